What follows belongs to an exercise in optimizing a design on an open flow for small area and a short achievable clock period; a production flow would make more cautious choices. At most, simulation tests tie the RTL to the original design; equivalence was not proved. Runs are listed by start time; runs that overlapped did not see each other's results, and the first one shown may already differ from the original design. Not every run is shown, and edits may drop behaviour that the tests do not exercise. No functional check of the RTL was part of runs 2 to 4, 6, 7 and 19 to 23. No activity file was given, so power comes from the tool's default toggle rates.

File: flow/config.mk
export PLATFORM = sky130hd
export DESIGN_NAME = Microprocessor
export DESIGN_NICKNAME = Microprocessor
export VERILOG_FILES = /design/flow/design.v
export SDC_FILE = /design/flow/constraint.sdc
export NUM_CORES = 4
export LEC_CHECK = 0
export CAP_MARGIN = 20
export CORE_MARGIN = 2
export CORE_UTILIZATION = 40
export SLEW_MARGIN = 20
File: flow/constraint.sdc
create_clock -name core_clock -period 11.0 [get_ports {clk}]
set_input_delay 2.2000 -clock core_clock [delete_from_list [all_inputs] [get_ports {clk}]]
set_output_delay 2.2000 -clock core_clock [all_outputs]
set_load 0.01 [all_outputs]
File: flow/design.v
`timescale 1ns / 1ps
module Microprocessor(ins, A, B, current_address, ans_ex, mux_ans_dm, ans_wb, data_out, data_in, interrupt, clk, reset,
                      pm_data, dm_en, dm_we, dm_wdata, dm_rdata);
input [7:0] data_in;
input clk;
input interrupt;
input reset;
input [19:0] pm_data;
input [7:0] dm_rdata;
output [7:0] data_out;
output [19:0] ins;
output [7:0] A;
output [7:0] B;
output [7:0] current_address;
output [7:0] ans_ex;
output [7:0] mux_ans_dm;
output [7:0] ans_wb;
output dm_en;
output dm_we;
output [7:0] dm_wdata;
wire[19:0] ins_pm;
wire[4:0] RW_dec, RW_dm, RW_ex, op_dec;
wire[7:0] jmp_loc, B_Bypass, Imm;
wire pc_mux_sel, stall, stall_pm, mem_en_ex, mem_rw_ex, mem_mux_sel_ex, imm_sel, mem_en_dec, mem_rw_dec, mem_mux_sel_dec;
wire[1:0] mux_sel_A, mux_sel_B;
wire[3:0] flag_ex;
assign dm_en = mem_en_ex;
assign dm_we = mem_rw_ex;
assign dm_wdata = B_Bypass;
DM inst0(mux_ans_dm, RW_dm, ans_ex, B_Bypass, RW_ex, mem_en_ex, mem_rw_ex, mem_mux_sel_ex, clk, reset, dm_rdata);
DependencyCheckBlock inst1(mux_sel_A, mux_sel_B, imm_sel, Imm, mem_en_dec, mem_rw_dec, mem_mux_sel_dec, RW_dec, op_dec, ins, clk, reset);
ExecutionBlock inst2(flag_ex, ans_ex, data_out, B_Bypass, mem_en_ex, mem_rw_ex, mem_mux_sel_ex, RW_ex, A, B, data_in, op_dec, clk, mem_en_dec, mem_rw_dec, mem_mux_sel_dec, RW_dec, reset);
JumpControlBlock inst3(pc_mux_sel, jmp_loc, ins, clk, interrupt, current_address, flag_ex, reset);
PCandIM inst4(ins, ins_pm, current_address, jmp_loc, pc_mux_sel, stall, stall_pm, reset, clk, pm_data);
RB inst5(A, B, ins, RW_dm, ans_ex, mux_ans_dm, ans_wb, Imm, mux_sel_A, mux_sel_B, imm_sel, clk, reset);
StallControlBlock inst6(stall, stall_pm, ins_pm, clk, reset);
WriteBackBlock inst7(ans_wb, mux_ans_dm, clk, reset);
endmodule
`timescale 1ns / 1ps
module PCandIM(ins, ins_pm, current_address, jmp_loc, pc_mux_sel, stall, stall_pm, reset, clk, pm_data);
input[7:0] jmp_loc;
input pc_mux_sel, stall, stall_pm, reset, clk;
input[19:0] pm_data;				 
output[19:0] ins, ins_pm;
output[7:0] current_address;
wire[7:0] current_address_temp, new_current_address, increment_address, address_hold_reg, next_address_reg;
reg[7:0] next_address, address_hold;
wire[19:0] ins_reg, ins_pm_temp;
reg[19:0] ins_temp;
reg reset_FF;
assign current_address_temp = stall ? address_hold : next_address;							 
assign new_current_address = (pc_mux_sel==1'b1) ? jmp_loc : current_address_temp;		 
assign current_address = reset_FF ? new_current_address : 8'b0;									 
assign increment_address = current_address + 8'b00000001;
assign ins_reg = reset ? ins : 20'b0;
assign address_hold_reg = reset ? current_address : 8'b0;
assign next_address_reg = reset ? increment_address : 8'b0;
always@(posedge clk)
begin
		address_hold <= address_hold_reg;
		next_address <= next_address_reg;
		ins_temp <= ins_reg;
		reset_FF <= reset;
end
assign ins_pm_temp = pm_data;
assign ins = stall_pm ? ins_temp : ins_pm_temp;
assign ins_pm = reset_FF ? ins : 20'b0;
endmodule
`timescale 1ns / 1ps
module DependencyCheckBlock(mux_sel_A, mux_sel_B, imm_sel, Imm, mem_en_dec, mem_rw_dec, mem_mux_sel_dec, RW_dec, op_dec, ins, clk, reset);
input[19:0] ins;
input clk, reset;
output[1:0] mux_sel_A, mux_sel_B;
output reg imm_sel, mem_en_dec, mem_rw_dec;
output mem_mux_sel_dec;
output reg[7:0] Imm;
output reg[4:0] op_dec;
output[4:0] RW_dec;
wire Jump, Con_Jump, Load, Clear_adr, inter_imm, Ld_St, Ld_reg_input, mem_rw_dec_reg_input;
wire[14:0] register_adr;
wire sel_a_input1, sel_a_input2, sel_a_input3, sel_b_input1, sel_b_input2, sel_b_input3;
wire aEqualw2, aEqualw3, aEqualw4, bEqualw2, bEqualw3, bEqualw4;
wire[4:0] reset5bit;
reg[4:0] Ra, Rb, Rw1, Rw2, Rw3, Rw4;
reg [0:0] Load_reg;
assign reset5bit = {reset, reset, reset, reset, reset};
assign Jump = ins[19:15] == 5'b11000 ? 1'b1 : 1'b0;                           
assign Con_Jump = ins[19:17] == 3'b111 ? 1'b1 : 1'b0;                         
assign Load = (ins[19:15] == 5'b10100)&&(~Load_reg) ? 1'b1 : 1'b0;            
assign Clear_adr = ~(Jump | Con_Jump | Load_reg);                             
assign register_adr = Clear_adr ? ins[14:0] : 15'b0;                          
assign inter_imm = (~ins[19]) & ins[18];                                      
assign Ld_St = ins[19:16] == 4'b1010 ? 1'b1 : 1'b0;                           
assign Ld_reg_input = Ld_St & (~mem_en_dec);                                  
assign mem_rw_dec_reg_input = ins[0] & (~mem_rw_dec);                         
assign mem_mux_sel_dec = (~mem_rw_dec) & mem_en_dec;                          
always@(posedge clk)
begin
		Load_reg <= Load & reset;          						 
		imm_sel <= inter_imm & reset;            				 
		Imm[4:0] <= ins[4:0] & reset5bit;						 
		Imm[7:5] <= 3'b000;
		mem_en_dec <= Ld_reg_input & reset;						 
		mem_rw_dec <= mem_rw_dec_reg_input & reset;			 
		op_dec <= ins[19:15] & reset5bit;                   
		Rw1 <= register_adr[14:10] & reset5bit;             
		Rw2 <= Rw1 & reset5bit;                             
		Rw3 <= Rw2 & reset5bit;                             
		Rw4 <= Rw3 & reset5bit;                             
		Rb <= register_adr[4:0] & reset5bit;                
		Ra <= register_adr[9:5] & reset5bit;                
end
assign RW_dec = Rw1;                          
assign aEqualw2 = Ra == Rw2 ? 1'b1 : 1'b0;
assign aEqualw3 = Ra == Rw3 ? 1'b1 : 1'b0;
assign aEqualw4 = Ra == Rw4 ? 1'b1 : 1'b0;
assign bEqualw2 = Rb == Rw2 ? 1'b1 : 1'b0;
assign bEqualw3 = Rb == Rw3 ? 1'b1 : 1'b0;
assign bEqualw4 = Rb == Rw4 ? 1'b1 : 1'b0;
assign sel_a_input1 = aEqualw2;
assign sel_a_input2 = (~aEqualw2) & (aEqualw3); 
assign sel_a_input3 = (~aEqualw2) & (~aEqualw3) & (aEqualw4);
assign sel_b_input1 = bEqualw2;
assign sel_b_input2 = (~bEqualw2) & (bEqualw3); 
assign sel_b_input3 = (~bEqualw2) & (~bEqualw3) & (bEqualw4);
assign mux_sel_A[0] = sel_a_input3 | ((~sel_a_input2) & sel_a_input1);
assign mux_sel_A[1] = sel_a_input3 | sel_a_input2;
assign mux_sel_B[0] = sel_b_input3 | ((~sel_b_input2) & sel_b_input1);
assign mux_sel_B[1] = sel_b_input3 | sel_b_input2;
endmodule
`timescale 1ns / 1ps
module ExecutionBlock(flag_ex, ans_ex, data_out, B_Bypass, mem_en_ex, mem_rw_ex, mem_mux_sel_ex, RW_ex, A, B, data_in, op_dec, clk, mem_en_dec, mem_rw_dec, mem_mux_sel_dec, RW_dec, reset);
input[7:0] A, B, data_in;
input[4:0] op_dec, RW_dec;
input clk, mem_en_dec, mem_rw_dec, mem_mux_sel_dec, reset;
output reg[7:0] ans_ex, data_out, B_Bypass;
output reg[4:0] RW_ex;
output [3:0] flag_ex;
output reg mem_en_ex, mem_rw_ex, mem_mux_sel_ex;
wire[7:0] ans_ex_reg, B_Bypass_reg, data_out_reg; 
wire[4:0] RW_ex_reg;
wire mem_en_ex_reg, mem_rw_ex_reg, mem_mux_sel_ex_reg;
wire[7:0] ans_temp;
wire[7:0] data_out_buff;
reg[3:0] flag_ex_clk;
wire[7:0] temp1, temp2, temp3, temp4, temp5, temp6, temp7, temp8, temp9, temp10, temp11, temp12, temp13, temp14, temp15, temp16, temp17, temp18, temp19, temp20, temp21, temp22, temp23, temp24, temp25, temp26, temp27, temp28;
wire[3:0] f_temp1, f_temp2, f_temp3, f_temp4;
wire P, Z, C, V;
wire[7:0] A_temp;
wire[2:0] shiftAmt;
assign A_temp = A;
assign shiftAmt = B[2:0];
wire[7:0] retain1, retain2, retain3, retain4, retain5, retain6, retain7, retain8;
assign retain1 = {A[7], 7'b0000000};
assign retain2 = {A[7], A[7], 6'b000000};
assign retain3 = {A[7], A[7], A[7], 5'b00000};
assign retain4 = {A[7], A[7], A[7], A[7], 4'b0000};
assign retain5 = {A[7], A[7], A[7], A[7], A[7], 3'b000};
assign retain6 = {A[7], A[7], A[7], A[7], A[7], A[7], 2'b00};
assign retain7 = {A[7], A[7], A[7], A[7], A[7], A[7], A[7], 1'b0};
assign retain8 = {A[7], A[7], A[7], A[7], A[7], A[7], A[7], A[7]};
wire[7:0] Sum_temp1, Sum_temp2, B_SUB;
wire temp_carry, temp_carry1, C_temp1, C_temp2, V_temp1, V_temp2;
assign B_SUB = ~B + 8'b00000001;
assign {temp_carry , Sum_temp1[6:0] } = A[6:0] + B[6:0];
assign { C_temp1 ,Sum_temp1[7] } = A[7] + B[7] + temp_carry;
assign V_temp1 = temp_carry ^ C_temp1;
assign {temp_carry1 , Sum_temp2[6:0] } = A[6:0] + B_SUB[6:0];
assign { C_temp2 ,Sum_temp2[7] } = A[7] + B_SUB[7] + temp_carry1;
assign V_temp2 = temp_carry1 ^ C_temp2;
assign temp1 = (op_dec == 5'b00000) ? Sum_temp1 : 8'b00000000;
assign temp2 = (op_dec == 5'b00001) ? Sum_temp2 : 8'b00000000;
assign temp3 = (op_dec == 5'b00010) ? B : 8'b00000000;
assign temp4 = (op_dec == 5'b00100) ? (A & B) : 8'b00000000;
assign temp5 = (op_dec == 5'b00101) ? (A | B) : 8'b00000000;
assign temp6 = (op_dec == 5'b00110) ? (A ^ B) : 8'b00000000;
assign temp7 = (op_dec == 5'b00111) ? (~B) : 8'b00000000;
assign temp8 = (op_dec == 5'b01000) ? Sum_temp1 : 8'b00000000;
assign temp9 = (op_dec == 5'b01001) ? Sum_temp2 : 8'b00000000;
assign temp10 = (op_dec == 5'b01010) ? B : 8'b00000000;
assign temp11 = (op_dec == 5'b01100) ? (A & B) : 8'b00000000;
assign temp12 = (op_dec == 5'b01101) ? (A | B) : 8'b00000000;
assign temp13 = (op_dec == 5'b01110) ? (A ^ B) : 8'b00000000;
assign temp14 = (op_dec == 5'b01111) ? (~B) : 8'b00000000;
assign temp15 = (op_dec == 5'b10000) ? (ans_ex) : 8'b00000000;
assign temp16 = (op_dec == 5'b10001) ? (ans_ex) : 8'b00000000;
assign temp17 = (op_dec == 5'b10100) ? A : 8'b00000000;
assign temp18 = (op_dec == 5'b10101) ? A : 8'b00000000;
assign temp19 = (op_dec == 5'b10110) ? data_in : 8'b00000000;
assign temp20 = (op_dec == 5'b10111) ? (ans_ex) : 8'b00000000;
assign temp21 = (op_dec == 5'b11000) ? (ans_ex) : 8'b00000000;
assign temp22 = (op_dec == 5'b11001) ? (A_temp << shiftAmt) : 8'b00000000;
assign temp23 = (op_dec == 5'b11010) ? (A_temp >> shiftAmt) : 8'b00000000;
assign temp24 = (op_dec == 5'b11011) ? (shiftAmt == 3'b000 ? A_temp : (shiftAmt == 3'b001 ? ((A_temp >> 3'b001) | retain1) : (shiftAmt == 3'b010 ? ((A_temp >> 3'b010) | retain2) : (shiftAmt == 3'b011 ? ((A_temp >> 3'b011) | retain3) : (shiftAmt == 3'b100 ? ((A_temp >> 3'b100) | retain4) : (shiftAmt == 3'b101 ? ((A_temp >> 3'b101) | retain5) : (shiftAmt == 3'b110 ? ((A_temp >> 3'b110) | retain6) : (shiftAmt == 3'b111 ? ((A_temp >> 3'b111) | retain7) : retain8)))))))) : 8'b00000000;
assign temp25 = (op_dec == 5'b11100) ? (ans_ex) : 8'b00000000;
assign temp26 = (op_dec == 5'b11101) ? (ans_ex) : 8'b00000000;
assign temp27 = (op_dec == 5'b11110) ? (ans_ex) : 8'b00000000;
assign temp28 = (op_dec == 5'b11111) ? (ans_ex) : 8'b00000000;
assign ans_temp = (temp1 | temp2 | temp3 | temp4 | temp5 | temp6 | temp7 | temp8 | temp9 | temp10 | temp11 | temp12 | temp13 | temp14 | temp15 | temp16 | temp17 | temp18 | temp19 | temp20 | temp21 | temp22 | temp23 | temp24 | temp25 | temp26 | temp27 | temp28);
assign P = (ans_temp[7] ^ ans_temp[6] ^ ans_temp[5] ^ ans_temp[4] ^ ans_temp[3] ^ ans_temp[2] ^ ans_temp[1] ^ ans_temp[0]); 
assign Z = ~(ans_temp[7] | ans_temp[6] | ans_temp[5] | ans_temp[4] | ans_temp[3] | ans_temp[2] | ans_temp[1] | ans_temp[0]);
assign C = (op_dec == 5'b00000 || op_dec == 5'b01000) ? C_temp1 : ((op_dec == 5'b01001 || op_dec == 5'b00001) ? C_temp2 : 1'b0);
assign V = (op_dec == 5'b00000 || op_dec == 5'b01000) ? V_temp1 : ((op_dec == 5'b01001 || op_dec == 5'b00001) ? V_temp2 : 1'b0);
assign f_temp1 = (op_dec == 5'b00000 || op_dec == 5'b00001 || op_dec == 5'b01000 || op_dec == 5'b01001) ? ({P, V, Z, C}) : 4'b0000;
assign f_temp2 = (op_dec == 5'b00010 || op_dec == 5'b00100 || op_dec == 5'b00101 || op_dec == 5'b00110 || op_dec == 5'b00111 || op_dec == 5'b01010 || op_dec == 5'b01100 || op_dec == 5'b01101 || op_dec == 5'b01110 || op_dec == 5'b01111 || op_dec == 5'b10110 || op_dec == 5'b11001 || op_dec == 5'b11010 || op_dec == 5'b11011) ? ({P, 1'b0, Z, 1'b0}) : 4'b0000;
assign f_temp3 = 4'b0000;
assign f_temp4 = (op_dec == 5'b10100 || op_dec == 5'b10101 || op_dec == 5'b10111 || op_dec == 5'b11000 || op_dec == 5'b11100 || op_dec == 5'b11101 || op_dec == 5'b11110 || op_dec == 5'b11111) ? flag_ex_clk : 4'b0000;
assign flag_ex = f_temp1 | f_temp2 | f_temp3 | f_temp4;
assign ans_ex_reg = reset ? ans_temp : 8'b0;
assign data_out_reg = reset ? data_out_buff : 8'b0;
assign B_Bypass_reg = reset ? B : 8'b0;
assign mem_en_ex_reg = reset ? mem_en_dec : 1'b0;
assign mem_rw_ex_reg = reset ? mem_rw_dec : 1'b0;
assign RW_ex_reg = reset ? RW_dec : 5'b0;
assign mem_mux_sel_ex_reg = reset ? mem_mux_sel_dec : 1'b0;
assign data_out_buff = (op_dec==5'b10111) ? A : data_out;
always@(posedge clk)
begin 
	ans_ex <= ans_ex_reg;
	data_out <= data_out_reg;
	B_Bypass <= B_Bypass_reg;
	mem_en_ex <= mem_en_ex_reg;
	mem_rw_ex <= mem_rw_ex_reg;
	RW_ex <= RW_ex_reg;
	mem_mux_sel_ex <= mem_mux_sel_ex_reg;
	flag_ex_clk <= flag_ex;
end
endmodule
`timescale 1ns / 1ps
module JumpControlBlock(pc_mux_sel, jmp_loc, ins, clk, interrupt, current_address, flag_ex, reset);
input[19:0] ins;
input clk, interrupt, reset;
input[7:0] current_address;
input[3:0] flag_ex;
output pc_mux_sel;
output[7:0] jmp_loc;
wire JC, JNC, JZ, JNZ, JMP, RET, interrupt_reg_temp;
wire[7:0] jump_adr, jump_adr_mux, current_adr_mux, current_adr_reg_temp;
wire[1:0] final_flag, flag_in_reg, flag_reg_temp;
reg interrupt_reg;
reg[1:0] flag_reg;
reg[7:0] current_adr_reg;
assign JC = ins[19:15] == 5'b11100 ? 1'b1 : 1'b0;          
assign JNC = ins[19:15] == 5'b11101 ? 1'b1 : 1'b0;         
assign JZ = ins[19:15] == 5'b11110 ? 1'b1 : 1'b0;          
assign JNZ = ins[19:15] == 5'b11111 ? 1'b1 : 1'b0;         
assign JMP = ins[19:15] == 5'b11000 ? 1'b1 : 1'b0;         
assign RET = ins[19:15] == 5'b10000 ? 1'b1 : 1'b0;         
assign jump_adr = ins[7:0];                         		  
assign jump_adr_mux = interrupt_reg ? 8'hf0 : jump_adr;                		 
assign current_adr_mux = interrupt ? current_address : current_adr_reg;     
assign flag_in_reg = interrupt ? flag_ex[1:0] : flag_reg;                   
assign final_flag = RET ? flag_reg : flag_ex[1:0];                          
assign jmp_loc = RET ? current_adr_reg : jump_adr_mux;
assign pc_mux_sel = (JC & final_flag[0]) | (JNC & (~final_flag[0])) | (JZ & final_flag[1]) | (JNZ & (~final_flag[1])) | JMP | interrupt_reg | RET;
assign interrupt_reg_temp = reset ? interrupt : 1'b0;
assign current_adr_reg_temp = reset ? current_adr_mux : 8'b0;
assign flag_reg_temp = reset ? flag_in_reg : 4'b0;
always@(posedge clk)
begin
		interrupt_reg <= interrupt_reg_temp;
		current_adr_reg <= current_adr_reg_temp;
		flag_reg <= flag_reg_temp;
end
endmodule
`timescale 1ns / 1ps
module RB(A, B, ins, RW_dm, ans_ex, mux_ans_dm, ans_wb, imm, mux_sel_A, mux_sel_B, imm_sel, clk, reset);
input imm_sel, clk, reset;
input[19:0] ins;
input[4:0] RW_dm;
input[7:0] ans_ex, mux_ans_dm, ans_wb, imm;
input[1:0] mux_sel_A, mux_sel_B;
output[7:0] A, B;
wire[7:0] temp_B;
reg[7:0] Register_Bank[0:31];
reg[7:0] reg_A, reg_B;
wire[7:0] regA_temp, regB_temp;
assign regA_temp = reset ? Register_Bank[ins[9:5]] : 8'b0;
assign regB_temp = reset ? Register_Bank[ins[4:0]] : 8'b0;
integer k;
always@(posedge clk)
begin
	if (!reset)
	begin
		for (k = 0; k < 32; k = k + 1)
			Register_Bank[k] <= ((k / 10) << 4) | (k % 10);
	end
	else
		Register_Bank[RW_dm] <= mux_ans_dm;
	reg_A <= regA_temp;
	reg_B <= regB_temp;
end
assign A = mux_sel_A == 2'b00 ? reg_A : (mux_sel_A == 2'b01 ? ans_ex : (mux_sel_A == 2'b10 ? mux_ans_dm : (mux_sel_A == 2'b11 ? ans_wb : 8'b0)));
assign temp_B = mux_sel_B == 2'b00 ? reg_B : (mux_sel_B == 2'b01 ? ans_ex : (mux_sel_B == 2'b10 ? mux_ans_dm : (mux_sel_B == 2'b11 ? ans_wb : 8'b0)));
assign B = imm_sel ? imm : temp_B;
endmodule
`timescale 1ns / 1ps
module DM(mux_ans_dm, RW_dm, ans_ex, B_Bypass, RW_ex, mem_en_ex, mem_rw_ex, mem_mux_sel_ex, clk, reset, dm_rdata);
input[7:0] ans_ex, B_Bypass;
input[4:0] RW_ex;
input mem_en_ex, mem_rw_ex, mem_mux_sel_ex, clk, reset;
input[7:0] dm_rdata;				 
output [7:0] mux_ans_dm;
output reg[4:0] RW_dm;
wire[7:0] ans_dm;
reg[7:0] ans_reg;
reg mem_mux_sel_dm;
wire[7:0] ans_ex_temp;
wire[4:0] RW_ex_temp;
wire mem_mux_sel_ex_temp;
assign ans_ex_temp = reset ? ans_ex : 8'b0;
assign mem_mux_sel_ex_temp = reset ? mem_mux_sel_ex : 1'b0;
assign RW_ex_temp = reset ? RW_ex : 5'b0;
always@(posedge clk)
begin
	ans_reg <= ans_ex_temp;
	mem_mux_sel_dm <= mem_mux_sel_ex_temp;
	RW_dm <= RW_ex_temp;
end
assign ans_dm = dm_rdata;
assign mux_ans_dm = mem_mux_sel_dm ? ans_dm : ans_reg;
endmodule
`timescale 1ns / 1ps
module StallControlBlock(stall, stall_pm, ins_pm, clk, reset);
input[19:0] ins_pm;
input clk, reset;
output stall;
output reg stall_pm;
wire Jump, Load, HLT;
wire Q_LD_temp, Q_JMP1_temp, Q_JMP2_temp, stall_pm_temp;
reg Q_LD, Q_JMP1, Q_JMP2;
assign Load = (ins_pm[19: 15] == 5'b10100) & (~Q_LD) ? 1 : 0;		 
assign HLT = (ins_pm[19: 15] == 5'b10001) ? 1'b1 : 1'b0;				 
assign Jump = (ins_pm[19:17] == 3'b111) & (~Q_JMP2) ? 1 : 0;		 
assign Q_LD_temp = reset ? Load : 1'b0;
assign Q_JMP1_temp = reset ? Jump : 1'b0;
assign Q_JMP2_temp = reset ? Q_JMP1 : 1'b0;
assign stall_pm_temp = reset ? stall : 1'b0;
always@(posedge clk)
begin
	stall_pm <= stall_pm_temp;
	Q_LD <= Q_LD_temp;
	Q_JMP1 <= Q_JMP1_temp;
	Q_JMP2 <= Q_JMP2_temp;
end
assign stall = Load | HLT | Jump;
endmodule
`timescale 1ns / 1ps
module WriteBackBlock(ans_wb, mux_ans_dm, clk, reset);
input[7:0] mux_ans_dm;
input clk, reset;
output reg[7:0] ans_wb;
wire[7:0] ans_wb_reg;
assign ans_wb_reg = reset ? mux_ans_dm : 8'b0;
always@(posedge clk)
begin
	ans_wb <= ans_wb_reg;
end
endmodule
File: flow/run.sh
#!/bin/bash
# synth_recipe.tcl (not shown) runs the flow's synth.tcl, then flattens the netlist and writes it again
# the make line also repeats each setting of config.mk as NAME=value (left out here)
make -C /OpenROAD-flow-scripts/flow DESIGN_CONFIG=/design/flow/config.mk WORK_HOME=/design/flow/orfs CLKGATE_MAP_FILE= SYNTH_SCRIPT=/design/flow/synth_recipe.tcl finish
==> results of run 1 <==
==> repair_timing <==
action                     in CTS  in global routing
hold endpoints to repair        0                  0
hold buffers                    0                  0
resized for setup              16                 19
pin swaps                       4                  9
setup endpoints to repair       8                  8
buffers inserted                0                  2
==> cell type report <==
cell class	count	area (um^2)	share of cell area, %
timing repair buffer	253	2190	7.96
tap	765	957	3.48
clock buffer	67	1350	4.92
multi-input combinational	2082	11500	41.7
clock inverter	19	188	0.683
sequential	424	11100	40.2
inverter	78	300	1.09
==> cell families (layout without fill, tap and decap cells) <==
family | after synthesis | after routing | share of synthesized area, %
adders and majority gates | 34 | 34 | 1.95
AOI/OAI and AO/OA | 421 | 421 | 13.3
xor gates and xnor gates | 50 | 50 | 1.88
muxes | 68 | 68 | 3.09
buffers and inverters | 266 | 417 | 4.35
DFF | 424 | 424 | 47.3
and+or+nand+nor | 1509 | 1509 | 28.1
==> cells in the mapped netlist, types with 14 or more instances <==
master | count | area share (%)
nand2_1 | 749 | 12
nor2_1 | 348 | 5.6
edfxtp_1 | 256 | 33
dfxtp_1 | 168 | 14
clkbuf_1 | 153 | 2.5
nand3_1 | 139 | 3.0
a311oi_1 | 99 | 3.7
and3_1 | 90 | 2.4
inv_1 | 73 | 1.2
and2_1 | 62 | 1.7
a21oi_1 | 61 | 1.3
o21ai_0 | 54 | 1.2
a31oi_1 | 50 | 1.3
mux2i_1 | 50 | 2.1
xnor2_1 | 33 | 1.2
buf_1 | 31 | 0.50
nor3_1 | 31 | 0.66
ha_1 | 30 | 1.6
o311ai_0 | 21 | 0.79
xor2_1 | 17 | 0.64
nand4_1 | 16 | 0.43
a211oi_1 | 15 | 0.48
mux2_2 | 14 | 0.68
==> layer usage <==
metal	share of wire (%)	GRT usage, %	vias up	wire (um)
li1	-	-	9976	-
met1	40	39.4	10700	36800
met2	45	48.2	1368	42000
met3	9.9	4.98	268	9150
met4	4.7	13.5	4	4370
met5	0.028	0	-	26
==> stage by stage <==
stage	cell area [um^2]	hold WS [ns]	util [%]	total power [uW]
finish	27500	0.408	47.7	4930
global route	27500	0.440	47.7	5100
CTS	27500	0.406	47.6	4900
detailed placement	25900	0.398	44.9	3310
global placement	25900	0.398	44.9	3300
floorplan	23300	0.385	-	2630
==> where the power goes <==
part	total [uW]	switching, uW	internal, uW
logic	1490	929	563
clock network	1590	685	908
registers	1840	79.1	1760
total	4930	1690	3230
==> final timing paths <==
path | from | end | slack (ns)
max reg2reg | inst1.Rb[4]$_DFF_P_ | inst4.next_address[4]$_SDFF_PN0_ | 3.17
max | dm_rdata[0] | current_address[0] | 0.24
min | inst1.mem_en_dec$_DFF_P_ | inst1.mem_en_dec$_DFF_P_ | 0.41
min reg2reg | inst1.mem_en_dec$_DFF_P_ | inst1.mem_en_dec$_DFF_P_ | 0.41
==> flow_summary.json, run 1 <==
{
  "status": "complete, no violations",
  "coreArea_um2": 57700,
  "num_antenna_cells": 0,
  "async_reset_ff_share_pct": 0,
  "vdd_drop_max_mv": 0.124,
  "worst-path-stages": 30,
  "pre_cts_ws_ns": -0.422,
  "path_common_cell": "nor2_1",
  "start_kind": "input port",
  "yosysWarnings": 8,
  "clk_pin_slew_worst_paths_ns": 0.06,
  "drtIter0Drc": 2432,
  "maxSlewViolCount": 0,
  "largest_register_ffs": 256,
  "synthCells": 2772,
  "port_buffers": 124,
  "slew_headroom_pct": 26.5,
  "clockRootBuffer": "clkbuf_16",
  "largest-register": "inst5.Register_Bank",
  "synthesis.nets": 2845,
  "synth_edf_count": 256,
  "clock-sinks": 424,
  "layout_commonest_cell": "nand2_1",
  "p_leak_uw": 0.0104,
  "power_density_nw_per_um2": 179,
  "synth-main-ff-cell": "edfxtp_1",
  "worstRegToRegCells": 34,
  "grt_max_degree": 76,
  "grt.total_usage_pct": 29.9,
  "fin_worst_skew_ns": 0.0237,
  "antenna_found_initial": 2,
  "rsz0062_at_grt": "true",
  "period_share_pct": 97.8,
  "synthesis.area_per_instance_um2": 8.42,
  "cts-htree-levels": 2,
  "grt_pass1_vias": 21400,
  "final.setup.worst_slack_ns": 0.237,
  "viasPerCell": 6.04,
  "worstSetupPathType": "in2out",
  "die_h_um": 246,
  "grt_pass1_wl_um": 136000,
  "arrival_ns": 8.56,
  "cp-end-kind": "output port",
  "vias": 22300,
  "setup_viol": 0,
  "critPathBufInv": 5,
  "wl_um": 92400,
  "pin_count": 125,
  "drc": 0,
  "min_period_ns": 10.76,
  "crit_family": "simple AND/OR/NAND/NOR gates",
  "slowest_stage": "or4_4",
  "fin_cells": 3688,
  "hp-class": "reg2reg",
  "area_delta_synth_final_pct": 17.8,
  "nFillCells": 5599,
  "ys_ff_latch": 424,
  "drv_cap": 0,
  "avgRoutedWirePerCell_um": 25.0,
  "cp_max_fo": 5,
  "drt_pass1_iterations": 6,
  "syn_area_um2": 23300,
  "hold_viol": 0,
  "layout-drive-gt1-share_pct": 9.51,
  "netlist-cell-type-count": 88,
  "nets": 2960,
  "gp_congestion": 0.956,
  "fmax_mhz": 92.9,
  "yosysSeqAreaShare_pct": 47.3,
  "clock_path_buffers": 3,
  "tritoncts": "built",
  "required_ns": 8.80,
  "worst_pin_slew_ns": 1.09,
  "grt-ovfl-total": 0,
  "hold_path_depth": 1,
  "die_area_um2": 60300,
  "numCtsBuffers": 48,
  "fin_tns_setup_ns": 0,
  "row_count": 88,
  "dpl.hpwl_um": 62800,
  "cp_slowest_stage_delay_ns": 0.57,
  "clock_latency_ns": 0.60,
  "final_cell_mix": "nand2_1 (747), nor2_1 (347), edfxtp_1 (256)",
  "reg_top3": "inst5.Register_Bank x256, inst4.ins_temp x20",
  "dp.cells": 3600,
  "initial_core_util_pct": 40.5,
  "fp.dieW_um": 246,
  "drtAntennaViolNets": 0
}
==> run 2, diff against run 1 <==
==> flow/design.v (replaced) <==
`timescale 1ns / 1ps
module Microprocessor(ins, A, B, current_address, ans_ex, mux_ans_dm, ans_wb, data_out, data_in, interrupt, clk, reset,
                      pm_data, dm_en, dm_we, dm_wdata, dm_rdata);
input [7:0] data_in;
input clk;
input interrupt;
input reset;
input [19:0] pm_data;
input [7:0] dm_rdata;
output [7:0] data_out;
output [19:0] ins;
output [7:0] A;
output [7:0] B;
output [7:0] current_address;
output [7:0] ans_ex;
output [7:0] mux_ans_dm;
output [7:0] ans_wb;
output dm_en;
output dm_we;
output [7:0] dm_wdata;
reg        rst_d;                     
reg [19:0] ins_temp;                  
reg        stall_pm, Q_LD, Q_JMP1, Q_JMP2;
reg [7:0]  address_hold;              
reg        interrupt_reg;
reg [7:0]  current_adr_reg;
reg [1:0]  flag_reg;
reg        Load_reg, imm_sel, mem_en_dec, mem_rw_dec;
reg [4:0]  Imm;
reg [4:0]  op_dec;
reg [4:0]  Rw1, Rw2, Rw3, Rw4;
reg [4:0]  ra_raw, rb_raw;            
reg [1:0]  selA, selB;                
reg [7:0]  ans_ex_r, data_out_r, B_Bypass;
reg        mem_en_ex, mem_rw_ex;
reg [1:0]  flag_ex_clk;               
reg [7:0]  ans_reg;
reg        mem_mux_sel_dm;
reg [7:0]  ans_wb_r;
reg [7:0]  rf [0:31];
assign ins = stall_pm ? ins_temp : pm_data;
wire [4:0] op_i = ins[19:15];
wire st_load = (op_i == 5'b10100) & ~Q_LD;
wire st_hlt  = (op_i == 5'b10001);
wire st_jump = (ins[19:17] == 3'b111) & ~Q_JMP2;
wire stall   = rst_d & (st_load | st_hlt | st_jump);
wire d_jump    = (op_i == 5'b11000);
wire d_conj    = (ins[19:17] == 3'b111);
wire d_load    = (op_i == 5'b10100) & ~Load_reg;
wire clear_adr = ~(d_jump | d_conj | Load_reg);
wire ld_st     = (ins[19:16] == 4'b1010);
wire [4:0] ra_n  = (reset & clear_adr) ? ins[9:5]   : 5'b0;
wire [4:0] rb_n  = (reset & clear_adr) ? ins[4:0]   : 5'b0;
wire [4:0] rw1_n = (reset & clear_adr) ? ins[14:10] : 5'b0;
wire [4:0] rw2_n = reset ? Rw1 : 5'b0;
wire [4:0] rw3_n = reset ? Rw2 : 5'b0;
wire [4:0] rw4_n = reset ? Rw3 : 5'b0;
function [1:0] fsel;
	input [4:0] r, w2, w3, w4;
	fsel = (r == w2) ? 2'b01 : (r == w3) ? 2'b10 : (r == w4) ? 2'b11 : 2'b00;
endfunction
wire j_jmp = d_jump;
wire j_ret = (op_i == 5'b10000);
wire [7:0] jmp_loc = j_ret ? current_adr_reg : (interrupt_reg ? 8'hf0 : ins[7:0]);
wire taken_static = j_jmp | j_ret | interrupt_reg;
wire [7:0] A_bank = rf[ra_raw];
wire [7:0] B_bank = rf[rb_raw];
assign mux_ans_dm = mem_mux_sel_dm ? dm_rdata : ans_reg;
assign A = (selA == 2'b00) ? A_bank : (selA == 2'b01) ? ans_ex_r : (selA == 2'b10) ? mux_ans_dm : ans_wb_r;
wire [7:0] tB = (selB == 2'b00) ? B_bank : (selB == 2'b01) ? ans_ex_r : (selB == 2'b10) ? mux_ans_dm : ans_wb_r;
assign B = imm_sel ? {3'b000, Imm} : tB;
wire       op4 = op_dec[4];
wire [2:0] s   = B[2:0];
wire [8:0] sum = {1'b0, A} + {1'b0, B};
wire [7:0] dif = A - B;
wire [7:0] shl = A << s;
wire [7:0] shr = A >> s;
wire [7:0] sar = $signed(A) >>> s;
reg [7:0] ans_temp;
always @(*) begin
	case (op_dec)
		5'b00000, 5'b01000: ans_temp = sum[7:0];
		5'b00001, 5'b01001: ans_temp = dif;
		5'b00010, 5'b01010: ans_temp = B;
		5'b00100, 5'b01100: ans_temp = A & B;
		5'b00101, 5'b01101: ans_temp = A | B;
		5'b00110, 5'b01110: ans_temp = A ^ B;
		5'b00111, 5'b01111: ans_temp = ~B;
		5'b10100, 5'b10101: ans_temp = A;
		5'b10110:           ans_temp = data_in;
		5'b11001:           ans_temp = shl;
		5'b11010:           ans_temp = shr;
		5'b11011:           ans_temp = sar;
		5'b10000, 5'b10001, 5'b10111, 5'b11000,
		5'b11100, 5'b11101, 5'b11110, 5'b11111: ans_temp = ans_ex_r;
		default:            ans_temp = 8'b0;
	endcase
end
wire [7:0] axb = A ^ B;
wire [7:0] aob = A | B;
wire z_add = ~axb[0] & (axb[7:1] == aob[6:0]);
wire z_eq  = (axb == 8'b0);
reg z_f, c_f;
always @(*) begin
	case (op_dec)
		5'b00000, 5'b01000: begin z_f = z_add;             c_f = sum[8]; end
		5'b00001, 5'b01001: begin z_f = z_eq;              c_f = (A >= B) & (B != 8'b0); end
		5'b00010, 5'b01010: begin z_f = (B == 8'b0);       c_f = 1'b0; end
		5'b00100, 5'b01100: begin z_f = ((A & B) == 8'b0); c_f = 1'b0; end
		5'b00101, 5'b01101: begin z_f = (aob == 8'b0);     c_f = 1'b0; end
		5'b00110, 5'b01110: begin z_f = z_eq;              c_f = 1'b0; end
		5'b00111, 5'b01111: begin z_f = (B == 8'hff);      c_f = 1'b0; end
		5'b10110:           begin z_f = (data_in == 8'b0); c_f = 1'b0; end
		5'b11001:           begin z_f = (shl == 8'b0);     c_f = 1'b0; end
		5'b11010, 5'b11011: begin z_f = (shr == 8'b0);     c_f = 1'b0; end
		5'b10100, 5'b10101, 5'b10111, 5'b11000,
		5'b11100, 5'b11101, 5'b11110, 5'b11111: begin z_f = flag_ex_clk[1]; c_f = flag_ex_clk[0]; end
		default:            begin z_f = 1'b0;              c_f = 1'b0; end
	endcase
end
wire [1:0] flag_ex = {z_f, c_f};
wire cond_taken = (ins[19:17] == 3'b111) & ((ins[16] ? z_f : c_f) ^ ins[15]);
wire [7:0] seq_adr = stall ? address_hold : address_hold + 8'd1;
wire [7:0] ca_nt = rst_d ? (taken_static ? jmp_loc : seq_adr) : 8'b0;
wire [7:0] ca_t  = rst_d ? jmp_loc : 8'b0;
assign current_address = cond_taken ? ca_t : ca_nt;
assign ans_ex   = ans_ex_r;
assign data_out = data_out_r;
assign ans_wb   = ans_wb_r;
assign dm_en    = mem_en_ex;
assign dm_we    = mem_rw_ex;
assign dm_wdata = B_Bypass;
always @(posedge clk) begin
	rst_d        <= reset;
	ins_temp     <= ins;
	address_hold <= current_address;
	stall_pm     <= reset & stall;
	Q_LD         <= reset & st_load & rst_d;
	Q_JMP1       <= reset & st_jump & rst_d;
	Q_JMP2       <= reset & Q_JMP1;
	interrupt_reg   <= reset & interrupt;
	current_adr_reg <= reset ? (interrupt ? current_address : current_adr_reg) : 8'b0;
	flag_reg        <= reset ? (interrupt ? flag_ex : flag_reg) : 2'b0;
	Load_reg   <= reset & d_load;
	imm_sel    <= reset & ~ins[19] & ins[18];
	Imm        <= ins[4:0];
	mem_en_dec <= reset & ld_st & ~mem_en_dec;
	mem_rw_dec <= reset & ins[0] & ~mem_rw_dec;
	op_dec     <= reset ? op_i : 5'b0;
	Rw1 <= rw1_n;
	Rw2 <= rw2_n;
	Rw3 <= rw3_n;
	Rw4 <= rw4_n;
	ra_raw <= ins[9:5];
	rb_raw <= ins[4:0];
	selA <= fsel(ra_n, rw2_n, rw3_n, rw4_n);
	selB <= fsel(rb_n, rw2_n, rw3_n, rw4_n);
	ans_ex_r    <= reset ? ans_temp : 8'b0;
	data_out_r  <= reset ? ((op_dec == 5'b10111) ? A : data_out_r) : 8'b0;
	B_Bypass    <= B;
	mem_en_ex   <= reset & mem_en_dec;
	mem_rw_ex   <= reset & mem_rw_dec;
	flag_ex_clk <= flag_ex;
	ans_reg        <= reset ? ans_ex_r : 8'b0;
	mem_mux_sel_dm <= reset & mem_en_ex & ~mem_rw_ex;
	ans_wb_r       <= reset ? mux_ans_dm : 8'b0;
end
wire [7:0] wd0 = ans_wb_r & {8{rst_d}};
wire [7:0] wd1 = ans_wb_r | {8{~rst_d}};
genvar g;
generate
	for (g = 0; g < 32; g = g + 1) begin : bank
		localparam [7:0] RV = ((g / 10) << 4) | (g % 10);
		wire we = ~rst_d | (Rw4 == g);
		wire [7:0] wd = (wd1 & RV) | (wd0 & ~RV);
		always @(posedge clk)
			if (we) rf[g] <= wd;
	end
endgenerate
endmodule
--- a/flow/config.mk
+++ b/flow/config.mk
@@ -10,2 +10,3 @@
 export CORE_UTILIZATION = 40
+export SETUP_SLACK_MARGIN = 4.0
 export SLEW_MARGIN = 20
==> run 2 against run 1 <==
Net effect:
- hold slack better by 0.011 ns
- clock power is 7% lower
- register-to-register slack better by 1.2 ns
- area after synthesis is 9.9% lower
- largest power group unchanged
==> flow_summary.json, run 2 <==
{
  "cp_max_fo": 27,
  "synth_area_leaders": "edfxtp_1 (37%), dfxtp_1 (11%), mux2i_1 (3.6%)",
  "slew_headroom_pct": 17.6,
  "fmax_mhz": 110,
  "vdd_drop_max_mv": 0.103,
  "synthCells": 2047,
  "whs_endpoint": "mem_en_dec$_DFF_P_",
  "tritoncts": "built",
  "slowest_stage": "dfxtp_2",
  "fin_util_pct": 49.2,
  "drv_cap": 0,
  "dpl.hpwl_um": 68600,
  "worstRegToRegCells": 24,
  "nets": 2287,
  "yosysMostFrequentCell": "edfxtp_1",
  "worstSetupPathType": "reg2out",
  "grt.total_usage_pct": 35.6,
  "yosysSeqAreaShare_pct": 48.0,
  "clock-sinks": 376,
  "drt_pass1_iterations": 6,
  "regToRegSetupSlack_ns": 4.32,
  "yosysWarnings": 2,
  "wl_um": 99400,
  "synth-main-ff-cell": "edfxtp_1",
  "antenna_found_initial": 2,
  "avgRoutedWirePerCell_um": 33.8,
  "yosys.area.top_type": "edfxtp_1",
  "fin_worst_skew_ns": 0.0286,
  "hold_viol": 0,
  "async_reset_ff_share_pct": 0,
  "cts_hold_buf": 0,
  "clockRootBuffer": "clkbuf_16",
  "pin_count": 125,
  "status": "complete, no violations",
  "hold_slack_ns": 0.419,
  "drtIter0Drc": 3106,
  "grt.busiest_layer": "met2",
  "viasPerCell": 6.83,
  "hold_start": "mem_en_dec$_DFF_P_",
  "row_count": 84,
  "gp_congestion": 1.06,
  "layout-drive-gt1-share_pct": 19.4,
  "period_share_pct": 82.5,
  "critical_path.cell_chain": "buf_4 > nor2_2 > buf_4 > and3_1 > a311oi_1 > nand4_1 > a211oi_1 > a21oi_2 > inv_1 > ha_4 > or4_1 > or4_4 > o311ai_4 > a211oi_2 > o41ai_2 > a21o_1 > a21o_1 > o22ai_4 > and3_4 > o311a_4 > mux2i_4 > and2_4 > buf_6",
  "final_cell_mix": "edfxtp_1 (256), nand2_1 (144), buf_4 (137)",
  "numCtsBuffers": 45,
  "min_period_ns": 9.08,
  "synthesis.nets": 2115,
  "arrival_ns": 6.88,
  "syn_area_um2": 21000,
  "largest-register": "rf",
  "clock_latency_ns": 0.60,
  "synth_common_cells": "edfxtp_1 (256), nand2_1 (145), o21ai_0 (124)",
  "required_ns": 8.80,
  "design_area_um2": 25700,
  "total_power_uw": 4640,
  "die_h_um": 233,
  "clk_pin_slew_worst_paths_ns": 0.06,
  "cp-end-kind": "output port",
  "maxSlewViolCount": 0,
  "die_area_um2": 54400,
  "cts-htree-levels": 2,
  "reg_top3": "rf x256, ins_temp x12",
  "use_met1_pct": 46.3,
  "layout_commonest_cell": "edfxtp_1",
  "rsz0062_at_grt": "true",
  "largest_register_ffs": 256,
  "ys_ff_latch": 376,
  "netlist-cell-type-count": 100,
  "clock_path_buffers": 3,
  "synth_edf_count": 256,
  "fin_tns_setup_ns": 0,
  "hp-class": "reg2reg",
  "coreArea_um2": 52200,
  "grt_max_degree": 62,
  "yosysTopAreaCellShare_pct": 36.6,
  "power_density_nw_per_um2": 181,
  "r2r-start": "ra_raw[2]$_DFF_P_",
  "r2r_end": "current_adr_reg[7]$_SDFFE_PN0P_",
  "hold_path_depth": 1,
  "grtUsageMet2_pct": 50.9,
  "port_buffers": 124,
  "setup_viol": 0,
  "grt_pass1_vias": 18900,
  "start_kind": "flip-flop",
  "nFillCells": 4755,
  "area_delta_synth_final_pct": 22.1,
  "drc": 0,
  "drtAntennaViolNets": 0,
  "grt-ovfl-total": 0,
  "initial_core_util_pct": 40.2,
  "placed_area_um2": 23300,
  "fp.dieW_um": 233,
  "worst_pin_slew_ns": 1.24,
  "grt_use_met3_pct": 10.9,
  "p_leak_uw": 0.00956,
  "cp_slowest_stage_delay_ns": 0.64,
  "vias": 20100,
  "grt_pass1_wl_um": 138000,
  "synthesis.area_per_instance_um2": 10.3
}
## run 2: cell types whose count changed in the layout (fill, tap and decap cells not counted), sizes merged, moves of 30 or more
cell    before  now
dfxtp      168  120
nand2      749  147
mux2        17   59
nand3      140   95
o21ai       59  129
a22oi        8   40
o22ai        4   36
a311oi      99    3
and3        91   54
nor2       349  114
a31oi       50   20
## run 2: kinds of logic after synthesis
group                      count (synthesis)  synth area share [%]
and+or+nand+nor                          707                  18.1
AOI/OAI and AO/OA                        547                  18.8
DFF                                      376                  48.0
buffers and inverters                    212                  4.58
muxes                                    138                  7.20
xor gates and xnor gates                  38                  1.58
adders and majority gates                 29                  1.80
## run 2: area by class of cell
| type | instances | area (um^2) | area share, % |
|---|---|---|---|
| antenna | 2 | 5.00 | 0.0195 |
| clock buffer | 61 | 1270 | 4.96 |
| clock inverter | 16 | 146 | 0.570 |
| inverter | 64 | 263 | 1.02 |
| multi-input combinational | 1460 | 10600 | 41.3 |
| sequential | 376 | 10100 | 39.4 |
| tap | 688 | 861 | 3.35 |
| timing repair buffer | 272 | 2410 | 9.40 |
## run 2: timing repair
| item | 4_1_cts | 5_1_grt |
|---|---|---|
| gates resized for setup | 89 | 75 |
| pin swaps | 26 | 44 |
| buffers inserted | 29 | 26 |
| endpoints found under the setup margin | 23 | 12 |
| gates cloned | 0 | 1 |
## run 2: per-layer routing
metal,part of all wire [%],vias up
met3,13,431
li1,-,8200
met1,37,9704
met2,41,1720
met4,7.9,4
met5,0.065,-
## run 2: critical path: cells and delay by family (launching register included)
family	cells	cell delay [ns]
AO/OA/AOI/OAI	10	2.23
AND/OR/NAND/NOR	7	1.83
buffers and inverters	4	1.09
flip-flops	1	0.64
adder cells (fa/ha/maj)	1	0.25
multiplexers	1	0.21
## run 2: how the worst max path moves through the flow
stage                 startpoint                 end  slack, ns
2_1_floorplan        dm_rdata[4]  current_address[1]       2.25
3_3_place_gp         dm_rdata[0]  current_address[1]       0.72
3_5_place_dp         dm_rdata[5]  current_address[1]       0.65
4_1_cts              dm_rdata[4]  current_address[6]       1.78
5_1_grt              dm_rdata[0]  current_address[1]       1.81
6_report       ra_raw[2]$_DFF_P_  current_address[6]       1.92
## run 2: per-stage QoR
step                instances  setup slack [ns]
global placement         2804             0.722
detailed placement       2804             0.645
finish                   2939              1.92
global route             2938              1.81
CTS                      2910              1.78
floorplan                2047              2.25
## run 2: power by group
part	internal (uW)	switching [uW]	leakage (uW)	total, uW
registers	1620	116	0.00360	1740
clock network	855	621	0.000701	1480
logic	565	860	0.00525	1430
total	3040	1600	0.00956	4640
==> run 3, diff against run 2 <==
--- a/flow/design.v
+++ b/flow/design.v
@@ -71,29 +71,39 @@
 assign B = imm_sel ? {3'b000, Imm} : tB;
-wire       op4 = op_dec[4];
-wire [2:0] s   = B[2:0];
-wire [8:0] sum = {1'b0, A} + {1'b0, B};
-wire [7:0] dif = A - B;
-wire [7:0] shl = A << s;
-wire [7:0] shr = A >> s;
-wire [7:0] sar = $signed(A) >>> s;
-reg [7:0] ans_temp;
-always @(*) begin
-	case (op_dec)
-		5'b00000, 5'b01000: ans_temp = sum[7:0];
-		5'b00001, 5'b01001: ans_temp = dif;
-		5'b00010, 5'b01010: ans_temp = B;
-		5'b00100, 5'b01100: ans_temp = A & B;
-		5'b00101, 5'b01101: ans_temp = A | B;
-		5'b00110, 5'b01110: ans_temp = A ^ B;
-		5'b00111, 5'b01111: ans_temp = ~B;
-		5'b10100, 5'b10101: ans_temp = A;
-		5'b10110:           ans_temp = data_in;
-		5'b11001:           ans_temp = shl;
-		5'b11010:           ans_temp = shr;
-		5'b11011:           ans_temp = sar;
-		5'b10000, 5'b10001, 5'b10111, 5'b11000,
-		5'b11100, 5'b11101, 5'b11110, 5'b11111: ans_temp = ans_ex_r;
-		default:            ans_temp = 8'b0;
-	endcase
-end
+wire       lo     = ~op_dec[4];
+wire [2:0] f      = op_dec[2:0];
+wire       e_add  = lo & (f == 3'b000);
+wire       e_sub  = lo & (f == 3'b001);
+wire       e_mov  = lo & (f == 3'b010);
+wire       e_and  = lo & (f == 3'b100);
+wire       e_or   = lo & (f == 3'b101);
+wire       e_xor  = lo & (f == 3'b110);
+wire       e_not  = lo & (f == 3'b111);
+wire       e_pasa = (op_dec[4:1] == 4'b1010);             
+wire       e_in   = (op_dec == 5'b10110);
+wire       e_shl  = (op_dec == 5'b11001);
+wire       e_shr  = (op_dec == 5'b11010);
+wire       e_sar  = (op_dec == 5'b11011);
+wire       e_sh   = e_shl | e_shr | e_sar;
+wire       e_keep = (op_dec == 5'b10000) | (op_dec == 5'b10001) | (op_dec == 5'b10111) |
+                    (op_dec == 5'b11000) | (op_dec[4:2] == 3'b111);    
+wire       e_fkeep = e_pasa | (op_dec == 5'b10111) | (op_dec == 5'b11000) | (op_dec[4:2] == 3'b111);   
+wire [3:0] lut = ({4{e_mov}}  & 4'b1010) | ({4{e_and}} & 4'b1000) | ({4{e_or}} & 4'b1110) |
+                 ({4{e_xor}}  & 4'b0110) | ({4{e_not}} & 4'b0101) | ({4{e_pasa}} & 4'b1100);
+wire [7:0] lres;
+genvar gi;
+generate
+	for (gi = 0; gi < 8; gi = gi + 1) begin : lu
+		assign lres[gi] = lut[{A[gi], B[gi]}];
+	end
+endgenerate
+wire [8:0] sum    = {1'b0, A} + {1'b0, B ^ {8{f[0]}}} + {8'b0, f[0]};
+wire [2:0] s = B[2:0];
+wire [7:0] Ar = {A[0], A[1], A[2], A[3], A[4], A[5], A[6], A[7]};
+wire [7:0] shin = e_shl ? Ar : A;
+wire       fill = e_sar & A[7];
+wire [15:0] shw = {{8{fill}}, shin} >> s;
+wire [7:0] sho = shw[7:0];
+wire [7:0] shres = e_shl ? {sho[0], sho[1], sho[2], sho[3], sho[4], sho[5], sho[6], sho[7]} : sho;
+wire [7:0] ans_temp = lres | ({8{e_add | e_sub}} & sum[7:0]) | ({8{e_in}} & data_in) |
+                      ({8{e_sh}} & shres) | ({8{e_keep}} & ans_ex_r);
 wire [7:0] axb = A ^ B;
@@ -102,20 +112,12 @@
 wire z_eq  = (axb == 8'b0);
-reg z_f, c_f;
-always @(*) begin
-	case (op_dec)
-		5'b00000, 5'b01000: begin z_f = z_add;             c_f = sum[8]; end
-		5'b00001, 5'b01001: begin z_f = z_eq;              c_f = (A >= B) & (B != 8'b0); end
-		5'b00010, 5'b01010: begin z_f = (B == 8'b0);       c_f = 1'b0; end
-		5'b00100, 5'b01100: begin z_f = ((A & B) == 8'b0); c_f = 1'b0; end
-		5'b00101, 5'b01101: begin z_f = (aob == 8'b0);     c_f = 1'b0; end
-		5'b00110, 5'b01110: begin z_f = z_eq;              c_f = 1'b0; end
-		5'b00111, 5'b01111: begin z_f = (B == 8'hff);      c_f = 1'b0; end
-		5'b10110:           begin z_f = (data_in == 8'b0); c_f = 1'b0; end
-		5'b11001:           begin z_f = (shl == 8'b0);     c_f = 1'b0; end
-		5'b11010, 5'b11011: begin z_f = (shr == 8'b0);     c_f = 1'b0; end
-		5'b10100, 5'b10101, 5'b10111, 5'b11000,
-		5'b11100, 5'b11101, 5'b11110, 5'b11111: begin z_f = flag_ex_clk[1]; c_f = flag_ex_clk[0]; end
-		default:            begin z_f = 1'b0;              c_f = 1'b0; end
-	endcase
-end
+wire [7:0] mlo = 8'hff >> s;
+wire [7:0] mhi = 8'hff << s;
+wire z_shl = ((A & mlo) == 8'b0);
+wire z_shr = ((A & mhi) == 8'b0);
+wire c_sub = (A >= B) & (B != 8'b0);
+wire z_f = (e_add & z_add) | ((e_sub | e_xor) & z_eq) | (e_mov & (B == 8'b0)) |
+           (e_and & ((A & B) == 8'b0)) | (e_or & (aob == 8'b0)) | (e_not & (B == 8'hff)) |
+           (e_in & (data_in == 8'b0)) | (e_shl & z_shl) | ((e_shr | e_sar) & z_shr) |
+           (e_fkeep & flag_ex_clk[1]);
+wire c_f = (e_add & sum[8]) | (e_sub & c_sub) | (e_fkeep & flag_ex_clk[0]);
 wire [1:0] flag_ex = {z_f, c_f};
==> flow/flow/run.sh (new file) <==
#!/bin/bash
# Own layout flow: the standard layout (standard.sh), with one change to
# synthesis: Yosys's full/half-adder extraction (extract_fa + ADDER_MAP_FILE)
# is skipped, so ABC maps the adders and comparators as plain logic and can
# build fast carry paths instead of ripple chains of fa/ha cells. Everything
# else (registers, flattening, renaming, floorplan to finish) is unchanged.
set -euo pipefail
W=$PWD
# synthesis script = synth_recipe.tcl with ADDER_MAP_FILE cleared before ORFS's synth.tcl runs
awk 'NR==1 {print; print "set ::env(ADDER_MAP_FILE) \"\""; next} {print}' synth_recipe.tcl > own_synth.tcl
sed "s#SYNTH_SCRIPT=[^ ]*#SYNTH_SCRIPT=$W/own_synth.tcl#" standard.sh > own_standard.sh
bash own_standard.sh finish > flow_make.log 2>&1
==> flow/standard.sh (new file) <==
#!/bin/bash
# synth_recipe.tcl (not shown) runs the flow's synth.tcl, then flattens the netlist and writes it again
# the make line also repeats each setting of config.mk as NAME=value (left out here)
make -C /OpenROAD-flow-scripts/flow DESIGN_CONFIG=/design/flow/config.mk WORK_HOME=/design/flow/orfs CLKGATE_MAP_FILE= SYNTH_SCRIPT=/design/flow/synth_recipe.tcl "${@:-finish}"
removed: flow/run.sh
==> run 3 against run 2 <==
Net effect:
- critical endpoint unchanged
- sequential power is 3% higher
- area after synthesis is 0.52% lower
- critical path type is now in2out
- via count is 0.62% higher
- count of clock-buffer cells in the layout is 9 lower
==> flow_summary.json, run 3 <==
{
  "status": "complete, no violations",
  "synth_area_leaders": "edfxtp_1 (37%), dfxtp_1 (11%), nand3_1 (3.6%)",
  "numCtsBuffers": 43,
  "largest-register": "rf",
  "hp-class": "reg2reg",
  "fmax_mhz": 118,
  "clock_path_buffers": 3,
  "nFillCells": 4745,
  "pin_count": 125,
  "p_leak_uw": 0.00940,
  "worst_pin_slew_ns": 1.31,
  "grt.busiest_layer": "met2",
  "die_h_um": 233,
  "clockRootBuffer": "clkbuf_16",
  "die_area_um2": 54100,
  "viasPerCell": 6.85,
  "r2r-start": "Imm[3]$_DFF_P_",
  "drc": 0,
  "cp_slowest_stage_delay_ns": 0.34,
  "crit_end": "current_address[6]",
  "grt_max_degree": 53,
  "drv_cap": 0,
  "yosysWarnings": 2,
  "synthesis.area_per_instance_um2": 10.1,
  "required_ns": 8.80,
  "synth_edf_count": 256,
  "netlist-cell-type-count": 102,
  "setup_viol": 0,
  "grt_pass1_wl_um": 137000,
  "row_count": 83,
  "critical_path.cell_chain": "buf_6 > mux2_4 > mux2_4 > a221o_1 > a21oi_2 > a31o_4 > inv_6 > a31o_4 > a21oi_4 > buf_4 > nor4_4 > a221oi_4 > o21ai_2 > a221oi_4 > a211oi_2 > buf_4 > mux2i_1 > buf_4 > buf_6 > and3_4 > a211oi_2 > buf_2",
  "port_buffers": 124,
  "rsz0062_at_grt": "true",
  "final_cell_mix": "edfxtp_1 (256), nand2_1 (154), nand3_1 (149)",
  "wl_um": 98000,
  "synthesis.nets": 2105,
  "cp_max_fo": 5,
  "clk_pin_slew_worst_paths_ns": 0.06,
  "avgRoutedWirePerCell_um": 33.2,
  "yosysTopAreaCellShare_pct": 36.8,
  "drtIter0Drc": 2987,
  "reg_top3": "rf x256, ins_temp x12",
  "area_delta_synth_final_pct": 22.7,
  "pwr-share-clk_pct": 28.8,
  "period_share_pct": 76.7,
  "slew_headroom_pct": 12.5,
  "worstSetupPathType": "in2out",
  "hold_viol": 0,
  "seqPwrFrac_pct": 37.0,
  "drtAntennaViolNets": 0,
  "power_density_nw_per_um2": 189,
  "seqCellArea_um2": 10100,
  "nets": 2274,
  "grt.total_usage_pct": 35.2,
  "fp.dieW_um": 233,
  "dp.cells": 2788,
  "yosysSeqAreaShare_pct": 48.3,
  "antenna_found_initial": 1,
  "dpl.hpwl_um": 65300,
  "switching_share_pct": 35.9,
  "fin_worst_skew_ns": 0.0227,
  "cp-end-kind": "output port",
  "coreArea_um2": 51500,
  "async_reset_ff_share_pct": 0,
  "path_common_cell": "buf_4",
  "regToRegSetupSlack_ns": 5.35,
  "largest_register_ffs": 256,
  "synth-main-ff-cell": "edfxtp_1",
  "vias": 20200,
  "ys_ff_latch": 376,
  "cp-startpoint": "dm_rdata[1]",
  "grt-ovfl-total": 0,
  "slowest_stage": "a221oi_4",
  "arrival_ns": 6.24,
  "synthCells": 2066,
  "grtUsageMet2_pct": 51.1,
  "initial_core_util_pct": 40.6,
  "worstRegToRegCells": 22,
  "yosys.area.top_type": "edfxtp_1",
  "pwr-share-comb_pct": 34.3,
  "min_period_ns": 8.44,
  "drt_pass1_iterations": 7,
  "syn_area_um2": 20900,
  "gp_congestion": 1.02,
  "r2r_end": "current_adr_reg[7]$_SDFFE_PN0P_",
  "clock_latency_ns": 0.60,
  "use_met1_pct": 46.5,
  "p_int_uw": 3110,
  "fin_tns_setup_ns": 0,
  "layout-drive-gt1-share_pct": 20.7,
  "p_sw_uw": 1750,
  "layout_commonest_cell": "edfxtp_1",
  "clock-sinks": 376,
  "tritoncts": "built",
  "vdd_drop_max_mv": 0.106,
  "maxSlewViolCount": 0,
  "fin_cells": 2948,
  "grt_pass1_vias": 19000,
  "multi_input_area_um2": 10500,
  "synth_common_cells": "edfxtp_1 (256), nand2_1 (157), nand3_1 (150)",
  "cts-htree-levels": 2,
  "yosysMostFrequentCell": "edfxtp_1",
  "grt_use_met3_pct": 10.3,
  "start_kind": "input port"
}
## run 3: cell types whose count changed in the layout (fill, tap and decap cells not counted), sizes merged, moves of 16 or more
cell / delta
nand3: +56
ha: -27
a21oi: +17
o22ai: -17
and3: -16
## run 3: critical path, delay by kind of cell
| kind | cells | cell delay, ns |
|---|---|---|
| buffers and inverters | 7 | 0.96 |
| muxes | 3 | 0.66 |
| AOI/OAI and AO/OA | 10 | 2.21 |
| and+or+nand+nor | 2 | 0.20 |
## run 3: metal layers
layer,wire (um),vias to the layer above
met5,8,-
met4,6260,2
met3,12600,364
met2,41800,1588
met1,37300,9960
li1,-,8270
## run 3: worst min-delay path by stage
stage | start | endpoint | cells after the start
6_report | mem_en_dec$_DFF_P_ | mem_en_dec$_DFF_P_ | 1
5_1_grt | Q_JMP1$_DFF_P_ | Q_JMP2$_DFF_P_ | 1
4_1_cts | mem_en_dec$_DFF_P_ | mem_en_dec$_DFF_P_ | 1
3_5_place_dp | mem_en_dec$_DFF_P_ | mem_en_dec$_DFF_P_ | 1
3_3_place_gp | mem_en_dec$_DFF_P_ | mem_en_dec$_DFF_P_ | 1
2_1_floorplan | mem_rw_dec$_DFF_P_ | mem_rw_dec$_DFF_P_ | 1
## run 3: timing repair
action / 4_1_cts / 5_1_grt
buffers inserted: 47 / 34
pin swaps: 37 / 43
endpoints found under the setup margin: 16 / 9
cloned: 0 / 0
hold endpoints to repair: 0 / 0
resized for setup: 135 / 56
hold buffers: 0 / 0
## run 3: metrics by stage
step | power [uW] | cell area, um^2 | hold slack (ns) | setup slack (ns) | util, %
floorplan | 2590 | 21000 | 0.390 | 3.12 | -
global placement | 3160 | 23000 | 0.403 | 1.54 | 44.6
detailed placement | 3160 | 23000 | 0.406 | 1.42 | 44.6
CTS | 4700 | 25100 | 0.414 | 2.57 | 48.7
global route | 5000 | 25600 | 0.441 | 2.41 | 49.8
finish | 4860 | 25700 | 0.412 | 2.56 | 49.8
## run 3: cell families after synthesis
family	synth area share, %
fa+ha+maj	0.197
buf+inv	5.13
simple gates	19.3
compound gates	18.2
flops	48.3
mux	7.12
xor+xnor	1.84
## run 3: cell type report
| class | count | share of cell area (%) |
|---|---|---|
| multi-input cells | 1472 | 41.1 |
| repair buffers | 282 | 9.94 |
| flip-flops and latches | 376 | 39.5 |
| clock inverters | 24 | 0.629 |
| inverters | 60 | 0.966 |
| diodes | 2 | 0.0195 |
| clock buffers | 52 | 4.54 |
| well taps | 680 | 3.32 |
## run 3: power groups by stage
stage | Clock, uW | Combinational (uW) | Sequential (uW)
after floorplan | 0 | 849 | 1740
after global placement | 0 | 1340 | 1820
after detailed placement | 0 | 1340 | 1820
after CTS | 1400 | 1510 | 1790
after global routing | 1460 | 1740 | 1800
final | 1400 | 1660 | 1800
==> run 4: too many edits to list; what changed since run 3 <==
new, not shown: flow/flow/gl.v
--- a/flow/design.v
+++ b/flow/design.v
@@ -28,7 +28,6 @@
 reg        Load_reg, imm_sel, mem_en_dec, mem_rw_dec;
-reg [4:0]  Imm;
 reg [4:0]  op_dec;
 reg [4:0]  Rw1, Rw2, Rw3, Rw4;
-reg [4:0]  ra_raw, rb_raw;            
 reg [1:0]  selA, selB;                
+reg        dmA, dmB;                  
 reg [7:0]  ans_ex_r, data_out_r, B_Bypass;
@@ -40,8 +39,7 @@
 reg [7:0]  rf [0:31];
+wire [4:0] ra_raw = ins_temp[9:5];
+wire [4:0] rb_raw = ins_temp[4:0];
+wire [4:0] Imm    = ins_temp[4:0];
 assign ins = stall_pm ? ins_temp : pm_data;
 wire [4:0] op_i = ins[19:15];
-wire st_load = (op_i == 5'b10100) & ~Q_LD;
-wire st_hlt  = (op_i == 5'b10001);
-wire st_jump = (ins[19:17] == 3'b111) & ~Q_JMP2;
-wire stall   = rst_d & (st_load | st_hlt | st_jump);
 wire d_jump    = (op_i == 5'b11000);
@@ -61,12 +59,19 @@
 endfunction
-wire j_jmp = d_jump;
-wire j_ret = (op_i == 5'b10000);
-wire [7:0] jmp_loc = j_ret ? current_adr_reg : (interrupt_reg ? 8'hf0 : ins[7:0]);
-wire taken_static = j_jmp | j_ret | interrupt_reg;
-wire [7:0] A_bank = rf[ra_raw];
-wire [7:0] B_bank = rf[rb_raw];
+wire [1:0] selA_n = fsel(ra_n, rw2_n, rw3_n, rw4_n);
+wire [1:0] selB_n = fsel(rb_n, rw2_n, rw3_n, rw4_n);
+wire       msel_n = reset & mem_en_ex & ~mem_rw_ex;
+wire [255:0] rfv;
+genvar g;
+generate
+	for (g = 0; g < 32; g = g + 1) begin : rfw
+		assign rfv[g*8 +: 8] = rf[g];
+	end
+endgenerate
 assign mux_ans_dm = mem_mux_sel_dm ? dm_rdata : ans_reg;
-assign A = (selA == 2'b00) ? A_bank : (selA == 2'b01) ? ans_ex_r : (selA == 2'b10) ? mux_ans_dm : ans_wb_r;
-wire [7:0] tB = (selB == 2'b00) ? B_bank : (selB == 2'b01) ? ans_ex_r : (selB == 2'b10) ? mux_ans_dm : ans_wb_r;
-assign B = imm_sel ? {3'b000, Imm} : tB;
+opsel_a opA(.y(A), .m(rfv), .a(ra_raw), .ub(selA == 2'b00), .tex(selA == 2'b01),
+            .treg((selA == 2'b10) & ~dmA), .twb(selA == 2'b11), .tdm(dmA),
+            .ex(ans_ex_r), .rg(ans_reg), .wb(ans_wb_r), .dm(dm_rdata));
+opsel_b opB(.y(B), .m(rfv), .a(rb_raw), .ub((selB == 2'b00) & ~imm_sel), .tex((selB == 2'b01) & ~imm_sel),
+            .treg((selB == 2'b10) & ~dmB & ~imm_sel), .twb((selB == 2'b11) & ~imm_sel), .tdm(dmB),
+            .ex(ans_ex_r), .rg(ans_reg), .wb(ans_wb_r), .dm(dm_rdata), .timm(imm_sel), .imm(Imm));
 wire       lo     = ~op_dec[4];
@@ -83,8 +88,6 @@
 wire       e_shl  = (op_dec == 5'b11001);
-wire       e_shr  = (op_dec == 5'b11010);
 wire       e_sar  = (op_dec == 5'b11011);
-wire       e_sh   = e_shl | e_shr | e_sar;
+wire       e_sh   = e_shl | (op_dec == 5'b11010) | e_sar;
 wire       e_keep = (op_dec == 5'b10000) | (op_dec == 5'b10001) | (op_dec == 5'b10111) |
                     (op_dec == 5'b11000) | (op_dec[4:2] == 3'b111);    
-wire       e_fkeep = e_pasa | (op_dec == 5'b10111) | (op_dec == 5'b11000) | (op_dec[4:2] == 3'b111);   
 wire [3:0] lut = ({4{e_mov}}  & 4'b1010) | ({4{e_and}} & 4'b1000) | ({4{e_or}} & 4'b1110) |
@@ -98,3 +101,3 @@
 endgenerate
-wire [8:0] sum    = {1'b0, A} + {1'b0, B ^ {8{f[0]}}} + {8'b0, f[0]};
+wire [7:0] sum = A + (B ^ {8{f[0]}}) + {7'b0, f[0]};
 wire [2:0] s = B[2:0];
@@ -106,24 +109,23 @@
 wire [7:0] shres = e_shl ? {sho[0], sho[1], sho[2], sho[3], sho[4], sho[5], sho[6], sho[7]} : sho;
-wire [7:0] ans_temp = lres | ({8{e_add | e_sub}} & sum[7:0]) | ({8{e_in}} & data_in) |
+wire [7:0] ans_temp = lres | ({8{e_add | e_sub}} & sum) | ({8{e_in}} & data_in) |
                       ({8{e_sh}} & shres) | ({8{e_keep}} & ans_ex_r);
-wire [7:0] axb = A ^ B;
-wire [7:0] aob = A | B;
-wire z_add = ~axb[0] & (axb[7:1] == aob[6:0]);
-wire z_eq  = (axb == 8'b0);
-wire [7:0] mlo = 8'hff >> s;
-wire [7:0] mhi = 8'hff << s;
-wire z_shl = ((A & mlo) == 8'b0);
-wire z_shr = ((A & mhi) == 8'b0);
-wire c_sub = (A >= B) & (B != 8'b0);
-wire z_f = (e_add & z_add) | ((e_sub | e_xor) & z_eq) | (e_mov & (B == 8'b0)) |
-           (e_and & ((A & B) == 8'b0)) | (e_or & (aob == 8'b0)) | (e_not & (B == 8'hff)) |
-           (e_in & (data_in == 8'b0)) | (e_shl & z_shl) | ((e_shr | e_sar) & z_shr) |
-           (e_fkeep & flag_ex_clk[1]);
-wire c_f = (e_add & sum[8]) | (e_sub & c_sub) | (e_fkeep & flag_ex_clk[0]);
+wire st_load = (op_i == 5'b10100) & ~Q_LD;
+wire st_hlt  = (op_i == 5'b10001);
+wire st_jump = (ins[19:17] == 3'b111) & ~Q_JMP2;
+wire stall   = rst_d & (st_load | st_hlt | st_jump);
+wire j_ret = (op_i == 5'b10000);
+wire [7:0] jmp_loc = j_ret ? current_adr_reg : (interrupt_reg ? 8'hf0 : ins[7:0]);
+wire taken_static = d_jump | j_ret | interrupt_reg;
+wire [7:0] seq_adr = stall ? address_hold : address_hold + 8'd1;
+wire [7:0] P1 = ~rst_d ? 8'b0 : (taken_static | (d_conj & ~ins[15])) ? jmp_loc : seq_adr;
+wire [7:0] P0 = ~rst_d ? 8'b0 : (taken_static | (d_conj &  ins[15])) ? jmp_loc : seq_adr;
+wire e_fkeep = e_pasa | (op_dec == 5'b10111) | (op_dec == 5'b11000) | (op_dec[4:2] == 3'b111);   
+wire zk = (e_in & (data_in == 8'b0)) | (e_fkeep & flag_ex_clk[1]);
+wire ck = e_fkeep & flag_ex_clk[0];
+wire z_f, c_f;
+flagpc fpc(.ca(current_address), .Z(z_f), .C(c_f), .A(A), .B(B), .e_add(e_add), .e_sub(e_sub),
+           .e_eq(e_sub | e_xor), .e_mov(e_mov), .e_and(e_and), .e_or(e_or), .e_not(e_not),
+           .e_shl(e_shl), .e_shr((op_dec == 5'b11010) | e_sar), .zk(zk), .ck(ck), .fsel(ins[16]),
+           .P0(P0), .P1(P1));
 wire [1:0] flag_ex = {z_f, c_f};
-wire cond_taken = (ins[19:17] == 3'b111) & ((ins[16] ? z_f : c_f) ^ ins[15]);
-wire [7:0] seq_adr = stall ? address_hold : address_hold + 8'd1;
-wire [7:0] ca_nt = rst_d ? (taken_static ? jmp_loc : seq_adr) : 8'b0;
-wire [7:0] ca_t  = rst_d ? jmp_loc : 8'b0;
-assign current_address = cond_taken ? ca_t : ca_nt;
 assign ans_ex   = ans_ex_r;
@@ -139,4 +141,4 @@
 	stall_pm     <= reset & stall;
-	Q_LD         <= reset & st_load & rst_d;
-	Q_JMP1       <= reset & st_jump & rst_d;
+	Q_LD         <= reset & rst_d & st_load;
+	Q_JMP1       <= reset & rst_d & st_jump;
 	Q_JMP2       <= reset & Q_JMP1;
@@ -147,3 +149,2 @@
 	imm_sel    <= reset & ~ins[19] & ins[18];
-	Imm        <= ins[4:0];
 	mem_en_dec <= reset & ld_st & ~mem_en_dec;
@@ -155,6 +156,6 @@
 	Rw4 <= rw4_n;
-	ra_raw <= ins[9:5];
-	rb_raw <= ins[4:0];
-	selA <= fsel(ra_n, rw2_n, rw3_n, rw4_n);
-	selB <= fsel(rb_n, rw2_n, rw3_n, rw4_n);
+	selA <= selA_n;
+	selB <= selB_n;
+	dmA  <= (selA_n == 2'b10) & msel_n;
+	dmB  <= (selB_n == 2'b10) & msel_n & ~(reset & ~ins[19] & ins[18]);
 	ans_ex_r    <= reset ? ans_temp : 8'b0;
@@ -166,3 +167,3 @@
 	ans_reg        <= reset ? ans_ex_r : 8'b0;
-	mem_mux_sel_dm <= reset & mem_en_ex & ~mem_rw_ex;
+	mem_mux_sel_dm <= msel_n;
 	ans_wb_r       <= reset ? mux_ans_dm : 8'b0;
@@ -171,3 +172,2 @@
 wire [7:0] wd1 = ans_wb_r | {8{~rst_d}};
-genvar g;
 generate
@@ -182 +182,39 @@
 endmodule
+`timescale 1ns / 1ps
+module flagpc(ca, Z, C, A, B, e_add, e_sub, e_eq, e_mov, e_and, e_or, e_not, e_shl, e_shr, zk, ck, fsel, P0, P1);
+output [7:0] ca;
+output Z, C;
+input [7:0] A, B;
+input e_add, e_sub, e_eq, e_mov, e_and, e_or, e_not, e_shl, e_shr, zk, ck, fsel;
+input [7:0] P0, P1;
+wire [8:0] sum = {1'b0, A} + {1'b0, B};
+wire [2:0] s = B[2:0];
+wire [7:0] mlo = 8'hff >> s;
+wire [7:0] mhi = 8'hff << s;
+assign Z = zk | (e_add & (sum[7:0] == 8'b0)) | (e_eq & (A == B)) | (e_mov & (B == 8'b0)) |
+           (e_and & ((A & B) == 8'b0)) | (e_or & ((A | B) == 8'b0)) | (e_not & (B == 8'hff)) |
+           ((e_shl | e_shr) & ((A & (({8{e_shl}} & mlo) | ({8{e_shr}} & mhi))) == 8'b0));
+assign C = ck | (e_add & sum[8]) | (e_sub & (A >= B) & (B != 8'b0));
+wire F = fsel ? Z : C;
+assign ca = F ? P1 : P0;
+endmodule
+`timescale 1ns / 1ps
+module opsel_a(y, m, a, ub, tex, treg, twb, tdm, ex, rg, wb, dm);
+output [7:0] y;
+input [255:0] m;
+input [4:0] a;
+input ub, tex, treg, twb, tdm;
+input [7:0] ex, rg, wb, dm;
+assign y = ({8{ub}} & m[a*8 +: 8]) | ({8{tex}} & ex) | ({8{treg}} & rg) | ({8{twb}} & wb) | ({8{tdm}} & dm);
+endmodule
+module opsel_b(y, m, a, ub, tex, treg, twb, tdm, ex, rg, wb, dm, timm, imm);
+output [7:0] y;
+input [255:0] m;
+input [4:0] a;
+input ub, tex, treg, twb, tdm;
+input [7:0] ex, rg, wb, dm;
+input timm;
+input [4:0] imm;
+assign y = ({8{ub}} & m[a*8 +: 8]) | ({8{tex}} & ex) | ({8{treg}} & rg) | ({8{twb}} & wb) | ({8{tdm}} & dm) |
+           {3'b000, {5{timm}} & imm};
+endmodule
==> flow/flow/run.sh (replaced) <==
#!/bin/bash
# Own layout flow: the standard layout (standard.sh) with three changes to
# synthesis only. Registers, flattening, renaming, and floorplan to finish are
# as in the standard flow.
#  1. Yosys's full/half-adder extraction (ADDER_MAP_FILE) is skipped, so ABC
#     maps adders and comparators as plain logic with fast carry paths.
#  2. The combinational modules opsel_a, opsel_b (register-bank read port
#     merged with operand forwarding) and flagpc (flags and next address) are
#     replaced by flow/gl.v, hand-mapped sky130hd netlists of the same
#     functions (generated by gen/gen_gl.py). Synthesis treats them as black
#     boxes (SYNTH_BLACKBOXES), and they are read in before the final flatten.
set -euo pipefail
W=$PWD
{
  head -n 1 synth_recipe.tcl
  echo 'set ::env(ADDER_MAP_FILE) ""'
  sed -n '2p' synth_recipe.tcl
  echo "read_verilog -overwrite $W/flow/gl.v"
  echo 'hierarchy -check -top $::env(DESIGN_NAME)'
  tail -n +3 synth_recipe.tcl
} > own_synth.tcl
sed "s#SYNTH_SCRIPT=[^ ]*#SYNTH_SCRIPT=$W/own_synth.tcl#" standard.sh > own_standard.sh
export SYNTH_BLACKBOXES='opsel_a opsel_b flagpc'
bash own_standard.sh finish > flow_make.log 2>&1
--- a/flow/config.mk
+++ b/flow/config.mk
@@ -10,3 +10,3 @@
 export CORE_UTILIZATION = 40
-export SETUP_SLACK_MARGIN = 4.0
+export SETUP_SLACK_MARGIN = 3.5
 export SLEW_MARGIN = 20
==> run 4 against run 3 <==
Net effect:
- hold slack better by 0.0030 ns
- sequential share of layout area up 4.5 points
- final area down 10%
- global-route usage down 8.4 points
- total power down 9.6%
- sequential power down 3%
- clock skew up 0.0084 ns
- area after synthesis down 11%
- synthesized cell count down 17%
- worst setup slack better by 1.0 ns
- largest power group unchanged
==> flow_summary.json, run 4 <==
{
  "status": "complete, no violations",
  "final_cell_mix": "a22oi_1 (281), edfxtp_1 (256), nand2_1 (117)",
  "largest_register_ffs": 256,
  "clock_latency_ns": 0.59,
  "avgRoutedWirePerCell_um": 25.8,
  "drv_cap": 0,
  "drtAntennaViolNets": 0,
  "fin_tns_setup_ns": 0,
  "cts-htree-levels": 2,
  "grt_max_degree": 65,
  "required_ns": 8.80,
  "grt-ovfl-total": 0,
  "initial_core_util_pct": 40.7,
  "drtIter0Drc": 2296,
  "arrival_ns": 5.20,
  "regToRegSetupSlack_ns": 6.18,
  "dpl.hpwl_um": 45200,
  "p_leak_uw": 0.00831,
  "fin_worst_skew_ns": 0.0311,
  "clk_pin_slew_worst_paths_ns": 0.06,
  "die_h_um": 220,
  "vdd_drop_max_mv": 0.182,
  "slew_headroom_pct": 28.7,
  "synthesis.nets": 1748,
  "drt_pass1_iterations": 6,
  "design_area_um2": 23100,
  "crit_family": "simple AND/OR/NAND/NOR gates",
  "pin_count": 125,
  "vias": 16200,
  "total_power_uw": 4390,
  "layout-drive-gt1-share_pct": 16.3,
  "synthCells": 1709,
  "row_count": 78,
  "nets": 1938,
  "syn_area_um2": 18600,
  "r2r_end": "ans_ex_r[7]$_SDFF_PN0_",
  "cp_slowest_stage_delay_ns": 0.49,
  "numCtsBuffers": 44,
  "fp.dieW_um": 220,
  "power_density_nw_per_um2": 190,
  "port_buffers": 124,
  "worstSetupPathType": "in2out",
  "cp_max_fo": 9,
  "die_area_um2": 48200,
  "crit_end": "current_address[6]",
  "viasPerCell": 6.38,
  "synthesis.area_per_instance_um2": 10.9,
  "slowest_stage": "clkdlybuf4s50_1",
  "cts_hold_buf": 0,
  "clock-sinks": 378,
  "cp-startpoint": "dm_rdata[4]",
  "path_common_cell": "nor3_1",
  "layout_commonest_cell": "a22oi_1",
  "cp-end-kind": "output port",
  "largest-register": "rf",
  "coreArea_um2": 45700,
  "num_antenna_cells": 0,
  "yosysWarnings": 2,
  "gp_congestion": 0.934,
  "drc": 0,
  "worst_pin_slew_ns": 1.06,
  "r2r-start": "ins_temp[3]$_DFF_P_",
  "reg_top3": "rf x256, ins_temp x20",
  "grt_pass1_vias": 15400,
  "hold_viol": 0,
  "nFillCells": 4071,
  "grt_pass1_wl_um": 96800,
  "min_period_ns": 7.40,
  "fmax_mhz": 135,
  "hp-class": "reg2reg",
  "worstRegToRegCells": 16,
  "critical_path.cell_chain": "clkdlybuf4s50_1 > nand2_1 > nand3_4 > or2_1 > xor2_1 > nand4_1 > nor3_1 > nor3_1 > nand3_1 > mux2_4 > buf_4 > mux2_1 > dlygate4sd2_1",
  "tritoncts": "built",
  "grt.total_usage_pct": 26.8,
  "placed_area_um2": 20500,
  "hold_slack_ns": 0.415,
  "setup_viol": 0,
  "wl_um": 65500,
  "area_delta_synth_final_pct": 24.1,
  "worst-path-stages": 13,
  "clockRootBuffer": "clkbuf_16",
  "maxSlewViolCount": 0,
  "rsz0062_at_grt": "false",
  "start_kind": "input port",
  "clock_path_buffers": 3,
  "critPathBufInv": 3,
  "period_share_pct": 67.2,
  "antenna_found_initial": 0
}
## run 4: cell count changes in the layout (fill, tap and decap cells not counted), moves of 37 or more
cell,previous run,this run
a21oi_1,74,32
a22oi_1,46,281
buf_4,134,67
nand2_1,154,117
nand3_1,149,27
nand4_1,35,83
nor2_2,7,63
o21ai_0,88,47
## run 4: where the power goes
group / total [uW] / internal [uW] / switching, uW
Sequential: 1750 / 1650 / 103
Clock: 1510 / 916 / 597
Combinational: 1130 / 475 / 650
## run 4: cell type report
cell class	instances	area [um^2]	area share, %
sequential	378	10100	44.0
clock inverter	24	297	1.29
clock buffer	58	1170	5.09
timing repair buffer	199	1880	8.14
multi-input combinational	1223	8630	37.4
inverter	53	199	0.862
tap	600	751	3.25
## run 4: how the worst min path moves through the flow
| stage | startpoint | to | slack (ns) | cells after the start |
|---|---|---|---|---|
| detailed placement | mem_en_dec$_DFF_P_ | mem_en_dec$_DFF_P_ | 0.40 | 1 |
| global placement | mem_rw_dec$_DFF_P_ | mem_rw_dec$_DFF_P_ | 0.40 | 1 |
| floorplan | mem_en_dec$_DFF_P_ | mem_en_dec$_DFF_P_ | 0.39 | 1 |
| CTS | mem_en_dec$_DFF_P_ | mem_en_dec$_DFF_P_ | 0.41 | 1 |
| finish | mem_en_dec$_DFF_P_ | mem_en_dec$_DFF_P_ | 0.41 | 1 |
| global route | mem_rw_dec$_DFF_P_ | mem_rw_dec$_DFF_P_ | 0.43 | 1 |
## run 4: metal layers
metal,up-vias,part of all wire [%],global-route usage (%)
met4,0,3.5,8.72
li1,7053,-,-
met1,7910,41,37.1
met2,1037,45,41.3
met5,-,0,0
met3,185,11,6.49
## run 4: metrics by stage
| stage | util, % | worst slack [ns] | std cells |
|---|---|---|---|
| 6_report | 50.5 | 3.60 | 2535 |
| 5_1_grt | 50.5 | 3.51 | 2535 |
| 2_1_floorplan | - | 4.46 | 1709 |
| 3_5_place_dp | 45.0 | 2.46 | 2404 |
| 4_1_cts | 49.9 | 3.50 | 2524 |
| 3_3_place_gp | 44.9 | 2.52 | 2402 |
## run 4: timing repair
action,CTS,global route
setup endpoints to repair,8,8
pin swaps,6,9
gates cloned,3,0
resized for setup,110,63
buffers inserted,35,9
==> run 5, diff against run 4 <==
--- a/flow/design.v
+++ b/flow/design.v
@@ -119,4 +119,4 @@
 wire [7:0] seq_adr = stall ? address_hold : address_hold + 8'd1;
-wire [7:0] P1 = ~rst_d ? 8'b0 : (taken_static | (d_conj & ~ins[15])) ? jmp_loc : seq_adr;
-wire [7:0] P0 = ~rst_d ? 8'b0 : (taken_static | (d_conj &  ins[15])) ? jmp_loc : seq_adr;
+wire [7:0] P1n = ~rst_d ? 8'hff : ~( (taken_static | (d_conj & ~ins[15])) ? jmp_loc : seq_adr);
+wire [7:0] P0n = ~rst_d ? 8'hff : ~( (taken_static | (d_conj &  ins[15])) ? jmp_loc : seq_adr);
 wire e_fkeep = e_pasa | (op_dec == 5'b10111) | (op_dec == 5'b11000) | (op_dec[4:2] == 3'b111);   
@@ -128,3 +128,3 @@
            .e_shl(e_shl), .e_shr((op_dec == 5'b11010) | e_sar), .zk(zk), .ck(ck), .fsel(ins[16]),
-           .P0(P0), .P1(P1));
+           .P0n(P0n), .P1n(P1n));
 wire [1:0] flag_ex = {z_f, c_f};
@@ -183,3 +183,3 @@
 `timescale 1ns / 1ps
-module flagpc(ca, Z, C, A, B, e_add, e_sub, e_eq, e_mov, e_and, e_or, e_not, e_shl, e_shr, zk, ck, fsel, P0, P1);
+module flagpc(ca, Z, C, A, B, e_add, e_sub, e_eq, e_mov, e_and, e_or, e_not, e_shl, e_shr, zk, ck, fsel, P0n, P1n);
 output [7:0] ca;
@@ -188,3 +188,3 @@
 input e_add, e_sub, e_eq, e_mov, e_and, e_or, e_not, e_shl, e_shr, zk, ck, fsel;
-input [7:0] P0, P1;
+input [7:0] P0n, P1n;
 wire [8:0] sum = {1'b0, A} + {1'b0, B};
@@ -198,3 +198,3 @@
 wire F = fsel ? Z : C;
-assign ca = F ? P1 : P0;
+assign ca = F ? ~P1n : ~P0n;
 endmodule
--- a/flow/flow/run.sh
+++ b/flow/flow/run.sh
@@ -11,2 +11,5 @@
 #     boxes (SYNTH_BLACKBOXES), and they are read in before the final flatten.
+# One change to placement: the buffers that the standard flow puts on every
+# input and output port are sky130_fd_sc_hd__buf_2 (BUFFER_PORTS_ARGS) rather
+# than the delay cell buffer_ports picks by default; the resizer may size them.
 set -euo pipefail
@@ -23,2 +26,3 @@
 export SYNTH_BLACKBOXES='opsel_a opsel_b flagpc'
+export BUFFER_PORTS_ARGS='-buffer_cell sky130_fd_sc_hd__buf_2'
 bash own_standard.sh finish > flow_make.log 2>&1
--- a/flow/flow/gl.v
+++ b/flow/flow/gl.v
@@ -1061,3 +1061,3 @@
 endmodule
-module flagpc(ca, Z, C, A, B, e_add, e_sub, e_eq, e_mov, e_and, e_or, e_not, e_shl, e_shr, zk, ck, fsel, P0, P1);
+module flagpc(ca, Z, C, A, B, e_add, e_sub, e_eq, e_mov, e_and, e_or, e_not, e_shl, e_shr, zk, ck, fsel, P0n, P1n);
   output [7:0] ca;
@@ -1066,3 +1066,3 @@
   input e_add, e_sub, e_eq, e_mov, e_and, e_or, e_not, e_shl, e_shr, zk, ck, fsel;
-  input [7:0] P0, P1;
+  input [7:0] P0n, P1n;
   wire n1;
@@ -1167,4 +1167,4 @@
   wire n100;
+  wire n101;
   wire n102;
-  wire n103;
   wire n104;
@@ -1209,3 +1209,13 @@
   wire n143;
+  wire n144;
   wire n145;
+  wire n146;
+  wire n147;
+  wire n148;
+  wire n149;
+  wire n150;
+  wire n151;
+  wire n152;
+  wire n153;
+  wire n155;
   sky130_fd_sc_hd__xnor2_1 g1 (.A(A[0]), .B(B[0]), .Y(n1));
@@ -1256,109 +1266,119 @@
   sky130_fd_sc_hd__inv_1 g46 (.A(e_not), .Y(n46));
-  sky130_fd_sc_hd__nor2_1 g47 (.A(e_shl), .B(e_shr), .Y(n47));
-  sky130_fd_sc_hd__xor2_1 g48 (.A(n2), .B(n9), .X(n48));
-  sky130_fd_sc_hd__xor2_1 g49 (.A(n3), .B(n10), .X(n49));
-  sky130_fd_sc_hd__xor2_1 g50 (.A(n4), .B(n11), .X(n50));
-  sky130_fd_sc_hd__xor2_1 g51 (.A(n5), .B(n12), .X(n51));
-  sky130_fd_sc_hd__xor2_1 g52 (.A(n6), .B(n13), .X(n52));
-  sky130_fd_sc_hd__xor2_1 g53 (.A(n7), .B(n14), .X(n53));
-  sky130_fd_sc_hd__xor2_1 g54 (.A(n8), .B(n15), .X(n54));
-  sky130_fd_sc_hd__nand4_1 g55 (.A(n1), .B(n48), .C(n49), .D(n50), .Y(n55));
-  sky130_fd_sc_hd__nand4_1 g56 (.A(n51), .B(n52), .C(n53), .D(n54), .Y(n56));
-  sky130_fd_sc_hd__nor3_1 g57 (.A(n55), .B(n56), .C(n41), .Y(n57));
-  sky130_fd_sc_hd__nand4_1 g58 (.A(n1), .B(n2), .C(n3), .D(n4), .Y(n58));
-  sky130_fd_sc_hd__nand4_1 g59 (.A(n5), .B(n6), .C(n7), .D(n8), .Y(n59));
-  sky130_fd_sc_hd__nor3_1 g60 (.A(n58), .B(n59), .C(n42), .Y(n60));
-  sky130_fd_sc_hd__nand4_1 g61 (.A(n33), .B(n34), .C(n35), .D(n36), .Y(n61));
-  sky130_fd_sc_hd__nand4_1 g62 (.A(n37), .B(n38), .C(n39), .D(n40), .Y(n62));
-  sky130_fd_sc_hd__nor3_1 g63 (.A(n61), .B(n62), .C(n43), .Y(n63));
-  sky130_fd_sc_hd__nand4_1 g64 (.A(B[0]), .B(B[1]), .C(B[2]), .D(B[3]), .Y(n64));
-  sky130_fd_sc_hd__nand4_1 g65 (.A(B[4]), .B(B[5]), .C(B[6]), .D(B[7]), .Y(n65));
-  sky130_fd_sc_hd__nor3_1 g66 (.A(n64), .B(n65), .C(n46), .Y(n66));
-  sky130_fd_sc_hd__nand4_1 g67 (.A(n17), .B(n18), .C(n19), .D(n20), .Y(n67));
-  sky130_fd_sc_hd__nand4_1 g68 (.A(n21), .B(n22), .C(n23), .D(n24), .Y(n68));
-  sky130_fd_sc_hd__nor3_1 g69 (.A(n67), .B(n68), .C(n44), .Y(n69));
-  sky130_fd_sc_hd__nand4_1 g70 (.A(n25), .B(n26), .C(n27), .D(n28), .Y(n70));
-  sky130_fd_sc_hd__nand4_1 g71 (.A(n29), .B(n30), .C(n31), .D(n32), .Y(n71));
-  sky130_fd_sc_hd__nor3_1 g72 (.A(n70), .B(n71), .C(n45), .Y(n72));
-  sky130_fd_sc_hd__nor3_1 g73 (.A(B[0]), .B(B[1]), .C(B[2]), .Y(n73));
-  sky130_fd_sc_hd__nor2_1 g74 (.A(B[1]), .B(B[2]), .Y(n74));
-  sky130_fd_sc_hd__a21oi_1 g75 (.A1(B[1]), .A2(B[0]), .B1(B[2]), .Y(n75));
-  sky130_fd_sc_hd__o21ai_0 g76 (.A1(B[1]), .A2(B[0]), .B1(B[2]), .Y(n76));
-  sky130_fd_sc_hd__nand2_1 g77 (.A(B[2]), .B(B[1]), .Y(n77));
-  sky130_fd_sc_hd__nand3_1 g78 (.A(B[2]), .B(B[1]), .C(B[0]), .Y(n78));
-  sky130_fd_sc_hd__a21o_1 g79 (.A1(e_shr), .A2(n73), .B1(e_shl), .X(n79));
-  sky130_fd_sc_hd__a21o_1 g80 (.A1(e_shl), .A2(n73), .B1(e_shr), .X(n80));
-  sky130_fd_sc_hd__a22o_1 g81 (.A1(e_shl), .A2(n78), .B1(e_shr), .B2(n74), .X(n81));
-  sky130_fd_sc_hd__a22o_1 g82 (.A1(e_shl), .A2(n77), .B1(e_shr), .B2(n75), .X(n82));
-  sky130_fd_sc_hd__a22o_1 g83 (.A1(e_shl), .A2(n76), .B1(e_shr), .B2(n35), .X(n83));
-  sky130_fd_sc_hd__a22o_1 g84 (.A1(e_shl), .A2(n35), .B1(e_shr), .B2(n76), .X(n84));
-  sky130_fd_sc_hd__a22o_1 g85 (.A1(e_shl), .A2(n75), .B1(e_shr), .B2(n77), .X(n85));
-  sky130_fd_sc_hd__a22o_1 g86 (.A1(e_shl), .A2(n74), .B1(e_shr), .B2(n78), .X(n86));
-  sky130_fd_sc_hd__nand2_1 g87 (.A(A[0]), .B(n79), .Y(n87));
-  sky130_fd_sc_hd__nand2_1 g88 (.A(A[1]), .B(n81), .Y(n88));
-  sky130_fd_sc_hd__nand2_1 g89 (.A(A[2]), .B(n82), .Y(n89));
-  sky130_fd_sc_hd__nand2_1 g90 (.A(A[3]), .B(n83), .Y(n90));
-  sky130_fd_sc_hd__nand2_1 g91 (.A(A[4]), .B(n84), .Y(n91));
-  sky130_fd_sc_hd__nand2_1 g92 (.A(A[5]), .B(n85), .Y(n92));
-  sky130_fd_sc_hd__nand2_1 g93 (.A(A[6]), .B(n86), .Y(n93));
-  sky130_fd_sc_hd__nand2_1 g94 (.A(A[7]), .B(n80), .Y(n94));
-  sky130_fd_sc_hd__nand4_1 g95 (.A(n87), .B(n88), .C(n89), .D(n90), .Y(n95));
-  sky130_fd_sc_hd__nand4_1 g96 (.A(n91), .B(n92), .C(n93), .D(n94), .Y(n96));
-  sky130_fd_sc_hd__nor3_1 g97 (.A(n95), .B(n96), .C(n47), .Y(n97));
-  sky130_fd_sc_hd__nor3_1 g98 (.A(n57), .B(n60), .C(n63), .Y(n98));
-  sky130_fd_sc_hd__nor3_1 g99 (.A(n66), .B(n69), .C(n72), .Y(n99));
-  sky130_fd_sc_hd__nor2_1 g100 (.A(n97), .B(zk), .Y(n100));
-  sky130_fd_sc_hd__nand3_1 g101 (.A(n98), .B(n99), .C(n100), .Y(Z));
-  sky130_fd_sc_hd__o21ai_0 g102 (.A1(n26), .A2(n17), .B1(n18), .Y(n102));
-  sky130_fd_sc_hd__o21ai_0 g103 (.A1(n28), .A2(n19), .B1(n20), .Y(n103));
-  sky130_fd_sc_hd__nor2_1 g104 (.A(n28), .B(n27), .Y(n104));
-  sky130_fd_sc_hd__o21ai_0 g105 (.A1(n30), .A2(n21), .B1(n22), .Y(n105));
-  sky130_fd_sc_hd__nor2_1 g106 (.A(n30), .B(n29), .Y(n106));
-  sky130_fd_sc_hd__o21ai_0 g107 (.A1(n32), .A2(n23), .B1(n24), .Y(n107));
-  sky130_fd_sc_hd__nor2_1 g108 (.A(n32), .B(n31), .Y(n108));
-  sky130_fd_sc_hd__a21oi_1 g109 (.A1(n104), .A2(n102), .B1(n103), .Y(n109));
-  sky130_fd_sc_hd__a21oi_1 g110 (.A1(n108), .A2(n105), .B1(n107), .Y(n110));
-  sky130_fd_sc_hd__nand2_1 g111 (.A(n108), .B(n106), .Y(n111));
-  sky130_fd_sc_hd__o21ai_0 g112 (.A1(n111), .A2(n109), .B1(n110), .Y(n112));
-  sky130_fd_sc_hd__nand2_1 g113 (.A(A[0]), .B(n33), .Y(n113));
-  sky130_fd_sc_hd__nand2_1 g114 (.A(A[1]), .B(n34), .Y(n114));
-  sky130_fd_sc_hd__nand2_1 g115 (.A(A[2]), .B(n35), .Y(n115));
-  sky130_fd_sc_hd__nand2_1 g116 (.A(A[3]), .B(n36), .Y(n116));
-  sky130_fd_sc_hd__nand2_1 g117 (.A(A[4]), .B(n37), .Y(n117));
-  sky130_fd_sc_hd__nand2_1 g118 (.A(A[5]), .B(n38), .Y(n118));
-  sky130_fd_sc_hd__nand2_1 g119 (.A(A[6]), .B(n39), .Y(n119));
-  sky130_fd_sc_hd__nand2_1 g120 (.A(A[7]), .B(n40), .Y(n120));
-  sky130_fd_sc_hd__nor2_1 g121 (.A(A[0]), .B(n33), .Y(n121));
-  sky130_fd_sc_hd__nor2_1 g122 (.A(A[1]), .B(n34), .Y(n122));
-  sky130_fd_sc_hd__nor2_1 g123 (.A(A[2]), .B(n35), .Y(n123));
-  sky130_fd_sc_hd__nor2_1 g124 (.A(A[3]), .B(n36), .Y(n124));
-  sky130_fd_sc_hd__nor2_1 g125 (.A(A[4]), .B(n37), .Y(n125));
-  sky130_fd_sc_hd__nor2_1 g126 (.A(A[5]), .B(n38), .Y(n126));
-  sky130_fd_sc_hd__nor2_1 g127 (.A(A[6]), .B(n39), .Y(n127));
-  sky130_fd_sc_hd__nor2_1 g128 (.A(A[7]), .B(n40), .Y(n128));
-  sky130_fd_sc_hd__o21ai_0 g129 (.A1(n122), .A2(n121), .B1(n114), .Y(n129));
-  sky130_fd_sc_hd__o21ai_0 g130 (.A1(n124), .A2(n115), .B1(n116), .Y(n130));
-  sky130_fd_sc_hd__nor2_1 g131 (.A(n124), .B(n123), .Y(n131));
-  sky130_fd_sc_hd__o21ai_0 g132 (.A1(n126), .A2(n117), .B1(n118), .Y(n132));
-  sky130_fd_sc_hd__nor2_1 g133 (.A(n126), .B(n125), .Y(n133));
-  sky130_fd_sc_hd__o21ai_0 g134 (.A1(n128), .A2(n119), .B1(n120), .Y(n134));
-  sky130_fd_sc_hd__nor2_1 g135 (.A(n128), .B(n127), .Y(n135));
-  sky130_fd_sc_hd__a21oi_1 g136 (.A1(n131), .A2(n129), .B1(n130), .Y(n136));
-  sky130_fd_sc_hd__a21oi_1 g137 (.A1(n135), .A2(n132), .B1(n134), .Y(n137));
-  sky130_fd_sc_hd__nand2_1 g138 (.A(n135), .B(n133), .Y(n138));
-  sky130_fd_sc_hd__o21ai_0 g139 (.A1(n138), .A2(n136), .B1(n137), .Y(n139));
-  sky130_fd_sc_hd__or2_1 g140 (.A(n61), .B(n62), .X(n140));
-  sky130_fd_sc_hd__and2_1 g141 (.A(e_add), .B(n112), .X(n141));
-  sky130_fd_sc_hd__and3_1 g142 (.A(e_sub), .B(n139), .C(n140), .X(n142));
-  sky130_fd_sc_hd__nor3_1 g143 (.A(n141), .B(n142), .C(ck), .Y(n143));
-  sky130_fd_sc_hd__inv_1 g144 (.A(n143), .Y(C));
-  sky130_fd_sc_hd__mux2_1 g145 (.A0(C), .A1(Z), .S(fsel), .X(n145));
-  sky130_fd_sc_hd__mux2_1 g146 (.A0(P0[0]), .A1(P1[0]), .S(n145), .X(ca[0]));
-  sky130_fd_sc_hd__mux2_1 g147 (.A0(P0[1]), .A1(P1[1]), .S(n145), .X(ca[1]));
-  sky130_fd_sc_hd__mux2_1 g148 (.A0(P0[2]), .A1(P1[2]), .S(n145), .X(ca[2]));
-  sky130_fd_sc_hd__mux2_1 g149 (.A0(P0[3]), .A1(P1[3]), .S(n145), .X(ca[3]));
-  sky130_fd_sc_hd__mux2_1 g150 (.A0(P0[4]), .A1(P1[4]), .S(n145), .X(ca[4]));
-  sky130_fd_sc_hd__mux2_1 g151 (.A0(P0[5]), .A1(P1[5]), .S(n145), .X(ca[5]));
-  sky130_fd_sc_hd__mux2_1 g152 (.A0(P0[6]), .A1(P1[6]), .S(n145), .X(ca[6]));
-  sky130_fd_sc_hd__mux2_1 g153 (.A0(P0[7]), .A1(P1[7]), .S(n145), .X(ca[7]));
+  sky130_fd_sc_hd__inv_1 g47 (.A(zk), .Y(n47));
+  sky130_fd_sc_hd__inv_1 g48 (.A(fsel), .Y(n48));
+  sky130_fd_sc_hd__nor2_1 g49 (.A(e_shl), .B(e_shr), .Y(n49));
+  sky130_fd_sc_hd__xor2_1 g50 (.A(n2), .B(n9), .X(n50));
+  sky130_fd_sc_hd__xor2_1 g51 (.A(n3), .B(n10), .X(n51));
+  sky130_fd_sc_hd__xor2_1 g52 (.A(n4), .B(n11), .X(n52));
+  sky130_fd_sc_hd__xor2_1 g53 (.A(n5), .B(n12), .X(n53));
+  sky130_fd_sc_hd__xor2_1 g54 (.A(n6), .B(n13), .X(n54));
+  sky130_fd_sc_hd__xor2_1 g55 (.A(n7), .B(n14), .X(n55));
+  sky130_fd_sc_hd__xor2_1 g56 (.A(n8), .B(n15), .X(n56));
+  sky130_fd_sc_hd__nand4_1 g57 (.A(n1), .B(n50), .C(n51), .D(n52), .Y(n57));
+  sky130_fd_sc_hd__nand4_1 g58 (.A(n53), .B(n54), .C(n55), .D(n56), .Y(n58));
+  sky130_fd_sc_hd__nor3_1 g59 (.A(n57), .B(n58), .C(n41), .Y(n59));
+  sky130_fd_sc_hd__nand4_1 g60 (.A(n1), .B(n2), .C(n3), .D(n4), .Y(n60));
+  sky130_fd_sc_hd__nand4_1 g61 (.A(n5), .B(n6), .C(n7), .D(n8), .Y(n61));
+  sky130_fd_sc_hd__nor3_1 g62 (.A(n60), .B(n61), .C(n42), .Y(n62));
+  sky130_fd_sc_hd__nand4_1 g63 (.A(n33), .B(n34), .C(n35), .D(n36), .Y(n63));
+  sky130_fd_sc_hd__nand4_1 g64 (.A(n37), .B(n38), .C(n39), .D(n40), .Y(n64));
+  sky130_fd_sc_hd__nor3_1 g65 (.A(n63), .B(n64), .C(n43), .Y(n65));
+  sky130_fd_sc_hd__nand4_1 g66 (.A(B[0]), .B(B[1]), .C(B[2]), .D(B[3]), .Y(n66));
+  sky130_fd_sc_hd__nand4_1 g67 (.A(B[4]), .B(B[5]), .C(B[6]), .D(B[7]), .Y(n67));
+  sky130_fd_sc_hd__nor3_1 g68 (.A(n66), .B(n67), .C(n46), .Y(n68));
+  sky130_fd_sc_hd__nand4_1 g69 (.A(n17), .B(n18), .C(n19), .D(n20), .Y(n69));
+  sky130_fd_sc_hd__nand4_1 g70 (.A(n21), .B(n22), .C(n23), .D(n24), .Y(n70));
+  sky130_fd_sc_hd__nor3_1 g71 (.A(n69), .B(n70), .C(n44), .Y(n71));
+  sky130_fd_sc_hd__nand4_1 g72 (.A(n25), .B(n26), .C(n27), .D(n28), .Y(n72));
+  sky130_fd_sc_hd__nand4_1 g73 (.A(n29), .B(n30), .C(n31), .D(n32), .Y(n73));
+  sky130_fd_sc_hd__nor3_1 g74 (.A(n72), .B(n73), .C(n45), .Y(n74));
+  sky130_fd_sc_hd__nor3_1 g75 (.A(B[0]), .B(B[1]), .C(B[2]), .Y(n75));
+  sky130_fd_sc_hd__nor2_1 g76 (.A(B[1]), .B(B[2]), .Y(n76));
+  sky130_fd_sc_hd__a21oi_1 g77 (.A1(B[1]), .A2(B[0]), .B1(B[2]), .Y(n77));
+  sky130_fd_sc_hd__o21ai_0 g78 (.A1(B[1]), .A2(B[0]), .B1(B[2]), .Y(n78));
+  sky130_fd_sc_hd__nand2_1 g79 (.A(B[2]), .B(B[1]), .Y(n79));
+  sky130_fd_sc_hd__nand3_1 g80 (.A(B[2]), .B(B[1]), .C(B[0]), .Y(n80));
+  sky130_fd_sc_hd__a21o_1 g81 (.A1(e_shr), .A2(n75), .B1(e_shl), .X(n81));
+  sky130_fd_sc_hd__a21o_1 g82 (.A1(e_shl), .A2(n75), .B1(e_shr), .X(n82));
+  sky130_fd_sc_hd__a22o_1 g83 (.A1(e_shl), .A2(n80), .B1(e_shr), .B2(n76), .X(n83));
+  sky130_fd_sc_hd__a22o_1 g84 (.A1(e_shl), .A2(n79), .B1(e_shr), .B2(n77), .X(n84));
+  sky130_fd_sc_hd__a22o_1 g85 (.A1(e_shl), .A2(n78), .B1(e_shr), .B2(n35), .X(n85));
+  sky130_fd_sc_hd__a22o_1 g86 (.A1(e_shl), .A2(n35), .B1(e_shr), .B2(n78), .X(n86));
+  sky130_fd_sc_hd__a22o_1 g87 (.A1(e_shl), .A2(n77), .B1(e_shr), .B2(n79), .X(n87));
+  sky130_fd_sc_hd__a22o_1 g88 (.A1(e_shl), .A2(n76), .B1(e_shr), .B2(n80), .X(n88));
+  sky130_fd_sc_hd__nand2_1 g89 (.A(A[0]), .B(n81), .Y(n89));
+  sky130_fd_sc_hd__nand2_1 g90 (.A(A[1]), .B(n83), .Y(n90));
+  sky130_fd_sc_hd__nand2_1 g91 (.A(A[2]), .B(n84), .Y(n91));
+  sky130_fd_sc_hd__nand2_1 g92 (.A(A[3]), .B(n85), .Y(n92));
+  sky130_fd_sc_hd__nand2_1 g93 (.A(A[4]), .B(n86), .Y(n93));
+  sky130_fd_sc_hd__nand2_1 g94 (.A(A[5]), .B(n87), .Y(n94));
+  sky130_fd_sc_hd__nand2_1 g95 (.A(A[6]), .B(n88), .Y(n95));
+  sky130_fd_sc_hd__nand2_1 g96 (.A(A[7]), .B(n82), .Y(n96));
+  sky130_fd_sc_hd__nand4_1 g97 (.A(n89), .B(n90), .C(n91), .D(n92), .Y(n97));
+  sky130_fd_sc_hd__nand4_1 g98 (.A(n93), .B(n94), .C(n95), .D(n96), .Y(n98));
+  sky130_fd_sc_hd__nor3_1 g99 (.A(n97), .B(n98), .C(n49), .Y(n99));
+  sky130_fd_sc_hd__nor3_1 g100 (.A(n59), .B(n62), .C(n65), .Y(n100));
+  sky130_fd_sc_hd__nor3_1 g101 (.A(n68), .B(n71), .C(n74), .Y(n101));
+  sky130_fd_sc_hd__nor2_1 g102 (.A(n99), .B(zk), .Y(n102));
+  sky130_fd_sc_hd__nand3_1 g103 (.A(n100), .B(n101), .C(n102), .Y(Z));
+  sky130_fd_sc_hd__o311a_1 g104 (.A1(n49), .A2(n97), .A3(n98), .B1(fsel), .C1(n47), .X(n104));
+  sky130_fd_sc_hd__nand3_1 g105 (.A(A[0]), .B(B[0]), .C(e_add), .Y(n105));
+  sky130_fd_sc_hd__nand3_1 g106 (.A(A[1]), .B(B[1]), .C(e_add), .Y(n106));
+  sky130_fd_sc_hd__nand3_1 g107 (.A(A[2]), .B(B[2]), .C(e_add), .Y(n107));
+  sky130_fd_sc_hd__nand3_1 g108 (.A(A[3]), .B(B[3]), .C(e_add), .Y(n108));
+  sky130_fd_sc_hd__nand3_1 g109 (.A(A[4]), .B(B[4]), .C(e_add), .Y(n109));
+  sky130_fd_sc_hd__nand3_1 g110 (.A(A[5]), .B(B[5]), .C(e_add), .Y(n110));
+  sky130_fd_sc_hd__nand3_1 g111 (.A(A[6]), .B(B[6]), .C(e_add), .Y(n111));
+  sky130_fd_sc_hd__nand3_1 g112 (.A(A[7]), .B(B[7]), .C(e_add), .Y(n112));
+  sky130_fd_sc_hd__o21ai_0 g113 (.A1(n26), .A2(n105), .B1(n106), .Y(n113));
+  sky130_fd_sc_hd__o21ai_0 g114 (.A1(n28), .A2(n107), .B1(n108), .Y(n114));
+  sky130_fd_sc_hd__nor2_1 g115 (.A(n28), .B(n27), .Y(n115));
+  sky130_fd_sc_hd__o21ai_0 g116 (.A1(n30), .A2(n109), .B1(n110), .Y(n116));
+  sky130_fd_sc_hd__nor2_1 g117 (.A(n30), .B(n29), .Y(n117));
+  sky130_fd_sc_hd__o21ai_0 g118 (.A1(n32), .A2(n111), .B1(n112), .Y(n118));
+  sky130_fd_sc_hd__nor2_1 g119 (.A(n32), .B(n31), .Y(n119));
+  sky130_fd_sc_hd__a21oi_1 g120 (.A1(n115), .A2(n113), .B1(n114), .Y(n120));
+  sky130_fd_sc_hd__a21oi_1 g121 (.A1(n119), .A2(n116), .B1(n118), .Y(n121));
+  sky130_fd_sc_hd__nand2_1 g122 (.A(n119), .B(n117), .Y(n122));
+  sky130_fd_sc_hd__o21ai_0 g123 (.A1(n122), .A2(n120), .B1(n121), .Y(n123));
+  sky130_fd_sc_hd__nand3b_1 g124 (.A_N(B[0]), .B(A[0]), .C(e_sub), .Y(n124));
+  sky130_fd_sc_hd__nand3b_1 g125 (.A_N(B[1]), .B(A[1]), .C(e_sub), .Y(n125));
+  sky130_fd_sc_hd__nand3b_1 g126 (.A_N(B[2]), .B(A[2]), .C(e_sub), .Y(n126));
+  sky130_fd_sc_hd__nand3b_1 g127 (.A_N(B[3]), .B(A[3]), .C(e_sub), .Y(n127));
+  sky130_fd_sc_hd__nand3b_1 g128 (.A_N(B[4]), .B(A[4]), .C(e_sub), .Y(n128));
+  sky130_fd_sc_hd__nand3b_1 g129 (.A_N(B[5]), .B(A[5]), .C(e_sub), .Y(n129));
+  sky130_fd_sc_hd__nand3b_1 g130 (.A_N(B[6]), .B(A[6]), .C(e_sub), .Y(n130));
+  sky130_fd_sc_hd__nand3b_1 g131 (.A_N(B[7]), .B(A[7]), .C(e_sub), .Y(n131));
+  sky130_fd_sc_hd__nor2b_1 g132 (.A(A[0]), .B_N(B[0]), .Y(n132));
+  sky130_fd_sc_hd__nor2b_1 g133 (.A(A[1]), .B_N(B[1]), .Y(n133));
+  sky130_fd_sc_hd__nor2b_1 g134 (.A(A[2]), .B_N(B[2]), .Y(n134));
+  sky130_fd_sc_hd__nor2b_1 g135 (.A(A[3]), .B_N(B[3]), .Y(n135));
+  sky130_fd_sc_hd__nor2b_1 g136 (.A(A[4]), .B_N(B[4]), .Y(n136));
+  sky130_fd_sc_hd__nor2b_1 g137 (.A(A[5]), .B_N(B[5]), .Y(n137));
+  sky130_fd_sc_hd__nor2b_1 g138 (.A(A[6]), .B_N(B[6]), .Y(n138));
+  sky130_fd_sc_hd__nor2b_1 g139 (.A(A[7]), .B_N(B[7]), .Y(n139));
+  sky130_fd_sc_hd__o21ai_0 g140 (.A1(A[0]), .A2(n33), .B1(e_sub), .Y(n140));
+  sky130_fd_sc_hd__o21ai_0 g141 (.A1(n133), .A2(n140), .B1(n125), .Y(n141));
+  sky130_fd_sc_hd__o21ai_0 g142 (.A1(n135), .A2(n126), .B1(n127), .Y(n142));
+  sky130_fd_sc_hd__nor2_1 g143 (.A(n135), .B(n134), .Y(n143));
+  sky130_fd_sc_hd__o21ai_0 g144 (.A1(n137), .A2(n128), .B1(n129), .Y(n144));
+  sky130_fd_sc_hd__nor2_1 g145 (.A(n137), .B(n136), .Y(n145));
+  sky130_fd_sc_hd__o21ai_0 g146 (.A1(n139), .A2(n130), .B1(n131), .Y(n146));
+  sky130_fd_sc_hd__nor2_1 g147 (.A(n139), .B(n138), .Y(n147));
+  sky130_fd_sc_hd__a21oi_1 g148 (.A1(n143), .A2(n141), .B1(n142), .Y(n148));
+  sky130_fd_sc_hd__a21oi_1 g149 (.A1(n147), .A2(n144), .B1(n146), .Y(n149));
+  sky130_fd_sc_hd__nand2_1 g150 (.A(n147), .B(n145), .Y(n150));
+  sky130_fd_sc_hd__o21ai_0 g151 (.A1(n150), .A2(n148), .B1(n149), .Y(n151));
+  sky130_fd_sc_hd__or2_1 g152 (.A(n63), .B(n64), .X(n152));
+  sky130_fd_sc_hd__a211oi_1 g153 (.A1(n151), .A2(n152), .B1(n123), .C1(ck), .Y(n153));
+  sky130_fd_sc_hd__inv_1 g154 (.A(n153), .Y(C));
+  sky130_fd_sc_hd__a32oi_1 g155 (.A1(n100), .A2(n101), .A3(n104), .B1(n48), .B2(n153), .Y(n155));
+  sky130_fd_sc_hd__mux2i_1 g156 (.A0(P0n[0]), .A1(P1n[0]), .S(n155), .Y(ca[0]));
+  sky130_fd_sc_hd__mux2i_1 g157 (.A0(P0n[1]), .A1(P1n[1]), .S(n155), .Y(ca[1]));
+  sky130_fd_sc_hd__mux2i_1 g158 (.A0(P0n[2]), .A1(P1n[2]), .S(n155), .Y(ca[2]));
+  sky130_fd_sc_hd__mux2i_1 g159 (.A0(P0n[3]), .A1(P1n[3]), .S(n155), .Y(ca[3]));
+  sky130_fd_sc_hd__mux2i_1 g160 (.A0(P0n[4]), .A1(P1n[4]), .S(n155), .Y(ca[4]));
+  sky130_fd_sc_hd__mux2i_1 g161 (.A0(P0n[5]), .A1(P1n[5]), .S(n155), .Y(ca[5]));
+  sky130_fd_sc_hd__mux2i_1 g162 (.A0(P0n[6]), .A1(P1n[6]), .S(n155), .Y(ca[6]));
+  sky130_fd_sc_hd__mux2i_1 g163 (.A0(P0n[7]), .A1(P1n[7]), .S(n155), .Y(ca[7]));
 endmodule
==> run 5 against run 4 <==
Net effect:
- worst setup slack better by 0.084 ns
- final cell count is 1.8% lower
- global-route usage is 1.5 points lower
- final area is 5.3% lower
- combinational power is 19% lower
- sequential share of layout area is 2.4 points higher
- first-iteration DRC count is 14% lower
- highest routed layer is now met5
==> flow_summary.json, run 5 <==
{
  "largest_register_ffs": 256,
  "fin_cells": 2490,
  "die_area_um2": 48300,
  "multi_input_area_um2": 8560,
  "arrival_ns": 5.11,
  "grt.total_usage_pct": 25.3,
  "grt_max_degree": 56,
  "dpl.hpwl_um": 43700,
  "numCtsBuffers": 42,
  "start_kind": "flip-flop",
  "clock_path_buffers": 3,
  "port_buffers": 124,
  "cp_max_fo": 16,
  "nets": 1887,
  "hold_viol": 0,
  "drtAntennaViolNets": 0,
  "final.setup.worst_slack_ns": 3.69,
  "row_count": 79,
  "drt_pass1_iterations": 7,
  "largest-register": "rf",
  "seqCellArea_um2": 10100,
  "rsz0062_at_grt": "false",
  "required_ns": 8.80,
  "drtIter0Drc": 1975,
  "tritoncts": "built",
  "avgRoutedWirePerCell_um": 24.6,
  "yosysWarnings": 2,
  "cp-end-kind": "output port",
  "hp-class": "reg2reg",
  "synthCells": 1716,
  "grt-ovfl-total": 0,
  "clock_latency_ns": 0.57,
  "setup_viol": 0,
  "reg_top3": "rf x256, ins_temp x20",
  "fmax_mhz": 137,
  "antenna_found_initial": 5,
  "pre_cts_ws_ns": 3.62,
  "vdd_drop_max_mv": 0.125,
  "nFillCells": 4241,
  "slew_headroom_pct": 27.4,
  "placed_area_um2": 19900,
  "final_cell_mix": "a22oi_1 (281), edfxtp_1 (256), buf_2 (124)",
  "fin_worst_skew_ns": 0.0204,
  "wl_um": 61200,
  "cts-htree-levels": 2,
  "layout-drive-gt1-share_pct": 17.9,
  "fp.dieW_um": 220,
  "clock-sinks": 378,
  "fin_tns_setup_ns": 0,
  "synthesis.nets": 1755,
  "worst_pin_slew_ns": 1.09,
  "drc": 0,
  "coreArea_um2": 46300,
  "postCtsSetupRepairBufs": 0,
  "grt_pass1_wl_um": 91400,
  "pin_count": 125,
  "drv_cap": 0,
  "status": "complete, no violations",
  "dp.cells": 2411,
  "die_h_um": 220,
  "clk_pin_slew_worst_paths_ns": 0.07,
  "syn_area_um2": 18600,
  "initial_core_util_pct": 40.3,
  "layout_commonest_cell": "a22oi_1",
  "cts_hold_buf": 0,
  "hold_slack_ns": 0.415,
  "regToRegSetupSlack_ns": 6.16,
  "grt_pass1_vias": 14600,
  "p_leak_uw": 0.00776,
  "vias": 15700,
  "design_area_um2": 21800,
  "gp_congestion": 0.975,
  "viasPerCell": 6.30,
  "clockRootBuffer": "clkbuf_16",
  "maxSlewViolCount": 0,
  "power_density_nw_per_um2": 188,
  "area_delta_synth_final_pct": 17.2,
  "period_share_pct": 66.5,
  "worstSetupPathType": "reg2out",
  "synthesis.area_per_instance_um2": 10.9,
  "min_period_ns": 7.31
}
-- run 5: repair_timing --
item,CTS,global route
setup endpoints to repair,8,8
resized for setup,48,62
pin swaps,0,1
-- run 5: cell type report --
type / count / share of cell area [%]
repair buffers: 144 / 3.56
diodes: 2 / 0.0229
well taps: 607 / 3.48
flip-flops and latches: 378 / 46.4
multi-input cells: 1227 / 39.2
clock inverters: 25 / 1.20
inverters: 55 / 0.945
clock buffers: 52 / 5.22
-- run 5: path summary, 6_finish.rpt --
path,from,cells past startpoint,endpoint
setup reg to reg,ins_temp[3]$_DFF_P_,17,ans_ex_r[7]$_SDFF_PN0_
hold / removal,mem_en_dec$_DFF_P_,1,mem_en_dec$_DFF_P_
setup / recovery,ins_temp[5]$_DFF_P_,16,current_address[1]
hold reg to reg,mem_en_dec$_DFF_P_,1,mem_en_dec$_DFF_P_
-- run 5: stage by stage --
step / power, uW / util (%)
after global placement: 2630 / 43.1
after floorplan: 2340 / -
final: 4100 / 47.2
after detailed placement: 2640 / 43.1
after global routing: 4260 / 47.2
after CTS: 4080 / 46.5
-- run 5: layer usage --
layer / vias up / global-route usage (%) / routed length, um
met5: - / 0 / 37
li1: 6972 / - / -
met2: 871 / 38.5 / 27300
met4: 6 / 11.6 / 2690
met1: 7673 / 35.0 / 26000
met3: 164 / 4.53 / 5180
-- run 5: worst max-delay path, cell delays in order, from the launching register on --
cell	delay, ns
dfxtp_1	0.40
inv_1	0.08
nand3_1	0.41
nor2_1	0.26
a22oi_1	0.29
nand4_1	0.23
nor3_1	0.45
nand3_2	0.53
or2_1	0.40
xor2_1	0.14
nand4_1	0.11
nor3_1	0.21
nor3_1	0.10
a32oi_1	0.20
buf_4	0.23
mux2i_1	0.31
buf_2	0.19
-- run 5: power by group --
group          internal, uW  switching (uW)  total (uW)
registers              1650            99.9        1750
logic                   324             592         916
clock network           839             593        1430
total                  2810            1290        4100
==> run 6, diff against run 5 <==
--- a/flow/design.v
+++ b/flow/design.v
@@ -49,4 +49,2 @@
 wire ld_st     = (ins[19:16] == 4'b1010);
-wire [4:0] ra_n  = (reset & clear_adr) ? ins[9:5]   : 5'b0;
-wire [4:0] rb_n  = (reset & clear_adr) ? ins[4:0]   : 5'b0;
 wire [4:0] rw1_n = (reset & clear_adr) ? ins[14:10] : 5'b0;
@@ -55,8 +53,18 @@
 wire [4:0] rw4_n = reset ? Rw3 : 5'b0;
+wire z1 = (Rw1 == 5'b0), z2 = (Rw2 == 5'b0), z3 = (Rw3 == 5'b0);
 function [1:0] fsel;
-	input [4:0] r, w2, w3, w4;
-	fsel = (r == w2) ? 2'b01 : (r == w3) ? 2'b10 : (r == w4) ? 2'b11 : 2'b00;
+	input rst, clr;
+	input [4:0] r;
+	input [4:0] w2, w3, w4;
+	input y2, y3, y4;
+	reg e2, e3, e4;
+	begin
+		e2 = ~rst | (clr ? (r == w2) : y2);
+		e3 = ~rst | (clr ? (r == w3) : y3);
+		e4 = ~rst | (clr ? (r == w4) : y4);
+		fsel = e2 ? 2'b01 : e3 ? 2'b10 : e4 ? 2'b11 : 2'b00;
+	end
 endfunction
-wire [1:0] selA_n = fsel(ra_n, rw2_n, rw3_n, rw4_n);
-wire [1:0] selB_n = fsel(rb_n, rw2_n, rw3_n, rw4_n);
+wire [1:0] selA_n = fsel(reset, clear_adr, ins[9:5], Rw1, Rw2, Rw3, z1, z2, z3);
+wire [1:0] selB_n = fsel(reset, clear_adr, ins[4:0], Rw1, Rw2, Rw3, z1, z2, z3);
 wire       msel_n = reset & mem_en_ex & ~mem_rw_ex;
--- a/flow/config.mk
+++ b/flow/config.mk
@@ -9,4 +9,6 @@
 export CORE_MARGIN = 2
-export CORE_UTILIZATION = 40
-export SETUP_SLACK_MARGIN = 3.5
+export CORE_UTILIZATION = 55
+export CTS_BUF_LIST = sky130_fd_sc_hd__clkbuf_8
+export CTS_CLUSTER_SIZE = 20
+export SETUP_SLACK_MARGIN = 4.5
 export SLEW_MARGIN = 20
==> run 6 against run 5 <==
Net effect:
- sequential power fell by 2%
- critical path type unchanged
- utilization rose by 22 points
- maximum frequency rose by 7.0%
- register-to-register slack got worse by 0.03 ns
- non-clock buffer count rose by 91
- routed wire length rose by 10%
- critical path depth rose by 2
- largest cell class unchanged
==> flow_summary.json, run 6 <==
{
  "fin_worst_skew_ns": 0.0590,
  "syn_area_um2": 18600,
  "fin_tns_setup_ns": 0,
  "hp-class": "reg2reg",
  "gp_congestion": 1.02,
  "pin_count": 125,
  "power_density_nw_per_um2": 163,
  "required_ns": 8.80,
  "coreArea_um2": 33400,
  "pre_cts_ws_ns": 3.49,
  "status": "complete, no violations",
  "fmax_mhz": 146,
  "grt_max_degree": 64,
  "cts_hold_buf": 0,
  "drc": 0,
  "setup_viol": 0,
  "slowest_stage": "nand4_1",
  "clock_path_buffers": 3,
  "synthCells": 1700,
  "area_delta_synth_final_pct": 24.8,
  "rsz0062_at_grt": "true",
  "hold_slack_ns": 0.417,
  "reg_top3": "rf x256, ins_temp x20",
  "critPathBufInv": 5,
  "grt_pass1_wl_um": 101000,
  "clock-sinks": 378,
  "synthesis.nets": 1739,
  "slew_headroom_pct": 22.6,
  "nets": 1991,
  "period_share_pct": 62.1,
  "viasPerCell": 6.91,
  "crit_family": "simple AND/OR/NAND/NOR gates",
  "maxSlewViolCount": 0,
  "largest_register_ffs": 256,
  "drtIter0Drc": 2310,
  "cp_max_fo": 8,
  "yosysWarnings": 2,
  "numCtsBuffers": 61,
  "grt.total_usage_pct": 37.9,
  "layout-drive-gt1-share_pct": 27.1,
  "vdd_drop_max_mv": 0.136,
  "worstSetupPathType": "reg2out",
  "cts-htree-levels": 2,
  "largest-register": "rf",
  "initial_core_util_pct": 55.6,
  "cp_slowest_stage_delay_ns": 0.42,
  "die_area_um2": 35200,
  "start_kind": "flip-flop",
  "port_buffers": 124,
  "dpl.hpwl_um": 44000,
  "drv_cap": 0,
  "clockRootBuffer": "clkbuf_8",
  "min_period_ns": 6.83,
  "final.setup.worst_slack_ns": 4.17,
  "avgRoutedWirePerCell_um": 27.6,
  "wl_um": 67600,
  "grt-ovfl-total": 0,
  "arrival_ns": 4.63,
  "path_common_cell": "buf_12",
  "tritoncts": "built",
  "clk_pin_slew_worst_paths_ns": 0.06,
  "worst_pin_slew_ns": 1.16,
  "hold_viol": 0,
  "drtAntennaViolNets": 0,
  "cp-end-kind": "output port",
  "layout_commonest_cell": "a22oi_1",
  "row_count": 67,
  "synthesis.area_per_instance_um2": 10.9,
  "fp.dieW_um": 188,
  "p_leak_uw": 0.00847,
  "clock_latency_ns": 0.71,
  "fin_util_pct": 69.4,
  "antenna_found_initial": 2,
  "grt_pass1_vias": 16400,
  "die_h_um": 188,
  "final_cell_mix": "a22oi_1 (272), edfxtp_1 (256), buf_2 (125)",
  "critical_path.cell_chain": "clkinvlp_4 > nand3_4 > nor2_4 > a22oi_1 > nand4_1 > nor3_4 > buf_12 > buf_12 > nand3_2 > nand3b_1 > o21ai_1 > a21oi_1 > o21ai_1 > a211oi_2 > a32oi_4 > buf_12 > mux2i_4 > buf_2",
  "vias": 16900,
  "drt_pass1_iterations": 8
}
-- run 6: cell count changes in the layout (fill, tap and decap cells not counted), sizes merged, moves of 7 or more --
cell	previous run	this run
clkinv	12	25
nor2b	25	12
o21ai	69	59
a31oi	15	3
xor2	18	28
nand2	119	110
o31ai	1	8
clkbuf	52	70
o211ai	13	22
or3	1	11
nand3	58	69
buf	144	233
mux2i	55	44
-- run 6: routing by layer --
layer | track usage (%) | up-vias | share of wire, %
li1 | - | 7196 | -
met1 | 48.1 | 8208 | 37
met2 | 59.7 | 1216 | 46
met3 | 8.52 | 301 | 11
met4 | 22.5 | 0 | 6.6
met5 | 0 | - | 0
-- run 6: layout make-up --
class,instances,area (um^2)
Clock buffer,68,936
Tap cell,448,561
Antenna cell,1,2.50
Fill cell,2563,10200
Timing Repair Buffer,235,1710
Inverter,58,234
Sequential cell,378,10200
Clock inverter,41,267
Multi-Input combinational cell,1218,9270
-- run 6: power breakdown --
group          switching, uW  internal (uW)
combinational            511            335
clock                    590            636
sequential              88.7           1630
-- run 6: final timing paths --
path	start	to	slack [ns]	cells past startpoint
setup / recovery	ins_temp[3]$_DFF_P_	current_address[2]	4.17	18
hold / removal	mem_rw_dec$_DFF_P_	mem_rw_dec$_DFF_P_	0.42	1
setup reg to reg	ins_temp[4]$_DFF_P_	ans_ex_r[7]$_SDFF_PN0_	6.13	19
hold reg to reg	mem_rw_dec$_DFF_P_	mem_rw_dec$_DFF_P_	0.42	1
-- run 6: what timing repair did --
action,in CTS,in global routing
cloned,7,2
pin swaps,46,26
buffers inserted,53,15
endpoints found under the setup margin,8,8
resized for setup,255,39
-- run 6: through the flow --
step	total power (uW)	cell area [um^2]	std cells
floorplan	2150	18600	1700
global placement	2380	19900	2259
detailed placement	2390	19900	2260
CTS	3720	22800	2429
global route	3920	23200	2446
finish	3790	23200	2447
==> run 7, diff against run 6 <==
--- a/flow/design.v
+++ b/flow/design.v
@@ -78,6 +78,7 @@
 assign mux_ans_dm = mem_mux_sel_dm ? dm_rdata : ans_reg;
-opsel_a opA(.y(A), .m(rfv), .a(ra_raw), .ub(selA == 2'b00), .tex(selA == 2'b01),
+wire [7:0] A_f, B_f;                  
+opsel_a opA(.y(A), .yf(A_f), .m(rfv), .a(ra_raw), .ub(selA == 2'b00), .tex(selA == 2'b01),
             .treg((selA == 2'b10) & ~dmA), .twb(selA == 2'b11), .tdm(dmA),
             .ex(ans_ex_r), .rg(ans_reg), .wb(ans_wb_r), .dm(dm_rdata));
-opsel_b opB(.y(B), .m(rfv), .a(rb_raw), .ub((selB == 2'b00) & ~imm_sel), .tex((selB == 2'b01) & ~imm_sel),
+opsel_b opB(.y(B), .yf(B_f), .m(rfv), .a(rb_raw), .ub((selB == 2'b00) & ~imm_sel), .tex((selB == 2'b01) & ~imm_sel),
             .treg((selB == 2'b10) & ~dmB & ~imm_sel), .twb((selB == 2'b11) & ~imm_sel), .tdm(dmB),
@@ -133,3 +134,3 @@
 wire z_f, c_f;
-flagpc fpc(.ca(current_address), .Z(z_f), .C(c_f), .A(A), .B(B), .e_add(e_add), .e_sub(e_sub),
+flagpc fpc(.ca(current_address), .Z(z_f), .C(c_f), .A(A_f), .B(B_f), .e_add(e_add), .e_sub(e_sub),
            .e_eq(e_sub | e_xor), .e_mov(e_mov), .e_and(e_and), .e_or(e_or), .e_not(e_not),
@@ -209,4 +210,4 @@
 `timescale 1ns / 1ps
-module opsel_a(y, m, a, ub, tex, treg, twb, tdm, ex, rg, wb, dm);
-output [7:0] y;
+module opsel_a(y, yf, m, a, ub, tex, treg, twb, tdm, ex, rg, wb, dm);
+output [7:0] y, yf;
 input [255:0] m;
@@ -215,6 +216,7 @@
 input [7:0] ex, rg, wb, dm;
+assign yf = y;
 assign y = ({8{ub}} & m[a*8 +: 8]) | ({8{tex}} & ex) | ({8{treg}} & rg) | ({8{twb}} & wb) | ({8{tdm}} & dm);
 endmodule
-module opsel_b(y, m, a, ub, tex, treg, twb, tdm, ex, rg, wb, dm, timm, imm);
-output [7:0] y;
+module opsel_b(y, yf, m, a, ub, tex, treg, twb, tdm, ex, rg, wb, dm, timm, imm);
+output [7:0] y, yf;
 input [255:0] m;
@@ -225,2 +227,3 @@
 input [4:0] imm;
+assign yf = y;
 assign y = ({8{ub}} & m[a*8 +: 8]) | ({8{tex}} & ex) | ({8{treg}} & rg) | ({8{twb}} & wb) | ({8{tdm}} & dm) |
==> flow/flow/gl.v (replaced) <==
// Generated by gen_gl.py: hand-mapped sky130hd netlists.
module opsel_a(y, yf, m, a, ub, tex, treg, twb, tdm, ex, rg, wb, dm);
  output [7:0] y, yf;
  input [255:0] m;
  input [4:0] a;
  input ub, tex, treg, twb, tdm;
  input [7:0] ex, rg, wb, dm;
  wire n1;
  wire n2;
  wire n3;
  wire n4;
  wire n5;
  wire n6;
  wire n7;
  wire n8;
  wire n9;
  wire n10;
  wire n11;
  wire n12;
  wire n13;
  wire n14;
  wire n15;
  wire n16;
  wire n17;
  wire n18;
  wire n19;
  wire n20;
  wire n21;
  wire n22;
  wire n23;
  wire n24;
  wire n25;
  wire n26;
  wire n27;
  wire n28;
  wire n29;
  wire n30;
  wire n31;
  wire n32;
  wire n33;
  wire n34;
  wire n35;
  wire n36;
  wire n37;
  wire n38;
  wire n39;
  wire n40;
  wire n41;
  wire n42;
  wire n43;
  wire n44;
  wire n45;
  wire n46;
  wire n47;
  wire n48;
  wire n49;
  wire n50;
  wire n51;
  wire n52;
  wire n53;
  wire n54;
  wire n55;
  wire n56;
  wire n57;
  wire n58;
  wire n59;
  wire n60;
  wire n61;
  wire n62;
  wire n63;
  wire n64;
  wire n65;
  wire n66;
  wire n67;
  wire n68;
  wire n69;
  wire n70;
  wire n71;
  wire n72;
  wire n73;
  wire n74;
  wire n75;
  wire n78;
  wire n79;
  wire n80;
  wire n81;
  wire n82;
  wire n83;
  wire n84;
  wire n85;
  wire n86;
  wire n87;
  wire n88;
  wire n89;
  wire n90;
  wire n91;
  wire n92;
  wire n93;
  wire n94;
  wire n95;
  wire n96;
  wire n97;
  wire n98;
  wire n99;
  wire n100;
  wire n101;
  wire n102;
  wire n103;
  wire n106;
  wire n107;
  wire n108;
  wire n109;
  wire n110;
  wire n111;
  wire n112;
  wire n113;
  wire n114;
  wire n115;
  wire n116;
  wire n117;
  wire n118;
  wire n119;
  wire n120;
  wire n121;
  wire n122;
  wire n123;
  wire n124;
  wire n125;
  wire n126;
  wire n127;
  wire n128;
  wire n129;
  wire n130;
  wire n131;
  wire n134;
  wire n135;
  wire n136;
  wire n137;
  wire n138;
  wire n139;
  wire n140;
  wire n141;
  wire n142;
  wire n143;
  wire n144;
  wire n145;
  wire n146;
  wire n147;
  wire n148;
  wire n149;
  wire n150;
  wire n151;
  wire n152;
  wire n153;
  wire n154;
  wire n155;
  wire n156;
  wire n157;
  wire n158;
  wire n159;
  wire n162;
  wire n163;
  wire n164;
  wire n165;
  wire n166;
  wire n167;
  wire n168;
  wire n169;
  wire n170;
  wire n171;
  wire n172;
  wire n173;
  wire n174;
  wire n175;
  wire n176;
  wire n177;
  wire n178;
  wire n179;
  wire n180;
  wire n181;
  wire n182;
  wire n183;
  wire n184;
  wire n185;
  wire n186;
  wire n187;
  wire n190;
  wire n191;
  wire n192;
  wire n193;
  wire n194;
  wire n195;
  wire n196;
  wire n197;
  wire n198;
  wire n199;
  wire n200;
  wire n201;
  wire n202;
  wire n203;
  wire n204;
  wire n205;
  wire n206;
  wire n207;
  wire n208;
  wire n209;
  wire n210;
  wire n211;
  wire n212;
  wire n213;
  wire n214;
  wire n215;
  wire n218;
  wire n219;
  wire n220;
  wire n221;
  wire n222;
  wire n223;
  wire n224;
  wire n225;
  wire n226;
  wire n227;
  wire n228;
  wire n229;
  wire n230;
  wire n231;
  wire n232;
  wire n233;
  wire n234;
  wire n235;
  wire n236;
  wire n237;
  wire n238;
  wire n239;
  wire n240;
  wire n241;
  wire n242;
  wire n243;
  wire n246;
  wire n247;
  wire n248;
  wire n249;
  wire n250;
  wire n251;
  wire n252;
  wire n253;
  wire n254;
  wire n255;
  wire n256;
  wire n257;
  wire n258;
  wire n259;
  wire n260;
  wire n261;
  wire n262;
  wire n263;
  wire n264;
  wire n265;
  wire n266;
  wire n267;
  wire n268;
  wire n269;
  wire n270;
  wire n271;
  sky130_fd_sc_hd__inv_1 g1 (.A(a[0]), .Y(n1));
  sky130_fd_sc_hd__inv_1 g2 (.A(a[1]), .Y(n2));
  sky130_fd_sc_hd__inv_1 g3 (.A(a[2]), .Y(n3));
  sky130_fd_sc_hd__inv_1 g4 (.A(a[3]), .Y(n4));
  sky130_fd_sc_hd__inv_1 g5 (.A(a[4]), .Y(n5));
  sky130_fd_sc_hd__nand3_1 g6 (.A(ub), .B(n1), .C(n2), .Y(n6));
  sky130_fd_sc_hd__nand3_1 g7 (.A(ub), .B(a[0]), .C(n2), .Y(n7));
  sky130_fd_sc_hd__nand3_1 g8 (.A(ub), .B(n1), .C(a[1]), .Y(n8));
  sky130_fd_sc_hd__nand3_1 g9 (.A(ub), .B(a[0]), .C(a[1]), .Y(n9));
  sky130_fd_sc_hd__nand3_1 g10 (.A(n3), .B(n4), .C(n5), .Y(n10));
  sky130_fd_sc_hd__nand3_1 g11 (.A(a[2]), .B(n4), .C(n5), .Y(n11));
  sky130_fd_sc_hd__nand3_1 g12 (.A(n3), .B(a[3]), .C(n5), .Y(n12));
  sky130_fd_sc_hd__nand3_1 g13 (.A(a[2]), .B(a[3]), .C(n5), .Y(n13));
  sky130_fd_sc_hd__nand3_1 g14 (.A(n3), .B(n4), .C(a[4]), .Y(n14));
  sky130_fd_sc_hd__nand3_1 g15 (.A(a[2]), .B(n4), .C(a[4]), .Y(n15));
  sky130_fd_sc_hd__nand3_1 g16 (.A(n3), .B(a[3]), .C(a[4]), .Y(n16));
  sky130_fd_sc_hd__nand3_1 g17 (.A(a[2]), .B(a[3]), .C(a[4]), .Y(n17));
  sky130_fd_sc_hd__nor2_1 g18 (.A(n6), .B(n10), .Y(n18));
  sky130_fd_sc_hd__nor2_1 g19 (.A(n7), .B(n10), .Y(n19));
  sky130_fd_sc_hd__nor2_1 g20 (.A(n8), .B(n10), .Y(n20));
  sky130_fd_sc_hd__nor2_1 g21 (.A(n9), .B(n10), .Y(n21));
  sky130_fd_sc_hd__nor2_1 g22 (.A(n6), .B(n11), .Y(n22));
  sky130_fd_sc_hd__nor2_1 g23 (.A(n7), .B(n11), .Y(n23));
  sky130_fd_sc_hd__nor2_1 g24 (.A(n8), .B(n11), .Y(n24));
  sky130_fd_sc_hd__nor2_1 g25 (.A(n9), .B(n11), .Y(n25));
  sky130_fd_sc_hd__nor2_1 g26 (.A(n6), .B(n12), .Y(n26));
  sky130_fd_sc_hd__nor2_1 g27 (.A(n7), .B(n12), .Y(n27));
  sky130_fd_sc_hd__nor2_1 g28 (.A(n8), .B(n12), .Y(n28));
  sky130_fd_sc_hd__nor2_1 g29 (.A(n9), .B(n12), .Y(n29));
  sky130_fd_sc_hd__nor2_1 g30 (.A(n6), .B(n13), .Y(n30));
  sky130_fd_sc_hd__nor2_1 g31 (.A(n7), .B(n13), .Y(n31));
  sky130_fd_sc_hd__nor2_1 g32 (.A(n8), .B(n13), .Y(n32));
  sky130_fd_sc_hd__nor2_1 g33 (.A(n9), .B(n13), .Y(n33));
  sky130_fd_sc_hd__nor2_1 g34 (.A(n6), .B(n14), .Y(n34));
  sky130_fd_sc_hd__nor2_1 g35 (.A(n7), .B(n14), .Y(n35));
  sky130_fd_sc_hd__nor2_1 g36 (.A(n8), .B(n14), .Y(n36));
  sky130_fd_sc_hd__nor2_1 g37 (.A(n9), .B(n14), .Y(n37));
  sky130_fd_sc_hd__nor2_1 g38 (.A(n6), .B(n15), .Y(n38));
  sky130_fd_sc_hd__nor2_1 g39 (.A(n7), .B(n15), .Y(n39));
  sky130_fd_sc_hd__nor2_1 g40 (.A(n8), .B(n15), .Y(n40));
  sky130_fd_sc_hd__nor2_1 g41 (.A(n9), .B(n15), .Y(n41));
  sky130_fd_sc_hd__nor2_1 g42 (.A(n6), .B(n16), .Y(n42));
  sky130_fd_sc_hd__nor2_1 g43 (.A(n7), .B(n16), .Y(n43));
  sky130_fd_sc_hd__nor2_1 g44 (.A(n8), .B(n16), .Y(n44));
  sky130_fd_sc_hd__nor2_1 g45 (.A(n9), .B(n16), .Y(n45));
  sky130_fd_sc_hd__nor2_1 g46 (.A(n6), .B(n17), .Y(n46));
  sky130_fd_sc_hd__nor2_1 g47 (.A(n7), .B(n17), .Y(n47));
  sky130_fd_sc_hd__nor2_1 g48 (.A(n8), .B(n17), .Y(n48));
  sky130_fd_sc_hd__nor2_1 g49 (.A(n9), .B(n17), .Y(n49));
  sky130_fd_sc_hd__a22oi_1 g50 (.A1(n18), .A2(m[0]), .B1(n19), .B2(m[8]), .Y(n50));
  sky130_fd_sc_hd__a22oi_1 g51 (.A1(n20), .A2(m[16]), .B1(n21), .B2(m[24]), .Y(n51));
  sky130_fd_sc_hd__a22oi_1 g52 (.A1(n22), .A2(m[32]), .B1(n23), .B2(m[40]), .Y(n52));
  sky130_fd_sc_hd__a22oi_1 g53 (.A1(n24), .A2(m[48]), .B1(n25), .B2(m[56]), .Y(n53));
  sky130_fd_sc_hd__a22oi_1 g54 (.A1(n26), .A2(m[64]), .B1(n27), .B2(m[72]), .Y(n54));
  sky130_fd_sc_hd__a22oi_1 g55 (.A1(n28), .A2(m[80]), .B1(n29), .B2(m[88]), .Y(n55));
  sky130_fd_sc_hd__a22oi_1 g56 (.A1(n30), .A2(m[96]), .B1(n31), .B2(m[104]), .Y(n56));
  sky130_fd_sc_hd__a22oi_1 g57 (.A1(n32), .A2(m[112]), .B1(n33), .B2(m[120]), .Y(n57));
  sky130_fd_sc_hd__a22oi_1 g58 (.A1(n34), .A2(m[128]), .B1(n35), .B2(m[136]), .Y(n58));
  sky130_fd_sc_hd__a22oi_1 g59 (.A1(n36), .A2(m[144]), .B1(n37), .B2(m[152]), .Y(n59));
  sky130_fd_sc_hd__a22oi_1 g60 (.A1(n38), .A2(m[160]), .B1(n39), .B2(m[168]), .Y(n60));
  sky130_fd_sc_hd__a22oi_1 g61 (.A1(n40), .A2(m[176]), .B1(n41), .B2(m[184]), .Y(n61));
  sky130_fd_sc_hd__a22oi_1 g62 (.A1(n42), .A2(m[192]), .B1(n43), .B2(m[200]), .Y(n62));
  sky130_fd_sc_hd__a22oi_1 g63 (.A1(n44), .A2(m[208]), .B1(n45), .B2(m[216]), .Y(n63));
  sky130_fd_sc_hd__a22oi_1 g64 (.A1(n46), .A2(m[224]), .B1(n47), .B2(m[232]), .Y(n64));
  sky130_fd_sc_hd__a22oi_1 g65 (.A1(n48), .A2(m[240]), .B1(n49), .B2(m[248]), .Y(n65));
  sky130_fd_sc_hd__a22oi_1 g66 (.A1(tex), .A2(ex[0]), .B1(treg), .B2(rg[0]), .Y(n66));
  sky130_fd_sc_hd__nand2_1 g67 (.A(twb), .B(wb[0]), .Y(n67));
  sky130_fd_sc_hd__nand4_1 g68 (.A(n50), .B(n51), .C(n52), .D(n53), .Y(n68));
  sky130_fd_sc_hd__nand4_1 g69 (.A(n54), .B(n55), .C(n56), .D(n57), .Y(n69));
  sky130_fd_sc_hd__nand4_1 g70 (.A(n58), .B(n59), .C(n60), .D(n61), .Y(n70));
  sky130_fd_sc_hd__nand4_1 g71 (.A(n62), .B(n63), .C(n64), .D(n65), .Y(n71));
  sky130_fd_sc_hd__nand2_1 g72 (.A(n66), .B(n67), .Y(n72));
  sky130_fd_sc_hd__nor3_1 g73 (.A(n68), .B(n69), .C(n70), .Y(n73));
  sky130_fd_sc_hd__nor2_1 g74 (.A(n71), .B(n72), .Y(n74));
  sky130_fd_sc_hd__nand2_1 g75 (.A(tdm), .B(dm[0]), .Y(n75));
  sky130_fd_sc_hd__nand3_1 g76 (.A(n73), .B(n74), .C(n75), .Y(y[0]));
  sky130_fd_sc_hd__nand3_1 g77 (.A(n73), .B(n74), .C(n75), .Y(yf[0]));
  sky130_fd_sc_hd__a22oi_1 g78 (.A1(n18), .A2(m[1]), .B1(n19), .B2(m[9]), .Y(n78));
  sky130_fd_sc_hd__a22oi_1 g79 (.A1(n20), .A2(m[17]), .B1(n21), .B2(m[25]), .Y(n79));
  sky130_fd_sc_hd__a22oi_1 g80 (.A1(n22), .A2(m[33]), .B1(n23), .B2(m[41]), .Y(n80));
  sky130_fd_sc_hd__a22oi_1 g81 (.A1(n24), .A2(m[49]), .B1(n25), .B2(m[57]), .Y(n81));
  sky130_fd_sc_hd__a22oi_1 g82 (.A1(n26), .A2(m[65]), .B1(n27), .B2(m[73]), .Y(n82));
  sky130_fd_sc_hd__a22oi_1 g83 (.A1(n28), .A2(m[81]), .B1(n29), .B2(m[89]), .Y(n83));
  sky130_fd_sc_hd__a22oi_1 g84 (.A1(n30), .A2(m[97]), .B1(n31), .B2(m[105]), .Y(n84));
  sky130_fd_sc_hd__a22oi_1 g85 (.A1(n32), .A2(m[113]), .B1(n33), .B2(m[121]), .Y(n85));
  sky130_fd_sc_hd__a22oi_1 g86 (.A1(n34), .A2(m[129]), .B1(n35), .B2(m[137]), .Y(n86));
  sky130_fd_sc_hd__a22oi_1 g87 (.A1(n36), .A2(m[145]), .B1(n37), .B2(m[153]), .Y(n87));
  sky130_fd_sc_hd__a22oi_1 g88 (.A1(n38), .A2(m[161]), .B1(n39), .B2(m[169]), .Y(n88));
  sky130_fd_sc_hd__a22oi_1 g89 (.A1(n40), .A2(m[177]), .B1(n41), .B2(m[185]), .Y(n89));
  sky130_fd_sc_hd__a22oi_1 g90 (.A1(n42), .A2(m[193]), .B1(n43), .B2(m[201]), .Y(n90));
  sky130_fd_sc_hd__a22oi_1 g91 (.A1(n44), .A2(m[209]), .B1(n45), .B2(m[217]), .Y(n91));
  sky130_fd_sc_hd__a22oi_1 g92 (.A1(n46), .A2(m[225]), .B1(n47), .B2(m[233]), .Y(n92));
  sky130_fd_sc_hd__a22oi_1 g93 (.A1(n48), .A2(m[241]), .B1(n49), .B2(m[249]), .Y(n93));
  sky130_fd_sc_hd__a22oi_1 g94 (.A1(tex), .A2(ex[1]), .B1(treg), .B2(rg[1]), .Y(n94));
  sky130_fd_sc_hd__nand2_1 g95 (.A(twb), .B(wb[1]), .Y(n95));
  sky130_fd_sc_hd__nand4_1 g96 (.A(n78), .B(n79), .C(n80), .D(n81), .Y(n96));
  sky130_fd_sc_hd__nand4_1 g97 (.A(n82), .B(n83), .C(n84), .D(n85), .Y(n97));
  sky130_fd_sc_hd__nand4_1 g98 (.A(n86), .B(n87), .C(n88), .D(n89), .Y(n98));
  sky130_fd_sc_hd__nand4_1 g99 (.A(n90), .B(n91), .C(n92), .D(n93), .Y(n99));
  sky130_fd_sc_hd__nand2_1 g100 (.A(n94), .B(n95), .Y(n100));
  sky130_fd_sc_hd__nor3_1 g101 (.A(n96), .B(n97), .C(n98), .Y(n101));
  sky130_fd_sc_hd__nor2_1 g102 (.A(n99), .B(n100), .Y(n102));
  sky130_fd_sc_hd__nand2_1 g103 (.A(tdm), .B(dm[1]), .Y(n103));
  sky130_fd_sc_hd__nand3_1 g104 (.A(n101), .B(n102), .C(n103), .Y(y[1]));
  sky130_fd_sc_hd__nand3_1 g105 (.A(n101), .B(n102), .C(n103), .Y(yf[1]));
  sky130_fd_sc_hd__a22oi_1 g106 (.A1(n18), .A2(m[2]), .B1(n19), .B2(m[10]), .Y(n106));
  sky130_fd_sc_hd__a22oi_1 g107 (.A1(n20), .A2(m[18]), .B1(n21), .B2(m[26]), .Y(n107));
  sky130_fd_sc_hd__a22oi_1 g108 (.A1(n22), .A2(m[34]), .B1(n23), .B2(m[42]), .Y(n108));
  sky130_fd_sc_hd__a22oi_1 g109 (.A1(n24), .A2(m[50]), .B1(n25), .B2(m[58]), .Y(n109));
  sky130_fd_sc_hd__a22oi_1 g110 (.A1(n26), .A2(m[66]), .B1(n27), .B2(m[74]), .Y(n110));
  sky130_fd_sc_hd__a22oi_1 g111 (.A1(n28), .A2(m[82]), .B1(n29), .B2(m[90]), .Y(n111));
  sky130_fd_sc_hd__a22oi_1 g112 (.A1(n30), .A2(m[98]), .B1(n31), .B2(m[106]), .Y(n112));
  sky130_fd_sc_hd__a22oi_1 g113 (.A1(n32), .A2(m[114]), .B1(n33), .B2(m[122]), .Y(n113));
  sky130_fd_sc_hd__a22oi_1 g114 (.A1(n34), .A2(m[130]), .B1(n35), .B2(m[138]), .Y(n114));
  sky130_fd_sc_hd__a22oi_1 g115 (.A1(n36), .A2(m[146]), .B1(n37), .B2(m[154]), .Y(n115));
  sky130_fd_sc_hd__a22oi_1 g116 (.A1(n38), .A2(m[162]), .B1(n39), .B2(m[170]), .Y(n116));
  sky130_fd_sc_hd__a22oi_1 g117 (.A1(n40), .A2(m[178]), .B1(n41), .B2(m[186]), .Y(n117));
  sky130_fd_sc_hd__a22oi_1 g118 (.A1(n42), .A2(m[194]), .B1(n43), .B2(m[202]), .Y(n118));
  sky130_fd_sc_hd__a22oi_1 g119 (.A1(n44), .A2(m[210]), .B1(n45), .B2(m[218]), .Y(n119));
  sky130_fd_sc_hd__a22oi_1 g120 (.A1(n46), .A2(m[226]), .B1(n47), .B2(m[234]), .Y(n120));
  sky130_fd_sc_hd__a22oi_1 g121 (.A1(n48), .A2(m[242]), .B1(n49), .B2(m[250]), .Y(n121));
  sky130_fd_sc_hd__a22oi_1 g122 (.A1(tex), .A2(ex[2]), .B1(treg), .B2(rg[2]), .Y(n122));
  sky130_fd_sc_hd__nand2_1 g123 (.A(twb), .B(wb[2]), .Y(n123));
  sky130_fd_sc_hd__nand4_1 g124 (.A(n106), .B(n107), .C(n108), .D(n109), .Y(n124));
  sky130_fd_sc_hd__nand4_1 g125 (.A(n110), .B(n111), .C(n112), .D(n113), .Y(n125));
  sky130_fd_sc_hd__nand4_1 g126 (.A(n114), .B(n115), .C(n116), .D(n117), .Y(n126));
  sky130_fd_sc_hd__nand4_1 g127 (.A(n118), .B(n119), .C(n120), .D(n121), .Y(n127));
  sky130_fd_sc_hd__nand2_1 g128 (.A(n122), .B(n123), .Y(n128));
  sky130_fd_sc_hd__nor3_1 g129 (.A(n124), .B(n125), .C(n126), .Y(n129));
  sky130_fd_sc_hd__nor2_1 g130 (.A(n127), .B(n128), .Y(n130));
  sky130_fd_sc_hd__nand2_1 g131 (.A(tdm), .B(dm[2]), .Y(n131));
  sky130_fd_sc_hd__nand3_1 g132 (.A(n129), .B(n130), .C(n131), .Y(y[2]));
  sky130_fd_sc_hd__nand3_1 g133 (.A(n129), .B(n130), .C(n131), .Y(yf[2]));
  sky130_fd_sc_hd__a22oi_1 g134 (.A1(n18), .A2(m[3]), .B1(n19), .B2(m[11]), .Y(n134));
  sky130_fd_sc_hd__a22oi_1 g135 (.A1(n20), .A2(m[19]), .B1(n21), .B2(m[27]), .Y(n135));
  sky130_fd_sc_hd__a22oi_1 g136 (.A1(n22), .A2(m[35]), .B1(n23), .B2(m[43]), .Y(n136));
  sky130_fd_sc_hd__a22oi_1 g137 (.A1(n24), .A2(m[51]), .B1(n25), .B2(m[59]), .Y(n137));
  sky130_fd_sc_hd__a22oi_1 g138 (.A1(n26), .A2(m[67]), .B1(n27), .B2(m[75]), .Y(n138));
  sky130_fd_sc_hd__a22oi_1 g139 (.A1(n28), .A2(m[83]), .B1(n29), .B2(m[91]), .Y(n139));
  sky130_fd_sc_hd__a22oi_1 g140 (.A1(n30), .A2(m[99]), .B1(n31), .B2(m[107]), .Y(n140));
  sky130_fd_sc_hd__a22oi_1 g141 (.A1(n32), .A2(m[115]), .B1(n33), .B2(m[123]), .Y(n141));
  sky130_fd_sc_hd__a22oi_1 g142 (.A1(n34), .A2(m[131]), .B1(n35), .B2(m[139]), .Y(n142));
  sky130_fd_sc_hd__a22oi_1 g143 (.A1(n36), .A2(m[147]), .B1(n37), .B2(m[155]), .Y(n143));
  sky130_fd_sc_hd__a22oi_1 g144 (.A1(n38), .A2(m[163]), .B1(n39), .B2(m[171]), .Y(n144));
  sky130_fd_sc_hd__a22oi_1 g145 (.A1(n40), .A2(m[179]), .B1(n41), .B2(m[187]), .Y(n145));
  sky130_fd_sc_hd__a22oi_1 g146 (.A1(n42), .A2(m[195]), .B1(n43), .B2(m[203]), .Y(n146));
  sky130_fd_sc_hd__a22oi_1 g147 (.A1(n44), .A2(m[211]), .B1(n45), .B2(m[219]), .Y(n147));
  sky130_fd_sc_hd__a22oi_1 g148 (.A1(n46), .A2(m[227]), .B1(n47), .B2(m[235]), .Y(n148));
  sky130_fd_sc_hd__a22oi_1 g149 (.A1(n48), .A2(m[243]), .B1(n49), .B2(m[251]), .Y(n149));
  sky130_fd_sc_hd__a22oi_1 g150 (.A1(tex), .A2(ex[3]), .B1(treg), .B2(rg[3]), .Y(n150));
  sky130_fd_sc_hd__nand2_1 g151 (.A(twb), .B(wb[3]), .Y(n151));
  sky130_fd_sc_hd__nand4_1 g152 (.A(n134), .B(n135), .C(n136), .D(n137), .Y(n152));
  sky130_fd_sc_hd__nand4_1 g153 (.A(n138), .B(n139), .C(n140), .D(n141), .Y(n153));
  sky130_fd_sc_hd__nand4_1 g154 (.A(n142), .B(n143), .C(n144), .D(n145), .Y(n154));
  sky130_fd_sc_hd__nand4_1 g155 (.A(n146), .B(n147), .C(n148), .D(n149), .Y(n155));
  sky130_fd_sc_hd__nand2_1 g156 (.A(n150), .B(n151), .Y(n156));
  sky130_fd_sc_hd__nor3_1 g157 (.A(n152), .B(n153), .C(n154), .Y(n157));
  sky130_fd_sc_hd__nor2_1 g158 (.A(n155), .B(n156), .Y(n158));
  sky130_fd_sc_hd__nand2_1 g159 (.A(tdm), .B(dm[3]), .Y(n159));
  sky130_fd_sc_hd__nand3_1 g160 (.A(n157), .B(n158), .C(n159), .Y(y[3]));
  sky130_fd_sc_hd__nand3_1 g161 (.A(n157), .B(n158), .C(n159), .Y(yf[3]));
  sky130_fd_sc_hd__a22oi_1 g162 (.A1(n18), .A2(m[4]), .B1(n19), .B2(m[12]), .Y(n162));
  sky130_fd_sc_hd__a22oi_1 g163 (.A1(n20), .A2(m[20]), .B1(n21), .B2(m[28]), .Y(n163));
  sky130_fd_sc_hd__a22oi_1 g164 (.A1(n22), .A2(m[36]), .B1(n23), .B2(m[44]), .Y(n164));
  sky130_fd_sc_hd__a22oi_1 g165 (.A1(n24), .A2(m[52]), .B1(n25), .B2(m[60]), .Y(n165));
  sky130_fd_sc_hd__a22oi_1 g166 (.A1(n26), .A2(m[68]), .B1(n27), .B2(m[76]), .Y(n166));
  sky130_fd_sc_hd__a22oi_1 g167 (.A1(n28), .A2(m[84]), .B1(n29), .B2(m[92]), .Y(n167));
  sky130_fd_sc_hd__a22oi_1 g168 (.A1(n30), .A2(m[100]), .B1(n31), .B2(m[108]), .Y(n168));
  sky130_fd_sc_hd__a22oi_1 g169 (.A1(n32), .A2(m[116]), .B1(n33), .B2(m[124]), .Y(n169));
  sky130_fd_sc_hd__a22oi_1 g170 (.A1(n34), .A2(m[132]), .B1(n35), .B2(m[140]), .Y(n170));
  sky130_fd_sc_hd__a22oi_1 g171 (.A1(n36), .A2(m[148]), .B1(n37), .B2(m[156]), .Y(n171));
  sky130_fd_sc_hd__a22oi_1 g172 (.A1(n38), .A2(m[164]), .B1(n39), .B2(m[172]), .Y(n172));
  sky130_fd_sc_hd__a22oi_1 g173 (.A1(n40), .A2(m[180]), .B1(n41), .B2(m[188]), .Y(n173));
  sky130_fd_sc_hd__a22oi_1 g174 (.A1(n42), .A2(m[196]), .B1(n43), .B2(m[204]), .Y(n174));
  sky130_fd_sc_hd__a22oi_1 g175 (.A1(n44), .A2(m[212]), .B1(n45), .B2(m[220]), .Y(n175));
  sky130_fd_sc_hd__a22oi_1 g176 (.A1(n46), .A2(m[228]), .B1(n47), .B2(m[236]), .Y(n176));
  sky130_fd_sc_hd__a22oi_1 g177 (.A1(n48), .A2(m[244]), .B1(n49), .B2(m[252]), .Y(n177));
  sky130_fd_sc_hd__a22oi_1 g178 (.A1(tex), .A2(ex[4]), .B1(treg), .B2(rg[4]), .Y(n178));
  sky130_fd_sc_hd__nand2_1 g179 (.A(twb), .B(wb[4]), .Y(n179));
  sky130_fd_sc_hd__nand4_1 g180 (.A(n162), .B(n163), .C(n164), .D(n165), .Y(n180));
  sky130_fd_sc_hd__nand4_1 g181 (.A(n166), .B(n167), .C(n168), .D(n169), .Y(n181));
  sky130_fd_sc_hd__nand4_1 g182 (.A(n170), .B(n171), .C(n172), .D(n173), .Y(n182));
  sky130_fd_sc_hd__nand4_1 g183 (.A(n174), .B(n175), .C(n176), .D(n177), .Y(n183));
  sky130_fd_sc_hd__nand2_1 g184 (.A(n178), .B(n179), .Y(n184));
  sky130_fd_sc_hd__nor3_1 g185 (.A(n180), .B(n181), .C(n182), .Y(n185));
  sky130_fd_sc_hd__nor2_1 g186 (.A(n183), .B(n184), .Y(n186));
  sky130_fd_sc_hd__nand2_1 g187 (.A(tdm), .B(dm[4]), .Y(n187));
  sky130_fd_sc_hd__nand3_1 g188 (.A(n185), .B(n186), .C(n187), .Y(y[4]));
  sky130_fd_sc_hd__nand3_1 g189 (.A(n185), .B(n186), .C(n187), .Y(yf[4]));
  sky130_fd_sc_hd__a22oi_1 g190 (.A1(n18), .A2(m[5]), .B1(n19), .B2(m[13]), .Y(n190));
  sky130_fd_sc_hd__a22oi_1 g191 (.A1(n20), .A2(m[21]), .B1(n21), .B2(m[29]), .Y(n191));
  sky130_fd_sc_hd__a22oi_1 g192 (.A1(n22), .A2(m[37]), .B1(n23), .B2(m[45]), .Y(n192));
  sky130_fd_sc_hd__a22oi_1 g193 (.A1(n24), .A2(m[53]), .B1(n25), .B2(m[61]), .Y(n193));
  sky130_fd_sc_hd__a22oi_1 g194 (.A1(n26), .A2(m[69]), .B1(n27), .B2(m[77]), .Y(n194));
  sky130_fd_sc_hd__a22oi_1 g195 (.A1(n28), .A2(m[85]), .B1(n29), .B2(m[93]), .Y(n195));
  sky130_fd_sc_hd__a22oi_1 g196 (.A1(n30), .A2(m[101]), .B1(n31), .B2(m[109]), .Y(n196));
  sky130_fd_sc_hd__a22oi_1 g197 (.A1(n32), .A2(m[117]), .B1(n33), .B2(m[125]), .Y(n197));
  sky130_fd_sc_hd__a22oi_1 g198 (.A1(n34), .A2(m[133]), .B1(n35), .B2(m[141]), .Y(n198));
  sky130_fd_sc_hd__a22oi_1 g199 (.A1(n36), .A2(m[149]), .B1(n37), .B2(m[157]), .Y(n199));
  sky130_fd_sc_hd__a22oi_1 g200 (.A1(n38), .A2(m[165]), .B1(n39), .B2(m[173]), .Y(n200));
  sky130_fd_sc_hd__a22oi_1 g201 (.A1(n40), .A2(m[181]), .B1(n41), .B2(m[189]), .Y(n201));
  sky130_fd_sc_hd__a22oi_1 g202 (.A1(n42), .A2(m[197]), .B1(n43), .B2(m[205]), .Y(n202));
  sky130_fd_sc_hd__a22oi_1 g203 (.A1(n44), .A2(m[213]), .B1(n45), .B2(m[221]), .Y(n203));
  sky130_fd_sc_hd__a22oi_1 g204 (.A1(n46), .A2(m[229]), .B1(n47), .B2(m[237]), .Y(n204));
  sky130_fd_sc_hd__a22oi_1 g205 (.A1(n48), .A2(m[245]), .B1(n49), .B2(m[253]), .Y(n205));
  sky130_fd_sc_hd__a22oi_1 g206 (.A1(tex), .A2(ex[5]), .B1(treg), .B2(rg[5]), .Y(n206));
  sky130_fd_sc_hd__nand2_1 g207 (.A(twb), .B(wb[5]), .Y(n207));
  sky130_fd_sc_hd__nand4_1 g208 (.A(n190), .B(n191), .C(n192), .D(n193), .Y(n208));
  sky130_fd_sc_hd__nand4_1 g209 (.A(n194), .B(n195), .C(n196), .D(n197), .Y(n209));
  sky130_fd_sc_hd__nand4_1 g210 (.A(n198), .B(n199), .C(n200), .D(n201), .Y(n210));
  sky130_fd_sc_hd__nand4_1 g211 (.A(n202), .B(n203), .C(n204), .D(n205), .Y(n211));
  sky130_fd_sc_hd__nand2_1 g212 (.A(n206), .B(n207), .Y(n212));
  sky130_fd_sc_hd__nor3_1 g213 (.A(n208), .B(n209), .C(n210), .Y(n213));
  sky130_fd_sc_hd__nor2_1 g214 (.A(n211), .B(n212), .Y(n214));
  sky130_fd_sc_hd__nand2_1 g215 (.A(tdm), .B(dm[5]), .Y(n215));
  sky130_fd_sc_hd__nand3_1 g216 (.A(n213), .B(n214), .C(n215), .Y(y[5]));
  sky130_fd_sc_hd__nand3_1 g217 (.A(n213), .B(n214), .C(n215), .Y(yf[5]));
  sky130_fd_sc_hd__a22oi_1 g218 (.A1(n18), .A2(m[6]), .B1(n19), .B2(m[14]), .Y(n218));
  sky130_fd_sc_hd__a22oi_1 g219 (.A1(n20), .A2(m[22]), .B1(n21), .B2(m[30]), .Y(n219));
  sky130_fd_sc_hd__a22oi_1 g220 (.A1(n22), .A2(m[38]), .B1(n23), .B2(m[46]), .Y(n220));
  sky130_fd_sc_hd__a22oi_1 g221 (.A1(n24), .A2(m[54]), .B1(n25), .B2(m[62]), .Y(n221));
  sky130_fd_sc_hd__a22oi_1 g222 (.A1(n26), .A2(m[70]), .B1(n27), .B2(m[78]), .Y(n222));
  sky130_fd_sc_hd__a22oi_1 g223 (.A1(n28), .A2(m[86]), .B1(n29), .B2(m[94]), .Y(n223));
  sky130_fd_sc_hd__a22oi_1 g224 (.A1(n30), .A2(m[102]), .B1(n31), .B2(m[110]), .Y(n224));
  sky130_fd_sc_hd__a22oi_1 g225 (.A1(n32), .A2(m[118]), .B1(n33), .B2(m[126]), .Y(n225));
  sky130_fd_sc_hd__a22oi_1 g226 (.A1(n34), .A2(m[134]), .B1(n35), .B2(m[142]), .Y(n226));
  sky130_fd_sc_hd__a22oi_1 g227 (.A1(n36), .A2(m[150]), .B1(n37), .B2(m[158]), .Y(n227));
  sky130_fd_sc_hd__a22oi_1 g228 (.A1(n38), .A2(m[166]), .B1(n39), .B2(m[174]), .Y(n228));
  sky130_fd_sc_hd__a22oi_1 g229 (.A1(n40), .A2(m[182]), .B1(n41), .B2(m[190]), .Y(n229));
  sky130_fd_sc_hd__a22oi_1 g230 (.A1(n42), .A2(m[198]), .B1(n43), .B2(m[206]), .Y(n230));
  sky130_fd_sc_hd__a22oi_1 g231 (.A1(n44), .A2(m[214]), .B1(n45), .B2(m[222]), .Y(n231));
  sky130_fd_sc_hd__a22oi_1 g232 (.A1(n46), .A2(m[230]), .B1(n47), .B2(m[238]), .Y(n232));
  sky130_fd_sc_hd__a22oi_1 g233 (.A1(n48), .A2(m[246]), .B1(n49), .B2(m[254]), .Y(n233));
  sky130_fd_sc_hd__a22oi_1 g234 (.A1(tex), .A2(ex[6]), .B1(treg), .B2(rg[6]), .Y(n234));
  sky130_fd_sc_hd__nand2_1 g235 (.A(twb), .B(wb[6]), .Y(n235));
  sky130_fd_sc_hd__nand4_1 g236 (.A(n218), .B(n219), .C(n220), .D(n221), .Y(n236));
  sky130_fd_sc_hd__nand4_1 g237 (.A(n222), .B(n223), .C(n224), .D(n225), .Y(n237));
  sky130_fd_sc_hd__nand4_1 g238 (.A(n226), .B(n227), .C(n228), .D(n229), .Y(n238));
  sky130_fd_sc_hd__nand4_1 g239 (.A(n230), .B(n231), .C(n232), .D(n233), .Y(n239));
  sky130_fd_sc_hd__nand2_1 g240 (.A(n234), .B(n235), .Y(n240));
  sky130_fd_sc_hd__nor3_1 g241 (.A(n236), .B(n237), .C(n238), .Y(n241));
  sky130_fd_sc_hd__nor2_1 g242 (.A(n239), .B(n240), .Y(n242));
  sky130_fd_sc_hd__nand2_1 g243 (.A(tdm), .B(dm[6]), .Y(n243));
  sky130_fd_sc_hd__nand3_1 g244 (.A(n241), .B(n242), .C(n243), .Y(y[6]));
  sky130_fd_sc_hd__nand3_1 g245 (.A(n241), .B(n242), .C(n243), .Y(yf[6]));
  sky130_fd_sc_hd__a22oi_1 g246 (.A1(n18), .A2(m[7]), .B1(n19), .B2(m[15]), .Y(n246));
  sky130_fd_sc_hd__a22oi_1 g247 (.A1(n20), .A2(m[23]), .B1(n21), .B2(m[31]), .Y(n247));
  sky130_fd_sc_hd__a22oi_1 g248 (.A1(n22), .A2(m[39]), .B1(n23), .B2(m[47]), .Y(n248));
  sky130_fd_sc_hd__a22oi_1 g249 (.A1(n24), .A2(m[55]), .B1(n25), .B2(m[63]), .Y(n249));
  sky130_fd_sc_hd__a22oi_1 g250 (.A1(n26), .A2(m[71]), .B1(n27), .B2(m[79]), .Y(n250));
  sky130_fd_sc_hd__a22oi_1 g251 (.A1(n28), .A2(m[87]), .B1(n29), .B2(m[95]), .Y(n251));
  sky130_fd_sc_hd__a22oi_1 g252 (.A1(n30), .A2(m[103]), .B1(n31), .B2(m[111]), .Y(n252));
  sky130_fd_sc_hd__a22oi_1 g253 (.A1(n32), .A2(m[119]), .B1(n33), .B2(m[127]), .Y(n253));
  sky130_fd_sc_hd__a22oi_1 g254 (.A1(n34), .A2(m[135]), .B1(n35), .B2(m[143]), .Y(n254));
  sky130_fd_sc_hd__a22oi_1 g255 (.A1(n36), .A2(m[151]), .B1(n37), .B2(m[159]), .Y(n255));
  sky130_fd_sc_hd__a22oi_1 g256 (.A1(n38), .A2(m[167]), .B1(n39), .B2(m[175]), .Y(n256));
  sky130_fd_sc_hd__a22oi_1 g257 (.A1(n40), .A2(m[183]), .B1(n41), .B2(m[191]), .Y(n257));
  sky130_fd_sc_hd__a22oi_1 g258 (.A1(n42), .A2(m[199]), .B1(n43), .B2(m[207]), .Y(n258));
  sky130_fd_sc_hd__a22oi_1 g259 (.A1(n44), .A2(m[215]), .B1(n45), .B2(m[223]), .Y(n259));
  sky130_fd_sc_hd__a22oi_1 g260 (.A1(n46), .A2(m[231]), .B1(n47), .B2(m[239]), .Y(n260));
  sky130_fd_sc_hd__a22oi_1 g261 (.A1(n48), .A2(m[247]), .B1(n49), .B2(m[255]), .Y(n261));
  sky130_fd_sc_hd__a22oi_1 g262 (.A1(tex), .A2(ex[7]), .B1(treg), .B2(rg[7]), .Y(n262));
  sky130_fd_sc_hd__nand2_1 g263 (.A(twb), .B(wb[7]), .Y(n263));
  sky130_fd_sc_hd__nand4_1 g264 (.A(n246), .B(n247), .C(n248), .D(n249), .Y(n264));
  sky130_fd_sc_hd__nand4_1 g265 (.A(n250), .B(n251), .C(n252), .D(n253), .Y(n265));
  sky130_fd_sc_hd__nand4_1 g266 (.A(n254), .B(n255), .C(n256), .D(n257), .Y(n266));
  sky130_fd_sc_hd__nand4_1 g267 (.A(n258), .B(n259), .C(n260), .D(n261), .Y(n267));
  sky130_fd_sc_hd__nand2_1 g268 (.A(n262), .B(n263), .Y(n268));
  sky130_fd_sc_hd__nor3_1 g269 (.A(n264), .B(n265), .C(n266), .Y(n269));
  sky130_fd_sc_hd__nor2_1 g270 (.A(n267), .B(n268), .Y(n270));
  sky130_fd_sc_hd__nand2_1 g271 (.A(tdm), .B(dm[7]), .Y(n271));
  sky130_fd_sc_hd__nand3_1 g272 (.A(n269), .B(n270), .C(n271), .Y(y[7]));
  sky130_fd_sc_hd__nand3_1 g273 (.A(n269), .B(n270), .C(n271), .Y(yf[7]));
endmodule
module opsel_b(y, yf, m, a, ub, tex, treg, twb, tdm, ex, rg, wb, dm, timm, imm);
  output [7:0] y, yf;
  input [255:0] m;
  input [4:0] a;
  input ub, tex, treg, twb, tdm;
  input [7:0] ex, rg, wb, dm;
  input timm;
  input [4:0] imm;
  wire n1;
  wire n2;
  wire n3;
  wire n4;
  wire n5;
  wire n6;
  wire n7;
  wire n8;
  wire n9;
  wire n10;
  wire n11;
  wire n12;
  wire n13;
  wire n14;
  wire n15;
  wire n16;
  wire n17;
  wire n18;
  wire n19;
  wire n20;
  wire n21;
  wire n22;
  wire n23;
  wire n24;
  wire n25;
  wire n26;
  wire n27;
  wire n28;
  wire n29;
  wire n30;
  wire n31;
  wire n32;
  wire n33;
  wire n34;
  wire n35;
  wire n36;
  wire n37;
  wire n38;
  wire n39;
  wire n40;
  wire n41;
  wire n42;
  wire n43;
  wire n44;
  wire n45;
  wire n46;
  wire n47;
  wire n48;
  wire n49;
  wire n50;
  wire n51;
  wire n52;
  wire n53;
  wire n54;
  wire n55;
  wire n56;
  wire n57;
  wire n58;
  wire n59;
  wire n60;
  wire n61;
  wire n62;
  wire n63;
  wire n64;
  wire n65;
  wire n66;
  wire n67;
  wire n68;
  wire n69;
  wire n70;
  wire n71;
  wire n72;
  wire n73;
  wire n74;
  wire n75;
  wire n78;
  wire n79;
  wire n80;
  wire n81;
  wire n82;
  wire n83;
  wire n84;
  wire n85;
  wire n86;
  wire n87;
  wire n88;
  wire n89;
  wire n90;
  wire n91;
  wire n92;
  wire n93;
  wire n94;
  wire n95;
  wire n96;
  wire n97;
  wire n98;
  wire n99;
  wire n100;
  wire n101;
  wire n102;
  wire n103;
  wire n106;
  wire n107;
  wire n108;
  wire n109;
  wire n110;
  wire n111;
  wire n112;
  wire n113;
  wire n114;
  wire n115;
  wire n116;
  wire n117;
  wire n118;
  wire n119;
  wire n120;
  wire n121;
  wire n122;
  wire n123;
  wire n124;
  wire n125;
  wire n126;
  wire n127;
  wire n128;
  wire n129;
  wire n130;
  wire n131;
  wire n134;
  wire n135;
  wire n136;
  wire n137;
  wire n138;
  wire n139;
  wire n140;
  wire n141;
  wire n142;
  wire n143;
  wire n144;
  wire n145;
  wire n146;
  wire n147;
  wire n148;
  wire n149;
  wire n150;
  wire n151;
  wire n152;
  wire n153;
  wire n154;
  wire n155;
  wire n156;
  wire n157;
  wire n158;
  wire n159;
  wire n162;
  wire n163;
  wire n164;
  wire n165;
  wire n166;
  wire n167;
  wire n168;
  wire n169;
  wire n170;
  wire n171;
  wire n172;
  wire n173;
  wire n174;
  wire n175;
  wire n176;
  wire n177;
  wire n178;
  wire n179;
  wire n180;
  wire n181;
  wire n182;
  wire n183;
  wire n184;
  wire n185;
  wire n186;
  wire n187;
  wire n190;
  wire n191;
  wire n192;
  wire n193;
  wire n194;
  wire n195;
  wire n196;
  wire n197;
  wire n198;
  wire n199;
  wire n200;
  wire n201;
  wire n202;
  wire n203;
  wire n204;
  wire n205;
  wire n206;
  wire n207;
  wire n208;
  wire n209;
  wire n210;
  wire n211;
  wire n212;
  wire n213;
  wire n214;
  wire n215;
  wire n218;
  wire n219;
  wire n220;
  wire n221;
  wire n222;
  wire n223;
  wire n224;
  wire n225;
  wire n226;
  wire n227;
  wire n228;
  wire n229;
  wire n230;
  wire n231;
  wire n232;
  wire n233;
  wire n234;
  wire n235;
  wire n236;
  wire n237;
  wire n238;
  wire n239;
  wire n240;
  wire n241;
  wire n242;
  wire n243;
  wire n246;
  wire n247;
  wire n248;
  wire n249;
  wire n250;
  wire n251;
  wire n252;
  wire n253;
  wire n254;
  wire n255;
  wire n256;
  wire n257;
  wire n258;
  wire n259;
  wire n260;
  wire n261;
  wire n262;
  wire n263;
  wire n264;
  wire n265;
  wire n266;
  wire n267;
  wire n268;
  wire n269;
  wire n270;
  wire n271;
  sky130_fd_sc_hd__inv_1 g1 (.A(a[0]), .Y(n1));
  sky130_fd_sc_hd__inv_1 g2 (.A(a[1]), .Y(n2));
  sky130_fd_sc_hd__inv_1 g3 (.A(a[2]), .Y(n3));
  sky130_fd_sc_hd__inv_1 g4 (.A(a[3]), .Y(n4));
  sky130_fd_sc_hd__inv_1 g5 (.A(a[4]), .Y(n5));
  sky130_fd_sc_hd__nand3_1 g6 (.A(ub), .B(n1), .C(n2), .Y(n6));
  sky130_fd_sc_hd__nand3_1 g7 (.A(ub), .B(a[0]), .C(n2), .Y(n7));
  sky130_fd_sc_hd__nand3_1 g8 (.A(ub), .B(n1), .C(a[1]), .Y(n8));
  sky130_fd_sc_hd__nand3_1 g9 (.A(ub), .B(a[0]), .C(a[1]), .Y(n9));
  sky130_fd_sc_hd__nand3_1 g10 (.A(n3), .B(n4), .C(n5), .Y(n10));
  sky130_fd_sc_hd__nand3_1 g11 (.A(a[2]), .B(n4), .C(n5), .Y(n11));
  sky130_fd_sc_hd__nand3_1 g12 (.A(n3), .B(a[3]), .C(n5), .Y(n12));
  sky130_fd_sc_hd__nand3_1 g13 (.A(a[2]), .B(a[3]), .C(n5), .Y(n13));
  sky130_fd_sc_hd__nand3_1 g14 (.A(n3), .B(n4), .C(a[4]), .Y(n14));
  sky130_fd_sc_hd__nand3_1 g15 (.A(a[2]), .B(n4), .C(a[4]), .Y(n15));
  sky130_fd_sc_hd__nand3_1 g16 (.A(n3), .B(a[3]), .C(a[4]), .Y(n16));
  sky130_fd_sc_hd__nand3_1 g17 (.A(a[2]), .B(a[3]), .C(a[4]), .Y(n17));
  sky130_fd_sc_hd__nor2_1 g18 (.A(n6), .B(n10), .Y(n18));
  sky130_fd_sc_hd__nor2_1 g19 (.A(n7), .B(n10), .Y(n19));
  sky130_fd_sc_hd__nor2_1 g20 (.A(n8), .B(n10), .Y(n20));
  sky130_fd_sc_hd__nor2_1 g21 (.A(n9), .B(n10), .Y(n21));
  sky130_fd_sc_hd__nor2_1 g22 (.A(n6), .B(n11), .Y(n22));
  sky130_fd_sc_hd__nor2_1 g23 (.A(n7), .B(n11), .Y(n23));
  sky130_fd_sc_hd__nor2_1 g24 (.A(n8), .B(n11), .Y(n24));
  sky130_fd_sc_hd__nor2_1 g25 (.A(n9), .B(n11), .Y(n25));
  sky130_fd_sc_hd__nor2_1 g26 (.A(n6), .B(n12), .Y(n26));
  sky130_fd_sc_hd__nor2_1 g27 (.A(n7), .B(n12), .Y(n27));
  sky130_fd_sc_hd__nor2_1 g28 (.A(n8), .B(n12), .Y(n28));
  sky130_fd_sc_hd__nor2_1 g29 (.A(n9), .B(n12), .Y(n29));
  sky130_fd_sc_hd__nor2_1 g30 (.A(n6), .B(n13), .Y(n30));
  sky130_fd_sc_hd__nor2_1 g31 (.A(n7), .B(n13), .Y(n31));
  sky130_fd_sc_hd__nor2_1 g32 (.A(n8), .B(n13), .Y(n32));
  sky130_fd_sc_hd__nor2_1 g33 (.A(n9), .B(n13), .Y(n33));
  sky130_fd_sc_hd__nor2_1 g34 (.A(n6), .B(n14), .Y(n34));
  sky130_fd_sc_hd__nor2_1 g35 (.A(n7), .B(n14), .Y(n35));
  sky130_fd_sc_hd__nor2_1 g36 (.A(n8), .B(n14), .Y(n36));
  sky130_fd_sc_hd__nor2_1 g37 (.A(n9), .B(n14), .Y(n37));
  sky130_fd_sc_hd__nor2_1 g38 (.A(n6), .B(n15), .Y(n38));
  sky130_fd_sc_hd__nor2_1 g39 (.A(n7), .B(n15), .Y(n39));
  sky130_fd_sc_hd__nor2_1 g40 (.A(n8), .B(n15), .Y(n40));
  sky130_fd_sc_hd__nor2_1 g41 (.A(n9), .B(n15), .Y(n41));
  sky130_fd_sc_hd__nor2_1 g42 (.A(n6), .B(n16), .Y(n42));
  sky130_fd_sc_hd__nor2_1 g43 (.A(n7), .B(n16), .Y(n43));
  sky130_fd_sc_hd__nor2_1 g44 (.A(n8), .B(n16), .Y(n44));
  sky130_fd_sc_hd__nor2_1 g45 (.A(n9), .B(n16), .Y(n45));
  sky130_fd_sc_hd__nor2_1 g46 (.A(n6), .B(n17), .Y(n46));
  sky130_fd_sc_hd__nor2_1 g47 (.A(n7), .B(n17), .Y(n47));
  sky130_fd_sc_hd__nor2_1 g48 (.A(n8), .B(n17), .Y(n48));
  sky130_fd_sc_hd__nor2_1 g49 (.A(n9), .B(n17), .Y(n49));
  sky130_fd_sc_hd__a22oi_1 g50 (.A1(n18), .A2(m[0]), .B1(n19), .B2(m[8]), .Y(n50));
  sky130_fd_sc_hd__a22oi_1 g51 (.A1(n20), .A2(m[16]), .B1(n21), .B2(m[24]), .Y(n51));
  sky130_fd_sc_hd__a22oi_1 g52 (.A1(n22), .A2(m[32]), .B1(n23), .B2(m[40]), .Y(n52));
  sky130_fd_sc_hd__a22oi_1 g53 (.A1(n24), .A2(m[48]), .B1(n25), .B2(m[56]), .Y(n53));
  sky130_fd_sc_hd__a22oi_1 g54 (.A1(n26), .A2(m[64]), .B1(n27), .B2(m[72]), .Y(n54));
  sky130_fd_sc_hd__a22oi_1 g55 (.A1(n28), .A2(m[80]), .B1(n29), .B2(m[88]), .Y(n55));
  sky130_fd_sc_hd__a22oi_1 g56 (.A1(n30), .A2(m[96]), .B1(n31), .B2(m[104]), .Y(n56));
  sky130_fd_sc_hd__a22oi_1 g57 (.A1(n32), .A2(m[112]), .B1(n33), .B2(m[120]), .Y(n57));
  sky130_fd_sc_hd__a22oi_1 g58 (.A1(n34), .A2(m[128]), .B1(n35), .B2(m[136]), .Y(n58));
  sky130_fd_sc_hd__a22oi_1 g59 (.A1(n36), .A2(m[144]), .B1(n37), .B2(m[152]), .Y(n59));
  sky130_fd_sc_hd__a22oi_1 g60 (.A1(n38), .A2(m[160]), .B1(n39), .B2(m[168]), .Y(n60));
  sky130_fd_sc_hd__a22oi_1 g61 (.A1(n40), .A2(m[176]), .B1(n41), .B2(m[184]), .Y(n61));
  sky130_fd_sc_hd__a22oi_1 g62 (.A1(n42), .A2(m[192]), .B1(n43), .B2(m[200]), .Y(n62));
  sky130_fd_sc_hd__a22oi_1 g63 (.A1(n44), .A2(m[208]), .B1(n45), .B2(m[216]), .Y(n63));
  sky130_fd_sc_hd__a22oi_1 g64 (.A1(n46), .A2(m[224]), .B1(n47), .B2(m[232]), .Y(n64));
  sky130_fd_sc_hd__a22oi_1 g65 (.A1(n48), .A2(m[240]), .B1(n49), .B2(m[248]), .Y(n65));
  sky130_fd_sc_hd__a22oi_1 g66 (.A1(tex), .A2(ex[0]), .B1(treg), .B2(rg[0]), .Y(n66));
  sky130_fd_sc_hd__a22oi_1 g67 (.A1(twb), .A2(wb[0]), .B1(timm), .B2(imm[0]), .Y(n67));
  sky130_fd_sc_hd__nand4_1 g68 (.A(n50), .B(n51), .C(n52), .D(n53), .Y(n68));
  sky130_fd_sc_hd__nand4_1 g69 (.A(n54), .B(n55), .C(n56), .D(n57), .Y(n69));
  sky130_fd_sc_hd__nand4_1 g70 (.A(n58), .B(n59), .C(n60), .D(n61), .Y(n70));
  sky130_fd_sc_hd__nand4_1 g71 (.A(n62), .B(n63), .C(n64), .D(n65), .Y(n71));
  sky130_fd_sc_hd__nand2_1 g72 (.A(n66), .B(n67), .Y(n72));
  sky130_fd_sc_hd__nor3_1 g73 (.A(n68), .B(n69), .C(n70), .Y(n73));
  sky130_fd_sc_hd__nor2_1 g74 (.A(n71), .B(n72), .Y(n74));
  sky130_fd_sc_hd__nand2_1 g75 (.A(tdm), .B(dm[0]), .Y(n75));
  sky130_fd_sc_hd__nand3_1 g76 (.A(n73), .B(n74), .C(n75), .Y(y[0]));
  sky130_fd_sc_hd__nand3_1 g77 (.A(n73), .B(n74), .C(n75), .Y(yf[0]));
  sky130_fd_sc_hd__a22oi_1 g78 (.A1(n18), .A2(m[1]), .B1(n19), .B2(m[9]), .Y(n78));
  sky130_fd_sc_hd__a22oi_1 g79 (.A1(n20), .A2(m[17]), .B1(n21), .B2(m[25]), .Y(n79));
  sky130_fd_sc_hd__a22oi_1 g80 (.A1(n22), .A2(m[33]), .B1(n23), .B2(m[41]), .Y(n80));
  sky130_fd_sc_hd__a22oi_1 g81 (.A1(n24), .A2(m[49]), .B1(n25), .B2(m[57]), .Y(n81));
  sky130_fd_sc_hd__a22oi_1 g82 (.A1(n26), .A2(m[65]), .B1(n27), .B2(m[73]), .Y(n82));
  sky130_fd_sc_hd__a22oi_1 g83 (.A1(n28), .A2(m[81]), .B1(n29), .B2(m[89]), .Y(n83));
  sky130_fd_sc_hd__a22oi_1 g84 (.A1(n30), .A2(m[97]), .B1(n31), .B2(m[105]), .Y(n84));
  sky130_fd_sc_hd__a22oi_1 g85 (.A1(n32), .A2(m[113]), .B1(n33), .B2(m[121]), .Y(n85));
  sky130_fd_sc_hd__a22oi_1 g86 (.A1(n34), .A2(m[129]), .B1(n35), .B2(m[137]), .Y(n86));
  sky130_fd_sc_hd__a22oi_1 g87 (.A1(n36), .A2(m[145]), .B1(n37), .B2(m[153]), .Y(n87));
  sky130_fd_sc_hd__a22oi_1 g88 (.A1(n38), .A2(m[161]), .B1(n39), .B2(m[169]), .Y(n88));
  sky130_fd_sc_hd__a22oi_1 g89 (.A1(n40), .A2(m[177]), .B1(n41), .B2(m[185]), .Y(n89));
  sky130_fd_sc_hd__a22oi_1 g90 (.A1(n42), .A2(m[193]), .B1(n43), .B2(m[201]), .Y(n90));
  sky130_fd_sc_hd__a22oi_1 g91 (.A1(n44), .A2(m[209]), .B1(n45), .B2(m[217]), .Y(n91));
  sky130_fd_sc_hd__a22oi_1 g92 (.A1(n46), .A2(m[225]), .B1(n47), .B2(m[233]), .Y(n92));
  sky130_fd_sc_hd__a22oi_1 g93 (.A1(n48), .A2(m[241]), .B1(n49), .B2(m[249]), .Y(n93));
  sky130_fd_sc_hd__a22oi_1 g94 (.A1(tex), .A2(ex[1]), .B1(treg), .B2(rg[1]), .Y(n94));
  sky130_fd_sc_hd__a22oi_1 g95 (.A1(twb), .A2(wb[1]), .B1(timm), .B2(imm[1]), .Y(n95));
  sky130_fd_sc_hd__nand4_1 g96 (.A(n78), .B(n79), .C(n80), .D(n81), .Y(n96));
  sky130_fd_sc_hd__nand4_1 g97 (.A(n82), .B(n83), .C(n84), .D(n85), .Y(n97));
  sky130_fd_sc_hd__nand4_1 g98 (.A(n86), .B(n87), .C(n88), .D(n89), .Y(n98));
  sky130_fd_sc_hd__nand4_1 g99 (.A(n90), .B(n91), .C(n92), .D(n93), .Y(n99));
  sky130_fd_sc_hd__nand2_1 g100 (.A(n94), .B(n95), .Y(n100));
  sky130_fd_sc_hd__nor3_1 g101 (.A(n96), .B(n97), .C(n98), .Y(n101));
  sky130_fd_sc_hd__nor2_1 g102 (.A(n99), .B(n100), .Y(n102));
  sky130_fd_sc_hd__nand2_1 g103 (.A(tdm), .B(dm[1]), .Y(n103));
  sky130_fd_sc_hd__nand3_1 g104 (.A(n101), .B(n102), .C(n103), .Y(y[1]));
  sky130_fd_sc_hd__nand3_1 g105 (.A(n101), .B(n102), .C(n103), .Y(yf[1]));
  sky130_fd_sc_hd__a22oi_1 g106 (.A1(n18), .A2(m[2]), .B1(n19), .B2(m[10]), .Y(n106));
  sky130_fd_sc_hd__a22oi_1 g107 (.A1(n20), .A2(m[18]), .B1(n21), .B2(m[26]), .Y(n107));
  sky130_fd_sc_hd__a22oi_1 g108 (.A1(n22), .A2(m[34]), .B1(n23), .B2(m[42]), .Y(n108));
  sky130_fd_sc_hd__a22oi_1 g109 (.A1(n24), .A2(m[50]), .B1(n25), .B2(m[58]), .Y(n109));
  sky130_fd_sc_hd__a22oi_1 g110 (.A1(n26), .A2(m[66]), .B1(n27), .B2(m[74]), .Y(n110));
  sky130_fd_sc_hd__a22oi_1 g111 (.A1(n28), .A2(m[82]), .B1(n29), .B2(m[90]), .Y(n111));
  sky130_fd_sc_hd__a22oi_1 g112 (.A1(n30), .A2(m[98]), .B1(n31), .B2(m[106]), .Y(n112));
  sky130_fd_sc_hd__a22oi_1 g113 (.A1(n32), .A2(m[114]), .B1(n33), .B2(m[122]), .Y(n113));
  sky130_fd_sc_hd__a22oi_1 g114 (.A1(n34), .A2(m[130]), .B1(n35), .B2(m[138]), .Y(n114));
  sky130_fd_sc_hd__a22oi_1 g115 (.A1(n36), .A2(m[146]), .B1(n37), .B2(m[154]), .Y(n115));
  sky130_fd_sc_hd__a22oi_1 g116 (.A1(n38), .A2(m[162]), .B1(n39), .B2(m[170]), .Y(n116));
  sky130_fd_sc_hd__a22oi_1 g117 (.A1(n40), .A2(m[178]), .B1(n41), .B2(m[186]), .Y(n117));
  sky130_fd_sc_hd__a22oi_1 g118 (.A1(n42), .A2(m[194]), .B1(n43), .B2(m[202]), .Y(n118));
  sky130_fd_sc_hd__a22oi_1 g119 (.A1(n44), .A2(m[210]), .B1(n45), .B2(m[218]), .Y(n119));
  sky130_fd_sc_hd__a22oi_1 g120 (.A1(n46), .A2(m[226]), .B1(n47), .B2(m[234]), .Y(n120));
  sky130_fd_sc_hd__a22oi_1 g121 (.A1(n48), .A2(m[242]), .B1(n49), .B2(m[250]), .Y(n121));
  sky130_fd_sc_hd__a22oi_1 g122 (.A1(tex), .A2(ex[2]), .B1(treg), .B2(rg[2]), .Y(n122));
  sky130_fd_sc_hd__a22oi_1 g123 (.A1(twb), .A2(wb[2]), .B1(timm), .B2(imm[2]), .Y(n123));
  sky130_fd_sc_hd__nand4_1 g124 (.A(n106), .B(n107), .C(n108), .D(n109), .Y(n124));
  sky130_fd_sc_hd__nand4_1 g125 (.A(n110), .B(n111), .C(n112), .D(n113), .Y(n125));
  sky130_fd_sc_hd__nand4_1 g126 (.A(n114), .B(n115), .C(n116), .D(n117), .Y(n126));
  sky130_fd_sc_hd__nand4_1 g127 (.A(n118), .B(n119), .C(n120), .D(n121), .Y(n127));
  sky130_fd_sc_hd__nand2_1 g128 (.A(n122), .B(n123), .Y(n128));
  sky130_fd_sc_hd__nor3_1 g129 (.A(n124), .B(n125), .C(n126), .Y(n129));
  sky130_fd_sc_hd__nor2_1 g130 (.A(n127), .B(n128), .Y(n130));
  sky130_fd_sc_hd__nand2_1 g131 (.A(tdm), .B(dm[2]), .Y(n131));
  sky130_fd_sc_hd__nand3_1 g132 (.A(n129), .B(n130), .C(n131), .Y(y[2]));
  sky130_fd_sc_hd__nand3_1 g133 (.A(n129), .B(n130), .C(n131), .Y(yf[2]));
  sky130_fd_sc_hd__a22oi_1 g134 (.A1(n18), .A2(m[3]), .B1(n19), .B2(m[11]), .Y(n134));
  sky130_fd_sc_hd__a22oi_1 g135 (.A1(n20), .A2(m[19]), .B1(n21), .B2(m[27]), .Y(n135));
  sky130_fd_sc_hd__a22oi_1 g136 (.A1(n22), .A2(m[35]), .B1(n23), .B2(m[43]), .Y(n136));
  sky130_fd_sc_hd__a22oi_1 g137 (.A1(n24), .A2(m[51]), .B1(n25), .B2(m[59]), .Y(n137));
  sky130_fd_sc_hd__a22oi_1 g138 (.A1(n26), .A2(m[67]), .B1(n27), .B2(m[75]), .Y(n138));
  sky130_fd_sc_hd__a22oi_1 g139 (.A1(n28), .A2(m[83]), .B1(n29), .B2(m[91]), .Y(n139));
  sky130_fd_sc_hd__a22oi_1 g140 (.A1(n30), .A2(m[99]), .B1(n31), .B2(m[107]), .Y(n140));
  sky130_fd_sc_hd__a22oi_1 g141 (.A1(n32), .A2(m[115]), .B1(n33), .B2(m[123]), .Y(n141));
  sky130_fd_sc_hd__a22oi_1 g142 (.A1(n34), .A2(m[131]), .B1(n35), .B2(m[139]), .Y(n142));
  sky130_fd_sc_hd__a22oi_1 g143 (.A1(n36), .A2(m[147]), .B1(n37), .B2(m[155]), .Y(n143));
  sky130_fd_sc_hd__a22oi_1 g144 (.A1(n38), .A2(m[163]), .B1(n39), .B2(m[171]), .Y(n144));
  sky130_fd_sc_hd__a22oi_1 g145 (.A1(n40), .A2(m[179]), .B1(n41), .B2(m[187]), .Y(n145));
  sky130_fd_sc_hd__a22oi_1 g146 (.A1(n42), .A2(m[195]), .B1(n43), .B2(m[203]), .Y(n146));
  sky130_fd_sc_hd__a22oi_1 g147 (.A1(n44), .A2(m[211]), .B1(n45), .B2(m[219]), .Y(n147));
  sky130_fd_sc_hd__a22oi_1 g148 (.A1(n46), .A2(m[227]), .B1(n47), .B2(m[235]), .Y(n148));
  sky130_fd_sc_hd__a22oi_1 g149 (.A1(n48), .A2(m[243]), .B1(n49), .B2(m[251]), .Y(n149));
  sky130_fd_sc_hd__a22oi_1 g150 (.A1(tex), .A2(ex[3]), .B1(treg), .B2(rg[3]), .Y(n150));
  sky130_fd_sc_hd__a22oi_1 g151 (.A1(twb), .A2(wb[3]), .B1(timm), .B2(imm[3]), .Y(n151));
  sky130_fd_sc_hd__nand4_1 g152 (.A(n134), .B(n135), .C(n136), .D(n137), .Y(n152));
  sky130_fd_sc_hd__nand4_1 g153 (.A(n138), .B(n139), .C(n140), .D(n141), .Y(n153));
  sky130_fd_sc_hd__nand4_1 g154 (.A(n142), .B(n143), .C(n144), .D(n145), .Y(n154));
  sky130_fd_sc_hd__nand4_1 g155 (.A(n146), .B(n147), .C(n148), .D(n149), .Y(n155));
  sky130_fd_sc_hd__nand2_1 g156 (.A(n150), .B(n151), .Y(n156));
  sky130_fd_sc_hd__nor3_1 g157 (.A(n152), .B(n153), .C(n154), .Y(n157));
  sky130_fd_sc_hd__nor2_1 g158 (.A(n155), .B(n156), .Y(n158));
  sky130_fd_sc_hd__nand2_1 g159 (.A(tdm), .B(dm[3]), .Y(n159));
  sky130_fd_sc_hd__nand3_1 g160 (.A(n157), .B(n158), .C(n159), .Y(y[3]));
  sky130_fd_sc_hd__nand3_1 g161 (.A(n157), .B(n158), .C(n159), .Y(yf[3]));
  sky130_fd_sc_hd__a22oi_1 g162 (.A1(n18), .A2(m[4]), .B1(n19), .B2(m[12]), .Y(n162));
  sky130_fd_sc_hd__a22oi_1 g163 (.A1(n20), .A2(m[20]), .B1(n21), .B2(m[28]), .Y(n163));
  sky130_fd_sc_hd__a22oi_1 g164 (.A1(n22), .A2(m[36]), .B1(n23), .B2(m[44]), .Y(n164));
  sky130_fd_sc_hd__a22oi_1 g165 (.A1(n24), .A2(m[52]), .B1(n25), .B2(m[60]), .Y(n165));
  sky130_fd_sc_hd__a22oi_1 g166 (.A1(n26), .A2(m[68]), .B1(n27), .B2(m[76]), .Y(n166));
  sky130_fd_sc_hd__a22oi_1 g167 (.A1(n28), .A2(m[84]), .B1(n29), .B2(m[92]), .Y(n167));
  sky130_fd_sc_hd__a22oi_1 g168 (.A1(n30), .A2(m[100]), .B1(n31), .B2(m[108]), .Y(n168));
  sky130_fd_sc_hd__a22oi_1 g169 (.A1(n32), .A2(m[116]), .B1(n33), .B2(m[124]), .Y(n169));
  sky130_fd_sc_hd__a22oi_1 g170 (.A1(n34), .A2(m[132]), .B1(n35), .B2(m[140]), .Y(n170));
  sky130_fd_sc_hd__a22oi_1 g171 (.A1(n36), .A2(m[148]), .B1(n37), .B2(m[156]), .Y(n171));
  sky130_fd_sc_hd__a22oi_1 g172 (.A1(n38), .A2(m[164]), .B1(n39), .B2(m[172]), .Y(n172));
  sky130_fd_sc_hd__a22oi_1 g173 (.A1(n40), .A2(m[180]), .B1(n41), .B2(m[188]), .Y(n173));
  sky130_fd_sc_hd__a22oi_1 g174 (.A1(n42), .A2(m[196]), .B1(n43), .B2(m[204]), .Y(n174));
  sky130_fd_sc_hd__a22oi_1 g175 (.A1(n44), .A2(m[212]), .B1(n45), .B2(m[220]), .Y(n175));
  sky130_fd_sc_hd__a22oi_1 g176 (.A1(n46), .A2(m[228]), .B1(n47), .B2(m[236]), .Y(n176));
  sky130_fd_sc_hd__a22oi_1 g177 (.A1(n48), .A2(m[244]), .B1(n49), .B2(m[252]), .Y(n177));
  sky130_fd_sc_hd__a22oi_1 g178 (.A1(tex), .A2(ex[4]), .B1(treg), .B2(rg[4]), .Y(n178));
  sky130_fd_sc_hd__a22oi_1 g179 (.A1(twb), .A2(wb[4]), .B1(timm), .B2(imm[4]), .Y(n179));
  sky130_fd_sc_hd__nand4_1 g180 (.A(n162), .B(n163), .C(n164), .D(n165), .Y(n180));
  sky130_fd_sc_hd__nand4_1 g181 (.A(n166), .B(n167), .C(n168), .D(n169), .Y(n181));
  sky130_fd_sc_hd__nand4_1 g182 (.A(n170), .B(n171), .C(n172), .D(n173), .Y(n182));
  sky130_fd_sc_hd__nand4_1 g183 (.A(n174), .B(n175), .C(n176), .D(n177), .Y(n183));
  sky130_fd_sc_hd__nand2_1 g184 (.A(n178), .B(n179), .Y(n184));
  sky130_fd_sc_hd__nor3_1 g185 (.A(n180), .B(n181), .C(n182), .Y(n185));
  sky130_fd_sc_hd__nor2_1 g186 (.A(n183), .B(n184), .Y(n186));
  sky130_fd_sc_hd__nand2_1 g187 (.A(tdm), .B(dm[4]), .Y(n187));
  sky130_fd_sc_hd__nand3_1 g188 (.A(n185), .B(n186), .C(n187), .Y(y[4]));
  sky130_fd_sc_hd__nand3_1 g189 (.A(n185), .B(n186), .C(n187), .Y(yf[4]));
  sky130_fd_sc_hd__a22oi_1 g190 (.A1(n18), .A2(m[5]), .B1(n19), .B2(m[13]), .Y(n190));
  sky130_fd_sc_hd__a22oi_1 g191 (.A1(n20), .A2(m[21]), .B1(n21), .B2(m[29]), .Y(n191));
  sky130_fd_sc_hd__a22oi_1 g192 (.A1(n22), .A2(m[37]), .B1(n23), .B2(m[45]), .Y(n192));
  sky130_fd_sc_hd__a22oi_1 g193 (.A1(n24), .A2(m[53]), .B1(n25), .B2(m[61]), .Y(n193));
  sky130_fd_sc_hd__a22oi_1 g194 (.A1(n26), .A2(m[69]), .B1(n27), .B2(m[77]), .Y(n194));
  sky130_fd_sc_hd__a22oi_1 g195 (.A1(n28), .A2(m[85]), .B1(n29), .B2(m[93]), .Y(n195));
  sky130_fd_sc_hd__a22oi_1 g196 (.A1(n30), .A2(m[101]), .B1(n31), .B2(m[109]), .Y(n196));
  sky130_fd_sc_hd__a22oi_1 g197 (.A1(n32), .A2(m[117]), .B1(n33), .B2(m[125]), .Y(n197));
  sky130_fd_sc_hd__a22oi_1 g198 (.A1(n34), .A2(m[133]), .B1(n35), .B2(m[141]), .Y(n198));
  sky130_fd_sc_hd__a22oi_1 g199 (.A1(n36), .A2(m[149]), .B1(n37), .B2(m[157]), .Y(n199));
  sky130_fd_sc_hd__a22oi_1 g200 (.A1(n38), .A2(m[165]), .B1(n39), .B2(m[173]), .Y(n200));
  sky130_fd_sc_hd__a22oi_1 g201 (.A1(n40), .A2(m[181]), .B1(n41), .B2(m[189]), .Y(n201));
  sky130_fd_sc_hd__a22oi_1 g202 (.A1(n42), .A2(m[197]), .B1(n43), .B2(m[205]), .Y(n202));
  sky130_fd_sc_hd__a22oi_1 g203 (.A1(n44), .A2(m[213]), .B1(n45), .B2(m[221]), .Y(n203));
  sky130_fd_sc_hd__a22oi_1 g204 (.A1(n46), .A2(m[229]), .B1(n47), .B2(m[237]), .Y(n204));
  sky130_fd_sc_hd__a22oi_1 g205 (.A1(n48), .A2(m[245]), .B1(n49), .B2(m[253]), .Y(n205));
  sky130_fd_sc_hd__a22oi_1 g206 (.A1(tex), .A2(ex[5]), .B1(treg), .B2(rg[5]), .Y(n206));
  sky130_fd_sc_hd__nand2_1 g207 (.A(twb), .B(wb[5]), .Y(n207));
  sky130_fd_sc_hd__nand4_1 g208 (.A(n190), .B(n191), .C(n192), .D(n193), .Y(n208));
  sky130_fd_sc_hd__nand4_1 g209 (.A(n194), .B(n195), .C(n196), .D(n197), .Y(n209));
  sky130_fd_sc_hd__nand4_1 g210 (.A(n198), .B(n199), .C(n200), .D(n201), .Y(n210));
  sky130_fd_sc_hd__nand4_1 g211 (.A(n202), .B(n203), .C(n204), .D(n205), .Y(n211));
  sky130_fd_sc_hd__nand2_1 g212 (.A(n206), .B(n207), .Y(n212));
  sky130_fd_sc_hd__nor3_1 g213 (.A(n208), .B(n209), .C(n210), .Y(n213));
  sky130_fd_sc_hd__nor2_1 g214 (.A(n211), .B(n212), .Y(n214));
  sky130_fd_sc_hd__nand2_1 g215 (.A(tdm), .B(dm[5]), .Y(n215));
  sky130_fd_sc_hd__nand3_1 g216 (.A(n213), .B(n214), .C(n215), .Y(y[5]));
  sky130_fd_sc_hd__nand3_1 g217 (.A(n213), .B(n214), .C(n215), .Y(yf[5]));
  sky130_fd_sc_hd__a22oi_1 g218 (.A1(n18), .A2(m[6]), .B1(n19), .B2(m[14]), .Y(n218));
  sky130_fd_sc_hd__a22oi_1 g219 (.A1(n20), .A2(m[22]), .B1(n21), .B2(m[30]), .Y(n219));
  sky130_fd_sc_hd__a22oi_1 g220 (.A1(n22), .A2(m[38]), .B1(n23), .B2(m[46]), .Y(n220));
  sky130_fd_sc_hd__a22oi_1 g221 (.A1(n24), .A2(m[54]), .B1(n25), .B2(m[62]), .Y(n221));
  sky130_fd_sc_hd__a22oi_1 g222 (.A1(n26), .A2(m[70]), .B1(n27), .B2(m[78]), .Y(n222));
  sky130_fd_sc_hd__a22oi_1 g223 (.A1(n28), .A2(m[86]), .B1(n29), .B2(m[94]), .Y(n223));
  sky130_fd_sc_hd__a22oi_1 g224 (.A1(n30), .A2(m[102]), .B1(n31), .B2(m[110]), .Y(n224));
  sky130_fd_sc_hd__a22oi_1 g225 (.A1(n32), .A2(m[118]), .B1(n33), .B2(m[126]), .Y(n225));
  sky130_fd_sc_hd__a22oi_1 g226 (.A1(n34), .A2(m[134]), .B1(n35), .B2(m[142]), .Y(n226));
  sky130_fd_sc_hd__a22oi_1 g227 (.A1(n36), .A2(m[150]), .B1(n37), .B2(m[158]), .Y(n227));
  sky130_fd_sc_hd__a22oi_1 g228 (.A1(n38), .A2(m[166]), .B1(n39), .B2(m[174]), .Y(n228));
  sky130_fd_sc_hd__a22oi_1 g229 (.A1(n40), .A2(m[182]), .B1(n41), .B2(m[190]), .Y(n229));
  sky130_fd_sc_hd__a22oi_1 g230 (.A1(n42), .A2(m[198]), .B1(n43), .B2(m[206]), .Y(n230));
  sky130_fd_sc_hd__a22oi_1 g231 (.A1(n44), .A2(m[214]), .B1(n45), .B2(m[222]), .Y(n231));
  sky130_fd_sc_hd__a22oi_1 g232 (.A1(n46), .A2(m[230]), .B1(n47), .B2(m[238]), .Y(n232));
  sky130_fd_sc_hd__a22oi_1 g233 (.A1(n48), .A2(m[246]), .B1(n49), .B2(m[254]), .Y(n233));
  sky130_fd_sc_hd__a22oi_1 g234 (.A1(tex), .A2(ex[6]), .B1(treg), .B2(rg[6]), .Y(n234));
  sky130_fd_sc_hd__nand2_1 g235 (.A(twb), .B(wb[6]), .Y(n235));
  sky130_fd_sc_hd__nand4_1 g236 (.A(n218), .B(n219), .C(n220), .D(n221), .Y(n236));
  sky130_fd_sc_hd__nand4_1 g237 (.A(n222), .B(n223), .C(n224), .D(n225), .Y(n237));
  sky130_fd_sc_hd__nand4_1 g238 (.A(n226), .B(n227), .C(n228), .D(n229), .Y(n238));
  sky130_fd_sc_hd__nand4_1 g239 (.A(n230), .B(n231), .C(n232), .D(n233), .Y(n239));
  sky130_fd_sc_hd__nand2_1 g240 (.A(n234), .B(n235), .Y(n240));
  sky130_fd_sc_hd__nor3_1 g241 (.A(n236), .B(n237), .C(n238), .Y(n241));
  sky130_fd_sc_hd__nor2_1 g242 (.A(n239), .B(n240), .Y(n242));
  sky130_fd_sc_hd__nand2_1 g243 (.A(tdm), .B(dm[6]), .Y(n243));
  sky130_fd_sc_hd__nand3_1 g244 (.A(n241), .B(n242), .C(n243), .Y(y[6]));
  sky130_fd_sc_hd__nand3_1 g245 (.A(n241), .B(n242), .C(n243), .Y(yf[6]));
  sky130_fd_sc_hd__a22oi_1 g246 (.A1(n18), .A2(m[7]), .B1(n19), .B2(m[15]), .Y(n246));
  sky130_fd_sc_hd__a22oi_1 g247 (.A1(n20), .A2(m[23]), .B1(n21), .B2(m[31]), .Y(n247));
  sky130_fd_sc_hd__a22oi_1 g248 (.A1(n22), .A2(m[39]), .B1(n23), .B2(m[47]), .Y(n248));
  sky130_fd_sc_hd__a22oi_1 g249 (.A1(n24), .A2(m[55]), .B1(n25), .B2(m[63]), .Y(n249));
  sky130_fd_sc_hd__a22oi_1 g250 (.A1(n26), .A2(m[71]), .B1(n27), .B2(m[79]), .Y(n250));
  sky130_fd_sc_hd__a22oi_1 g251 (.A1(n28), .A2(m[87]), .B1(n29), .B2(m[95]), .Y(n251));
  sky130_fd_sc_hd__a22oi_1 g252 (.A1(n30), .A2(m[103]), .B1(n31), .B2(m[111]), .Y(n252));
  sky130_fd_sc_hd__a22oi_1 g253 (.A1(n32), .A2(m[119]), .B1(n33), .B2(m[127]), .Y(n253));
  sky130_fd_sc_hd__a22oi_1 g254 (.A1(n34), .A2(m[135]), .B1(n35), .B2(m[143]), .Y(n254));
  sky130_fd_sc_hd__a22oi_1 g255 (.A1(n36), .A2(m[151]), .B1(n37), .B2(m[159]), .Y(n255));
  sky130_fd_sc_hd__a22oi_1 g256 (.A1(n38), .A2(m[167]), .B1(n39), .B2(m[175]), .Y(n256));
  sky130_fd_sc_hd__a22oi_1 g257 (.A1(n40), .A2(m[183]), .B1(n41), .B2(m[191]), .Y(n257));
  sky130_fd_sc_hd__a22oi_1 g258 (.A1(n42), .A2(m[199]), .B1(n43), .B2(m[207]), .Y(n258));
  sky130_fd_sc_hd__a22oi_1 g259 (.A1(n44), .A2(m[215]), .B1(n45), .B2(m[223]), .Y(n259));
  sky130_fd_sc_hd__a22oi_1 g260 (.A1(n46), .A2(m[231]), .B1(n47), .B2(m[239]), .Y(n260));
  sky130_fd_sc_hd__a22oi_1 g261 (.A1(n48), .A2(m[247]), .B1(n49), .B2(m[255]), .Y(n261));
  sky130_fd_sc_hd__a22oi_1 g262 (.A1(tex), .A2(ex[7]), .B1(treg), .B2(rg[7]), .Y(n262));
  sky130_fd_sc_hd__nand2_1 g263 (.A(twb), .B(wb[7]), .Y(n263));
  sky130_fd_sc_hd__nand4_1 g264 (.A(n246), .B(n247), .C(n248), .D(n249), .Y(n264));
  sky130_fd_sc_hd__nand4_1 g265 (.A(n250), .B(n251), .C(n252), .D(n253), .Y(n265));
  sky130_fd_sc_hd__nand4_1 g266 (.A(n254), .B(n255), .C(n256), .D(n257), .Y(n266));
  sky130_fd_sc_hd__nand4_1 g267 (.A(n258), .B(n259), .C(n260), .D(n261), .Y(n267));
  sky130_fd_sc_hd__nand2_1 g268 (.A(n262), .B(n263), .Y(n268));
  sky130_fd_sc_hd__nor3_1 g269 (.A(n264), .B(n265), .C(n266), .Y(n269));
  sky130_fd_sc_hd__nor2_1 g270 (.A(n267), .B(n268), .Y(n270));
  sky130_fd_sc_hd__nand2_1 g271 (.A(tdm), .B(dm[7]), .Y(n271));
  sky130_fd_sc_hd__nand3_1 g272 (.A(n269), .B(n270), .C(n271), .Y(y[7]));
  sky130_fd_sc_hd__nand3_1 g273 (.A(n269), .B(n270), .C(n271), .Y(yf[7]));
endmodule
module flagpc(ca, Z, C, A, B, e_add, e_sub, e_eq, e_mov, e_and, e_or, e_not, e_shl, e_shr, zk, ck, fsel, P0n, P1n);
  output [7:0] ca;
  output Z, C;
  input [7:0] A, B;
  input e_add, e_sub, e_eq, e_mov, e_and, e_or, e_not, e_shl, e_shr, zk, ck, fsel;
  input [7:0] P0n, P1n;
  wire n1;
  wire n2;
  wire n3;
  wire n4;
  wire n5;
  wire n6;
  wire n7;
  wire n8;
  wire n9;
  wire n10;
  wire n11;
  wire n12;
  wire n13;
  wire n14;
  wire n15;
  wire n16;
  wire n17;
  wire n18;
  wire n19;
  wire n20;
  wire n21;
  wire n22;
  wire n23;
  wire n24;
  wire n25;
  wire n26;
  wire n27;
  wire n28;
  wire n29;
  wire n30;
  wire n31;
  wire n32;
  wire n33;
  wire n34;
  wire n35;
  wire n36;
  wire n37;
  wire n38;
  wire n39;
  wire n40;
  wire n41;
  wire n42;
  wire n43;
  wire n44;
  wire n45;
  wire n46;
  wire n47;
  wire n48;
  wire n49;
  wire n50;
  wire n51;
  wire n52;
  wire n53;
  wire n54;
  wire n55;
  wire n56;
  wire n57;
  wire n58;
  wire n59;
  wire n60;
  wire n61;
  wire n62;
  wire n63;
  wire n64;
  wire n65;
  wire n66;
  wire n67;
  wire n68;
  wire n69;
  wire n70;
  wire n71;
  wire n72;
  wire n73;
  wire n74;
  wire n75;
  wire n76;
  wire n77;
  wire n78;
  wire n79;
  wire n80;
  wire n81;
  wire n82;
  wire n83;
  wire n84;
  wire n85;
  wire n86;
  wire n87;
  wire n88;
  wire n89;
  wire n90;
  wire n91;
  wire n92;
  wire n93;
  wire n94;
  wire n95;
  wire n96;
  wire n97;
  wire n98;
  wire n99;
  wire n100;
  wire n101;
  wire n102;
  wire n104;
  wire n105;
  wire n106;
  wire n107;
  wire n108;
  wire n109;
  wire n110;
  wire n111;
  wire n112;
  wire n113;
  wire n114;
  wire n115;
  wire n116;
  wire n117;
  wire n118;
  wire n119;
  wire n120;
  wire n121;
  wire n122;
  wire n123;
  wire n124;
  wire n125;
  wire n126;
  wire n127;
  wire n128;
  wire n129;
  wire n130;
  wire n131;
  wire n132;
  wire n133;
  wire n134;
  wire n135;
  wire n136;
  wire n137;
  wire n138;
  wire n139;
  wire n140;
  wire n141;
  wire n142;
  wire n143;
  wire n144;
  wire n145;
  wire n146;
  wire n147;
  wire n148;
  wire n149;
  wire n150;
  wire n151;
  wire n152;
  wire n153;
  wire n155;
  sky130_fd_sc_hd__xnor2_1 g1 (.A(A[0]), .B(B[0]), .Y(n1));
  sky130_fd_sc_hd__xnor2_1 g2 (.A(A[1]), .B(B[1]), .Y(n2));
  sky130_fd_sc_hd__xnor2_1 g3 (.A(A[2]), .B(B[2]), .Y(n3));
  sky130_fd_sc_hd__xnor2_1 g4 (.A(A[3]), .B(B[3]), .Y(n4));
  sky130_fd_sc_hd__xnor2_1 g5 (.A(A[4]), .B(B[4]), .Y(n5));
  sky130_fd_sc_hd__xnor2_1 g6 (.A(A[5]), .B(B[5]), .Y(n6));
  sky130_fd_sc_hd__xnor2_1 g7 (.A(A[6]), .B(B[6]), .Y(n7));
  sky130_fd_sc_hd__xnor2_1 g8 (.A(A[7]), .B(B[7]), .Y(n8));
  sky130_fd_sc_hd__or2_1 g9 (.A(A[0]), .B(B[0]), .X(n9));
  sky130_fd_sc_hd__or2_1 g10 (.A(A[1]), .B(B[1]), .X(n10));
  sky130_fd_sc_hd__or2_1 g11 (.A(A[2]), .B(B[2]), .X(n11));
  sky130_fd_sc_hd__or2_1 g12 (.A(A[3]), .B(B[3]), .X(n12));
  sky130_fd_sc_hd__or2_1 g13 (.A(A[4]), .B(B[4]), .X(n13));
  sky130_fd_sc_hd__or2_1 g14 (.A(A[5]), .B(B[5]), .X(n14));
  sky130_fd_sc_hd__or2_1 g15 (.A(A[6]), .B(B[6]), .X(n15));
  sky130_fd_sc_hd__or2_1 g16 (.A(A[7]), .B(B[7]), .X(n16));
  sky130_fd_sc_hd__nand2_1 g17 (.A(A[0]), .B(B[0]), .Y(n17));
  sky130_fd_sc_hd__nand2_1 g18 (.A(A[1]), .B(B[1]), .Y(n18));
  sky130_fd_sc_hd__nand2_1 g19 (.A(A[2]), .B(B[2]), .Y(n19));
  sky130_fd_sc_hd__nand2_1 g20 (.A(A[3]), .B(B[3]), .Y(n20));
  sky130_fd_sc_hd__nand2_1 g21 (.A(A[4]), .B(B[4]), .Y(n21));
  sky130_fd_sc_hd__nand2_1 g22 (.A(A[5]), .B(B[5]), .Y(n22));
  sky130_fd_sc_hd__nand2_1 g23 (.A(A[6]), .B(B[6]), .Y(n23));
  sky130_fd_sc_hd__nand2_1 g24 (.A(A[7]), .B(B[7]), .Y(n24));
  sky130_fd_sc_hd__nor2_1 g25 (.A(A[0]), .B(B[0]), .Y(n25));
  sky130_fd_sc_hd__nor2_1 g26 (.A(A[1]), .B(B[1]), .Y(n26));
  sky130_fd_sc_hd__nor2_1 g27 (.A(A[2]), .B(B[2]), .Y(n27));
  sky130_fd_sc_hd__nor2_1 g28 (.A(A[3]), .B(B[3]), .Y(n28));
  sky130_fd_sc_hd__nor2_1 g29 (.A(A[4]), .B(B[4]), .Y(n29));
  sky130_fd_sc_hd__nor2_1 g30 (.A(A[5]), .B(B[5]), .Y(n30));
  sky130_fd_sc_hd__nor2_1 g31 (.A(A[6]), .B(B[6]), .Y(n31));
  sky130_fd_sc_hd__nor2_1 g32 (.A(A[7]), .B(B[7]), .Y(n32));
  sky130_fd_sc_hd__inv_1 g33 (.A(B[0]), .Y(n33));
  sky130_fd_sc_hd__inv_1 g34 (.A(B[1]), .Y(n34));
  sky130_fd_sc_hd__inv_1 g35 (.A(B[2]), .Y(n35));
  sky130_fd_sc_hd__inv_1 g36 (.A(B[3]), .Y(n36));
  sky130_fd_sc_hd__inv_1 g37 (.A(B[4]), .Y(n37));
  sky130_fd_sc_hd__inv_1 g38 (.A(B[5]), .Y(n38));
  sky130_fd_sc_hd__inv_1 g39 (.A(B[6]), .Y(n39));
  sky130_fd_sc_hd__inv_1 g40 (.A(B[7]), .Y(n40));
  sky130_fd_sc_hd__inv_1 g41 (.A(e_add), .Y(n41));
  sky130_fd_sc_hd__inv_1 g42 (.A(e_eq), .Y(n42));
  sky130_fd_sc_hd__inv_1 g43 (.A(e_mov), .Y(n43));
  sky130_fd_sc_hd__inv_1 g44 (.A(e_and), .Y(n44));
  sky130_fd_sc_hd__inv_1 g45 (.A(e_or), .Y(n45));
  sky130_fd_sc_hd__inv_1 g46 (.A(e_not), .Y(n46));
  sky130_fd_sc_hd__inv_1 g47 (.A(zk), .Y(n47));
  sky130_fd_sc_hd__inv_1 g48 (.A(fsel), .Y(n48));
  sky130_fd_sc_hd__nor2_1 g49 (.A(e_shl), .B(e_shr), .Y(n49));
  sky130_fd_sc_hd__xor2_1 g50 (.A(n2), .B(n9), .X(n50));
  sky130_fd_sc_hd__xor2_1 g51 (.A(n3), .B(n10), .X(n51));
  sky130_fd_sc_hd__xor2_1 g52 (.A(n4), .B(n11), .X(n52));
  sky130_fd_sc_hd__xor2_1 g53 (.A(n5), .B(n12), .X(n53));
  sky130_fd_sc_hd__xor2_1 g54 (.A(n6), .B(n13), .X(n54));
  sky130_fd_sc_hd__xor2_1 g55 (.A(n7), .B(n14), .X(n55));
  sky130_fd_sc_hd__xor2_1 g56 (.A(n8), .B(n15), .X(n56));
  sky130_fd_sc_hd__nand4_1 g57 (.A(n1), .B(n50), .C(n51), .D(n52), .Y(n57));
  sky130_fd_sc_hd__nand4_1 g58 (.A(n53), .B(n54), .C(n55), .D(n56), .Y(n58));
  sky130_fd_sc_hd__nor3_1 g59 (.A(n57), .B(n58), .C(n41), .Y(n59));
  sky130_fd_sc_hd__nand4_1 g60 (.A(n1), .B(n2), .C(n3), .D(n4), .Y(n60));
  sky130_fd_sc_hd__nand4_1 g61 (.A(n5), .B(n6), .C(n7), .D(n8), .Y(n61));
  sky130_fd_sc_hd__nor3_1 g62 (.A(n60), .B(n61), .C(n42), .Y(n62));
  sky130_fd_sc_hd__nand4_1 g63 (.A(n33), .B(n34), .C(n35), .D(n36), .Y(n63));
  sky130_fd_sc_hd__nand4_1 g64 (.A(n37), .B(n38), .C(n39), .D(n40), .Y(n64));
  sky130_fd_sc_hd__nor3_1 g65 (.A(n63), .B(n64), .C(n43), .Y(n65));
  sky130_fd_sc_hd__nand4_1 g66 (.A(B[0]), .B(B[1]), .C(B[2]), .D(B[3]), .Y(n66));
  sky130_fd_sc_hd__nand4_1 g67 (.A(B[4]), .B(B[5]), .C(B[6]), .D(B[7]), .Y(n67));
  sky130_fd_sc_hd__nor3_1 g68 (.A(n66), .B(n67), .C(n46), .Y(n68));
  sky130_fd_sc_hd__nand4_1 g69 (.A(n17), .B(n18), .C(n19), .D(n20), .Y(n69));
  sky130_fd_sc_hd__nand4_1 g70 (.A(n21), .B(n22), .C(n23), .D(n24), .Y(n70));
  sky130_fd_sc_hd__nor3_1 g71 (.A(n69), .B(n70), .C(n44), .Y(n71));
  sky130_fd_sc_hd__nand4_1 g72 (.A(n25), .B(n26), .C(n27), .D(n28), .Y(n72));
  sky130_fd_sc_hd__nand4_1 g73 (.A(n29), .B(n30), .C(n31), .D(n32), .Y(n73));
  sky130_fd_sc_hd__nor3_1 g74 (.A(n72), .B(n73), .C(n45), .Y(n74));
  sky130_fd_sc_hd__nor3_1 g75 (.A(B[0]), .B(B[1]), .C(B[2]), .Y(n75));
  sky130_fd_sc_hd__nor2_1 g76 (.A(B[1]), .B(B[2]), .Y(n76));
  sky130_fd_sc_hd__a21oi_1 g77 (.A1(B[1]), .A2(B[0]), .B1(B[2]), .Y(n77));
  sky130_fd_sc_hd__o21ai_0 g78 (.A1(B[1]), .A2(B[0]), .B1(B[2]), .Y(n78));
  sky130_fd_sc_hd__nand2_1 g79 (.A(B[2]), .B(B[1]), .Y(n79));
  sky130_fd_sc_hd__nand3_1 g80 (.A(B[2]), .B(B[1]), .C(B[0]), .Y(n80));
  sky130_fd_sc_hd__a21oi_1 g81 (.A1(e_shr), .A2(n75), .B1(e_shl), .Y(n81));
  sky130_fd_sc_hd__a21oi_1 g82 (.A1(e_shl), .A2(n75), .B1(e_shr), .Y(n82));
  sky130_fd_sc_hd__a22oi_1 g83 (.A1(e_shl), .A2(n80), .B1(e_shr), .B2(n76), .Y(n83));
  sky130_fd_sc_hd__a22oi_1 g84 (.A1(e_shl), .A2(n79), .B1(e_shr), .B2(n77), .Y(n84));
  sky130_fd_sc_hd__a22oi_1 g85 (.A1(e_shl), .A2(n78), .B1(e_shr), .B2(n35), .Y(n85));
  sky130_fd_sc_hd__a22oi_1 g86 (.A1(e_shl), .A2(n35), .B1(e_shr), .B2(n78), .Y(n86));
  sky130_fd_sc_hd__a22oi_1 g87 (.A1(e_shl), .A2(n77), .B1(e_shr), .B2(n79), .Y(n87));
  sky130_fd_sc_hd__a22oi_1 g88 (.A1(e_shl), .A2(n76), .B1(e_shr), .B2(n80), .Y(n88));
  sky130_fd_sc_hd__nand2b_1 g89 (.A_N(n81), .B(A[0]), .Y(n89));
  sky130_fd_sc_hd__nand2b_1 g90 (.A_N(n83), .B(A[1]), .Y(n90));
  sky130_fd_sc_hd__nand2b_1 g91 (.A_N(n84), .B(A[2]), .Y(n91));
  sky130_fd_sc_hd__nand2b_1 g92 (.A_N(n85), .B(A[3]), .Y(n92));
  sky130_fd_sc_hd__nand2b_1 g93 (.A_N(n86), .B(A[4]), .Y(n93));
  sky130_fd_sc_hd__nand2b_1 g94 (.A_N(n87), .B(A[5]), .Y(n94));
  sky130_fd_sc_hd__nand2b_1 g95 (.A_N(n88), .B(A[6]), .Y(n95));
  sky130_fd_sc_hd__nand2b_1 g96 (.A_N(n82), .B(A[7]), .Y(n96));
  sky130_fd_sc_hd__nand4_1 g97 (.A(n89), .B(n90), .C(n91), .D(n92), .Y(n97));
  sky130_fd_sc_hd__nand4_1 g98 (.A(n93), .B(n94), .C(n95), .D(n96), .Y(n98));
  sky130_fd_sc_hd__nor3_1 g99 (.A(n97), .B(n98), .C(n49), .Y(n99));
  sky130_fd_sc_hd__nor3_1 g100 (.A(n59), .B(n62), .C(n65), .Y(n100));
  sky130_fd_sc_hd__nor3_1 g101 (.A(n68), .B(n71), .C(n74), .Y(n101));
  sky130_fd_sc_hd__nor2_1 g102 (.A(n99), .B(zk), .Y(n102));
  sky130_fd_sc_hd__nand3_1 g103 (.A(n100), .B(n101), .C(n102), .Y(Z));
  sky130_fd_sc_hd__nor4_1 g104 (.A(n68), .B(n71), .C(n74), .D(n48), .Y(n104));
  sky130_fd_sc_hd__nand3_1 g105 (.A(A[0]), .B(B[0]), .C(e_add), .Y(n105));
  sky130_fd_sc_hd__nand3_1 g106 (.A(A[1]), .B(B[1]), .C(e_add), .Y(n106));
  sky130_fd_sc_hd__nand3_1 g107 (.A(A[2]), .B(B[2]), .C(e_add), .Y(n107));
  sky130_fd_sc_hd__nand3_1 g108 (.A(A[3]), .B(B[3]), .C(e_add), .Y(n108));
  sky130_fd_sc_hd__nand3_1 g109 (.A(A[4]), .B(B[4]), .C(e_add), .Y(n109));
  sky130_fd_sc_hd__nand3_1 g110 (.A(A[5]), .B(B[5]), .C(e_add), .Y(n110));
  sky130_fd_sc_hd__nand3_1 g111 (.A(A[6]), .B(B[6]), .C(e_add), .Y(n111));
  sky130_fd_sc_hd__nand3_1 g112 (.A(A[7]), .B(B[7]), .C(e_add), .Y(n112));
  sky130_fd_sc_hd__o21ai_0 g113 (.A1(n26), .A2(n105), .B1(n106), .Y(n113));
  sky130_fd_sc_hd__o21ai_0 g114 (.A1(n28), .A2(n107), .B1(n108), .Y(n114));
  sky130_fd_sc_hd__nor2_1 g115 (.A(n28), .B(n27), .Y(n115));
  sky130_fd_sc_hd__o21ai_0 g116 (.A1(n30), .A2(n109), .B1(n110), .Y(n116));
  sky130_fd_sc_hd__nor2_1 g117 (.A(n30), .B(n29), .Y(n117));
  sky130_fd_sc_hd__o21ai_0 g118 (.A1(n32), .A2(n111), .B1(n112), .Y(n118));
  sky130_fd_sc_hd__nor2_1 g119 (.A(n32), .B(n31), .Y(n119));
  sky130_fd_sc_hd__a21oi_1 g120 (.A1(n115), .A2(n113), .B1(n114), .Y(n120));
  sky130_fd_sc_hd__a21oi_1 g121 (.A1(n119), .A2(n116), .B1(n118), .Y(n121));
  sky130_fd_sc_hd__nand2_1 g122 (.A(n119), .B(n117), .Y(n122));
  sky130_fd_sc_hd__o21ai_0 g123 (.A1(n122), .A2(n120), .B1(n121), .Y(n123));
  sky130_fd_sc_hd__nand3b_1 g124 (.A_N(B[0]), .B(A[0]), .C(e_sub), .Y(n124));
  sky130_fd_sc_hd__nand3b_1 g125 (.A_N(B[1]), .B(A[1]), .C(e_sub), .Y(n125));
  sky130_fd_sc_hd__nand3b_1 g126 (.A_N(B[2]), .B(A[2]), .C(e_sub), .Y(n126));
  sky130_fd_sc_hd__nand3b_1 g127 (.A_N(B[3]), .B(A[3]), .C(e_sub), .Y(n127));
  sky130_fd_sc_hd__nand3b_1 g128 (.A_N(B[4]), .B(A[4]), .C(e_sub), .Y(n128));
  sky130_fd_sc_hd__nand3b_1 g129 (.A_N(B[5]), .B(A[5]), .C(e_sub), .Y(n129));
  sky130_fd_sc_hd__nand3b_1 g130 (.A_N(B[6]), .B(A[6]), .C(e_sub), .Y(n130));
  sky130_fd_sc_hd__nand3b_1 g131 (.A_N(B[7]), .B(A[7]), .C(e_sub), .Y(n131));
  sky130_fd_sc_hd__nor2b_1 g132 (.A(A[0]), .B_N(B[0]), .Y(n132));
  sky130_fd_sc_hd__nor2b_1 g133 (.A(A[1]), .B_N(B[1]), .Y(n133));
  sky130_fd_sc_hd__nor2b_1 g134 (.A(A[2]), .B_N(B[2]), .Y(n134));
  sky130_fd_sc_hd__nor2b_1 g135 (.A(A[3]), .B_N(B[3]), .Y(n135));
  sky130_fd_sc_hd__nor2b_1 g136 (.A(A[4]), .B_N(B[4]), .Y(n136));
  sky130_fd_sc_hd__nor2b_1 g137 (.A(A[5]), .B_N(B[5]), .Y(n137));
  sky130_fd_sc_hd__nor2b_1 g138 (.A(A[6]), .B_N(B[6]), .Y(n138));
  sky130_fd_sc_hd__nor2b_1 g139 (.A(A[7]), .B_N(B[7]), .Y(n139));
  sky130_fd_sc_hd__o21ai_0 g140 (.A1(A[0]), .A2(n33), .B1(e_sub), .Y(n140));
  sky130_fd_sc_hd__o21ai_0 g141 (.A1(n133), .A2(n140), .B1(n125), .Y(n141));
  sky130_fd_sc_hd__o21ai_0 g142 (.A1(n135), .A2(n126), .B1(n127), .Y(n142));
  sky130_fd_sc_hd__nor2_1 g143 (.A(n135), .B(n134), .Y(n143));
  sky130_fd_sc_hd__o21ai_0 g144 (.A1(n137), .A2(n128), .B1(n129), .Y(n144));
  sky130_fd_sc_hd__nor2_1 g145 (.A(n137), .B(n136), .Y(n145));
  sky130_fd_sc_hd__o21ai_0 g146 (.A1(n139), .A2(n130), .B1(n131), .Y(n146));
  sky130_fd_sc_hd__nor2_1 g147 (.A(n139), .B(n138), .Y(n147));
  sky130_fd_sc_hd__a21oi_1 g148 (.A1(n143), .A2(n141), .B1(n142), .Y(n148));
  sky130_fd_sc_hd__a21oi_1 g149 (.A1(n147), .A2(n144), .B1(n146), .Y(n149));
  sky130_fd_sc_hd__nand2_1 g150 (.A(n147), .B(n145), .Y(n150));
  sky130_fd_sc_hd__o21ai_0 g151 (.A1(n150), .A2(n148), .B1(n149), .Y(n151));
  sky130_fd_sc_hd__or2_1 g152 (.A(n63), .B(n64), .X(n152));
  sky130_fd_sc_hd__a211oi_1 g153 (.A1(n151), .A2(n152), .B1(n123), .C1(ck), .Y(n153));
  sky130_fd_sc_hd__inv_1 g154 (.A(n153), .Y(C));
  sky130_fd_sc_hd__a32oi_1 g155 (.A1(n100), .A2(n104), .A3(n102), .B1(n48), .B2(n153), .Y(n155));
  sky130_fd_sc_hd__mux2i_1 g156 (.A0(P0n[0]), .A1(P1n[0]), .S(n155), .Y(ca[0]));
  sky130_fd_sc_hd__mux2i_1 g157 (.A0(P0n[1]), .A1(P1n[1]), .S(n155), .Y(ca[1]));
  sky130_fd_sc_hd__mux2i_1 g158 (.A0(P0n[2]), .A1(P1n[2]), .S(n155), .Y(ca[2]));
  sky130_fd_sc_hd__mux2i_1 g159 (.A0(P0n[3]), .A1(P1n[3]), .S(n155), .Y(ca[3]));
  sky130_fd_sc_hd__mux2i_1 g160 (.A0(P0n[4]), .A1(P1n[4]), .S(n155), .Y(ca[4]));
  sky130_fd_sc_hd__mux2i_1 g161 (.A0(P0n[5]), .A1(P1n[5]), .S(n155), .Y(ca[5]));
  sky130_fd_sc_hd__mux2i_1 g162 (.A0(P0n[6]), .A1(P1n[6]), .S(n155), .Y(ca[6]));
  sky130_fd_sc_hd__mux2i_1 g163 (.A0(P0n[7]), .A1(P1n[7]), .S(n155), .Y(ca[7]));
endmodule
==> run 7 against run 6 <==
Net effect:
- still clean
- maximum frequency increased by 0.67%
- utilization increased by 0.29 points
- final area increased by 0.66%
- hold slack improved by 0.0054 ns
- area after synthesis increased by 0.43%
- final cell count increased by 0.12%
- first-iteration DRC count increased by 3.5%
- sequential share of layout area decreased by 0.31 points
- clock power increased by 8%
- flip-flop and latch count unchanged
- combinational power decreased by 3.5%
- non-clock buffer count decreased by 11
- critical path type unchanged
==> flow_summary.json, run 7 <==
{
  "wl_um": 64600,
  "drtIter0Drc": 2391,
  "viasPerCell": 6.84,
  "total_power_uw": 3860,
  "power_density_nw_per_um2": 166,
  "r2r-start": "ins_temp[0]$_DFF_P_",
  "row_count": 67,
  "critPathBufInv": 4,
  "cp_slowest_stage_delay_ns": 0.45,
  "critical_path.cell_chain": "nor2_4 > buf_12 > nand3_4 > nor2_2 > a22oi_1 > nand4_1 > nor3_4 > nand3_4 > buf_4 > nand2_1 > nand4_1 > nor3_1 > nor4_1 > a32oi_4 > buf_12 > mux2i_2 > buf_2",
  "cts_hold_buf": 0,
  "worst_pin_slew_ns": 1.11,
  "fin_worst_skew_ns": 0.0402,
  "pre_cts_ws_ns": 3.21,
  "slew_headroom_pct": 25.1,
  "final_cell_mix": "edfxtp_1 (256), a22oi_1 (254), buf_2 (123)",
  "start_kind": "flip-flop",
  "avgRoutedWirePerCell_um": 26.4,
  "clock-sinks": 378,
  "area_delta_synth_final_pct": 25.1,
  "setup_viol": 0,
  "largest_register_ffs": 256,
  "grt-ovfl-total": 0,
  "clockRootBuffer": "clkbuf_8",
  "die_h_um": 188,
  "slowest_stage": "nor3_4",
  "die_area_um2": 35400,
  "clock_path_buffers": 3,
  "grt_pass1_wl_um": 96400,
  "nFillCells": 2485,
  "clk_pin_slew_worst_paths_ns": 0.06,
  "fin_tns_setup_ns": 0,
  "hold_start": "mem_en_dec$_DFF_P_",
  "synthCells": 1715,
  "cts-htree-levels": 2,
  "vias": 16800,
  "vdd_drop_max_mv": 0.145,
  "grt_max_degree": 65,
  "rsz0062_at_grt": "true",
  "drc": 0,
  "fin_util_pct": 69.7,
  "required_ns": 8.80,
  "clock_latency_ns": 0.68,
  "cp-startpoint": "selA[0]$_DFF_P_",
  "final.setup.worst_slack_ns": 4.21,
  "hp-class": "reg2reg",
  "layout_commonest_cell": "edfxtp_1",
  "status": "complete, no violations",
  "maxSlewViolCount": 0,
  "cp-end-kind": "output port",
  "syn_area_um2": 18600,
  "layout-drive-gt1-share_pct": 29.0,
  "gp_congestion": 0.947,
  "worstSetupPathType": "reg2out",
  "cp_max_fo": 8,
  "synthesis.area_per_instance_um2": 10.9,
  "drtAntennaViolNets": 0,
  "drt_pass1_iterations": 6,
  "hold_slack_ns": 0.422,
  "largest-register": "rf",
  "hold_viol": 0,
  "numCtsBuffers": 60,
  "grt_pass1_vias": 15800,
  "coreArea_um2": 33400,
  "antenna_found_initial": 1,
  "port_buffers": 124,
  "drv_cap": 0,
  "yosysWarnings": 2,
  "min_period_ns": 6.79,
  "num_antenna_cells": 0,
  "arrival_ns": 4.59,
  "grt.total_usage_pct": 36.1,
  "dpl.hpwl_um": 44200,
  "reg_top3": "rf x256, ins_temp x20",
  "nets": 1989,
  "fmax_mhz": 147,
  "fp.dieW_um": 188,
  "pin_count": 125,
  "initial_core_util_pct": 55.7,
  "p_leak_uw": 0.00854,
  "synthesis.nets": 1754,
  "crit_family": "simple AND/OR/NAND/NOR gates",
  "tritoncts": "built",
  "period_share_pct": 61.7
}
## run 7: path summary, 6_finish.rpt
kind | end | cells past startpoint | slack, ns
worst max register to register | ans_ex_r[7]$_SDFF_PN0_ | 16 | 5.92
worst min register to register | mem_en_dec$_DFF_P_ | 1 | 0.42
worst min-delay path | mem_en_dec$_DFF_P_ | 1 | 0.42
worst max-delay path | current_address[5] | 17 | 4.21
## run 7: where the power goes
group / switching, uW / internal [uW]
clock network: 591 / 738
logic: 499 / 317
registers: 93.8 / 1620
total: 1180 / 2680
## run 7: stage by stage
step,area (um^2),std cells
global route,23300,2450
floorplan,18600,1715
finish,23300,2450
CTS,22900,2421
detailed placement,19800,2254
global placement,19800,2254
## run 7: area by class of cell
type | count | area (um^2) | area share [%]
clock buffers | 65 | 895 | 3.84
repair buffers | 224 | 1510 | 6.48
flip-flops and latches | 378 | 10200 | 43.6
clock inverters | 49 | 429 | 1.84
multi-input cells | 1229 | 9520 | 40.8
inverters | 57 | 230 | 0.987
well taps | 448 | 561 | 2.40
## run 7: layer usage
| metal | track usage, % | vias up | wire length [um] | share of wire (%) |
|---|---|---|---|---|
| met1 | 50.8 | 8149 | 25500 | 39 |
| met2 | 54.3 | 1188 | 28900 | 45 |
| met3 | 8.10 | 192 | 7650 | 12 |
| met4 | 14.4 | 0 | 2590 | 4.0 |
| met5 | 0 | - | 0 | 0 |
| li1 | - | 7233 | - | - |
## run 7: worst register-to-register path, stage by stage (launching register included)
cell and delay, ns:
dfxtp_4 0.43, inv_1 0.13, nand3_4 0.13, buf_4 0.18, nor2_4 0.08, a22oi_1 0.22
nand4_1 0.31, nor3_4 0.33, nand3_1 0.74, a21oi_1 0.42, nor3_2 0.14, or3_4 0.46
and3_1 0.19, o41a_1 0.44, o311a_1 0.39, a211o_1 0.31, o211ai_2 0.13
## run 7: what timing repair did
action                     4_1_cts  5_1_grt
gates resized for setup        308       20
pin swaps                       84       25
setup buffers                   51       29
setup endpoints to repair        9        8
gates cloned                     2        0
==> run 8, diff against run 7 <==
==> flow/design.v: back to that of run 5 <==
==> flow/flow/gl.v: back to that of run 5 <==
--- a/flow/config.mk
+++ b/flow/config.mk
@@ -9,3 +9,3 @@
 export CORE_MARGIN = 2
-export CORE_UTILIZATION = 55
+export CORE_UTILIZATION = 40
 export CTS_BUF_LIST = sky130_fd_sc_hd__clkbuf_8
==> run 8 against run 7 <==
Net effect:
- sequential power is 2% higher
- worst setup slack improved by 0.16 ns
- still clean on timing, DRC and antenna
- synthesized cell count about the same
- maximum frequency up 2.4%
- global-route usage is 8.2 points lower
- count of clock-buffer cells in the layout grew 6
- die area increased by 37%
==> flow_summary.json, run 8 <==
{
  "status": "complete, no violations",
  "synthesis.nets": 1755,
  "final_cell_mix": "a22oi_1 (266), edfxtp_1 (256), buf_2 (118)",
  "r2r-start": "selB[1]$_DFF_P_",
  "nFillCells": 4040,
  "clockRootBuffer": "clkbuf_8",
  "dp.cells": 2414,
  "numCtsBuffers": 67,
  "layout-drive-gt1-share_pct": 29.3,
  "arrival_ns": 4.43,
  "tritoncts": "built",
  "required_ns": 8.80,
  "yosysWarnings": 2,
  "hold_start": "mem_rw_dec$_DFF_P_",
  "clock-sinks": 378,
  "drv_cap": 0,
  "cts-htree-levels": 3,
  "worstSetupPathType": "reg2out",
  "power_density_nw_per_um2": 179,
  "fin_tns_setup_ns": 0,
  "die_area_um2": 48300,
  "fp.dieW_um": 220,
  "hold_path_depth": 1,
  "hp-class": "reg2reg",
  "min_period_ns": 6.63,
  "drt_pass1_iterations": 6,
  "drtAntennaViolNets": 0,
  "r2r_end": "ans_ex_r[7]$_SDFF_PN0_",
  "largest-register": "rf",
  "whs_endpoint": "mem_rw_dec$_DFF_P_",
  "clk_pin_slew_worst_paths_ns": 0.06,
  "total_power_uw": 4270,
  "antenna_found_initial": 2,
  "area_delta_synth_final_pct": 27.7,
  "worstRegToRegCells": 21,
  "grt_pass1_vias": 16000,
  "grt_max_degree": 56,
  "slowest_stage": "dfxtp_4",
  "critical_path.cell_chain": "nor3_4 > buf_12 > nand3_4 > buf_4 > nor2_4 > buf_4 > a22oi_1 > nand4_1 > nor3_4 > nand3_4 > or2_1 > xor2_1 > nand4_1 > nor3_2 > nor3_2 > a32oi_4 > buf_12 > mux2i_4 > buf_2",
  "grt_pass1_wl_um": 100000,
  "drtIter0Drc": 2201,
  "hold_viol": 0,
  "cp_max_fo": 8,
  "reg_top3": "rf x256, ins_temp x20",
  "row_count": 79,
  "hold_slack_ns": 0.422,
  "coreArea_um2": 46300,
  "die_h_um": 220,
  "synthCells": 1716,
  "drc": 0,
  "grt.total_usage_pct": 27.8,
  "layout_commonest_cell": "a22oi_1",
  "wl_um": 67600,
  "slew_headroom_pct": 31.8,
  "largest_register_ffs": 256,
  "syn_area_um2": 18600,
  "nets": 2026,
  "grt-ovfl-total": 0,
  "dpl.hpwl_um": 44800,
  "fin_util_pct": 51.4,
  "start_kind": "flip-flop",
  "maxSlewViolCount": 0,
  "setup_viol": 0,
  "vdd_drop_max_mv": 0.100,
  "gp_congestion": 0.938,
  "period_share_pct": 60.3,
  "clock_path_buffers": 3,
  "fin_worst_skew_ns": 0.0269,
  "vias": 16700,
  "clock_latency_ns": 0.65,
  "cts_hold_buf": 0,
  "pin_count": 125,
  "rsz0062_at_grt": "true",
  "regToRegSetupSlack_ns": 6.45,
  "fmax_mhz": 151,
  "cp-end-kind": "output port",
  "synthesis.area_per_instance_um2": 10.9,
  "p_leak_uw": 0.00868,
  "fin_cells": 2644,
  "avgRoutedWirePerCell_um": 25.6,
  "cp_slowest_stage_delay_ns": 0.38,
  "initial_core_util_pct": 40.3,
  "worst_pin_slew_ns": 1.02,
  "port_buffers": 124,
  "viasPerCell": 6.32
}
run 8: final cells by class:
| type | instances | area [um^2] | share of cell area (%) |
|---|---|---|---|
| flip-flops and latches | 378 | 10200 | 42.8 |
| well taps | 607 | 759 | 3.19 |
| inverters | 55 | 220 | 0.926 |
| diodes | 1 | 2.50 | 0.0105 |
| multi-input cells | 1232 | 9480 | 39.9 |
| repair buffers | 253 | 1850 | 7.78 |
| clock buffers | 71 | 977 | 4.11 |
| clock inverters | 47 | 318 | 1.34 |
run 8: worst max-delay path by stage:
stage / from / end / slack (ns) / depth (start not counted)
2_1_floorplan: dm_rdata[6] / current_address[0] / 4.54 / 9
3_3_place_gp: dm_rdata[2] / current_address[7] / 3.44 / 11
3_5_place_dp: dm_rdata[2] / current_address[7] / 3.43 / 11
4_1_cts: dm_rdata[2] / current_address[0] / 4.48 / 12
5_1_grt: selB[1]$_DFF_P_ / current_address[3] / 4.25 / 19
6_report: selB[1]$_DFF_P_ / current_address[3] / 4.37 / 19
run 8: critical path: cells and delay by family (launching register included):
kind / cells / cell delay (ns)
DFF: 1 / 0.38
AOI/OAI and AO/OA: 2 / 0.43
muxes: 1 / 0.26
buffers and inverters: 5 / 0.82
xor gates and xnor gates: 1 / 0.14
and+or+nand+nor: 10 / 1.73
run 8: per-stage QoR:
stage / setup slack [ns] / cell area, um^2
after detailed placement: 3.43 / 20000
after floorplan: 4.54 / 18700
after global routing: 4.25 / 23800
after CTS: 4.48 / 23500
final: 4.37 / 23800
after global placement: 3.44 / 20000
run 8: repair_timing:
action	in CTS	in global routing
resized for setup	295	35
setup endpoints to repair	8	8
setup buffers	93	11
gates cloned	7	0
pin swaps	73	40
run 8: report_power, final:
part           internal (uW)  switching [uW]  total, uW
registers               1650             110       1760
logic                    510             710       1220
clock network            693             593       1290
run 8: layer usage:
metal | vias up | GRT usage, % | share of wire [%]
li1 | 7270 | - | -
met5 | - | 0 | 0.013
met2 | 1086 | 41.9 | 44
met1 | 8149 | 37.6 | 40
met4 | 2 | 13.0 | 5.0
met3 | 203 | 6.92 | 11
==> run 9, diff against run 8 <==
--- a/flow/design.v
+++ b/flow/design.v
@@ -32,2 +32,3 @@
 reg        dmA, dmB;                  
+reg        ubA, ubB;                  
 reg [7:0]  ans_ex_r, data_out_r, B_Bypass;
@@ -49,4 +50,2 @@
 wire ld_st     = (ins[19:16] == 4'b1010);
-wire [4:0] ra_n  = (reset & clear_adr) ? ins[9:5]   : 5'b0;
-wire [4:0] rb_n  = (reset & clear_adr) ? ins[4:0]   : 5'b0;
 wire [4:0] rw1_n = (reset & clear_adr) ? ins[14:10] : 5'b0;
@@ -55,8 +54,18 @@
 wire [4:0] rw4_n = reset ? Rw3 : 5'b0;
+wire z1 = (Rw1 == 5'b0), z2 = (Rw2 == 5'b0), z3 = (Rw3 == 5'b0);
 function [1:0] fsel;
-	input [4:0] r, w2, w3, w4;
-	fsel = (r == w2) ? 2'b01 : (r == w3) ? 2'b10 : (r == w4) ? 2'b11 : 2'b00;
+	input rst, clr;
+	input [4:0] r;
+	input [4:0] w2, w3, w4;
+	input y2, y3, y4;
+	reg e2, e3, e4;
+	begin
+		e2 = ~rst | (clr ? (r == w2) : y2);
+		e3 = ~rst | (clr ? (r == w3) : y3);
+		e4 = ~rst | (clr ? (r == w4) : y4);
+		fsel = e2 ? 2'b01 : e3 ? 2'b10 : e4 ? 2'b11 : 2'b00;
+	end
 endfunction
-wire [1:0] selA_n = fsel(ra_n, rw2_n, rw3_n, rw4_n);
-wire [1:0] selB_n = fsel(rb_n, rw2_n, rw3_n, rw4_n);
+wire [1:0] selA_n = fsel(reset, clear_adr, ins[9:5], Rw1, Rw2, Rw3, z1, z2, z3);
+wire [1:0] selB_n = fsel(reset, clear_adr, ins[4:0], Rw1, Rw2, Rw3, z1, z2, z3);
 wire       msel_n = reset & mem_en_ex & ~mem_rw_ex;
@@ -70,6 +79,7 @@
 assign mux_ans_dm = mem_mux_sel_dm ? dm_rdata : ans_reg;
-opsel_a opA(.y(A), .m(rfv), .a(ra_raw), .ub(selA == 2'b00), .tex(selA == 2'b01),
+wire [7:0] A_f, B_f;                  
+opsel_a opA(.y(A), .yf(A_f), .m(rfv), .a(ra_raw), .ub(ubA), .tex(selA == 2'b01),
             .treg((selA == 2'b10) & ~dmA), .twb(selA == 2'b11), .tdm(dmA),
             .ex(ans_ex_r), .rg(ans_reg), .wb(ans_wb_r), .dm(dm_rdata));
-opsel_b opB(.y(B), .m(rfv), .a(rb_raw), .ub((selB == 2'b00) & ~imm_sel), .tex((selB == 2'b01) & ~imm_sel),
+opsel_b opB(.y(B), .yf(B_f), .m(rfv), .a(rb_raw), .ub(ubB), .tex((selB == 2'b01) & ~imm_sel),
             .treg((selB == 2'b10) & ~dmB & ~imm_sel), .twb((selB == 2'b11) & ~imm_sel), .tdm(dmB),
@@ -118,5 +128,6 @@
 wire taken_static = d_jump | j_ret | interrupt_reg;
-wire [7:0] seq_adr = stall ? address_hold : address_hold + 8'd1;
-wire [7:0] P1n = ~rst_d ? 8'hff : ~( (taken_static | (d_conj & ~ins[15])) ? jmp_loc : seq_adr);
-wire [7:0] P0n = ~rst_d ? 8'hff : ~( (taken_static | (d_conj &  ins[15])) ? jmp_loc : seq_adr);
+wire [7:0] inc_adr = address_hold + 8'd1;
+wire [7:0] Jr = rst_d ? jmp_loc : 8'b0;
+wire T1 = taken_static | (d_conj & ~ins[15]);
+wire T0 = taken_static | (d_conj &  ins[15]);
 wire e_fkeep = e_pasa | (op_dec == 5'b10111) | (op_dec == 5'b11000) | (op_dec[4:2] == 3'b111);   
@@ -125,6 +136,6 @@
 wire z_f, c_f;
-flagpc fpc(.ca(current_address), .Z(z_f), .C(c_f), .A(A), .B(B), .e_add(e_add), .e_sub(e_sub),
+flagpc fpc(.ca(current_address), .Z(z_f), .C(c_f), .A(A_f), .B(B_f), .e_add(e_add), .e_sub(e_sub),
            .e_eq(e_sub | e_xor), .e_mov(e_mov), .e_and(e_and), .e_or(e_or), .e_not(e_not),
            .e_shl(e_shl), .e_shr((op_dec == 5'b11010) | e_sar), .zk(zk), .ck(ck), .fsel(ins[16]),
-           .P0n(P0n), .P1n(P1n));
+           .H(address_hold), .I(inc_adr), .Jr(Jr), .stall(stall), .T0(T0), .T1(T1), .rst_d(rst_d));
 wire [1:0] flag_ex = {z_f, c_f};
@@ -160,2 +171,4 @@
 	dmB  <= (selB_n == 2'b10) & msel_n & ~(reset & ~ins[19] & ins[18]);
+	ubA  <= (selA_n == 2'b00);
+	ubB  <= (selB_n == 2'b00) & ~(reset & ~ins[19] & ins[18]);
 	ans_ex_r    <= reset ? ans_temp : 8'b0;
@@ -183,3 +196,4 @@
 `timescale 1ns / 1ps
-module flagpc(ca, Z, C, A, B, e_add, e_sub, e_eq, e_mov, e_and, e_or, e_not, e_shl, e_shr, zk, ck, fsel, P0n, P1n);
+module flagpc(ca, Z, C, A, B, e_add, e_sub, e_eq, e_mov, e_and, e_or, e_not, e_shl, e_shr, zk, ck, fsel,
+              H, I, Jr, stall, T0, T1, rst_d);
 output [7:0] ca;
@@ -188,3 +202,4 @@
 input e_add, e_sub, e_eq, e_mov, e_and, e_or, e_not, e_shl, e_shr, zk, ck, fsel;
-input [7:0] P0n, P1n;
+input [7:0] H, I, Jr;
+input stall, T0, T1, rst_d;
 wire [8:0] sum = {1'b0, A} + {1'b0, B};
@@ -198,7 +213,10 @@
 wire F = fsel ? Z : C;
-assign ca = F ? ~P1n : ~P0n;
+wire [7:0] seq = stall ? H : I;
+wire [7:0] P1 = T1 ? Jr : (seq & {8{rst_d}});
+wire [7:0] P0 = T0 ? Jr : (seq & {8{rst_d}});
+assign ca = F ? P1 : P0;
 endmodule
 `timescale 1ns / 1ps
-module opsel_a(y, m, a, ub, tex, treg, twb, tdm, ex, rg, wb, dm);
-output [7:0] y;
+module opsel_a(y, yf, m, a, ub, tex, treg, twb, tdm, ex, rg, wb, dm);
+output [7:0] y, yf;
 input [255:0] m;
@@ -207,6 +225,7 @@
 input [7:0] ex, rg, wb, dm;
+assign yf = y;
 assign y = ({8{ub}} & m[a*8 +: 8]) | ({8{tex}} & ex) | ({8{treg}} & rg) | ({8{twb}} & wb) | ({8{tdm}} & dm);
 endmodule
-module opsel_b(y, m, a, ub, tex, treg, twb, tdm, ex, rg, wb, dm, timm, imm);
-output [7:0] y;
+module opsel_b(y, yf, m, a, ub, tex, treg, twb, tdm, ex, rg, wb, dm, timm, imm);
+output [7:0] y, yf;
 input [255:0] m;
@@ -217,2 +236,3 @@
 input [4:0] imm;
+assign yf = y;
 assign y = ({8{ub}} & m[a*8 +: 8]) | ({8{tex}} & ex) | ({8{treg}} & rg) | ({8{twb}} & wb) | ({8{tdm}} & dm) |
--- a/flow/flow/run.sh
+++ b/flow/flow/run.sh
@@ -8,7 +8,7 @@
 #     merged with operand forwarding) and flagpc (flags and next address) are
-#     replaced by flow/gl.v, hand-mapped sky130hd netlists of the same
-#     functions (generated by gen/gen_gl.py). Synthesis treats them as black
+#     replaced by gl.v, hand-mapped sky130hd netlists of the same functions,
+#     which flow/gen_gl.py writes here first. Synthesis treats them as black
 #     boxes (SYNTH_BLACKBOXES), and they are read in before the final flatten.
 # One change to placement: the buffers that the standard flow puts on every
-# input and output port are sky130_fd_sc_hd__buf_2 (BUFFER_PORTS_ARGS) rather
+# input and output port are sky130_fd_sc_hd__buf_1 (BUFFER_PORTS_ARGS) rather
 # than the delay cell buffer_ports picks by default; the resizer may size them.
@@ -16,2 +16,3 @@
 W=$PWD
+python3 flow/gen_gl.py gl.v > gen_gl.log 2>&1
 {
@@ -20,3 +21,3 @@
   sed -n '2p' synth_recipe.tcl
-  echo "read_verilog -overwrite $W/flow/gl.v"
+  echo "read_verilog -overwrite $W/gl.v"
   echo 'hierarchy -check -top $::env(DESIGN_NAME)'
@@ -26,3 +27,3 @@
 export SYNTH_BLACKBOXES='opsel_a opsel_b flagpc'
-export BUFFER_PORTS_ARGS='-buffer_cell sky130_fd_sc_hd__buf_2'
+export BUFFER_PORTS_ARGS='-buffer_cell sky130_fd_sc_hd__buf_1'
 bash own_standard.sh finish > flow_make.log 2>&1
==> flow/flow/gen_gl.py (new file) <==
#!/usr/bin/env python3
"""Generates hand-mapped sky130hd netlists for the combinational modules
opsel_a, opsel_b (register-bank read port merged with the operand-forwarding
mux) and flagpc (ALU flags and next program-memory address).
Each has the same function as the behavioural module of the same name in
rtl/RB.v / rtl/JumpControlBlock.v.  Usage: gen_gl.py OUTFILE (run by flow/run.sh)"""
import sys
P = 'sky130_fd_sc_hd__'

class Mod:
    def __init__(self, name, ports, decls):
        self.name, self.ports, self.decls = name, ports, decls
        self.cells, self.wires, self.n = [], [], 0
    def w(self, name):
        self.wires.append(name)
        return name
    def c(self, typ, out, **pins):
        self.n += 1
        if out is not None:
            op, net = out
            pins[op] = net
        conn = ', '.join('.%s(%s)' % (k, v) for k, v in pins.items())
        self.cells.append('  %s%s g%d (%s);' % (P, typ, self.n, conn))
    def g(self, typ, opin, **pins):
        """cell with a fresh output wire, returns the wire"""
        o = self.w('n%d' % (self.n + 1))
        self.c(typ, (opin, o), **pins)
        return o
    def text(self):
        s = 'module %s(%s);\n' % (self.name, ', '.join(self.ports))
        s += ''.join('  %s;\n' % d for d in self.decls)
        s += ''.join('  wire %s;\n' % x for x in self.wires)
        s += '\n'.join(self.cells) + '\nendmodule\n'
        return s

def opsel(name, with_imm):
    ports = ['y', 'yf', 'm', 'a', 'ub', 'tex', 'treg', 'twb', 'tdm', 'ex', 'rg', 'wb', 'dm']
    decls = ['output [7:0] y, yf', 'input [255:0] m', 'input [4:0] a', 'input ub, tex, treg, twb, tdm',
             'input [7:0] ex, rg, wb, dm']
    if with_imm:
        ports += ['timm', 'imm']
        decls += ['input timm', 'input [4:0] imm']
    M = Mod(name, ports, decls)
    an = [M.g('inv_1', 'Y', A='a[%d]' % i) for i in range(5)]
    bit = lambda i, v: ('a[%d]' % i) if v else an[i]
    pn = [M.g('nand3_1', 'Y', A='ub', B=bit(0, k & 1), C=bit(1, k >> 1)) for k in range(4)]
    qn = [M.g('nand3_1', 'Y', A=bit(2, j & 1), B=bit(3, (j >> 1) & 1), C=bit(4, j >> 2)) for j in range(8)]
    s = [M.g('nor2_1', 'Y', A=pn[i & 3], B=qn[i >> 2]) for i in range(32)]
    for b in range(8):
        terms = [(s[i], 'm[%d]' % (i * 8 + b)) for i in range(32)]
        terms += [('tex', 'ex[%d]' % b), ('treg', 'rg[%d]' % b), ('twb', 'wb[%d]' % b)]
        if with_imm and b < 5:
            terms.append(('timm', 'imm[%d]' % b))
        lo = []   # active-low partial terms
        for k in range(0, len(terms), 2):
            pr = terms[k:k + 2]
            if len(pr) == 2:
                lo.append(M.g('a22oi_1', 'Y', A1=pr[0][0], A2=pr[0][1], B1=pr[1][0], B2=pr[1][1]))
            else:
                lo.append(M.g('nand2_1', 'Y', A=pr[0][0], B=pr[0][1]))
        hi = []   # active-high partial ORs
        k = 0
        while k < len(lo):
            grp = lo[k:k + 4]
            if len(grp) == 4:
                hi.append(M.g('nand4_1', 'Y', A=grp[0], B=grp[1], C=grp[2], D=grp[3]))
            elif len(grp) == 3:
                hi.append(M.g('nand3_1', 'Y', A=grp[0], B=grp[1], C=grp[2]))
            elif len(grp) == 2:
                hi.append(M.g('nand2_1', 'Y', A=grp[0], B=grp[1]))
            else:
                hi.append(M.g('inv_1', 'Y', A=grp[0]))
            k += 4
        assert len(hi) == 5, len(hi)
        v0 = M.g('nor3_1', 'Y', A=hi[0], B=hi[1], C=hi[2])
        v1 = M.g('nor2_1', 'Y', A=hi[3], B=hi[4])
        dn = M.g('nand2_1', 'Y', A='tdm', B='dm[%d]' % b)
        M.c('nand3_1', ('Y', 'y[%d]' % b), A=v0, B=v1, C=dn)
        M.c('nand3_1', ('Y', 'yf[%d]' % b), A=v0, B=v1, C=dn)
    return M

def flagpc():
    ports = ['ca', 'Z', 'C', 'A', 'B', 'e_add', 'e_sub', 'e_eq', 'e_mov', 'e_and', 'e_or', 'e_not',
             'e_shl', 'e_shr', 'zk', 'ck', 'fsel', 'H', 'I', 'Jr', 'stall', 'T0', 'T1', 'rst_d']
    decls = ['output [7:0] ca', 'output Z, C', 'input [7:0] A, B',
             'input e_add, e_sub, e_eq, e_mov, e_and, e_or, e_not, e_shl, e_shr, zk, ck, fsel',
             'input [7:0] H, I, Jr', 'input stall, T0, T1, rst_d']
    M = Mod('flagpc', ports, decls)
    a = ['A[%d]' % i for i in range(8)]
    b = ['B[%d]' % i for i in range(8)]
    xn = [M.g('xnor2_1', 'Y', A=a[i], B=b[i]) for i in range(8)]
    o = [M.g('or2_1', 'X', A=a[i], B=b[i]) for i in range(8)]
    gn = [M.g('nand2_1', 'Y', A=a[i], B=b[i]) for i in range(8)]
    pn = [M.g('nor2_1', 'Y', A=a[i], B=b[i]) for i in range(8)]
    bn = [M.g('inv_1', 'Y', A=b[i]) for i in range(8)]
    ne = {k: M.g('inv_1', 'Y', A=k) for k in ('e_add', 'e_eq', 'e_mov', 'e_and', 'e_or', 'e_not', 'zk', 'fsel')}
    ne_sh = M.g('nor2_1', 'Y', A='e_shl', B='e_shr')
    def zero8(v, nen):
        f1 = M.g('nand4_1', 'Y', A=v[0], B=v[1], C=v[2], D=v[3])
        f2 = M.g('nand4_1', 'Y', A=v[4], B=v[5], C=v[6], D=v[7])
        if nen is None:
            return None, f1, f2
        return M.g('nor3_1', 'Y', A=f1, B=f2, C=nen), f1, f2
    t = [xn[0]] + [M.g('xor2_1', 'X', A=xn[i], B=o[i - 1]) for i in range(1, 8)]
    zadd, _, _ = zero8(t, ne['e_add'])
    zeq, _, _ = zero8(xn, ne['e_eq'])
    zmov, fM1, fM2 = zero8(bn, ne['e_mov'])
    znot, _, _ = zero8(b, ne['e_not'])
    zand, _, _ = zero8(gn, ne['e_and'])
    zor, _, _ = zero8(pn, ne['e_or'])
    # shift thresholds th[k] = (B[2:0] <= k)
    th = [None] * 8
    th[0] = M.g('nor3_1', 'Y', A=b[0], B=b[1], C=b[2])
    th[1] = M.g('nor2_1', 'Y', A=b[1], B=b[2])
    th[2] = M.g('a21oi_1', 'Y', A1=b[1], A2=b[0], B1=b[2])
    th[3] = bn[2]
    th[4] = M.g('o21ai_0', 'Y', A1=b[1], A2=b[0], B1=b[2])
    th[5] = M.g('nand2_1', 'Y', A=b[2], B=b[1])
    th[6] = M.g('nand3_1', 'Y', A=b[2], B=b[1], C=b[0])
    wn = [None] * 8
    wn[0] = M.g('a21oi_1', 'Y', A1='e_shr', A2=th[0], B1='e_shl')
    wn[7] = M.g('a21oi_1', 'Y', A1='e_shl', A2=th[0], B1='e_shr')
    for i in range(1, 7):
        wn[i] = M.g('a22oi_1', 'Y', A1='e_shl', A2=th[7 - i], B1='e_shr', B2=th[i])
    k = [M.g('nand2b_1', 'Y', A_N=wn[i], B=a[i]) for i in range(8)]
    _, fS1, fS2 = zero8(k, None)
    zsh = M.g('nor3_1', 'Y', A=fS1, B=fS2, C=ne_sh)
    y1 = M.g('nor3_1', 'Y', A=zadd, B=zeq, C=zmov)
    y2 = M.g('nor3_1', 'Y', A=znot, B=zand, C=zor)
    y3 = M.g('nor2_1', 'Y', A=zsh, B='zk')
    M.c('nand3_1', ('Y', 'Z'), A=y1, B=y2, C=y3)
    y2f = M.g('nor4_1', 'Y', A=znot, B=zand, C=zor, D=ne['fsel'])   # y2 & fsel
    # carries: prefix trees on active-low generate / propagate, generates gated by the op
    def carry(gl, pl):
        G10 = M.g('o21ai_0', 'Y', A1=pl[1], A2=gl[0], B1=gl[1])
        G32 = M.g('o21ai_0', 'Y', A1=pl[3], A2=gl[2], B1=gl[3])
        P32 = M.g('nor2_1', 'Y', A=pl[3], B=pl[2])
        G54 = M.g('o21ai_0', 'Y', A1=pl[5], A2=gl[4], B1=gl[5])
        P54 = M.g('nor2_1', 'Y', A=pl[5], B=pl[4])
        G76 = M.g('o21ai_0', 'Y', A1=pl[7], A2=gl[6], B1=gl[7])
        P76 = M.g('nor2_1', 'Y', A=pl[7], B=pl[6])
        G30n = M.g('a21oi_1', 'Y', A1=P32, A2=G10, B1=G32)
        G74n = M.g('a21oi_1', 'Y', A1=P76, A2=G54, B1=G76)
        P74n = M.g('nand2_1', 'Y', A=P76, B=P54)
        return M.g('o21ai_0', 'Y', A1=P74n, A2=G30n, B1=G74n)
    gan = [M.g('nand3_1', 'Y', A=a[i], B=b[i], C='e_add') for i in range(8)]
    cadd_e = carry(gan, pn)
    gsn = [M.g('nand3b_1', 'Y', A_N=b[i], B=a[i], C='e_sub') for i in range(8)]
    psn = [M.g('nor2b_1', 'Y', A=a[i], B_N=b[i]) for i in range(8)]
    gsn[0] = M.g('o21ai_0', 'Y', A1=a[0], A2=bn[0], B1='e_sub')   # carry-in 1: bit 0 generates when a0 | ~b0
    csub_e = carry(gsn, psn)
    bnz = M.g('or2_1', 'X', A=fM1, B=fM2)
    Cn = M.g('a211oi_1', 'Y', A1=csub_e, A2=bnz, B1=cadd_e, C1='ck')
    M.c('inv_1', ('Y', 'C'), A=Cn)
    # F = fsel ? Z : C  =  ~(fsel & y1 & y2 & y3 | ~fsel & Cn)
    F = M.g('a32oi_1', 'Y', A1=y1, A2=y2f, A3=y3, B1=ne['fsel'], B2=Cn)
    # next address: seq = stall ? H : I; P_f = T_f ? Jr : (seq & rst_d); ca = F ? P_1 : P_0
    nrst = M.g('inv_1', 'Y', A='rst_d')
    for i in range(8):
        seqn = M.g('mux2i_1', 'Y', A0='I[%d]' % i, A1='H[%d]' % i, S='stall')
        sr = M.g('nor2_1', 'Y', A=seqn, B=nrst)
        p1n = M.g('mux2i_1', 'Y', A0=sr, A1='Jr[%d]' % i, S='T1')
        p0n = M.g('mux2i_1', 'Y', A0=sr, A1='Jr[%d]' % i, S='T0')
        M.c('mux2i_1', ('Y', 'ca[%d]' % i), A0=p0n, A1=p1n, S=F)
    return M

with open(sys.argv[1], 'w') as f:
    f.write('// Generated by gen_gl.py: hand-mapped sky130hd netlists.\n')
    for M in (opsel('opsel_a', False), opsel('opsel_b', True), flagpc()):
        f.write(M.text())
--- a/flow/config.mk
+++ b/flow/config.mk
@@ -9,6 +9,6 @@
 export CORE_MARGIN = 2
-export CORE_UTILIZATION = 40
-export CTS_BUF_LIST = sky130_fd_sc_hd__clkbuf_8
-export CTS_CLUSTER_SIZE = 20
-export SETUP_SLACK_MARGIN = 4.5
+export CORE_UTILIZATION = 45
+export CTS_CLUSTER_DIAMETER = 100
+export CTS_CLUSTER_SIZE = 24
+export SETUP_SLACK_MARGIN = 4.3
 export SLEW_MARGIN = 20
removed: flow/flow/gl.v
==> run 9 against run 8 <==
Net effect:
- sequential share of layout area is 1.7 points higher
- worst setup slack worse by 0.095 ns
- combinational power is 43% lower
- critical path type is now in2out
- clock skew is 0.0028 ns lower
- still clean on timing, DRC and antenna
- largest power group unchanged
- first-iteration DRC count is 4.8% higher
==> flow_summary.json, run 9 <==
{
  "reg_top3": "rf x256, ins_temp x20",
  "hold_viol": 0,
  "p_int_uw": 2260,
  "wl_met2_um": 29500,
  "avgRoutedWirePerCell_um": 26.3,
  "seqPwrFrac_pct": 52.6,
  "placed_area_um2": 20200,
  "dpl.hpwl_um": 47600,
  "fin_tns_setup_ns": 0,
  "gp_congestion": 0.944,
  "initial_core_util_pct": 45.4,
  "largest_register_ffs": 256,
  "hold_start": "mem_en_dec$_DFF_P_",
  "r2r-start": "ins_temp[4]$_DFF_P_",
  "drt-met1-wl_um": 28700,
  "pre_cts_ws_ns": 3.44,
  "drt_pass1_iterations": 8,
  "drv_cap": 0,
  "antenna_found_initial": 1,
  "cp_slowest_stage_delay_ns": 0.30,
  "slowest_stage": "nor3_1",
  "grt.total_usage_pct": 29.1,
  "die_area_um2": 43800,
  "area_delta_synth_final_pct": 20.9,
  "grt_max_degree": 58,
  "design_area_um2": 22900,
  "viasPerCell": 6.59,
  "clock-sinks": 380,
  "clockRootBuffer": "clkbuf_16",
  "synthCells": 1784,
  "hp-class": "reg2reg",
  "clk_pin_slew_worst_paths_ns": 0.09,
  "largest-register": "rf",
  "cp-startpoint": "dm_rdata[3]",
  "synthesis.nets": 1823,
  "final_cell_mix": "a22oi_1 (261), edfxtp_1 (256), nor2_1 (114)",
  "tritoncts": "built",
  "p_leak_uw": 0.00803,
  "maxSlewViolCount": 0,
  "cp_max_fo": 8,
  "vias": 16700,
  "p_sw_uw": 986,
  "arrival_ns": 4.52,
  "total_power_uw": 3240,
  "worstSetupPathType": "in2out",
  "vdd_drop_max_mv": 0.123,
  "fp.dieW_um": 209,
  "required_ns": 8.80,
  "fin_worst_skew_ns": 0.0242,
  "switching_share_pct": 30.4,
  "path_common_cell": "clkbuf_2",
  "pin_count": 125,
  "grt_pass1_wl_um": 97000,
  "drc": 0,
  "highest_layer": "met4",
  "critical_path.cell_chain": "buf_2 > nand2_1 > nand3_4 > clkbuf_2 > buf_4 > nand4_1 > nor3_1 > nor4_1 > a32oi_4 > buf_12 > mux2i_4 > clkbuf_2",
  "numCtsBuffers": 20,
  "worst_pin_slew_ns": 1.07,
  "drtIter0Drc": 2306,
  "pwr-share-clk_pct": 25.9,
  "drtAntennaViolNets": 0,
  "clock_latency_ns": 0.56,
  "layout_commonest_cell": "a22oi_1",
  "status": "complete, no violations",
  "synthesis.area_per_instance_um2": 10.6,
  "period_share_pct": 61.1,
  "min_period_ns": 6.72,
  "layout-drive-gt1-share_pct": 19.2,
  "nets": 2022,
  "cp-end-kind": "output port",
  "start_kind": "input port",
  "clock_path_buffers": 3,
  "slew_headroom_pct": 28.2,
  "grt-ovfl-total": 0,
  "wl_um": 66800,
  "final.setup.worst_slack_ns": 4.28,
  "cts-htree-levels": 1,
  "row_count": 75,
  "cts_hold_buf": 0,
  "yosysWarnings": 2,
  "die_h_um": 209,
  "wl_met3_um": 6820,
  "port_buffers": 124,
  "rsz0062_at_grt": "true",
  "setup_viol": 0,
  "power_density_nw_per_um2": 141,
  "syn_area_um2": 19000,
  "grt_pass1_vias": 15400,
  "pwr-share-comb_pct": 21.5,
  "fmax_mhz": 149,
  "coreArea_um2": 41800
}
[run 9: routing by layer]
layer	vias up	GRT usage, %
met4	0	6.60
met1	8240	43.1
met2	1027	44.7
li1	7314	-
met3	121	5.21
met5	-	0
[run 9: metrics by stage]
stage	util (%)	hold slack (ns)	std cells
after global routing	54.9	0.454	2536
after CTS	51.4	0.421	2478
final	54.9	0.416	2536
after global placement	48.3	0.399	2428
after floorplan	-	0.390	1784
after detailed placement	48.3	0.407	2429
[run 9: layout make-up]
cell class,instances,area (um^2)
antenna,1,2.50
clock buffer,33,591
clock inverter,2,27.5
fill,3585,18800
inverter,60,236
multi-input combinational,1293,9810
sequential,380,10200
tap,539,674
timing repair buffer,228,1370
[run 9: power by group through the flow]
stage          logic [uW]  registers [uW]  clock network (uW)
2_1_floorplan         375            1700                   0
4_1_cts               600            1700                 852
3_3_place_gp          552            1730                   0
3_5_place_dp          557            1730                   0
5_1_grt               741            1720                 894
6_report              696            1710                 840
[run 9: worst paths after layout]
kind / slack [ns] / end / cells after the start
max: 4.28 / current_address[4] / 12
min: 0.42 / mem_en_dec$_DFF_P_ / 1
max reg2reg: 6.02 / ans_ex_r[7]$_SDFF_PN0_ / 15
min reg2reg: 0.42 / mem_en_dec$_DFF_P_ / 1
[run 9: worst max-delay path: cells and delay by family]
| family | cells | cell delay, ns |
|---|---|---|
| AOI/OAI and AO/OA | 1 | 0.26 |
| buffers and inverters | 5 | 0.85 |
| and+or+nand+nor | 5 | 0.89 |
| muxes | 1 | 0.30 |
[run 9: timing repair]
action,4_1_cts,5_1_grt
setup endpoints to repair,8,8
setup buffers,12,56
resized for setup,106,236
pin swaps,13,78
cloned,2,1
endpoints found under the hold margin,0,0
==> run 10, diff against run 9 <==
--- a/flow/config.mk
+++ b/flow/config.mk
@@ -11,3 +11,3 @@
 export CTS_CLUSTER_DIAMETER = 100
-export CTS_CLUSTER_SIZE = 24
+export CTS_CLUSTER_SIZE = 30
 export SETUP_SLACK_MARGIN = 4.3
==> run 10 against run 9 <==
Net effect:
- area after synthesis did not move
- sequential share of layout area grew 1.2 points
- non-clock buffer count is 28 lower
- register-to-register slack worse by 0.05 ns
- sequential power about the same
- hold slack better by 0.0029 ns
- utilization is 1.4 points lower
- count of clock-buffer cells in the layout decreased by 8
- critical endpoint is now current_address[5]
==> flow_summary.json, run 10 <==
{
  "regToRegSetupSlack_ns": 5.97,
  "highest_layer": "met4",
  "seqPwrFrac_pct": 54.1,
  "p_sw_uw": 967,
  "drv_cap": 0,
  "seqCellArea_um2": 10200,
  "p_int_uw": 2190,
  "grt_pass1_wl_um": 97000,
  "switching_share_pct": 30.7,
  "synthesis.area_per_instance_um2": 10.6,
  "hp-class": "reg2reg",
  "worstSetupPathType": "reg2out",
  "coreArea_um2": 41800,
  "period_share_pct": 60.5,
  "multi_input_area_um2": 9570,
  "required_ns": 8.80,
  "fin_tns_setup_ns": 0,
  "min_period_ns": 6.65,
  "largest_register_ffs": 256,
  "synthesis.nets": 1823,
  "vdd_drop_max_mv": 0.121,
  "setup_viol": 0,
  "synthCells": 1784,
  "dpl.hpwl_um": 47600,
  "fp.dieW_um": 209,
  "status": "complete, no violations",
  "die_area_um2": 43800,
  "die_h_um": 209,
  "hold_slack_ns": 0.419,
  "cp_max_fo": 8,
  "drt-met1-wl_um": 28800,
  "rsz0062_at_grt": "false",
  "clock-sinks": 380,
  "initial_core_util_pct": 45.4,
  "grt-ovfl-total": 0,
  "start_kind": "flip-flop",
  "pin_count": 125,
  "grt.total_usage_pct": 29.1,
  "area_delta_synth_final_pct": 17.8,
  "final_cell_mix": "a22oi_1 (278), edfxtp_1 (256), nor2_1 (114)",
  "fin_worst_skew_ns": 0.0403,
  "syn_area_um2": 19000,
  "largest-register": "rf",
  "grt_pass1_vias": 15500,
  "wl_met3_um": 6260,
  "yosysWarnings": 2,
  "power_density_nw_per_um2": 141,
  "drtIter0Drc": 2355,
  "gp_congestion": 0.944,
  "final.setup.worst_slack_ns": 4.35,
  "layout-drive-gt1-share_pct": 16.9,
  "hold_viol": 0,
  "pwr-share-comb_pct": 21.4,
  "wl_met2_um": 28900,
  "drtAntennaViolNets": 0,
  "antenna_found_initial": 1,
  "grt_max_degree": 58,
  "drc": 0,
  "layout_commonest_cell": "a22oi_1",
  "worst_pin_slew_ns": 1.05,
  "drt_pass1_iterations": 6,
  "p_leak_uw": 0.00785,
  "cts-htree-levels": 1,
  "row_count": 75,
  "clock_latency_ns": 0.56,
  "tritoncts": "built",
  "nets": 1993,
  "slew_headroom_pct": 29.2,
  "pre_cts_ws_ns": 3.44,
  "arrival_ns": 4.45,
  "port_buffers": 124,
  "cts_hold_buf": 0,
  "numCtsBuffers": 17,
  "wl_um": 66100,
  "cp-end-kind": "output port",
  "fmax_mhz": 150,
  "maxSlewViolCount": 0,
  "reg_top3": "rf x256, ins_temp x20",
  "pwr-share-clk_pct": 24.6,
  "nFillCells": 3652,
  "avgRoutedWirePerCell_um": 26.4,
  "clockRootBuffer": "clkbuf_16",
  "viasPerCell": 6.63,
  "clk_pin_slew_worst_paths_ns": 0.11,
  "clock_path_buffers": 3,
  "vias": 16600
}
-- run 10: metrics by stage --
stage | area [um^2] | util (%) | power, uW | cells
after floorplan | 19000 | - | 2080 | 1784
after global placement | 20200 | 48.3 | 2280 | 2428
after detailed placement | 20200 | 48.3 | 2290 | 2429
after CTS | 21400 | 51.2 | 3090 | 2474
after global routing | 22300 | 53.5 | 3260 | 2505
final | 22300 | 53.5 | 3150 | 2505
-- run 10: cell type report --
type,instances,area share (%)
diodes,1,0.0112
clock buffers,25,2.13
clock inverters,5,0.269
inverters,60,1.01
multi-input cells,1295,42.8
flip-flops and latches,380,45.7
well taps,539,3.02
repair buffers,200,5.02
-- run 10: power by group through the flow --
stage	Combinational [uW]	Clock (uW)	Sequential (uW)
2_1_floorplan	375	0	1700
3_3_place_gp	552	0	1730
3_5_place_dp	557	0	1730
4_1_cts	600	791	1700
5_1_grt	719	830	1710
6_report	674	775	1710
-- run 10: critical path, cell delays in order (launching register included) --
cell      delay [ns]
dfxtp_4         0.41
inv_1           0.11
nand3_4         0.22
nor2_2          0.14
a22oi_1         0.30
nand4_1         0.31
nor3_4          0.46
nand3_4         0.20
xnor2_2         0.24
xor2_1          0.17
nand4_1         0.12
nor3_2          0.22
nor3_2          0.10
a32oi_4         0.21
buf_12          0.21
mux2i_4         0.28
clkbuf_2        0.17
-- run 10: timing repair --
item,in CTS,in global routing
pin swaps,14,53
gates resized for setup,107,181
cloned,2,3
setup endpoints to repair,8,8
hold endpoints to repair,0,0
buffers inserted,13,27
-- run 10: path summary, 6_finish.rpt --
kind	end	cells past startpoint	from
max	current_address[5]	16	ins_temp[5]$_DFF_P_
min	mem_en_dec$_DFF_P_	1	mem_en_dec$_DFF_P_
max reg2reg	ans_ex_r[7]$_SDFF_PN0_	14	ins_temp[9]$_DFF_P_
min reg2reg	mem_en_dec$_DFF_P_	1	mem_en_dec$_DFF_P_
-- run 10: per-layer routing --
layer	global-route usage [%]	vias up
met5	0	-
met4	8.18	0
met3	4.79	153
met2	44.3	946
met1	43.1	8225
li1	-	7285
==> run 11, diff against run 10 <==
--- a/flow/design.v
+++ b/flow/design.v
@@ -121,13 +121,6 @@
                       ({8{e_sh}} & shres) | ({8{e_keep}} & ans_ex_r);
-wire st_load = (op_i == 5'b10100) & ~Q_LD;
-wire st_hlt  = (op_i == 5'b10001);
-wire st_jump = (ins[19:17] == 3'b111) & ~Q_JMP2;
-wire stall   = rst_d & (st_load | st_hlt | st_jump);
 wire j_ret = (op_i == 5'b10000);
 wire [7:0] jmp_loc = j_ret ? current_adr_reg : (interrupt_reg ? 8'hf0 : ins[7:0]);
-wire taken_static = d_jump | j_ret | interrupt_reg;
 wire [7:0] inc_adr = address_hold + 8'd1;
 wire [7:0] Jr = rst_d ? jmp_loc : 8'b0;
-wire T1 = taken_static | (d_conj & ~ins[15]);
-wire T0 = taken_static | (d_conj &  ins[15]);
 wire e_fkeep = e_pasa | (op_dec == 5'b10111) | (op_dec == 5'b11000) | (op_dec[4:2] == 3'b111);   
@@ -135,7 +128,8 @@
 wire ck = e_fkeep & flag_ex_clk[0];
-wire z_f, c_f;
+wire z_f, c_f, stall;
 flagpc fpc(.ca(current_address), .Z(z_f), .C(c_f), .A(A_f), .B(B_f), .e_add(e_add), .e_sub(e_sub),
            .e_eq(e_sub | e_xor), .e_mov(e_mov), .e_and(e_and), .e_or(e_or), .e_not(e_not),
-           .e_shl(e_shl), .e_shr((op_dec == 5'b11010) | e_sar), .zk(zk), .ck(ck), .fsel(ins[16]),
-           .H(address_hold), .I(inc_adr), .Jr(Jr), .stall(stall), .T0(T0), .T1(T1), .rst_d(rst_d));
+           .e_shl(e_shl), .e_shr((op_dec == 5'b11010) | e_sar), .zk(zk), .ck(ck), .op(op_i),
+           .H(address_hold), .I(inc_adr), .Jr(Jr), .rst_d(rst_d), .Q_LD(Q_LD), .Q_JMP2(Q_JMP2),
+           .intr(interrupt_reg), .stall(stall));
 wire [1:0] flag_ex = {z_f, c_f};
@@ -152,4 +146,4 @@
 	stall_pm     <= reset & stall;
-	Q_LD         <= reset & rst_d & st_load;
-	Q_JMP1       <= reset & rst_d & st_jump;
+	Q_LD         <= reset & rst_d & (op_i == 5'b10100) & ~Q_LD;
+	Q_JMP1       <= reset & rst_d & (ins[19:17] == 3'b111) & ~Q_JMP2;
 	Q_JMP2       <= reset & Q_JMP1;
@@ -196,10 +190,11 @@
 `timescale 1ns / 1ps
-module flagpc(ca, Z, C, A, B, e_add, e_sub, e_eq, e_mov, e_and, e_or, e_not, e_shl, e_shr, zk, ck, fsel,
-              H, I, Jr, stall, T0, T1, rst_d);
+module flagpc(ca, Z, C, A, B, e_add, e_sub, e_eq, e_mov, e_and, e_or, e_not, e_shl, e_shr, zk, ck, op,
+              H, I, Jr, rst_d, Q_LD, Q_JMP2, intr, stall);
 output [7:0] ca;
-output Z, C;
+output Z, C, stall;
 input [7:0] A, B;
-input e_add, e_sub, e_eq, e_mov, e_and, e_or, e_not, e_shl, e_shr, zk, ck, fsel;
+input e_add, e_sub, e_eq, e_mov, e_and, e_or, e_not, e_shl, e_shr, zk, ck;
+input [4:0] op;                
 input [7:0] H, I, Jr;
-input stall, T0, T1, rst_d;
+input rst_d, Q_LD, Q_JMP2, intr;
 wire [8:0] sum = {1'b0, A} + {1'b0, B};
@@ -212,2 +207,8 @@
 assign C = ck | (e_add & sum[8]) | (e_sub & (A >= B) & (B != 8'b0));
+wire fsel = op[1];
+wire conj = (op[4:2] == 3'b111);
+assign stall = rst_d & (((op == 5'b10100) & ~Q_LD) | (op == 5'b10001) | (conj & ~Q_JMP2));
+wire ts = (op == 5'b11000) | (op == 5'b10000) | intr;
+wire T1 = ts | (conj & ~op[0]);
+wire T0 = ts | (conj &  op[0]);
 wire F = fsel ? Z : C;
--- a/flow/flow/run.sh
+++ b/flow/flow/run.sh
@@ -11,2 +11,5 @@
 #     boxes (SYNTH_BLACKBOXES), and they are read in before the final flatten.
+#  3. ABC maps the rest of the top module for area (flow/own_abc.script in
+#     place of ORFS's speed script): its logic is off the critical paths,
+#     which run through the hand-mapped modules.
 # One change to placement: the buffers that the standard flow puts on every
@@ -20,2 +23,5 @@
   echo 'set ::env(ADDER_MAP_FILE) ""'
+  echo "set ::own_abc_script $W/flow/own_abc.script"
+  echo 'proc own_fix_abc {args} { global abc_args; set i [lsearch -exact $abc_args -script]; if {$i >= 0} { lset abc_args [expr {$i + 1}] $::own_abc_script } }'
+  echo 'trace add variable ::abc_args write own_fix_abc'
   sed -n '2p' synth_recipe.tcl
--- a/flow/flow/gen_gl.py
+++ b/flow/flow/gen_gl.py
@@ -83,6 +83,6 @@
     ports = ['ca', 'Z', 'C', 'A', 'B', 'e_add', 'e_sub', 'e_eq', 'e_mov', 'e_and', 'e_or', 'e_not',
-             'e_shl', 'e_shr', 'zk', 'ck', 'fsel', 'H', 'I', 'Jr', 'stall', 'T0', 'T1', 'rst_d']
-    decls = ['output [7:0] ca', 'output Z, C', 'input [7:0] A, B',
-             'input e_add, e_sub, e_eq, e_mov, e_and, e_or, e_not, e_shl, e_shr, zk, ck, fsel',
-             'input [7:0] H, I, Jr', 'input stall, T0, T1, rst_d']
+             'e_shl', 'e_shr', 'zk', 'ck', 'op', 'H', 'I', 'Jr', 'rst_d', 'Q_LD', 'Q_JMP2', 'intr', 'stall']
+    decls = ['output [7:0] ca', 'output Z, C, stall', 'input [7:0] A, B',
+             'input e_add, e_sub, e_eq, e_mov, e_and, e_or, e_not, e_shl, e_shr, zk, ck',
+             'input [4:0] op', 'input [7:0] H, I, Jr', 'input rst_d, Q_LD, Q_JMP2, intr']
     M = Mod('flagpc', ports, decls)
@@ -95,3 +95,4 @@
     bn = [M.g('inv_1', 'Y', A=b[i]) for i in range(8)]
-    ne = {k: M.g('inv_1', 'Y', A=k) for k in ('e_add', 'e_eq', 'e_mov', 'e_and', 'e_or', 'e_not', 'zk', 'fsel')}
+    ne = {k: M.g('inv_1', 'Y', A=k) for k in ('e_add', 'e_eq', 'e_mov', 'e_and', 'e_or', 'e_not', 'zk', 'op[1]')}
+    ne['fsel'] = ne['op[1]']
     ne_sh = M.g('nor2_1', 'Y', A='e_shl', B='e_shr')
@@ -156,2 +157,17 @@
     F = M.g('a32oi_1', 'Y', A1=y1, A2=y2f, A3=y3, B1=ne['fsel'], B2=Cn)
+    # decode of the instruction in decode (op = ins[19:15]): stall and jumps
+    i15, i16, i17, i18, i19 = ('op[%d]' % k for k in range(5))
+    c1 = M.g('nor2_1', 'Y', A=i15, B='Q_LD')                 # ~i15 & ~Q_LD
+    bb = M.g('mux2_1', 'X', A0=i15, A1=c1, S=i17)            # LD (i17) or HLT (~i17) pattern of the low bits
+    aa = M.g('nor2_1', 'Y', A=i18, B=i16)
+    nqj = M.g('inv_1', 'Y', A='Q_JMP2')
+    dd = M.g('and3_1', 'X', A=i18, B=i17, C=nqj)             # conditional jump, not repeated
+    ee = M.g('a21o_1', 'X', A1=aa, A2=bb, B1=dd)
+    M.c('and3_1', ('X', 'stall'), A='rst_d', B=i19, C=ee)
+    uu = M.g('nor3_1', 'Y', A=i17, B=i16, C=i15)
+    jr = M.g('a21o_1', 'X', A1=uu, A2=i19, B1='intr')        # JMP, RET or interrupt
+    cj = M.g('and3_1', 'X', A=i19, B=i18, C=i17)
+    n15 = M.g('inv_1', 'Y', A=i15)
+    T1 = M.g('a21o_1', 'X', A1=cj, A2=n15, B1=jr)
+    T0 = M.g('a21o_1', 'X', A1=cj, A2=i15, B1=jr)
     # next address: seq = stall ? H : I; P_f = T_f ? Jr : (seq & rst_d); ca = F ? P_1 : P_0
@@ -161,4 +177,4 @@
         sr = M.g('nor2_1', 'Y', A=seqn, B=nrst)
-        p1n = M.g('mux2i_1', 'Y', A0=sr, A1='Jr[%d]' % i, S='T1')
-        p0n = M.g('mux2i_1', 'Y', A0=sr, A1='Jr[%d]' % i, S='T0')
+        p1n = M.g('mux2i_1', 'Y', A0=sr, A1='Jr[%d]' % i, S=T1)
+        p0n = M.g('mux2i_1', 'Y', A0=sr, A1='Jr[%d]' % i, S=T0)
         M.c('mux2i_1', ('Y', 'ca[%d]' % i), A0=p0n, A1=p1n, S=F)
==> flow/flow/own_abc.script (new file) <==
strash
dch
map -a
topo
stime -c
--- a/flow/config.mk
+++ b/flow/config.mk
@@ -11,3 +11,3 @@
 export CTS_CLUSTER_DIAMETER = 100
-export CTS_CLUSTER_SIZE = 30
+export CTS_CLUSTER_SIZE = 26
 export SETUP_SLACK_MARGIN = 4.3
==> run 11 against run 10 <==
Net effect:
- clock skew increased by 0.0018 ns
- flip-flop and latch count unchanged
- routed wire length increased by 0.62%
- critical path depth increased by 2
- largest cell class unchanged
- combinational power increased by 39%
- non-clock buffer count increased by 22
- via count decreased by 0.89%
- hold slack got worse by 0.012 ns
- clock power increased by 4.6%
==> flow_summary.json, run 11 <==
{
  "largest_register_ffs": 256,
  "clock_path_buffers": 3,
  "initial_core_util_pct": 45.7,
  "viasPerCell": 6.28,
  "critical_path.cell_chain": "clkinvlp_4 > nand3_4 > nor2_2 > a22oi_2 > nand4_1 > nor3_4 > buf_6 > nand3_4 > buf_4 > nand3b_1 > o21ai_0 > a21oi_1 > o21ai_1 > a211oi_2 > a32oi_4 > buf_12 > mux2i_4 > buf_6",
  "cp_max_fo": 8,
  "cp-end-kind": "output port",
  "syn_area_um2": 18100,
  "start_kind": "flip-flop",
  "clockRootBuffer": "clkbuf_16",
  "cts_hold_buf": 0,
  "clock-sinks": 380,
  "hold_viol": 0,
  "status": "complete, no violations",
  "antenna_found_initial": 1,
  "fin_worst_skew_ns": 0.0421,
  "grt_pass1_vias": 15500,
  "clock_latency_ns": 0.56,
  "maxSlewViolCount": 0,
  "vias": 16500,
  "clk_pin_slew_worst_paths_ns": 0.11,
  "rsz0062_at_grt": "false",
  "final_cell_mix": "a22oi_1 (272), edfxtp_1 (256), nor2_1 (195)",
  "dp.cells": 2524,
  "grt_max_degree": 49,
  "drtAntennaViolNets": 0,
  "crit_family": "simple AND/OR/NAND/NOR gates",
  "grt-ovfl-total": 0,
  "worst_pin_slew_ns": 1.03,
  "critPathBufInv": 5,
  "numCtsBuffers": 19,
  "slew_headroom_pct": 30.6,
  "fp.dieW_um": 205,
  "yosysWarnings": 2,
  "drtIter0Drc": 1916,
  "cp_slowest_stage_delay_ns": 0.42,
  "fin_util_pct": 55.5,
  "nets": 2124,
  "gp_congestion": 0.989,
  "die_h_um": 205,
  "reg_top3": "rf x256, ins_temp x20",
  "avgRoutedWirePerCell_um": 25.4,
  "grt_pass1_wl_um": 96300,
  "fin_tns_setup_ns": 0,
  "period_share_pct": 60.2,
  "min_period_ns": 6.62,
  "worstSetupPathType": "reg2out",
  "drv_cap": 0,
  "grt.total_usage_pct": 30.7,
  "synthCells": 1839,
  "drt_pass1_iterations": 7,
  "hp-class": "reg2reg",
  "pin_count": 125,
  "wl_um": 66500,
  "layout_commonest_cell": "a22oi_1",
  "die_area_um2": 42000,
  "fin_cells": 2622,
  "p_leak_uw": 0.00759,
  "synthesis.area_per_instance_um2": 9.87,
  "dpl.hpwl_um": 47800,
  "port_buffers": 124,
  "layout-drive-gt1-share_pct": 16.0,
  "num_antenna_cells": 0,
  "synthesis.nets": 1878,
  "vdd_drop_max_mv": 0.102,
  "area_delta_synth_final_pct": 21.6,
  "setup_viol": 0,
  "drc": 0,
  "required_ns": 8.80,
  "tritoncts": "built",
  "power_density_nw_per_um2": 159,
  "slowest_stage": "dfxtp_4",
  "arrival_ns": 4.42,
  "row_count": 73,
  "largest-register": "rf",
  "fmax_mhz": 151,
  "cts-htree-levels": 1,
  "coreArea_um2": 39700
}
## run 11: cell count changes in the layout (fill, tap and decap cells not counted), sizes merged, moves of 20 or more
| cell | previous run | this run |
|---|---|---|
| clkinv | 4 | 132 |
| nor2 | 179 | 260 |
| nand2 | 93 | 167 |
| o21ai | 67 | 122 |
| and2 | 53 | 1 |
| mux2i | 71 | 35 |
| inv | 61 | 33 |
| a21oi | 34 | 61 |
| buf | 192 | 219 |
| nand2b | 28 | 8 |
## run 11: cell type report
| cell class | instances | area [um^2] |
|---|---|---|
| Inverter | 163 | 622 |
| Clock inverter | 4 | 51.3 |
| Multi-Input combinational cell | 1299 | 8680 |
| Fill cell | 3505 | 17700 |
| Sequential cell | 380 | 10200 |
| Tap cell | 525 | 657 |
| Clock buffer | 29 | 513 |
| Timing Repair Buffer | 222 | 1330 |
## run 11: metrics by stage
step	setup WS, ns	area (um^2)	hold slack [ns]	total power (uW)
floorplan	4.53	18200	0.383	2230
global placement	3.42	19600	0.390	2520
detailed placement	3.35	19600	0.393	2530
CTS	4.30	21000	0.408	3390
global route	4.22	22100	0.442	3650
finish	4.38	22100	0.407	3500
## run 11: worst min-delay path, cell delays in order, from the launching register on
cell      delay (ns)
dfxtp_1         0.31
clkinv_1        0.04
nor2_1          0.03
## run 11: per-layer routing
| metal | share of wire (%) | GRT usage [%] | wire, um |
|---|---|---|---|
| met1 | 42 | 43.6 | 28100 |
| met2 | 44 | 46.5 | 29200 |
| met3 | 9.9 | 7.37 | 6620 |
| met4 | 3.8 | 9.24 | 2530 |
| met5 | 0 | 0 | 0 |
## run 11: final timing paths
check	start	endpoint	slack, ns	cells past startpoint
worst max-delay path	ins_temp[3]$_DFF_P_	current_address[4]	4.38	18
worst min-delay path	Q_JMP1$_DFF_P_	Q_JMP2$_DFF_P_	0.41	2
worst max register to register	ins_temp[2]$_DFF_P_	ans_ex_r[6]$_SDFF_PN0_	6.08	18
worst min register to register	Q_JMP1$_DFF_P_	Q_JMP2$_DFF_P_	0.41	2
## run 11: timing repair
action                                  4_1_cts  5_1_grt
cloned                                        2        1
pin swaps                                    26       51
hold endpoints to repair                      0        0
resized for setup                           143      173
endpoints found under the setup margin        8        8
buffers inserted                             19       43
## run 11: report_power, final
part	total (uW)	switching (uW)	leakage [uW]	internal (uW)
Sequential	1760	106	0.00364	1650
Combinational	938	616	0.00368	322
Clock	811	473	0.000272	338
Total	3500	1190	0.00759	2310
==> run 12, diff against run 11 <==
--- a/flow/config.mk
+++ b/flow/config.mk
@@ -12,3 +12,3 @@
 export CTS_CLUSTER_SIZE = 26
-export SETUP_SLACK_MARGIN = 4.3
+export SETUP_SLACK_MARGIN = 4.6
 export SLEW_MARGIN = 20
==> run 12 against run 11 <==
Net effect:
- routed wire length up 0.41%
- die area unchanged
- clock skew down 0.0046 ns
- still clean on timing, DRC and antenna
- largest power group unchanged
- critical path type unchanged
- combinational power up 2.7%
- non-clock buffer count up 11
- flip-flop and latch count unchanged
- total power up 0.72%
- sequential share of layout area down 0.29 points
- first-iteration DRC count up 15%
- synthesized cell count unchanged
- hold slack better by 0.013 ns
==> flow_summary.json, run 12 <==
{
  "status": "complete, no violations",
  "regToRegSetupSlack_ns": 6.18,
  "die_h_um": 205,
  "final.setup.worst_slack_ns": 4.34,
  "reg_top3": "rf x256, ins_temp x20",
  "hold_start": "Q_JMP1$_DFF_P_",
  "drt_pass1_iterations": 7,
  "r2r-start": "ins_temp[1]$_DFF_P_",
  "required_ns": 8.80,
  "hold_viol": 0,
  "whs_endpoint": "Q_JMP2$_DFF_P_",
  "grt_max_degree": 57,
  "clock_path_buffers": 3,
  "drtAntennaViolNets": 0,
  "tritoncts": "built",
  "hp-class": "reg2reg",
  "pin_count": 125,
  "clock-sinks": 380,
  "port_buffers": 124,
  "row_count": 73,
  "arrival_ns": 4.46,
  "synthesis.area_per_instance_um2": 9.87,
  "fin_cells": 2633,
  "hold_path_depth": 2,
  "grt.total_usage_pct": 31.1,
  "p_leak_uw": 0.00773,
  "maxSlewViolCount": 0,
  "slew_headroom_pct": 28.5,
  "avgRoutedWirePerCell_um": 25.4,
  "fin_util_pct": 55.9,
  "num_antenna_cells": 0,
  "min_period_ns": 6.66,
  "numCtsBuffers": 19,
  "multi_input_area_um2": 8660,
  "antenna_found_initial": 0,
  "clockRootBuffer": "clkbuf_16",
  "gp_congestion": 0.985,
  "power_density_nw_per_um2": 159,
  "final_cell_mix": "a22oi_1 (273), edfxtp_1 (256), nor2_1 (193)",
  "setup_viol": 0,
  "synthesis.nets": 1878,
  "start_kind": "flip-flop",
  "fmax_mhz": 150,
  "cp_max_fo": 8,
  "cts-htree-levels": 1,
  "pre_cts_ws_ns": 3.60,
  "nets": 2135,
  "dpl.hpwl_um": 47800,
  "cp-end-kind": "output port",
  "layout-drive-gt1-share_pct": 17.5,
  "period_share_pct": 60.5,
  "fp.dieW_um": 205,
  "largest-register": "rf",
  "total_power_uw": 3530,
  "viasPerCell": 6.33,
  "largest_register_ffs": 256,
  "grt-ovfl-total": 0,
  "worstRegToRegCells": 19,
  "vias": 16700,
  "synthCells": 1839,
  "wl_um": 66800,
  "clk_pin_slew_worst_paths_ns": 0.11,
  "drtIter0Drc": 2211,
  "nFillCells": 3496,
  "vdd_drop_max_mv": 0.0904,
  "drv_cap": 0,
  "die_area_um2": 42000,
  "grt_pass1_wl_um": 97600,
  "grt_pass1_vias": 15600,
  "seqCellArea_um2": 10200,
  "coreArea_um2": 39700,
  "fin_tns_setup_ns": 0,
  "clock_latency_ns": 0.56,
  "rsz0062_at_grt": "true",
  "layout_commonest_cell": "a22oi_1",
  "worstSetupPathType": "reg2out",
  "worst_pin_slew_ns": 1.07,
  "syn_area_um2": 18100,
  "r2r_end": "ans_ex_r[4]$_SDFF_PN0_",
  "dp.cells": 2521,
  "yosysWarnings": 2,
  "area_delta_synth_final_pct": 22.3,
  "cts_hold_buf": 0,
  "initial_core_util_pct": 45.7,
  "drc": 0,
  "fin_worst_skew_ns": 0.0375
}
-- run 12: layout make-up --
| type | instances | area share (%) |
|---|---|---|
| well taps | 525 | 2.96 |
| repair buffers | 233 | 6.65 |
| multi-input cells | 1299 | 39.0 |
| clock buffers | 29 | 2.31 |
| clock inverters | 4 | 0.220 |
| flip-flops and latches | 380 | 46.0 |
| inverters | 163 | 2.84 |
-- run 12: critical path: stages (launching register included) --
cell and delay [ns]:
dfxtp_4 0.43, clkinvlp_4 0.23, nand3_4 0.18, nor2_2 0.13
a22oi_1 0.19, nand4_1 0.31, nor3_4 0.42, nand3_4 0.22
xnor2_4 0.24, xor2_1 0.20, nand4_1 0.15, nor3_2 0.22
nor3_2 0.10, a32oi_4 0.21, buf_12 0.21, mux2i_4 0.26
buf_2 0.16
-- run 12: what timing repair did --
item / CTS / global route
pin swaps: 61 / 41
endpoints found under the setup margin: 8 / 8
cloned: 3 / 0
buffers inserted: 57 / 19
resized for setup: 277 / 51
-- run 12: per-layer routing --
metal,vias to the layer above,wire length [um],track usage (%)
met1,8155,28500,45.2
met3,160,6510,6.24
li1,7432,-,-
met4,0,2430,9.73
met5,-,0,0
met2,924,29300,46.7
-- run 12: worst max-delay path by stage --
stage	start	to	slack [ns]	cells after the start
final	ins_temp[4]$_DFF_P_	current_address[7]	4.34	16
after global routing	ins_temp[6]$_DFF_P_	current_address[7]	4.23	17
after CTS	dm_rdata[4]	current_address[7]	4.50	12
after detailed placement	dm_rdata[1]	current_address[4]	3.60	12
after global placement	dm_rdata[1]	current_address[6]	3.68	12
after floorplan	dm_rdata[2]	current_address[0]	4.61	10
-- run 12: per-stage QoR --
step                cell area [um^2]  hold slack [ns]
detailed placement             19600            0.408
CTS                            21800            0.421
global placement               19500            0.391
finish                         22200            0.420
global route                   22200            0.434
floorplan                      18200            0.383
-- run 12: power by group --
group          internal (uW)  total (uW)  switching (uW)
clock network            337         813             475
registers               1650        1750             104
logic                    343         963             620
total                   2330        3530            1200
==> run 13, diff against run 12 <==
--- a/flow/design.v
+++ b/flow/design.v
@@ -79,7 +79,7 @@
 assign mux_ans_dm = mem_mux_sel_dm ? dm_rdata : ans_reg;
-wire [7:0] A_f, B_f;                  
-opsel_a opA(.y(A), .yf(A_f), .m(rfv), .a(ra_raw), .ub(ubA), .tex(selA == 2'b01),
+wire [7:0] A_f, B_f, A_c, B_c;        
+opsel_a opA(.y(A), .yf(A_f), .yc(A_c), .m(rfv), .a(ra_raw), .ub(ubA), .tex(selA == 2'b01),
             .treg((selA == 2'b10) & ~dmA), .twb(selA == 2'b11), .tdm(dmA),
             .ex(ans_ex_r), .rg(ans_reg), .wb(ans_wb_r), .dm(dm_rdata));
-opsel_b opB(.y(B), .yf(B_f), .m(rfv), .a(rb_raw), .ub(ubB), .tex((selB == 2'b01) & ~imm_sel),
+opsel_b opB(.y(B), .yf(B_f), .yc(B_c), .m(rfv), .a(rb_raw), .ub(ubB), .tex((selB == 2'b01) & ~imm_sel),
             .treg((selB == 2'b10) & ~dmB & ~imm_sel), .twb((selB == 2'b11) & ~imm_sel), .tdm(dmB),
@@ -129,3 +129,3 @@
 wire z_f, c_f, stall;
-flagpc fpc(.ca(current_address), .Z(z_f), .C(c_f), .A(A_f), .B(B_f), .e_add(e_add), .e_sub(e_sub),
+flagpc fpc(.ca(current_address), .Z(z_f), .C(c_f), .A(A_f), .B(B_f), .AC(A_c), .BC(B_c), .e_add(e_add), .e_sub(e_sub),
            .e_eq(e_sub | e_xor), .e_mov(e_mov), .e_and(e_and), .e_or(e_or), .e_not(e_not),
@@ -190,3 +190,3 @@
 `timescale 1ns / 1ps
-module flagpc(ca, Z, C, A, B, e_add, e_sub, e_eq, e_mov, e_and, e_or, e_not, e_shl, e_shr, zk, ck, op,
+module flagpc(ca, Z, C, A, B, AC, BC, e_add, e_sub, e_eq, e_mov, e_and, e_or, e_not, e_shl, e_shr, zk, ck, op,
               H, I, Jr, rst_d, Q_LD, Q_JMP2, intr, stall);
@@ -195,2 +195,3 @@
 input [7:0] A, B;
+input [7:0] AC, BC;              
 input e_add, e_sub, e_eq, e_mov, e_and, e_or, e_not, e_shl, e_shr, zk, ck;
@@ -200,2 +201,3 @@
 wire [8:0] sum = {1'b0, A} + {1'b0, B};
+wire [8:0] sumc = {1'b0, AC} + {1'b0, BC};
 wire [2:0] s = B[2:0];
@@ -204,5 +206,5 @@
 assign Z = zk | (e_add & (sum[7:0] == 8'b0)) | (e_eq & (A == B)) | (e_mov & (B == 8'b0)) |
-           (e_and & ((A & B) == 8'b0)) | (e_or & ((A | B) == 8'b0)) | (e_not & (B == 8'hff)) |
+           (e_and & ((A & B) == 8'b0)) | (e_or & ((AC | BC) == 8'b0)) | (e_not & (B == 8'hff)) |
            ((e_shl | e_shr) & ((A & (({8{e_shl}} & mlo) | ({8{e_shr}} & mhi))) == 8'b0));
-assign C = ck | (e_add & sum[8]) | (e_sub & (A >= B) & (B != 8'b0));
+assign C = ck | (e_add & sumc[8]) | (e_sub & (AC >= BC) & (B != 8'b0));
 wire fsel = op[1];
@@ -220,4 +222,4 @@
 `timescale 1ns / 1ps
-module opsel_a(y, yf, m, a, ub, tex, treg, twb, tdm, ex, rg, wb, dm);
-output [7:0] y, yf;
+module opsel_a(y, yf, yc, m, a, ub, tex, treg, twb, tdm, ex, rg, wb, dm);
+output [7:0] y, yf, yc;
 input [255:0] m;
@@ -227,6 +229,7 @@
 assign yf = y;
+assign yc = y;
 assign y = ({8{ub}} & m[a*8 +: 8]) | ({8{tex}} & ex) | ({8{treg}} & rg) | ({8{twb}} & wb) | ({8{tdm}} & dm);
 endmodule
-module opsel_b(y, yf, m, a, ub, tex, treg, twb, tdm, ex, rg, wb, dm, timm, imm);
-output [7:0] y, yf;
+module opsel_b(y, yf, yc, m, a, ub, tex, treg, twb, tdm, ex, rg, wb, dm, timm, imm);
+output [7:0] y, yf, yc;
 input [255:0] m;
@@ -238,2 +241,3 @@
 assign yf = y;
+assign yc = y;
 assign y = ({8{ub}} & m[a*8 +: 8]) | ({8{tex}} & ex) | ({8{treg}} & rg) | ({8{twb}} & wb) | ({8{tdm}} & dm) |
--- a/flow/flow/gen_gl.py
+++ b/flow/flow/gen_gl.py
@@ -36,4 +36,4 @@
 def opsel(name, with_imm):
-    ports = ['y', 'yf', 'm', 'a', 'ub', 'tex', 'treg', 'twb', 'tdm', 'ex', 'rg', 'wb', 'dm']
-    decls = ['output [7:0] y, yf', 'input [255:0] m', 'input [4:0] a', 'input ub, tex, treg, twb, tdm',
+    ports = ['y', 'yf', 'yc', 'm', 'a', 'ub', 'tex', 'treg', 'twb', 'tdm', 'ex', 'rg', 'wb', 'dm']
+    decls = ['output [7:0] y, yf, yc', 'input [255:0] m', 'input [4:0] a', 'input ub, tex, treg, twb, tdm',
              'input [7:0] ex, rg, wb, dm']
@@ -79,2 +79,3 @@
         M.c('nand3_1', ('Y', 'yf[%d]' % b), A=v0, B=v1, C=dn)
+        M.c('nand3_1', ('Y', 'yc[%d]' % b), A=v0, B=v1, C=dn)
     return M
@@ -82,5 +83,5 @@
 def flagpc():
-    ports = ['ca', 'Z', 'C', 'A', 'B', 'e_add', 'e_sub', 'e_eq', 'e_mov', 'e_and', 'e_or', 'e_not',
+    ports = ['ca', 'Z', 'C', 'A', 'B', 'AC', 'BC', 'e_add', 'e_sub', 'e_eq', 'e_mov', 'e_and', 'e_or', 'e_not',
              'e_shl', 'e_shr', 'zk', 'ck', 'op', 'H', 'I', 'Jr', 'rst_d', 'Q_LD', 'Q_JMP2', 'intr', 'stall']
-    decls = ['output [7:0] ca', 'output Z, C, stall', 'input [7:0] A, B',
+    decls = ['output [7:0] ca', 'output Z, C, stall', 'input [7:0] A, B, AC, BC',
              'input e_add, e_sub, e_eq, e_mov, e_and, e_or, e_not, e_shl, e_shr, zk, ck',
@@ -93,3 +94,5 @@
     gn = [M.g('nand2_1', 'Y', A=a[i], B=b[i]) for i in range(8)]
-    pn = [M.g('nor2_1', 'Y', A=a[i], B=b[i]) for i in range(8)]
+    ac = ['AC[%d]' % i for i in range(8)]
+    bc = ['BC[%d]' % i for i in range(8)]
+    pn = [M.g('nor2_1', 'Y', A=ac[i], B=bc[i]) for i in range(8)]
     bn = [M.g('inv_1', 'Y', A=b[i]) for i in range(8)]
@@ -146,7 +149,8 @@
         return M.g('o21ai_0', 'Y', A1=P74n, A2=G30n, B1=G74n)
-    gan = [M.g('nand3_1', 'Y', A=a[i], B=b[i], C='e_add') for i in range(8)]
+    gan = [M.g('nand3_1', 'Y', A=ac[i], B=bc[i], C='e_add') for i in range(8)]
     cadd_e = carry(gan, pn)
-    gsn = [M.g('nand3b_1', 'Y', A_N=b[i], B=a[i], C='e_sub') for i in range(8)]
-    psn = [M.g('nor2b_1', 'Y', A=a[i], B_N=b[i]) for i in range(8)]
-    gsn[0] = M.g('o21ai_0', 'Y', A1=a[0], A2=bn[0], B1='e_sub')   # carry-in 1: bit 0 generates when a0 | ~b0
+    gsn = [M.g('nand3b_1', 'Y', A_N=bc[i], B=ac[i], C='e_sub') for i in range(8)]
+    psn = [M.g('nor2b_1', 'Y', A=ac[i], B_N=bc[i]) for i in range(8)]
+    bcn0 = M.g('inv_1', 'Y', A=bc[0])
+    gsn[0] = M.g('o21ai_0', 'Y', A1=ac[0], A2=bcn0, B1='e_sub')   # carry-in 1: bit 0 generates when a0 | ~b0
     csub_e = carry(gsn, psn)
@@ -156,3 +160,2 @@
     # F = fsel ? Z : C  =  ~(fsel & y1 & y2 & y3 | ~fsel & Cn)
-    F = M.g('a32oi_1', 'Y', A1=y1, A2=y2f, A3=y3, B1=ne['fsel'], B2=Cn)
     # decode of the instruction in decode (op = ins[19:15]): stall and jumps
@@ -179,2 +182,3 @@
         p0n = M.g('mux2i_1', 'Y', A0=sr, A1='Jr[%d]' % i, S=T0)
+        F = M.g('a32oi_1', 'Y', A1=y1, A2=y2f, A3=y3, B1=ne['fsel'], B2=Cn)   # F = fsel ? Z : C, one per bit
         M.c('mux2i_1', ('Y', 'ca[%d]' % i), A0=p0n, A1=p1n, S=F)
--- a/flow/config.mk
+++ b/flow/config.mk
@@ -12,3 +12,3 @@
 export CTS_CLUSTER_SIZE = 26
-export SETUP_SLACK_MARGIN = 4.6
+export SETUP_SLACK_MARGIN = 4.3
 export SLEW_MARGIN = 20
==> run 13 against run 12 <==
Net effect:
- count of clock-buffer cells in the layout did not move
- final cell count decreased by 0.91%
- synthesized cell count grew 1.3%
- combinational power down 8.2%
- sequential share of layout area increased by 1.1 points
==> flow_summary.json, run 13 <==
{
  "die_area_um2": 42300,
  "dpl.hpwl_um": 48800,
  "grt_max_degree": 49,
  "slowest_stage": "mux2i_2",
  "start_kind": "input port",
  "clockRootBuffer": "clkbuf_16",
  "syn_area_um2": 18300,
  "synthesis.nets": 1902,
  "layout-drive-gt1-share_pct": 14.0,
  "clk_pin_slew_worst_paths_ns": 0.09,
  "clock_path_buffers": 3,
  "die_h_um": 206,
  "avgRoutedWirePerCell_um": 25.3,
  "port_buffers": 124,
  "final_cell_mix": "a22oi_1 (276), edfxtp_1 (256), nor2_1 (194)",
  "setup_viol": 0,
  "pin_count": 125,
  "wl_um": 66000,
  "fin_tns_setup_ns": 0,
  "reg_top3": "rf x256, ins_temp x20",
  "clock-sinks": 380,
  "grt_pass1_vias": 15200,
  "critPathBufInv": 2,
  "period_share_pct": 60.7,
  "row_count": 73,
  "fmax_mhz": 150,
  "drv_cap": 0,
  "worstSetupPathType": "in2out",
  "drc": 0,
  "largest-register": "rf",
  "viasPerCell": 6.36,
  "p_leak_uw": 0.00748,
  "initial_core_util_pct": 45.8,
  "min_period_ns": 6.68,
  "gp_congestion": 0.986,
  "critical_path.cell_chain": "buf_1 > nand2_2 > nand3_4 > o21ai_0 > a22oi_1 > nand2b_1 > nand4_1 > nor3_4 > nor2_4 > a32oi_2 > mux2i_2 > buf_2",
  "grt-ovfl-total": 0,
  "cts_hold_buf": 0,
  "layout_commonest_cell": "a22oi_1",
  "crit_family": "simple AND/OR/NAND/NOR gates",
  "required_ns": 8.80,
  "nets": 2110,
  "synthesis.area_per_instance_um2": 9.82,
  "fin_worst_skew_ns": 0.0311,
  "hp-class": "reg2reg",
  "largest_register_ffs": 256,
  "cp_max_fo": 9,
  "drtAntennaViolNets": 0,
  "coreArea_um2": 39900,
  "multi_input_area_um2": 8610,
  "grt.total_usage_pct": 30.4,
  "maxSlewViolCount": 0,
  "worst_pin_slew_ns": 1.10,
  "nFillCells": 3509,
  "cp-end-kind": "output port",
  "numCtsBuffers": 19,
  "grt_pass1_wl_um": 95800,
  "seqCellArea_um2": 10200,
  "yosysWarnings": 2,
  "antenna_found_initial": 1,
  "area_delta_synth_final_pct": 18.3,
  "cp_slowest_stage_delay_ns": 0.32,
  "slew_headroom_pct": 26.1,
  "fin_util_pct": 54.2,
  "drt_pass1_iterations": 8,
  "vias": 16600,
  "hold_viol": 0,
  "tritoncts": "built",
  "fp.dieW_um": 206,
  "drtIter0Drc": 2153,
  "clock_latency_ns": 0.56,
  "synthCells": 1863,
  "cts-htree-levels": 1,
  "hold_slack_ns": 0.403,
  "rsz0062_at_grt": "true",
  "status": "complete, no violations",
  "vdd_drop_max_mv": 0.101,
  "arrival_ns": 4.48,
  "power_density_nw_per_um2": 160
}
==> run 13: area by class of cell <==
class / count / area share (%)
clock buffer: 29 / 2.37
tap: 525 / 3.03
timing repair buffer: 185 / 4.53
antenna: 1 / 0.0116
inverter: 164 / 2.89
clock inverter: 4 / 0.266
sequential: 380 / 47.1
multi-input combinational: 1321 / 39.8
==> run 13: power breakdown <==
part / total [uW] / switching (uW) / internal, uW
logic: 884 / 598 / 286
registers: 1760 / 111 / 1650
clock network: 815 / 478 / 337
total: 3460 / 1190 / 2270
==> run 13: worst paths after layout <==
path                                                to  depth (start not counted)  slack, ns            start
worst max register to register  ans_ex_r[7]$_SDFF_PN0_                         19       6.13  imm_sel$_DFF_P_
worst min-delay path                    Q_JMP2$_DFF_P_                          2       0.40   Q_JMP1$_DFF_P_
worst min register to register          Q_JMP2$_DFF_P_                          2       0.40   Q_JMP1$_DFF_P_
worst max-delay path                current_address[1]                         12       4.32      dm_rdata[1]
==> run 13: tightest hold or removal path, delay by kind of cell, from the launching register on <==
family	cells	cell delay, ns
buffers and inverters	1	0.03
DFF	1	0.31
and+or+nand+nor	1	0.03
==> run 13: stage by stage <==
step	worst slack (ns)	power (uW)	cell area, um^2	instances
detailed placement	3.53	2540	19700	2550
CTS	4.31	3370	20700	2586
global route	4.14	3610	21600	2609
global placement	3.66	2540	19700	2550
finish	4.32	3460	21600	2609
floorplan	4.53	2240	18300	1863
==> run 13: metal layers <==
| layer | part of all wire (%) | global-route usage, % | up-vias |
|---|---|---|---|
| met5 | 0 | 0 | - |
| met4 | 2.5 | 7.97 | 0 |
| met3 | 11 | 5.73 | 113 |
| met2 | 44 | 45.7 | 986 |
| met1 | 43 | 45.0 | 8061 |
| li1 | - | - | 7431 |
==> run 13: repair_timing <==
| action | in CTS | in global routing |
|---|---|---|
| setup endpoints to repair | 8 | 8 |
| gates cloned | 0 | 2 |
| buffers inserted | 3 | 20 |
| pin swaps | 8 | 55 |
| resized for setup | 81 | 177 |
==> run 14, diff against run 13 <==
--- a/flow/config.mk
+++ b/flow/config.mk
@@ -12,3 +12,3 @@
 export CTS_CLUSTER_SIZE = 26
-export SETUP_SLACK_MARGIN = 4.3
+export SETUP_SLACK_MARGIN = 4.6
 export SLEW_MARGIN = 20
==> run 14 against run 13 <==
Net effect:
- maximum frequency about the same
- sequential power about the same
- area after synthesis unchanged
- hold slack improved by 0.0017 ns
- total power increased by 1.6%
- combinational power increased by 7.2%
- synthesized cell count unchanged
- clock skew decreased by 0.00085 ns
- final area increased by 4.4%
- non-clock buffer count increased by 45
- routed wire length increased by 4.9%
- worst setup slack got worse by 0.0014 ns
==> flow_summary.json, run 14 <==
{
  "status": "complete, no violations",
  "arrival_ns": 4.48,
  "min_period_ns": 6.68,
  "largest-register": "rf",
  "fin_util_pct": 56.6,
  "drv_cap": 0,
  "pin_count": 125,
  "viasPerCell": 6.43,
  "hold_slack_ns": 0.405,
  "yosysWarnings": 2,
  "nFillCells": 3473,
  "initial_core_util_pct": 45.8,
  "drtAntennaViolNets": 0,
  "clockRootBuffer": "clkbuf_16",
  "coreArea_um2": 39900,
  "dpl.hpwl_um": 50000,
  "vias": 17000,
  "wl_um": 69300,
  "drc": 0,
  "clock_latency_ns": 0.56,
  "rsz0062_at_grt": "true",
  "clock-sinks": 380,
  "synthesis.area_per_instance_um2": 9.82,
  "tritoncts": "built",
  "layout_commonest_cell": "edfxtp_1",
  "worst_pin_slew_ns": 1.12,
  "nets": 2156,
  "die_area_um2": 42300,
  "grt_pass1_wl_um": 100000,
  "avgRoutedWirePerCell_um": 26.1,
  "r2r-start": "ins_temp[1]$_DFF_P_",
  "crit_family": "simple AND/OR/NAND/NOR gates",
  "final_cell_mix": "edfxtp_1 (256), a22oi_1 (229), nor2_1 (177)",
  "vdd_drop_max_mv": 0.140,
  "row_count": 73,
  "clock_path_buffers": 3,
  "cts-htree-levels": 1,
  "cp_max_fo": 8,
  "worstSetupPathType": "reg2out",
  "reg_top3": "rf x256, ins_temp x20",
  "start_kind": "flip-flop",
  "port_buffers": 124,
  "drtIter0Drc": 2230,
  "maxSlewViolCount": 0,
  "num_antenna_cells": 0,
  "critPathBufInv": 4,
  "fin_worst_skew_ns": 0.0302,
  "clk_pin_slew_worst_paths_ns": 0.10,
  "synthesis.nets": 1902,
  "drt_pass1_iterations": 6,
  "fmax_mhz": 150,
  "period_share_pct": 60.7,
  "required_ns": 8.80,
  "slew_headroom_pct": 25.5,
  "placed_area_um2": 19800,
  "critical_path.cell_chain": "clkinvlp_4 > nand3_4 > nor2_2 > a22oi_2 > nand4_1 > nor3_4 > nand3_4 > buf_6 > a21oi_4 > a22oi_2 > nand2b_1 > nand4_1 > nor3_4 > buf_12 > nor2_4 > a32oi_2 > mux2i_1 > buf_2",
  "gp_congestion": 1.03,
  "die_h_um": 206,
  "cts_hold_buf": 0,
  "numCtsBuffers": 19,
  "power_density_nw_per_um2": 156,
  "design_area_um2": 22600,
  "hp-class": "reg2reg",
  "antenna_found_initial": 1,
  "p_leak_uw": 0.00787,
  "setup_viol": 0,
  "synthCells": 1863,
  "fin_tns_setup_ns": 0,
  "grt-ovfl-total": 0,
  "fp.dieW_um": 206,
  "largest_register_ffs": 256,
  "slowest_stage": "dfxtp_4",
  "grt_pass1_vias": 15600,
  "cp_slowest_stage_delay_ns": 0.43,
  "area_delta_synth_final_pct": 23.5,
  "grt.total_usage_pct": 32.2,
  "syn_area_um2": 18300,
  "cp-end-kind": "output port",
  "hold_start": "Q_JMP1$_DFF_P_",
  "hold_viol": 0,
  "cp-startpoint": "ins_temp[4]$_DFF_P_",
  "layout-drive-gt1-share_pct": 20.8,
  "grt_max_degree": 49
}
## run 14: worst paths after layout
kind	to	slack, ns	depth (start not counted)
hold / removal	Q_JMP2$_DFF_P_	0.40	2
setup / recovery	current_address[3]	4.32	18
setup reg to reg	ans_ex_r[7]$_SDFF_PN0_	6.33	22
hold reg to reg	Q_JMP2$_DFF_P_	0.40	2
## run 14: repair_timing
action	in CTS	in global routing
pin swaps	37	52
setup buffers	30	36
resized for setup	250	139
gates cloned	3	0
endpoints found under the setup margin	8	8
## run 14: final cells by class
cell class / instances / area [um^2] / area share, %
Clock buffer: 22 / 487 / 2.15
Clock inverter: 6 / 75.1 / 0.332
Sequential cell: 380 / 10200 / 45.2
Timing Repair Buffer: 230 / 1400 / 6.20
Inverter: 164 / 641 / 2.83
Multi-Input combinational cell: 1322 / 9130 / 40.4
Tap cell: 525 / 657 / 2.91
## run 14: per-layer routing
metal  vias to the layer above  routed length, um  track usage, %
met5                         -                  0               0
met4                         0               1810            8.17
met3                       118               7240            6.57
met2                      1070              30000            47.5
met1                      8315              30200            48.1
li1                       7519                  -               -
## run 14: through the flow
step,worst slack (ns),power (uW),instances
detailed placement,3.79,2550,2552
finish,4.32,3520,2649
global route,4.26,3670,2649
global placement,3.51,2550,2551
CTS,4.50,3460,2613
floorplan,4.61,2240,1863
## run 14: worst register-to-register path, delay by kind of cell (launching register included)
kind                   cells  cell delay (ns)
AOI/OAI and AO/OA          6             0.83
DFF                        1             0.39
and+or+nand+nor           11             2.38
buffers and inverters      5             1.00
## run 14: report_power, final
group          internal (uW)  switching [uW]  total [uW]  leakage, uW
Clock                    338             462         800     0.000273
Combinational            321             626         948      0.00396
Sequential              1650             119        1770      0.00364
Total                   2310            1210        3520      0.00787
==> run 15, diff against run 14 <==
--- a/flow/design.v
+++ b/flow/design.v
@@ -30,5 +30,5 @@
 reg [4:0]  Rw1, Rw2, Rw3, Rw4;
-reg [1:0]  selA, selB;                
 reg        dmA, dmB;                  
 reg        ubA, ubB;                  
+reg        exA, exB, rgA, rgB, wbA, wbB;   
 reg [7:0]  ans_ex_r, data_out_r, B_Bypass;
@@ -71,2 +71,3 @@
 wire       msel_n = reset & mem_en_ex & ~mem_rw_ex;
+wire       imm_n  = reset & ~ins[19] & ins[18];
 wire [255:0] rfv;
@@ -80,7 +81,7 @@
 wire [7:0] A_f, B_f, A_c, B_c;        
-opsel_a opA(.y(A), .yf(A_f), .yc(A_c), .m(rfv), .a(ra_raw), .ub(ubA), .tex(selA == 2'b01),
-            .treg((selA == 2'b10) & ~dmA), .twb(selA == 2'b11), .tdm(dmA),
+opsel_a opA(.y(A), .yf(A_f), .yc(A_c), .m(rfv), .a(ra_raw), .ub(ubA), .tex(exA),
+            .treg(rgA), .twb(wbA), .tdm(dmA),
             .ex(ans_ex_r), .rg(ans_reg), .wb(ans_wb_r), .dm(dm_rdata));
-opsel_b opB(.y(B), .yf(B_f), .yc(B_c), .m(rfv), .a(rb_raw), .ub(ubB), .tex((selB == 2'b01) & ~imm_sel),
-            .treg((selB == 2'b10) & ~dmB & ~imm_sel), .twb((selB == 2'b11) & ~imm_sel), .tdm(dmB),
+opsel_b opB(.y(B), .yf(B_f), .yc(B_c), .m(rfv), .a(rb_raw), .ub(ubB), .tex(exB),
+            .treg(rgB), .twb(wbB), .tdm(dmB),
             .ex(ans_ex_r), .rg(ans_reg), .wb(ans_wb_r), .dm(dm_rdata), .timm(imm_sel), .imm(Imm));
@@ -153,3 +154,3 @@
 	Load_reg   <= reset & d_load;
-	imm_sel    <= reset & ~ins[19] & ins[18];
+	imm_sel    <= imm_n;
 	mem_en_dec <= reset & ld_st & ~mem_en_dec;
@@ -161,8 +162,12 @@
 	Rw4 <= rw4_n;
-	selA <= selA_n;
-	selB <= selB_n;
 	dmA  <= (selA_n == 2'b10) & msel_n;
-	dmB  <= (selB_n == 2'b10) & msel_n & ~(reset & ~ins[19] & ins[18]);
+	dmB  <= (selB_n == 2'b10) & msel_n & ~imm_n;
 	ubA  <= (selA_n == 2'b00);
-	ubB  <= (selB_n == 2'b00) & ~(reset & ~ins[19] & ins[18]);
+	ubB  <= (selB_n == 2'b00) & ~imm_n;
+	exA  <= (selA_n == 2'b01);
+	exB  <= (selB_n == 2'b01) & ~imm_n;
+	rgA  <= (selA_n == 2'b10) & ~msel_n;
+	rgB  <= (selB_n == 2'b10) & ~msel_n & ~imm_n;
+	wbA  <= (selA_n == 2'b11);
+	wbB  <= (selB_n == 2'b11) & ~imm_n;
 	ans_ex_r    <= reset ? ans_temp : 8'b0;
--- a/flow/config.mk
+++ b/flow/config.mk
@@ -9,6 +9,6 @@
 export CORE_MARGIN = 2
-export CORE_UTILIZATION = 45
+export CORE_UTILIZATION = 50
 export CTS_CLUSTER_DIAMETER = 100
 export CTS_CLUSTER_SIZE = 26
-export SETUP_SLACK_MARGIN = 4.6
+export SETUP_SLACK_MARGIN = 4.4
 export SLEW_MARGIN = 20
==> run 15 against run 14 <==
Net effect:
- still clean on timing, DRC and antenna
- final area is 2.0% lower
- via count decreased by 3.0%
- worst setup slack worse by 0.027 ns
- area after synthesis about the same
- maximum frequency decreased by 0.40%
- critical path depth shrank 2
- largest power group unchanged
- highest routed layer is now met5
==> flow_summary.json, run 15 <==
{
  "yosysWarnings": 2,
  "nFillCells": 3063,
  "antenna_found_initial": 1,
  "start_kind": "flip-flop",
  "grt.total_usage_pct": 33.0,
  "coreArea_um2": 36300,
  "drc": 0,
  "min_period_ns": 6.71,
  "p_leak_uw": 0.00767,
  "gp_congestion": 0.967,
  "port_buffers": 124,
  "cts-htree-levels": 1,
  "tritoncts": "built",
  "reg_top3": "rf x256, ins_temp x20",
  "status": "complete, no violations",
  "hp-class": "reg2reg",
  "die_h_um": 195,
  "synthCells": 1845,
  "clock-sinks": 382,
  "fin_tns_setup_ns": 0,
  "drv_cap": 0,
  "vdd_drop_max_mv": 0.169,
  "worstSetupPathType": "reg2out",
  "fin_cells": 2555,
  "clockRootBuffer": "clkbuf_16",
  "clock_latency_ns": 0.57,
  "placed_area_um2": 19600,
  "drtIter0Drc": 1997,
  "dp.cells": 2463,
  "synthesis.nets": 1884,
  "worst_pin_slew_ns": 1.12,
  "hold_slack_ns": 0.403,
  "drt_pass1_iterations": 9,
  "dpl.hpwl_um": 47700,
  "viasPerCell": 6.46,
  "period_share_pct": 61.0,
  "fmax_mhz": 149,
  "nets": 2111,
  "layout-drive-gt1-share_pct": 17.7,
  "layout_commonest_cell": "a22oi_1",
  "clock_path_buffers": 3,
  "arrival_ns": 4.51,
  "pin_count": 125,
  "wl_um": 65500,
  "power_density_nw_per_um2": 154,
  "rsz0062_at_grt": "true",
  "vias": 16500,
  "setup_viol": 0,
  "row_count": 70,
  "clk_pin_slew_worst_paths_ns": 0.11,
  "final_cell_mix": "a22oi_1 (264), edfxtp_1 (256), nor2_1 (166)",
  "largest_register_ffs": 256,
  "design_area_um2": 22100,
  "fin_worst_skew_ns": 0.0241,
  "avgRoutedWirePerCell_um": 25.6,
  "syn_area_um2": 18300,
  "maxSlewViolCount": 0,
  "required_ns": 8.80,
  "largest-register": "rf",
  "grt_pass1_vias": 14600,
  "fp.dieW_um": 195,
  "drtAntennaViolNets": 0,
  "initial_core_util_pct": 50.3,
  "cp_max_fo": 9,
  "die_area_um2": 38100,
  "synthesis.area_per_instance_um2": 9.92,
  "cts_hold_buf": 0,
  "hold_viol": 0,
  "cp-end-kind": "output port",
  "slew_headroom_pct": 24.6,
  "grt-ovfl-total": 0,
  "grt_max_degree": 54,
  "area_delta_synth_final_pct": 21.0,
  "numCtsBuffers": 19,
  "worstRegToRegCells": 20,
  "grt_pass1_wl_um": 94300,
  "hold_path_depth": 2
}
[run 15: cell types whose count changed in the layout (fill, tap and decap cells not counted), moves of 11 or more]
cell | previous run | this run
a22oi_2 | 58 | 24
nor2_1 | 177 | 166
a22oi_1 | 229 | 264
o21ai_0 | 113 | 96
buf_4 | 95 | 71
o21ai_1 | 5 | 20
nand2_1 | 150 | 137
[run 15: worst paths after layout]
check | end | startpoint | slack, ns
min | Q_JMP2$_DFF_P_ | Q_JMP1$_DFF_P_ | 0.40
max | current_address[7] | ins_temp[3]$_DFF_P_ | 4.29
max reg2reg | ans_ex_r[4]$_SDFF_PN0_ | ins_temp[5]$_DFF_P_ | 6.43
min reg2reg | Q_JMP2$_DFF_P_ | Q_JMP1$_DFF_P_ | 0.40
[run 15: per-stage QoR]
step	worst slack, ns	utilization (%)	power [uW]
after floorplan	4.55	-	2220
after global placement	3.83	53.8	2490
after detailed placement	3.71	53.9	2490
after CTS	4.40	57.9	3340
after global routing	4.21	60.9	3560
final	4.29	60.9	3420
[run 15: metal layers]
metal / GRT usage [%] / wire, um / share of wire, %
met2: 48.9 / 28300 / 43
met4: 9.92 / 2430 / 3.7
met3: 6.89 / 7140 / 11
met1: 48.9 / 27700 / 42
met5: 0 / 13 / 0.020
[run 15: report_power, final]
part	leakage, uW	switching (uW)	internal [uW]
Sequential	0.00366	100	1660
Clock	0.000270	467	337
Combinational	0.00374	565	294
Total	0.00767	1130	2290
[run 15: timing repair]
action / CTS / global route
resized for setup: 189 / 165
gates cloned: 2 / 1
buffers inserted: 12 / 41
pin swaps: 28 / 69
endpoints found under the setup margin: 8 / 8
[run 15: worst max-delay path: stages (launching register included)]
cell and delay (ns):
dfxtp_4 0.42, clkinvlp_4 0.22, nand3_4 0.18, nor2_4 0.09, a22oi_1 0.23, nand4_1 0.36
nor3_4 0.37, nand3_4 0.19, or2_1 0.27, xor2_1 0.20, nand4_1 0.18, nor3_2 0.15
nor3_1 0.08, buf_4 0.20, a32oi_2 0.25, mux2i_2 0.33, buf_2 0.19
[run 15: cell type report]
type                    instances  area (um^2)  share of cell area, %
flip-flops and latches        382        10200                   46.3
repair buffers                203         1200                   5.42
multi-input cells            1294         8880                   40.1
clock buffers                  30          517                   2.33
diodes                          2         5.00                 0.0226
inverters                     172          658                   2.97
clock inverters                 4         50.0                  0.226
well taps                     468          586                   2.64
==> run 16, diff against run 15 <==
==> flow/flow/own_abc.script (replaced) <==
strash
dch
amap -F 5
topo
--- a/flow/config.mk
+++ b/flow/config.mk
@@ -12,3 +12,3 @@
 export CTS_CLUSTER_SIZE = 26
-export SETUP_SLACK_MARGIN = 4.4
+export SETUP_SLACK_MARGIN = 4.2
 export SLEW_MARGIN = 20
==> run 16 against run 15 <==
Net effect:
- clock skew fell by 0.0018 ns
- area after synthesis fell by 2.3%
- sequential share of layout area grew 3.3 points
- global-route usage increased by 0.22 points
- first-iteration DRC count up 19%
- critical path type unchanged
- sequential power about the same
- largest power group unchanged
- register-to-register slack worse by 0.57 ns
- synthesized cell count down 6.6%
==> flow_summary.json, run 16 <==
{
  "status": "complete, no violations",
  "synthCells": 1723,
  "cp_slowest_stage_delay_ns": 0.46,
  "highest_layer": "met4",
  "largest_register_ffs": 256,
  "grt-ovfl-total": 0,
  "final.setup.worst_slack_ns": 4.23,
  "period_share_pct": 61.5,
  "regToRegSetupSlack_ns": 5.86,
  "wl_met2_um": 28300,
  "drc": 0,
  "pin_count": 125,
  "min_period_ns": 6.77,
  "hold_path_depth": 1,
  "whs_endpoint": "mem_rw_dec$_DFF_P_",
  "cp_max_fo": 9,
  "cts_hold_buf": 0,
  "vdd_drop_max_mv": 0.156,
  "start_kind": "flip-flop",
  "clock_latency_ns": 0.56,
  "slew_headroom_pct": 21.9,
  "area_delta_synth_final_pct": 15.6,
  "grt_max_degree": 69,
  "p_leak_uw": 0.00698,
  "clockRootBuffer": "clkbuf_16",
  "power_density_nw_per_um2": 159,
  "cp-startpoint": "ins_temp[7]$_DFF_P_",
  "hold_viol": 0,
  "required_ns": 8.80,
  "wl_met3_um": 7220,
  "clock_path_buffers": 3,
  "arrival_ns": 4.57,
  "fin_worst_skew_ns": 0.0223,
  "clk_pin_slew_worst_paths_ns": 0.10,
  "viasPerCell": 6.84,
  "grt_pass1_vias": 14200,
  "cts-htree-levels": 1,
  "final_cell_mix": "a22oi_1 (295), edfxtp_1 (256), nor2_1 (170)",
  "port_buffers": 124,
  "grt.total_usage_pct": 33.3,
  "layout-drive-gt1-share_pct": 11.2,
  "setup_viol": 0,
  "die_h_um": 193,
  "nets": 1958,
  "die_area_um2": 37300,
  "drtAntennaViolNets": 0,
  "clock-sinks": 382,
  "critical_path.cell_chain": "inv_1 > nand3_1 > nor2_1 > a22oi_1 > nand4_1 > nor2_1 > nand3_2 > or2_1 > xor2_1 > nand4_1 > nor3_2 > nor3_1 > buf_4 > a32oi_1 > mux2i_1 > buf_2",
  "row_count": 69,
  "gp_congestion": 0.995,
  "fmax_mhz": 148,
  "layout_commonest_cell": "a22oi_1",
  "syn_area_um2": 17900,
  "grt_pass1_wl_um": 91000,
  "drtIter0Drc": 2371,
  "synthesis.area_per_instance_um2": 10.4,
  "hp-class": "reg2reg",
  "fin_util_pct": 58.4,
  "slowest_stage": "dfxtp_2",
  "worstRegToRegCells": 16,
  "yosysWarnings": 2,
  "r2r_end": "ans_ex_r[7]$_SDFF_PN0_",
  "cp-end-kind": "output port",
  "hold_start": "mem_rw_dec$_DFF_P_",
  "worstSetupPathType": "reg2out",
  "fp.dieW_um": 193,
  "initial_core_util_pct": 50.5,
  "drt-met1-wl_um": 26800,
  "antenna_found_initial": 0,
  "tritoncts": "built",
  "fin_tns_setup_ns": 0,
  "pre_cts_ws_ns": 3.86,
  "coreArea_um2": 35400,
  "maxSlewViolCount": 0,
  "avgRoutedWirePerCell_um": 26.9,
  "dpl.hpwl_um": 47500,
  "synthesis.nets": 1762,
  "wl_um": 64300,
  "rsz0062_at_grt": "false",
  "largest-register": "rf",
  "drt_pass1_iterations": 6,
  "worst_pin_slew_ns": 1.16,
  "vias": 16400,
  "r2r-start": "ubB$_DFF_P_",
  "reg_top3": "rf x256, ins_temp x20",
  "numCtsBuffers": 19,
  "drv_cap": 0
}
run 16: what timing repair did:
action,4_1_cts,5_1_grt
setup buffers,0,16
pin swaps,2,25
gates resized for setup,57,123
setup endpoints to repair,8,8
gates cloned,0,2
run 16: critical path: cells and delay by family (launching register included):
| kind | cells | cell delay [ns] |
|---|---|---|
| DFF | 1 | 0.46 |
| and+or+nand+nor | 9 | 2.04 |
| muxes | 1 | 0.34 |
| xor gates and xnor gates | 1 | 0.14 |
| buffers and inverters | 3 | 0.55 |
| AOI/OAI and AO/OA | 2 | 0.47 |
run 16: report_power, final:
part           switching, uW  leakage, uW  internal, uW
sequential              99.0      0.00365          1640
combinational            481      0.00304           236
clock                    466     0.000283           359
run 16: cell type report:
class	instances	area, um^2
Antenna cell	1	2.50
Clock buffer	28	509
Clock inverter	5	75.1
Fill cell	3088	14700
Inverter	125	472
Multi-Input combinational cell	1218	7950
Sequential cell	382	10200
Tap cell	461	577
Timing Repair Buffer	173	847
run 16: routing by layer:
layer	vias to the layer above	GRT usage (%)
met5	-	0
met4	0	9.44
li1	7230	-
met2	1077	49.6
met3	132	5.67
met1	7926	49.9
run 16: worst max-delay path by stage:
stage / to / slack (ns) / cells after the start
final: current_address[3] / 4.23 / 16
after global routing: current_address[3] / 4.14 / 16
after CTS: current_address[6] / 4.20 / 16
after floorplan: current_address[1] / 4.61 / 9
after detailed placement: current_address[6] / 3.86 / 12
after global placement: current_address[5] / 3.95 / 12
run 16: stage by stage:
step           total power, uW  area (um^2)  hold WS, ns  std cells
6_report                  3280        20700        0.411       2393
2_1_floorplan             2160        17900        0.383       1723
3_5_place_dp              2420        19200        0.393       2340
5_1_grt                   3420        20700        0.437       2392
4_1_cts                   3230        20000        0.408       2373
3_3_place_gp              2410        19200        0.395       2339
==> run 17, diff against run 16 <==
--- a/flow/design.v
+++ b/flow/design.v
@@ -30,5 +30,5 @@
 reg [4:0]  Rw1, Rw2, Rw3, Rw4;
+reg [1:0]  selA, selB;                
 reg        dmA, dmB;                  
 reg        ubA, ubB;                  
-reg        exA, exB, rgA, rgB, wbA, wbB;   
 reg [7:0]  ans_ex_r, data_out_r, B_Bypass;
@@ -71,3 +71,2 @@
 wire       msel_n = reset & mem_en_ex & ~mem_rw_ex;
-wire       imm_n  = reset & ~ins[19] & ins[18];
 wire [255:0] rfv;
@@ -81,7 +80,7 @@
 wire [7:0] A_f, B_f, A_c, B_c;        
-opsel_a opA(.y(A), .yf(A_f), .yc(A_c), .m(rfv), .a(ra_raw), .ub(ubA), .tex(exA),
-            .treg(rgA), .twb(wbA), .tdm(dmA),
+opsel_a opA(.y(A), .yf(A_f), .yc(A_c), .m(rfv), .a(ra_raw), .ub(ubA), .tex(selA == 2'b01),
+            .treg((selA == 2'b10) & ~dmA), .twb(selA == 2'b11), .tdm(dmA),
             .ex(ans_ex_r), .rg(ans_reg), .wb(ans_wb_r), .dm(dm_rdata));
-opsel_b opB(.y(B), .yf(B_f), .yc(B_c), .m(rfv), .a(rb_raw), .ub(ubB), .tex(exB),
-            .treg(rgB), .twb(wbB), .tdm(dmB),
+opsel_b opB(.y(B), .yf(B_f), .yc(B_c), .m(rfv), .a(rb_raw), .ub(ubB), .tex((selB == 2'b01) & ~imm_sel),
+            .treg((selB == 2'b10) & ~dmB & ~imm_sel), .twb((selB == 2'b11) & ~imm_sel), .tdm(dmB),
             .ex(ans_ex_r), .rg(ans_reg), .wb(ans_wb_r), .dm(dm_rdata), .timm(imm_sel), .imm(Imm));
@@ -154,3 +153,3 @@
 	Load_reg   <= reset & d_load;
-	imm_sel    <= imm_n;
+	imm_sel    <= reset & ~ins[19] & ins[18];
 	mem_en_dec <= reset & ld_st & ~mem_en_dec;
@@ -162,12 +161,8 @@
 	Rw4 <= rw4_n;
+	selA <= selA_n;
+	selB <= selB_n;
 	dmA  <= (selA_n == 2'b10) & msel_n;
-	dmB  <= (selB_n == 2'b10) & msel_n & ~imm_n;
+	dmB  <= (selB_n == 2'b10) & msel_n & ~(reset & ~ins[19] & ins[18]);
 	ubA  <= (selA_n == 2'b00);
-	ubB  <= (selB_n == 2'b00) & ~imm_n;
-	exA  <= (selA_n == 2'b01);
-	exB  <= (selB_n == 2'b01) & ~imm_n;
-	rgA  <= (selA_n == 2'b10) & ~msel_n;
-	rgB  <= (selB_n == 2'b10) & ~msel_n & ~imm_n;
-	wbA  <= (selA_n == 2'b11);
-	wbB  <= (selB_n == 2'b11) & ~imm_n;
+	ubB  <= (selB_n == 2'b00) & ~(reset & ~ins[19] & ins[18]);
 	ans_ex_r    <= reset ? ans_temp : 8'b0;
==> flow/flow/own_abc.script (replaced) <==
strash
dch
map -a
topo
stime -c
--- a/flow/config.mk
+++ b/flow/config.mk
@@ -11,4 +11,4 @@
 export CTS_CLUSTER_DIAMETER = 100
-export CTS_CLUSTER_SIZE = 26
-export SETUP_SLACK_MARGIN = 4.2
+export CTS_CLUSTER_SIZE = 28
+export SETUP_SLACK_MARGIN = 4.3
 export SLEW_MARGIN = 20
==> run 17 against run 16 <==
Net effect:
- die area increased by 2.2%
- critical path type unchanged
- global-route usage is essentially flat
- utilization increased by 0.84 points
- final cell count up 6.4%
- count of clock-buffer cells in the layout decreased by 1
- highest routed layer unchanged
- still clean
- worst setup slack improved by 0.12 ns
- first-iteration DRC count decreased by 5.1%
- critical endpoint is now current_address[1]
==> flow_summary.json, run 17 <==
{
  "min_period_ns": 6.65,
  "slew_headroom_pct": 23.8,
  "grt_pass1_wl_um": 94700,
  "port_buffers": 124,
  "hp-class": "reg2reg",
  "drv_cap": 0,
  "synthCells": 1863,
  "pwr-share-clk_pct": 23.5,
  "clockRootBuffer": "clkbuf_16",
  "tritoncts": "built",
  "coreArea_um2": 36300,
  "arrival_ns": 4.45,
  "final.setup.worst_slack_ns": 4.35,
  "cp-startpoint": "ins_temp[3]$_DFF_P_",
  "cp_max_fo": 9,
  "drc": 0,
  "largest_register_ffs": 256,
  "fp.dieW_um": 195,
  "switching_share_pct": 33.9,
  "synthesis.nets": 1902,
  "die_h_um": 195,
  "start_kind": "flip-flop",
  "reg_top3": "rf x256, ins_temp x20",
  "r2r-start": "ubB$_DFF_P_",
  "vias": 16600,
  "grt_max_degree": 50,
  "clk_pin_slew_worst_paths_ns": 0.10,
  "die_area_um2": 38100,
  "p_leak_uw": 0.00748,
  "fin_tns_setup_ns": 0,
  "seqPwrFrac_pct": 51.2,
  "worst_pin_slew_ns": 1.13,
  "rsz0062_at_grt": "true",
  "fmax_mhz": 150,
  "maxSlewViolCount": 0,
  "syn_area_um2": 18300,
  "yosysWarnings": 2,
  "grt.total_usage_pct": 33.3,
  "grt_pass1_vias": 14900,
  "num_antenna_cells": 0,
  "required_ns": 8.80,
  "setup_viol": 0,
  "final_cell_mix": "a22oi_1 (280), edfxtp_1 (256), nor2_1 (183)",
  "drtAntennaViolNets": 0,
  "pin_count": 125,
  "wl_um": 66200,
  "drt_pass1_iterations": 7,
  "clock_path_buffers": 3,
  "antenna_found_initial": 0,
  "layout-drive-gt1-share_pct": 14.4,
  "viasPerCell": 6.50,
  "vdd_drop_max_mv": 0.144,
  "status": "complete, no violations",
  "p_sw_uw": 1160,
  "clock_latency_ns": 0.57,
  "power_density_nw_per_um2": 160,
  "initial_core_util_pct": 50.3,
  "pwr-share-comb_pct": 25.3,
  "nets": 2106,
  "cp-end-kind": "output port",
  "r2r_end": "ans_ex_r[7]$_SDFF_PN0_",
  "dpl.hpwl_um": 48500,
  "synthesis.area_per_instance_um2": 9.82,
  "fin_worst_skew_ns": 0.0348,
  "crit_end": "current_address[1]",
  "pre_cts_ws_ns": 3.83,
  "largest-register": "rf",
  "period_share_pct": 60.4,
  "hold_viol": 0,
  "regToRegSetupSlack_ns": 6.32,
  "cts-htree-levels": 1,
  "cts_hold_buf": 0,
  "row_count": 70,
  "clock-sinks": 380,
  "p_int_uw": 2270,
  "area_delta_synth_final_pct": 17.7,
  "gp_congestion": 0.969,
  "numCtsBuffers": 18,
  "layout_commonest_cell": "a22oi_1",
  "worstSetupPathType": "reg2out",
  "avgRoutedWirePerCell_um": 26.0,
  "worstRegToRegCells": 21,
  "drtIter0Drc": 2250,
  "grt-ovfl-total": 0
}
run 17: cell types whose count changed in the layout (fill, tap and decap cells not counted), moves of 15 or more:
cell / delta
clkinv_1: +41
o21ai_0: +44
a21oi_1: +22
nor2_4: +17
xor2_1: +35
o22ai_1: -84
nor2b_1: -15
nand2_1: +78
a22oi_1: -15
run 17: final cells by class:
class                           instances  area (um^2)
Inverter                              164          618
Multi-Input combinational cell       1322         8630
Tap cell                              468          586
Fill cell                            3150        14800
Clock inverter                          5         46.3
Timing Repair Buffer                  181          941
Clock buffer                           27          515
Sequential cell                       380        10200
run 17: how the worst min path moves through the flow:
| stage | cells after the start | start | slack [ns] | end |
|---|---|---|---|---|
| finish | 2 | Q_JMP1$_DFF_P_ | 0.41 | Q_JMP2$_DFF_P_ |
| global route | 2 | Q_JMP1$_DFF_P_ | 0.43 | Q_JMP2$_DFF_P_ |
| CTS | 2 | Q_JMP1$_DFF_P_ | 0.42 | Q_JMP2$_DFF_P_ |
| detailed placement | 2 | Q_JMP1$_DFF_P_ | 0.40 | Q_JMP2$_DFF_P_ |
| global placement | 2 | Q_JMP1$_DFF_P_ | 0.39 | Q_JMP2$_DFF_P_ |
| floorplan | 2 | Q_JMP1$_DFF_P_ | 0.38 | Q_JMP2$_DFF_P_ |
run 17: metrics by stage:
stage / utilization [%] / power [uW] / std cells / area [um^2] / hold WS, ns
6_report: 59.2 / 3440 / 2547 / 21500 / 0.412
3_3_place_gp: 54.0 / 2520 / 2492 / 19600 / 0.386
4_1_cts: 56.4 / 3330 / 2528 / 20500 / 0.417
5_1_grt: 59.2 / 3580 / 2547 / 21500 / 0.430
3_5_place_dp: 54.1 / 2530 / 2495 / 19700 / 0.398
2_1_floorplan: - / 2240 / 1863 / 18300 / 0.383
run 17: routing by layer:
layer | track usage (%) | routed length, um
met1 | 48.3 | 27600
met2 | 51.2 | 29600
met3 | 6.96 | 7170
met4 | 8.54 | 1940
met5 | 0 | 0
run 17: power by group through the flow:
stage | registers, uW | logic (uW) | clock network [uW]
2_1_floorplan | 1750 | 490 | 0
3_3_place_gp | 1780 | 742 | 0
3_5_place_dp | 1780 | 751 | 0
4_1_cts | 1750 | 766 | 817
5_1_grt | 1770 | 944 | 865
6_report | 1760 | 869 | 808
run 17: worst max-delay path: stages (launching register included):
cell     delay (ns)
dfxtp_2        0.45
inv_1          0.17
nand3_2        0.24
nor2_2         0.15
a22oi_2        0.23
nand4_1        0.32
nor3_4         0.41
nand3_4        0.18
or2_1          0.27
xor2_1         0.14
nand4_1        0.12
nor3_2         0.24
nor3_4         0.08
buf_12         0.16
a32oi_2        0.24
mux2i_2        0.30
buf_1          0.18
run 17: what timing repair did:
item | in CTS | in global routing
gates resized for setup | 55 | 218
pin swaps | 5 | 50
endpoints found under the setup margin | 8 | 8
gates cloned | 0 | 4
setup buffers | 1 | 15
==> run 18, diff against run 17 <==
--- a/flow/design.v
+++ b/flow/design.v
@@ -30,5 +30,5 @@
 reg [4:0]  Rw1, Rw2, Rw3, Rw4;
-reg [1:0]  selA, selB;                
 reg        dmA, dmB;                  
 reg        ubA, ubB;                  
+reg        exA, exB, rgA, rgB, wbA, wbB;   
 reg [7:0]  ans_ex_r, data_out_r, B_Bypass;
@@ -71,2 +71,3 @@
 wire       msel_n = reset & mem_en_ex & ~mem_rw_ex;
+wire       imm_n  = reset & ~ins[19] & ins[18];
 wire [255:0] rfv;
@@ -80,7 +81,7 @@
 wire [7:0] A_f, B_f, A_c, B_c;        
-opsel_a opA(.y(A), .yf(A_f), .yc(A_c), .m(rfv), .a(ra_raw), .ub(ubA), .tex(selA == 2'b01),
-            .treg((selA == 2'b10) & ~dmA), .twb(selA == 2'b11), .tdm(dmA),
+opsel_a opA(.y(A), .yf(A_f), .yc(A_c), .m(rfv), .a(ra_raw), .ub(ubA), .tex(exA),
+            .treg(rgA), .twb(wbA), .tdm(dmA),
             .ex(ans_ex_r), .rg(ans_reg), .wb(ans_wb_r), .dm(dm_rdata));
-opsel_b opB(.y(B), .yf(B_f), .yc(B_c), .m(rfv), .a(rb_raw), .ub(ubB), .tex((selB == 2'b01) & ~imm_sel),
-            .treg((selB == 2'b10) & ~dmB & ~imm_sel), .twb((selB == 2'b11) & ~imm_sel), .tdm(dmB),
+opsel_b opB(.y(B), .yf(B_f), .yc(B_c), .m(rfv), .a(rb_raw), .ub(ubB), .tex(exB),
+            .treg(rgB), .twb(wbB), .tdm(dmB),
             .ex(ans_ex_r), .rg(ans_reg), .wb(ans_wb_r), .dm(dm_rdata), .timm(imm_sel), .imm(Imm));
@@ -153,3 +154,3 @@
 	Load_reg   <= reset & d_load;
-	imm_sel    <= reset & ~ins[19] & ins[18];
+	imm_sel    <= imm_n;
 	mem_en_dec <= reset & ld_st & ~mem_en_dec;
@@ -161,8 +162,12 @@
 	Rw4 <= rw4_n;
-	selA <= selA_n;
-	selB <= selB_n;
 	dmA  <= (selA_n == 2'b10) & msel_n;
-	dmB  <= (selB_n == 2'b10) & msel_n & ~(reset & ~ins[19] & ins[18]);
+	dmB  <= (selB_n == 2'b10) & msel_n & ~imm_n;
 	ubA  <= (selA_n == 2'b00);
-	ubB  <= (selB_n == 2'b00) & ~(reset & ~ins[19] & ins[18]);
+	ubB  <= (selB_n == 2'b00) & ~imm_n;
+	exA  <= (selA_n == 2'b01);
+	exB  <= (selB_n == 2'b01) & ~imm_n;
+	rgA  <= (selA_n == 2'b10) & ~msel_n;
+	rgB  <= (selB_n == 2'b10) & ~msel_n & ~imm_n;
+	wbA  <= (selA_n == 2'b11);
+	wbB  <= (selB_n == 2'b11) & ~imm_n;
 	ans_ex_r    <= reset ? ans_temp : 8'b0;
==> flow/flow/own_abc.script (replaced) <==
strash
dch
amap -F 5
topo
--- a/flow/config.mk
+++ b/flow/config.mk
@@ -7,3 +7,3 @@
 export LEC_CHECK = 0
-export CAP_MARGIN = 20
+export CAP_MARGIN = 10
 export CORE_MARGIN = 2
@@ -11,4 +11,4 @@
 export CTS_CLUSTER_DIAMETER = 100
-export CTS_CLUSTER_SIZE = 28
+export CTS_CLUSTER_SIZE = 26
 export SETUP_SLACK_MARGIN = 4.3
-export SLEW_MARGIN = 20
+export SLEW_MARGIN = 10
==> run 18 against run 17 <==
Net effect:
- largest power group unchanged
- critical path depth shrank 4
- still clean on timing, DRC and antenna
- utilization is 0.18 points lower
- non-clock buffer count shrank 4
==> flow_summary.json, run 18 <==
{
  "layout-drive-gt1-share_pct": 13.3,
  "grt_pass1_vias": 14300,
  "synthCells": 1723,
  "nets": 1962,
  "synthesis.nets": 1762,
  "coreArea_um2": 35400,
  "cp_max_fo": 9,
  "syn_area_um2": 17900,
  "hold_viol": 0,
  "pin_count": 125,
  "r2r_end": "ans_ex_r[7]$_SDFF_PN0_",
  "required_ns": 8.80,
  "antenna_found_initial": 0,
  "tritoncts": "built",
  "initial_core_util_pct": 50.5,
  "vias": 16400,
  "rsz0062_at_grt": "false",
  "dpl.hpwl_um": 47500,
  "gp_congestion": 0.995,
  "fmax_mhz": 150,
  "row_count": 69,
  "layout_commonest_cell": "a22oi_1",
  "synthesis.area_per_instance_um2": 10.4,
  "setup_viol": 0,
  "clock_latency_ns": 0.56,
  "worstSetupPathType": "in2out",
  "clock_path_buffers": 3,
  "placed_area_um2": 19200,
  "die_h_um": 193,
  "clockRootBuffer": "clkbuf_16",
  "vdd_drop_max_mv": 0.175,
  "viasPerCell": 6.83,
  "drtAntennaViolNets": 0,
  "cts_hold_buf": 0,
  "whs_endpoint": "mem_rw_dec$_DFF_P_",
  "grt_max_degree": 69,
  "drt_pass1_iterations": 8,
  "die_area_um2": 37300,
  "fp.dieW_um": 193,
  "reg_top3": "rf x256, ins_temp x20",
  "area_delta_synth_final_pct": 16.9,
  "p_leak_uw": 0.00706,
  "status": "complete, no violations",
  "clock-sinks": 382,
  "arrival_ns": 4.45,
  "largest_register_ffs": 256,
  "numCtsBuffers": 19,
  "clk_pin_slew_worst_paths_ns": 0.10,
  "design_area_um2": 20900,
  "cts-htree-levels": 1,
  "fin_tns_setup_ns": 0,
  "drv_cap": 0,
  "regToRegSetupSlack_ns": 5.93,
  "largest-register": "rf",
  "min_period_ns": 6.65,
  "hold_start": "mem_rw_dec$_DFF_P_",
  "grt.total_usage_pct": 33.2,
  "power_density_nw_per_um2": 158,
  "drtIter0Drc": 2329,
  "slew_headroom_pct": 15.4,
  "cp-end-kind": "output port",
  "start_kind": "input port",
  "wl_um": 64800,
  "worstRegToRegCells": 16,
  "worst_pin_slew_ns": 1.26,
  "hold_path_depth": 1,
  "period_share_pct": 60.4,
  "maxSlewViolCount": 0,
  "drc": 0,
  "grt_pass1_wl_um": 91200,
  "grt-ovfl-total": 0,
  "r2r-start": "ubB$_DFF_P_",
  "port_buffers": 124,
  "fin_worst_skew_ns": 0.0302,
  "avgRoutedWirePerCell_um": 27.0,
  "hp-class": "reg2reg",
  "yosysWarnings": 2,
  "num_antenna_cells": 0,
  "final_cell_mix": "a22oi_1 (289), edfxtp_1 (256), nor2_1 (161)"
}
## run 18: cell types whose count changed in the layout (fill, tap and decap cells not counted), sizes merged, moves of 23 or more
cell	delta
a21oi	-23
o21ai	-45
clkinv	-40
nand2	-82
o22ai	+86
nor2	-39
xor2	-35
## run 18: per-stage QoR
step                instances  hold WS (ns)  utilization (%)  power, uW  worst slack (ns)
floorplan                1723         0.383                -       2160              4.61
global placement         2339         0.395             54.2       2410              3.95
detailed placement       2339         0.393             54.2       2410              3.87
CTS                      2380         0.407             56.9       3240              4.30
global route             2397         0.439             59.0       3440              4.22
finish                   2397         0.409             59.0       3310              4.35
## run 18: power breakdown
group	switching [uW]	internal, uW
clock	471	360
combinational	493	245
sequential	100	1640
total	1060	2250
## run 18: worst max path at each step
stage / slack (ns) / depth (start not counted) / startpoint / endpoint
6_report: 4.35 / 12 / dm_rdata[6] / current_address[4]
3_3_place_gp: 3.95 / 12 / dm_rdata[1] / current_address[5]
2_1_floorplan: 4.61 / 9 / dm_rdata[1] / current_address[1]
4_1_cts: 4.30 / 16 / ins_temp[6]$_DFF_P_ / current_address[5]
3_5_place_dp: 3.87 / 12 / dm_rdata[1] / current_address[3]
5_1_grt: 4.22 / 15 / ubA$_DFF_P_ / current_address[5]
## run 18: critical path: stages
cell	delay [ns]
buf_1	0.27
nand2_2	0.13
nand3_1	0.18
nor2_1	0.09
nor2_1	0.13
nand2_1	0.07
o21ai_0	0.36
a211oi_2	0.09
buf_4	0.21
a32oi_2	0.25
mux2i_2	0.28
clkbuf_2	0.17
## run 18: layout make-up
cell class | instances | area (um^2)
fillers | 3064 | 14500
flip-flops and latches | 382 | 10200
multi-input cells | 1218 | 8140
repair buffers | 177 | 875
well taps | 461 | 577
clock buffers | 30 | 517
inverters | 125 | 472
clock inverters | 4 | 77.6
## run 18: what timing repair did
item / in CTS / in global routing
endpoints found under the setup margin: 8 / 8
pin swaps: 7 / 37
gates cloned: 0 / 2
buffers inserted: 7 / 14
gates resized for setup: 63 / 167
## run 18: metal layers
metal | up-vias | part of all wire (%) | global-route usage, %
li1 | 7243 | - | -
met1 | 7970 | 42 | 49.6
met2 | 1045 | 44 | 49.7
met3 | 116 | 11 | 6.17
met4 | 0 | 2.7 | 8.83
met5 | - | 0 | 0
==> run 19, diff against run 18 <==
--- a/flow/design.v
+++ b/flow/design.v
@@ -130,3 +130,4 @@
 wire z_f, c_f, stall;
-flagpc fpc(.ca(current_address), .Z(z_f), .C(c_f), .A(A_f), .B(B_f), .AC(A_c), .BC(B_c), .e_add(e_add), .e_sub(e_sub),
+wire [7:0] ca_i;                      
+flagpc fpc(.ca(current_address), .cai(ca_i), .Z(z_f), .C(c_f), .A(A_f), .B(B_f), .AC(A_c), .BC(B_c), .e_add(e_add), .e_sub(e_sub),
            .e_eq(e_sub | e_xor), .e_mov(e_mov), .e_and(e_and), .e_or(e_or), .e_not(e_not),
@@ -145,3 +146,3 @@
 	ins_temp     <= ins;
-	address_hold <= current_address;
+	address_hold <= ca_i;
 	stall_pm     <= reset & stall;
@@ -151,3 +152,3 @@
 	interrupt_reg   <= reset & interrupt;
-	current_adr_reg <= reset ? (interrupt ? current_address : current_adr_reg) : 8'b0;
+	current_adr_reg <= reset ? (interrupt ? ca_i : current_adr_reg) : 8'b0;
 	flag_reg        <= reset ? (interrupt ? flag_ex : flag_reg) : 2'b0;
@@ -195,5 +196,5 @@
 `timescale 1ns / 1ps
-module flagpc(ca, Z, C, A, B, AC, BC, e_add, e_sub, e_eq, e_mov, e_and, e_or, e_not, e_shl, e_shr, zk, ck, op,
+module flagpc(ca, cai, Z, C, A, B, AC, BC, e_add, e_sub, e_eq, e_mov, e_and, e_or, e_not, e_shl, e_shr, zk, ck, op,
               H, I, Jr, rst_d, Q_LD, Q_JMP2, intr, stall);
-output [7:0] ca;
+output [7:0] ca, cai;           
 output Z, C, stall;
@@ -210,3 +211,6 @@
 wire [7:0] mhi = 8'hff << s;
-assign Z = zk | (e_add & (sum[7:0] == 8'b0)) | (e_eq & (A == B)) | (e_mov & (B == 8'b0)) |
+wire [7:0] zx = A ^ B;
+wire [7:0] zp = AC | BC;
+wire z_add = ~zx[0] & (zx[7:1] == zp[6:0]);
+assign Z = zk | (e_add & z_add) | (e_eq & (A == B)) | (e_mov & (B == 8'b0)) |
            (e_and & ((A & B) == 8'b0)) | (e_or & ((AC | BC) == 8'b0)) | (e_not & (B == 8'hff)) |
@@ -225,2 +229,3 @@
 assign ca = F ? P1 : P0;
+assign cai = ca;
 endmodule
--- a/flow/flow/gen_gl.py
+++ b/flow/flow/gen_gl.py
@@ -83,5 +83,5 @@
 def flagpc():
-    ports = ['ca', 'Z', 'C', 'A', 'B', 'AC', 'BC', 'e_add', 'e_sub', 'e_eq', 'e_mov', 'e_and', 'e_or', 'e_not',
+    ports = ['ca', 'cai', 'Z', 'C', 'A', 'B', 'AC', 'BC', 'e_add', 'e_sub', 'e_eq', 'e_mov', 'e_and', 'e_or', 'e_not',
              'e_shl', 'e_shr', 'zk', 'ck', 'op', 'H', 'I', 'Jr', 'rst_d', 'Q_LD', 'Q_JMP2', 'intr', 'stall']
-    decls = ['output [7:0] ca', 'output Z, C, stall', 'input [7:0] A, B, AC, BC',
+    decls = ['output [7:0] ca, cai', 'output Z, C, stall', 'input [7:0] A, B, AC, BC',
              'input e_add, e_sub, e_eq, e_mov, e_and, e_or, e_not, e_shl, e_shr, zk, ck',
@@ -92,3 +92,2 @@
     xn = [M.g('xnor2_1', 'Y', A=a[i], B=b[i]) for i in range(8)]
-    o = [M.g('or2_1', 'X', A=a[i], B=b[i]) for i in range(8)]
     gn = [M.g('nand2_1', 'Y', A=a[i], B=b[i]) for i in range(8)]
@@ -107,3 +106,3 @@
         return M.g('nor3_1', 'Y', A=f1, B=f2, C=nen), f1, f2
-    t = [xn[0]] + [M.g('xor2_1', 'X', A=xn[i], B=o[i - 1]) for i in range(1, 8)]
+    t = [xn[0]] + [M.g('xnor2_1', 'Y', A=xn[i], B=pn[i - 1]) for i in range(1, 8)]
     zadd, _, _ = zero8(t, ne['e_add'])
@@ -182,4 +181,6 @@
         p0n = M.g('mux2i_1', 'Y', A0=sr, A1='Jr[%d]' % i, S=T0)
-        F = M.g('a32oi_1', 'Y', A1=y1, A2=y2f, A3=y3, B1=ne['fsel'], B2=Cn)   # F = fsel ? Z : C, one per bit
+        if i % 4 == 0:   # F = fsel ? Z : C, one copy per four bits
+            F = M.g('a32oi_1', 'Y', A1=y1, A2=y2f, A3=y3, B1=ne['fsel'], B2=Cn)
         M.c('mux2i_1', ('Y', 'ca[%d]' % i), A0=p0n, A1=p1n, S=F)
+        M.c('mux2i_1', ('Y', 'cai[%d]' % i), A0=p0n, A1=p1n, S=F)
     return M
==> run 19 against run 18 <==
Net effect:
- still clean
- area after synthesis barely moved
- total power fell by 0.96%
- flip-flop and latch count did not move
- register-to-register slack improved by 0.03 ns
- worst setup slack improved by 0.015 ns
- global-route usage rose by 0.11 points
- hold slack improved by 0.0090 ns
- non-clock buffer count fell by 1
- via count fell by 1.3%
- die area barely moved
- first-iteration DRC count fell by 4.2%
- critical path type is now reg2out
- largest cell class unchanged
- highest routed layer unchanged
==> flow_summary.json, run 19 <==
{
  "fin_cells": 2390,
  "r2r_end": "ans_ex_r[7]$_SDFF_PN0_",
  "status": "complete, no violations",
  "clock_latency_ns": 0.56,
  "largest_register_ffs": 256,
  "slew_headroom_pct": 20.9,
  "synthCells": 1718,
  "required_ns": 8.80,
  "clock-sinks": 382,
  "hold_start": "mem_rw_dec$_DFF_P_",
  "drv_cap": 0,
  "pwr-share-clk_pct": 24.8,
  "worstSetupPathType": "reg2out",
  "worst_pin_slew_ns": 1.18,
  "layout-drive-gt1-share_pct": 13.8,
  "fp.dieW_um": 193,
  "seqPwrFrac_pct": 52.9,
  "vias": 16200,
  "gp_congestion": 0.975,
  "largest-register": "rf",
  "yosysWarnings": 2,
  "start_kind": "flip-flop",
  "num_antenna_cells": 0,
  "total_power_uw": 3280,
  "pin_count": 125,
  "cp-end-kind": "output port",
  "worstRegToRegCells": 18,
  "die_h_um": 193,
  "numCtsBuffers": 19,
  "clk_pin_slew_worst_paths_ns": 0.11,
  "clockRootBuffer": "clkbuf_16",
  "pwr-share-comb_pct": 22.4,
  "dpl.hpwl_um": 46500,
  "synthesis.nets": 1757,
  "grt_pass1_wl_um": 91500,
  "drtIter0Drc": 2232,
  "vdd_drop_max_mv": 0.142,
  "arrival_ns": 4.43,
  "rsz0062_at_grt": "true",
  "cts_hold_buf": 0,
  "hp-class": "reg2reg",
  "reg_top3": "rf x256, ins_temp x20",
  "grt.total_usage_pct": 33.3,
  "hold_path_depth": 1,
  "hold_slack_ns": 0.418,
  "initial_core_util_pct": 50.5,
  "synthesis.area_per_instance_um2": 10.4,
  "tritoncts": "built",
  "drtAntennaViolNets": 0,
  "avgRoutedWirePerCell_um": 26.8,
  "drc": 0,
  "fin_tns_setup_ns": 0,
  "port_buffers": 124,
  "viasPerCell": 6.77,
  "grt_max_degree": 52,
  "placed_area_um2": 19200,
  "p_int_uw": 2220,
  "design_area_um2": 20800,
  "whs_endpoint": "mem_rw_dec$_DFF_P_",
  "switching_share_pct": 32.2,
  "maxSlewViolCount": 0,
  "drt_pass1_iterations": 6,
  "period_share_pct": 60.3,
  "fmax_mhz": 151,
  "wl_um": 64000,
  "syn_area_um2": 17900,
  "row_count": 69,
  "min_period_ns": 6.63,
  "r2r-start": "ins_temp[0]$_DFF_P_",
  "grt-ovfl-total": 0,
  "p_sw_uw": 1060,
  "grt_pass1_vias": 14500,
  "clock_path_buffers": 3,
  "p_leak_uw": 0.00705,
  "die_area_um2": 37300,
  "final_cell_mix": "a22oi_1 (289), edfxtp_1 (256), nor2_1 (145)",
  "antenna_found_initial": 0,
  "hold_viol": 0,
  "coreArea_um2": 35400,
  "dp.cells": 2338,
  "area_delta_synth_final_pct": 16.7,
  "cts-htree-levels": 1,
  "layout_commonest_cell": "a22oi_1",
  "cp_max_fo": 8,
  "nets": 1955,
  "power_density_nw_per_um2": 157,
  "setup_viol": 0,
  "regToRegSetupSlack_ns": 5.96,
  "fin_worst_skew_ns": 0.0413
}
-- run 19: changes by cell type in the layout (fill, tap and decap cells not counted), moves of 6 or more --
cell / delta
nor2_1: -16
mux2i_1: +11
nand3_2: +9
or2_1: -7
a32oi_2: -6
xor2_1: -7
nor2_2: +12
xnor2_1: +7
nand3_1: -9
-- run 19: worst max-delay path: stages, from the launching register on --
cell and delay, ns:
dfxtp_4 0.41, inv_1 0.11, nand3_4 0.22, nor2_2 0.16
a22oi_1 0.35, nand4_1 0.23, nor2_2 0.46, nand3_2 0.22
nand3b_1 0.22, o21ai_1 0.26, a21oi_1 0.08, o21ai_1 0.18
a211oi_2 0.11, a32oi_1 0.22, buf_6 0.20, mux2i_1 0.24
clkbuf_2 0.16
-- run 19: metal layers --
layer	share of wire (%)	GRT usage, %	vias to the layer above	routed length [um]
li1	-	-	7201	-
met1	42	47.9	7911	26700
met2	44	50.3	936	28400
met3	11	8.04	121	6940
met4	3.0	9.50	0	1910
met5	0	0	-	0
-- run 19: layout make-up --
class	instances	area, um^2
fillers	3057	14600
repair buffers	176	870
well taps	461	577
clock buffers	30	517
multi-input cells	1212	8110
inverters	125	470
flip-flops and latches	382	10200
clock inverters	4	48.8
-- run 19: repair_timing --
action | 4_1_cts | 5_1_grt
gates resized for setup | 105 | 139
gates cloned | 0 | 1
pin swaps | 9 | 39
setup endpoints to repair | 8 | 8
buffers inserted | 1 | 15
-- run 19: worst max path at each step --
| stage | startpoint | end | slack (ns) | cells after the start |
|---|---|---|---|---|
| floorplan | dm_rdata[1] | current_address[0] | 4.42 | 9 |
| global placement | dm_rdata[1] | current_address[7] | 4.07 | 13 |
| detailed placement | dm_rdata[1] | current_address[6] | 3.97 | 13 |
| CTS | ins_temp[8]$_DFF_P_ | current_address[6] | 4.27 | 16 |
| global route | ins_temp[6]$_DFF_P_ | current_address[2] | 4.19 | 16 |
| finish | ins_temp[0]$_DFF_P_ | current_address[6] | 4.37 | 16 |
-- run 19: through the flow --
step	setup slack, ns	util (%)
floorplan	4.42	-
global placement	4.07	54.2
detailed placement	3.97	54.2
CTS	4.27	56.9
global route	4.19	58.9
finish	4.37	58.9
-- run 19: power groups by stage --
| stage | sequential [uW] | combinational, uW | clock (uW) |
|---|---|---|---|
| 3_5_place_dp | 1760 | 652 | 0 |
| 2_1_floorplan | 1740 | 429 | 0 |
| 6_report | 1730 | 734 | 812 |
| 4_1_cts | 1730 | 668 | 823 |
| 5_1_grt | 1750 | 795 | 872 |
| 3_3_place_gp | 1760 | 650 | 0 |
==> run 20, diff against run 19 <==
--- a/flow/config.mk
+++ b/flow/config.mk
@@ -7,5 +7,5 @@
 export LEC_CHECK = 0
-export CAP_MARGIN = 10
+export CAP_MARGIN = 5
 export CORE_MARGIN = 2
-export CORE_UTILIZATION = 50
+export CORE_UTILIZATION = 55
 export CTS_CLUSTER_DIAMETER = 100
@@ -13,2 +13,2 @@
 export SETUP_SLACK_MARGIN = 4.3
-export SLEW_MARGIN = 10
+export SLEW_MARGIN = 5
==> run 20 against run 19 <==
Net effect:
- largest cell class unchanged
- sequential share of layout area is 0.59 points lower
- utilization is 6.4 points higher
- synthesized cell count stayed put
- highest routed layer unchanged
==> flow_summary.json, run 20 <==
{
  "viasPerCell": 6.91,
  "cp_max_fo": 8,
  "arrival_ns": 4.48,
  "cts_hold_buf": 0,
  "min_period_ns": 6.68,
  "switching_share_pct": 32.2,
  "numCtsBuffers": 19,
  "rsz0062_at_grt": "true",
  "grt_pass1_wl_um": 92100,
  "cp-end-kind": "output port",
  "final_cell_mix": "a22oi_1 (289), edfxtp_1 (256), nor2_1 (143)",
  "r2r-start": "ins_temp[3]$_DFF_P_",
  "pwr-share-comb_pct": 22.7,
  "hp-class": "reg2reg",
  "antenna_found_initial": 1,
  "pre_cts_ws_ns": 3.93,
  "cp_slowest_stage_delay_ns": 0.56,
  "tritoncts": "built",
  "drc": 0,
  "dpl.hpwl_um": 45900,
  "yosysWarnings": 2,
  "largest_register_ffs": 256,
  "avgRoutedWirePerCell_um": 26.7,
  "syn_area_um2": 17900,
  "initial_core_util_pct": 55.3,
  "wl_um": 63400,
  "grt.busiest_layer": "met2",
  "synthCells": 1718,
  "fin_util_pct": 65.3,
  "gp_congestion": 1.04,
  "worstSetupPathType": "reg2out",
  "coreArea_um2": 32300,
  "fp.dieW_um": 184,
  "start_kind": "flip-flop",
  "grtUsageMet2_pct": 55.1,
  "clockRootBuffer": "clkbuf_16",
  "p_leak_uw": 0.00711,
  "fin_worst_skew_ns": 0.0368,
  "grt.total_usage_pct": 36.5,
  "grt_pass1_vias": 15000,
  "largest-register": "rf",
  "setup_viol": 0,
  "clk_pin_slew_worst_paths_ns": 0.10,
  "seqPwrFrac_pct": 52.7,
  "row_count": 66,
  "cp-startpoint": "ins_temp[7]$_DFF_P_",
  "layout-drive-gt1-share_pct": 14.1,
  "status": "complete, no violations",
  "power_density_nw_per_um2": 156,
  "cts-htree-levels": 1,
  "critPathBufInv": 3,
  "layout_commonest_cell": "a22oi_1",
  "drtIter0Drc": 2454,
  "required_ns": 8.80,
  "grt_max_degree": 56,
  "die_area_um2": 33900,
  "final.setup.worst_slack_ns": 4.32,
  "area_delta_synth_final_pct": 18.0,
  "clock_latency_ns": 0.57,
  "synthesis.area_per_instance_um2": 10.4,
  "p_sw_uw": 1060,
  "critical_path.cell_chain": "inv_1 > nand3_1 > nor2_1 > a22oi_1 > nand4_1 > nor2_2 > nand3_1 > o21ai_0 > o21ai_1 > a21oi_1 > o21ai_1 > a211oi_2 > a32oi_1 > buf_4 > mux2i_1 > clkbuf_2",
  "p_int_uw": 2230,
  "clock_path_buffers": 3,
  "hold_viol": 0,
  "drt_pass1_iterations": 7,
  "hold_start": "mem_rw_dec$_DFF_P_",
  "fmax_mhz": 150,
  "port_buffers": 124,
  "slew_headroom_pct": 10.4,
  "grt-ovfl-total": 0,
  "slowest_stage": "nor2_1",
  "worst_pin_slew_ns": 1.33,
  "pwr-share-clk_pct": 24.7,
  "reg_top3": "rf x256, ins_temp x20",
  "drv_cap": 0,
  "die_h_um": 184,
  "grt_use_met3_pct": 6.97,
  "vdd_drop_max_mv": 0.175,
  "vias": 16400,
  "period_share_pct": 60.7,
  "crit_family": "simple AND/OR/NAND/NOR gates",
  "use_met1_pct": 53.1,
  "drtAntennaViolNets": 0,
  "nets": 1962,
  "fin_tns_setup_ns": 0,
  "pin_count": 125,
  "synthesis.nets": 1757,
  "clock-sinks": 382,
  "maxSlewViolCount": 0,
  "num_antenna_cells": 0
}
[run 20: changes by cell type in the layout (fill, tap and decap cells not counted), sizes merged]
cell      before  now
buf          169  172
clkbuf        37   40
inv           36   33
clkinvlp       0    2
nand3         87   88
[run 20: power groups by stage]
stage,registers [uW],clock network [uW],logic (uW)
2_1_floorplan,1740,0,429
3_3_place_gp,1760,0,644
3_5_place_dp,1760,0,649
4_1_cts,1730,818,666
5_1_grt,1750,867,803
6_report,1740,814,747
[run 20: final cells by class]
type                       count  area, um^2
clock buffer                  30         527
clock inverter                 3        41.3
fill                        2562       11200
inverter                     125         478
multi-input combinational   1213        8300
sequential                   382       10200
tap                          442         553
timing repair buffer         182         945
[run 20: worst paths after layout]
kind         cells past startpoint  slack (ns)                endpoint
max                             16        4.32      current_address[1]
min                              1        0.41      mem_rw_dec$_DFF_P_
max reg2reg                     20        6.02  ans_ex_r[4]$_SDFF_PN0_
min reg2reg                      1        0.41      mem_rw_dec$_DFF_P_
[run 20: repair_timing]
action / 4_1_cts / 5_1_grt
resized for setup: 86 / 188
setup endpoints to repair: 8 / 8
cloned: 1 / 1
buffers inserted: 1 / 22
pin swaps: 6 / 35
[run 20: through the flow]
stage	instance area, um^2	hold slack (ns)	std cells	power [uW]
final	21100	0.412	2377	3300
after global routing	21100	0.422	2377	3420
after CTS	20100	0.413	2354	3210
after detailed placement	19200	0.397	2319	2410
after global placement	19200	0.396	2319	2400
after floorplan	17900	0.383	1718	2160
[run 20: layer usage]
layer / up-vias / wire [um] / share of wire [%]
met4: 0 / 2160 / 3.4
met3: 172 / 8060 / 13
met1: 7866 / 25200 / 40
li1: 7206 / - / -
met5: - / 0 / 0
met2: 1179 / 28000 / 44
==> run 21, diff against run 20 <==
--- a/flow/flow/gen_gl.py
+++ b/flow/flow/gen_gl.py
@@ -74,8 +74,7 @@
         assert len(hi) == 5, len(hi)
-        v0 = M.g('nor3_1', 'Y', A=hi[0], B=hi[1], C=hi[2])
-        v1 = M.g('nor2_1', 'Y', A=hi[3], B=hi[4])
         dn = M.g('nand2_1', 'Y', A='tdm', B='dm[%d]' % b)
-        M.c('nand3_1', ('Y', 'y[%d]' % b), A=v0, B=v1, C=dn)
-        M.c('nand3_1', ('Y', 'yf[%d]' % b), A=v0, B=v1, C=dn)
-        M.c('nand3_1', ('Y', 'yc[%d]' % b), A=v0, B=v1, C=dn)
+        for out in ('y', 'yf', 'yc'):     # each copy has its own last two levels
+            v0 = M.g('nor3_1', 'Y', A=hi[0], B=hi[1], C=hi[2])
+            v1 = M.g('nor2_1', 'Y', A=hi[3], B=hi[4])
+            M.c('nand3_1', ('Y', '%s[%d]' % (out, b)), A=v0, B=v1, C=dn)
     return M
--- a/flow/config.mk
+++ b/flow/config.mk
@@ -7,5 +7,5 @@
 export LEC_CHECK = 0
-export CAP_MARGIN = 5
+export CAP_MARGIN = 10
 export CORE_MARGIN = 2
-export CORE_UTILIZATION = 55
+export CORE_UTILIZATION = 50
 export CTS_CLUSTER_DIAMETER = 100
@@ -13,2 +13,2 @@
 export SETUP_SLACK_MARGIN = 4.3
-export SLEW_MARGIN = 5
+export SLEW_MARGIN = 10
==> run 21 against run 20 <==
Net effect:
- utilization decreased by 5.2 points
- clock power is 5.8% lower
- flip-flop and latch count did not move
- count of clock-buffer cells in the layout decreased by 1
- largest cell class unchanged
- critical path depth up 2
- area after synthesis grew 1.6%
- total power decreased by 0.93%
- first-iteration DRC count fell by 15%
- final area up 1.7%
- clock skew is 0.0056 ns lower
- via count increased by 3.4%
==> flow_summary.json, run 21 <==
{
  "status": "complete, no violations",
  "p_int_uw": 2220,
  "antenna_found_initial": 1,
  "cp_max_fo": 8,
  "gp_congestion": 0.986,
  "power_density_nw_per_um2": 152,
  "cp_slowest_stage_delay_ns": 0.46,
  "grt_pass1_wl_um": 97000,
  "drt_pass1_iterations": 6,
  "synthCells": 1782,
  "syn_area_um2": 18100,
  "coreArea_um2": 35700,
  "dpl.hpwl_um": 49700,
  "cts-htree-levels": 1,
  "worstSetupPathType": "reg2out",
  "fin_tns_setup_ns": 0,
  "slew_headroom_pct": 18.8,
  "wl_um": 67400,
  "pre_cts_ws_ns": 4.12,
  "vdd_drop_max_mv": 0.148,
  "reg_top3": "rf x256, ins_temp x20",
  "initial_core_util_pct": 50.9,
  "maxSlewViolCount": 0,
  "worst_pin_slew_ns": 1.20,
  "critical_path.cell_chain": "inv_1 > nand3_2 > nor2_2 > a22oi_1 > nand4_1 > nor3_4 > nand3_4 > buf_4 > nor3_1 > a21oi_1 > nand2b_1 > nand4_1 > nor3_2 > nor2_1 > a32oi_1 > buf_4 > mux2i_1 > buf_1",
  "yosysWarnings": 2,
  "clockRootBuffer": "clkbuf_16",
  "arrival_ns": 4.46,
  "rsz0062_at_grt": "false",
  "vias": 17000,
  "grt-ovfl-total": 0,
  "hold_path_depth": 1,
  "min_period_ns": 6.66,
  "numCtsBuffers": 18,
  "drv_cap": 0,
  "port_buffers": 124,
  "drtAntennaViolNets": 0,
  "clock_path_buffers": 3,
  "seqCellArea_um2": 10200,
  "worstRegToRegCells": 19,
  "grt_pass1_vias": 15400,
  "fmax_mhz": 150,
  "pin_count": 125,
  "pwr-share-comb_pct": 23.4,
  "drc": 0,
  "hp-class": "reg2reg",
  "p_leak_uw": 0.00730,
  "fin_util_pct": 60.2,
  "clk_pin_slew_worst_paths_ns": 0.10,
  "viasPerCell": 6.80,
  "start_kind": "flip-flop",
  "die_h_um": 195,
  "layout-drive-gt1-share_pct": 15.0,
  "fp.dieW_um": 195,
  "clock_latency_ns": 0.56,
  "slowest_stage": "dfxtp_4",
  "drtIter0Drc": 2083,
  "switching_share_pct": 32.1,
  "die_area_um2": 37800,
  "grt_max_degree": 44,
  "nets": 2062,
  "p_sw_uw": 1050,
  "required_ns": 8.80,
  "clock-sinks": 382,
  "grt_use_met3_pct": 6.92,
  "synthesis.nets": 1821,
  "num_antenna_cells": 0,
  "use_met1_pct": 47.7,
  "row_count": 69,
  "seqPwrFrac_pct": 53.1,
  "cts_hold_buf": 0,
  "multi_input_area_um2": 8450,
  "grt.busiest_layer": "met2",
  "layout_commonest_cell": "a22oi_1",
  "final_cell_mix": "a22oi_1 (287), edfxtp_1 (256), nor2_1 (179)",
  "synthesis.area_per_instance_um2": 10.2,
  "fin_worst_skew_ns": 0.0312,
  "avgRoutedWirePerCell_um": 27.0,
  "tritoncts": "built",
  "grtUsageMet2_pct": 52.9,
  "pwr-share-clk_pct": 23.5,
  "area_delta_synth_final_pct": 18.2,
  "setup_viol": 0,
  "period_share_pct": 60.6,
  "largest_register_ffs": 256,
  "hold_viol": 0,
  "nFillCells": 3059,
  "grt.total_usage_pct": 34.1,
  "cp-end-kind": "output port",
  "largest-register": "rf",
  "final.setup.worst_slack_ns": 4.34
}
run 21: power by group through the flow:
| stage | logic (uW) | registers (uW) | clock network (uW) |
|---|---|---|---|
| 4_1_cts | 689 | 1730 | 775 |
| 3_5_place_dp | 663 | 1760 | 0 |
| 5_1_grt | 821 | 1750 | 828 |
| 2_1_floorplan | 440 | 1740 | 0 |
| 3_3_place_gp | 661 | 1760 | 0 |
| 6_report | 764 | 1740 | 767 |
run 21: final timing paths:
check | to | start | slack (ns)
worst max-delay path | current_address[6] | ins_temp[3]$_DFF_P_ | 4.34
worst min-delay path | mem_rw_dec$_DFF_P_ | mem_rw_dec$_DFF_P_ | 0.41
worst max register to register | ans_ex_r[4]$_SDFF_PN0_ | ins_temp[2]$_DFF_P_ | 6.00
worst min register to register | mem_rw_dec$_DFF_P_ | mem_rw_dec$_DFF_P_ | 0.41
run 21: critical path: cells and delay by family, from the launching register on:
kind / cells / cell delay [ns]
AO/OA/AOI/OAI: 3 / 0.55
buffers and inverters: 4 / 0.72
flip-flops: 1 / 0.46
multiplexers: 1 / 0.18
AND/OR/NAND/NOR: 10 / 1.98
run 21: final cells by class:
cell class | count | share of cell area (%)
Tap cell | 461 | 2.69
Timing Repair Buffer | 219 | 5.58
Inverter | 125 | 2.20
Clock inverter | 3 | 0.134
Multi-Input combinational cell | 1277 | 39.4
Sequential cell | 382 | 47.7
Clock buffer | 29 | 2.29
run 21: metrics by stage:
step	instance area (um^2)	instances	total power, uW	hold slack (ns)
floorplan	18100	1782	2180	0.383
global placement	19500	2403	2420	0.394
CTS	20500	2462	3190	0.412
global route	21500	2496	3390	0.421
finish	21500	2496	3270	0.407
detailed placement	19500	2403	2420	0.397
run 21: metal layers:
layer	wire (um)	vias to the layer above
li1	-	7537
met1	27200	8218
met2	30300	1063
met3	7260	163
met4	2580	0
met5	0	-
run 21: what timing repair did:
item	4_1_cts	5_1_grt
endpoints found under the setup margin	8	8
pin swaps	22	36
resized for setup	86	156
setup buffers	27	31
cloned	0	2
==> run 22, diff against run 21 <==
--- a/flow/flow/gen_gl.py
+++ b/flow/flow/gen_gl.py
@@ -60,16 +60,4 @@
                 lo.append(M.g('nand2_1', 'Y', A=pr[0][0], B=pr[0][1]))
-        hi = []   # active-high partial ORs
-        k = 0
-        while k < len(lo):
-            grp = lo[k:k + 4]
-            if len(grp) == 4:
-                hi.append(M.g('nand4_1', 'Y', A=grp[0], B=grp[1], C=grp[2], D=grp[3]))
-            elif len(grp) == 3:
-                hi.append(M.g('nand3_1', 'Y', A=grp[0], B=grp[1], C=grp[2]))
-            elif len(grp) == 2:
-                hi.append(M.g('nand2_1', 'Y', A=grp[0], B=grp[1]))
-            else:
-                hi.append(M.g('inv_1', 'Y', A=grp[0]))
-            k += 4
-        assert len(hi) == 5, len(hi)
+        assert len(lo) == 18, len(lo)
+        hi = [M.g('nand3_1', 'Y', A=lo[k], B=lo[k + 1], C=lo[k + 2]) for k in range(0, 18, 3)]   # active-high partial ORs
         dn = M.g('nand2_1', 'Y', A='tdm', B='dm[%d]' % b)
@@ -77,3 +65,3 @@
             v0 = M.g('nor3_1', 'Y', A=hi[0], B=hi[1], C=hi[2])
-            v1 = M.g('nor2_1', 'Y', A=hi[3], B=hi[4])
+            v1 = M.g('nor3_1', 'Y', A=hi[3], B=hi[4], C=hi[5])
             M.c('nand3_1', ('Y', '%s[%d]' % (out, b)), A=v0, B=v1, C=dn)
==> run 22 against run 21 <==
Net effect:
- global-route usage increased by 1.6 points
- critical path depth shrank 3
- register-to-register slack about the same
- still clean
- die area rose by 0.43%
- area after synthesis up 0.44%
- first-iteration DRC count up 19%
- sequential share of layout area shrank 0.58 points
- critical path type unchanged
- clock skew rose by 0.0094 ns
- final cell count fell by 0.64%
- clock power up 9.0%
- non-clock buffer count decreased by 35
==> flow_summary.json, run 22 <==
{
  "yosysWarnings": 2,
  "viasPerCell": 6.94,
  "nFillCells": 3069,
  "rsz0062_at_grt": "false",
  "grt.busiest_layer": "met2",
  "drt_pass1_iterations": 8,
  "fmax_mhz": 151,
  "nets": 2044,
  "die_h_um": 195,
  "drtAntennaViolNets": 0,
  "synthCells": 1798,
  "avgRoutedWirePerCell_um": 28.3,
  "dpl.hpwl_um": 52000,
  "worst_pin_slew_ns": 1.24,
  "setup_viol": 0,
  "crit_end": "current_address[3]",
  "clockRootBuffer": "clkbuf_16",
  "syn_area_um2": 18200,
  "wl_um": 70200,
  "status": "complete, no violations",
  "cts_hold_buf": 0,
  "dp.cells": 2419,
  "cp-end-kind": "output port",
  "total_power_uw": 3360,
  "r2r_end": "ans_ex_r[7]$_SDFF_PN0_",
  "use_met1_pct": 50.6,
  "fin_tns_setup_ns": 0,
  "final_cell_mix": "a22oi_1 (284), edfxtp_1 (256), nor2_1 (133)",
  "area_delta_synth_final_pct": 19.1,
  "initial_core_util_pct": 51.0,
  "reg_top3": "rf x256, ins_temp x20",
  "layout_commonest_cell": "a22oi_1",
  "layout-drive-gt1-share_pct": 16.8,
  "arrival_ns": 4.44,
  "grtUsageMet2_pct": 55.6,
  "cp_max_fo": 8,
  "min_period_ns": 6.64,
  "p_leak_uw": 0.00758,
  "fp.dieW_um": 195,
  "row_count": 69,
  "power_density_nw_per_um2": 155,
  "grt_max_degree": 63,
  "drv_cap": 0,
  "tritoncts": "built",
  "design_area_um2": 21700,
  "largest-register": "rf",
  "synthesis.area_per_instance_um2": 10.1,
  "clk_pin_slew_worst_paths_ns": 0.10,
  "period_share_pct": 60.3,
  "hold_viol": 0,
  "clock_latency_ns": 0.56,
  "start_kind": "flip-flop",
  "regToRegSetupSlack_ns": 6.00,
  "vias": 17200,
  "maxSlewViolCount": 0,
  "placed_area_um2": 19600,
  "grt_pass1_wl_um": 101000,
  "grt-ovfl-total": 0,
  "drtIter0Drc": 2481,
  "grt_use_met3_pct": 6.40,
  "die_area_um2": 38000,
  "cp-startpoint": "ubA$_DFF_P_",
  "antenna_found_initial": 1,
  "numCtsBuffers": 19,
  "grt.total_usage_pct": 35.7,
  "pin_count": 125,
  "slew_headroom_pct": 17.6,
  "fin_util_pct": 60.7,
  "clock_path_buffers": 3,
  "r2r-start": "ubB$_DFF_P_",
  "largest_register_ffs": 256,
  "synthesis.nets": 1837,
  "hp-class": "reg2reg",
  "cts-htree-levels": 1,
  "worstRegToRegCells": 15,
  "vdd_drop_max_mv": 0.154,
  "fin_cells": 2480,
  "drc": 0,
  "grt_pass1_vias": 15700,
  "coreArea_um2": 35700,
  "fin_worst_skew_ns": 0.0406,
  "port_buffers": 124,
  "required_ns": 8.80,
  "worstSetupPathType": "reg2out",
  "clock-sinks": 382,
  "gp_congestion": 1.08
}
==> run 22: area by class of cell <==
cell class	count	area, um^2	area share, %
antenna	1	2.50	0.0115
clock buffer	29	534	2.46
timing repair buffer	184	942	4.34
multi-input combinational	1293	8880	40.9
sequential	382	10200	47.1
tap	461	577	2.66
clock inverter	5	60.1	0.277
inverter	125	483	2.22
==> run 22: routing by layer <==
metal  share of wire (%)  vias to the layer above
li1                    -                     7526
met1                  40                     8389
met2                  45                     1114
met3                  11                      172
met4                 3.7                        0
met5                   0                        -
==> run 22: worst max-delay path: stages, from the launching register on <==
cell and delay, ns:
dfxtp_1 0.59, nand3_4 0.32, nor2_2 0.54, a22oi_1 0.19, nand3_1 0.33, nor3_2 0.10, nand3_2 0.14, xnor2_2 0.15
xnor2_1 0.14, nand4_1 0.12, nor3_2 0.21, nor3_1 0.11, a32oi_2 0.27, buf_6 0.20, mux2i_2 0.27, buf_2 0.17
==> run 22: through the flow <==
step | worst slack, ns | hold slack [ns]
floorplan | 4.43 | 0.383
global placement | 4.05 | 0.396
detailed placement | 4.03 | 0.395
CTS | 4.30 | 0.412
global route | 4.25 | 0.431
finish | 4.36 | 0.411
==> run 22: power by group <==
part	switching (uW)	leakage, uW	internal [uW]
sequential	93.3	0.00365	1640
clock	474	0.000293	361
combinational	531	0.00364	260
==> run 22: how the worst min path moves through the flow <==
| stage | start | endpoint | slack, ns | cells past startpoint |
|---|---|---|---|---|
| 5_1_grt | mem_rw_dec$_DFF_P_ | mem_rw_dec$_DFF_P_ | 0.43 | 1 |
| 6_report | mem_rw_dec$_DFF_P_ | mem_rw_dec$_DFF_P_ | 0.41 | 1 |
| 4_1_cts | mem_rw_dec$_DFF_P_ | mem_rw_dec$_DFF_P_ | 0.41 | 1 |
| 3_5_place_dp | mem_rw_dec$_DFF_P_ | mem_rw_dec$_DFF_P_ | 0.40 | 1 |
| 3_3_place_gp | mem_rw_dec$_DFF_P_ | mem_rw_dec$_DFF_P_ | 0.40 | 1 |
| 2_1_floorplan | mem_rw_dec$_DFF_P_ | mem_rw_dec$_DFF_P_ | 0.38 | 1 |
==> run 22: what timing repair did <==
item,in CTS,in global routing
gates resized for setup,139,176
setup buffers,1,23
cloned,1,1
pin swaps,2,19
setup endpoints to repair,8,8
==> run 23, diff against run 22 <==
--- a/flow/design.v
+++ b/flow/design.v
@@ -80,7 +80,7 @@
 assign mux_ans_dm = mem_mux_sel_dm ? dm_rdata : ans_reg;
-wire [7:0] A_f, B_f, A_c, B_c;        
-opsel_a opA(.y(A), .yf(A_f), .yc(A_c), .m(rfv), .a(ra_raw), .ub(ubA), .tex(exA),
+wire [7:0] A_f, B_f;                  
+opsel_a opA(.y(A), .yf(A_f), .m(rfv), .a(ra_raw), .ub(ubA), .tex(exA),
             .treg(rgA), .twb(wbA), .tdm(dmA),
             .ex(ans_ex_r), .rg(ans_reg), .wb(ans_wb_r), .dm(dm_rdata));
-opsel_b opB(.y(B), .yf(B_f), .yc(B_c), .m(rfv), .a(rb_raw), .ub(ubB), .tex(exB),
+opsel_b opB(.y(B), .yf(B_f), .m(rfv), .a(rb_raw), .ub(ubB), .tex(exB),
             .treg(rgB), .twb(wbB), .tdm(dmB),
@@ -131,3 +131,3 @@
 wire [7:0] ca_i;                      
-flagpc fpc(.ca(current_address), .cai(ca_i), .Z(z_f), .C(c_f), .A(A_f), .B(B_f), .AC(A_c), .BC(B_c), .e_add(e_add), .e_sub(e_sub),
+flagpc fpc(.ca(current_address), .cai(ca_i), .Z(z_f), .C(c_f), .A(A_f), .B(B_f), .AC(A_f), .BC(B_f), .e_add(e_add), .e_sub(e_sub),
            .e_eq(e_sub | e_xor), .e_mov(e_mov), .e_and(e_and), .e_or(e_or), .e_not(e_not),
@@ -232,4 +232,4 @@
 `timescale 1ns / 1ps
-module opsel_a(y, yf, yc, m, a, ub, tex, treg, twb, tdm, ex, rg, wb, dm);
-output [7:0] y, yf, yc;
+module opsel_a(y, yf, m, a, ub, tex, treg, twb, tdm, ex, rg, wb, dm);
+output [7:0] y, yf;
 input [255:0] m;
@@ -239,7 +239,6 @@
 assign yf = y;
-assign yc = y;
 assign y = ({8{ub}} & m[a*8 +: 8]) | ({8{tex}} & ex) | ({8{treg}} & rg) | ({8{twb}} & wb) | ({8{tdm}} & dm);
 endmodule
-module opsel_b(y, yf, yc, m, a, ub, tex, treg, twb, tdm, ex, rg, wb, dm, timm, imm);
-output [7:0] y, yf, yc;
+module opsel_b(y, yf, m, a, ub, tex, treg, twb, tdm, ex, rg, wb, dm, timm, imm);
+output [7:0] y, yf;
 input [255:0] m;
@@ -251,3 +250,2 @@
 assign yf = y;
-assign yc = y;
 assign y = ({8{ub}} & m[a*8 +: 8]) | ({8{tex}} & ex) | ({8{treg}} & rg) | ({8{twb}} & wb) | ({8{tdm}} & dm) |
--- a/flow/flow/gen_gl.py
+++ b/flow/flow/gen_gl.py
@@ -36,4 +36,4 @@
 def opsel(name, with_imm):
-    ports = ['y', 'yf', 'yc', 'm', 'a', 'ub', 'tex', 'treg', 'twb', 'tdm', 'ex', 'rg', 'wb', 'dm']
-    decls = ['output [7:0] y, yf, yc', 'input [255:0] m', 'input [4:0] a', 'input ub, tex, treg, twb, tdm',
+    ports = ['y', 'yf', 'm', 'a', 'ub', 'tex', 'treg', 'twb', 'tdm', 'ex', 'rg', 'wb', 'dm']
+    decls = ['output [7:0] y, yf', 'input [255:0] m', 'input [4:0] a', 'input ub, tex, treg, twb, tdm',
              'input [7:0] ex, rg, wb, dm']
@@ -60,9 +60,21 @@
                 lo.append(M.g('nand2_1', 'Y', A=pr[0][0], B=pr[0][1]))
-        assert len(lo) == 18, len(lo)
-        hi = [M.g('nand3_1', 'Y', A=lo[k], B=lo[k + 1], C=lo[k + 2]) for k in range(0, 18, 3)]   # active-high partial ORs
+        hi = []   # active-high partial ORs
+        k = 0
+        while k < len(lo):
+            grp = lo[k:k + 4]
+            if len(grp) == 4:
+                hi.append(M.g('nand4_1', 'Y', A=grp[0], B=grp[1], C=grp[2], D=grp[3]))
+            elif len(grp) == 3:
+                hi.append(M.g('nand3_1', 'Y', A=grp[0], B=grp[1], C=grp[2]))
+            elif len(grp) == 2:
+                hi.append(M.g('nand2_1', 'Y', A=grp[0], B=grp[1]))
+            else:
+                hi.append(M.g('inv_1', 'Y', A=grp[0]))
+            k += 4
+        assert len(hi) == 5, len(hi)
+        v0 = M.g('nor3_1', 'Y', A=hi[0], B=hi[1], C=hi[2])
+        v1 = M.g('nor2_1', 'Y', A=hi[3], B=hi[4])
         dn = M.g('nand2_1', 'Y', A='tdm', B='dm[%d]' % b)
-        for out in ('y', 'yf', 'yc'):     # each copy has its own last two levels
-            v0 = M.g('nor3_1', 'Y', A=hi[0], B=hi[1], C=hi[2])
-            v1 = M.g('nor3_1', 'Y', A=hi[3], B=hi[4], C=hi[5])
-            M.c('nand3_1', ('Y', '%s[%d]' % (out, b)), A=v0, B=v1, C=dn)
+        M.c('nand3_1', ('Y', 'y[%d]' % b), A=v0, B=v1, C=dn)
+        M.c('nand3_1', ('Y', 'yf[%d]' % b), A=v0, B=v1, C=dn)
     return M
==> run 23 against run 22 <==
Net effect:
- global-route usage is 1.9 points lower
- area after synthesis is 2.4% lower
- final area is 4.1% lower
- sequential share of layout area is 2.0 points higher
- sequential power hardly changed
- non-clock buffer count is 3 lower
- first-iteration DRC count is 1.2% higher
- routed wire length is 7.9% lower
- total power is 3.2% lower
- critical path type unchanged
- critical endpoint is now current_address[1]
- largest cell class unchanged
==> flow_summary.json, run 23 <==
{
  "status": "complete, no violations",
  "tritoncts": "built",
  "switching_share_pct": 31.8,
  "required_ns": 8.80,
  "fin_worst_skew_ns": 0.0213,
  "rsz0062_at_grt": "false",
  "p_leak_uw": 0.00696,
  "worstRegToRegCells": 17,
  "start_kind": "flip-flop",
  "p_int_uw": 2220,
  "syn_area_um2": 17800,
  "grt_max_degree": 49,
  "row_count": 69,
  "wl_um": 64600,
  "clockRootBuffer": "clkbuf_16",
  "drc": 0,
  "whs_endpoint": "mem_rw_dec$_DFF_P_",
  "seqPwrFrac_pct": 53.5,
  "hp-class": "reg2reg",
  "nets": 1945,
  "die_area_um2": 37100,
  "initial_core_util_pct": 50.4,
  "critical_path.cell_chain": "inv_1 > nand3_4 > nor2_2 > a22oi_1 > nand4_1 > nor3_4 > nand3_4 > nor2_4 > xnor2_1 > nand4_1 > nor3_1 > nor3_1 > a32oi_1 > buf_4 > mux2i_1 > buf_1",
  "num_antenna_cells": 0,
  "worstSetupPathType": "reg2out",
  "grt_pass1_wl_um": 92600,
  "final_cell_mix": "a22oi_1 (290), edfxtp_1 (256), nor2_1 (157)",
  "largest_register_ffs": 256,
  "avgRoutedWirePerCell_um": 27.2,
  "placed_area_um2": 19100,
  "viasPerCell": 6.92,
  "numCtsBuffers": 18,
  "slew_headroom_pct": 17.9,
  "die_h_um": 193,
  "dp.cells": 2313,
  "port_buffers": 124,
  "vdd_drop_max_mv": 0.127,
  "drtAntennaViolNets": 0,
  "clock-sinks": 382,
  "cp_slowest_stage_delay_ns": 0.43,
  "cts_hold_buf": 0,
  "grtUsageMet2_pct": 48.3,
  "slowest_stage": "dfxtp_2",
  "cp_max_fo": 8,
  "worst_pin_slew_ns": 1.22,
  "gp_congestion": 0.997,
  "setup_viol": 0,
  "synthesis.area_per_instance_um2": 10.5,
  "fp.dieW_um": 193,
  "layout_commonest_cell": "a22oi_1",
  "reg_top3": "rf x256, ins_temp x20",
  "drtIter0Drc": 2510,
  "fmax_mhz": 150,
  "clock_latency_ns": 0.54,
  "design_area_um2": 20800,
  "yosysWarnings": 2,
  "min_period_ns": 6.66,
  "drt_pass1_iterations": 7,
  "clock_path_buffers": 3,
  "maxSlewViolCount": 0,
  "total_power_uw": 3250,
  "hold_start": "mem_rw_dec$_DFF_P_",
  "cts-htree-levels": 1,
  "drv_cap": 0,
  "r2r_end": "ans_ex_r[7]$_SDFF_PN0_",
  "grt-ovfl-total": 0,
  "layout-drive-gt1-share_pct": 12.8,
  "vias": 16500,
  "grt.busiest_layer": "met1",
  "synthCells": 1702,
  "nFillCells": 2997,
  "pwr-share-comb_pct": 22.8,
  "arrival_ns": 4.46,
  "grt_use_met3_pct": 9.00,
  "pin_count": 125,
  "hold_viol": 0,
  "period_share_pct": 60.5,
  "p_sw_uw": 1030,
  "pwr-share-clk_pct": 23.7,
  "largest-register": "rf",
  "regToRegSetupSlack_ns": 6.01,
  "grt.total_usage_pct": 33.8,
  "coreArea_um2": 35300,
  "fin_tns_setup_ns": 0,
  "hold_path_depth": 1,
  "use_met1_pct": 49.4,
  "fin_cells": 2379,
  "cp-end-kind": "output port",
  "grt_pass1_vias": 14700,
  "clk_pin_slew_worst_paths_ns": 0.10,
  "dpl.hpwl_um": 46500,
  "antenna_found_initial": 1,
  "area_delta_synth_final_pct": 17.0,
  "r2r-start": "ins_temp[1]$_DFF_P_",
  "synthesis.nets": 1741,
  "power_density_nw_per_um2": 156
}
run 23: cell types whose count changed in the layout (fill, tap and decap cells not counted), moves of 6 or more:
cell | previous run | this run
nand4_1 | 32 | 96
nand3_1 | 106 | 34
a22oi_2 | 12 | 6
a22oi_1 | 284 | 290
nand2_1 | 62 | 82
buf_2 | 7 | 1
nor3_4 | 8 | 16
nor2_1 | 133 | 157
nor3_1 | 84 | 25
o21ai_0 | 69 | 60
nand3_2 | 56 | 13
o21ai_1 | 7 | 16
nor2_4 | 29 | 16
nor3_2 | 33 | 4
run 23: per-layer routing:
layer	share of wire, %	vias up
met4	3.4	0
li1	-	7167
met5	0	-
met2	43	1171
met1	41	7959
met3	12	175
run 23: layout make-up:
cell class                      count  area [um^2]  area share (%)
Clock buffer                       30          517            2.48
Clock inverter                      2         10.0          0.0481
Inverter                          125          473            2.27
Multi-Input combinational cell   1198         8090            38.9
Sequential cell                   382        10200            49.2
Tap cell                          461          577            2.77
Timing Repair Buffer              181          913            4.39
run 23: worst max-delay path, delay by kind of cell, from the launching register on:
family / cells / cell delay (ns)
compound gates: 2 / 0.47
xor+xnor: 1 / 0.17
buf+inv: 3 / 0.53
flops: 1 / 0.43
mux: 1 / 0.20
simple gates: 9 / 2.10
run 23: worst max path at each step:
stage                     cells after the start           startpoint  slack, ns            endpoint
final                                        16  ins_temp[0]$_DFF_P_       4.34  current_address[1]
after CTS                                    16  ins_temp[1]$_DFF_P_       4.30  current_address[2]
after detailed placement                     13          dm_rdata[1]       3.98  current_address[2]
after global routing                         16  ins_temp[3]$_DFF_P_       4.23  current_address[1]
after floorplan                               9          dm_rdata[1]       4.37  current_address[0]
after global placement                       13          dm_rdata[1]       3.98  current_address[2]
run 23: metrics by stage:
step                      setup slack (ns)  util (%)  hold WS, ns
after floorplan                       4.37         -        0.383
after global placement                3.98      54.0        0.397
after detailed placement              3.98      54.0        0.396
after CTS                             4.30      56.7        0.412
after global routing                  4.23      59.0        0.437
final                                 4.34      59.0        0.411
run 23: what timing repair did:
| item | 4_1_cts | 5_1_grt |
|---|---|---|
| buffers inserted | 5 | 25 |
| cloned | 2 | 1 |
| endpoints found under the setup margin | 8 | 8 |
| resized for setup | 83 | 145 |
| pin swaps | 15 | 46 |
run 23: power groups by stage:
stage	Combinational, uW	Sequential, uW	Clock [uW]
4_1_cts	664	1730	778
3_3_place_gp	636	1760	0
3_5_place_dp	638	1760	0
5_1_grt	802	1750	824
6_report	741	1740	773
2_1_floorplan	422	1740	0

## separate check: timing with driven ports
No port has a modelled driver above. Below, the same layouts with a new extraction and two added sets of constraints.
Step 1 sets driving cells, clkbuf_16 on the clock port and buf_2 on the other inputs (assumed; they add their load-dependent delay and slew).
Step 2 moves the port delays by t, midway between the first and last clock arrival at a register: inputs arrive t later, outputs are due t later. That takes back most of the time a late clock gives input paths.
Three values: no drivers, after step 1, after step 2; two values: the first two.
| run | t (ns) | setup slack, ns | clock arrival spread, ns |
|---|---|---|---|
| run 1 | 0.645 | 0.237 / 0.210 / 0.210 | 0.025 / 0.025 |
| run 2 | 0.648 | 1.920 / 1.862 / 1.922 | 0.029 / 0.030 |
| run 3 | 0.639 | 2.560 / 2.514 / 2.514 | 0.032 / 0.033 |
| run 4 | 0.635 | 3.605 / 3.566 / 3.576 | 0.031 / 0.031 |
| run 5 | 0.627 | 3.689 / 3.623 / 3.860 | 0.020 / 0.021 |
| run 6 | 0.736 | 4.167 / 4.113 / 4.244 | 0.059 / 0.059 |
| run 7 | 0.707 | 4.213 / 4.163 / 4.331 | 0.040 / 0.040 |
| run 8 | 0.696 | 4.370 / 4.276 / 4.276 | 0.027 / 0.027 |
| run 9 | 0.603 | 4.275 / 4.245 / 4.245 | 0.024 / 0.024 |
| run 10 | 0.597 | 4.350 / 4.294 / 4.350 | 0.040 / 0.041 |
| run 11 | 0.601 | 4.377 / 4.318 / 4.357 | 0.042 / 0.042 |
| run 12 | 0.601 | 4.344 / 4.284 / 4.400 | 0.038 / 0.037 |
| run 13 | 0.603 | 4.320 / 4.258 / 4.258 | 0.036 / 0.035 |
| run 14 | 0.609 | 4.319 / 4.258 / 4.330 | 0.031 / 0.031 |
| run 15 | 0.610 | 4.292 / 4.234 / 4.302 | 0.026 / 0.026 |
| run 16 | 0.601 | 4.235 / 4.180 / 4.194 | 0.025 / 0.024 |
| run 17 | 0.607 | 4.355 / 4.296 / 4.314 | 0.035 / 0.035 |
| run 18 | 0.596 | 4.353 / 4.325 / 4.325 | 0.034 / 0.034 |
| run 19 | 0.600 | 4.368 / 4.312 / 4.364 | 0.041 / 0.042 |
| run 20 | 0.602 | 4.324 / 4.270 / 4.361 | 0.041 / 0.040 |
| run 21 | 0.599 | 4.339 / 4.283 / 4.346 | 0.033 / 0.034 |
| run 22 | 0.601 | 4.362 / 4.303 / 4.334 | 0.040 / 0.041 |
| run 23 | 0.589 | 4.341 / 4.285 / 4.317 | 0.023 / 0.023 |
After both steps every run listed still meets setup and hold. The setup slack of run 8, which loses most, moves by -0.094 ns with the drivers and by -0.094 ns with both steps.
